This is an optimization exercise on Yosys and OpenROAD, whose aim is small area, a short achievable clock period and few clock cycles, not a production implementation. At most, simulation tests tie the RTL to the original design; equivalence was not proved. Order is by start time. A run may have started before the one above it ended, and the first run may already hold edits. The series may have gaps, and a smaller design here may also do less where the tests do not look. For runs 8, 11 and 19, only the layout was checked, not whether the RTL still works. Power and IR drop assume default switching activity.

==> design/flow/design.v <==
module categorizer #(parameter bit EN_OUT_FF = 1'b0) (
  input                      CLK        ,
  input                      RSTn       ,
  input               [15:0] F          ,
  output logic        [ 5:0] TYPE       ,  
  output logic signed [ 6:0] EXPONENT   ,
  output logic        [10:0] SIGNIFICAND
);
  logic               NaNs       ;
  logic               NaNq       ;
  logic               Inf        ;
  logic               zero       ;
  logic               normal     ;
  logic               subnormal  ;
  logic signed [ 6:0] exponent   ;
  logic        [10:0] significand;
  logic exp_ones, exp_zeroes, sig_zeroes;
  assign exp_ones   =  &F[14:10];
  assign exp_zeroes = ~|F[14:10];
  assign sig_zeroes = ~|F[ 9: 0];
  assign NaNs = exp_ones & ~sig_zeroes & ~F[9];
  assign NaNq = exp_ones & F[9];
  assign Inf = exp_ones & sig_zeroes;
  assign zero = exp_zeroes & sig_zeroes;
  assign normal = ~exp_ones & ~exp_zeroes;
  assign subnormal = exp_zeroes & ~sig_zeroes;
  always_comb
    casez ({normal, F[9:0]})
      11'b1_??????????: begin
        significand = {1'b1, F[9:0]};
        exponent = F[14:10] - 15;
      end
      11'b0_1?????????: begin
        significand = F[9:0] << 1;
        exponent = -14 - 1;
      end
      11'b0_01????????: begin
        significand = F[9:0] << 2;
        exponent = -14 - 2;
      end
      11'b0_001???????: begin
        significand = F[9:0] << 3;
        exponent = -14 - 3;
      end
      11'b0_0001??????: begin
        significand = F[9:0] << 4;
        exponent = -14 - 4;
      end
      11'b0_00001?????: begin
        significand = F[9:0] << 5;
        exponent = -14 - 5;
      end
      11'b0_000001????: begin
        significand = F[9:0] << 6;
        exponent = -14 - 6;
      end
      11'b0_0000001???: begin
        significand = F[9:0] << 7;
        exponent = -14 - 7;
      end
      11'b0_00000001??: begin
        significand = F[9:0] << 8;
        exponent = -14 - 8;
      end
      11'b0_000000001?: begin
        significand = F[9:0] << 9;
        exponent = -14 - 9;
      end
      default: begin
        significand = F[9:0] << 10;
        exponent = -14 - 10;
      end
    endcase
  generate
    if (EN_OUT_FF)
      always_ff @( posedge CLK)
  begin
          TYPE[0] <= NaNs;
          TYPE[1] <= NaNq;
          TYPE[2] <= Inf;
          TYPE[3] <= zero;
          TYPE[4] <= subnormal;
          TYPE[5] <= normal;
          EXPONENT    <= exponent;
          SIGNIFICAND <= significand;
        end
    else
      always_comb begin
        TYPE[0] = NaNs;
        TYPE[1] = NaNq;
        TYPE[2] = Inf;
        TYPE[3] = zero;
        TYPE[4] = subnormal;
        TYPE[5] = normal;
        EXPONENT    = exponent;
        SIGNIFICAND = significand;
      end
  endgenerate
endmodule
module sig_mul #(parameter bit EN_OUT_FF = 1'b0) (
  input                     CLK ,
  input                     RSTn,
  input        [ 1:0][10:0] F   ,
  output logic [21:0]       P
);
  logic [21:0] prod;
  always_comb
    prod = F[0] * F[1];
  generate
    if (EN_OUT_FF)
      always_ff @(  posedge CLK)
          P <= prod;
    else
      always_comb
        P = prod;
  endgenerate
endmodule
module extreme_value_detector #(parameter bit EN_OUT_FF = 1'b0) (
  input                     CLK   ,
  input                     RSTn  ,
  input        [ 1:0][ 5:0] TYPES ,  
  input        [ 1:0][15:0] F     ,
  output logic [ 5:0]       P_TYPE,
  output logic [15:0]       P
);
  logic sign;
  logic [15:0] nans        ;
  logic [15:0] nanq        ;
  logic [15:0] inf         ;
  logic [15:0] zero_or_subs;
  logic        p_nans;
  logic        p_nanq;
  logic        p_inf ;
  logic        p_zero;
  logic [15:0] p     ;
  always_comb begin
    sign = F[0][15] ^ F[1][15];
    if (|{TYPES[1][0], TYPES[0][0]}) begin
      if (TYPES[0][0])
        nans = F[0];
      else
        nans = F[1];
      p_nans = 1'b1;
    end else begin
      nans = 'b0;
      p_nans = 1'b0;
    end
    if ((|{TYPES[1][1], TYPES[0][1]}) || (|{TYPES[1][2], TYPES[0][2]} && |{TYPES[1][3], TYPES[0][3]}))
      p_nanq = 1'b1;
    else
      p_nanq = 1'b0;
    if ((|{TYPES[1][2], TYPES[0][2]}) && (|{TYPES[1][3], TYPES[0][3]}))
      nanq = {sign, {5{1'b1}}, 1'b1, {9{1'b0}}};
    else if (|{TYPES[1][1], TYPES[0][1]}) begin
      if (TYPES[0][1])
        nanq = F[0];
      else
        nanq = F[1];
    end else
      nanq = 'b0;
    if ((|{TYPES[1][2], TYPES[0][2]}) && !(|{TYPES[1][3], TYPES[0][3]})) begin
      inf = {sign, {5{1'b1}}, {10{1'b0}}};
      p_inf = 1'b1;
    end else begin
      inf = 'b0;
      p_inf = 1'b0;
    end
    if (|{TYPES[1][3], TYPES[0][3]} || &{TYPES[1][4], TYPES[0][4]}) begin
      zero_or_subs = {sign, {15{1'b0}}};
      p_zero = 1'b1;
    end else begin
      zero_or_subs = 'b0;
      p_zero = 1'b0;
    end
  end
  logic [5:0] p_type;
  always_comb begin
    if (p_nans)
      p_type = 6'b000001;
    else if (p_nanq)
      p_type = 6'b000010;
    else if (p_inf)
      p_type = 6'b000100;
    else if (p_zero)
      p_type = 6'b001000;
    else
      p_type = 'b0;
    case (p_type)
      6'b000001: p = nans;
      6'b000010: p = nanq;
      6'b000100: p = inf;
      default  : p = zero_or_subs;
    endcase
  end
  generate
    if (EN_OUT_FF)
      always_ff @(  posedge CLK)
  begin
          P_TYPE <= p_type;
          P <= p;
        end
    else
      always_comb begin
        P_TYPE = p_type;
        P = p;
      end
  endgenerate
endmodule
module norm_calc #(parameter bit EN_OUT_FF = 1'b0) (
  input                           CLK                ,
  input                           RSTn               ,
  input        signed [ 1:0][6:0] EXPONENT           ,
  input               [21:0]      SIGNIFICAND_MUL    ,
  output logic                    SO                 ,  
  output logic signed [ 6:0]      EXPONENT_PRODUCT   ,
  output logic        [10:0]      SIGNIFICAND_PRODUCT,
  output logic        [ 2:0]      TYPE
);
  logic signed [ 6:0] exp_prod           ;
  logic signed [ 6:0] exponent_product   ;
  logic        [10:0] sig_prod           ;
  logic        [10:0] significand_product;
  logic prod_zero;
  logic prod_sub ;
  logic prod_inf ;
  always_comb begin
    exp_prod = EXPONENT[0] + EXPONENT[1] + SIGNIFICAND_MUL[21];
    if (SIGNIFICAND_MUL[21])
      sig_prod = SIGNIFICAND_MUL[21 -: 11];
    else
      sig_prod = SIGNIFICAND_MUL[20 -: 11];
    if (exp_prod < -24)
      prod_zero = 1'b1;
    else
      prod_zero = 1'b0;
    if ((exp_prod < -14) && (exp_prod > -25))
      prod_sub = 1'b1;
    else
      prod_sub = 1'b0;
    if (exp_prod > 15)
      prod_inf = 1'b1;
    else
      prod_inf = 1'b0;
  end
  always_comb begin
    case ({prod_zero, prod_sub, prod_inf})
      3'b001: begin
        exponent_product = 6'b111111;
        significand_product = 11'b00000000000;
      end
      3'b010: begin
        exponent_product = exp_prod;
        significand_product = sig_prod;
      end
      3'b100: begin
        exponent_product = 6'b000000;
        significand_product = 11'b00000000000;
      end
      default: begin
        exponent_product = exp_prod + 15;
        significand_product = sig_prod;
      end
    endcase
  end
  generate
    if (EN_OUT_FF)
      always_ff @(  posedge CLK)
  begin
          SO                  <= prod_sub;
          EXPONENT_PRODUCT    <= exponent_product;
          SIGNIFICAND_PRODUCT <= significand_product;
          TYPE                <= {prod_zero, prod_sub, prod_inf};
        end
    else
      always_comb begin
        SO                  = prod_sub;
        EXPONENT_PRODUCT    = exponent_product;
        SIGNIFICAND_PRODUCT = significand_product;
        TYPE                = {prod_zero, prod_sub, prod_inf};
      end
  endgenerate
endmodule
module subnorm_calc #(parameter bit EN_OUT_FF = 1'b0) (
  input                      CLK                ,
  input                      RSTn               ,
  input               [ 5:0] EXTR_TYPE          ,
  input               [15:0] EXTR_DATA          ,
  input                      SUB_V              ,
  input                      SIGN               ,
  input               [ 2:0] NORMAL_TYPE        ,
  input        signed [ 6:0] EXPONENT_PRODUCT   ,
  input               [10:0] SIGNIFICAND_PRODUCT,
  output logic        [ 5:0] P_TYPE             ,
  output logic        [15:0] P
);
  logic [ 5:0] p_type;
  logic [15:0] p     ;
  always_comb begin
    if (|EXTR_TYPE[3:0]) begin
        p_type = EXTR_TYPE;
        p = EXTR_DATA;
    end else if (SUB_V) begin
        p_type = 6'b010000;
        p[15   ] = SIGN;
        p[14:10] = 'b0;
          case (-EXPONENT_PRODUCT)
          7'd24  : p[9:0] = SIGNIFICAND_PRODUCT >> 10;
          7'd23   : p[9:0] = SIGNIFICAND_PRODUCT >>  9;
          7'd22   : p[9:0] = SIGNIFICAND_PRODUCT >>  8;
          7'd21   : p[9:0] = SIGNIFICAND_PRODUCT >>  7;
          7'd20   : p[9:0] = SIGNIFICAND_PRODUCT >>  6;
          7'd19   : p[9:0] = SIGNIFICAND_PRODUCT >>  5;
          7'd18   : p[9:0] = SIGNIFICAND_PRODUCT >>  4;
          7'd17   : p[9:0] = SIGNIFICAND_PRODUCT >>  3;
          7'd16   : p[9:0] = SIGNIFICAND_PRODUCT >>  2;
          7'd15   : p[9:0] = SIGNIFICAND_PRODUCT >>  1;
          default: p[9:0] = SIGNIFICAND_PRODUCT;
        endcase
    end else begin
      if (|NORMAL_TYPE)
        p_type = {2'b00, NORMAL_TYPE[2], NORMAL_TYPE[0], 2'b00};
      else
        p_type = 6'b100000;
      p[15   ] = SIGN;
      p[14:10] = EXPONENT_PRODUCT;
      p[ 9: 0] = SIGNIFICAND_PRODUCT;
    end
  end
  generate
    if (EN_OUT_FF)
      always_ff @(  posedge CLK)
  begin
          P_TYPE <= p_type;
          P <= p;
        end
    else
      always_comb begin
        P_TYPE = p_type;
        P = p;
      end
  endgenerate
endmodule
module multiplier #(parameter SYNC_STAGES = 0) (
  input                     CLK   ,
  input                     RSTn  ,
  input                     DVI   ,
  input        [ 1:0][15:0] DI    ,
  output logic              DVO   ,
  output       [ 5:0]       P_TYPE,  
  output       [15:0]       P
);
  localparam EN_SUBNORM_FF = SYNC_STAGES > 0 ? 1'b1 : 1'b0;
  localparam EN_NORM_FF    = SYNC_STAGES > 1 ? 1'b1 : 1'b0;
  localparam EN_MUL_FF     = SYNC_STAGES > 2 ? 1'b1 : 1'b0;
  localparam EN_CAT_FF     = SYNC_STAGES > 3 ? 1'b1 : 1'b0;
  logic [2:0] normal_type;
  logic [4:0] valid;
  always_comb
    valid[0] = DVI;
  always_ff @(negedge RSTn, posedge CLK)
    if (!RSTn)
      valid[4:1] <= 'b0;
    else
      valid[4:1] <= valid[3:0];
  logic [3:0] sign;
  always_comb
    sign[0] = DI[0][15] ^ DI[1][15];
  always_ff @( posedge CLK)
      sign[3:1] <= sign[2:0];
  logic [1:0][5:0] op_type;
  logic        [1:0][10:0] significand;
  logic signed [1:0][ 6:0] exponent   ;
  for (genvar i = 0; i < 2; i++)
    categorizer #(EN_CAT_FF) cat (
      .CLK        (CLK           ),
      .RSTn       (RSTn          ),
      .F          (DI[i]         ),
      .TYPE       (op_type[i]    ),
      .EXPONENT   (exponent[i]   ),
      .SIGNIFICAND(significand[i])
    );
  logic [1:0][15:0] input_data;
  generate
    if (EN_CAT_FF)
      always_ff @(negedge RSTn, posedge CLK)
        if (!RSTn)
          input_data <= 'b0;
        else
          input_data <= DI;
    else
      always_comb
        input_data = DI;
    endgenerate
  logic [ 5:0] extreme_data_type;
  logic [15:0] extreme_data     ;
  extreme_value_detector #(EN_MUL_FF) extreme_det (
    .CLK   (CLK              ),
    .RSTn  (RSTn             ),
    .TYPES (op_type          ),
    .F     (input_data       ),
    .P_TYPE(extreme_data_type),
    .P     (extreme_data     )
  );
  logic [21:0] significand_mul;
  sig_mul #(EN_MUL_FF) significand_multiplier (
    .CLK (CLK            ),
    .RSTn(RSTn           ),
    .F   (significand    ),
    .P   (significand_mul)
  );
  logic signed [1:0][6:0] exp;
  generate
    if (EN_MUL_FF)
      always_ff @(negedge RSTn, posedge CLK)
        if (!RSTn)
          exp <= 'b0;
        else
          exp <= exponent;
    else
      always_comb
        exp = exponent;
  endgenerate
  logic        [10:0] significand_product;
  logic signed [ 6:0] exponent_product   ;
  logic               subnormal_prod     ;
  norm_calc #(EN_NORM_FF) normal_calc (
    .CLK                (CLK                ),
    .RSTn               (RSTn               ),
    .EXPONENT           (exp                ),
    .SIGNIFICAND_MUL    (significand_mul    ),
    .SO                 (subnormal_prod     ),
    .EXPONENT_PRODUCT   (exponent_product   ),
    .SIGNIFICAND_PRODUCT(significand_product),
    .TYPE               (normal_type        )
  );
  logic [ 5:0] extr_data_type;
  logic [15:0] extr_data     ;
  generate
    if (EN_NORM_FF)
      always_ff @(negedge RSTn, posedge CLK)
        if (!RSTn) begin
          extr_data_type <= 'b0;
          extr_data <= 'b0;
        end else begin
          extr_data_type <= extreme_data_type;
          extr_data <= extreme_data;
        end
    else
      always_comb begin
        extr_data_type = extreme_data_type;
        extr_data = extreme_data;
      end
  endgenerate
  logic subnormal_sign;
  generate
    if (SYNC_STAGES > 3)
      always_comb
        subnormal_sign = sign[3];
    else if (SYNC_STAGES > 2)
      always_comb
        subnormal_sign = sign[2];
    else if (SYNC_STAGES > 1)
      always_comb
        subnormal_sign = sign[1];
    else
      always_comb
        subnormal_sign = sign[0];
  endgenerate
  subnorm_calc #(EN_SUBNORM_FF) subnormal_calc (
    .CLK                (CLK                ),
    .RSTn               (RSTn               ),
    .EXTR_TYPE          (extr_data_type     ),
    .EXTR_DATA          (extr_data          ),
    .SUB_V              (subnormal_prod     ),
    .SIGN               (subnormal_sign     ),
    .NORMAL_TYPE        (normal_type        ),
    .EXPONENT_PRODUCT   (exponent_product   ),
    .SIGNIFICAND_PRODUCT(significand_product),
    .P_TYPE             (P_TYPE             ),
    .P                  (P                  )
  );
  generate
    if (SYNC_STAGES > 3)
      always_comb
        DVO = valid[4];
    else if (SYNC_STAGES > 2)
      always_comb
        DVO = valid[3];
    else if (SYNC_STAGES > 1)
      always_comb
        DVO = valid[2];
    else if (SYNC_STAGES > 0)
      always_comb
        DVO = valid[1];
    else
      always_comb
        DVO = valid[0];
  endgenerate
endmodule
module post_add_norm #(parameter bit EN_OUT_FF = 1'b0) (
  input                      CLK                ,
  input                      RSTn               ,
  input                      DVI                ,
  input        signed [ 6:0] LARGEST_EXPONENT   ,
  input        signed [41:0] SUM_OF_SIGNIFICANDS,
  output logic signed [ 6:0] ACTUAL_EXPONENT    ,
  output logic        [10:0] ACTUAL_SIGNIFICAND ,
  output logic        [ 9:0] ACTUAL_OUTPUT_DATA
);
  logic [ 3:0] skip1      ;
  logic [ 5:0] stage1_exp ;
  logic [19:0] stage1_data;
  logic [ 7:0] skip2      ;
  logic [ 5:0] stage2_exp ;
  logic [10:0] stage2_data;
  logic signed [ 6:0] actual_exponent   ;
  logic        [10:0] actual_significand;
  logic        [ 9:0] output_data       ;
  always_comb begin
    for (int i = 0; i < 4; i++)
      if (SUM_OF_SIGNIFICANDS[40 - i*8 -: 8] == {8{SUM_OF_SIGNIFICANDS[41]}})
        skip1[3-i] = 1'b1;
      else
        skip1[3-i] = 1'b0;
    casez (skip1)
      4'b1111: begin
        stage1_data = {SUM_OF_SIGNIFICANDS[9:0], {10{1'b0}}};
        stage1_exp = 6'd32;
      end
      4'b111?: begin
        stage1_data = {SUM_OF_SIGNIFICANDS[17:0], {2{1'b0}}};
        stage1_exp = 6'd24;
      end
      4'b11??: begin
        stage1_data = SUM_OF_SIGNIFICANDS[25 -: 20];
        stage1_exp = 6'd16;
      end
      4'b1???: begin
        stage1_data = SUM_OF_SIGNIFICANDS[33 -: 20];
        stage1_exp = 6'd8;
      end
      default: begin
        stage1_data = SUM_OF_SIGNIFICANDS[41 -: 20];
        stage1_exp = 6'd0;
      end
    endcase
  end
  for (genvar i = 1; i < 9; i++)
    always_comb
      if (stage1_data[18 -: i] == {i{stage1_data[19]}})
        skip2[8-i] = 1'b1;
      else
        skip2[8-i] = 1'b0;
  always_comb begin
    casez (skip2)
      8'b11111111: begin
        stage2_data = stage1_data[10 -: 11];
        stage2_exp = 8;
      end
      8'b1111111?: begin
        stage2_data = stage1_data[11 -: 11];
        stage2_exp = 7;
      end
      8'b111111??: begin
        stage2_data = stage1_data[12 -: 11];
        stage2_exp = 6;
      end
      8'b11111???: begin
        stage2_data = stage1_data[13 -: 11];
        stage2_exp = 5;
      end
      8'b1111????: begin
        stage2_data = stage1_data[14 -: 11];
        stage2_exp = 4;
      end
      8'b111?????: begin
        stage2_data = stage1_data[15 -: 11];
        stage2_exp = 3;
      end
      8'b11??????: begin
        stage2_data = stage1_data[16 -: 11];
        stage2_exp = 2;
      end
      8'b1???????: begin
        stage2_data = stage1_data[17 -: 11];
        stage2_exp = 1;
      end
      default: begin
        stage2_data = stage1_data[18 -: 11];
        stage2_exp = 0;
      end
    endcase
    actual_exponent = LARGEST_EXPONENT - stage1_exp - stage2_exp;
    actual_significand = stage2_data;
    case (actual_exponent)
      -7'd24 : output_data = actual_significand[10:1] >> 9;
      -7'd23 : output_data = actual_significand[10:1] >> 8;
      -7'd22 : output_data = actual_significand[10:1] >> 7;
      -7'd21 : output_data = actual_significand[10:1] >> 6;
      -7'd20 : output_data = actual_significand[10:1] >> 5;
      -7'd19 : output_data = actual_significand[10:1] >> 4;
      -7'd18 : output_data = actual_significand[10:1] >> 3;
      -7'd17 : output_data = actual_significand[10:1] >> 2;
      -7'd16 : output_data = actual_significand[10:1] >> 1;
      -7'd15 : output_data = actual_significand[10:1];
      default: output_data = actual_significand[ 9:0];
    endcase
  end
  generate
    if (EN_OUT_FF)
      always_ff @( posedge CLK)
 begin
          if (DVI) begin
            ACTUAL_EXPONENT    <= actual_exponent;
            ACTUAL_SIGNIFICAND <= actual_significand;
            ACTUAL_OUTPUT_DATA <= output_data;
          end
        end
    else
      always_comb begin
        ACTUAL_EXPONENT    = actual_exponent;
        ACTUAL_SIGNIFICAND = actual_significand;
        ACTUAL_OUTPUT_DATA = output_data;
      end
  endgenerate
endmodule
module final_result #(parameter bit EN_OUT_FF = 1'b0) (
  input                      CLK                ,
  input                      RSTn               ,
  input                      DVI                ,
  input               [ 2:0] EXTREME_TYPE       ,
  input                      EXTREME_SIGN       ,
  input                      ACTUAL_SIGN        ,
  input        signed [41:0] SUM_OF_SIGNIFICANDS,
  input        signed [ 6:0] ACTUAL_EXPONENT    ,
  input               [10:0] ACTUAL_SIGNIFICAND ,
  input               [ 9:0] ACTUAL_OUTPUT_DATA ,
  output logic        [15:0] DO                 ,
  output logic        [ 5:0] DO_TYPE
);
  logic overflow, zero, subnormal;
  logic [15:0] output_data ;
  logic [ 5:0] output_type ;
  always_comb begin
    if (((signed'(ACTUAL_EXPONENT) == 7'sd15) && (&ACTUAL_SIGNIFICAND) && |SUM_OF_SIGNIFICANDS[28:0]) || (signed'(ACTUAL_EXPONENT) > 7'sd15))
      overflow = 1'b1;
    else
      overflow = 1'b0;
    if (((signed'(ACTUAL_EXPONENT) == -7'sd24) && (ACTUAL_OUTPUT_DATA[9:0] == 'b0) && (SUM_OF_SIGNIFICANDS == 'b0)) || (signed'(ACTUAL_EXPONENT) < -7'sd24))
      zero = 1'b1;
    else
      zero = 1'b0;
    if (ACTUAL_EXPONENT < -14)
      subnormal = 1'b1;
    else
      subnormal = 1'b0;
    if (|EXTREME_TYPE)
      output_data[15] = EXTREME_SIGN;
    else
      output_data[15] = ACTUAL_SIGN;
    if (EXTREME_TYPE[0]) begin
      output_data[14:10] = 5'b11111;
      output_data[ 9: 0] = 10'hFFF;
      output_type = 6'b000001;
    end else if (EXTREME_TYPE[1]) begin
      output_data[14:10] = 5'b11111;
      output_data[    9] = 1'b1;
      output_data[ 8: 0] = 10'hFFF;
      output_type = 6'b000010;;
    end else if (overflow || EXTREME_TYPE[2]) begin
      output_data[14:10] = 5'b11111;
      output_data[ 9: 0] = 10'h000;
      output_type = 6'b000100;
    end else if (zero) begin
      output_data[14:0] = 15'h0000;
      output_type = 6'b001000;
    end else if (subnormal) begin
      output_data[14:10] = 5'b00000;
      output_data[ 9: 0] = ACTUAL_OUTPUT_DATA;
      output_type = 6'b010000;
    end else begin
      output_data[14:10] = ACTUAL_EXPONENT + 15;
      output_data[ 9: 0] = ACTUAL_OUTPUT_DATA;
      output_type = 6'b100000;
    end
  end
  generate
    if (EN_OUT_FF)
      always_ff @( posedge CLK)
 begin
          if (DVI) begin
            DO      <= output_data;
            DO_TYPE <= output_type;
          end
        end
    else
      always_comb begin
        DO      = output_data;
        DO_TYPE = output_type;
      end
  endgenerate
endmodule
module acc #(
  parameter             SYNC_STAGES = 0   ,
  parameter bit         MODE        = 1'b0,
  parameter logic [5:0] RELEASE_CNT = 6'd2
) (
  input               CLK    ,
  input               RSTn   ,
  input               DVI    ,
  input               RELEASE,
  input        [ 5:0] DI_TYPE,
  input        [15:0] DI     ,
  output logic        DVO    ,
  output logic [ 5:0] DO_TYPE,
  output logic [15:0] DO
);
  parameter EN_FINAL_FF = SYNC_STAGES > 0 ? 1'b1 : 1'b0;
  parameter EN_POST_FF  = SYNC_STAGES > 1 ? 1'b1 : 1'b0;
  logic [10:0] presig          ;
  logic [11:0] new_significand_;
  logic signed [41:0] new_significand;
  logic signed [41:0] significand;
  logic signed [41:0] sig_sum;
  logic signed [41:0] sig_prod;
  logic signed [ 6:0] actual_exponent   ;
  logic        [10:0] actual_significand;
  logic        [ 9:0] output_data       ;
  logic [4:0] shift;
  logic [1:0] sign       ;
  logic       actual_sign;
  logic [4:0] dv_pp   ;
  logic       post_dv ;
  logic       final_dv;
  logic [2:0]      extreme_type   ;
  logic [2:0]      extreme_type_  ;
  logic [1:0][2:0] extreme_type_pp;
  logic            extreme_sign   ;
  logic            extreme_sign_  ;
  logic [1:0]      extreme_sign_pp;
  logic [15:0] input_data;
  logic output_valid;
  logic [5:0] rel_cnt ;
  logic       rel     ;
  logic       release_;
  always_ff @(negedge RSTn, posedge CLK)
    if (!RSTn)
      rel_cnt <= 6'd0;
    else begin
      if (DVI)
        if (rel_cnt < RELEASE_CNT-1)
          rel_cnt <= rel_cnt + 1;
        else
          rel_cnt <= 6'd0;
    end
  always_ff @(negedge RSTn, posedge CLK)
    if (!RSTn)
      rel <= 1'b0;
    else begin
      if (DVI)
        if (rel_cnt == RELEASE_CNT-1)
          rel <= 1'b1;
        else
          rel <= 1'b0;
    end
  generate
    if (MODE)
      always_comb
        release_ = rel;
    else
      always_comb
        release_ = RELEASE;
  endgenerate
  always_ff @(negedge RSTn, posedge CLK)
    if (!RSTn) begin
      extreme_type <= 3'b000;
      extreme_sign <= 1'b0;
    end else if (DVI && (release_  || (!(|extreme_type) && |DI_TYPE[2:0]))) begin
      extreme_type <= DI_TYPE;
      extreme_sign <= DI[15];
    end
  always_comb begin
    extreme_type_pp[0] = extreme_type;
    extreme_sign_pp[0] = extreme_sign;
  end
  always_ff @(posedge CLK) begin
    extreme_type_pp[1] <= extreme_type_pp[0];
    extreme_sign_pp[1] <= extreme_sign_pp[0];
  end
  always_comb
    dv_pp[0] = DVI;
  always_ff @(posedge CLK)
    dv_pp[4:1] <= dv_pp[3:0];
  always_comb begin
    if (DI_TYPE[3])
      input_data = 16'h0000;
    else
      input_data = DI;
    presig[10] = DI_TYPE[5];
    presig[9:0] =  input_data[9:0];
    if ( input_data[15])
      new_significand_ = (presig[10:0] ^ {11{1'b1}}) + 1;
    else
      new_significand_ = presig;
    new_significand_[11] =  input_data[15];
    shift = 30 - DI_TYPE[4] -  input_data[14:10];
    new_significand[41:0] = signed'({new_significand_[11], new_significand_, 29'd0}) >>> shift;
    sig_sum = sig_prod + new_significand;
  end
  always_ff @(negedge RSTn, posedge CLK)
    if (!RSTn) begin
      sig_prod <= 'b0;
    end else if (DVI) begin
      if (release_ )
        sig_prod <= new_significand;
      else
        sig_prod <= sig_sum;
    end
  always_comb
    if (sig_prod[41])
      significand = -sig_prod;
    else
      significand = sig_prod;
  post_add_norm #(EN_POST_FF) post_norm (
    .CLK                (CLK               ),
    .RSTn               (RSTn              ),
    .DVI                (post_dv           ),
    .LARGEST_EXPONENT   (16                ),
    .SUM_OF_SIGNIFICANDS(significand       ),
    .ACTUAL_EXPONENT    (actual_exponent   ),
    .ACTUAL_SIGNIFICAND (actual_significand),
    .ACTUAL_OUTPUT_DATA (output_data       )
  );
  always_ff @(posedge CLK)
    sign <= {sign[0], sig_prod[41] };
  generate
    if (SYNC_STAGES > 2)
      always_comb
        actual_sign = sign[1];
    else if (SYNC_STAGES > 1)
      always_comb
        actual_sign = sign[0];
    else
      always_comb
        actual_sign = sig_prod[41] ;
  endgenerate
  generate
    if (SYNC_STAGES > 1)
      always_comb begin
        extreme_type_ = extreme_type_pp[1];
        extreme_sign_ = extreme_sign_pp[1];
      end
    else
      always_comb begin
        extreme_type_ = extreme_type_pp[0];
        extreme_sign_ = extreme_sign_pp[0];
      end
  endgenerate
  logic sum_nz_q, sum_low_nz_q;
  always_ff @(posedge CLK)
    if (post_dv) begin
      sum_nz_q     <= |significand;
      sum_low_nz_q <= |significand[28:0];
    end
  logic signed [41:0] final_sum;
  always_comb
    final_sum = {12'd0, sum_nz_q, 28'd0, sum_low_nz_q};
  final_result #(EN_FINAL_FF) final_res (
    .CLK                (CLK               ),
    .RSTn               (RSTn              ),
    .DVI                (final_dv          ),
    .EXTREME_TYPE       (extreme_type_     ),
    .EXTREME_SIGN       (extreme_sign_     ),
    .ACTUAL_SIGN        (actual_sign       ),
    .SUM_OF_SIGNIFICANDS(final_sum         ),
    .ACTUAL_EXPONENT    (actual_exponent   ),
    .ACTUAL_SIGNIFICAND (actual_significand),
    .ACTUAL_OUTPUT_DATA (output_data       ),
    .DO                 (DO                ),
    .DO_TYPE            (DO_TYPE           )
  );
  generate
    if (SYNC_STAGES > 1)
      always_comb begin
        post_dv      = dv_pp[1];
        final_dv     = dv_pp[2];
        output_valid = dv_pp[3];
      end
    else if (SYNC_STAGES > 0)
      always_comb begin
        post_dv      = 1'b0;
        final_dv     = dv_pp[1];
        output_valid = dv_pp[2];
      end
    else
      always_comb begin
        post_dv      = 1'b0;
        final_dv     = 1'b0;
        output_valid = dv_pp[1];
      end
  endgenerate
  logic [5:0] valid_cnt;
  always_ff @(negedge RSTn, posedge CLK)
    if (!RSTn)
      valid_cnt <= 6'd0;
    else begin
      if (output_valid)
        if (valid_cnt < RELEASE_CNT-1)
          valid_cnt <= valid_cnt + 1;
        else
          valid_cnt <= 6'd0;
    end
  generate
    if (MODE)
      always_comb
        if (output_valid && (valid_cnt == RELEASE_CNT-1))
          DVO = 1'b1;
        else
          DVO = 1'b0;
    else
      always_comb
        DVO = output_valid;
  endgenerate
endmodule
module mac #(
  parameter             MULTIPIER_SYNC_STAGES   = 0   ,
  parameter             ACCUMULATOR_SYNC_STAGES = 0   ,
  parameter bit         ACC_CNT_RELEASE_MODE    = 1'b0,
  parameter logic [5:0] ACC_RELEASE_CNT         = 6'd2
) (
  input               CLK    ,
  input               RSTn   ,
  input               RELEASE,
  input               DVI    ,
  input  [ 1:0][15:0] DI     ,
  output              DVO    ,
  output [ 5:0]       DO_TYPE,
  output [15:0]       DO
);
  logic [MULTIPIER_SYNC_STAGES-1:0] release_pp ;
  logic [                      5:0] mul_do_type;
  logic [                     15:0] mul_do     ;
  logic                             acc_release;
  logic                             mul_dvo    ;
  multiplier #(MULTIPIER_SYNC_STAGES) mul (
    .CLK   (CLK        ),
    .RSTn  (RSTn       ),
    .DVI   (DVI        ),
    .DI    (DI         ),
    .DVO   (mul_dvo    ),
    .P_TYPE(mul_do_type),
    .P     (mul_do     )
  );
  always_ff @(posedge CLK)
    release_pp <= {release_pp[MULTIPIER_SYNC_STAGES-2:0], RELEASE};
  generate
    if (ACC_CNT_RELEASE_MODE)
      always_comb
        acc_release = 1'b0;
    else begin
      if (MULTIPIER_SYNC_STAGES == 0)
        always_comb
          acc_release = RELEASE;
      else
        always_comb
          acc_release = release_pp[MULTIPIER_SYNC_STAGES-1];
    end
  endgenerate
  acc #(ACCUMULATOR_SYNC_STAGES, ACC_CNT_RELEASE_MODE, ACC_RELEASE_CNT) accum (
    .CLK    (CLK        ),
    .RSTn   (RSTn       ),
    .DVI    (mul_dvo    ),
    .RELEASE(acc_release),
    .DI_TYPE(mul_do_type),
    .DI     (mul_do     ),
    .DVO    (DVO        ),
    .DO_TYPE(DO_TYPE    ),
    .DO     (DO         )
  );
endmodule
module sa #(parameter DIMENSION = 4) (
  input                                             CLK ,
  input                                             RSTn,
  input        [DIMENSION-1:0]                      DVI ,
  input        [          1:0][DIMENSION-1:0][15:0] DI  ,
  output logic [DIMENSION-1:0][DIMENSION-1:0]       DVO ,
  output logic [DIMENSION-1:0][DIMENSION-1:0][15:0] DO
);
  logic [DIMENSION-1:0][DIMENSION-1:0][15:0] row_pp   ;
  logic [DIMENSION-1:0][DIMENSION-1:0][15:0] column_pp;
  logic [DIMENSION-1:0][DIMENSION-1:0]       dv_pp    ;
  for (genvar i = 0; i < DIMENSION; i++) begin
    always_comb
      row_pp[i][0] = DI[0][i];
    always_ff @(posedge CLK)
      row_pp[i][DIMENSION-1:1] <= row_pp[i][DIMENSION-2:0];
    always_comb
      column_pp[i][0] = DI[1][i];
    always_ff @(posedge CLK)
      column_pp[i][DIMENSION-1:1] <= column_pp[i][DIMENSION-2:0];
    always_comb
      dv_pp[i][0] = DVI[i];
    always_ff @(posedge CLK)
      dv_pp[i][DIMENSION-1:1] <= dv_pp[i][DIMENSION-2:0];
  end
  logic [DIMENSION-1:0][DIMENSION-1:0]       dvo ;
  logic [DIMENSION-1:0][DIMENSION-1:0][15:0] dout;
  logic        dvo_1_1, dvo_1_2, dvo_2_1, dvo_2_2;
  logic [15:0] do_1_1, do_1_2, do_2_1, do_2_2;
  for (genvar i = 0; i < DIMENSION; i++)
    for (genvar j = 0; j < DIMENSION; j++) begin
      mac #(4,2,1'b1,DIMENSION) mul_n_acc (
        .CLK    (CLK                            ),
        .RSTn   (RSTn                           ),
        .RELEASE(1'b0                           ),
        .DVI    (dv_pp[i][j]                    ),
        .DI     ({column_pp[j][i], row_pp[i][j]}),
        .DVO    (DVO[i][j]                      ),
        .DO_TYPE(                               ),
        .DO     (DO[i][j]                       )
      );
    end
endmodule
==> design/flow/run.sh <==
#!/bin/bash
# synth_recipe.tcl (not shown) runs the flow's synth.tcl, then flattens the netlist and writes it again
# the make line also repeats each setting of config.mk as NAME=value (left out here)
make -C /OpenROAD-flow-scripts/flow DESIGN_CONFIG=/design/flow/config.mk WORK_HOME=/design/flow/orfs CLKGATE_MAP_FILE= SYNTH_SCRIPT=/design/flow/synth_recipe.tcl finish
==> design/flow/config.mk <==
export PLATFORM = sky130hd
export DESIGN_NAME = sa
export DESIGN_NICKNAME = sa
export VERILOG_FILES = /design/flow/design.v
export SDC_FILE = /design/flow/constraint.sdc
export NUM_CORES = 8
export LEC_CHECK = 0
export CAP_MARGIN = 20
export CORE_MARGIN = 2
export CORE_UTILIZATION = 40
export SLEW_MARGIN = 20
==> design/flow/constraint.sdc <==
create_clock -name core_clock -period 10.0 [get_ports {CLK}]
set_input_delay 2.0000 -clock core_clock [delete_from_list [all_inputs] [get_ports {CLK}]]
set_output_delay 2.0000 -clock core_clock [all_outputs]
set_load 0.01 [all_outputs]
==> results of run 1 <==
-- metal layers --
metal  track usage  vias to the layer above  part of all wire  routed length, microns
met1        0.3320                   155100              0.45                  518000
met3       0.03665                     1926             0.066                   76400
met4       0.07324                       60             0.032                   36700
met5             0                        -           0.00032                     371
li1              -                   151400                 -                       -
met2        0.3847                    11170              0.45                  523700
-- registers in the layout (all words and copies together) (netlist names), 112 cells and up, named ones only --
name / flops
genblk2.genblk1.mul_n_acc.mul.exp: 192
genblk2.genblk1.mul_n_acc.mul.extreme_det.P: 256
genblk2.genblk1.mul_n_acc.accum.sig_prod: 672
genblk2.genblk1.mul_n_acc.mul.genblk1.cat.SIGNIFICAND: 352
genblk2.genblk1.mul_n_acc.mul.genblk1.cat.EXPONENT: 192
genblk2.genblk1.mul_n_acc.mul.genblk1.cat.TYPE: 160
genblk2.genblk1.mul_n_acc.mul.subnormal_calc.P: 256
row_pp: 192
genblk2.genblk1.mul_n_acc.mul.extr_data: 256
genblk2.genblk1.mul_n_acc.accum.post_norm.ACTUAL_SIGNIFICAND: 176
genblk2.genblk1.mul_n_acc.accum.final_res.DO: 256
genblk2.genblk1.mul_n_acc.accum.post_norm.ACTUAL_EXPONENT: 112
column_pp: 192
genblk2.genblk1.mul_n_acc.mul.input_data: 512
genblk2.genblk1.mul_n_acc.mul.significand_multiplier.P: 192
genblk2.genblk1.mul_n_acc.accum.post_norm.ACTUAL_OUTPUT_DATA: 160
genblk2.genblk1.mul_n_acc.mul.normal_calc.EXPONENT_PRODUCT: 112
-- synth_stat cells (231+ instances only) --
cell type and number:
a221oi_1 261, a21o_1 649, clkbuf_1 2146, mux2_2 246, a31oi_1 478, or3_1 281
nor2_1 4027, mux2i_1 778, o21a_1 309, nand2_1 4377, xor2_1 850, fa_1 1312
edfxtp_1 736, a21oi_1 3233, a211oi_1 333, nand2b_1 348, and3_1 445, a22o_1 231
nor4_1 400, and2_1 1275, o22ai_1 370, nor3_1 1014, xnor2_1 914, nand3_1 847
inv_1 2737, o21ai_0 2503, nor2b_1 560, nand4_1 288, o31ai_1 375, ha_1 2094
a22oi_1 314, o211ai_1 323, dfxtp_1 2476, dfrtp_1 2032
-- metrics by stage --
step / cell area, sq um / util
global route: 404500 / 0.4403
CTS: 404300 / 0.4401
floorplan: 368600 / -
global placement: 382600 / 0.4165
detailed placement: 382600 / 0.4165
finish: 404600 / 0.4404
-- worst max-delay path: cells and delay by family, from the launching register on --
kind	cells	cell delay, ns
AO/OA/AOI/OAI	10	2.29
XOR/XNOR	2	0.60
adder cells (fa/ha/maj)	4	1.10
buffers and inverters	4	0.52
flip-flops	1	0.46
multiplexers	1	0.37
AND/OR/NAND/NOR	10	3.64
-- area by class of cell --
cell class	count	share of cell area
timing repair buffer	930	0.02013
clock buffer	836	0.04371
inverter	2802	0.02601
multi-input combinational	32650	0.5592
tap	12210	0.03777
antenna	65	0.0004020
sequential	5244	0.3029
clock inverter	320	0.009837
-- kinds of logic after synthesis --
logic type,count (synthesis)
flip-flops,5244
multiplexers,1030
AO/OA/AOI/OAI,11510
buffers and inverters,5259
XOR/XNOR,1766
AND/OR/NAND/NOR,14940
adder cells (fa/ha/maj),3406
-- timing repair --
| action | CTS | global route |
|---|---|---|
| gates resized for setup | 0 | 3 |
| setup buffers | 0 | 2 |
| endpoints found under the setup margin | 0 | 6 |
-- final timing paths --
path,endpoint,depth (start not counted)
worst min register to register,genblk2[2].genblk1[1].mul_n_acc.mul.extr_data[13],0
worst min-delay path,genblk2[2].genblk1[1].mul_n_acc.mul.extr_data[13],0
max in group asynchronous,genblk2[3].genblk1[2].mul_n_acc.mul.valid[4],4
worst max register to register,flop,31
worst max-delay path,flop,31
min in group asynchronous,genblk2[0].genblk1[0].mul_n_acc.mul.input_data[21],1
==> results.py, run 1 <==
metrics = {
    "global_routing": {
        "grt_first_pass_wirelength_mm": 1801,
        "grt_max_degree": 161,
        "antenna_found_initial": 156,
        "grt_use_total": 0.2392,
        "first_global_vias": 306800,
        "grt_overflow": 0,
    },
    "finish": {
        "multi_input_area_sq_um": 226300,
        "register_area_sq_um": 122600,
        "fin_cells": 55060,
        "area_growth_pct": 9.776,
        "finalNetCount": 45800,
        "final_cell_mix": "nand2_1 (4377), nor2_1 (4012), a21oi_1 (3228)",
        "layout_commonest_cell": "nand2_1",
        "post_route_cells_drive_above_1_share": 0.05911,
        "n_fill_cell": 89580,
    },
    "clock_network": {
        "cts_buffers": 629,
        "cts_buffer_depth": 5,
        "cts.sinks": 5244,
        "path_clk_slew_ns": 0.06,
        "htreeDepth": 6,
        "cts_tree": "built",
        "holdBufCountCts": 0,
        "root_buffer": "clkbuf_16",
        "clock_latency_ns": 1.11,
    },
    "placed_design": {
        "globalplace.congestion": 0.9453,
        "pre_cts_ws_ns": 0.8672,
        "io_buffers": 405,
        "dp_hpwl_mm": 878.7,
        "place_inst": 53830,
    },
    "logic_synthesis": {
        "netlist.area_leader.share": 0.1380,
        "synth_area_sq_um": 368600,
        "synth_top_family_by_area": "compound AO/OA/AOI/OAI gates",
        "syn_area_per_cell_sq_um": 8.541,
        "async_flop_share": 0.3875,
        "synthMuxAreaShare": 0.02896,
        "ys_seq_area_frac": 0.3324,
        "yosys_warnings": 14,
        "yosys.area_share.xor_xnor": 0.04201,
        "ys_ff_latch": 5244,
        "synth_ff_type": "dfxtp_1",
        "synth_compound_area_frac": 0.2040,
        "netlist_top_cells_area": "dfrtp_1 (14%), dfxtp_1 (13%), fa_1 (7.1%), ha_1 (7.1%), edfxtp_1 (6.0%)",
        "yosysUniqueCellTypes": 147,
        "synthAdderAreaFrac": 0.1423,
        "syn_nets": 46700,
        "synth_edf_count": 736,
        "synth_cells": 43160,
        "yosys.area_share.simple": 0.1958,
        "synth_top_area_cell": "dfrtp_1",
    },
    "sta": {
        "setup_ws_ns": 0.7247,
        "fin_hold_ws_ns": 0.2692,
        "setup_violations": 0,
        "period_minus_slack_ns": 9.275,
        "hold_violations": 0,
        "tightest_slew_ns": 1.256,
        "finClkSkew_ns": 0.1110,
        "relSlewSlack": 0.1587,
        "finalSetupTns_ns": 0,
        "fin_crit_sh": 0.9275,
        "clock.fmax_mhz": 107.8,
        "rsz0062_at_grt": "false",
        "finalMaxSlewViolations": 0,
    },
    "floorplan": {
        "die_area_sq_um": 929100,
        "fp.dieH_microns": 963.9,
        "start_util": 0.4012,
        "fp.dieW_microns": 963.9,
        "io_pins": 406,
        "core.rowCount": 352,
        "design.core.area_sq_um": 918700,
    },
    "worst_setup_path": {
        "crit_fanout": 11,
        "endpoint_kind": "flop",
        "critPathMaxStageDelay_ns": 0.65,
        "cp.arrival_ns": 10.01,
        "timing.critical_path.mode_cell": "ha_1",
        "cp-start-kind": "flop",
        "cp.required_ns": 10.74,
        "r2r_slack_ns": 0.72,
        "cp_slowest_cell": "or4b_2",
        "path_class": "flop to flop",
    },
    "drt": {
        "wl_per_cell_microns": 20.98,
        "vias": 319600,
        "drt_iter0_markers": 31250,
        "viasPerCell": 5.805,
        "drcViolationCount": 0,
        "routed_wl_mm": 1155,
        "dr.pass1.iters": 10,
        "drtAntennaViolNets": 0,
    },
    "run": {
        "maxCapViolations": 0,
    },
    "worst_hold_path": {
        "hp-class": "flop to flop",
    },
    "run_status": {
        "status": "complete, no violations",
    },
}
Testbench counts, summed over its fixed seeds: cycles 1,128.
Power of run 1 is not shown: the default activity estimate is doubtful for this run.
==> run 2, diff against run 1 <==
==> design/flow/design.v (replaced) <==
module categorizer (
  input        [15:0] F,
  output logic [18:0] D
);
  logic [4:0] ef;
  logic [9:0] f;
  logic       exp_ones, exp_zero, f_zero;
  logic [3:0] lz;
  logic [9:0] fs;
  always_comb begin
    ef = F[14:10];
    f  = F[9:0];
    exp_ones = &ef;
    exp_zero = ~|ef;
    f_zero   = ~|f;
    lz = 4'd9;
    for (int k = 0; k < 10; k++)
      if (f[k])
        lz = 4'(9 - k);
    fs = f << (lz + 4'd1);
    D[18] = F[15];
    D[17] = ~exp_ones & ~(exp_zero & f_zero);
    D[16] = exp_ones;
    if (exp_ones) begin
      D[15:10] = 6'd0;
      D[9:2]   = 8'd0;
      D[1]     = f[9];
      D[0]     = ~f_zero;
    end else if (exp_zero) begin
      D[15:10] = 6'(4'd9 - lz);
      D[9:0]   = fs;
    end else begin
      D[15:10] = 6'(ef) + 6'd9;
      D[9:0]   = f;
    end
  end
endmodule
module sig_mul (
  input  [9:0] A,
  input  [9:0] B,
  output [21:0] S,
  output [21:0] C
);
  wire t1;
  wire t2;
  wire t3;
  wire t4;
  wire t5;
  wire t6;
  wire t7;
  wire t8;
  wire t9;
  wire t10;
  wire t11;
  wire t12;
  wire t13;
  wire t14;
  wire t15;
  wire t16;
  wire t17;
  wire t18;
  wire t19;
  wire t20;
  wire t21;
  wire t22;
  wire t23;
  wire t24;
  wire t25;
  wire t26;
  wire t27;
  wire t28;
  wire t29;
  wire t30;
  wire t31;
  wire t32;
  wire t33;
  wire t34;
  wire t35;
  wire t36;
  wire t37;
  wire t38;
  wire t39;
  wire t40;
  wire t41;
  wire t42;
  wire t43;
  wire t44;
  wire t45;
  wire t46;
  wire t47;
  wire t48;
  wire t49;
  wire t50;
  wire t51;
  wire t52;
  wire t53;
  wire t54;
  wire t55;
  wire t56;
  wire t57;
  wire t58;
  wire t59;
  wire t60;
  wire t61;
  wire t62;
  wire t63;
  wire t64;
  wire t65;
  wire t66;
  wire t67;
  wire t68;
  wire t69;
  wire t70;
  wire t71;
  wire t72;
  wire t73;
  wire t74;
  wire t75;
  wire t76;
  wire t77;
  wire t78;
  wire t79;
  wire t80;
  wire t81;
  wire t82;
  wire t83;
  wire t84;
  wire t85;
  wire t86;
  wire t87;
  wire t88;
  wire t89;
  wire t90;
  wire t91;
  wire t92;
  wire t93;
  wire t94;
  wire t95;
  wire t96;
  wire t97;
  wire t98;
  wire t99;
  wire t100;
  wire t101;
  wire t102;
  wire t103;
  wire t104;
  wire t105;
  wire t106;
  wire t107;
  wire t108;
  wire t109;
  wire t110;
  wire t111;
  wire t112;
  wire t113;
  wire t114;
  wire t115;
  wire t116;
  wire t117;
  wire t118;
  wire t119;
  wire t120;
  wire t121;
  wire t122;
  wire t123;
  wire t124;
  wire t125;
  wire t126;
  wire t127;
  wire t128;
  wire t129;
  wire t130;
  wire t131;
  wire t132;
  wire t133;
  wire t134;
  wire t135;
  wire t136;
  wire t137;
  wire t138;
  wire t139;
  wire t140;
  wire t141;
  wire t142;
  wire t143;
  wire t144;
  wire t145;
  wire t146;
  wire t147;
  wire t148;
  wire t149;
  wire t150;
  wire t151;
  wire t152;
  wire t153;
  wire t154;
  wire t155;
  wire t156;
  wire t157;
  wire t158;
  wire t159;
  wire t160;
  wire t161;
  wire t162;
  wire t163;
  wire t164;
  wire t165;
  wire t166;
  wire t167;
  wire t168;
  wire t169;
  wire t170;
  wire t171;
  wire t172;
  wire t173;
  wire t174;
  wire t175;
  wire t176;
  wire t177;
  wire t178;
  wire t179;
  wire t180;
  assign t1 = (A[0] & B[9]) ^ (A[1] & B[8]);
  assign t2 = (A[0] & B[9]) & (A[1] & B[8]);
  assign t3 = (A[1] & B[9]) ^ (A[2] & B[8]) ^ (A[3] & B[7]);
  assign t4 = ((A[1] & B[9]) & (A[2] & B[8])) | ((A[1] & B[9]) & (A[3] & B[7])) | ((A[2] & B[8]) & (A[3] & B[7]));
  assign t5 = (A[4] & B[6]) ^ (A[5] & B[5]);
  assign t6 = (A[4] & B[6]) & (A[5] & B[5]);
  assign t7 = (A[2] & B[9]) ^ (A[3] & B[8]) ^ (A[4] & B[7]);
  assign t8 = ((A[2] & B[9]) & (A[3] & B[8])) | ((A[2] & B[9]) & (A[4] & B[7])) | ((A[3] & B[8]) & (A[4] & B[7]));
  assign t9 = (A[5] & B[6]) ^ (A[6] & B[5]);
  assign t10 = (A[5] & B[6]) & (A[6] & B[5]);
  assign t11 = (A[3] & B[9]) ^ (A[4] & B[8]) ^ (A[5] & B[7]);
  assign t12 = ((A[3] & B[9]) & (A[4] & B[8])) | ((A[3] & B[9]) & (A[5] & B[7])) | ((A[4] & B[8]) & (A[5] & B[7]));
  assign t13 = (A[0] & B[6]) ^ (A[1] & B[5]);
  assign t14 = (A[0] & B[6]) & (A[1] & B[5]);
  assign t15 = (A[0] & B[7]) ^ (A[1] & B[6]) ^ (A[2] & B[5]);
  assign t16 = ((A[0] & B[7]) & (A[1] & B[6])) | ((A[0] & B[7]) & (A[2] & B[5])) | ((A[1] & B[6]) & (A[2] & B[5]));
  assign t17 = (A[3] & B[4]) ^ (A[4] & B[3]);
  assign t18 = (A[3] & B[4]) & (A[4] & B[3]);
  assign t19 = (A[0] & B[8]) ^ (A[1] & B[7]) ^ (A[2] & B[6]);
  assign t20 = ((A[0] & B[8]) & (A[1] & B[7])) | ((A[0] & B[8]) & (A[2] & B[6])) | ((A[1] & B[7]) & (A[2] & B[6]));
  assign t21 = (A[3] & B[5]) ^ (A[4] & B[4]) ^ (A[5] & B[3]);
  assign t22 = ((A[3] & B[5]) & (A[4] & B[4])) | ((A[3] & B[5]) & (A[5] & B[3])) | ((A[4] & B[4]) & (A[5] & B[3]));
  assign t23 = (A[6] & B[2]) ^ (A[7] & B[1]);
  assign t24 = (A[6] & B[2]) & (A[7] & B[1]);
  assign t25 = t1 ^ (A[2] & B[7]) ^ (A[3] & B[6]);
  assign t26 = (t1 & (A[2] & B[7])) | (t1 & (A[3] & B[6])) | ((A[2] & B[7]) & (A[3] & B[6]));
  assign t27 = (A[4] & B[5]) ^ (A[5] & B[4]) ^ (A[6] & B[3]);
  assign t28 = ((A[4] & B[5]) & (A[5] & B[4])) | ((A[4] & B[5]) & (A[6] & B[3])) | ((A[5] & B[4]) & (A[6] & B[3]));
  assign t29 = (A[7] & B[2]) ^ (A[8] & B[1]) ^ (A[9] & B[0]);
  assign t30 = ((A[7] & B[2]) & (A[8] & B[1])) | ((A[7] & B[2]) & (A[9] & B[0])) | ((A[8] & B[1]) & (A[9] & B[0]));
  assign t31 = t3 ^ t5 ^ (A[6] & B[4]);
  assign t32 = (t3 & t5) | (t3 & (A[6] & B[4])) | (t5 & (A[6] & B[4]));
  assign t33 = (A[7] & B[3]) ^ (A[8] & B[2]) ^ (A[9] & B[1]);
  assign t34 = ((A[7] & B[3]) & (A[8] & B[2])) | ((A[7] & B[3]) & (A[9] & B[1])) | ((A[8] & B[2]) & (A[9] & B[1]));
  assign t35 = A[0] ^ B[0] ^ t2;
  assign t36 = (A[0] & B[0]) | (A[0] & t2) | (B[0] & t2);
  assign t37 = t7 ^ t9 ^ (A[7] & B[4]);
  assign t38 = (t7 & t9) | (t7 & (A[7] & B[4])) | (t9 & (A[7] & B[4]));
  assign t39 = (A[8] & B[3]) ^ (A[9] & B[2]) ^ A[1];
  assign t40 = ((A[8] & B[3]) & (A[9] & B[2])) | ((A[8] & B[3]) & A[1]) | ((A[9] & B[2]) & A[1]);
  assign t41 = B[1] ^ t4 ^ t6;
  assign t42 = (B[1] & t4) | (B[1] & t6) | (t4 & t6);
  assign t43 = t11 ^ (A[6] & B[6]) ^ (A[7] & B[5]);
  assign t44 = (t11 & (A[6] & B[6])) | (t11 & (A[7] & B[5])) | ((A[6] & B[6]) & (A[7] & B[5]));
  assign t45 = (A[8] & B[4]) ^ (A[9] & B[3]) ^ A[2];
  assign t46 = ((A[8] & B[4]) & (A[9] & B[3])) | ((A[8] & B[4]) & A[2]) | ((A[9] & B[3]) & A[2]);
  assign t47 = B[2] ^ t8 ^ t10;
  assign t48 = (B[2] & t8) | (B[2] & t10) | (t8 & t10);
  assign t49 = (A[4] & B[9]) ^ (A[5] & B[8]) ^ (A[6] & B[7]);
  assign t50 = ((A[4] & B[9]) & (A[5] & B[8])) | ((A[4] & B[9]) & (A[6] & B[7])) | ((A[5] & B[8]) & (A[6] & B[7]));
  assign t51 = (A[7] & B[6]) ^ (A[8] & B[5]) ^ (A[9] & B[4]);
  assign t52 = ((A[7] & B[6]) & (A[8] & B[5])) | ((A[7] & B[6]) & (A[9] & B[4])) | ((A[8] & B[5]) & (A[9] & B[4]));
  assign t53 = A[3] ^ B[3] ^ t12;
  assign t54 = (A[3] & B[3]) | (A[3] & t12) | (B[3] & t12);
  assign t55 = (A[5] & B[9]) ^ (A[6] & B[8]) ^ (A[7] & B[7]);
  assign t56 = ((A[5] & B[9]) & (A[6] & B[8])) | ((A[5] & B[9]) & (A[7] & B[7])) | ((A[6] & B[8]) & (A[7] & B[7]));
  assign t57 = (A[8] & B[6]) ^ (A[9] & B[5]) ^ A[4];
  assign t58 = ((A[8] & B[6]) & (A[9] & B[5])) | ((A[8] & B[6]) & A[4]) | ((A[9] & B[5]) & A[4]);
  assign t59 = (A[6] & B[9]) ^ (A[7] & B[8]) ^ (A[8] & B[7]);
  assign t60 = ((A[6] & B[9]) & (A[7] & B[8])) | ((A[6] & B[9]) & (A[8] & B[7])) | ((A[7] & B[8]) & (A[8] & B[7]));
  assign t61 = (A[0] & B[4]) ^ (A[1] & B[3]);
  assign t62 = (A[0] & B[4]) & (A[1] & B[3]);
  assign t63 = (A[0] & B[5]) ^ (A[1] & B[4]) ^ (A[2] & B[3]);
  assign t64 = ((A[0] & B[5]) & (A[1] & B[4])) | ((A[0] & B[5]) & (A[2] & B[3])) | ((A[1] & B[4]) & (A[2] & B[3]));
  assign t65 = (A[3] & B[2]) ^ (A[4] & B[1]);
  assign t66 = (A[3] & B[2]) & (A[4] & B[1]);
  assign t67 = t13 ^ (A[2] & B[4]) ^ (A[3] & B[3]);
  assign t68 = (t13 & (A[2] & B[4])) | (t13 & (A[3] & B[3])) | ((A[2] & B[4]) & (A[3] & B[3]));
  assign t69 = (A[4] & B[2]) ^ (A[5] & B[1]) ^ (A[6] & B[0]);
  assign t70 = ((A[4] & B[2]) & (A[5] & B[1])) | ((A[4] & B[2]) & (A[6] & B[0])) | ((A[5] & B[1]) & (A[6] & B[0]));
  assign t71 = t15 ^ t17 ^ (A[5] & B[2]);
  assign t72 = (t15 & t17) | (t15 & (A[5] & B[2])) | (t17 & (A[5] & B[2]));
  assign t73 = (A[6] & B[1]) ^ (A[7] & B[0]) ^ t14;
  assign t74 = ((A[6] & B[1]) & (A[7] & B[0])) | ((A[6] & B[1]) & t14) | ((A[7] & B[0]) & t14);
  assign t75 = t19 ^ t21 ^ t23;
  assign t76 = (t19 & t21) | (t19 & t23) | (t21 & t23);
  assign t77 = (A[8] & B[0]) ^ t16 ^ t18;
  assign t78 = ((A[8] & B[0]) & t16) | ((A[8] & B[0]) & t18) | (t16 & t18);
  assign t79 = t25 ^ t27 ^ t29;
  assign t80 = (t25 & t27) | (t25 & t29) | (t27 & t29);
  assign t81 = t20 ^ t22 ^ t24;
  assign t82 = (t20 & t22) | (t20 & t24) | (t22 & t24);
  assign t83 = t31 ^ t33 ^ t35;
  assign t84 = (t31 & t33) | (t31 & t35) | (t33 & t35);
  assign t85 = t26 ^ t28 ^ t30;
  assign t86 = (t26 & t28) | (t26 & t30) | (t28 & t30);
  assign t87 = t37 ^ t39 ^ t41;
  assign t88 = (t37 & t39) | (t37 & t41) | (t39 & t41);
  assign t89 = t32 ^ t34 ^ t36;
  assign t90 = (t32 & t34) | (t32 & t36) | (t34 & t36);
  assign t91 = t43 ^ t45 ^ t47;
  assign t92 = (t43 & t45) | (t43 & t47) | (t45 & t47);
  assign t93 = t38 ^ t40 ^ t42;
  assign t94 = (t38 & t40) | (t38 & t42) | (t40 & t42);
  assign t95 = t49 ^ t51 ^ t53;
  assign t96 = (t49 & t51) | (t49 & t53) | (t51 & t53);
  assign t97 = t44 ^ t46 ^ t48;
  assign t98 = (t44 & t46) | (t44 & t48) | (t46 & t48);
  assign t99 = t55 ^ t57 ^ B[4];
  assign t100 = (t55 & t57) | (t55 & B[4]) | (t57 & B[4]);
  assign t101 = t50 ^ t52 ^ t54;
  assign t102 = (t50 & t52) | (t50 & t54) | (t52 & t54);
  assign t103 = t59 ^ (A[9] & B[6]) ^ A[5];
  assign t104 = (t59 & (A[9] & B[6])) | (t59 & A[5]) | ((A[9] & B[6]) & A[5]);
  assign t105 = B[5] ^ t56 ^ t58;
  assign t106 = (B[5] & t56) | (B[5] & t58) | (t56 & t58);
  assign t107 = (A[7] & B[9]) ^ (A[8] & B[8]) ^ (A[9] & B[7]);
  assign t108 = ((A[7] & B[9]) & (A[8] & B[8])) | ((A[7] & B[9]) & (A[9] & B[7])) | ((A[8] & B[8]) & (A[9] & B[7]));
  assign t109 = A[6] ^ B[6] ^ t60;
  assign t110 = (A[6] & B[6]) | (A[6] & t60) | (B[6] & t60);
  assign t111 = (A[8] & B[9]) ^ (A[9] & B[8]) ^ A[7];
  assign t112 = ((A[8] & B[9]) & (A[9] & B[8])) | ((A[8] & B[9]) & A[7]) | ((A[9] & B[8]) & A[7]);
  assign t113 = (A[0] & B[3]) ^ (A[1] & B[2]);
  assign t114 = (A[0] & B[3]) & (A[1] & B[2]);
  assign t115 = t61 ^ (A[2] & B[2]) ^ (A[3] & B[1]);
  assign t116 = (t61 & (A[2] & B[2])) | (t61 & (A[3] & B[1])) | ((A[2] & B[2]) & (A[3] & B[1]));
  assign t117 = t63 ^ t65 ^ (A[5] & B[0]);
  assign t118 = (t63 & t65) | (t63 & (A[5] & B[0])) | (t65 & (A[5] & B[0]));
  assign t119 = t67 ^ t69 ^ t64;
  assign t120 = (t67 & t69) | (t67 & t64) | (t69 & t64);
  assign t121 = t71 ^ t73 ^ t68;
  assign t122 = (t71 & t73) | (t71 & t68) | (t73 & t68);
  assign t123 = t75 ^ t77 ^ t72;
  assign t124 = (t75 & t77) | (t75 & t72) | (t77 & t72);
  assign t125 = t79 ^ t81 ^ t76;
  assign t126 = (t79 & t81) | (t79 & t76) | (t81 & t76);
  assign t127 = t83 ^ t85 ^ t80;
  assign t128 = (t83 & t85) | (t83 & t80) | (t85 & t80);
  assign t129 = t87 ^ t89 ^ t84;
  assign t130 = (t87 & t89) | (t87 & t84) | (t89 & t84);
  assign t131 = t91 ^ t93 ^ t88;
  assign t132 = (t91 & t93) | (t91 & t88) | (t93 & t88);
  assign t133 = t95 ^ t97 ^ t92;
  assign t134 = (t95 & t97) | (t95 & t92) | (t97 & t92);
  assign t135 = t99 ^ t101 ^ t96;
  assign t136 = (t99 & t101) | (t99 & t96) | (t101 & t96);
  assign t137 = t103 ^ t105 ^ t100;
  assign t138 = (t103 & t105) | (t103 & t100) | (t105 & t100);
  assign t139 = t107 ^ t109 ^ t104;
  assign t140 = (t107 & t109) | (t107 & t104) | (t109 & t104);
  assign t141 = t111 ^ B[7] ^ t108;
  assign t142 = (t111 & B[7]) | (t111 & t108) | (B[7] & t108);
  assign t143 = (A[9] & B[9]) ^ A[8] ^ B[8];
  assign t144 = ((A[9] & B[9]) & A[8]) | ((A[9] & B[9]) & B[8]) | (A[8] & B[8]);
  assign t145 = (A[0] & B[2]) ^ (A[1] & B[1]);
  assign t146 = (A[0] & B[2]) & (A[1] & B[1]);
  assign t147 = t113 ^ (A[2] & B[1]) ^ (A[3] & B[0]);
  assign t148 = (t113 & (A[2] & B[1])) | (t113 & (A[3] & B[0])) | ((A[2] & B[1]) & (A[3] & B[0]));
  assign t149 = t115 ^ (A[4] & B[0]) ^ t114;
  assign t150 = (t115 & (A[4] & B[0])) | (t115 & t114) | ((A[4] & B[0]) & t114);
  assign t151 = t117 ^ t62 ^ t116;
  assign t152 = (t117 & t62) | (t117 & t116) | (t62 & t116);
  assign t153 = t119 ^ t66 ^ t118;
  assign t154 = (t119 & t66) | (t119 & t118) | (t66 & t118);
  assign t155 = t121 ^ t70 ^ t120;
  assign t156 = (t121 & t70) | (t121 & t120) | (t70 & t120);
  assign t157 = t123 ^ t74 ^ t122;
  assign t158 = (t123 & t74) | (t123 & t122) | (t74 & t122);
  assign t159 = t125 ^ t78 ^ t124;
  assign t160 = (t125 & t78) | (t125 & t124) | (t78 & t124);
  assign t161 = t127 ^ t82 ^ t126;
  assign t162 = (t127 & t82) | (t127 & t126) | (t82 & t126);
  assign t163 = t129 ^ t86 ^ t128;
  assign t164 = (t129 & t86) | (t129 & t128) | (t86 & t128);
  assign t165 = t131 ^ t90 ^ t130;
  assign t166 = (t131 & t90) | (t131 & t130) | (t90 & t130);
  assign t167 = t133 ^ t94 ^ t132;
  assign t168 = (t133 & t94) | (t133 & t132) | (t94 & t132);
  assign t169 = t135 ^ t98 ^ t134;
  assign t170 = (t135 & t98) | (t135 & t134) | (t98 & t134);
  assign t171 = t137 ^ t102 ^ t136;
  assign t172 = (t137 & t102) | (t137 & t136) | (t102 & t136);
  assign t173 = t139 ^ t106 ^ t138;
  assign t174 = (t139 & t106) | (t139 & t138) | (t106 & t138);
  assign t175 = t141 ^ t110 ^ t140;
  assign t176 = (t141 & t110) | (t141 & t140) | (t110 & t140);
  assign t177 = t143 ^ t112 ^ t142;
  assign t178 = (t143 & t112) | (t143 & t142) | (t112 & t142);
  assign t179 = A[9] ^ B[9] ^ t144;
  assign t180 = (A[9] & B[9]) | (A[9] & t144) | (B[9] & t144);
  wire [21:0] r0 = {1'b0, 1'b1, t179, t177, t175, t173, t171, t169, t167, t165, t163, t161, t159, t157, t155, t153, t151, t149, t147, t145, (A[0] & B[1]), (A[0] & B[0])};
  wire [21:0] r1 = {1'b0, t180, t178, t176, t174, t172, t170, t168, t166, t164, t162, t160, t158, t156, t154, t152, t150, t148, t146, (A[2] & B[0]), (A[1] & B[0]), 1'b0};
  assign S = r0;
  assign C = r1;
endmodule
module norm_calc (
  input        [21:0] MS  ,
  input        [21:0] MC  ,
  input        [ 6:0] ESUM,
  input               SGN ,
  input               NZ  ,
  input               SP  ,
  output logic [41:0] X   ,
  output logic        CI  ,
  output logic        SPO    
);
  logic [21:0] m;
  logic [11:0] mt;
  logic        add, neg;
  logic [ 5:0] r;
  logic [81:0] v;
  always_comb begin
    m   = MS + MC;
    add = NZ & (ESUM >= 7'd23) & ~ESUM[6];
    neg = add & SGN;
    mt  = add ? ({m[21:11], m[10] & ~m[21]} ^ {12{SGN}}) : 12'd0;
    r   = ~ESUM[5:0];
    v   = {{41{neg}}, mt, {29{neg}}};
    X   = 42'(v >> r);
    CI  = neg;
    SPO = SP | (NZ & (ESUM[6] | ((ESUM[5:0] == 6'd63) & m[21])));
  end
endmodule
module multiplier (
  input        [18:0] A     ,
  input        [18:0] B     ,
  output logic [21:0] MS    ,
  output logic [21:0] MC    ,
  output logic [ 6:0] ESUM  ,
  output logic        SGN   ,
  output logic        NZ    ,  
  output logic        SP    ,  
  output logic        NAN   ,
  output logic        SPSIGN
);
  logic a_zero, b_zero, a_inf, b_inf, a_nan, b_nan, a_snan, b_snan;
  sig_mul sm (
    .A(A[9:0]),
    .B(B[9:0]),
    .S(MS    ),
    .C(MC    )
  );
  always_comb begin
    ESUM = 7'(A[15:10]) + 7'(B[15:10]);
    SGN  = A[18] ^ B[18];
    NZ   = A[17] & B[17];
    a_zero = ~A[17] & ~A[16];
    b_zero = ~B[17] & ~B[16];
    a_nan  = A[16] & A[0];
    b_nan  = B[16] & B[0];
    a_inf  = A[16] & ~A[0];
    b_inf  = B[16] & ~B[0];
    a_snan = a_nan & ~A[1];
    b_snan = b_nan & ~B[1];
    NAN = a_nan | b_nan | (a_inf & b_zero) | (a_zero & b_inf);
    SP  = NAN | a_inf | b_inf;
    if (a_snan)
      SPSIGN = A[18];
    else if (b_snan)
      SPSIGN = B[18];
    else if (a_nan)
      SPSIGN = A[18];
    else if (b_nan)
      SPSIGN = B[18];
    else
      SPSIGN = A[18] ^ B[18];
  end
endmodule
module post_add_norm (
  input        [41:0] SUM ,
  output logic        SIGN,
  output logic [41:0] MAG
);
  always_comb begin
    SIGN = SUM[41];
    MAG  = SIGN ? -SUM : SUM;
  end
endmodule
module final_result (
  input        [41:0] MAG    ,
  input               SIGN   ,
  input               SP_ANY ,
  input               SP_NAN ,
  input               SP_SIGN,
  output logic [15:0] DO
);
  logic [ 4:0] lz;
  logic [ 4:0] sh;
  logic [39:0] norm;
  logic [ 4:0] expo;
  logic        ovf;
  always_comb begin
    lz = 5'd30;
    for (int k = 10; k < 40; k++)
      if (MAG[k])
        lz = 5'(39 - k);
    sh   = (lz == 5'd30) ? 5'd29 : lz;
    norm = MAG[39:0] << sh;
    expo = 5'd30 - lz;
    ovf = (|MAG[41:40]) || ((&MAG[39:29]) && (|MAG[28:0]));
    if (SP_ANY)
      DO = {SP_SIGN, SP_NAN ? 15'h7FFF : 15'h7C00};
    else if (ovf)
      DO = {SIGN, 15'h7C00};
    else
      DO = {SIGN, expo, norm[38:29]};
  end
endmodule
module acc (
  input               CLK    ,
  input               RSTn   ,
  input               DVI    ,
  input        [41:0] X      ,
  input               CI     ,
  input               SP     ,
  input               NAN    ,
  input               SPSIGN ,
  output logic [41:0] ACC    ,
  output logic        FIN    ,  
  output logic        SP_ANY ,
  output logic        SP_NAN ,
  output logic        SP_SIGN
);
  logic [1:0] cnt;
  logic       first;
  always_comb
    first = (cnt == 2'd0);
  always_ff @(posedge CLK)
    ACC <= ((DVI && first) ? 42'd0 : ACC) + X + 42'(CI);
  always_ff @(negedge RSTn, posedge CLK)
    if (!RSTn) begin
      cnt <= 2'd0;
      FIN <= 1'b0;
    end else begin
      if (DVI)
        cnt <= cnt + 2'd1;
      FIN <= DVI && (cnt == 2'd3);
    end
  always_ff @(posedge CLK)
    if (DVI && (first || (!SP_ANY && SP))) begin
      SP_ANY  <= SP;
      SP_NAN  <= NAN;
      SP_SIGN <= SPSIGN;
    end
endmodule
module mac (
  input               CLK ,
  input               RSTn,
  input               DVI ,
  input        [18:0] A   ,
  input        [18:0] B   ,
  output logic        FIN ,
  output logic [44:0] RES
);
  logic [21:0] p_ms, p_mc;
  logic [ 6:0] p_esum;
  logic        p_sgn, p_nz, p_sp, p_nan, p_spsign;
  multiplier mul (
    .A     (A       ),
    .B     (B       ),
    .MS    (p_ms    ),
    .MC    (p_mc    ),
    .ESUM  (p_esum  ),
    .SGN   (p_sgn   ),
    .NZ    (p_nz    ),
    .SP    (p_sp    ),
    .NAN   (p_nan   ),
    .SPSIGN(p_spsign)
  );
  logic        m_v;
  logic [21:0] m_ms, m_mc;
  logic [ 6:0] m_esum;
  logic        m_sgn, m_nz, m_sp, m_nan, m_spsign;
  always_ff @(negedge RSTn, posedge CLK)
    if (!RSTn)
      m_v <= 1'b0;
    else
      m_v <= DVI;
  always_ff @(posedge CLK) begin
    m_ms     <= p_ms;
    m_mc     <= p_mc;
    m_esum   <= p_esum;
    m_sgn    <= p_sgn;
    m_nz     <= p_nz & DVI;
    m_sp     <= p_sp;
    m_nan    <= p_nan;
    m_spsign <= p_spsign;
  end
  logic [41:0] q_x;
  logic        q_ci, q_sp;
  norm_calc align (
    .MS  (m_ms  ),
    .MC  (m_mc  ),
    .ESUM(m_esum),
    .SGN (m_sgn ),
    .NZ  (m_nz  ),
    .SP  (m_sp  ),
    .X   (q_x   ),
    .CI  (q_ci  ),
    .SPO (q_sp  )
  );
  logic        a_v;
  logic [41:0] a_x;
  logic        a_ci, a_sp, a_nan, a_spsign;
  always_ff @(negedge RSTn, posedge CLK)
    if (!RSTn)
      a_v <= 1'b0;
    else
      a_v <= m_v;
  always_ff @(posedge CLK) begin
    a_x      <= q_x;
    a_ci     <= q_ci;
    a_sp     <= q_sp;
    a_nan    <= m_nan;
    a_spsign <= m_spsign;
  end
  acc accum (
    .CLK    (CLK      ),
    .RSTn   (RSTn     ),
    .DVI    (a_v      ),
    .X      (a_x      ),
    .CI     (a_ci     ),
    .SP     (a_sp     ),
    .NAN    (a_nan    ),
    .SPSIGN (a_spsign ),
    .ACC    (RES[41:0]),
    .FIN    (FIN      ),
    .SP_ANY (RES[42]  ),
    .SP_NAN (RES[43]  ),
    .SP_SIGN(RES[44]  )
  );
endmodule
module sa #(parameter DIMENSION = 4) (
  input                                             CLK ,
  input                                             RSTn,
  input        [DIMENSION-1:0]                      DVI ,
  input        [          1:0][DIMENSION-1:0][15:0] DI  ,
  output logic [DIMENSION-1:0][DIMENSION-1:0]       DVO ,
  output logic [DIMENSION-1:0][DIMENSION-1:0][15:0] DO
);
  localparam N = DIMENSION;
  localparam W = 19;   
  logic [N-1:0][W-1:0] row_dec, col_dec;
  for (genvar i = 0; i < N; i++) begin : g_dec
    categorizer row_cat (.F(DI[0][i]), .D(row_dec[i]));
    categorizer col_cat (.F(DI[1][i]), .D(col_dec[i]));
  end
  logic [N-1:0][N-1:0][W-1:0] row_pp, col_pp;
  logic [N-1:0][N-1:0]        dv_pp;
  for (genvar i = 0; i < N; i++) begin : g_pp
    always_ff @(posedge CLK) begin
      row_pp[i][0] <= row_dec[i];
      col_pp[i][0] <= col_dec[i];
      for (int d = 1; d < N; d++) begin
        row_pp[i][d] <= row_pp[i][d-1];
        col_pp[i][d] <= col_pp[i][d-1];
      end
    end
    always_ff @(negedge RSTn, posedge CLK)
      if (!RSTn)
        dv_pp[i] <= '0;
      else
        dv_pp[i] <= {dv_pp[i][N-2:0], DVI[i]};
  end
  logic [N-1:0][N-1:0]       fin;
  logic [N-1:0][N-1:0][44:0] res;
  logic [N-1:0][44:0]        sel;
  logic [N-1:0][15:0]        result;
  logic [N-1:0][15:0]        do_q;
  logic [N-1:0][41:0]        mag_q;
  logic [N-1:0]              sign_q;
  logic [N-1:0][2:0]         sp_q;
  logic [N-1:0][N-1:0]       fin_q;
  logic [N-1:0]              n_sign;
  logic [N-1:0][41:0]        n_mag;
  for (genvar i = 0; i < N; i++) begin : g_row
    for (genvar j = 0; j < N; j++) begin : g_pe
      mac pe (
        .CLK (CLK         ),
        .RSTn(RSTn        ),
        .DVI (dv_pp[i][j] ),
        .A   (row_pp[i][j]),
        .B   (col_pp[j][i]),
        .FIN (fin[i][j]   ),
        .RES (res[i][j]   )
      );
    end
    always_comb begin
      sel[i] = '0;
      for (int j = 0; j < N; j++)
        sel[i] = sel[i] | (res[i][j] & {45{fin[i][j]}});
    end
    post_add_norm abs_val (
      .SUM (sel[i][41:0]),
      .SIGN(n_sign[i]   ),
      .MAG (n_mag[i]    )
    );
    always_ff @(posedge CLK) begin
      mag_q[i]  <= n_mag[i];
      sign_q[i] <= n_sign[i];
      sp_q[i]   <= sel[i][44:42];
    end
    always_ff @(negedge RSTn, posedge CLK)
      if (!RSTn)
        fin_q[i] <= '0;
      else
        fin_q[i] <= fin[i];
    final_result fr (
      .MAG    (mag_q[i]   ),
      .SIGN   (sign_q[i]  ),
      .SP_ANY (sp_q[i][0] ),
      .SP_NAN (sp_q[i][1] ),
      .SP_SIGN(sp_q[i][2] ),
      .DO     (result[i]  )
    );
    always_ff @(posedge CLK)
      do_q[i] <= result[i];
    always_ff @(negedge RSTn, posedge CLK)
      if (!RSTn)
        DVO[i] <= '0;
      else
        DVO[i] <= fin_q[i];
    for (genvar j = 0; j < N; j++) begin : g_do
      always_comb
        DO[i][j] = do_q[i];
    end
  end
endmodule
--- a/design/flow/config.mk
+++ b/design/flow/config.mk
@@ -9,3 +9,4 @@
 export CORE_MARGIN = 2
 export CORE_UTILIZATION = 40
+export SETUP_SLACK_MARGIN = 5
 export SLEW_MARGIN = 20
==> run 2 against run 1 <==
Still clean on timing, DRC and antenna. Die area fell by 42%. Synthesized cell count fell by 43%. Non-clock buffer count fell by 291. Hold slack improved by 0.053 ns. Clock skew fell by 0.027 ns. Global-route usage rose by 0.38 points. Critical path type unchanged. Highest routed layer unchanged.
==> results.py, run 2 <==
metrics = {
    "logic_synthesis": {
        "async_flop_share": 0.03218,
        "netlist_top_cells_area": "dfxtp_1 (29%), fa_1 (12%), ha_1 (7.7%), and2_1 (4.0%), xnor2_1 (3.7%)",
        "yosys_warnings": 8,
        "ys_seq_area_frac": 0.3060,
        "netlist.area_leader.share": 0.2872,
        "yosys-top-cells-count": "dfxtp_1 (3080), nor2_1 (2095), inv_1 (1998), nand2_1 (1904), a21oi_1 (1378)",
        "yosysUniqueCellTypes": 105,
        "synth.most_common_cell": "dfxtp_1",
        "synth_area_sq_um": 214700,
        "synth_cells": 24380,
        "syn_nets": 27160,
        "synth_top_area_cell": "dfxtp_1",
        "ys_ff_latch": 3232,
        "synth_edf_count": 48,
        "synth_ff_type": "dfxtp_1",
        "syn_area_per_cell_sq_um": 8.804,
    },
    "pwr": {
        "powerDensity_nw_per_um2": 338.8,
        "p_comb_frac": 0.552,
        "clkPwrFrac": 0.183,
        "power_w": 0.08063,
        "switchingPower_w": 0.03624,
        "vdd_drop_max_uv": 198.9,
        "swShare": 0.4495,
        "pwr-share-seq": 0.265,
        "p_int_w": 0.04438,
        "leakage_nw": 106.0,
    },
    "placed_design": {
        "globalplace.congestion": 0.9455,
        "io_buffers": 405,
        "place_inst": 31020,
        "dp_hpwl_mm": 528.3,
    },
    "sta": {
        "finClkSkew_ns": 0.08407,
        "fin_hold_ws_ns": 0.3217,
        "setup_violations": 0,
        "clock.fmax_mhz": 206.9,
        "fin_crit_sh": 0.4833,
        "finalMaxSlewViolations": 0,
        "finalSetupTns_ns": 0,
        "relSlewSlack": 0.2096,
        "rsz0062_at_grt": "false",
        "tightest_slew_ns": 1.156,
        "period_minus_slack_ns": 4.833,
        "hold_violations": 0,
    },
    "global_routing": {
        "grt_use_total": 0.2430,
        "grt_overflow": 0,
        "antenna_found_initial": 55,
        "grt_first_pass_wirelength_mm": 1039,
        "first_global_vias": 170800,
        "grt_max_degree": 52,
    },
    "floorplan": {
        "io_pins": 406,
        "design.core.area_sq_um": 535500,
        "start_util": 0.4009,
        "fp.dieH_microns": 736.6,
        "die_area_sq_um": 542600,
        "core.rowCount": 269,
        "fp.dieW_microns": 736.6,
    },
    "drt": {
        "dr.pass1.iters": 7,
        "viasPerCell": 5.600,
        "wl_per_cell_microns": 21.52,
        "drtAntennaViolNets": 0,
        "drt_iter0_markers": 17230,
        "vias": 177800,
        "drcViolationCount": 0,
        "routed_wl_mm": 682.9,
    },
    "clock_network": {
        "cts_buffers": 371,
        "path_clk_slew_ns": 0.06,
        "htreeDepth": 5,
        "root_buffer": "clkbuf_16",
        "clock_latency_ns": 1.03,
        "cts.sinks": 3232,
        "cts_buffer_depth": 4,
        "cts_tree": "built",
    },
    "finish": {
        "largest_registers": "g_row.g_pe.pe.a_x (672), g_row.g_pe.pe.accum.ACC (672), g_row.g_pe.pe.m_mc (320)",
        "fin_cells": 31740,
        "post_route_cells_drive_above_1_share": 0.05054,
        "area_growth_pct": 10.86,
        "final_cell_mix": "dfxtp_1 (3076), nor2_1 (2091), inv_1 (1998)",
        "layout_commonest_cell": "dfxtp_1",
        "finalNetCount": 27000,
    },
    "worst_setup_path": {
        "cp.arrival_ns": 5.77,
        "crit_fanout": 42,
        "path_class": "flop to flop",
        "cp-start-kind": "flop",
        "endpoint_kind": "flop",
        "cp.required_ns": 10.94,
    },
    "run": {
        "maxCapViolations": 0,
    },
    "run_status": {
        "status": "complete, no violations",
    },
    "worst_hold_path": {
        "hp-class": "flop to flop",
    },
}
## run 2: layer usage
| metal | track usage | up-vias | routed length [microns] |
|---|---|---|---|
| li1 | - | 83860 | - |
| met1 | 0.3456 | 86130 | 310700 |
| met2 | 0.3741 | 6554 | 295100 |
| met3 | 0.03955 | 1176 | 50520 |
| met4 | 0.08120 | 34 | 26420 |
| met5 | 0 | - | 212 |
## run 2: repair_timing
item / 4_1_cts / 5_1_grt
pin swaps: 0 / 5
hold buffers: 0 / 0
gates resized for setup: 5 / 60
gates cloned: 0 / 0
setup buffers: 0 / 11
setup endpoints to repair: 6 / 74
## run 2: cells by family after synthesis
kind of cell,count (synthesis),synth area share
buffers and inverters,3250,0.06031
multiplexers,604,0.02963
flip-flops,3232,0.3060
AO/OA/AOI/OAI,5771,0.1789
AND/OR/NAND/NOR,7575,0.1708
adder cells (fa/ha/maj),2644,0.2005
XOR/XNOR,1308,0.05375
## run 2: worst paths after layout
path                       slack [ns]                              from  cells after the start                                 to
max in group asynchronous        7.62                              RSTn                      2                          dv_pp[14]
setup reg to reg                 5.17  g_row[3].g_pe[2].pe.accum.cnt[0]                     20  g_row[3].g_pe[2].pe.accum.ACC[40]
hold reg to reg                  0.32         g_row[1].g_pe[1].pe.m_nan                      0          g_row[1].g_pe[1].pe.a_nan
min in group asynchronous        0.91                              RSTn                      1                             DVO[6]
hold / removal                   0.32         g_row[1].g_pe[1].pe.m_nan                      0          g_row[1].g_pe[1].pe.a_nan
setup / recovery                 5.17  g_row[3].g_pe[2].pe.accum.cnt[0]                     20  g_row[3].g_pe[2].pe.accum.ACC[40]
## run 2: worst max-delay path, stage by stage, from the launching register on
cell and delay [ns]:
dfrtp_1 0.38, inv_1 0.06, ha_1 0.21, nand2_1 0.07, buf_4 0.34, nand2_1 0.13
fa_1 0.41, inv_1 0.09, fa_1 0.22, a21o_1 0.12, a21oi_1 0.10, o21bai_1 0.21
a21oi_1 0.20, a2111oi_0 0.64, o21ai_0 0.23, a21boi_0 0.22, o21ai_0 0.13, a21boi_0 0.43
o31ai_2 0.15, o21ai_0 0.25, xor2_1 0.15
## run 2: power groups by stage
stage	clock, W	combinational (W)	sequential [W]
2_1_floorplan	0	0.0333	0.0194
3_3_place_gp	0	0.0430	0.0215
3_5_place_dp	0	0.0435	0.0216
4_1_cts	0.0150	0.0438	0.0214
5_1_grt	0.0155	0.0493	0.0217
6_report	0.0147	0.0445	0.0214
## run 2: layout make-up
| class | count | area [sq um] |
|---|---|---|
| antenna | 24 | 60.06 |
| clock buffer | 481 | 10280 |
| clock inverter | 200 | 2922 |
| fill | 52040 | 297500 |
| inverter | 2080 | 7807 |
| multi-input combinational | 17900 | 136400 |
| sequential | 3232 | 65710 |
| tap | 7181 | 8985 |
| timing repair buffer | 639 | 5839 |
## run 2: per-stage QoR
step           area, sq um  setup WS, ns    util
3_3_place_gp        224400         4.253  0.4190
3_5_place_dp        224400         4.399  0.4190
4_1_cts             237600         5.009  0.4437
6_report            238000         5.167  0.4445
5_1_grt             238000         4.983  0.4444
2_1_floorplan       214700         5.605       -
Testbench counts for the RTL of run 2, summed over its fixed seeds: cycles 1,120.
==> run 3, diff against run 2 <==
==> design/flow/design.v (replaced) <==
module categorizer (
  input        [15:0] F,
  output logic [18:0] D
);
  logic [4:0] ef;
  logic [9:0] f;
  logic       exp_ones, exp_zero, f_zero;
  logic [3:0] lz;
  logic [9:0] fs;
  always_comb begin
    ef = F[14:10];
    f  = F[9:0];
    exp_ones = &ef;
    exp_zero = ~|ef;
    f_zero   = ~|f;
    lz = 4'd9;
    for (int k = 0; k < 10; k++)
      if (f[k])
        lz = 4'(9 - k);
    fs = f << (lz + 4'd1);
    D[18] = F[15];
    D[17] = ~exp_ones & ~(exp_zero & f_zero);
    D[16] = exp_ones;
    if (exp_ones) begin
      D[15:10] = 6'd0;
      D[9:2]   = 8'd0;
      D[1]     = f[9];
      D[0]     = ~f_zero;
    end else if (exp_zero) begin
      D[15:10] = 6'(4'd9 - lz);
      D[9:0]   = fs;
    end else begin
      D[15:10] = 6'(ef) + 6'd9;
      D[9:0]   = f;
    end
  end
endmodule
module sig_mul (
  input  [9:0] A,
  input  [4:0] NEG,
  input  [5:0] ONE,
  input  [5:0] TWO,
  output [21:10] S,
  output [21:10] C,
  output CO   
);
  wire t1;
  wire t2;
  wire t3;
  wire t4;
  wire t5;
  wire t6;
  wire t7;
  wire t8;
  wire t9;
  wire t10;
  wire t11;
  wire t12;
  wire t13;
  wire t14;
  wire t15;
  wire t16;
  wire t17;
  wire t18;
  wire t19;
  wire t20;
  wire t21;
  wire t22;
  wire t23;
  wire t24;
  wire t25;
  wire t26;
  wire t27;
  wire t28;
  wire t29;
  wire t30;
  wire t31;
  wire t32;
  wire t33;
  wire t34;
  wire t35;
  wire t36;
  wire t37;
  wire t38;
  wire t39;
  wire t40;
  wire t41;
  wire t42;
  wire t43;
  wire t44;
  wire t45;
  wire t46;
  wire t47;
  wire t48;
  wire t49;
  wire t50;
  wire t51;
  wire t52;
  wire t53;
  wire t54;
  wire t55;
  wire t56;
  wire t57;
  wire t58;
  wire t59;
  wire t60;
  wire t61;
  wire t62;
  wire t63;
  wire t64;
  wire t65;
  wire t66;
  wire t67;
  wire t68;
  wire t69;
  wire t70;
  wire t71;
  wire t72;
  wire t73;
  wire t74;
  wire t75;
  wire t76;
  wire t77;
  wire t78;
  wire t79;
  wire t80;
  wire t81;
  wire t82;
  wire t83;
  wire t84;
  wire t85;
  wire t86;
  wire t87;
  wire t88;
  wire t89;
  wire t90;
  wire t91;
  wire t92;
  wire t93;
  wire t94;
  wire t95;
  wire t96;
  wire t97;
  wire t98;
  wire t99;
  wire t100;
  wire t101;
  wire t102;
  wire t103;
  wire t104;
  wire t105;
  wire t106;
  wire t107;
  wire t108;
  wire t109;
  wire t110;
  wire t111;
  wire t112;
  wire t113;
  wire t114;
  wire t115;
  wire t116;
  wire t117;
  wire t118;
  wire t119;
  wire t120;
  wire t121;
  wire t122;
  wire t123;
  wire t124;
  wire t125;
  wire t126;
  wire t127;
  wire t128;
  wire t129;
  wire t130;
  wire t131;
  wire t132;
  wire t133;
  wire t134;
  wire t135;
  wire t136;
  wire t137;
  wire t138;
  wire t139;
  wire t140;
  wire t141;
  wire t142;
  wire t143;
  wire t144;
  wire t145;
  wire t146;
  wire t147;
  wire t148;
  wire t149;
  wire t150;
  wire t151;
  wire t152;
  wire t153;
  wire t154;
  wire t155;
  wire t156;
  wire t157;
  wire t158;
  wire t159;
  wire t160;
  wire t161;
  wire t162;
  wire t163;
  wire t164;
  wire t165;
  wire t166;
  wire t167;
  wire t168;
  wire t169;
  wire t170;
  wire t171;
  wire t172;
  wire t173;
  wire t174;
  wire t175;
  wire t176;
  wire t177;
  wire t178;
  wire t179;
  wire t180;
  wire t181;
  wire t182;
  wire t183;
  wire t184;
  assign t1 = (((ONE[0] & A[0])) ^ NEG[0]);
  assign t2 = (((ONE[0] & A[1]) | (TWO[0] & A[0])) ^ NEG[0]);
  assign t3 = (((ONE[0] & A[2]) | (TWO[0] & A[1])) ^ NEG[0]);
  assign t4 = (((ONE[0] & A[3]) | (TWO[0] & A[2])) ^ NEG[0]);
  assign t5 = (((ONE[0] & A[4]) | (TWO[0] & A[3])) ^ NEG[0]);
  assign t6 = (((ONE[0] & A[5]) | (TWO[0] & A[4])) ^ NEG[0]);
  assign t7 = (((ONE[0] & A[6]) | (TWO[0] & A[5])) ^ NEG[0]);
  assign t8 = (((ONE[0] & A[7]) | (TWO[0] & A[6])) ^ NEG[0]);
  assign t9 = (((ONE[0] & A[8]) | (TWO[0] & A[7])) ^ NEG[0]);
  assign t10 = (((ONE[0] & A[9]) | (TWO[0] & A[8])) ^ NEG[0]);
  assign t11 = (((ONE[0]) | (TWO[0] & A[9])) ^ NEG[0]);
  assign t12 = (((TWO[0])) ^ NEG[0]);
  assign t13 = (((ONE[1] & A[0])) ^ NEG[1]);
  assign t14 = (((ONE[1] & A[1]) | (TWO[1] & A[0])) ^ NEG[1]);
  assign t15 = (((ONE[1] & A[2]) | (TWO[1] & A[1])) ^ NEG[1]);
  assign t16 = (((ONE[1] & A[3]) | (TWO[1] & A[2])) ^ NEG[1]);
  assign t17 = (((ONE[1] & A[4]) | (TWO[1] & A[3])) ^ NEG[1]);
  assign t18 = (((ONE[1] & A[5]) | (TWO[1] & A[4])) ^ NEG[1]);
  assign t19 = (((ONE[1] & A[6]) | (TWO[1] & A[5])) ^ NEG[1]);
  assign t20 = (((ONE[1] & A[7]) | (TWO[1] & A[6])) ^ NEG[1]);
  assign t21 = (((ONE[1] & A[8]) | (TWO[1] & A[7])) ^ NEG[1]);
  assign t22 = (((ONE[1] & A[9]) | (TWO[1] & A[8])) ^ NEG[1]);
  assign t23 = (((ONE[1]) | (TWO[1] & A[9])) ^ NEG[1]);
  assign t24 = (((TWO[1])) ^ NEG[1]);
  assign t25 = (((ONE[2] & A[0])) ^ NEG[2]);
  assign t26 = (((ONE[2] & A[1]) | (TWO[2] & A[0])) ^ NEG[2]);
  assign t27 = (((ONE[2] & A[2]) | (TWO[2] & A[1])) ^ NEG[2]);
  assign t28 = (((ONE[2] & A[3]) | (TWO[2] & A[2])) ^ NEG[2]);
  assign t29 = (((ONE[2] & A[4]) | (TWO[2] & A[3])) ^ NEG[2]);
  assign t30 = (((ONE[2] & A[5]) | (TWO[2] & A[4])) ^ NEG[2]);
  assign t31 = (((ONE[2] & A[6]) | (TWO[2] & A[5])) ^ NEG[2]);
  assign t32 = (((ONE[2] & A[7]) | (TWO[2] & A[6])) ^ NEG[2]);
  assign t33 = (((ONE[2] & A[8]) | (TWO[2] & A[7])) ^ NEG[2]);
  assign t34 = (((ONE[2] & A[9]) | (TWO[2] & A[8])) ^ NEG[2]);
  assign t35 = (((ONE[2]) | (TWO[2] & A[9])) ^ NEG[2]);
  assign t36 = (((TWO[2])) ^ NEG[2]);
  assign t37 = (((ONE[3] & A[0])) ^ NEG[3]);
  assign t38 = (((ONE[3] & A[1]) | (TWO[3] & A[0])) ^ NEG[3]);
  assign t39 = (((ONE[3] & A[2]) | (TWO[3] & A[1])) ^ NEG[3]);
  assign t40 = (((ONE[3] & A[3]) | (TWO[3] & A[2])) ^ NEG[3]);
  assign t41 = (((ONE[3] & A[4]) | (TWO[3] & A[3])) ^ NEG[3]);
  assign t42 = (((ONE[3] & A[5]) | (TWO[3] & A[4])) ^ NEG[3]);
  assign t43 = (((ONE[3] & A[6]) | (TWO[3] & A[5])) ^ NEG[3]);
  assign t44 = (((ONE[3] & A[7]) | (TWO[3] & A[6])) ^ NEG[3]);
  assign t45 = (((ONE[3] & A[8]) | (TWO[3] & A[7])) ^ NEG[3]);
  assign t46 = (((ONE[3] & A[9]) | (TWO[3] & A[8])) ^ NEG[3]);
  assign t47 = (((ONE[3]) | (TWO[3] & A[9])) ^ NEG[3]);
  assign t48 = (((TWO[3])) ^ NEG[3]);
  assign t49 = (((ONE[4] & A[0])) ^ NEG[4]);
  assign t50 = (((ONE[4] & A[1]) | (TWO[4] & A[0])) ^ NEG[4]);
  assign t51 = (((ONE[4] & A[2]) | (TWO[4] & A[1])) ^ NEG[4]);
  assign t52 = (((ONE[4] & A[3]) | (TWO[4] & A[2])) ^ NEG[4]);
  assign t53 = (((ONE[4] & A[4]) | (TWO[4] & A[3])) ^ NEG[4]);
  assign t54 = (((ONE[4] & A[5]) | (TWO[4] & A[4])) ^ NEG[4]);
  assign t55 = (((ONE[4] & A[6]) | (TWO[4] & A[5])) ^ NEG[4]);
  assign t56 = (((ONE[4] & A[7]) | (TWO[4] & A[6])) ^ NEG[4]);
  assign t57 = (((ONE[4] & A[8]) | (TWO[4] & A[7])) ^ NEG[4]);
  assign t58 = (((ONE[4] & A[9]) | (TWO[4] & A[8])) ^ NEG[4]);
  assign t59 = (((ONE[4]) | (TWO[4] & A[9])) ^ NEG[4]);
  assign t60 = (((TWO[4])) ^ NEG[4]);
  assign t61 = ((ONE[5] & A[0]));
  assign t62 = ((ONE[5] & A[1]) | (TWO[5] & A[0]));
  assign t63 = ((ONE[5] & A[2]) | (TWO[5] & A[1]));
  assign t64 = ((ONE[5] & A[3]) | (TWO[5] & A[2]));
  assign t65 = ((ONE[5] & A[4]) | (TWO[5] & A[3]));
  assign t66 = ((ONE[5] & A[5]) | (TWO[5] & A[4]));
  assign t67 = ((ONE[5] & A[6]) | (TWO[5] & A[5]));
  assign t68 = ((ONE[5] & A[7]) | (TWO[5] & A[6]));
  assign t69 = ((ONE[5] & A[8]) | (TWO[5] & A[7]));
  assign t70 = ((ONE[5] & A[9]) | (TWO[5] & A[8]));
  assign t71 = ((ONE[5]) | (TWO[5] & A[9]));
  assign t72 = ((TWO[5]));
  assign t73 = t7 ^ t17;
  assign t74 = t7 & t17;
  assign t75 = t8 ^ t18;
  assign t76 = t8 & t18;
  assign t77 = t9 ^ t19 ^ t29;
  assign t78 = (t9 & t19) | (t9 & t29) | (t19 & t29);
  assign t79 = t39 ^ t49;
  assign t80 = t39 & t49;
  assign t81 = t10 ^ t20 ^ t30;
  assign t82 = (t10 & t20) | (t10 & t30) | (t20 & t30);
  assign t83 = t40 ^ t50;
  assign t84 = t40 & t50;
  assign t85 = t11 ^ t21 ^ t31;
  assign t86 = (t11 & t21) | (t11 & t31) | (t21 & t31);
  assign t87 = t41 ^ t51 ^ t61;
  assign t88 = (t41 & t51) | (t41 & t61) | (t51 & t61);
  assign t89 = t12 ^ t22 ^ t32;
  assign t90 = (t12 & t22) | (t12 & t32) | (t22 & t32);
  assign t91 = t42 ^ t52 ^ t62;
  assign t92 = (t42 & t52) | (t42 & t62) | (t52 & t62);
  assign t93 = t23 ^ t33 ^ t43;
  assign t94 = (t23 & t33) | (t23 & t43) | (t33 & t43);
  assign t95 = t53 ^ t63 ^ NEG[0];
  assign t96 = (t53 & t63) | (t53 & NEG[0]) | (t63 & NEG[0]);
  assign t97 = t24 ^ t34 ^ t44;
  assign t98 = (t24 & t34) | (t24 & t44) | (t34 & t44);
  assign t99 = t54 ^ t64 ^ NEG[0];
  assign t100 = (t54 & t64) | (t54 & NEG[0]) | (t64 & NEG[0]);
  assign t101 = t35 ^ t45 ^ t55;
  assign t102 = (t35 & t45) | (t35 & t55) | (t45 & t55);
  assign t103 = t65 ^ ~NEG[0] ^ ~NEG[1];
  assign t104 = (t65 & ~NEG[0]) | (t65 & ~NEG[1]) | (~NEG[0] & ~NEG[1]);
  assign t105 = t36 ^ t46 ^ t56;
  assign t106 = (t36 & t46) | (t36 & t56) | (t46 & t56);
  assign t107 = t66 ^ 1'b1;
  assign t108 = t66 & 1'b1;
  assign t109 = t47 ^ t57 ^ t67;
  assign t110 = (t47 & t57) | (t47 & t67) | (t57 & t67);
  assign t111 = t48 ^ t58;
  assign t112 = t48 & t58;
  assign t113 = t5 ^ t15;
  assign t114 = t5 & t15;
  assign t115 = t6 ^ t16;
  assign t116 = t6 & t16;
  assign t117 = t73 ^ t27 ^ t37;
  assign t118 = (t73 & t27) | (t73 & t37) | (t27 & t37);
  assign t119 = t75 ^ t28 ^ t38;
  assign t120 = (t75 & t28) | (t75 & t38) | (t28 & t38);
  assign t121 = t77 ^ t79 ^ NEG[4];
  assign t122 = (t77 & t79) | (t77 & NEG[4]) | (t79 & NEG[4]);
  assign t123 = t81 ^ t83 ^ t78;
  assign t124 = (t81 & t83) | (t81 & t78) | (t83 & t78);
  assign t125 = t85 ^ t87 ^ t82;
  assign t126 = (t85 & t87) | (t85 & t82) | (t87 & t82);
  assign t127 = t89 ^ t91 ^ t86;
  assign t128 = (t89 & t91) | (t89 & t86) | (t91 & t86);
  assign t129 = t93 ^ t95 ^ t90;
  assign t130 = (t93 & t95) | (t93 & t90) | (t95 & t90);
  assign t131 = t97 ^ t99 ^ t94;
  assign t132 = (t97 & t99) | (t97 & t94) | (t99 & t94);
  assign t133 = t101 ^ t103 ^ t98;
  assign t134 = (t101 & t103) | (t101 & t98) | (t103 & t98);
  assign t135 = t105 ^ t107 ^ t102;
  assign t136 = (t105 & t107) | (t105 & t102) | (t107 & t102);
  assign t137 = t109 ^ ~NEG[2] ^ t106;
  assign t138 = (t109 & ~NEG[2]) | (t109 & t106) | (~NEG[2] & t106);
  assign t139 = t111 ^ t68 ^ 1'b1;
  assign t140 = (t111 & t68) | (t111 & 1'b1) | (t68 & 1'b1);
  assign t141 = t59 ^ t69 ^ ~NEG[3];
  assign t142 = (t59 & t69) | (t59 & ~NEG[3]) | (t69 & ~NEG[3]);
  assign t143 = t60 ^ t70;
  assign t144 = t60 & t70;
  assign t145 = t3 ^ t13;
  assign t146 = t3 & t13;
  assign t147 = t4 ^ t14;
  assign t148 = t4 & t14;
  assign t149 = t113 ^ t25 ^ NEG[2];
  assign t150 = (t113 & t25) | (t113 & NEG[2]) | (t25 & NEG[2]);
  assign t151 = t115 ^ t26 ^ t114;
  assign t152 = (t115 & t26) | (t115 & t114) | (t26 & t114);
  assign t153 = t117 ^ NEG[3] ^ t116;
  assign t154 = (t117 & NEG[3]) | (t117 & t116) | (NEG[3] & t116);
  assign t155 = t119 ^ t74 ^ t118;
  assign t156 = (t119 & t74) | (t119 & t118) | (t74 & t118);
  assign t157 = t121 ^ t76 ^ t120;
  assign t158 = (t121 & t76) | (t121 & t120) | (t76 & t120);
  assign t159 = t123 ^ t80 ^ t122;
  assign t160 = (t123 & t80) | (t123 & t122) | (t80 & t122);
  assign t161 = t125 ^ t84 ^ t124;
  assign t162 = (t125 & t84) | (t125 & t124) | (t84 & t124);
  assign t163 = t127 ^ t88 ^ t126;
  assign t164 = (t127 & t88) | (t127 & t126) | (t88 & t126);
  assign t165 = t129 ^ t92 ^ t128;
  assign t166 = (t129 & t92) | (t129 & t128) | (t92 & t128);
  assign t167 = t131 ^ t96 ^ t130;
  assign t168 = (t131 & t96) | (t131 & t130) | (t96 & t130);
  assign t169 = t133 ^ t100 ^ t132;
  assign t170 = (t133 & t100) | (t133 & t132) | (t100 & t132);
  assign t171 = t135 ^ t104 ^ t134;
  assign t172 = (t135 & t104) | (t135 & t134) | (t104 & t134);
  assign t173 = t137 ^ t108 ^ t136;
  assign t174 = (t137 & t108) | (t137 & t136) | (t108 & t136);
  assign t175 = t139 ^ t110 ^ t138;
  assign t176 = (t139 & t110) | (t139 & t138) | (t110 & t138);
  assign t177 = t141 ^ t112 ^ t140;
  assign t178 = (t141 & t112) | (t141 & t140) | (t112 & t140);
  assign t179 = t143 ^ 1'b1 ^ t142;
  assign t180 = (t143 & 1'b1) | (t143 & t142) | (1'b1 & t142);
  assign t181 = t71 ^ ~NEG[4] ^ t144;
  assign t182 = (t71 & ~NEG[4]) | (t71 & t144) | (~NEG[4] & t144);
  assign t183 = t72 ^ 1'b1;
  assign t184 = t72 & 1'b1;
  wire [21:0] r0 = {t183, t181, t179, t177, t175, t173, t171, t169, t167, t165, t163, t161, t159, t157, t155, t153, t151, t149, t147, t145, t2, t1};
  wire [21:0] r1 = {t182, t180, t178, t176, t174, t172, t170, t168, t166, t164, t162, t160, t158, t156, t154, t152, t150, t148, t146, NEG[1], 1'b0, NEG[0]};
  wire [10:0] low = {1'b0, r0[9:0]} + {1'b0, r1[9:0]};
  assign S = r0[21:10];
  assign C = r1[21:10];
  assign CO = low[10];
endmodule
module booth_enc (
  input        [9:0] B,
  output logic [4:0] NEG,
  output logic [5:0] ONE,
  output logic [5:0] TWO
);
  logic [11:0] b;   
  always_comb begin
    b = {1'b1, B, 1'b0};
    for (int k = 0; k < 5; k++) begin
      NEG[k] = b[2*k+2] & ~(b[2*k+1] & b[2*k]);
      ONE[k] = b[2*k+1] ^ b[2*k];
      TWO[k] = (b[2*k+2] & ~b[2*k+1] & ~b[2*k]) | (~b[2*k+2] & b[2*k+1] & b[2*k]);
    end
    ONE[5] = ~b[10];
    TWO[5] = b[10];
  end
endmodule
module subnorm_calc (
  input        [11:0] MS  ,
  input        [11:0] MC  ,
  input               CO  ,
  input        [ 6:0] ESUM,
  input               SGN ,
  input               NZ  ,
  input               SP  ,
  output logic [41:0] X   ,
  output logic        CI  ,
  output logic        SPO    
);
  logic [11:0] m;
  logic [11:0] mt;
  logic        add, neg;
  logic [ 5:0] r;
  logic [81:0] v;
  always_comb begin
    m   = MS + MC + 12'(CO);
    add = NZ & (ESUM >= 7'd23) & ~ESUM[6];
    neg = add & SGN;
    mt  = add ? ({m[11:1], m[0] & ~m[11]} ^ {12{SGN}}) : 12'd0;
    r   = ~ESUM[5:0];
    v   = {{41{neg}}, mt, {29{neg}}};
    X   = 42'(v >> r);
    CI  = neg;
    SPO = SP | (NZ & (ESUM[6] | ((ESUM[5:0] == 6'd63) & m[11])));
  end
endmodule
module multiplier (
  input        [18:0] A     ,
  input        [25:0] B     ,
  output logic [11:0] MS    ,
  output logic [11:0] MC    ,
  output logic        CO    ,
  output logic [ 6:0] ESUM  ,
  output logic        SGN   ,
  output logic        NZ    ,  
  output logic        SP    ,  
  output logic        NAN   ,
  output logic        SPSIGN
);
  logic a_zero, b_zero, a_inf, b_inf, a_nan, b_nan, a_snan, b_snan;
  sig_mul sm (
    .A  (A[9:0]  ),
    .NEG(B[16:12]),
    .ONE(B[11:6] ),
    .TWO(B[5:0]  ),
    .S  (MS      ),
    .C  (MC      ),
    .CO (CO      )
  );
  always_comb begin
    ESUM = 7'(A[15:10]) + 7'(B[22:17]);
    SGN  = A[18] ^ B[25];
    NZ   = A[17] & B[24];
    a_zero = ~A[17] & ~A[16];
    b_zero = ~B[24] & ~B[23];
    a_nan  = A[16] & A[0];
    b_nan  = B[23] & B[0];
    a_inf  = A[16] & ~A[0];
    b_inf  = B[23] & ~B[0];
    a_snan = a_nan & ~A[1];
    b_snan = b_nan & ~B[1];
    NAN = a_nan | b_nan | (a_inf & b_zero) | (a_zero & b_inf);
    SP  = NAN | a_inf | b_inf;
    if (a_snan)
      SPSIGN = A[18];
    else if (b_snan)
      SPSIGN = B[25];
    else if (a_nan)
      SPSIGN = A[18];
    else if (b_nan)
      SPSIGN = B[25];
    else
      SPSIGN = A[18] ^ B[25];
  end
endmodule
module post_add_norm (
  input        [41:0] SUM ,
  output logic        SIGN,
  output logic [41:0] MAG
);
  always_comb begin
    SIGN = SUM[41];
    MAG  = SIGN ? -SUM : SUM;
  end
endmodule
module final_result (
  input        [41:0] MAG    ,
  input               SIGN   ,
  input               SP_ANY ,
  input               SP_NAN ,
  input               SP_SIGN,
  output logic [15:0] DO
);
  logic [39:0] v;
  logic [ 4:0] lz;
  logic        sub;
  logic        ovf;
  always_comb begin
    v = MAG[39:0];
    lz[4] = ~|v[39:24]; if (lz[4]) v = v << 16;
    lz[3] = ~|v[39:32]; if (lz[3]) v = v << 8;
    lz[2] = ~|v[39:36]; if (lz[2]) v = v << 4;
    lz[1] = ~|v[39:38]; if (lz[1]) v = v << 2;
    lz[0] = ~v[39];     if (lz[0]) v = v << 1;
    sub = ~|MAG[39:10];   
    ovf = (|MAG[41:40]) || ((&MAG[39:29]) && (|MAG[28:0]));
    if (SP_ANY)
      DO = {SP_SIGN, SP_NAN ? 15'h7FFF : 15'h7C00};
    else if (ovf)
      DO = {SIGN, 15'h7C00};
    else if (sub)
      DO = {SIGN, 5'd0, MAG[9:0]};
    else
      DO = {SIGN, 5'd30 - lz, v[38:29]};
  end
endmodule
module acc (
  input               CLK    ,
  input               RSTn   ,
  input               DVI    ,
  input               DVN    ,  
  input        [41:0] X      ,
  input               CI     ,
  input               SP     ,
  input               NAN    ,
  input               SPSIGN ,
  output logic [41:0] ACC    ,
  output logic        FIN    ,  
  output logic        SP_ANY ,
  output logic        SP_NAN ,
  output logic        SP_SIGN
);
  logic [1:0] cnt;
  logic       first;   
  logic       first_n;
  logic       clr;     
  always_comb
    first_n = DVI ? (cnt == 2'd3) : first;
  always_ff @(negedge RSTn, posedge CLK)
    if (!RSTn)
      clr <= 1'b0;
    else
      clr <= DVN && first_n;
  always_ff @(posedge CLK)
    ACC <= (clr ? 42'd0 : ACC) + X + 42'(CI);
  always_ff @(negedge RSTn, posedge CLK)
    if (!RSTn) begin
      cnt   <= 2'd0;
      first <= 1'b1;
      FIN   <= 1'b0;
    end else begin
      if (DVI) begin
        cnt   <= cnt + 2'd1;
      end
      first <= first_n;
      FIN <= DVI && (cnt == 2'd3);
    end
  always_ff @(posedge CLK)
    if (DVI && (first || (!SP_ANY && SP))) begin
      SP_ANY  <= SP;
      SP_NAN  <= NAN;
      SP_SIGN <= SPSIGN;
    end
endmodule
module mac (
  input               CLK ,
  input               RSTn,
  input               DVI ,
  input        [18:0] A   ,
  input        [25:0] B   ,
  output logic        FIN ,
  output logic [44:0] RES
);
  logic [11:0] p_ms, p_mc;
  logic        p_co;
  logic [ 6:0] p_esum;
  logic        p_sgn, p_nz, p_sp, p_nan, p_spsign;
  multiplier mul (
    .A     (A       ),
    .B     (B       ),
    .MS    (p_ms    ),
    .MC    (p_mc    ),
    .CO    (p_co    ),
    .ESUM  (p_esum  ),
    .SGN   (p_sgn   ),
    .NZ    (p_nz    ),
    .SP    (p_sp    ),
    .NAN   (p_nan   ),
    .SPSIGN(p_spsign)
  );
  logic        m_v;
  logic [11:0] m_ms, m_mc;
  logic        m_co;
  logic [ 6:0] m_esum;
  logic        m_sgn, m_nz, m_sp, m_nan, m_spsign;
  always_ff @(negedge RSTn, posedge CLK)
    if (!RSTn)
      m_v <= 1'b0;
    else
      m_v <= DVI;
  always_ff @(posedge CLK) begin
    m_ms     <= p_ms;
    m_mc     <= p_mc;
    m_co     <= p_co;
    m_esum   <= p_esum;
    m_sgn    <= p_sgn;
    m_nz     <= p_nz & DVI;
    m_sp     <= p_sp;
    m_nan    <= p_nan;
    m_spsign <= p_spsign;
  end
  logic [41:0] q_x;
  logic        q_ci, q_sp;
  subnorm_calc align (
    .MS  (m_ms  ),
    .MC  (m_mc  ),
    .CO  (m_co  ),
    .ESUM(m_esum),
    .SGN (m_sgn ),
    .NZ  (m_nz  ),
    .SP  (m_sp  ),
    .X   (q_x   ),
    .CI  (q_ci  ),
    .SPO (q_sp  )
  );
  logic        a_v;
  logic [41:0] a_x;
  logic        a_ci, a_sp, a_nan, a_spsign;
  always_ff @(negedge RSTn, posedge CLK)
    if (!RSTn)
      a_v <= 1'b0;
    else
      a_v <= m_v;
  always_ff @(posedge CLK) begin
    a_x      <= q_x;
    a_ci     <= q_ci;
    a_sp     <= q_sp;
    a_nan    <= m_nan;
    a_spsign <= m_spsign;
  end
  acc accum (
    .CLK    (CLK      ),
    .RSTn   (RSTn     ),
    .DVI    (a_v      ),
    .DVN    (m_v      ),
    .X      (a_x      ),
    .CI     (a_ci     ),
    .SP     (a_sp     ),
    .NAN    (a_nan    ),
    .SPSIGN (a_spsign ),
    .ACC    (RES[41:0]),
    .FIN    (FIN      ),
    .SP_ANY (RES[42]  ),
    .SP_NAN (RES[43]  ),
    .SP_SIGN(RES[44]  )
  );
endmodule
module sa #(parameter DIMENSION = 4) (
  input                                             CLK ,
  input                                             RSTn,
  input        [DIMENSION-1:0]                      DVI ,
  input        [          1:0][DIMENSION-1:0][15:0] DI  ,
  output logic [DIMENSION-1:0][DIMENSION-1:0]       DVO ,
  output logic [DIMENSION-1:0][DIMENSION-1:0][15:0] DO
);
  localparam N = DIMENSION;
  localparam W  = 19;   
  localparam WC = 26;   
  logic [N-1:0][W-1:0]  row_dec, col_dec;
  logic [N-1:0][WC-1:0] col_enc;
  logic [1:0][N-1:0][15:0] di_q;
  logic [N-1:0]            dvi_q;
  always_ff @(posedge CLK)
    di_q <= DI;
  always_ff @(negedge RSTn, posedge CLK)
    if (!RSTn)
      dvi_q <= '0;
    else
      dvi_q <= DVI;
  for (genvar i = 0; i < N; i++) begin : g_dec
    logic [4:0] neg;
    logic [5:0] one, two;
    categorizer row_cat (.F(di_q[0][i]), .D(row_dec[i]));
    categorizer col_cat (.F(di_q[1][i]), .D(col_dec[i]));
    booth_enc   col_bth (.B(col_dec[i][9:0]), .NEG(neg), .ONE(one), .TWO(two));
    always_comb
      if (col_dec[i][16])
        col_enc[i] = {col_dec[i][18:10], 15'd0, col_dec[i][1:0]};
      else
        col_enc[i] = {col_dec[i][18:10], neg, one, two};
  end
  logic [N-1:0][N-1:0][W-1:0]  row_pp;
  logic [N-1:0][N-1:0][WC-1:0] col_pp;
  logic [N-1:0][N-1:0]        dv_pp;
  for (genvar i = 0; i < N; i++) begin : g_pp
    always_ff @(posedge CLK) begin
      row_pp[i][0] <= row_dec[i];
      col_pp[i][0] <= col_enc[i];
      for (int d = 1; d < N; d++) begin
        row_pp[i][d] <= row_pp[i][d-1];
        col_pp[i][d] <= col_pp[i][d-1];
      end
    end
    always_ff @(negedge RSTn, posedge CLK)
      if (!RSTn)
        dv_pp[i] <= '0;
      else
        dv_pp[i] <= {dv_pp[i][N-2:0], dvi_q[i]};
  end
  logic [N-1:0][N-1:0]       fin;
  logic [N-1:0][N-1:0][44:0] res;
  logic [N-1:0][44:0]        sel;
  logic [N-1:0][15:0]        result;
  logic [N-1:0][15:0]        do_q;
  logic [N-1:0][41:0]        mag_q;
  logic [N-1:0]              sign_q;
  logic [N-1:0][2:0]         sp_q;
  logic [N-1:0][N-1:0]       fin_q;
  logic [N-1:0]              n_sign;
  logic [N-1:0][41:0]        n_mag;
  for (genvar i = 0; i < N; i++) begin : g_row
    for (genvar j = 0; j < N; j++) begin : g_pe
      mac pe (
        .CLK (CLK         ),
        .RSTn(RSTn        ),
        .DVI (dv_pp[i][j] ),
        .A   (row_pp[i][j]),
        .B   (col_pp[j][i]),
        .FIN (fin[i][j]   ),
        .RES (res[i][j]   )
      );
    end
    always_comb begin
      sel[i] = '0;
      for (int j = 0; j < N; j++)
        sel[i] = sel[i] | (res[i][j] & {45{fin[i][j]}});
    end
    post_add_norm abs_val (
      .SUM (sel[i][41:0]),
      .SIGN(n_sign[i]   ),
      .MAG (n_mag[i]    )
    );
    always_ff @(posedge CLK) begin
      mag_q[i]  <= n_mag[i];
      sign_q[i] <= n_sign[i];
      sp_q[i]   <= sel[i][44:42];
    end
    always_ff @(negedge RSTn, posedge CLK)
      if (!RSTn)
        fin_q[i] <= '0;
      else
        fin_q[i] <= fin[i];
    final_result fr (
      .MAG    (mag_q[i]   ),
      .SIGN   (sign_q[i]  ),
      .SP_ANY (sp_q[i][0] ),
      .SP_NAN (sp_q[i][1] ),
      .SP_SIGN(sp_q[i][2] ),
      .DO     (result[i]  )
    );
    always_ff @(posedge CLK)
      do_q[i] <= result[i];
    always_ff @(negedge RSTn, posedge CLK)
      if (!RSTn)
        DVO[i] <= '0;
      else
        DVO[i] <= fin_q[i];
    for (genvar j = 0; j < N; j++) begin : g_do
      always_comb
        DO[i][j] = do_q[i];
    end
  end
endmodule
==> design/flow/flow/run.sh (new file) <==
#!/bin/bash
# Own layout flow: the standard synthesis unchanged, then the standard
# ORFS steps with timing repair aimed below the 10 ns clock period (the
# design is still laid out and signed off at the design's clock period and
# constraints).  Each step's output goes to a log file of its own.
set -euo pipefail

# extra make variables for the layout steps
EXTRA="MATCH_CELL_FOOTPRINT=0 SETUP_SLACK_MARGIN=6.7"

bash standard.sh synth > synth.log 2>&1
sed "s|\"\${@:-finish}\"|$EXTRA \"\${@:-finish}\"|" standard.sh > layout.sh
for step in floorplan place cts route finish; do
  bash layout.sh $step > $step.log 2>&1
done
==> design/flow/standard.sh (new file) <==
#!/bin/bash
# synth_recipe.tcl (not shown) runs the flow's synth.tcl, then flattens the netlist and writes it again
# the make line also repeats each setting of config.mk as NAME=value (left out here)
make -C /OpenROAD-flow-scripts/flow DESIGN_CONFIG=/design/flow/config.mk WORK_HOME=/design/flow/orfs CLKGATE_MAP_FILE= SYNTH_SCRIPT=/design/flow/synth_recipe.tcl "${@:-finish}"
--- a/design/flow/config.mk
+++ b/design/flow/config.mk
@@ -6,7 +6,7 @@
 export NUM_CORES = 8
 export LEC_CHECK = 0
+export ABC_AREA = 1
 export CAP_MARGIN = 20
 export CORE_MARGIN = 2
 export CORE_UTILIZATION = 40
-export SETUP_SLACK_MARGIN = 5
 export SLEW_MARGIN = 20
removed: design/flow/run.sh
==> run 3 against run 2 <==
Utilization increased by 1.7 points. Maximum frequency up 33%. Design area is essentially flat. Synthesized area shrank 3.5%. Synthesized cell count is 14% higher. Clock power hardly changed. Still clean. Critical path type is now flop to output port. Final cell count rose by 12%. Largest power group unchanged. Clock skew fell by 0.0035 ns.
==> results.py, run 3 <==
metrics = {
    "run_status": {
        "status": "complete, no violations",
    },
    "clock_network": {
        "root_buffer": "clkbuf_16",
        "path_clk_slew_ns": 0.06,
        "htreeDepth": 5,
        "cts_buffer_depth": 4,
        "cts_tree": "built",
        "clock_latency_ns": 1.03,
        "cts.sinks": 3284,
        "cts_buffers": 372,
    },
    "logic_synthesis": {
        "ys_seq_area_frac": 0.3232,
        "synth_top_area_cell": "dfxtp_1",
        "synth_edf_count": 48,
        "synth_top_family_by_area": "simple AND/OR/NAND/NOR gates",
        "yosys_warnings": 9,
        "yosys.area_share.simple": 0.2004,
        "netlist_top_cells_area": "dfxtp_1 (30%), nand2_1 (10%), ha_1 (7.8%), fa_1 (7.1%), inv_1 (6.9%)",
        "syn_area_per_cell_sq_um": 7.484,
        "synth_cells": 27680,
        "synth.most_common_cell": "nand2_1",
        "synthMuxAreaShare": 0.0005315,
        "netlist.area_leader.share": 0.2992,
        "async_flop_share": 0.04263,
        "synth_area_sq_um": 207200,
        "synth_compound_area_frac": 0.1385,
        "synth_ff_type": "dfxtp_1",
        "yosysUniqueCellTypes": 78,
        "ys_ff_latch": 3284,
        "synthAdderAreaFrac": 0.1492,
        "yosys.area_share.xor_xnor": 0.08849,
        "syn_nets": 29840,
        "yosys-top-cells-count": "nand2_1 (5606), inv_1 (3825), dfxtp_1 (3096), nor2_1 (2288), nand3_1 (1690)",
    },
    "drt": {
        "vias": 186200,
        "drcViolationCount": 0,
        "drt_iter0_markers": 16790,
        "routed_wl_mm": 725.9,
        "dr.pass1.iters": 7,
        "viasPerCell": 5.255,
        "wl_per_cell_microns": 20.49,
        "drtAntennaViolNets": 0,
    },
    "finish": {
        "multi_input_area_sq_um": 121700,
        "final_cell_mix": "nand2_1 (5587), inv_1 (3683), dfxtp_1 (2726)",
        "finalNetCount": 30330,
        "largest_registers": "g_row.g_pe.pe.a_x (672), g_row.g_pe.pe.accum.ACC (672), col_pp (416)",
        "post_route_cells_drive_above_1_share": 0.1049,
        "register_area_sq_um": 67930,
        "layout_commonest_cell": "nand2_1",
        "n_fill_cell": 51590,
        "area_growth_pct": 14.98,
    },
    "pwr": {
        "power_w": 0.08620,
        "vdd_drop_max_uv": 212.3,
        "leakage_nw": 117.9,
        "powerDensity_nw_per_um2": 361.9,
    },
    "floorplan": {
        "fp.dieW_microns": 723.6,
        "io_pins": 406,
        "core.rowCount": 264,
        "die_area_sq_um": 523700,
        "start_util": 0.4012,
        "design.core.area_sq_um": 516300,
        "fp.dieH_microns": 723.6,
    },
    "worst_setup_path": {
        "endpoint_kind": "output port",
        "critPathMaxStageDelay_ns": 0.47,
        "crit_family": "flip-flops",
        "crit_chain": "buf_6",
        "cp.arrival_ns": 1.62,
        "path_class": "flop to output port",
        "path_buf_inv": 1,
        "cp-start-kind": "flop",
        "cp_slowest_cell": "dfrtp_2",
        "cp.required_ns": 8.00,
        "crit_fanout": 1,
    },
    "placed_design": {
        "globalplace.congestion": 0.9817,
        "io_buffers": 405,
        "dp_hpwl_mm": 574.2,
    },
    "global_routing": {
        "grt_max_degree": 63,
        "antenna_found_initial": 45,
        "grt_overflow": 0,
        "first_global_vias": 176200,
        "grt_first_pass_wirelength_mm": 1071,
        "grt_use_total": 0.2644,
    },
    "sta": {
        "fin_crit_sh": 0.3624,
        "setup_violations": 0,
        "finClkSkew_ns": 0.08061,
        "period_minus_slack_ns": 3.624,
        "finalSetupTns_ns": 0,
        "tightest_slew_ns": 1.056,
        "rsz0062_at_grt": "true",
        "relSlewSlack": 0.2919,
        "finalMaxSlewViolations": 0,
        "clock.fmax_mhz": 275.9,
        "hold_violations": 0,
    },
    "run": {
        "maxCapViolations": 0,
    },
    "worst_hold_path": {
        "hp-class": "flop to flop",
    },
}
## run 3: changes by cell type after synthesis, sizes merged, moves of 432 or more
cell   change
xor2    +1223
inv     +1903
nand3   +1249
o22ai   +1028
nand2   +3738
xnor2    -432
and2    -1380
fa       -592
mux2i    -467
## run 3: final timing paths
path                                                    from                           end  slack, ns  cells after the start
worst max-delay path                                  DVO[4]                        DVO[4]       6.38                      1
worst min-delay path            g_row[0].g_pe[3].pe.m_spsign  g_row[0].g_pe[3].pe.a_spsign       0.32                      0
worst max register to register                   col_pp[234]      g_row[1].g_pe[2].pe.m_co       6.64                     10
worst min register to register  g_row[0].g_pe[3].pe.m_spsign  g_row[0].g_pe[3].pe.a_spsign       0.32                      0
max in group asynchronous                               RSTn                       DVO[10]       7.61                      2
min in group asynchronous                               RSTn                      fin_q[0]       0.85                      1
## run 3: per-stage QoR
stage	instance area (sq um)	hold WS, ns	std cells	setup WS, ns	util
after floorplan	207200	0.3096	27680	6.739	-
after global placement	215500	0.3113	34050	5.848	0.4174
after detailed placement	215500	0.3121	34050	5.816	0.4174
after CTS	231800	0.3184	34910	6.284	0.4490
after global routing	238100	0.3245	35410	6.332	0.4613
final	238200	0.3213	35420	6.376	0.4613
## run 3: cells by family (layout without fill, tap and decap cells)
group	after synthesis	after routing
AND/OR/NAND/NOR	10110	10110
XOR/XNOR	2093	2093
AO/OA/AOI/OAI	4946	4946
flip-flops	3284	3284
buffers and inverters	5206	6010
adder cells (fa/ha/maj)	2028	2028
other	0	26
multiplexers	11	11
## run 3: metal layers
layer | global-route usage | share of wire | vias up
met4 | 0.1134 | 0.050 | 6
met1 | 0.3589 | 0.44 | 87750
met5 | 0 | 0.000061 | -
li1 | - | - | 90510
met2 | 0.4200 | 0.44 | 6571
met3 | 0.03674 | 0.071 | 1320
## run 3: area by class of cell
| type | count | share of cell area |
|---|---|---|
| diodes | 26 | 0.0002732 |
| clock buffers | 483 | 0.04346 |
| clock inverters | 204 | 0.01040 |
| inverters | 4195 | 0.07102 |
| multi-input cells | 19190 | 0.5110 |
| flip-flops and latches | 3284 | 0.2852 |
| well taps | 6916 | 0.03633 |
| repair buffers | 1089 | 0.04138 |
| repair inverters | 39 | 0.0009088 |
## run 3: timing repair
item                                    in CTS  in global routing
pin swaps                                   12                 90
endpoints found under the setup margin    1236               1177
hold buffers                                 0                  0
gates cloned                                15                 31
buffers inserted                           154                457
gates resized for setup                   1845                763
## run 3: where the power goes
| group | internal (W) | switching [W] | leakage (nW) |
|---|---|---|---|
| clock network | 0.00830 | 0.00606 | 6.22 |
| logic | 0.0181 | 0.0318 | 83.5 |
| registers | 0.0182 | 0.00382 | 28.2 |
| total | 0.0445 | 0.0417 | 118 |
Testbench counts for the RTL of run 3, summed over its fixed seeds: cycles 1,128.
==> run 4, diff against run 3 <==
--- a/design/flow/design.v
+++ b/design/flow/design.v
@@ -521,7 +521,13 @@
   output logic [41:0] MAG
 );
+  logic [41:0] z;
   always_comb begin
     SIGN = SUM[41];
-    MAG  = SIGN ? -SUM : SUM;
+    z = {SUM[40:0], 1'b0};
+    for (int l = 1; l < 42; l = l * 2)
+      for (int i = 0; i < 42; i++)
+        if ((i / l) % 2 == 1)
+          z[i] = z[i] | z[(i / l) * l - 1];
+    MAG = SUM ^ ({42{SIGN}} & z);
   end
 endmodule
@@ -584,6 +590,21 @@
     else
       clr <= DVN && first_n;
+  logic [41:0] a, g, p, gg, pp;
+  always_comb begin
+    a  = clr ? 42'd0 : ACC;
+    g  = a & X;
+    p  = a ^ X;
+    gg = g;
+    pp = p;
+    gg[0] = g[0] | (p[0] & CI);
+    for (int l = 1; l < 42; l = l * 2)
+      for (int i = 0; i < 42; i++)
+        if ((i / l) % 2 == 1) begin
+          gg[i] = gg[i] | (pp[i] & gg[(i / l) * l - 1]);
+          pp[i] = pp[i] & pp[(i / l) * l - 1];
+        end
+  end
   always_ff @(posedge CLK)
-    ACC <= (clr ? 42'd0 : ACC) + X + 42'(CI);
+    ACC <= p ^ {gg[40:0], CI};
   always_ff @(negedge RSTn, posedge CLK)
     if (!RSTn) begin
@@ -754,5 +775,5 @@
   logic [N-1:0][44:0]        sel;
   logic [N-1:0][15:0]        result;
-  logic [N-1:0][15:0]        do_q;
+  logic [N-1:0][N-1:0][15:0] do_q;
   logic [N-1:0][41:0]        mag_q;
   logic [N-1:0]              sign_q;
@@ -801,14 +822,13 @@
       .DO     (result[i]  )
     );
+    for (genvar j = 0; j < N; j++) begin : g_doq
+      always_ff @(posedge CLK)
+        do_q[i][j] <= result[i] & {16{fin_q[i][j]}};
+    end
     always_ff @(posedge CLK)
-      do_q[i] <= result[i];
-    always_ff @(negedge RSTn, posedge CLK)
-      if (!RSTn)
-        DVO[i] <= '0;
-      else
-        DVO[i] <= fin_q[i];
+      DVO[i] <= fin_q[i];
     for (genvar j = 0; j < N; j++) begin : g_do
       always_comb
-        DO[i][j] = do_q[i];
+        DO[i][j] = do_q[i][j];
     end
   end
--- a/design/flow/flow/run.sh
+++ b/design/flow/flow/run.sh
@@ -3,9 +3,11 @@
 # ORFS steps with timing repair aimed below the 10 ns clock period (the
 # design is still laid out and signed off at the design's clock period and
-# constraints).  Each step's output goes to a log file of its own.
+# constraints), gate resizing across cell footprints, and a clock tree
+# without dummy loads.  Each step's output goes to a log file of its own.
 set -euo pipefail
 
 # extra make variables for the layout steps
-EXTRA="MATCH_CELL_FOOTPRINT=0 SETUP_SLACK_MARGIN=6.7"
+EXTRA="MATCH_CELL_FOOTPRINT=0 SETUP_SLACK_MARGIN=6.5"
+export CTS_ARGS="-sink_clustering_enable -repair_clock_nets -sink_clustering_size 40 -sink_clustering_max_diameter 55 -dont_use_dummy_load"
 
 bash standard.sh synth > synth.log 2>&1
--- a/design/flow/config.mk
+++ b/design/flow/config.mk
@@ -9,4 +9,4 @@
 export CAP_MARGIN = 20
 export CORE_MARGIN = 2
-export CORE_UTILIZATION = 40
+export CORE_UTILIZATION = 50
 export SLEW_MARGIN = 20
==> run 4 against run 3 <==
Still clean. Wire length down 11%. Critical path depth rose by 9. Final cell count is 13% lower. Combinational power fell by 12%. First-iteration DRC count is 16% lower. Global-route usage is 4.2 points higher. Flip-flop and latch count up 192. Non-clock buffer count fell by 228. Utilization increased by 9.6 points. Count of clock-buffer cells in the layout down 117. Via count fell by 10%. Largest cell class unchanged.
==> results.py, run 4 <==
metrics = {
    "logic_synthesis": {
        "async_flop_share": 0.03567,
        "yosysUniqueCellTypes": 73,
        "ys_ff_latch": 3476,
        "ys_seq_area_frac": 0.3538,
        "syn_nets": 27480,
        "synth_cells": 25260,
        "netlist.area_leader.share": 0.3309,
        "synth_ff_type": "dfxtp_1",
        "netlist_top_cells_area": "dfxtp_1 (33%), nand2_1 (9.3%), fa_1 (8.2%), ha_1 (8.0%), xor2_1 (7.2%)",
        "synth_area_sq_um": 199900,
        "synth_top_area_cell": "dfxtp_1",
        "synth_edf_count": 48,
        "yosys-top-cells-count": "nand2_1 (4975), dfxtp_1 (3304), inv_1 (3257), nor2_1 (2004), nand3_1 (1646)",
        "yosys_warnings": 9,
        "synth.most_common_cell": "nand2_1",
        "syn_area_per_cell_sq_um": 7.914,
    },
    "drt": {
        "drcViolationCount": 0,
        "wl_met1_mm": 284.9,
        "highest_layer": "met5",
        "dr.pass1.iters": 8,
        "drt_iter0_markers": 14110,
        "met2WireLength_mm": 283.7,
        "drtAntennaViolNets": 0,
        "viasPerCell": 5.408,
        "wl_per_cell_microns": 20.82,
        "vias": 167200,
        "routed_wl_mm": 643.5,
        "dr_wl_met3_mm": 42.80,
    },
    "global_routing": {
        "first_global_vias": 158300,
        "grt_overflow": 0,
        "grt_use_total": 0.3066,
        "grt_first_pass_wirelength_mm": 962.1,
        "antenna_found_initial": 38,
        "grt_max_degree": 57,
    },
    "run_status": {
        "status": "complete, no violations",
    },
    "finish": {
        "post_route_cells_drive_above_1_share": 0.08134,
        "n_fill_cell": 37680,
        "layout_commonest_cell": "nand2_1",
        "area_growth_pct": 11.17,
        "largest_registers": "g_row.g_pe.pe.a_x (672), g_row.g_pe.pe.accum.ACC (672), col_pp (416)",
        "fin_cells": 30910,
        "final_cell_mix": "nand2_1 (4936), inv_1 (3188), dfxtp_1 (3099)",
        "finalNetCount": 27850,
    },
    "sta": {
        "setup_violations": 0,
        "clock.fmax_mhz": 286.3,
        "finalMaxSlewViolations": 0,
        "tightest_slew_ns": 1.190,
        "rsz0062_at_grt": "true",
        "finalSetupTns_ns": 0,
        "finClkSkew_ns": 0.09384,
        "period_minus_slack_ns": 3.493,
        "fin_crit_sh": 0.3493,
        "hold_violations": 0,
        "relSlewSlack": 0.2010,
    },
    "pwr": {
        "p_int_w": 0.04147,
        "clkPwrFrac": 0.148,
        "switchingPower_w": 0.03685,
        "powerDensity_nw_per_um2": 352.5,
        "swShare": 0.4705,
        "pwr-share-seq": 0.292,
        "p_comb_frac": 0.561,
        "vdd_drop_max_uv": 217.0,
        "leakage_nw": 112.8,
    },
    "worst_setup_path": {
        "endpoint_kind": "flop",
        "worst_r2r_endpoint": "g_row[2].g_pe[0].pe.a_x[27]",
        "cp_slowest_cell": "dfxtp_1",
        "crit_chain": "xnor2_1, xnor2_1, nand2_1, o21ai_0, o21ai_0, nand2_1, nand2_1, o21ai_0, nand2_1, nand2_1",
        "r2r_slack_ns": 6.51,
        "path_class": "flop to flop",
        "cp.required_ns": 10.92,
        "cp.arrival_ns": 4.41,
        "timing.rr.start": "g_row[2].g_pe[0].pe.m_sgn",
        "crit_fanout": 12,
        "crit_family": "XOR/XNOR gates",
        "cp-start-kind": "flop",
        "timing.critical_path.mode_cell": "nand2_1",
        "critPathMaxStageDelay_ns": 0.97,
        "path_buf_inv": 0,
        "ff2ff_path_depth": 10,
    },
    "clock_network": {
        "cts_buffers": 366,
        "holdBufCountCts": 0,
        "path_clk_slew_ns": 0.09,
        "cts_tree": "built",
        "cts.sinks": 3476,
        "clock_latency_ns": 0.99,
        "htreeDepth": 5,
        "cts_buffer_depth": 4,
        "root_buffer": "clkbuf_16",
    },
    "floorplan": {
        "core.rowCount": 232,
        "die_area_sq_um": 404800,
        "start_util": 0.5015,
        "fp.dieW_microns": 636.3,
        "fp.dieH_microns": 636.3,
        "design.core.area_sq_um": 398600,
        "io_pins": 406,
    },
    "worst_hold_path": {
        "hp-class": "flop to flop",
        "hold_end": "g_row[3].g_pe[0].pe.a_nan",
        "holdCritStartpoint": "g_row[3].g_pe[0].pe.m_nan",
        "hold_depth": 0,
    },
    "placed_design": {
        "io_buffers": 405,
        "dp_hpwl_mm": 510.2,
        "place_inst": 30100,
        "globalplace.congestion": 0.9680,
    },
    "run": {
        "maxCapViolations": 0,
    },
}
-- run 4: cell types whose count changed in the layout (fill, tap and decap cells not counted), sizes merged, moves of 126 or more --
cell and change:
nand2 -574, inv -533, a21oi -507, buf -474
nor2 -297, dfxtp +208, o21ai -190, clkinvlp -163
a31oi -126
-- run 4: repair_timing --
item | 4_1_cts | 5_1_grt
setup endpoints to repair | 1215 | 1109
pin swaps | 37 | 130
buffers inserted | 77 | 296
cloned | 19 | 24
hold endpoints to repair | 0 | 0
gates resized for setup | 825 | 569
-- run 4: metal layers --
layer / up-vias / track usage
met1: 78730 / 0.4178
met5: - / 0
li1: 81840 / -
met4: 14 / 0.1322
met3: 1079 / 0.04660
met2: 5498 / 0.4827
-- run 4: cell families after synthesis --
logic type      share of synthesized area
xor+xnor                          0.08873
buf+inv                           0.08659
simple gates                       0.1939
compound gates                     0.1153
flops                              0.3538
fa+ha+maj                          0.1614
mux                             0.0004006
-- run 4: through the flow --
step	setup slack (ns)	hold WS (ns)	utilization	power, W	instance area, sq um
final	6.507	0.3024	0.5575	0.07832	222200
after global routing	6.394	0.3159	0.5575	0.08504	222200
after CTS	6.472	0.2970	0.5468	0.07688	217900
after detailed placement	5.630	0.3121	0.5201	0.06462	207300
after global placement	5.713	0.3113	0.5201	0.06405	207300
after floorplan	6.630	0.3096	-	0.05166	199900
-- run 4: power groups by stage --
stage / clock [W] / combinational (W) / sequential, W
after detailed placement: 0 / 0.0417 / 0.0229
after floorplan: 0 / 0.0309 / 0.0208
after CTS: 0.0118 / 0.0423 / 0.0227
final: 0.0116 / 0.0439 / 0.0228
after global routing: 0.0123 / 0.0495 / 0.0232
after global placement: 0 / 0.0411 / 0.0229
-- run 4: cell type report --
| type | count | area, sq um | share of cell area |
|---|---|---|---|
| multi-input combinational | 17290 | 113500 | 0.5106 |
| timing repair buffer | 861 | 7574 | 0.03408 |
| tap | 5265 | 6588 | 0.02965 |
| antenna | 27 | 67.56 | 0.0003041 |
| sequential | 3476 | 71030 | 0.3196 |
| clock buffer | 366 | 9159 | 0.04122 |
| timing repair inverter | 26 | 130.1 | 0.0005856 |
| inverter | 3600 | 14210 | 0.06393 |
-- run 4: worst max path at each step --
stage | slack, ns | cells after the start | start | end
6_report | 6.51 | 10 | g_row[2].g_pe[0].pe.m_sgn | g_row[2].g_pe[0].pe.a_x[27]
2_1_floorplan | 6.63 | 17 | g_row[0].g_pe[0].pe.accum.clr | g_row[0].g_pe[0].pe.accum.ACC[32]
3_3_place_gp | 5.71 | 18 | g_row[0].g_pe[3].pe.accum.clr | g_row[0].g_pe[3].pe.accum.ACC[33]
3_5_place_dp | 5.63 | 17 | g_row[1].g_pe[2].pe.accum.clr | g_row[1].g_pe[2].pe.accum.ACC[32]
5_1_grt | 6.39 | 19 | g_row[1].g_pe[0].pe.m_mc[0] | g_row[1].g_pe[0].pe.a_x[36]
4_1_cts | 6.47 | 17 | g_row[1].g_pe[2].pe.accum.clr | g_row[1].g_pe[2].pe.accum.ACC[32]
Testbench counts for the RTL of run 4, summed over its fixed seeds: cycles 1,128.
==> run 5, diff against run 4 <==
--- a/design/flow/design.v
+++ b/design/flow/design.v
@@ -731,37 +731,30 @@
   localparam WC = 26;   
   logic [N-1:0][W-1:0]  row_dec, col_dec;
-  logic [N-1:0][WC-1:0] col_enc;
-  logic [1:0][N-1:0][15:0] di_q;
-  logic [N-1:0]            dvi_q;
-  always_ff @(posedge CLK)
-    di_q <= DI;
-  always_ff @(negedge RSTn, posedge CLK)
-    if (!RSTn)
-      dvi_q <= '0;
-    else
-      dvi_q <= DVI;
   for (genvar i = 0; i < N; i++) begin : g_dec
+    categorizer row_cat (.F(DI[0][i]), .D(row_dec[i]));
+    categorizer col_cat (.F(DI[1][i]), .D(col_dec[i]));
+  end
+  logic [N-1:0][N:0][W-1:0]    row_pp;
+  logic [N-1:0][W-1:0]         col_q;     
+  logic [N-1:0][WC-1:0]        col_enc;
+  logic [N-1:0][N-1:1][WC-1:0] col_pp;    
+  logic [N-1:0][N:0]           dv_pp;
+  for (genvar i = 0; i < N; i++) begin : g_pp
     logic [4:0] neg;
     logic [5:0] one, two;
-    categorizer row_cat (.F(di_q[0][i]), .D(row_dec[i]));
-    categorizer col_cat (.F(di_q[1][i]), .D(col_dec[i]));
-    booth_enc   col_bth (.B(col_dec[i][9:0]), .NEG(neg), .ONE(one), .TWO(two));
+    booth_enc col_bth (.B(col_q[i][9:0]), .NEG(neg), .ONE(one), .TWO(two));
     always_comb
-      if (col_dec[i][16])
-        col_enc[i] = {col_dec[i][18:10], 15'd0, col_dec[i][1:0]};
+      if (col_q[i][16])
+        col_enc[i] = {col_q[i][18:10], 15'd0, col_q[i][1:0]};
       else
-        col_enc[i] = {col_dec[i][18:10], neg, one, two};
-  end
-  logic [N-1:0][N-1:0][W-1:0]  row_pp;
-  logic [N-1:0][N-1:0][WC-1:0] col_pp;
-  logic [N-1:0][N-1:0]        dv_pp;
-  for (genvar i = 0; i < N; i++) begin : g_pp
+        col_enc[i] = {col_q[i][18:10], neg, one, two};
     always_ff @(posedge CLK) begin
       row_pp[i][0] <= row_dec[i];
-      col_pp[i][0] <= col_enc[i];
-      for (int d = 1; d < N; d++) begin
+      for (int d = 1; d <= N; d++)
         row_pp[i][d] <= row_pp[i][d-1];
+      col_q[i]     <= col_dec[i];
+      col_pp[i][1] <= col_enc[i];
+      for (int d = 2; d < N; d++)
         col_pp[i][d] <= col_pp[i][d-1];
-      end
     end
     always_ff @(negedge RSTn, posedge CLK)
@@ -769,5 +762,5 @@
         dv_pp[i] <= '0;
       else
-        dv_pp[i] <= {dv_pp[i][N-2:0], dvi_q[i]};
+        dv_pp[i] <= {dv_pp[i][N-1:0], DVI[i]};
   end
   logic [N-1:0][N-1:0]       fin;
@@ -775,5 +768,5 @@
   logic [N-1:0][44:0]        sel;
   logic [N-1:0][15:0]        result;
-  logic [N-1:0][N-1:0][15:0] do_q;
+  logic [N-1:0][15:0]        do_q;
   logic [N-1:0][41:0]        mag_q;
   logic [N-1:0]              sign_q;
@@ -784,10 +777,12 @@
   for (genvar i = 0; i < N; i++) begin : g_row
     for (genvar j = 0; j < N; j++) begin : g_pe
+      localparam int DR = (i == 0) ? j + 1 : j;
+      localparam int DC = (i == 0) ? 1 : i;
       mac pe (
-        .CLK (CLK         ),
-        .RSTn(RSTn        ),
-        .DVI (dv_pp[i][j] ),
-        .A   (row_pp[i][j]),
-        .B   (col_pp[j][i]),
+        .CLK (CLK          ),
+        .RSTn(RSTn         ),
+        .DVI (dv_pp[i][DR] ),
+        .A   (row_pp[i][DR]),
+        .B   (col_pp[j][DC]),
         .FIN (fin[i][j]   ),
         .RES (res[i][j]   )
@@ -822,13 +817,11 @@
       .DO     (result[i]  )
     );
-    for (genvar j = 0; j < N; j++) begin : g_doq
-      always_ff @(posedge CLK)
-        do_q[i][j] <= result[i] & {16{fin_q[i][j]}};
-    end
+    always_ff @(posedge CLK)
+      do_q[i] <= result[i];
     always_ff @(posedge CLK)
       DVO[i] <= fin_q[i];
     for (genvar j = 0; j < N; j++) begin : g_do
       always_comb
-        DO[i][j] = do_q[i][j];
+        DO[i][j] = do_q[i];
     end
   end
--- a/design/flow/flow/run.sh
+++ b/design/flow/flow/run.sh
@@ -3,10 +3,11 @@
 # ORFS steps with timing repair aimed below the 10 ns clock period (the
 # design is still laid out and signed off at the design's clock period and
-# constraints), gate resizing across cell footprints, and a clock tree
-# without dummy loads.  Each step's output goes to a log file of its own.
+# constraints), gate resizing across cell footprints, a clock tree without
+# dummy loads, and the DO pins that share a register placed side by side.
+# Each step's output goes to a log file of its own.
 set -euo pipefail
 
 # extra make variables for the layout steps
-EXTRA="MATCH_CELL_FOOTPRINT=0 SETUP_SLACK_MARGIN=6.5"
+EXTRA="MATCH_CELL_FOOTPRINT=0 SETUP_SLACK_MARGIN=6.45 PRE_IO_PLACEMENT_TCL=$(pwd)/flow/io.tcl"
 export CTS_ARGS="-sink_clustering_enable -repair_clock_nets -sink_clustering_size 40 -sink_clustering_max_diameter 55 -dont_use_dummy_load"
 
==> design/flow/flow/io.tcl (new file) <==
# Pin placement: the four DO ports of a row that show the same register bit
# (DO[i][0..3][b]) are placed next to each other.
for {set i 0} {$i < 4} {incr i} {
  for {set b 0} {$b < 16} {incr b} {
    set pins {}
    for {set j 0} {$j < 4} {incr j} {
      lappend pins "DO\[[expr {$i * 64 + $j * 16 + $b}]\]"
    }
    set_io_pin_constraint -group -order -pin_names $pins
  }
}
==> run 5 against run 4 <==
Flip-flop and latch count shrank 336. Hold slack lost 0.018 ns. Still clean on timing, DRC and antenna. Combinational power is essentially flat. Global-route usage grew 1.8 points. Critical path depth grew 3.
==> results.py, run 5 <==
metrics = {
    "floorplan": {
        "fp.dieW_microns": 627.2,
        "start_util": 0.5028,
        "fp.dieH_microns": 627.2,
        "io_pins": 406,
        "core.rowCount": 228,
        "design.core.area_sq_um": 386300,
        "die_area_sq_um": 393400,
    },
    "clock_network": {
        "htreeDepth": 5,
        "holdBufCountCts": 0,
        "cts_buffer_depth": 4,
        "cts_buffers": 345,
        "root_buffer": "clkbuf_16",
        "path_clk_slew_ns": 0.07,
        "cts_tree": "built",
        "clock_latency_ns": 0.99,
        "cts.sinks": 3140,
    },
    "drt": {
        "drcViolationCount": 0,
        "drt_iter0_markers": 15610,
        "routed_wl_mm": 657.6,
        "vias": 168200,
        "drtAntennaViolNets": 0,
        "wl_per_cell_microns": 21.27,
        "viasPerCell": 5.438,
        "dr.pass1.iters": 8,
    },
    "finish": {
        "fin_cells": 30920,
        "design_area_sq_um": 216200,
        "largest_registers": "g_row.g_pe.pe.a_x (672), g_row.g_pe.pe.accum.ACC (672), col_pp (312)",
        "final_cell_mix": "nand2_1 (5582), inv_1 (3177), dfxtp_1 (2765)",
        "area_growth_pct": 11.31,
        "layout_commonest_cell": "nand2_1",
        "finalNetCount": 27930,
        "post_route_cells_drive_above_1_share": 0.08439,
    },
    "placed_design": {
        "io_buffers": 405,
        "dp_hpwl_mm": 516.0,
        "place_area_sq_um": 201000,
        "place_inst": 30020,
        "globalplace.congestion": 0.9884,
    },
    "logic_synthesis": {
        "synth_ff_type": "dfxtp_1",
        "yosys.area_share.xor_xnor": 0.08330,
        "synth_cells": 25360,
        "syn_area_per_cell_sq_um": 7.658,
        "synth_top_family_by_area": "simple AND/OR/NAND/NOR gates",
        "synth_edf_count": 48,
        "syn_nets": 27580,
        "synthMuxAreaShare": 0.0007280,
        "synthAdderAreaFrac": 0.1661,
        "yosys-top-cells-count": "nand2_1 (5628), inv_1 (3271), dfxtp_1 (2971), nor2_1 (1807), nand3_1 (1743)",
        "yosys.area_share.simple": 0.2051,
        "yosys_warnings": 9,
        "netlist.area_leader.share": 0.3063,
        "synth.most_common_cell": "nand2_1",
        "synth_area_sq_um": 194200,
        "yosysUniqueCellTypes": 72,
        "ys_seq_area_frac": 0.3294,
        "synth_compound_area_frac": 0.1195,
        "netlist_top_cells_area": "dfxtp_1 (31%), nand2_1 (11%), fa_1 (8.4%), ha_1 (8.2%), xor2_1 (7.0%)",
        "async_flop_share": 0.03854,
        "ys_ff_latch": 3140,
        "synth_top_area_cell": "dfxtp_1",
    },
    "global_routing": {
        "grt_overflow": 0,
        "antenna_found_initial": 64,
        "first_global_vias": 157400,
        "grt_first_pass_wirelength_mm": 973.1,
        "grt_use_total": 0.3241,
        "grt_max_degree": 55,
    },
    "pwr": {
        "vdd_drop_max_uv": 235.4,
        "powerDensity_nw_per_um2": 351.1,
        "leakage_nw": 110.0,
    },
    "sta": {
        "hold_violations": 0,
        "fin_crit_sh": 0.3534,
        "finalMaxSlewViolations": 0,
        "finalSetupTns_ns": 0,
        "setup_violations": 0,
        "relSlewSlack": 0.1700,
        "period_minus_slack_ns": 3.534,
        "finClkSkew_ns": 0.09533,
        "rsz0062_at_grt": "true",
        "tightest_slew_ns": 1.244,
        "clock.fmax_mhz": 283.0,
    },
    "run_status": {
        "status": "complete, no violations",
    },
    "worst_hold_path": {
        "hp-class": "flop to flop",
    },
    "run": {
        "maxCapViolations": 0,
    },
    "worst_setup_path": {
        "crit_chain": "clkinvlp_4, o22ai_1, xor2_1, ha_1, fa_1, inv_1, fa_1, inv_1, ha_1, nand2_1, a21oi_1, a211oi_1, o21ai_0",
        "cp.required_ns": 10.81,
        "path_buf_inv": 3,
        "crit_family": "adder cells",
        "path_class": "flop to flop",
        "cp-start-kind": "flop",
        "cp.arrival_ns": 4.34,
        "critPathMaxStageDelay_ns": 0.58,
        "endpoint_kind": "flop",
        "cp_slowest_cell": "dfxtp_1",
        "crit_fanout": 5,
    },
}
-- run 5: cell count changes in the layout (fill, tap and decap cells not counted), sizes merged, moves of 27 or more --
cell,change
clkinv,-30
xnor2,-101
nand4,-33
nand2,+599
xor2,-77
o21ai,+29
buf,+146
nor2,-198
a21oi,+53
or2,-27
nand3,+84
dfxtp,-333
-- run 5: final cells by class --
cell class / count / area [sq um]
Antenna cell: 44 / 110.1
Clock buffer: 345 / 8633
Fill cell: 37150 / 170100
Inverter: 3588 / 14220
Multi-Input combinational cell: 17580 / 113400
Sequential cell: 3140 / 64330
Tap cell: 5175 / 6475
Timing Repair Buffer: 1025 / 8876
Timing Repair inverter: 28 / 142.6
-- run 5: worst reg2reg max path, stage by stage (launching register included) --
cell	delay, ns
dfxtp_1	0.58
clkinvlp_4	0.25
o22ai_1	0.27
xor2_1	0.21
ha_1	0.27
fa_1	0.48
inv_1	0.05
fa_1	0.48
inv_1	0.05
ha_1	0.30
nand2_1	0.06
a21oi_1	0.04
a211oi_1	0.23
o21ai_0	0.11
-- run 5: path summary, 6_finish.rpt --
path | slack (ns) | end | cells past startpoint | startpoint
hold / removal | 0.28 | col_pp[95] | 0 | col_q[29]
setup / recovery | 6.47 | g_row[0].g_pe[2].pe.m_co | 13 | g_row[0].g_pe[2].pe.A[6]
hold reg to reg | 0.28 | col_pp[95] | 0 | col_q[29]
setup reg to reg | 6.47 | g_row[0].g_pe[2].pe.m_co | 13 | g_row[0].g_pe[2].pe.A[6]
max in group asynchronous | 7.55 | g_row[2].g_pe[3].pe.accum.clr | 2 | RSTn
min in group asynchronous | 1.04 | fin_q[13] | 1 | RSTn
-- run 5: kinds of logic (layout without fill, tap and decap cells) --
group | count (synthesis) | count (layout)
AOI/OAI and AO/OA | 3982 | 3982
xor gates and xnor gates | 1847 | 1847
adders and majority gates | 2088 | 2088
buffers and inverters | 4643 | 4986
DFF | 3140 | 3140
muxes | 14 | 14
other | 0 | 44
and+or+nand+nor | 9646 | 9646
-- run 5: where the power goes --
group | switching (W) | internal (W) | leakage, nW
Sequential | 0.00339 | 0.0175 | 26.8
Clock | 0.00481 | 0.00600 | 4.25
Combinational | 0.0282 | 0.0160 | 79.0
-- run 5: per-layer routing --
| layer | vias to the layer above | share of wire | routed length (microns) | GRT usage |
|---|---|---|---|---|
| met3 | 1206 | 0.074 | 48790 | 0.04458 |
| met1 | 78990 | 0.43 | 285000 | 0.4411 |
| met4 | 10 | 0.057 | 37230 | 0.1543 |
| met2 | 5935 | 0.44 | 286600 | 0.5073 |
| li1 | 82030 | - | - | - |
| met5 | - | 0.00010 | 69 | 0 |
-- run 5: repair_timing --
item / 4_1_cts / 5_1_grt
resized for setup: 872 / 450
pin swaps: 77 / 134
setup endpoints to repair: 1301 / 861
cloned: 26 / 21
setup buffers: 196 / 272
-- run 5: through the flow --
| stage | total power [W] | hold WS, ns | setup slack [ns] | utilization |
|---|---|---|---|---|
| after floorplan | 0.04987 | 0.3096 | 6.295 | - |
| after global placement | 0.06239 | 0.3109 | 4.613 | 0.5204 |
| after detailed placement | 0.06295 | 0.3121 | 4.767 | 0.5205 |
| after CTS | 0.07481 | 0.2866 | 6.390 | 0.5507 |
| after global routing | 0.08242 | 0.2805 | 6.401 | 0.5595 |
| final | 0.07589 | 0.2848 | 6.466 | 0.5596 |
Testbench counts for the RTL of run 5, summed over its fixed seeds: cycles 1,120.
==> run 6, diff against run 5 <==
--- a/design/flow/design.v
+++ b/design/flow/design.v
@@ -768,5 +768,5 @@
   logic [N-1:0][44:0]        sel;
   logic [N-1:0][15:0]        result;
-  logic [N-1:0][15:0]        do_q;
+  logic [N-1:0][N-1:0][15:0] do_q;
   logic [N-1:0][41:0]        mag_q;
   logic [N-1:0]              sign_q;
@@ -817,11 +817,13 @@
       .DO     (result[i]  )
     );
-    always_ff @(posedge CLK)
-      do_q[i] <= result[i];
+    for (genvar j = 0; j < N; j++) begin : g_doq
+      always_ff @(posedge CLK)
+        do_q[i][j] <= result[i] & {16{fin_q[i][j]}};
+    end
     always_ff @(posedge CLK)
       DVO[i] <= fin_q[i];
     for (genvar j = 0; j < N; j++) begin : g_do
       always_comb
-        DO[i][j] = do_q[i];
+        DO[i][j] = do_q[i][j];
     end
   end
==> design/flow/flow/run.sh (replaced) <==
#!/bin/bash
# Own layout flow: the standard synthesis unchanged, then the standard
# ORFS steps with timing repair aimed below the 10 ns clock period (the
# design is still laid out and signed off at the design's clock period and
# constraints), gate resizing across cell footprints, and a clock tree
# without dummy loads.  Each step's output goes to a log file of its own.
set -euo pipefail

# extra make variables for the layout steps
EXTRA="MATCH_CELL_FOOTPRINT=0 SETUP_SLACK_MARGIN=6.45"
export CTS_ARGS="-sink_clustering_enable -repair_clock_nets -sink_clustering_size 40 -sink_clustering_max_diameter 55 -dont_use_dummy_load"

bash standard.sh synth > synth.log 2>&1
sed "s|\"\${@:-finish}\"|$EXTRA \"\${@:-finish}\"|" standard.sh > layout.sh
for step in floorplan place cts route finish; do
  bash layout.sh $step > $step.log 2>&1
done
--- a/design/flow/config.mk
+++ b/design/flow/config.mk
@@ -9,4 +9,4 @@
 export CAP_MARGIN = 20
 export CORE_MARGIN = 2
-export CORE_UTILIZATION = 50
+export CORE_UTILIZATION = 60
 export SLEW_MARGIN = 20
removed: design/flow/flow/io.tcl
==> run 6 against run 5 <==
Synthesized area is 1.3% higher. Register-to-register slack better by 0.04 ns. Still clean on timing, DRC and antenna. Clock skew is 0.0010 ns higher. Flip-flop and latch count is 192 higher. Setup slack better by 0.040 ns. Critical endpoint is now g_row[3].g_pe[2].pe.m_co.
==> results.py, run 6 <==
metrics = {
    "drt": {
        "wl_per_cell_microns": 20.87,
        "dr.pass1.iters": 6,
        "drcViolationCount": 0,
        "vias": 168400,
        "viasPerCell": 5.657,
        "routed_wl_mm": 621.2,
        "drtAntennaViolNets": 0,
        "drt_iter0_markers": 17720,
    },
    "floorplan": {
        "design.core.area_sq_um": 326900,
        "die_area_sq_um": 332500,
        "start_util": 0.6019,
        "fp.dieW_microns": 576.6,
        "fp.dieH_microns": 576.6,
        "core.rowCount": 210,
        "io_pins": 406,
    },
    "clock_network": {
        "cts.sinks": 3332,
        "htreeDepth": 5,
        "cts_buffer_depth": 4,
        "path_clk_slew_ns": 0.09,
        "root_buffer": "clkbuf_16",
        "cts_tree": "built",
        "holdBufCountCts": 0,
        "clock_latency_ns": 0.95,
        "cts_buffers": 303,
    },
    "sta": {
        "relSlewSlack": 0.1736,
        "fin_crit_sh": 0.3494,
        "tightest_slew_ns": 1.238,
        "finalMaxSlewViolations": 0,
        "clock.fmax_mhz": 286.2,
        "period_minus_slack_ns": 3.494,
        "hold_violations": 0,
        "rsz0062_at_grt": "true",
        "finalSetupTns_ns": 0,
        "setup_violations": 0,
        "fin_hold_ws_ns": 0.2616,
        "finClkSkew_ns": 0.09637,
    },
    "worst_setup_path": {
        "ff2ff_path_depth": 13,
        "cp.arrival_ns": 4.27,
        "crit_chain": "inv_1, o22ai_1, xor2_1, ha_1, inv_1, fa_1, inv_1, fa_1, ha_1, nand2_1, a21oi_1, a211oi_1, o21ai_0",
        "timing.critical_path.mode_cell": "inv_1",
        "cp.required_ns": 10.78,
        "cp_slowest_cell": "dfxtp_1",
        "critPathMaxStageDelay_ns": 0.50,
        "crit_family": "adder cells",
        "cp-start-kind": "flop",
        "endpoint_kind": "flop",
        "path_depth": 13,
        "path_class": "flop to flop",
        "path_buf_inv": 3,
        "crit_fanout": 12,
        "r2r_slack_ns": 6.51,
    },
    "placed_design": {
        "place_inst": 28950,
        "globalplace.congestion": 0.9926,
        "io_buffers": 405,
        "dp_hpwl_mm": 482.4,
        "place_area_sq_um": 203400,
    },
    "logic_synthesis": {
        "ys_seq_area_frac": 0.3447,
        "async_flop_share": 0.03631,
        "synth_cells": 25060,
        "netlist_top_cells_area": "dfxtp_1 (32%), nand2_1 (9.5%), fa_1 (8.3%), ha_1 (8.1%), xor2_1 (7.2%)",
        "synth_edf_count": 48,
        "syn_area_per_cell_sq_um": 7.849,
        "yosys_warnings": 9,
        "yosysUniqueCellTypes": 79,
        "synth_area_sq_um": 196700,
        "yosys-top-cells-count": "nand2_1 (4962), inv_1 (3224), dfxtp_1 (3163), nor2_1 (2017), nand3_1 (1655)",
        "ys_ff_latch": 3332,
        "synth_ff_type": "dfxtp_1",
        "synth.most_common_cell": "nand2_1",
        "synth_top_area_cell": "dfxtp_1",
        "netlist.area_leader.share": 0.3219,
        "syn_nets": 27290,
    },
    "finish": {
        "design_area_sq_um": 218400,
        "final_cell_mix": "nand2_1 (4911), inv_1 (3160), dfxtp_1 (3036)",
        "area_growth_pct": 11.04,
        "finalNetCount": 27590,
        "largest_registers": "g_row.g_pe.pe.a_x (672), g_row.g_pe.pe.accum.ACC (672), col_pp (312)",
        "fin_cells": 29770,
        "post_route_cells_drive_above_1_share": 0.07588,
        "layout_commonest_cell": "nand2_1",
    },
    "run": {
        "maxCapViolations": 0,
    },
    "run_status": {
        "status": "complete, no violations",
    },
    "global_routing": {
        "antenna_found_initial": 53,
        "first_global_vias": 157700,
        "grt_max_degree": 48,
        "grt_use_total": 0.3615,
        "grt_overflow": 0,
        "grt_first_pass_wirelength_mm": 931.4,
    },
    "worst_hold_path": {
        "hold_depth": 0,
        "hp-class": "flop to flop",
    },
}
==> run 6: kinds of logic (layout without fill, tap and decap cells) <==
| kind of cell | Yosys count | in the layout | share of synthesized area |
|---|---|---|---|
| compound gates | 3930 | 3931 | 0.1173 |
| mux | 12 | 12 | 0.0006106 |
| fa+ha+maj | 2088 | 2088 | 0.1639 |
| other cells | 0 | 50 | 0 |
| simple gates | 9245 | 9247 | 0.1966 |
| xor+xnor | 1998 | 1999 | 0.08903 |
| flops | 3332 | 3332 | 0.3447 |
| buf+inv | 4458 | 4760 | 0.08783 |
==> run 6: layer usage <==
layer / vias up / share of wire / global-route usage
li1: 81200 / - / -
met1: 78880 / 0.43 / 0.5044
met2: 7008 / 0.42 / 0.5386
met3: 1289 / 0.099 / 0.08041
met4: 20 / 0.049 / 0.1539
met5: - / 0.00021 / 0
==> run 6: final cells by class <==
cell class / instances / area (sq um)
Tap cell: 4346 / 5438
Sequential cell: 3332 / 68030
Inverter: 3504 / 13820
Clock buffer: 303 / 7582
Multi-Input combinational cell: 17280 / 114100
Timing Repair Buffer: 918 / 9196
Antenna cell: 50 / 125.1
Fill cell: 28230 / 108400
Timing Repair inverter: 35 / 175.2
==> run 6: final timing paths <==
check	from	end
hold reg to reg	g_row[0].g_pe[1].pe.A[3]	g_row[0].g_pe[2].pe.A[3]
hold / removal	g_row[0].g_pe[1].pe.A[3]	g_row[0].g_pe[2].pe.A[3]
setup / recovery	g_row[3].g_pe[2].pe.A[7]	g_row[3].g_pe[2].pe.m_co
setup reg to reg	g_row[3].g_pe[2].pe.A[7]	g_row[3].g_pe[2].pe.m_co
min in group asynchronous	RSTn	fin_q[12]
max in group asynchronous	RSTn	g_row[1].g_pe[2].pe.accum.clr
==> run 6: what timing repair did <==
item                                     CTS  global route
buffers inserted                         125           282
gates cloned                              27            23
pin swaps                                 44           117
gates resized for setup                  650           513
hold endpoints to repair                   0             0
endpoints found under the setup margin  1532          1142
==> run 6: per-stage QoR <==
stage | util | worst slack (ns)
finish | 0.6683 | 6.506
global route | 0.6682 | 6.352
global placement | 0.6223 | 4.742
floorplan | - | 6.269
detailed placement | 0.6224 | 4.738
CTS | 0.6556 | 6.451
Testbench counts for the RTL of run 6, summed over its fixed seeds: cycles 1,120.
Power of run 6 is not shown: the default activity estimate is doubtful for this run.
==> run 7, diff against run 6 <==
--- a/design/flow/flow/run.sh
+++ b/design/flow/flow/run.sh
@@ -8,5 +8,5 @@
 
 # extra make variables for the layout steps
-EXTRA="MATCH_CELL_FOOTPRINT=0 SETUP_SLACK_MARGIN=6.45"
+EXTRA="MATCH_CELL_FOOTPRINT=0 SETUP_SLACK_MARGIN=6.5"
 export CTS_ARGS="-sink_clustering_enable -repair_clock_nets -sink_clustering_size 40 -sink_clustering_max_diameter 55 -dont_use_dummy_load"
 
--- a/design/flow/config.mk
+++ b/design/flow/config.mk
@@ -9,4 +9,4 @@
 export CAP_MARGIN = 20
 export CORE_MARGIN = 2
-export CORE_UTILIZATION = 60
+export CORE_UTILIZATION = 50
 export SLEW_MARGIN = 20
==> run 7 against run 6 <==
First-iteration DRC count is 17% lower. Via count is 1.4% lower. Global-route usage down 4.7 points. Wire length is 4.2% higher. Utilization down 10 points. Design area rose by 1.2%. Critical path type unchanged. Highest routed layer unchanged.
==> results.py, run 7 <==
metrics = {
    "logic_synthesis": {
        "yosys-top-cells-count": "nand2_1 (4962), inv_1 (3224), dfxtp_1 (3163), nor2_1 (2017), nand3_1 (1655)",
        "synth_top_area_cell": "dfxtp_1",
        "synthMuxAreaShare": 0.0006106,
        "synth.most_common_cell": "nand2_1",
        "ys_seq_area_frac": 0.3447,
        "synth_top_family_by_area": "simple AND/OR/NAND/NOR gates",
        "async_flop_share": 0.03631,
        "netlist.area_leader.share": 0.3219,
        "synth_cells": 25060,
        "yosysUniqueCellTypes": 79,
        "syn_area_per_cell_sq_um": 7.849,
        "yosys.area_share.xor_xnor": 0.08903,
        "netlist_top_cells_area": "dfxtp_1 (32%), nand2_1 (9.5%), fa_1 (8.3%), ha_1 (8.1%), xor2_1 (7.2%)",
        "synth_area_sq_um": 196700,
        "synth_edf_count": 48,
        "syn_nets": 27290,
        "yosys.area_share.simple": 0.1966,
        "ys_ff_latch": 3332,
        "yosys_warnings": 9,
        "synth_compound_area_frac": 0.1173,
        "synthAdderAreaFrac": 0.1639,
        "synth_ff_type": "dfxtp_1",
    },
    "sta": {
        "rsz0062_at_grt": "true",
        "finalMaxSlewViolations": 0,
        "finalSetupTns_ns": 0,
        "hold_violations": 0,
        "tightest_slew_ns": 1.225,
        "finClkSkew_ns": 0.1009,
        "setup_violations": 0,
        "period_minus_slack_ns": 3.486,
        "fin_crit_sh": 0.3486,
        "setup_ws_ns": 6.514,
        "clock.fmax_mhz": 286.9,
        "relSlewSlack": 0.1824,
    },
    "drt": {
        "drcViolationCount": 0,
        "wl_per_cell_microns": 21.03,
        "routed_wl_mm": 647.2,
        "drtAntennaViolNets": 0,
        "viasPerCell": 5.398,
        "vias": 166100,
        "dr.pass1.iters": 8,
        "drt_iter0_markers": 14770,
    },
    "clock_network": {
        "clock_latency_ns": 0.99,
        "path_clk_slew_ns": 0.09,
        "holdBufCountCts": 0,
        "htreeDepth": 5,
        "cts_tree": "built",
        "cts.sinks": 3332,
        "cts_buffers": 349,
        "root_buffer": "clkbuf_16",
        "cts_buffer_depth": 4,
    },
    "worst_setup_path": {
        "cp.arrival_ns": 4.28,
        "r2r_slack_ns": 6.51,
        "cp.required_ns": 10.79,
        "endpoint_kind": "flop",
        "crit_start": "col_pp[83]",
        "cp-start-kind": "flop",
        "timing.rr.start": "col_pp[83]",
        "ff2ff_path_depth": 7,
        "worst_r2r_endpoint": "g_row[1].g_pe[1].pe.m_ms[1]",
        "crit_fanout": 19,
        "path_class": "flop to flop",
    },
    "finish": {
        "layout_commonest_cell": "nand2_1",
        "largest_registers": "g_row.g_pe.pe.a_x (672), g_row.g_pe.pe.accum.ACC (672), col_pp (312)",
        "area_growth_pct": 12.40,
        "final_cell_mix": "nand2_1 (4884), inv_1 (3123), dfxtp_1 (2974)",
        "finalNetCount": 27740,
        "design_area_sq_um": 221100,
        "final_util": 0.5641,
        "post_route_cells_drive_above_1_share": 0.09655,
        "n_fill_cell": 37230,
    },
    "global_routing": {
        "grt_use_total": 0.3146,
        "grt_max_degree": 47,
        "first_global_vias": 157500,
        "grt_overflow": 0,
        "antenna_found_initial": 63,
        "grt_first_pass_wirelength_mm": 967.0,
    },
    "floorplan": {
        "fp.dieH_microns": 631.3,
        "io_pins": 406,
        "core.rowCount": 230,
        "design.core.area_sq_um": 392000,
        "die_area_sq_um": 398500,
        "fp.dieW_microns": 631.3,
        "start_util": 0.5019,
    },
    "worst_hold_path": {
        "holdCritStartpoint": "g_row[3].g_pe[1].pe.m_spsign",
        "hold_depth": 0,
        "hold_end": "g_row[3].g_pe[1].pe.a_spsign",
        "hp-class": "flop to flop",
    },
    "placed_design": {
        "pre_cts_ws_ns": 4.656,
        "place_area_sq_um": 204700,
        "io_buffers": 405,
        "globalplace.congestion": 0.9657,
        "dp_hpwl_mm": 503.3,
    },
    "run": {
        "maxCapViolations": 0,
    },
    "run_status": {
        "status": "complete, no violations",
    },
}
[run 7: worst max-delay path by stage]
stage,slack [ns],cells past startpoint,to
4_1_cts,6.38,18,g_row[1].g_pe[0].pe.accum.ACC[33]
3_3_place_gp,4.59,13,col_q[66]
5_1_grt,6.44,24,g_row[2].g_pe[3].pe.accum.ACC[7]
2_1_floorplan,6.27,14,row_pp[8]
6_report,6.51,7,g_row[1].g_pe[1].pe.m_ms[1]
3_5_place_dp,4.66,13,col_q[66]
[run 7: layout make-up]
| class | instances | area (sq um) | share of cell area |
|---|---|---|---|
| flip-flops and latches | 3332 | 68120 | 0.3081 |
| well taps | 5220 | 6531 | 0.02954 |
| repair inverters | 40 | 207.7 | 0.0009393 |
| repair buffers | 1021 | 8897 | 0.04024 |
| clock buffers | 349 | 8733 | 0.03950 |
| multi-input cells | 17270 | 114500 | 0.5179 |
| inverters | 3504 | 14040 | 0.06348 |
| diodes | 31 | 77.57 | 0.0003508 |
[run 7: logic make-up (layout without fill, tap and decap cells)]
group / Yosys count / count (layout)
AOI/OAI and AO/OA: 3930 / 3930
xor gates and xnor gates: 1998 / 1998
buffers and inverters: 4458 / 4914
adders and majority gates: 2088 / 2088
muxes: 12 / 12
other: 0 / 31
DFF: 3332 / 3332
and+or+nand+nor: 9245 / 9246
[run 7: worst max-delay path, cell delays in order (launching register included)]
cell and delay [ns]:
dfxtp_1 0.63, clkinv_1 0.65, o22ai_1 0.37, inv_1 0.12
fa_1 0.57, inv_1 0.06, fa_1 0.53, fa_1 0.41
[run 7: per-stage QoR]
stage,cells,hold slack (ns)
after floorplan,25060,0.3096
after global placement,29820,0.3112
after detailed placement,29820,0.3121
after CTS,30430,0.3041
after global routing,30750,0.3118
final,30770,0.3046
[run 7: per-layer routing]
layer,vias up,wire length (microns),track usage
met1,78110,296900,0.4495
met5,-,72,0
li1,81490,-,-
met3,913,48660,0.05410
met4,12,23460,0.1016
met2,5581,278100,0.4813
[run 7: repair_timing]
action                     4_1_cts  5_1_grt
setup endpoints to repair     1619     1202
pin swaps                       57      147
buffers inserted               216      287
gates resized for setup       1104      664
cloned                          37       24
Power of run 7 is not shown: the default activity estimate is doubtful for this run.
==> run 8, diff against run 7 <==
--- a/design/flow/design.v
+++ b/design/flow/design.v
@@ -450,5 +450,6 @@
   output logic        SPO    
 );
-  logic [11:0] m;
+  logic [11:0] ms, mc, c;
+  logic        co;
   logic [11:0] mt;
   logic        add, neg;
@@ -456,13 +457,16 @@
   logic [81:0] v;
   always_comb begin
-    m   = MS + MC + 12'(CO);
     add = NZ & (ESUM >= 7'd23) & ~ESUM[6];
     neg = add & SGN;
-    mt  = add ? ({m[11:1], m[0] & ~m[11]} ^ {12{SGN}}) : 12'd0;
+    ms  = (MS & {12{add}}) ^ {12{neg}};
+    mc  = (MC & {12{add}}) ^ {12{neg}};
+    co  = (CO & add) ^ neg;
+    c   = ms + mc + 12'(co);
+    mt  = {c[11:1], ((c[0] ^ neg) & ~(c[11] ^ neg)) ^ neg};
     r   = ~ESUM[5:0];
     v   = {{41{neg}}, mt, {29{neg}}};
     X   = 42'(v >> r);
     CI  = neg;
-    SPO = SP | (NZ & (ESUM[6] | ((ESUM[5:0] == 6'd63) & m[11])));
+    SPO = SP | (NZ & (ESUM[6] | ((ESUM[5:0] == 6'd63) & (c[11] ^ neg))));
   end
 endmodule
@@ -768,5 +772,5 @@
   logic [N-1:0][44:0]        sel;
   logic [N-1:0][15:0]        result;
-  logic [N-1:0][N-1:0][15:0] do_q;
+  logic [N-1:0][15:0]        do_q;
   logic [N-1:0][41:0]        mag_q;
   logic [N-1:0]              sign_q;
@@ -817,13 +821,11 @@
       .DO     (result[i]  )
     );
-    for (genvar j = 0; j < N; j++) begin : g_doq
-      always_ff @(posedge CLK)
-        do_q[i][j] <= result[i] & {16{fin_q[i][j]}};
-    end
+    always_ff @(posedge CLK)
+      do_q[i] <= result[i];
     always_ff @(posedge CLK)
       DVO[i] <= fin_q[i];
     for (genvar j = 0; j < N; j++) begin : g_do
       always_comb
-        DO[i][j] = do_q[i][j];
+        DO[i][j] = do_q[i];
     end
   end
--- a/design/flow/flow/run.sh
+++ b/design/flow/flow/run.sh
@@ -3,10 +3,11 @@
 # ORFS steps with timing repair aimed below the 10 ns clock period (the
 # design is still laid out and signed off at the design's clock period and
-# constraints), gate resizing across cell footprints, and a clock tree
-# without dummy loads.  Each step's output goes to a log file of its own.
+# constraints), gate resizing across cell footprints, a clock tree without
+# dummy loads, and the DO pins that share a register placed side by side.
+# Each step's output goes to a log file of its own.
 set -euo pipefail
 
 # extra make variables for the layout steps
-EXTRA="MATCH_CELL_FOOTPRINT=0 SETUP_SLACK_MARGIN=6.5"
+EXTRA="MATCH_CELL_FOOTPRINT=0 SETUP_SLACK_MARGIN=6.5 PRE_IO_PLACEMENT_TCL=$(pwd)/flow/io.tcl"
 export CTS_ARGS="-sink_clustering_enable -repair_clock_nets -sink_clustering_size 40 -sink_clustering_max_diameter 55 -dont_use_dummy_load"
 
==> design/flow/flow/io.tcl (new file) <==
# Pin placement: the four DO ports of a row that show the same register bit
# (DO[i][0..3][b]) are placed next to each other.
for {set i 0} {$i < 4} {incr i} {
  for {set b 0} {$b < 16} {incr b} {
    set pins {}
    for {set j 0} {$j < 4} {incr j} {
      lappend pins "DO\[[expr {$i * 64 + $j * 16 + $b}]\]"
    }
    set_io_pin_constraint -group -order -pin_names $pins
  }
}
==> run 8 against run 7 <==
Maximum frequency shrank 1.4%. Flip-flop and latch count shrank 192. Synthesized cell count grew 1.1%. Register-to-register slack lost 0.05 ns. Final cell count grew 1.9%. Global-route usage grew 1.7 points. Via count grew 4.5%.
==> results.py, run 8 <==
metrics = {
    "worst_setup_path": {
        "ff2ff_path_depth": 25,
        "worst_r2r_endpoint": "g_row[1].g_pe[2].pe.a_x[5]",
        "cp.arrival_ns": 4.37,
        "path_class": "flop to flop",
        "cp_slowest_cell": "dfxtp_4",
        "timing.rr.start": "g_row[1].g_pe[2].pe.m_esum[5]",
        "cp-start-kind": "flop",
        "endpoint_kind": "flop",
        "r2r_slack_ns": 6.46,
        "critPathMaxStageDelay_ns": 0.35,
        "cp.required_ns": 10.83,
        "crit_fanout": 6,
    },
    "pwr": {
        "pwr-share-seq": 0.278,
        "switchingPower_w": 0.03579,
        "swShare": 0.4677,
        "vdd_drop_max_uv": 217.0,
        "p_comb_frac": 0.580,
        "powerDensity_nw_per_um2": 331.4,
        "p_int_w": 0.04073,
        "leakage_nw": 112.5,
        "clkPwrFrac": 0.141,
    },
    "clock_network": {
        "cts_tree": "built",
        "cts_buffers": 344,
        "clock_latency_ns": 1.00,
        "cts.sinks": 3140,
        "root_buffer": "clkbuf_16",
        "htreeDepth": 5,
        "path_clk_slew_ns": 0.07,
        "cts_buffer_depth": 4,
    },
    "global_routing": {
        "first_global_vias": 162700,
        "antenna_found_initial": 81,
        "grt_first_pass_wirelength_mm": 1010,
        "grt_max_degree": 56,
        "grt_use_total": 0.3315,
        "grt_overflow": 0,
    },
    "drt": {
        "vias": 173600,
        "wl_per_cell_microns": 21.97,
        "routed_wl_mm": 689.2,
        "drtAntennaViolNets": 0,
        "viasPerCell": 5.534,
        "drt_iter0_markers": 15710,
        "drcViolationCount": 0,
        "dr.pass1.iters": 9,
    },
    "sta": {
        "finalSetupTns_ns": 0,
        "finClkSkew_ns": 0.08306,
        "hold_violations": 0,
        "rsz0062_at_grt": "true",
        "clock.fmax_mhz": 282.8,
        "fin_crit_sh": 0.3536,
        "setup_violations": 0,
        "tightest_slew_ns": 1.248,
        "period_minus_slack_ns": 3.536,
        "finalMaxSlewViolations": 0,
        "relSlewSlack": 0.1665,
    },
    "floorplan": {
        "core.rowCount": 229,
        "fp.dieH_microns": 630.0,
        "die_area_sq_um": 396900,
        "fp.dieW_microns": 630.0,
        "io_pins": 406,
        "start_util": 0.5029,
        "design.core.area_sq_um": 389700,
    },
    "logic_synthesis": {
        "syn_nets": 27550,
        "ys_ff_latch": 3140,
        "syn_area_per_cell_sq_um": 7.736,
        "netlist.area_leader.share": 0.3035,
        "synth_cells": 25330,
        "yosysUniqueCellTypes": 70,
        "ys_seq_area_frac": 0.3264,
        "yosys-top-cells-count": "nand2_1 (4558), inv_1 (3458), dfxtp_1 (2971), nor2_1 (2085), nand3_1 (1658)",
        "async_flop_share": 0.03854,
        "synth_edf_count": 48,
        "yosys_warnings": 9,
        "synth_top_area_cell": "dfxtp_1",
        "synth_area_sq_um": 196000,
        "synth.most_common_cell": "nand2_1",
        "synth_ff_type": "dfxtp_1",
        "netlist_top_cells_area": "dfxtp_1 (30%), nand2_1 (8.7%), fa_1 (8.3%), ha_1 (8.1%), xor2_1 (6.9%)",
    },
    "worst_hold_path": {
        "hp-class": "flop to flop",
        "hold_depth": 0,
        "holdCritStartpoint": "col_q[71]",
        "hold_end": "col_pp[255]",
    },
    "finish": {
        "final_util": 0.5926,
        "area_growth_pct": 17.84,
        "layout_commonest_cell": "nand2_1",
        "finalNetCount": 28310,
        "post_route_cells_drive_above_1_share": 0.1652,
        "multi_input_area_sq_um": 123100,
        "largest_registers": "g_row.g_pe.pe.a_x (672), g_row.g_pe.pe.accum.ACC (672), col_pp (312)",
        "final_cell_mix": "nand2_1 (4135), inv_1 (3265), dfxtp_1 (2697)",
        "register_area_sq_um": 64700,
        "n_fill_cell": 35940,
    },
    "placed_design": {
        "globalplace.congestion": 1.007,
        "dp_hpwl_mm": 524.0,
        "io_buffers": 405,
    },
    "run": {
        "maxCapViolations": 0,
    },
    "run_status": {
        "status": "complete, no violations",
    },
}
run 8: cell types whose count changed in the layout (fill, tap and decap cells not counted), sizes merged, moves of 87 or more:
cell    change
xnor2     +320
nand2     -449
buf       +476
o211ai     +90
dfxtp     -192
xor2       -87
a21oi     +194
o21ai     +106
inv       +225
run 8: routing by layer:
metal / up-vias / part of all wire / wire length, microns / GRT usage
li1: 83000 / - / - / -
met1: 82280 / 0.43 / 294700 / 0.4504
met2: 6838 / 0.43 / 294800 / 0.5005
met3: 1453 / 0.085 / 58580 / 0.06425
met4: 30 / 0.059 / 40760 / 0.1698
met5: - / 0.00061 / 420 / 0
run 8: worst max-delay path, delay by kind of cell (launching register included):
kind                     cells  cell delay [ns]
flip-flops                   1             0.35
adder cells (fa/ha/maj)      1             0.17
AO/OA/AOI/OAI                7             1.05
XOR/XNOR                     2             0.34
buffers and inverters        7             0.82
AND/OR/NAND/NOR              8             0.65
run 8: timing repair:
action	CTS	global route
endpoints found under the setup margin	1600	1160
hold buffers	0	0
pin swaps	161	835
resized for setup	1927	2278
endpoints found under the hold margin	0	0
setup buffers	446	482
cloned	55	17
run 8: kinds of logic (layout without fill, tap and decap cells):
family,Yosys count,after routing,synth area share
AO/OA/AOI/OAI,4267,4267,0.1264
XOR/XNOR,2231,2231,0.09971
adder cells (fa/ha/maj),2088,2088,0.1646
buffers and inverters,4835,5567,0.09753
flip-flops,3140,3140,0.3264
multiplexers,18,18,0.0009322
other,0,84,0
AND/OR/NAND/NOR,8751,8778,0.1845
run 8: how the worst max path moves through the flow:
stage                                       start                     endpoint  slack, ns  cells after the start
floorplan                                   DI[1]                    row_pp[8]       6.27                     14
global placement    g_row[0].g_pe[0].pe.m_esum[2]  g_row[0].g_pe[0].pe.a_x[11]       4.63                     20
detailed placement  g_row[2].g_pe[1].pe.m_esum[3]  g_row[2].g_pe[1].pe.a_x[26]       4.55                     23
CTS                                      do_q[23]                       DO[71]       6.46                      1
global route        g_row[2].g_pe[1].pe.m_esum[5]  g_row[2].g_pe[1].pe.a_x[34]       6.25                     25
finish              g_row[1].g_pe[2].pe.m_esum[5]   g_row[1].g_pe[2].pe.a_x[5]       6.46                     25
run 8: layout make-up:
| class | count | area share |
|---|---|---|
| antenna | 84 | 0.0009103 |
| clock buffer | 344 | 0.03728 |
| inverter | 3719 | 0.06450 |
| multi-input combinational | 17380 | 0.5330 |
| sequential | 3140 | 0.2802 |
| tap | 5197 | 0.02816 |
| timing repair buffer | 1487 | 0.05554 |
| timing repair inverter | 17 | 0.0003847 |
run 8: through the flow:
stage,std cells,hold slack [ns],power [W],setup WS (ns),area [sq um]
final,31370,0.2492,0.07652,6.464,230900
after global routing,31320,0.2564,0.08262,6.248,230800
after CTS,30790,0.2500,0.07262,6.463,218500
after detailed placement,29940,0.3121,0.05964,4.555,203000
after global placement,29940,0.3113,0.05909,4.635,203000
after floorplan,25330,0.3096,0.04804,6.269,196700
run 8: power groups by stage:
stage	logic (W)	registers, W	clock network (W)
final	0.0444	0.0213	0.0108
after CTS	0.0403	0.0213	0.0110
after global routing	0.0496	0.0216	0.0115
after detailed placement	0.0381	0.0216	0
after floorplan	0.0288	0.0192	0
after global placement	0.0375	0.0216	0
==> run 9, diff against run 8 <==
--- a/design/flow/design.v
+++ b/design/flow/design.v
@@ -450,6 +450,5 @@
   output logic        SPO    
 );
-  logic [11:0] ms, mc, c;
-  logic        co;
+  logic [11:0] m;
   logic [11:0] mt;
   logic        add, neg;
@@ -457,16 +456,13 @@
   logic [81:0] v;
   always_comb begin
+    m   = MS + MC + 12'(CO);
     add = NZ & (ESUM >= 7'd23) & ~ESUM[6];
     neg = add & SGN;
-    ms  = (MS & {12{add}}) ^ {12{neg}};
-    mc  = (MC & {12{add}}) ^ {12{neg}};
-    co  = (CO & add) ^ neg;
-    c   = ms + mc + 12'(co);
-    mt  = {c[11:1], ((c[0] ^ neg) & ~(c[11] ^ neg)) ^ neg};
+    mt  = add ? ({m[11:1], m[0] & ~m[11]} ^ {12{SGN}}) : 12'd0;
     r   = ~ESUM[5:0];
     v   = {{41{neg}}, mt, {29{neg}}};
     X   = 42'(v >> r);
     CI  = neg;
-    SPO = SP | (NZ & (ESUM[6] | ((ESUM[5:0] == 6'd63) & (c[11] ^ neg))));
+    SPO = SP | (NZ & (ESUM[6] | ((ESUM[5:0] == 6'd63) & m[11])));
   end
 endmodule
==> design/flow/flow/run.sh (replaced) <==
#!/bin/bash
# Own layout flow: the standard synthesis unchanged, then the standard
# ORFS steps with timing repair aimed below the 10 ns clock period (the
# design is still laid out and signed off at the design's clock period and
# constraints), gate resizing across cell footprints, a clock tree without
# dummy loads, buf_2 port buffers, and the DO pins that share a register
# placed side by side.
# Each step's output goes to a log file of its own.
set -euo pipefail

# extra make variables for the layout steps
EXTRA="MATCH_CELL_FOOTPRINT=0 SETUP_SLACK_MARGIN=6.55 PRE_IO_PLACEMENT_TCL=$(pwd)/flow/io.tcl"
export BUFFER_PORTS_ARGS="-buffer_cell sky130_fd_sc_hd__buf_2"
export CTS_ARGS="-sink_clustering_enable -repair_clock_nets -sink_clustering_size 40 -sink_clustering_max_diameter 50 -dont_use_dummy_load"

bash standard.sh synth > synth.log 2>&1
sed "s|\"\${@:-finish}\"|$EXTRA \"\${@:-finish}\"|" standard.sh > layout.sh
for step in floorplan place cts route finish; do
  bash layout.sh $step > $step.log 2>&1
done
==> run 9 against run 8 <==
Maximum frequency increased by 1.6%. Clock power is 9% higher. Clock skew is 0.0055 ns higher. Via count decreased by 2.3%. Power rose by 2.0%. Non-clock buffer count down 258. Register-to-register slack improved by 0.13 ns. Sequential share of layout area grew 1.3 points. Combinational power increased by 2%. Hold slack improved by 0.018 ns. Final cell count is 0.42% lower. Critical endpoint is now DO[14].
==> results.py, run 9 <==
metrics = {
    "run_status": {
        "status": "complete, no violations",
    },
    "finish": {
        "largest_registers": "g_row.g_pe.pe.a_x (672), g_row.g_pe.pe.accum.ACC (672), col_pp (312)",
        "finalNetCount": 28180,
        "post_route_cells_drive_above_1_share": 0.1101,
        "final_util": 0.5703,
        "layout_commonest_cell": "nand2_1",
        "area_growth_pct": 13.43,
        "final_cell_mix": "nand2_1 (5564), inv_1 (3134), dfxtp_1 (2713)",
        "n_fill_cell": 36460,
    },
    "global_routing": {
        "use_met1": 0.4405,
        "antenna_found_initial": 67,
        "grt_first_pass_wirelength_mm": 977.2,
        "use_met2": 0.5044,
        "first_global_vias": 159000,
        "grt_overflow": 0,
        "grt_max_degree": 49,
        "grt_use_met3": 0.04587,
        "grt_use_total": 0.3248,
        "grt_busiest_layer": "met2",
    },
    "sta": {
        "relSlewSlack": 0.1783,
        "fin_hold_ws_ns": 0.2669,
        "clock.fmax_mhz": 287.4,
        "finalMaxSlewViolations": 0,
        "finClkSkew_ns": 0.08855,
        "period_minus_slack_ns": 3.480,
        "rsz0062_at_grt": "true",
        "finalSetupTns_ns": 0,
        "fin_crit_sh": 0.3480,
        "hold_violations": 0,
        "tightest_slew_ns": 1.231,
        "setup_violations": 0,
    },
    "logic_synthesis": {
        "ys_seq_area_frac": 0.3294,
        "synth_ff_type": "dfxtp_1",
        "synth_top_area_cell": "dfxtp_1",
        "syn_area_per_cell_sq_um": 7.658,
        "yosys-top-cells-count": "nand2_1 (5628), inv_1 (3271), dfxtp_1 (2971), nor2_1 (1807), nand3_1 (1743)",
        "syn_nets": 27580,
        "yosysUniqueCellTypes": 72,
        "async_flop_share": 0.03854,
        "synth.most_common_cell": "nand2_1",
        "netlist.area_leader.share": 0.3063,
        "netlist_top_cells_area": "dfxtp_1 (31%), nand2_1 (11%), fa_1 (8.4%), ha_1 (8.2%), xor2_1 (7.0%)",
        "yosys_warnings": 9,
        "synth_cells": 25360,
        "ys_ff_latch": 3140,
        "synth_area_sq_um": 194200,
        "synth_edf_count": 48,
    },
    "drt": {
        "routed_wl_mm": 661.6,
        "drt_iter0_markers": 15190,
        "drcViolationCount": 0,
        "viasPerCell": 5.428,
        "vias": 169600,
        "dr.pass1.iters": 9,
        "wl_per_cell_microns": 21.18,
        "drtAntennaViolNets": 0,
    },
    "clock_network": {
        "cts_tree": "built",
        "cts_buffers": 393,
        "path_clk_slew_ns": 0.07,
        "holdBufCountCts": 0,
        "htreeDepth": 5,
        "root_buffer": "clkbuf_16",
        "cts.sinks": 3140,
        "clock_latency_ns": 1.00,
        "cts_buffer_depth": 4,
    },
    "worst_setup_path": {
        "path_class": "flop to output port",
        "cp.arrival_ns": 1.48,
        "critPathMaxStageDelay_ns": 0.36,
        "crit_fanout": 4,
        "cp_slowest_cell": "dfxtp_4",
        "crit_family": "flip-flops",
        "cp.required_ns": 8.00,
        "timing.rr.start": "g_row[2].g_pe[2].pe.A[7]",
        "crit_chain": "buf_6",
        "path_buf_inv": 1,
        "endpoint_kind": "output port",
        "cp-start-kind": "flop",
        "crit_start": "do_q[14]",
    },
    "pwr": {
        "leakage_nw": 111.0,
        "powerDensity_nw_per_um2": 354.2,
        "vdd_drop_max_uv": 233.8,
    },
    "floorplan": {
        "fp.dieW_microns": 627.2,
        "die_area_sq_um": 393400,
        "start_util": 0.5028,
        "design.core.area_sq_um": 386300,
        "core.rowCount": 228,
        "io_pins": 406,
        "fp.dieH_microns": 627.2,
    },
    "placed_design": {
        "dp_hpwl_mm": 513.8,
        "globalplace.congestion": 0.9808,
        "io_buffers": 405,
    },
    "run": {
        "maxCapViolations": 0,
    },
    "worst_hold_path": {
        "hp-class": "flop to flop",
        "holdCritStartpoint": "g_row[2].g_pe[3].pe.m_nan",
    },
}
[run 9: cell types whose count changed in the layout (fill, tap and decap cells not counted), moves of 143 or more]
cell     previous run  this run
buf_4             937       735
buf_6             136       279
nand2_1          4135      5564
nand2_2           371        84
nand3_1          1290      1723
nand3_2           351        25
o21ai_0           707       908
xnor2_1           651       275
[run 9: logic make-up (layout without fill, tap and decap cells)]
group,count (synthesis),count (layout),synth area share
flops,3140,3140,0.3294
fa+ha+maj,2088,2088,0.1661
xor+xnor,1847,1847,0.08330
mux,14,14,0.0007280
buf+inv,4643,5242,0.09589
simple gates,9646,9646,0.2051
compound gates,3982,3982,0.1195
other cells,0,104,0
[run 9: area by class of cell]
cell class | instances | area [sq um] | area share
Multi-Input combinational cell | 17580 | 113800 | 0.5167
Sequential cell | 3140 | 64620 | 0.2933
Inverter | 3588 | 14420 | 0.06545
Timing Repair Buffer | 1229 | 10700 | 0.04858
Clock buffer | 393 | 9834 | 0.04464
Tap cell | 5175 | 6475 | 0.02939
Antenna cell | 104 | 260.3 | 0.001181
Timing Repair inverter | 32 | 163.9 | 0.0007441
[run 9: routing by layer]
metal | vias to the layer above | share of wire
met2 | 6108 | 0.44
li1 | 82620 | -
met1 | 79600 | 0.43
met4 | 10 | 0.058
met3 | 1238 | 0.073
met5 | - | 0.00012
[run 9: through the flow]
step / setup WS, ns / instances / cell area [sq um] / power (W)
floorplan: 6.295 / 25360 / 195000 / 0.04988
global placement: 5.658 / 30020 / 199200 / 0.06201
detailed placement: 5.627 / 30020 / 199300 / 0.06249
CTS: 6.437 / 30690 / 214800 / 0.07631
global route: 6.462 / 31200 / 220200 / 0.08461
finish: 6.520 / 31240 / 220300 / 0.07803
[run 9: where the power goes]
group	switching [W]	internal (W)
Clock	0.00498	0.00679
Sequential	0.00350	0.0175
Combinational	0.0286	0.0166
[run 9: what timing repair did]
item,4_1_cts,5_1_grt
endpoints found under the setup margin,1313,1095
pin swaps,101,141
gates resized for setup,859,543
cloned,33,26
buffers inserted,249,416
[run 9: worst paths after layout]
path | slack [ns] | to | depth (start not counted)
setup / recovery | 6.52 | DO[14] | 1
max in group asynchronous | 7.53 | g_row[1].g_pe[2].pe.accum.clr | 2
hold / removal | 0.27 | g_row[2].g_pe[3].pe.a_nan | 0
hold reg to reg | 0.27 | g_row[2].g_pe[3].pe.a_nan | 0
setup reg to reg | 6.59 | g_row[2].g_pe[2].pe.m_co | 10
min in group asynchronous | 1.09 | g_row[3].g_pe[1].pe.a_v | 1
[run 9: worst register-to-register path: cells and delay by family (launching register included)]
kind / cells / cell delay [ns]
AND/OR/NAND/NOR: 1 / 0.07
XOR/XNOR: 1 / 0.24
flip-flops: 1 / 0.56
adder cells (fa/ha/maj): 4 / 1.71
buffers and inverters: 2 / 0.38
AO/OA/AOI/OAI: 2 / 0.40
Testbench counts for the RTL of run 9, summed over its fixed seeds: cycles 1,120.
==> run 10, diff against run 9 <==
--- a/design/flow/flow/run.sh
+++ b/design/flow/flow/run.sh
@@ -4,6 +4,5 @@
 # design is still laid out and signed off at the design's clock period and
 # constraints), gate resizing across cell footprints, a clock tree without
-# dummy loads, buf_2 port buffers, and the DO pins that share a register
-# placed side by side.
+# dummy loads, and the DO pins that share a register placed side by side.
 # Each step's output goes to a log file of its own.
 set -euo pipefail
@@ -11,5 +10,4 @@
 # extra make variables for the layout steps
 EXTRA="MATCH_CELL_FOOTPRINT=0 SETUP_SLACK_MARGIN=6.55 PRE_IO_PLACEMENT_TCL=$(pwd)/flow/io.tcl"
-export BUFFER_PORTS_ARGS="-buffer_cell sky130_fd_sc_hd__buf_2"
 export CTS_ARGS="-sink_clustering_enable -repair_clock_nets -sink_clustering_size 40 -sink_clustering_max_diameter 50 -dont_use_dummy_load"
 
==> run 10 against run 9 <==
Flip-flop and latch count unchanged. First-iteration DRC count down 2.6%. Largest cell class unchanged. Critical path type unchanged. Maximum frequency down 0.13%. Sequential power about the same. Non-clock buffer count down 11. Critical endpoint is now DO[113].
==> results.py, run 10 <==
metrics = {
    "placed_design": {
        "dp_hpwl_mm": 510.3,
        "globalplace.congestion": 0.9826,
        "place_area_sq_um": 201200,
        "io_buffers": 405,
    },
    "global_routing": {
        "grt_use_total": 0.3234,
        "first_global_vias": 159400,
        "antenna_found_initial": 48,
        "grt_overflow": 0,
        "grt_max_degree": 49,
        "grt_first_pass_wirelength_mm": 974.6,
    },
    "logic_synthesis": {
        "async_flop_share": 0.03854,
        "yosys-top-cells-count": "nand2_1 (5628), inv_1 (3271), dfxtp_1 (2971), nor2_1 (1807), nand3_1 (1743)",
        "synth_area_sq_um": 194200,
        "syn_nets": 27580,
        "synth_edf_count": 48,
        "netlist_top_cells_area": "dfxtp_1 (31%), nand2_1 (11%), fa_1 (8.4%), ha_1 (8.2%), xor2_1 (7.0%)",
        "yosys.area_share.xor_xnor": 0.08330,
        "netlist.area_leader.share": 0.3063,
        "synthAdderAreaFrac": 0.1661,
        "synth_top_area_cell": "dfxtp_1",
        "syn_area_per_cell_sq_um": 7.658,
        "yosys.area_share.simple": 0.2051,
        "synth_compound_area_frac": 0.1195,
        "synth.most_common_cell": "nand2_1",
        "synth_cells": 25360,
        "ys_seq_area_frac": 0.3294,
        "synthMuxAreaShare": 0.0007280,
        "ys_ff_latch": 3140,
        "yosys_warnings": 9,
        "synth_top_family_by_area": "simple AND/OR/NAND/NOR gates",
        "yosysUniqueCellTypes": 72,
        "synth_ff_type": "dfxtp_1",
    },
    "worst_setup_path": {
        "crit_start": "do_q[17]",
        "ff2ff_path_depth": 10,
        "crit_chain": "buf_6",
        "path_buf_inv": 1,
        "critPathMaxStageDelay_ns": 0.39,
        "crit_family": "flip-flops",
        "timing.rr.start": "g_row[0].g_pe[2].pe.A[8]",
        "cp-start-kind": "flop",
        "cp.required_ns": 8.00,
        "cp_slowest_cell": "dfxtp_4",
        "crit_fanout": 4,
        "worst_r2r_endpoint": "g_row[0].g_pe[2].pe.m_co",
        "endpoint_kind": "output port",
        "cp.arrival_ns": 1.48,
        "r2r_slack_ns": 6.58,
        "path_class": "flop to output port",
    },
    "drt": {
        "met2WireLength_mm": 286.1,
        "drcViolationCount": 0,
        "routed_wl_mm": 655.7,
        "wl_per_cell_microns": 21.01,
        "highest_layer": "met5",
        "wl_met1_mm": 283.3,
        "dr.pass1.iters": 8,
        "dr_wl_met3_mm": 47.55,
        "vias": 169000,
        "viasPerCell": 5.417,
        "drt_iter0_markers": 14800,
        "drtAntennaViolNets": 0,
    },
    "floorplan": {
        "fp.dieH_microns": 627.2,
        "core.rowCount": 228,
        "fp.dieW_microns": 627.2,
        "design.core.area_sq_um": 386300,
        "die_area_sq_um": 393400,
        "start_util": 0.5028,
        "io_pins": 406,
    },
    "sta": {
        "period_minus_slack_ns": 3.484,
        "finClkSkew_ns": 0.08889,
        "finalSetupTns_ns": 0,
        "tightest_slew_ns": 1.212,
        "clock.fmax_mhz": 287.0,
        "finalMaxSlewViolations": 0,
        "relSlewSlack": 0.1912,
        "rsz0062_at_grt": "true",
        "fin_crit_sh": 0.3484,
        "hold_violations": 0,
        "setup_violations": 0,
    },
    "clock_network": {
        "root_buffer": "clkbuf_16",
        "clock_latency_ns": 1.00,
        "cts.sinks": 3140,
        "holdBufCountCts": 0,
        "cts_buffers": 384,
        "htreeDepth": 5,
        "cts_tree": "built",
        "cts_buffer_depth": 4,
        "path_clk_slew_ns": 0.07,
    },
    "finish": {
        "post_route_cells_drive_above_1_share": 0.1062,
        "finalNetCount": 28160,
        "area_growth_pct": 13.68,
        "design_area_sq_um": 220800,
        "largest_registers": "g_row.g_pe.pe.a_x (672), g_row.g_pe.pe.accum.ACC (672), col_pp (312)",
        "layout_commonest_cell": "nand2_1",
        "final_cell_mix": "nand2_1 (5548), inv_1 (3130), dfxtp_1 (2704)",
        "n_fill_cell": 36480,
    },
    "worst_hold_path": {
        "holdCritStartpoint": "col_q[18]",
        "hold_end": "col_pp[25]",
        "hold_depth": 0,
        "hp-class": "flop to flop",
    },
    "pwr": {
        "powerDensity_nw_per_um2": 351.5,
        "leakage_nw": 111.2,
        "vdd_drop_max_uv": 217.4,
    },
    "run": {
        "maxCapViolations": 0,
    },
    "run_status": {
        "status": "complete, no violations",
    },
}
run 10: where the power goes:
part	internal [W]	leakage [nW]	switching (W)
clock network	0.00665	4.73	0.00494
registers	0.0175	26.8	0.00339
logic	0.0166	79.6	0.0284
run 10: layout make-up:
type | instances | area [sq um] | area share
antenna | 96 | 240.2 | 0.001088
multi-input combinational | 17580 | 114000 | 0.5165
inverter | 3588 | 14420 | 0.06533
sequential | 3140 | 64600 | 0.2926
timing repair buffer | 1218 | 11260 | 0.05098
tap | 5175 | 6475 | 0.02933
timing repair inverter | 28 | 140.1 | 0.0006348
clock buffer | 384 | 9609 | 0.04353
run 10: stage by stage:
step	std cells	hold slack [ns]	util	setup slack [ns]	total power, W
6_report	31210	0.2744	0.5715	6.516	0.07759
5_1_grt	31180	0.2885	0.5714	6.428	0.08420
2_1_floorplan	25360	0.3096	-	6.295	0.04988
3_3_place_gp	30010	0.3111	0.5208	4.438	0.06223
4_1_cts	30720	0.2670	0.5585	6.444	0.07607
3_5_place_dp	30010	0.3121	0.5208	4.594	0.06280
run 10: worst max path at each step:
stage / end / slack, ns / cells after the start
finish: DO[113] / 6.52 / 1
global route: g_row[2].g_pe[2].pe.a_x[15] / 6.43 / 13
CTS: DO[113] / 6.44 / 1
detailed placement: g_row[2].g_pe[0].pe.A[8] / 4.59 / 14
global placement: g_row[2].g_pe[0].pe.A[8] / 4.44 / 14
floorplan: row_pp[8] / 6.30 / 15
run 10: timing repair:
| action | in CTS | in global routing |
|---|---|---|
| cloned | 39 | 20 |
| setup buffers | 293 | 370 |
| pin swaps | 129 | 190 |
| setup endpoints to repair | 1436 | 1143 |
| gates resized for setup | 1723 | 565 |
run 10: cells by family (layout without fill, tap and decap cells):
family	after synthesis	after routing
other	0	96
buffers and inverters	4643	5218
muxes	14	14
xor gates and xnor gates	1847	1847
and+or+nand+nor	9646	9647
adders and majority gates	2088	2088
DFF	3140	3140
AOI/OAI and AO/OA	3982	3982
run 10: metal layers:
layer  vias up  GRT usage
met4        24     0.1733
li1      82570          -
met2      5935     0.5004
met3      1316    0.05196
met1     79200     0.4330
met5         -          0
==> run 11, diff against run 10 <==
--- a/design/flow/design.v
+++ b/design/flow/design.v
@@ -439,30 +439,29 @@
 endmodule
 module subnorm_calc (
-  input        [11:0] MS  ,
-  input        [11:0] MC  ,
-  input               CO  ,
-  input        [ 6:0] ESUM,
-  input               SGN ,
-  input               NZ  ,
-  input               SP  ,
-  output logic [41:0] X   ,
-  output logic        CI  ,
-  output logic        SPO    
+  input        [11:0] MS   ,
+  input        [11:0] MC   ,
+  input               CO   ,
+  input        [ 5:0] R    ,
+  input               ADD  ,
+  input               OVF  ,
+  input               OVF63,
+  input               SGN  ,
+  input               SP   ,
+  output logic [41:0] X    ,
+  output logic        CI   ,
+  output logic        SPO     
 );
   logic [11:0] m;
   logic [11:0] mt;
-  logic        add, neg;
-  logic [ 5:0] r;
+  logic        neg;
   logic [81:0] v;
   always_comb begin
     m   = MS + MC + 12'(CO);
-    add = NZ & (ESUM >= 7'd23) & ~ESUM[6];
-    neg = add & SGN;
-    mt  = add ? ({m[11:1], m[0] & ~m[11]} ^ {12{SGN}}) : 12'd0;
-    r   = ~ESUM[5:0];
+    neg = ADD & SGN;
+    mt  = ADD ? ({m[11:1], m[0] & ~m[11]} ^ {12{SGN}}) : 12'd0;
     v   = {{41{neg}}, mt, {29{neg}}};
-    X   = 42'(v >> r);
+    X   = 42'(v >> R);
     CI  = neg;
-    SPO = SP | (NZ & (ESUM[6] | ((ESUM[5:0] == 6'd63) & m[11])));
+    SPO = SP | OVF | (OVF63 & m[11]);
   end
 endmodule
@@ -473,7 +472,9 @@
   output logic [11:0] MC    ,
   output logic        CO    ,
-  output logic [ 6:0] ESUM  ,
+  output logic [ 5:0] R     ,
+  output logic        ADD   ,
+  output logic        OVF   ,
+  output logic        OVF63 ,
   output logic        SGN   ,
-  output logic        NZ    ,  
   output logic        SP    ,  
   output logic        NAN   ,
@@ -481,4 +482,6 @@
 );
   logic a_zero, b_zero, a_inf, b_inf, a_nan, b_nan, a_snan, b_snan;
+  logic [6:0] esum;
+  logic       nz;
   sig_mul sm (
     .A  (A[9:0]  ),
@@ -491,7 +494,11 @@
   );
   always_comb begin
-    ESUM = 7'(A[15:10]) + 7'(B[22:17]);
-    SGN  = A[18] ^ B[25];
-    NZ   = A[17] & B[24];
+    esum  = 7'(A[15:10]) + 7'(B[22:17]);
+    nz    = A[17] & B[24];   
+    R     = ~esum[5:0];
+    ADD   = nz & (esum >= 7'd23) & ~esum[6];
+    OVF   = nz & esum[6];
+    OVF63 = nz & (esum[5:0] == 6'd63);
+    SGN   = A[18] ^ B[25];
     a_zero = ~A[17] & ~A[16];
     b_zero = ~B[24] & ~B[23];
@@ -637,6 +644,7 @@
   logic [11:0] p_ms, p_mc;
   logic        p_co;
-  logic [ 6:0] p_esum;
-  logic        p_sgn, p_nz, p_sp, p_nan, p_spsign;
+  logic [ 5:0] p_r;
+  logic        p_add, p_ovf, p_ovf63;
+  logic        p_sgn, p_sp, p_nan, p_spsign;
   multiplier mul (
     .A     (A       ),
@@ -645,7 +653,9 @@
     .MC    (p_mc    ),
     .CO    (p_co    ),
-    .ESUM  (p_esum  ),
+    .R     (p_r     ),
+    .ADD   (p_add   ),
+    .OVF   (p_ovf   ),
+    .OVF63 (p_ovf63 ),
     .SGN   (p_sgn   ),
-    .NZ    (p_nz    ),
     .SP    (p_sp    ),
     .NAN   (p_nan   ),
@@ -655,6 +665,7 @@
   logic [11:0] m_ms, m_mc;
   logic        m_co;
-  logic [ 6:0] m_esum;
-  logic        m_sgn, m_nz, m_sp, m_nan, m_spsign;
+  logic [ 5:0] m_r;
+  logic        m_add, m_ovf, m_ovf63;
+  logic        m_sgn, m_sp, m_nan, m_spsign;
   always_ff @(negedge RSTn, posedge CLK)
     if (!RSTn)
@@ -666,7 +677,9 @@
     m_mc     <= p_mc;
     m_co     <= p_co;
-    m_esum   <= p_esum;
+    m_r      <= p_r;
+    m_add    <= p_add & DVI;
+    m_ovf    <= p_ovf;
+    m_ovf63  <= p_ovf63;
     m_sgn    <= p_sgn;
-    m_nz     <= p_nz & DVI;
     m_sp     <= p_sp;
     m_nan    <= p_nan;
@@ -679,7 +692,9 @@
     .MC  (m_mc  ),
     .CO  (m_co  ),
-    .ESUM(m_esum),
+    .R    (m_r    ),
+    .ADD  (m_add  ),
+    .OVF  (m_ovf  ),
+    .OVF63(m_ovf63),
     .SGN (m_sgn ),
-    .NZ  (m_nz  ),
     .SP  (m_sp  ),
     .X   (q_x   ),
--- a/design/flow/flow/run.sh
+++ b/design/flow/flow/run.sh
@@ -4,5 +4,6 @@
 # design is still laid out and signed off at the design's clock period and
 # constraints), gate resizing across cell footprints, a clock tree without
-# dummy loads, and the DO pins that share a register placed side by side.
+# dummy loads, buf_2 port buffers, and the DO pins that share a register
+# placed side by side.
 # Each step's output goes to a log file of its own.
 set -euo pipefail
@@ -10,4 +11,5 @@
 # extra make variables for the layout steps
 EXTRA="MATCH_CELL_FOOTPRINT=0 SETUP_SLACK_MARGIN=6.55 PRE_IO_PLACEMENT_TCL=$(pwd)/flow/io.tcl"
+export BUFFER_PORTS_ARGS="-buffer_cell sky130_fd_sc_hd__buf_2"
 export CTS_ARGS="-sink_clustering_enable -repair_clock_nets -sink_clustering_size 40 -sink_clustering_max_diameter 50 -dont_use_dummy_load"
 
==> run 11 against run 10 <==
Synthesized cell count is 3.5% higher. Largest cell class unchanged. Highest routed layer unchanged. Flip-flop and latch count increased by 16. Power increased by 3.0%. Count of clock-buffer cells in the layout shrank 2. Combinational power rose by 4.9%.
==> results.py, run 11 <==
metrics = {
    "drt": {
        "dr.pass1.iters": 7,
        "routed_wl_mm": 674.3,
        "drcViolationCount": 0,
        "vias": 175200,
        "drt_iter0_markers": 16430,
        "wl_per_cell_microns": 21.13,
        "viasPerCell": 5.490,
        "drtAntennaViolNets": 0,
    },
    "sta": {
        "clock.fmax_mhz": 289.3,
        "fin_crit_sh": 0.3457,
        "finalSetupTns_ns": 0,
        "relSlewSlack": 0.1946,
        "hold_violations": 0,
        "setup_violations": 0,
        "finClkSkew_ns": 0.1066,
        "rsz0062_at_grt": "true",
        "tightest_slew_ns": 1.208,
        "period_minus_slack_ns": 3.457,
        "fin_hold_ws_ns": 0.2958,
        "finalMaxSlewViolations": 0,
    },
    "logic_synthesis": {
        "synth_cells": 26240,
        "synth.most_common_cell": "nand2_1",
        "yosys_warnings": 9,
        "synth_ff_type": "dfxtp_1",
        "synth_area_sq_um": 199000,
        "syn_area_per_cell_sq_um": 7.585,
        "synth_top_area_cell": "dfxtp_1",
        "yosys-top-cells-count": "nand2_1 (5637), inv_1 (3460), dfxtp_1 (2987), nor2_1 (1991), nand3_1 (1949)",
        "netlist_top_cells_area": "dfxtp_1 (30%), nand2_1 (11%), fa_1 (8.2%), ha_1 (8.0%), xor2_1 (6.7%)",
        "netlist.area_leader.share": 0.3005,
        "yosysUniqueCellTypes": 77,
        "syn_nets": 28460,
        "ys_ff_latch": 3156,
        "synth_edf_count": 48,
        "ys_seq_area_frac": 0.3231,
        "async_flop_share": 0.03834,
    },
    "floorplan": {
        "fp.dieW_microns": 634.9,
        "start_util": 0.5025,
        "core.rowCount": 231,
        "io_pins": 406,
        "design.core.area_sq_um": 396000,
        "die_area_sq_um": 403000,
        "fp.dieH_microns": 634.9,
    },
    "placed_design": {
        "io_buffers": 405,
        "dp_hpwl_mm": 525.6,
        "globalplace.congestion": 1.018,
    },
    "worst_setup_path": {
        "crit_family": "flip-flops",
        "endpoint_kind": "output port",
        "cp.arrival_ns": 1.46,
        "timing.rr.start": "col_pp[26]",
        "crit_chain": "buf_2",
        "crit_fanout": 4,
        "worst_r2r_endpoint": "g_row[2].g_pe[0].pe.m_co",
        "critPathMaxStageDelay_ns": 0.35,
        "r2r_slack_ns": 6.59,
        "ff2ff_path_depth": 12,
        "cp_slowest_cell": "dfxtp_4",
        "path_buf_inv": 1,
        "path_class": "flop to output port",
        "cp.required_ns": 8.00,
        "cp-start-kind": "flop",
    },
    "global_routing": {
        "grt_busiest_layer": "met2",
        "use_met2": 0.4908,
        "grt_first_pass_wirelength_mm": 1009,
        "first_global_vias": 165200,
        "grt_use_total": 0.3226,
        "grt_overflow": 0,
        "antenna_found_initial": 59,
        "use_met1": 0.4548,
        "grt_use_met3": 0.05383,
        "grt_max_degree": 51,
    },
    "finish": {
        "area_growth_pct": 12.13,
        "final_cell_mix": "nand2_1 (5544), inv_1 (3366), dfxtp_1 (2786)",
        "largest_registers": "g_row.g_pe.pe.a_x (672), g_row.g_pe.pe.accum.ACC (672), col_pp (312)",
        "finalNetCount": 28830,
        "layout_commonest_cell": "nand2_1",
        "post_route_cells_drive_above_1_share": 0.09972,
        "n_fill_cell": 37760,
    },
    "pwr": {
        "powerDensity_nw_per_um2": 358.0,
        "leakage_nw": 111.7,
        "vdd_drop_max_uv": 213.4,
    },
    "worst_hold_path": {
        "hold_depth": 0,
        "hp-class": "flop to flop",
        "holdCritStartpoint": "col_q[10]",
        "hold_end": "col_pp[17]",
    },
    "clock_network": {
        "holdBufCountCts": 0,
        "cts_tree": "built",
        "htreeDepth": 5,
        "cts.sinks": 3156,
        "cts_buffer_depth": 4,
        "clock_latency_ns": 0.99,
        "cts_buffers": 382,
        "path_clk_slew_ns": 0.06,
        "root_buffer": "clkbuf_16",
    },
    "run_status": {
        "status": "complete, no violations",
    },
    "run": {
        "maxCapViolations": 0,
    },
}
[run 11: changes by cell type after synthesis, moves of 48 or more]
cell,change
clkbuf_1,+113
clkinv_1,-48
inv_1,+189
nand3_1,+206
nor2_1,+184
nor3_1,+52
o211ai_1,+63
xnor2_1,+59
[run 11: kinds of logic (layout without fill, tap and decap cells)]
kind of cell / after synthesis / after routing / share of synthesized area
AND/OR/NAND/NOR: 10090 / 10090 / 0.2110
buffers and inverters: 4852 / 5221 / 0.09765
AO/OA/AOI/OAI: 4177 / 4177 / 0.1236
flip-flops: 3156 / 3156 / 0.3231
adder cells (fa/ha/maj): 2088 / 2088 / 0.1621
XOR/XNOR: 1867 / 1867 / 0.08225
multiplexers: 7 / 7 / 0.0003584
other: 0 / 58 / 0
[run 11: worst max path at each step]
stage	startpoint	cells after the start	to	slack, ns
floorplan	DI[113]	16	col_q[65]	6.28
global placement	DI[81]	13	col_q[28]	5.13
detailed placement	DI[81]	13	col_q[28]	5.12
CTS	do_q[47]	1	DO[191]	6.46
global route	do_q[47]	1	DO[159]	6.47
finish	do_q[47]	1	DO[191]	6.54
[run 11: power breakdown]
group / internal (W) / switching [W]
registers: 0.0177 / 0.00338
logic: 0.0171 / 0.0302
clock network: 0.00661 / 0.00493
total: 0.0414 / 0.0385
[run 11: area by class of cell]
cell class              count  area [sq um]  share of cell area
flip-flops and latches   3156         64790              0.2904
well taps                5242          6559             0.02939
repair buffers           1105          9651             0.04325
multi-input cells       18230        117700              0.5274
diodes                     58         145.1           0.0006505
repair inverters           17         87.58           0.0003925
inverters                3717         14670             0.06574
clock buffers             382          9559             0.04284
[run 11: per-layer routing]
layer  wire length (microns)  up-vias  share of wire
met3                   53620     1171          0.080
met2                  287700     6560           0.43
met1                  302900    82280           0.45
met4                   29800       22          0.044
li1                        -    85130              -
met5                     218        -        0.00032
[run 11: timing repair]
action,CTS,global route
gates cloned,29,13
pin swaps,109,166
setup buffers,269,237
resized for setup,792,557
setup endpoints to repair,823,952
[run 11: through the flow]
stage | cell area (sq um) | power [W] | worst slack (ns) | cells | util
global placement | 204100 | 0.06427 | 5.132 | 30920 | 0.5155
global route | 223100 | 0.08657 | 6.474 | 31880 | 0.5634
floorplan | 199900 | 0.05136 | 6.277 | 26240 | -
finish | 223100 | 0.07989 | 6.543 | 31910 | 0.5635
detailed placement | 204200 | 0.06481 | 5.119 | 30920 | 0.5156
CTS | 219500 | 0.07839 | 6.459 | 31600 | 0.5543
==> run 12, diff against run 11 <==
==> design/flow/design.v: back to that of run 5 <==
--- a/design/flow/flow/run.sh
+++ b/design/flow/flow/run.sh
@@ -10,5 +10,5 @@
 
 # extra make variables for the layout steps
-EXTRA="MATCH_CELL_FOOTPRINT=0 SETUP_SLACK_MARGIN=6.55 PRE_IO_PLACEMENT_TCL=$(pwd)/flow/io.tcl"
+EXTRA="MATCH_CELL_FOOTPRINT=0 SETUP_SLACK_MARGIN=6.62 PRE_IO_PLACEMENT_TCL=$(pwd)/flow/io.tcl"
 export BUFFER_PORTS_ARGS="-buffer_cell sky130_fd_sc_hd__buf_2"
 export CTS_ARGS="-sink_clustering_enable -repair_clock_nets -sink_clustering_size 40 -sink_clustering_max_diameter 50 -dont_use_dummy_load"
==> run 12 against run 11 <==
Global-route usage grew 0.12 points. Synthesized cell count shrank 3.3%. Design area shrank 0.79%. Final cell count shrank 2.0%. Setup slack lost 0.034 ns. Wire length shrank 2.2%. Largest power group unchanged. Highest routed layer unchanged.
==> results.py, run 12 <==
metrics = {
    "drt": {
        "viasPerCell": 5.424,
        "drcViolationCount": 0,
        "routed_wl_mm": 659.7,
        "drt_iter0_markers": 15040,
        "drtAntennaViolNets": 0,
        "dr.pass1.iters": 7,
        "vias": 169700,
        "wl_per_cell_microns": 21.09,
    },
    "clock_network": {
        "cts_buffer_depth": 4,
        "htreeDepth": 5,
        "path_clk_slew_ns": 0.08,
        "root_buffer": "clkbuf_16",
        "cts_tree": "built",
        "holdBufCountCts": 0,
        "cts.sinks": 3140,
        "cts_buffers": 384,
        "clock_latency_ns": 1.03,
    },
    "floorplan": {
        "core.rowCount": 228,
        "design.core.area_sq_um": 386300,
        "fp.dieW_microns": 627.2,
        "io_pins": 406,
        "start_util": 0.5028,
        "fp.dieH_microns": 627.2,
        "die_area_sq_um": 393400,
    },
    "pwr": {
        "clkPwrFrac": 0.148,
        "swShare": 0.4747,
        "vdd_drop_max_uv": 210.7,
        "switchingPower_w": 0.03710,
        "leakage_nw": 111.2,
        "p_comb_frac": 0.583,
        "pwr-share-seq": 0.269,
        "powerDensity_nw_per_um2": 353.0,
        "p_int_w": 0.04105,
    },
    "placed_design": {
        "globalplace.congestion": 0.9750,
        "place_inst": 30010,
        "place_area_sq_um": 199300,
        "dp_hpwl_mm": 509.5,
        "io_buffers": 405,
    },
    "worst_setup_path": {
        "cp.arrival_ns": 1.49,
        "path_class": "flop to output port",
        "critPathMaxStageDelay_ns": 0.39,
        "endpoint_kind": "output port",
        "crit_chain": "buf_6",
        "cp_slowest_cell": "dfxtp_4",
        "path_buf_inv": 1,
        "cp.required_ns": 8.00,
        "crit_fanout": 4,
        "cp-start-kind": "flop",
        "r2r_slack_ns": 6.62,
        "crit_family": "flip-flops",
    },
    "sta": {
        "finalSetupTns_ns": 0,
        "tightest_slew_ns": 1.194,
        "rsz0062_at_grt": "true",
        "relSlewSlack": 0.2031,
        "fin_hold_ws_ns": 0.2798,
        "setup_violations": 0,
        "fin_crit_sh": 0.3490,
        "clock.fmax_mhz": 286.5,
        "hold_violations": 0,
        "finalMaxSlewViolations": 0,
        "period_minus_slack_ns": 3.490,
        "finClkSkew_ns": 0.1148,
    },
    "logic_synthesis": {
        "netlist.area_leader.share": 0.3063,
        "synth_cells": 25360,
        "syn_nets": 27580,
        "synth_ff_type": "dfxtp_1",
        "synth_top_area_cell": "dfxtp_1",
        "ys_seq_area_frac": 0.3294,
        "synth_area_sq_um": 194200,
        "synth_edf_count": 48,
        "syn_area_per_cell_sq_um": 7.658,
        "yosys_warnings": 9,
        "async_flop_share": 0.03854,
        "yosys-top-cells-count": "nand2_1 (5628), inv_1 (3271), dfxtp_1 (2971), nor2_1 (1807), nand3_1 (1743)",
        "synth.most_common_cell": "nand2_1",
        "ys_ff_latch": 3140,
        "yosysUniqueCellTypes": 72,
        "netlist_top_cells_area": "dfxtp_1 (31%), nand2_1 (11%), fa_1 (8.4%), ha_1 (8.2%), xor2_1 (7.0%)",
    },
    "finish": {
        "n_fill_cell": 36340,
        "register_area_sq_um": 64730,
        "fin_cells": 31280,
        "multi_input_area_sq_um": 114200,
        "final_util": 0.5731,
        "design_area_sq_um": 221400,
        "finalNetCount": 28220,
        "largest_registers": "g_row.g_pe.pe.a_x (672), g_row.g_pe.pe.accum.ACC (672), col_pp (312)",
        "post_route_cells_drive_above_1_share": 0.1181,
        "layout_commonest_cell": "nand2_1",
        "area_growth_pct": 13.99,
        "final_cell_mix": "nand2_1 (5527), inv_1 (3104), dfxtp_1 (2668)",
    },
    "run": {
        "maxCapViolations": 0,
    },
    "global_routing": {
        "grt_overflow": 0,
        "grt_max_degree": 58,
        "antenna_found_initial": 57,
        "grt_first_pass_wirelength_mm": 973.9,
        "first_global_vias": 158600,
        "grt_use_total": 0.3238,
    },
    "run_status": {
        "status": "complete, no violations",
    },
    "worst_hold_path": {
        "hp-class": "flop to flop",
    },
}
[run 12: changes by cell type in the layout (fill, tap and decap cells not counted), moves of 52 or more]
cell        previous run  this run
inv_1               3366      3104
xnor2_1              337       275
o211ai_1             133        70
buf_4                630       760
clkinvlp_4           130       227
dfxtp_1             2786      2668
nor2_1              1956      1769
nor3_1               135        83
dfxtp_4               91       145
nand3_1             1912      1713
[run 12: timing repair]
item                        CTS  global route
gates resized for setup     945           703
cloned                       46            29
setup buffers               301           405
pin swaps                   124           207
setup endpoints to repair  1434          1188
[run 12: worst paths after layout]
kind	startpoint	endpoint	cells past startpoint
worst max-delay path	do_q[16]	DO[96]	1
worst min-delay path	g_row[2].g_pe[1].pe.m_spsign	g_row[2].g_pe[1].pe.a_spsign	0
worst max register to register	g_row[2].g_pe[2].pe.A[8]	g_row[2].g_pe[2].pe.m_co	10
worst min register to register	g_row[2].g_pe[1].pe.m_spsign	g_row[2].g_pe[1].pe.a_spsign	0
max in group asynchronous	RSTn	g_row[1].g_pe[1].pe.accum.clr	3
min in group asynchronous	RSTn	g_row[3].g_pe[0].pe.accum.clr	1
[run 12: cells by family after synthesis]
group | share of synthesized area
AOI/OAI and AO/OA | 0.1195
and+or+nand+nor | 0.2051
adders and majority gates | 0.1661
muxes | 0.0007280
buffers and inverters | 0.09589
xor gates and xnor gates | 0.08330
DFF | 0.3294
[run 12: layout make-up]
cell class                      count  share of cell area
Timing Repair Buffer             1269             0.05057
Clock buffer                      384             0.04341
Antenna cell                      108            0.001221
Sequential cell                  3140              0.2924
Tap cell                         5175             0.02925
Timing Repair inverter             41            0.001000
Inverter                         3588             0.06608
Multi-Input combinational cell  17580              0.5160
[run 12: per-layer routing]
layer | share of wire | global-route usage
met2 | 0.44 | 0.5001
met5 | 0.00018 | 0
met1 | 0.43 | 0.4364
met3 | 0.074 | 0.05477
met4 | 0.055 | 0.1629
[run 12: power groups by stage]
stage / combinational (W) / clock [W] / sequential, W
after global placement: 0.0410 / 0 / 0.0209
final: 0.0455 / 0.0116 / 0.0210
after floorplan: 0.0308 / 0 / 0.0190
after global routing: 0.0510 / 0.0123 / 0.0214
after detailed placement: 0.0415 / 0 / 0.0209
after CTS: 0.0435 / 0.0118 / 0.0209
[run 12: metrics by stage]
stage	power (W)	worst slack (ns)
floorplan	0.04989	6.308
global placement	0.06188	4.917
detailed placement	0.06240	5.012
CTS	0.07613	6.450
global route	0.08469	6.445
finish	0.07814	6.510
Testbench counts for the RTL of run 12, summed over its fixed seeds: cycles 1,120.
==> run 13, diff against run 12 <==
--- a/design/flow/flow/run.sh
+++ b/design/flow/flow/run.sh
@@ -10,7 +10,7 @@
 
 # extra make variables for the layout steps
-EXTRA="MATCH_CELL_FOOTPRINT=0 SETUP_SLACK_MARGIN=6.62 PRE_IO_PLACEMENT_TCL=$(pwd)/flow/io.tcl"
+EXTRA="MATCH_CELL_FOOTPRINT=0 SETUP_SLACK_MARGIN=6.55 PRE_IO_PLACEMENT_TCL=$(pwd)/flow/io.tcl"
 export BUFFER_PORTS_ARGS="-buffer_cell sky130_fd_sc_hd__buf_2"
-export CTS_ARGS="-sink_clustering_enable -repair_clock_nets -sink_clustering_size 40 -sink_clustering_max_diameter 50 -dont_use_dummy_load"
+export CTS_ARGS="-sink_clustering_enable -repair_clock_nets -sink_clustering_size 40 -sink_clustering_max_diameter 60 -dont_use_dummy_load"
 
 bash standard.sh synth > synth.log 2>&1
--- a/design/flow/config.mk
+++ b/design/flow/config.mk
@@ -9,4 +9,4 @@
 export CAP_MARGIN = 20
 export CORE_MARGIN = 2
-export CORE_UTILIZATION = 50
+export CORE_UTILIZATION = 55
 export SLEW_MARGIN = 20
==> run 13 against run 12 <==
Still clean. Die area down 9.0%. Utilization rose by 4.0 points. Power shrank 3.8%. Design area decreased by 2.5%. Highest routed layer unchanged.
==> results.py, run 13 <==
metrics = {
    "run_status": {
        "status": "complete, no violations",
    },
    "floorplan": {
        "core.rowCount": 218,
        "start_util": 0.5515,
        "io_pins": 406,
        "die_area_sq_um": 357900,
        "design.core.area_sq_um": 352100,
        "fp.dieH_microns": 598.2,
        "fp.dieW_microns": 598.2,
    },
    "logic_synthesis": {
        "synth_top_area_cell": "dfxtp_1",
        "synth_area_sq_um": 194200,
        "async_flop_share": 0.03854,
        "ys_seq_area_frac": 0.3294,
        "syn_nets": 27580,
        "synth_cells": 25360,
        "synth_ff_type": "dfxtp_1",
        "synth_edf_count": 48,
        "netlist_top_cells_area": "dfxtp_1 (31%), nand2_1 (11%), fa_1 (8.4%), ha_1 (8.2%), xor2_1 (7.0%)",
        "yosysUniqueCellTypes": 72,
        "yosys_warnings": 9,
        "ys_ff_latch": 3140,
        "yosys-top-cells-count": "nand2_1 (5628), inv_1 (3271), dfxtp_1 (2971), nor2_1 (1807), nand3_1 (1743)",
        "syn_area_per_cell_sq_um": 7.658,
        "synth.most_common_cell": "nand2_1",
        "netlist.area_leader.share": 0.3063,
    },
    "drt": {
        "viasPerCell": 5.524,
        "vias": 168500,
        "wl_per_cell_microns": 21.11,
        "drtAntennaViolNets": 0,
        "drt_iter0_markers": 13840,
        "dr.pass1.iters": 6,
        "routed_wl_mm": 643.9,
        "drcViolationCount": 0,
    },
    "worst_setup_path": {
        "crit_family": "flip-flops",
        "crit_fanout": 4,
        "cp.required_ns": 8.00,
        "crit_chain": "buf_6",
        "cp_slowest_cell": "dfxtp_4",
        "path_buf_inv": 1,
        "critPathMaxStageDelay_ns": 0.41,
        "cp.arrival_ns": 1.49,
        "path_class": "flop to output port",
        "cp-start-kind": "flop",
        "endpoint_kind": "output port",
    },
    "finish": {
        "final_util": 0.6127,
        "finalNetCount": 27970,
        "multi_input_area_sq_um": 113700,
        "final_cell_mix": "nand2_1 (5570), inv_1 (3153), dfxtp_1 (2708)",
        "largest_registers": "g_row.g_pe.pe.a_x (672), g_row.g_pe.pe.accum.ACC (672), col_pp (312)",
        "design_area_sq_um": 215800,
        "layout_commonest_cell": "nand2_1",
        "post_route_cells_drive_above_1_share": 0.1015,
        "register_area_sq_um": 64590,
        "fin_cells": 30500,
        "n_fill_cell": 32420,
        "area_growth_pct": 11.10,
    },
    "pwr": {
        "swShare": 0.4806,
        "switchingPower_w": 0.03612,
        "powerDensity_nw_per_um2": 348.3,
        "p_comb_frac": 0.592,
        "pwr-share-seq": 0.280,
        "p_int_w": 0.03903,
        "vdd_drop_max_uv": 232.6,
        "leakage_nw": 109.2,
        "clkPwrFrac": 0.128,
    },
    "placed_design": {
        "globalplace.congestion": 1.053,
        "dp_hpwl_mm": 504.6,
        "place_inst": 29570,
        "io_buffers": 405,
        "pre_cts_ws_ns": 4.910,
        "place_area_sq_um": 198600,
    },
    "sta": {
        "finalMaxSlewViolations": 0,
        "tightest_slew_ns": 1.168,
        "finalSetupTns_ns": 0,
        "finClkSkew_ns": 0.1005,
        "relSlewSlack": 0.2202,
        "setup_ws_ns": 6.509,
        "period_minus_slack_ns": 3.491,
        "rsz0062_at_grt": "true",
        "clock.fmax_mhz": 286.4,
        "fin_crit_sh": 0.3491,
        "setup_violations": 0,
        "hold_violations": 0,
    },
    "global_routing": {
        "antenna_found_initial": 50,
        "grt_use_total": 0.3501,
        "grt_first_pass_wirelength_mm": 959.3,
        "grt_overflow": 0,
        "grt_max_degree": 50,
        "first_global_vias": 159100,
    },
    "clock_network": {
        "clock_latency_ns": 1.00,
        "root_buffer": "clkbuf_16",
        "htreeDepth": 5,
        "cts_tree": "built",
        "path_clk_slew_ns": 0.12,
        "cts.sinks": 3140,
        "cts_buffer_depth": 4,
        "holdBufCountCts": 0,
        "cts_buffers": 287,
    },
    "run": {
        "maxCapViolations": 0,
    },
    "worst_hold_path": {
        "hp-class": "flop to flop",
    },
}
==> run 13: worst reg2reg max path, delay by kind of cell (launching register included) <==
family | cells | cell delay [ns]
AOI/OAI and AO/OA | 4 | 0.65
xor gates and xnor gates | 1 | 0.15
adders and majority gates | 3 | 1.40
buffers and inverters | 4 | 0.72
DFF | 1 | 0.35
and+or+nand+nor | 1 | 0.07
==> run 13: path summary, 6_finish.rpt <==
check / startpoint / endpoint / slack [ns] / cells after the start
worst max-delay path: do_q[50] / DO[210] / 6.51 / 1
worst min-delay path: g_row[1].g_pe[0].pe.m_spsign / g_row[1].g_pe[0].pe.a_spsign / 0.29 / 0
worst max register to register: g_row[2].g_pe[0].pe.A[0] / g_row[2].g_pe[0].pe.m_co / 6.54 / 13
worst min register to register: g_row[1].g_pe[0].pe.m_spsign / g_row[1].g_pe[0].pe.a_spsign / 0.29 / 0
max in group asynchronous: RSTn / g_row[2].g_pe[1].pe.accum.clr / 6.94 / 3
min in group asynchronous: RSTn / g_row[1].g_pe[0].pe.accum.cnt[0] / 1.02 / 1
==> run 13: final cells by class <==
cell class | instances | area share
Clock buffer | 287 | 0.03329
Timing Repair Buffer | 1125 | 0.04533
Tap cell | 4730 | 0.02743
Sequential cell | 3140 | 0.2994
Multi-Input combinational cell | 17580 | 0.5271
Timing Repair inverter | 28 | 0.0006495
Antenna cell | 27 | 0.0003132
Inverter | 3588 | 0.06654
==> run 13: repair_timing <==
item / CTS / global route
setup endpoints to repair: 1296 / 1102
setup buffers: 272 / 295
gates resized for setup: 839 / 486
gates cloned: 35 / 21
pin swaps: 100 / 144
==> run 13: cells by family (layout without fill, tap and decap cells) <==
family,after synthesis,in the layout,synth area share
adder cells (fa/ha/maj),2088,2088,0.1661
AO/OA/AOI/OAI,3982,3982,0.1195
XOR/XNOR,1847,1847,0.08330
multiplexers,14,14,0.0007280
flip-flops,3140,3140,0.3294
buffers and inverters,4643,5028,0.09589
other,0,27,0
AND/OR/NAND/NOR,9646,9646,0.2051
==> run 13: metrics by stage <==
step	total power [W]	hold slack (ns)
final	0.07515	0.2862
after global routing	0.08159	0.2996
after CTS	0.07356	0.2857
after detailed placement	0.06188	0.3121
after global placement	0.06122	0.3101
after floorplan	0.04988	0.3096
==> run 13: per-layer routing <==
| metal | vias to the layer above | share of wire | track usage |
|---|---|---|---|
| li1 | 82120 | - | - |
| met1 | 79050 | 0.41 | 0.4397 |
| met2 | 5879 | 0.45 | 0.5651 |
| met3 | 1428 | 0.068 | 0.05365 |
| met4 | 16 | 0.074 | 0.2188 |
| met5 | - | 0.00017 | 0 |
==> run 13: power by group through the flow <==
stage	clock network (W)	registers [W]	logic (W)
floorplan	0	0.0190	0.0308
global placement	0	0.0209	0.0403
detailed placement	0	0.0209	0.0410
CTS	0.00981	0.0209	0.0429
global route	0.0103	0.0214	0.0499
finish	0.00965	0.0210	0.0445
==> run 14, diff against run 13 <==
--- a/design/flow/flow/run.sh
+++ b/design/flow/flow/run.sh
@@ -12,5 +12,5 @@
 EXTRA="MATCH_CELL_FOOTPRINT=0 SETUP_SLACK_MARGIN=6.55 PRE_IO_PLACEMENT_TCL=$(pwd)/flow/io.tcl"
 export BUFFER_PORTS_ARGS="-buffer_cell sky130_fd_sc_hd__buf_2"
-export CTS_ARGS="-sink_clustering_enable -repair_clock_nets -sink_clustering_size 40 -sink_clustering_max_diameter 60 -dont_use_dummy_load"
+export CTS_ARGS="-sink_clustering_enable -repair_clock_nets -sink_clustering_size 40 -sink_clustering_max_diameter 55 -dont_use_dummy_load"
 
 bash standard.sh synth > synth.log 2>&1
--- a/design/flow/config.mk
+++ b/design/flow/config.mk
@@ -9,4 +9,5 @@
 export CAP_MARGIN = 20
 export CORE_MARGIN = 2
-export CORE_UTILIZATION = 55
+export CORE_UTILIZATION = 50
+export PLACE_DENSITY = 0.75
 export SLEW_MARGIN = 20
==> run 14 against run 13 <==
Setup slack better by 0.0028 ns. Flip-flop and latch count stayed put. Combinational power hardly changed. Synthesized area stayed put. Die area is 9.9% higher. Maximum frequency hardly changed. Clock skew is 0.017 ns higher. Largest cell class unchanged. Largest power group unchanged.
==> results.py, run 14 <==
metrics = {
    "finish": {
        "finalNetCount": 27990,
        "largest_registers": "g_row.g_pe.pe.a_x (672), g_row.g_pe.pe.accum.ACC (672), col_pp (312)",
        "final_util": 0.5608,
        "final_cell_mix": "nand2_1 (5557), inv_1 (3144), dfxtp_1 (2736)",
        "post_route_cells_drive_above_1_share": 0.1024,
        "area_growth_pct": 11.54,
        "layout_commonest_cell": "nand2_1",
        "design_area_sq_um": 216600,
        "n_fill_cell": 35170,
    },
    "worst_setup_path": {
        "worst_r2r_endpoint": "g_row[0].g_pe[1].pe.accum.ACC[7]",
        "crit_fanout": 19,
        "timing.rr.start": "g_row[0].g_pe[1].pe.accum.clr",
        "r2r_slack_ns": 6.53,
        "path_class": "input port to flop",
        "endpoint": "g_row[2].g_pe[0].pe.A[11]",
        "cp.required_ns": 10.82,
        "cp.arrival_ns": 4.31,
        "ff2ff_path_depth": 25,
        "crit_start": "DI[42]",
        "endpoint_kind": "flop",
        "cp-start-kind": "input port",
    },
    "floorplan": {
        "fp.dieW_microns": 627.2,
        "io_pins": 406,
        "die_area_sq_um": 393400,
        "core.rowCount": 228,
        "fp.dieH_microns": 627.2,
        "design.core.area_sq_um": 386300,
        "start_util": 0.5028,
    },
    "pwr": {
        "pwr-share-seq": 0.278,
        "vdd_drop_max_uv": 234.9,
        "clkPwrFrac": 0.135,
        "swShare": 0.4784,
        "leakage_nw": 109.3,
        "switchingPower_w": 0.03603,
        "p_int_w": 0.03927,
        "p_comb_frac": 0.587,
        "powerDensity_nw_per_um2": 347.6,
    },
    "placed_design": {
        "place_area_sq_um": 198900,
        "dp_hpwl_mm": 479.9,
        "globalplace.congestion": 1.003,
        "io_buffers": 405,
    },
    "sta": {
        "tightest_slew_ns": 1.462,
        "period_minus_slack_ns": 3.489,
        "finalMaxSlewViolations": 0,
        "setup_violations": 0,
        "clock.fmax_mhz": 286.6,
        "fin_crit_sh": 0.3489,
        "relSlewSlack": 0.02422,
        "hold_violations": 0,
        "rsz0062_at_grt": "true",
        "finClkSkew_ns": 0.1172,
        "finalSetupTns_ns": 0,
    },
    "drt": {
        "vias": 172000,
        "routed_wl_mm": 628.6,
        "drt_iter0_markers": 17120,
        "drcViolationCount": 0,
        "dr.pass1.iters": 8,
        "wl_per_cell_microns": 20.23,
        "drtAntennaViolNets": 0,
        "viasPerCell": 5.536,
    },
    "clock_network": {
        "cts.sinks": 3140,
        "cts_buffer_depth": 4,
        "path_clk_slew_ns": 0.08,
        "htreeDepth": 5,
        "cts_tree": "built",
        "clock_latency_ns": 0.99,
        "root_buffer": "clkbuf_16",
        "holdBufCountCts": 0,
        "cts_buffers": 314,
    },
    "run": {
        "maxCapViolations": 0,
    },
    "logic_synthesis": {
        "async_flop_share": 0.03854,
        "yosys-top-cells-count": "nand2_1 (5628), inv_1 (3271), dfxtp_1 (2971), nor2_1 (1807), nand3_1 (1743)",
        "syn_nets": 27580,
        "ys_ff_latch": 3140,
        "synth_area_sq_um": 194200,
        "netlist_top_cells_area": "dfxtp_1 (31%), nand2_1 (11%), fa_1 (8.4%), ha_1 (8.2%), xor2_1 (7.0%)",
        "synth_ff_type": "dfxtp_1",
        "yosys_warnings": 9,
        "yosysUniqueCellTypes": 72,
        "syn_area_per_cell_sq_um": 7.658,
        "synth_cells": 25360,
        "netlist.area_leader.share": 0.3063,
        "synth_edf_count": 48,
        "synth.most_common_cell": "nand2_1",
        "ys_seq_area_frac": 0.3294,
        "synth_top_area_cell": "dfxtp_1",
    },
    "global_routing": {
        "grt_use_total": 0.3051,
        "grt_busiest_layer": "met2",
        "use_met2": 0.4680,
        "grt_first_pass_wirelength_mm": 934.1,
        "grt_max_degree": 51,
        "antenna_found_initial": 80,
        "use_met1": 0.4033,
        "first_global_vias": 159900,
        "grt_overflow": 0,
        "grt_use_met3": 0.06514,
    },
    "run_status": {
        "status": "complete, no violations",
    },
    "worst_hold_path": {
        "hp-class": "flop to flop",
    },
}
## run 14: cell counts after synthesis
Identical to the previous run, type by type.
## run 14: through the flow
stage               total power (W)  cells  setup WS, ns  hold WS (ns)
global placement            0.06014  29970         5.106        0.3102
global route                0.08144  31040         6.431        0.2955
finish                      0.07530  31070         6.511        0.2912
detailed placement          0.06127  29970         5.224        0.3121
CTS                         0.07314  30560         6.439        0.2916
floorplan                   0.04988  25360         6.295        0.3096
## run 14: worst max-delay path: stages
cell	delay (ns)
buf_2	0.13
clkinvlp_4	0.42
ha_2	0.91
o21ai_0	0.28
buf_4	0.24
a21oi_1	0.32
## run 14: metal layers
layer / vias to the layer above / part of all wire
met3: 1541 / 0.096
met1: 80390 / 0.41
li1: 82310 / -
met5: - / 0.00087
met4: 48 / 0.060
met2: 7718 / 0.43
## run 14: worst min-delay path by stage
stage	start	to	slack [ns]	depth (start not counted)
2_1_floorplan	col_q[34]	col_pp[100]	0.31	0
3_3_place_gp	row_pp[16]	g_row[0].g_pe[0].pe.A[16]	0.31	0
3_5_place_dp	col_q[17]	col_pp[24]	0.31	0
4_1_cts	g_row[1].g_pe[1].pe.m_nan	g_row[1].g_pe[1].pe.a_nan	0.29	0
5_1_grt	col_q[33]	col_pp[99]	0.30	0
6_report	row_pp[16]	g_row[0].g_pe[0].pe.A[16]	0.29	0
## run 14: cell type report
class / instances / area, sq um / area share
flip-flops and latches: 3140 / 64490 / 0.2977
repair inverters: 37 / 193.9 / 0.0008953
well taps: 5175 / 6475 / 0.02989
inverters: 3588 / 14410 / 0.06651
multi-input cells: 17580 / 113700 / 0.5251
diodes: 131 / 327.8 / 0.001513
repair buffers: 1109 / 9115 / 0.04208
clock buffers: 314 / 7858 / 0.03627
## run 14: timing repair
item,in CTS,in global routing
gates resized for setup,690,537
endpoints found under the setup margin,1208,1002
gates cloned,33,34
pin swaps,101,160
buffers inserted,242,350
## run 14: logic make-up after synthesis
| group | share of synthesized area |
|---|---|
| mux | 0.0007280 |
| simple gates | 0.2051 |
| flops | 0.3294 |
| fa+ha+maj | 0.1661 |
| xor+xnor | 0.08330 |
| buf+inv | 0.09589 |
| compound gates | 0.1195 |
## run 14: power groups by stage
stage	sequential, W	combinational [W]	clock (W)
6_report	0.0210	0.0442	0.0102
3_3_place_gp	0.0208	0.0394	0
4_1_cts	0.0208	0.0421	0.0103
3_5_place_dp	0.0208	0.0404	0
2_1_floorplan	0.0190	0.0308	0
5_1_grt	0.0213	0.0494	0.0107
==> run 15, diff against run 14 <==
--- a/design/flow/config.mk
+++ b/design/flow/config.mk
@@ -10,4 +10,4 @@
 export CORE_MARGIN = 2
 export CORE_UTILIZATION = 50
-export PLACE_DENSITY = 0.75
+export PLACE_DENSITY = 0.82
 export SLEW_MARGIN = 20
==> run 15 against run 14 <==
Die area is the same. Critical path type is now flop to flop. Largest cell class unchanged. Design area is essentially flat. Largest power group unchanged. Critical endpoint is now g_row[3].g_pe[1].pe.m_co. First-iteration DRC count grew 13%.
==> results.py, run 15 <==
metrics = {
    "run_status": {
        "status": "complete, no violations",
    },
    "pwr": {
        "leakage_nw": 109.3,
        "power_w": 0.07526,
        "vdd_drop_max_uv": 252.4,
        "powerDensity_nw_per_um2": 347.6,
    },
    "sta": {
        "clock.fmax_mhz": 278.7,
        "hold_violations": 0,
        "setup_violations": 0,
        "fin_crit_sh": 0.3588,
        "finalMaxSlewViolations": 0,
        "tightest_slew_ns": 1.116,
        "rsz0062_at_grt": "true",
        "relSlewSlack": 0.2517,
        "finClkSkew_ns": 0.1009,
        "period_minus_slack_ns": 3.588,
        "finalSetupTns_ns": 0,
    },
    "drt": {
        "routed_wl_mm": 630.5,
        "vias": 174200,
        "drtAntennaViolNets": 0,
        "drt_iter0_markers": 19370,
        "viasPerCell": 5.599,
        "dr.pass1.iters": 12,
        "drcViolationCount": 0,
        "wl_per_cell_microns": 20.26,
    },
    "logic_synthesis": {
        "syn_area_per_cell_sq_um": 7.658,
        "synth_top_area_cell": "dfxtp_1",
        "async_flop_share": 0.03854,
        "yosys-top-cells-count": "nand2_1 (5628), inv_1 (3271), dfxtp_1 (2971), nor2_1 (1807), nand3_1 (1743)",
        "synth_area_sq_um": 194200,
        "ys_ff_latch": 3140,
        "yosysUniqueCellTypes": 72,
        "synth.most_common_cell": "nand2_1",
        "yosys_warnings": 9,
        "netlist.area_leader.share": 0.3063,
        "syn_nets": 27580,
        "synth_ff_type": "dfxtp_1",
        "synth_cells": 25360,
        "ys_seq_area_frac": 0.3294,
        "netlist_top_cells_area": "dfxtp_1 (31%), nand2_1 (11%), fa_1 (8.4%), ha_1 (8.2%), xor2_1 (7.0%)",
        "synth_edf_count": 48,
    },
    "finish": {
        "post_route_cells_drive_above_1_share": 0.1042,
        "fin_cells": 31120,
        "layout_commonest_cell": "nand2_1",
        "area_growth_pct": 11.49,
        "final_util": 0.5606,
        "largest_registers": "g_row.g_pe.pe.a_x (672), g_row.g_pe.pe.accum.ACC (672), col_pp (312)",
        "final_cell_mix": "nand2_1 (5573), inv_1 (3146), dfxtp_1 (2707)",
        "design_area_sq_um": 216500,
        "finalNetCount": 28040,
    },
    "worst_setup_path": {
        "timing.rr.start": "col_pp[138]",
        "path_class": "flop to flop",
        "cp_slowest_cell": "fa_1",
        "crit_start": "col_pp[138]",
        "cp.required_ns": 10.73,
        "crit_family": "adder cells",
        "crit_chain": "clkinvlp_4, o22ai_1, xor2_1, fa_1, fa_1, inv_1, fa_1, ha_1, a21oi_1, nand2_1",
        "cp.arrival_ns": 4.31,
        "path_buf_inv": 2,
        "cp-start-kind": "flop",
        "endpoint_kind": "flop",
        "timing.critical_path.mode_cell": "fa_1",
        "crit_fanout": 6,
        "r2r_slack_ns": 6.41,
        "critPathMaxStageDelay_ns": 0.49,
    },
    "placed_design": {
        "place_inst": 29960,
        "dp_hpwl_mm": 476.0,
        "globalplace.congestion": 1.015,
        "io_buffers": 405,
        "place_area_sq_um": 198800,
    },
    "clock_network": {
        "cts_tree": "built",
        "path_clk_slew_ns": 0.07,
        "cts.sinks": 3140,
        "cts_buffers": 304,
        "root_buffer": "clkbuf_16",
        "clock_latency_ns": 0.99,
        "cts_buffer_depth": 4,
        "htreeDepth": 5,
        "holdBufCountCts": 0,
    },
    "global_routing": {
        "antenna_found_initial": 96,
        "grt_overflow": 0,
        "grt_max_degree": 90,
        "first_global_vias": 162800,
        "grt_use_total": 0.3046,
        "grt_first_pass_wirelength_mm": 936.4,
    },
    "floorplan": {
        "fp.dieH_microns": 627.2,
        "fp.dieW_microns": 627.2,
        "design.core.area_sq_um": 386300,
        "core.rowCount": 228,
        "io_pins": 406,
        "start_util": 0.5028,
        "die_area_sq_um": 393400,
    },
    "worst_hold_path": {
        "holdCritStartpoint": "row_pp[16]",
        "hp-class": "flop to flop",
    },
    "run": {
        "maxCapViolations": 0,
    },
}
==> run 15: cells by family after synthesis <==
group           share of synthesized area
fa+ha+maj                          0.1661
simple gates                       0.2051
mux                             0.0007280
flops                              0.3294
buf+inv                           0.09589
xor+xnor                          0.08330
compound gates                     0.1195
==> run 15: worst paths after layout <==
check,end,cells past startpoint
worst max register to register,g_row[3].g_pe[1].pe.m_co,10
max in group asynchronous,g_row[1].g_pe[0].pe.accum.FIN,2
worst min-delay path,g_row[0].g_pe[0].pe.A[16],0
worst min register to register,g_row[0].g_pe[0].pe.A[16],0
worst max-delay path,g_row[3].g_pe[1].pe.m_co,10
min in group asynchronous,fin_q[12],1
==> run 15: metal layers <==
layer | GRT usage | up-vias | part of all wire
li1 | - | 82360 | -
met1 | 0.3953 | 81220 | 0.40
met2 | 0.4583 | 8703 | 0.42
met3 | 0.06607 | 1918 | 0.10
met4 | 0.1964 | 52 | 0.077
met5 | 0 | - | 0.00056
==> run 15: where the power goes <==
group	internal, W	switching, W	leakage [nW]
clock	0.00532	0.00465	3.75
sequential	0.0175	0.00354	26.8
combinational	0.0163	0.0280	78.8
==> run 15: repair_timing <==
item                                    in CTS  in global routing
gates cloned                                33                 25
endpoints found under the setup margin    1195               1037
resized for setup                          631                568
setup buffers                              280                385
pin swaps                                   96                144
==> run 15: layout make-up <==
type,count,area [sq um]
antenna,132,330.3
clock buffer,304,7607
fill,34160,169700
inverter,3588,14430
multi-input combinational,17580,113600
sequential,3140,64540
tap,5175,6475
timing repair buffer,1175,9435
timing repair inverter,30,152.6
==> run 15: metrics by stage <==
stage / setup WS (ns) / hold slack (ns)
floorplan: 6.295 / 0.3096
global placement: 5.011 / 0.3101
detailed placement: 5.048 / 0.3121
CTS: 6.508 / 0.2614
global route: 6.403 / 0.2607
finish: 6.412 / 0.2531
==> run 16, diff against run 15 <==
--- a/design/flow/flow/run.sh
+++ b/design/flow/flow/run.sh
@@ -12,5 +12,5 @@
 EXTRA="MATCH_CELL_FOOTPRINT=0 SETUP_SLACK_MARGIN=6.55 PRE_IO_PLACEMENT_TCL=$(pwd)/flow/io.tcl"
 export BUFFER_PORTS_ARGS="-buffer_cell sky130_fd_sc_hd__buf_2"
-export CTS_ARGS="-sink_clustering_enable -repair_clock_nets -sink_clustering_size 40 -sink_clustering_max_diameter 55 -dont_use_dummy_load"
+export CTS_ARGS="-sink_clustering_enable -repair_clock_nets -sink_clustering_size 40 -sink_clustering_max_diameter 60 -dont_use_dummy_load"
 
 bash standard.sh synth > synth.log 2>&1
--- a/design/flow/config.mk
+++ b/design/flow/config.mk
@@ -10,4 +10,4 @@
 export CORE_MARGIN = 2
 export CORE_UTILIZATION = 50
-export PLACE_DENSITY = 0.82
+export PLACE_DENSITY = 0.68
 export SLEW_MARGIN = 20
==> run 16 against run 15 <==
Non-clock buffer count down 68. Setup slack better by 0.15 ns. Register-to-register slack improved by 0.17 ns. Critical path type is now flop to output port. Largest power group unchanged. Highest routed layer unchanged.
==> results.py, run 16 <==
metrics = {
    "pwr": {
        "power_w": 0.07462,
        "leakage_nw": 108.7,
        "powerDensity_nw_per_um2": 346.8,
        "vdd_drop_max_uv": 215.4,
    },
    "logic_synthesis": {
        "netlist_top_cells_area": "dfxtp_1 (31%), nand2_1 (11%), fa_1 (8.4%), ha_1 (8.2%), xor2_1 (7.0%)",
        "synth_top_area_cell": "dfxtp_1",
        "synth_cells": 25360,
        "yosysUniqueCellTypes": 72,
        "synth.most_common_cell": "nand2_1",
        "synth_area_sq_um": 194200,
        "syn_nets": 27580,
        "netlist.area_leader.share": 0.3063,
        "async_flop_share": 0.03854,
        "yosys_warnings": 9,
        "synth_ff_type": "dfxtp_1",
        "yosys-top-cells-count": "nand2_1 (5628), inv_1 (3271), dfxtp_1 (2971), nor2_1 (1807), nand3_1 (1743)",
        "ys_seq_area_frac": 0.3294,
        "syn_area_per_cell_sq_um": 7.658,
        "ys_ff_latch": 3140,
        "synth_edf_count": 48,
    },
    "sta": {
        "finalSetupTns_ns": 0,
        "relSlewSlack": 0.1152,
        "setup_violations": 0,
        "fin_crit_sh": 0.3440,
        "rsz0062_at_grt": "true",
        "clock.fmax_mhz": 290.7,
        "finClkSkew_ns": 0.07788,
        "tightest_slew_ns": 1.325,
        "hold_violations": 0,
        "period_minus_slack_ns": 3.440,
        "finalMaxSlewViolations": 0,
    },
    "finish": {
        "largest_registers": "g_row.g_pe.pe.a_x (672), g_row.g_pe.pe.accum.ACC (672), col_pp (312)",
        "final_util": 0.5570,
        "area_growth_pct": 10.79,
        "layout_commonest_cell": "nand2_1",
        "post_route_cells_drive_above_1_share": 0.09956,
        "final_cell_mix": "nand2_1 (5571), inv_1 (3151), dfxtp_1 (2728)",
        "design_area_sq_um": 215200,
        "multi_input_area_sq_um": 113700,
        "finalNetCount": 27950,
        "register_area_sq_um": 64460,
        "n_fill_cell": 36160,
    },
    "clock_network": {
        "cts_buffers": 279,
        "cts_buffer_depth": 4,
        "htreeDepth": 5,
        "path_clk_slew_ns": 0.08,
        "cts.sinks": 3140,
        "root_buffer": "clkbuf_16",
        "clock_latency_ns": 0.96,
        "cts_tree": "built",
    },
    "floorplan": {
        "design.core.area_sq_um": 386300,
        "start_util": 0.5028,
        "fp.dieW_microns": 627.2,
        "fp.dieH_microns": 627.2,
        "die_area_sq_um": 393400,
        "io_pins": 406,
        "core.rowCount": 228,
    },
    "worst_setup_path": {
        "crit_family": "flip-flops",
        "timing.rr.start": "g_row[0].g_pe[2].pe.A[8]",
        "path_buf_inv": 1,
        "cp.required_ns": 8.00,
        "cp_slowest_cell": "dfxtp_4",
        "ff2ff_path_depth": 10,
        "critPathMaxStageDelay_ns": 0.39,
        "path_class": "flop to output port",
        "endpoint_kind": "output port",
        "r2r_slack_ns": 6.58,
        "cp-start-kind": "flop",
        "crit_chain": "buf_6",
        "worst_r2r_endpoint": "g_row[0].g_pe[2].pe.m_co",
        "crit_start": "do_q[31]",
        "crit_fanout": 4,
        "cp.arrival_ns": 1.44,
    },
    "run": {
        "maxCapViolations": 0,
    },
    "placed_design": {
        "dp_hpwl_mm": 486.2,
        "place_area_sq_um": 199000,
        "io_buffers": 405,
        "globalplace.congestion": 0.9938,
    },
    "drt": {
        "dr.pass1.iters": 9,
        "drtAntennaViolNets": 0,
        "vias": 169400,
        "drt_iter0_markers": 17230,
        "viasPerCell": 5.462,
        "wl_per_cell_microns": 20.24,
        "drcViolationCount": 0,
        "routed_wl_mm": 627.9,
    },
    "global_routing": {
        "first_global_vias": 157300,
        "grt_overflow": 0,
        "antenna_found_initial": 81,
        "grt_first_pass_wirelength_mm": 939.2,
        "grt_use_total": 0.3079,
        "grt_max_degree": 64,
    },
    "run_status": {
        "status": "complete, no violations",
    },
    "worst_hold_path": {
        "hold_end": "g_row[1].g_pe[2].pe.a_spsign",
        "hold_depth": 0,
        "hp-class": "flop to flop",
        "holdCritStartpoint": "g_row[1].g_pe[2].pe.m_spsign",
    },
}
[run 16: cell counts after synthesis]
Identical to the previous run, type by type.
[run 16: worst max path at each step]
| stage | to | slack [ns] | cells past startpoint |
|---|---|---|---|
| floorplan | row_pp[8] | 6.30 | 15 |
| global placement | g_row[2].g_pe[0].pe.A[8] | 5.01 | 14 |
| detailed placement | g_row[2].g_pe[0].pe.A[8] | 5.15 | 14 |
| CTS | g_row[1].g_pe[2].pe.accum.ACC[32] | 6.48 | 18 |
| global route | g_row[2].g_pe[0].pe.m_co | 6.38 | 12 |
| finish | DO[95] | 6.56 | 1 |
[run 16: cells by family (layout without fill, tap and decap cells)]
group / count (synthesis) / in the layout / synth area share
xor+xnor: 1847 / 1847 / 0.08330
mux: 14 / 14 / 0.0007280
simple gates: 9646 / 9646 / 0.2051
other cells: 0 / 120 / 0
fa+ha+maj: 2088 / 2088 / 0.1661
flops: 3140 / 3140 / 0.3294
buf+inv: 4643 / 5005 / 0.09589
compound gates: 3982 / 3982 / 0.1195
[run 16: cell type report]
class | instances | share of cell area
multi-input combinational | 17580 | 0.5283
sequential | 3140 | 0.2996
inverter | 3588 | 0.06668
timing repair buffer | 1107 | 0.04075
clock buffer | 279 | 0.03245
tap | 5175 | 0.03009
antenna | 120 | 0.001396
timing repair inverter | 31 | 0.0007327
[run 16: where the power goes]
group	total (W)	internal, W	switching, W
Sequential	0.0209	0.0175	0.00339
Combinational	0.0443	0.0162	0.0281
Clock	0.00946	0.00490	0.00456
Total	0.0746	0.0386	0.0360
[run 16: what timing repair did]
| item | CTS | global route |
|---|---|---|
| hold buffers | 0 | 0 |
| gates resized for setup | 630 | 479 |
| endpoints found under the setup margin | 1192 | 1014 |
| buffers inserted | 236 | 341 |
| cloned | 31 | 30 |
| pin swaps | 96 | 137 |
[run 16: worst register-to-register path, cell delays in order, from the launching register on]
cell and delay [ns]:
dfxtp_1 0.57, clkinvlp_4 0.25, o22ai_1 0.24, xor2_1 0.24, fa_1 0.47, fa_1 0.49, inv_1 0.05, fa_1 0.44
ha_1 0.32, a21oi_1 0.13, o21ai_1 0.08
[run 16: through the flow]
stage,setup WS [ns],cells,hold slack [ns]
2_1_floorplan,6.295,25360,0.3096
3_3_place_gp,5.010,29980,0.3100
3_5_place_dp,5.153,29980,0.3121
4_1_cts,6.481,30530,0.3048
5_1_grt,6.384,30990,0.3004
6_report,6.560,31020,0.3064
[run 16: routing by layer]
layer | vias up | track usage | routed length [microns]
met2 | 6726 | 0.4703 | 268100
met1 | 79280 | 0.4274 | 274500
met4 | 34 | 0.1325 | 31680
li1 | 82150 | - | -
met5 | - | 0 | 233
met3 | 1237 | 0.05338 | 53360
==> run 17, diff against run 16 <==
--- a/design/flow/flow/run.sh
+++ b/design/flow/flow/run.sh
@@ -12,5 +12,5 @@
 EXTRA="MATCH_CELL_FOOTPRINT=0 SETUP_SLACK_MARGIN=6.55 PRE_IO_PLACEMENT_TCL=$(pwd)/flow/io.tcl"
 export BUFFER_PORTS_ARGS="-buffer_cell sky130_fd_sc_hd__buf_2"
-export CTS_ARGS="-sink_clustering_enable -repair_clock_nets -sink_clustering_size 40 -sink_clustering_max_diameter 60 -dont_use_dummy_load"
+export CTS_ARGS="-sink_clustering_enable -repair_clock_nets -sink_clustering_size 40 -sink_clustering_max_diameter 55 -dont_use_dummy_load"
 
 bash standard.sh synth > synth.log 2>&1
==> run 17 against run 16 <==
Sequential power about the same. Critical path depth stayed put. Register-to-register slack worse by 0.02 ns. Wire length up 0.33%. Non-clock buffer count grew 20.
==> results.py, run 17 <==
metrics = {
    "floorplan": {
        "fp.dieH_microns": 627.2,
        "die_area_sq_um": 393400,
        "design.core.area_sq_um": 386300,
        "start_util": 0.5028,
        "core.rowCount": 228,
        "fp.dieW_microns": 627.2,
        "io_pins": 406,
    },
    "pwr": {
        "powerDensity_nw_per_um2": 348.3,
        "leakage_nw": 109.3,
        "power_w": 0.07547,
        "vdd_drop_max_uv": 233.3,
    },
    "clock_network": {
        "cts.sinks": 3140,
        "clock_latency_ns": 0.97,
        "cts_tree": "built",
        "htreeDepth": 5,
        "cts_buffers": 316,
        "root_buffer": "clkbuf_16",
        "holdBufCountCts": 0,
        "cts_buffer_depth": 4,
        "path_clk_slew_ns": 0.09,
    },
    "sta": {
        "fin_crit_sh": 0.3457,
        "rsz0062_at_grt": "true",
        "finalMaxSlewViolations": 0,
        "finClkSkew_ns": 0.09105,
        "tightest_slew_ns": 1.323,
        "relSlewSlack": 0.1167,
        "clock.fmax_mhz": 289.3,
        "finalSetupTns_ns": 0,
        "hold_violations": 0,
        "setup_violations": 0,
        "period_minus_slack_ns": 3.457,
    },
    "logic_synthesis": {
        "syn_nets": 27580,
        "synth_cells": 25360,
        "synth_ff_type": "dfxtp_1",
        "async_flop_share": 0.03854,
        "ys_seq_area_frac": 0.3294,
        "synth_edf_count": 48,
        "yosys_warnings": 9,
        "syn_area_per_cell_sq_um": 7.658,
        "synth_area_sq_um": 194200,
        "synth_top_area_cell": "dfxtp_1",
        "yosys-top-cells-count": "nand2_1 (5628), inv_1 (3271), dfxtp_1 (2971), nor2_1 (1807), nand3_1 (1743)",
        "ys_ff_latch": 3140,
        "yosysUniqueCellTypes": 72,
        "synth.most_common_cell": "nand2_1",
        "netlist_top_cells_area": "dfxtp_1 (31%), nand2_1 (11%), fa_1 (8.4%), ha_1 (8.2%), xor2_1 (7.0%)",
        "netlist.area_leader.share": 0.3063,
    },
    "finish": {
        "final_cell_mix": "nand2_1 (5577), inv_1 (3145), dfxtp_1 (2720)",
        "design_area_sq_um": 216700,
        "area_growth_pct": 11.57,
        "final_util": 0.5610,
        "post_route_cells_drive_above_1_share": 0.1018,
        "layout_commonest_cell": "nand2_1",
        "n_fill_cell": 35990,
        "largest_registers": "g_row.g_pe.pe.a_x (672), g_row.g_pe.pe.accum.ACC (672), col_pp (312)",
        "finalNetCount": 28000,
    },
    "worst_setup_path": {
        "cp.required_ns": 8.00,
        "path_class": "flop to output port",
        "cp_slowest_cell": "dfxtp_4",
        "path_buf_inv": 1,
        "crit_chain": "buf_6",
        "crit_family": "flip-flops",
        "crit_fanout": 4,
        "cp-start-kind": "flop",
        "endpoint_kind": "output port",
        "critPathMaxStageDelay_ns": 0.39,
        "cp.arrival_ns": 1.46,
    },
    "run_status": {
        "status": "complete, no violations",
    },
    "global_routing": {
        "grt_max_degree": 64,
        "grt_overflow": 0,
        "antenna_found_initial": 83,
        "first_global_vias": 157800,
        "grt_first_pass_wirelength_mm": 942.2,
        "grt_use_total": 0.3089,
    },
    "drt": {
        "drt_iter0_markers": 17340,
        "drcViolationCount": 0,
        "dr.pass1.iters": 6,
        "wl_per_cell_microns": 20.27,
        "drtAntennaViolNets": 0,
        "routed_wl_mm": 629.9,
        "viasPerCell": 5.478,
        "vias": 170300,
    },
    "placed_design": {
        "dp_hpwl_mm": 486.2,
        "io_buffers": 405,
        "globalplace.congestion": 0.9938,
        "place_area_sq_um": 199000,
    },
    "run": {
        "maxCapViolations": 0,
    },
    "worst_hold_path": {
        "hp-class": "flop to flop",
    },
}
-- run 17: cells by family after synthesis --
| kind of cell | count (synthesis) | share of synthesized area |
|---|---|---|
| AO/OA/AOI/OAI | 3982 | 0.1195 |
| XOR/XNOR | 1847 | 0.08330 |
| adder cells (fa/ha/maj) | 2088 | 0.1661 |
| buffers and inverters | 4643 | 0.09589 |
| flip-flops | 3140 | 0.3294 |
| multiplexers | 14 | 0.0007280 |
| AND/OR/NAND/NOR | 9646 | 0.2051 |
-- run 17: report_power, final --
part	internal, W	leakage (nW)	switching (W)	total, W
combinational	0.0163	78.6	0.0281	0.0444
sequential	0.0175	26.8	0.00341	0.0209
clock	0.00552	3.89	0.00468	0.0102
total	0.0393	109	0.0362	0.0755
-- run 17: timing repair --
action	in CTS	in global routing
resized for setup	709	486
buffers inserted	247	350
pin swaps	98	126
gates cloned	33	29
hold endpoints to repair	0	0
setup endpoints to repair	1181	1065
-- run 17: final timing paths --
kind / slack [ns] / end / startpoint / depth (start not counted)
max in group asynchronous: 7.19 / g_row[1].g_pe[2].pe.accum.clr / RSTn / 2
worst min-delay path: 0.30 / g_row[1].g_pe[3].pe.a_nan / g_row[1].g_pe[3].pe.m_nan / 0
worst max register to register: 6.56 / g_row[2].g_pe[1].pe.m_co / col_pp[105] / 10
worst min register to register: 0.30 / g_row[1].g_pe[3].pe.a_nan / g_row[1].g_pe[3].pe.m_nan / 0
worst max-delay path: 6.54 / DO[79] / do_q[31] / 1
min in group asynchronous: 1.09 / dv_pp[15] / RSTn / 1
-- run 17: layout make-up --
type | count | area, sq um | area share
Multi-Input combinational cell | 17580 | 113600 | 0.5243
Antenna cell | 128 | 320.3 | 0.001478
Clock buffer | 316 | 7908 | 0.03649
Timing Repair Buffer | 1127 | 9294 | 0.04289
Inverter | 3588 | 14370 | 0.06633
Sequential cell | 3140 | 64540 | 0.2979
Timing Repair inverter | 32 | 165.2 | 0.0007622
Tap cell | 5175 | 6475 | 0.02988
-- run 17: routing by layer --
layer,track usage,up-vias,share of wire
met2,0.4715,6894,0.43
li1,-,82290,-
met5,0,-,0.00028
met3,0.05177,1211,0.085
met1,0.4296,79850,0.44
met4,0.1342,26,0.049
-- run 17: per-stage QoR --
step           instances  setup WS, ns  hold WS (ns)
2_1_floorplan      25360         6.295        0.3096
3_3_place_gp       29980         5.010        0.3100
3_5_place_dp       29980         5.153        0.3121
4_1_cts            30580         6.470        0.3008
5_1_grt            31050         6.433        0.3035
6_report           31080         6.543        0.3008
==> run 18, diff against run 17 <==
--- a/design/flow/flow/run.sh
+++ b/design/flow/flow/run.sh
@@ -12,5 +12,5 @@
 EXTRA="MATCH_CELL_FOOTPRINT=0 SETUP_SLACK_MARGIN=6.55 PRE_IO_PLACEMENT_TCL=$(pwd)/flow/io.tcl"
 export BUFFER_PORTS_ARGS="-buffer_cell sky130_fd_sc_hd__buf_2"
-export CTS_ARGS="-sink_clustering_enable -repair_clock_nets -sink_clustering_size 40 -sink_clustering_max_diameter 55 -dont_use_dummy_load"
+export CTS_ARGS="-sink_clustering_enable -repair_clock_nets -sink_clustering_size 40 -sink_clustering_max_diameter 60 -dont_use_dummy_load"
 
 bash standard.sh synth > synth.log 2>&1
--- a/design/flow/config.mk
+++ b/design/flow/config.mk
@@ -10,4 +10,4 @@
 export CORE_MARGIN = 2
 export CORE_UTILIZATION = 50
-export PLACE_DENSITY = 0.68
+export PLACE_DENSITY = 0.65
 export SLEW_MARGIN = 20
==> run 18 against run 17 <==
Still clean on timing, DRC and antenna. Via count decreased by 0.60%. Critical path depth unchanged. Count of clock-buffer cells in the layout decreased by 14. Hold slack improved by 0.0067 ns. Utilization about the same. Synthesized area unchanged. Design area about the same. Sequential power about the same. Non-clock buffer count increased by 17. Critical path type unchanged. Highest routed layer unchanged.
==> results.py, run 18 <==
metrics = {
    "finish": {
        "post_route_cells_drive_above_1_share": 0.1047,
        "n_fill_cell": 36440,
        "fin_cells": 31080,
        "layout_commonest_cell": "nand2_1",
        "finalNetCount": 28010,
        "final_cell_mix": "nand2_1 (5565), inv_1 (3142), dfxtp_1 (2694)",
        "area_growth_pct": 11.62,
        "largest_registers": "g_row.g_pe.pe.a_x (672), g_row.g_pe.pe.accum.ACC (672), col_pp (312)",
    },
    "pwr": {
        "leakage_nw": 109.3,
        "vdd_drop_max_uv": 272.9,
        "powerDensity_nw_per_um2": 347.9,
    },
    "global_routing": {
        "grt_overflow": 0,
        "grt_use_total": 0.3160,
        "grt_max_degree": 89,
        "grt_first_pass_wirelength_mm": 955.9,
        "first_global_vias": 158100,
        "antenna_found_initial": 52,
    },
    "sta": {
        "tightest_slew_ns": 1.258,
        "finClkSkew_ns": 0.1063,
        "setup_violations": 0,
        "clock.fmax_mhz": 288.3,
        "fin_crit_sh": 0.3468,
        "rsz0062_at_grt": "true",
        "relSlewSlack": 0.1616,
        "finalMaxSlewViolations": 0,
        "finalSetupTns_ns": 0,
        "hold_violations": 0,
        "period_minus_slack_ns": 3.468,
    },
    "logic_synthesis": {
        "ys_seq_area_frac": 0.3294,
        "async_flop_share": 0.03854,
        "ys_ff_latch": 3140,
        "yosys.area_share.simple": 0.2051,
        "synthMuxAreaShare": 0.0007280,
        "synthAdderAreaFrac": 0.1661,
        "synth_top_family_by_area": "simple AND/OR/NAND/NOR gates",
        "synth_top_area_cell": "dfxtp_1",
        "synth_edf_count": 48,
        "synth_ff_type": "dfxtp_1",
        "synth_area_sq_um": 194200,
        "yosys-top-cells-count": "nand2_1 (5628), inv_1 (3271), dfxtp_1 (2971), nor2_1 (1807), nand3_1 (1743)",
        "netlist.area_leader.share": 0.3063,
        "yosys.area_share.xor_xnor": 0.08330,
        "synth_compound_area_frac": 0.1195,
        "synth.most_common_cell": "nand2_1",
        "yosysUniqueCellTypes": 72,
        "netlist_top_cells_area": "dfxtp_1 (31%), nand2_1 (11%), fa_1 (8.4%), ha_1 (8.2%), xor2_1 (7.0%)",
        "synth_cells": 25360,
        "yosys_warnings": 9,
        "syn_area_per_cell_sq_um": 7.658,
        "syn_nets": 27580,
    },
    "floorplan": {
        "design.core.area_sq_um": 386300,
        "start_util": 0.5028,
        "fp.dieH_microns": 627.2,
        "fp.dieW_microns": 627.2,
        "die_area_sq_um": 393400,
        "io_pins": 406,
        "core.rowCount": 228,
    },
    "worst_setup_path": {
        "cp.required_ns": 8.00,
        "endpoint_kind": "output port",
        "crit_chain": "buf_6",
        "path_class": "flop to output port",
        "crit_family": "flip-flops",
        "critPathMaxStageDelay_ns": 0.39,
        "crit_fanout": 4,
        "cp.arrival_ns": 1.47,
        "cp-start-kind": "flop",
        "cp_slowest_cell": "dfxtp_4",
        "path_buf_inv": 1,
    },
    "placed_design": {
        "dp_hpwl_mm": 498.8,
        "globalplace.congestion": 1.006,
        "io_buffers": 405,
        "place_inst": 30000,
    },
    "clock_network": {
        "cts_tree": "built",
        "cts_buffers": 302,
        "path_clk_slew_ns": 0.10,
        "cts.sinks": 3140,
        "htreeDepth": 5,
        "root_buffer": "clkbuf_16",
        "holdBufCountCts": 0,
        "cts_buffer_depth": 4,
        "clock_latency_ns": 1.01,
    },
    "drt": {
        "routed_wl_mm": 641.8,
        "met2WireLength_mm": 280.9,
        "vias": 169200,
        "drcViolationCount": 0,
        "dr.pass1.iters": 8,
        "wl_per_cell_microns": 20.65,
        "wl_met1_mm": 276.1,
        "dr_wl_met3_mm": 49.17,
        "viasPerCell": 5.446,
        "drtAntennaViolNets": 0,
        "highest_layer": "met5",
        "drt_iter0_markers": 15410,
    },
    "worst_hold_path": {
        "hp-class": "flop to flop",
    },
    "run": {
        "maxCapViolations": 0,
    },
    "run_status": {
        "status": "complete, no violations",
    },
}
[run 18: cell counts after synthesis]
No cell type changed its count.
[run 18: worst paths after layout]
kind / from / end / slack [ns] / cells after the start
worst max-delay path: do_q[46] / DO[174] / 6.53 / 1
worst max register to register: col_pp[221] / g_row[3].g_pe[2].pe.m_co / 6.57 / 9
worst min-delay path: col_q[70] / col_pp[254] / 0.31 / 0
max in group asynchronous: RSTn / g_row[0].g_pe[0].pe.accum.clr / 7.68 / 2
min in group asynchronous: RSTn / fin_q[15] / 1.01 / 1
worst min register to register: col_q[70] / col_pp[254] / 0.31 / 0
[run 18: kinds of logic (layout without fill, tap and decap cells)]
family	Yosys count	after routing
flops	3140	3140
other cells	0	119
fa+ha+maj	2088	2088
compound gates	3982	3982
buf+inv	4643	5065
simple gates	9646	9646
mux	14	14
xor+xnor	1847	1847
[run 18: stage by stage]
step | cell area, sq um | util | hold WS [ns] | setup slack (ns) | power, W
floorplan | 195000 | - | 0.3096 | 6.295 | 0.04988
global route | 216700 | 0.5610 | 0.3061 | 6.485 | 0.08190
global placement | 199200 | 0.5156 | 0.3102 | 4.935 | 0.06133
detailed placement | 199200 | 0.5156 | 0.3121 | 5.084 | 0.06210
CTS | 212600 | 0.5503 | 0.3082 | 6.480 | 0.07400
finish | 216800 | 0.5612 | 0.3075 | 6.532 | 0.07542
[run 18: layout make-up]
cell class | instances | area [sq um] | share of cell area
inverters | 3588 | 14400 | 0.06645
well taps | 5175 | 6475 | 0.02987
repair inverters | 31 | 155.1 | 0.0007157
repair buffers | 1144 | 9542 | 0.04402
clock buffers | 302 | 7557 | 0.03486
diodes | 119 | 297.8 | 0.001374
flip-flops and latches | 3140 | 64650 | 0.2983
multi-input cells | 17580 | 113700 | 0.5245
[run 18: metal layers]
layer,vias up,global-route usage
li1,82230,-
met5,-,0
met1,79590,0.4239
met2,6148,0.4922
met4,20,0.1579
met3,1253,0.05206
[run 18: power breakdown]
group / switching [W] / internal, W
sequential: 0.00344 / 0.0175
combinational: 0.0282 / 0.0164
clock: 0.00464 / 0.00528
total: 0.0363 / 0.0392
[run 18: repair_timing]
item / 4_1_cts / 5_1_grt
resized for setup: 813 / 516
setup endpoints to repair: 1333 / 1033
cloned: 38 / 21
setup buffers: 301 / 292
pin swaps: 117 / 160
==> run 19, diff against run 18 <==
--- a/design/flow/design.v
+++ b/design/flow/design.v
@@ -301,118 +301,118 @@
   assign t71 = ((ONE[5]) | (TWO[5] & A[9]));
   assign t72 = ((TWO[5]));
-  assign t73 = t7 ^ t17;
-  assign t74 = t7 & t17;
-  assign t75 = t8 ^ t18;
-  assign t76 = t8 & t18;
-  assign t77 = t9 ^ t19 ^ t29;
-  assign t78 = (t9 & t19) | (t9 & t29) | (t19 & t29);
-  assign t79 = t39 ^ t49;
-  assign t80 = t39 & t49;
-  assign t81 = t10 ^ t20 ^ t30;
-  assign t82 = (t10 & t20) | (t10 & t30) | (t20 & t30);
-  assign t83 = t40 ^ t50;
-  assign t84 = t40 & t50;
-  assign t85 = t11 ^ t21 ^ t31;
-  assign t86 = (t11 & t21) | (t11 & t31) | (t21 & t31);
-  assign t87 = t41 ^ t51 ^ t61;
-  assign t88 = (t41 & t51) | (t41 & t61) | (t51 & t61);
-  assign t89 = t12 ^ t22 ^ t32;
-  assign t90 = (t12 & t22) | (t12 & t32) | (t22 & t32);
-  assign t91 = t42 ^ t52 ^ t62;
-  assign t92 = (t42 & t52) | (t42 & t62) | (t52 & t62);
-  assign t93 = t23 ^ t33 ^ t43;
-  assign t94 = (t23 & t33) | (t23 & t43) | (t33 & t43);
-  assign t95 = t53 ^ t63 ^ NEG[0];
-  assign t96 = (t53 & t63) | (t53 & NEG[0]) | (t63 & NEG[0]);
-  assign t97 = t24 ^ t34 ^ t44;
-  assign t98 = (t24 & t34) | (t24 & t44) | (t34 & t44);
-  assign t99 = t54 ^ t64 ^ NEG[0];
-  assign t100 = (t54 & t64) | (t54 & NEG[0]) | (t64 & NEG[0]);
-  assign t101 = t35 ^ t45 ^ t55;
-  assign t102 = (t35 & t45) | (t35 & t55) | (t45 & t55);
-  assign t103 = t65 ^ ~NEG[0] ^ ~NEG[1];
-  assign t104 = (t65 & ~NEG[0]) | (t65 & ~NEG[1]) | (~NEG[0] & ~NEG[1]);
-  assign t105 = t36 ^ t46 ^ t56;
-  assign t106 = (t36 & t46) | (t36 & t56) | (t46 & t56);
-  assign t107 = t66 ^ 1'b1;
-  assign t108 = t66 & 1'b1;
-  assign t109 = t47 ^ t57 ^ t67;
-  assign t110 = (t47 & t57) | (t47 & t67) | (t57 & t67);
-  assign t111 = t48 ^ t58;
-  assign t112 = t48 & t58;
-  assign t113 = t5 ^ t15;
-  assign t114 = t5 & t15;
-  assign t115 = t6 ^ t16;
-  assign t116 = t6 & t16;
-  assign t117 = t73 ^ t27 ^ t37;
-  assign t118 = (t73 & t27) | (t73 & t37) | (t27 & t37);
-  assign t119 = t75 ^ t28 ^ t38;
-  assign t120 = (t75 & t28) | (t75 & t38) | (t28 & t38);
-  assign t121 = t77 ^ t79 ^ NEG[4];
-  assign t122 = (t77 & t79) | (t77 & NEG[4]) | (t79 & NEG[4]);
-  assign t123 = t81 ^ t83 ^ t78;
-  assign t124 = (t81 & t83) | (t81 & t78) | (t83 & t78);
-  assign t125 = t85 ^ t87 ^ t82;
-  assign t126 = (t85 & t87) | (t85 & t82) | (t87 & t82);
-  assign t127 = t89 ^ t91 ^ t86;
-  assign t128 = (t89 & t91) | (t89 & t86) | (t91 & t86);
-  assign t129 = t93 ^ t95 ^ t90;
-  assign t130 = (t93 & t95) | (t93 & t90) | (t95 & t90);
-  assign t131 = t97 ^ t99 ^ t94;
-  assign t132 = (t97 & t99) | (t97 & t94) | (t99 & t94);
-  assign t133 = t101 ^ t103 ^ t98;
-  assign t134 = (t101 & t103) | (t101 & t98) | (t103 & t98);
-  assign t135 = t105 ^ t107 ^ t102;
-  assign t136 = (t105 & t107) | (t105 & t102) | (t107 & t102);
-  assign t137 = t109 ^ ~NEG[2] ^ t106;
-  assign t138 = (t109 & ~NEG[2]) | (t109 & t106) | (~NEG[2] & t106);
-  assign t139 = t111 ^ t68 ^ 1'b1;
-  assign t140 = (t111 & t68) | (t111 & 1'b1) | (t68 & 1'b1);
-  assign t141 = t59 ^ t69 ^ ~NEG[3];
-  assign t142 = (t59 & t69) | (t59 & ~NEG[3]) | (t69 & ~NEG[3]);
-  assign t143 = t60 ^ t70;
-  assign t144 = t60 & t70;
-  assign t145 = t3 ^ t13;
-  assign t146 = t3 & t13;
-  assign t147 = t4 ^ t14;
-  assign t148 = t4 & t14;
-  assign t149 = t113 ^ t25 ^ NEG[2];
-  assign t150 = (t113 & t25) | (t113 & NEG[2]) | (t25 & NEG[2]);
-  assign t151 = t115 ^ t26 ^ t114;
-  assign t152 = (t115 & t26) | (t115 & t114) | (t26 & t114);
-  assign t153 = t117 ^ NEG[3] ^ t116;
-  assign t154 = (t117 & NEG[3]) | (t117 & t116) | (NEG[3] & t116);
-  assign t155 = t119 ^ t74 ^ t118;
-  assign t156 = (t119 & t74) | (t119 & t118) | (t74 & t118);
-  assign t157 = t121 ^ t76 ^ t120;
-  assign t158 = (t121 & t76) | (t121 & t120) | (t76 & t120);
-  assign t159 = t123 ^ t80 ^ t122;
-  assign t160 = (t123 & t80) | (t123 & t122) | (t80 & t122);
-  assign t161 = t125 ^ t84 ^ t124;
-  assign t162 = (t125 & t84) | (t125 & t124) | (t84 & t124);
-  assign t163 = t127 ^ t88 ^ t126;
-  assign t164 = (t127 & t88) | (t127 & t126) | (t88 & t126);
-  assign t165 = t129 ^ t92 ^ t128;
-  assign t166 = (t129 & t92) | (t129 & t128) | (t92 & t128);
-  assign t167 = t131 ^ t96 ^ t130;
-  assign t168 = (t131 & t96) | (t131 & t130) | (t96 & t130);
-  assign t169 = t133 ^ t100 ^ t132;
-  assign t170 = (t133 & t100) | (t133 & t132) | (t100 & t132);
-  assign t171 = t135 ^ t104 ^ t134;
-  assign t172 = (t135 & t104) | (t135 & t134) | (t104 & t134);
-  assign t173 = t137 ^ t108 ^ t136;
-  assign t174 = (t137 & t108) | (t137 & t136) | (t108 & t136);
-  assign t175 = t139 ^ t110 ^ t138;
-  assign t176 = (t139 & t110) | (t139 & t138) | (t110 & t138);
-  assign t177 = t141 ^ t112 ^ t140;
-  assign t178 = (t141 & t112) | (t141 & t140) | (t112 & t140);
-  assign t179 = t143 ^ 1'b1 ^ t142;
-  assign t180 = (t143 & 1'b1) | (t143 & t142) | (1'b1 & t142);
-  assign t181 = t71 ^ ~NEG[4] ^ t144;
-  assign t182 = (t71 & ~NEG[4]) | (t71 & t144) | (~NEG[4] & t144);
+  assign t73 = t3 ^ t13;
+  assign t74 = t3 & t13;
+  assign t75 = t4 ^ t14;
+  assign t76 = t4 & t14;
+  assign t77 = t5 ^ t15 ^ t25;
+  assign t78 = (t5 & t15) | (t5 & t25) | (t15 & t25);
+  assign t79 = t6 ^ t16 ^ t26;
+  assign t80 = (t6 & t16) | (t6 & t26) | (t16 & t26);
+  assign t81 = t7 ^ t17 ^ t27;
+  assign t82 = (t7 & t17) | (t7 & t27) | (t17 & t27);
+  assign t83 = t37 ^ NEG[3];
+  assign t84 = t37 & NEG[3];
+  assign t85 = t8 ^ t18 ^ t28;
+  assign t86 = (t8 & t18) | (t8 & t28) | (t18 & t28);
+  assign t87 = t9 ^ t19 ^ t29;
+  assign t88 = (t9 & t19) | (t9 & t29) | (t19 & t29);
+  assign t89 = t39 ^ t49 ^ NEG[4];
+  assign t90 = (t39 & t49) | (t39 & NEG[4]) | (t49 & NEG[4]);
+  assign t91 = t10 ^ t20 ^ t30;
+  assign t92 = (t10 & t20) | (t10 & t30) | (t20 & t30);
+  assign t93 = t40 ^ t50;
+  assign t94 = t40 & t50;
+  assign t95 = t11 ^ t21 ^ t31;
+  assign t96 = (t11 & t21) | (t11 & t31) | (t21 & t31);
+  assign t97 = t41 ^ t51 ^ t61;
+  assign t98 = (t41 & t51) | (t41 & t61) | (t51 & t61);
+  assign t99 = t12 ^ t22 ^ t32;
+  assign t100 = (t12 & t22) | (t12 & t32) | (t22 & t32);
+  assign t101 = t42 ^ t52 ^ t62;
+  assign t102 = (t42 & t52) | (t42 & t62) | (t52 & t62);
+  assign t103 = t23 ^ t33 ^ t43;
+  assign t104 = (t23 & t33) | (t23 & t43) | (t33 & t43);
+  assign t105 = t53 ^ t63 ^ NEG[0];
+  assign t106 = (t53 & t63) | (t53 & NEG[0]) | (t63 & NEG[0]);
+  assign t107 = t24 ^ t34 ^ t44;
+  assign t108 = (t24 & t34) | (t24 & t44) | (t34 & t44);
+  assign t109 = t54 ^ t64 ^ NEG[0];
+  assign t110 = (t54 & t64) | (t54 & NEG[0]) | (t64 & NEG[0]);
+  assign t111 = t35 ^ t45 ^ t55;
+  assign t112 = (t35 & t45) | (t35 & t55) | (t45 & t55);
+  assign t113 = t65 ^ ~NEG[0] ^ ~NEG[1];
+  assign t114 = (t65 & ~NEG[0]) | (t65 & ~NEG[1]) | (~NEG[0] & ~NEG[1]);
+  assign t115 = t36 ^ t46 ^ t56;
+  assign t116 = (t36 & t46) | (t36 & t56) | (t46 & t56);
+  assign t117 = t66 ^ 1'b1;
+  assign t118 = t66 & 1'b1;
+  assign t119 = t47 ^ t57 ^ t67;
+  assign t120 = (t47 & t57) | (t47 & t67) | (t57 & t67);
+  assign t121 = t48 ^ t58;
+  assign t122 = t48 & t58;
+  assign t123 = t77 ^ NEG[2];
+  assign t124 = t77 & NEG[2];
+  assign t125 = t79 ^ t78;
+  assign t126 = t79 & t78;
+  assign t127 = t81 ^ t83 ^ t80;
+  assign t128 = (t81 & t83) | (t81 & t80) | (t83 & t80);
+  assign t129 = t85 ^ t38 ^ t82;
+  assign t130 = (t85 & t38) | (t85 & t82) | (t38 & t82);
+  assign t131 = t87 ^ t89 ^ t86;
+  assign t132 = (t87 & t89) | (t87 & t86) | (t89 & t86);
+  assign t133 = t91 ^ t93 ^ t88;
+  assign t134 = (t91 & t93) | (t91 & t88) | (t93 & t88);
+  assign t135 = t95 ^ t97 ^ t92;
+  assign t136 = (t95 & t97) | (t95 & t92) | (t97 & t92);
+  assign t137 = t99 ^ t101 ^ t96;
+  assign t138 = (t99 & t101) | (t99 & t96) | (t101 & t96);
+  assign t139 = t103 ^ t105 ^ t100;
+  assign t140 = (t103 & t105) | (t103 & t100) | (t105 & t100);
+  assign t141 = t107 ^ t109 ^ t104;
+  assign t142 = (t107 & t109) | (t107 & t104) | (t109 & t104);
+  assign t143 = t111 ^ t113 ^ t108;
+  assign t144 = (t111 & t113) | (t111 & t108) | (t113 & t108);
+  assign t145 = t115 ^ t117 ^ t112;
+  assign t146 = (t115 & t117) | (t115 & t112) | (t117 & t112);
+  assign t147 = t119 ^ ~NEG[2] ^ t116;
+  assign t148 = (t119 & ~NEG[2]) | (t119 & t116) | (~NEG[2] & t116);
+  assign t149 = t121 ^ t68 ^ 1'b1;
+  assign t150 = (t121 & t68) | (t121 & 1'b1) | (t68 & 1'b1);
+  assign t151 = t59 ^ t69 ^ ~NEG[3];
+  assign t152 = (t59 & t69) | (t59 & ~NEG[3]) | (t69 & ~NEG[3]);
+  assign t153 = t60 ^ t70;
+  assign t154 = t60 & t70;
+  assign t155 = t129 ^ t84;
+  assign t156 = t129 & t84;
+  assign t157 = t131 ^ t130;
+  assign t158 = t131 & t130;
+  assign t159 = t133 ^ t90 ^ t132;
+  assign t160 = (t133 & t90) | (t133 & t132) | (t90 & t132);
+  assign t161 = t135 ^ t94 ^ t134;
+  assign t162 = (t135 & t94) | (t135 & t134) | (t94 & t134);
+  assign t163 = t137 ^ t98 ^ t136;
+  assign t164 = (t137 & t98) | (t137 & t136) | (t98 & t136);
+  assign t165 = t139 ^ t102 ^ t138;
+  assign t166 = (t139 & t102) | (t139 & t138) | (t102 & t138);
+  assign t167 = t141 ^ t106 ^ t140;
+  assign t168 = (t141 & t106) | (t141 & t140) | (t106 & t140);
+  assign t169 = t143 ^ t110 ^ t142;
+  assign t170 = (t143 & t110) | (t143 & t142) | (t110 & t142);
+  assign t171 = t145 ^ t114 ^ t144;
+  assign t172 = (t145 & t114) | (t145 & t144) | (t114 & t144);
+  assign t173 = t147 ^ t118 ^ t146;
+  assign t174 = (t147 & t118) | (t147 & t146) | (t118 & t146);
+  assign t175 = t149 ^ t120 ^ t148;
+  assign t176 = (t149 & t120) | (t149 & t148) | (t120 & t148);
+  assign t177 = t151 ^ t122 ^ t150;
+  assign t178 = (t151 & t122) | (t151 & t150) | (t122 & t150);
+  assign t179 = t153 ^ 1'b1 ^ t152;
+  assign t180 = (t153 & 1'b1) | (t153 & t152) | (1'b1 & t152);
+  assign t181 = t71 ^ ~NEG[4] ^ t154;
+  assign t182 = (t71 & ~NEG[4]) | (t71 & t154) | (~NEG[4] & t154);
   assign t183 = t72 ^ 1'b1;
   assign t184 = t72 & 1'b1;
-  wire [21:0] r0 = {t183, t181, t179, t177, t175, t173, t171, t169, t167, t165, t163, t161, t159, t157, t155, t153, t151, t149, t147, t145, t2, t1};
-  wire [21:0] r1 = {t182, t180, t178, t176, t174, t172, t170, t168, t166, t164, t162, t160, t158, t156, t154, t152, t150, t148, t146, NEG[1], 1'b0, NEG[0]};
+  wire [21:0] r0 = {t183, t181, t179, t177, t175, t173, t171, t169, t167, t165, t163, t161, t159, t157, t155, t127, t125, t123, t75, t73, t2, t1};
+  wire [21:0] r1 = {t182, t180, t178, t176, t174, t172, t170, t168, t166, t164, t162, t160, t158, t156, t128, t126, t124, t76, t74, NEG[1], 1'b0, NEG[0]};
   wire [10:0] low = {1'b0, r0[9:0]} + {1'b0, r1[9:0]};
   assign S = r0[21:10];
--- a/design/flow/config.mk
+++ b/design/flow/config.mk
@@ -10,4 +10,4 @@
 export CORE_MARGIN = 2
 export CORE_UTILIZATION = 50
-export PLACE_DENSITY = 0.65
+export PLACE_DENSITY = 0.68
 export SLEW_MARGIN = 20
==> run 19 against run 18 <==
First-iteration DRC count grew 2.0%. Non-clock buffer count shrank 33. Still clean. Clock skew rose by 0.0075 ns. Hold slack worse by 0.032 ns. Combinational power about the same.
==> results.py, run 19 <==
metrics = {
    "run_status": {
        "status": "complete, no violations",
    },
    "clock_network": {
        "clock_latency_ns": 0.97,
        "cts_tree": "built",
        "cts_buffers": 295,
        "holdBufCountCts": 0,
        "htreeDepth": 5,
        "cts.sinks": 3140,
        "root_buffer": "clkbuf_16",
        "path_clk_slew_ns": 0.09,
        "cts_buffer_depth": 4,
    },
    "sta": {
        "clock.fmax_mhz": 289.4,
        "period_minus_slack_ns": 3.455,
        "tightest_slew_ns": 1.221,
        "setup_violations": 0,
        "fin_crit_sh": 0.3455,
        "finalMaxSlewViolations": 0,
        "relSlewSlack": 0.1772,
        "setup_ws_ns": 6.545,
        "finalSetupTns_ns": 0,
        "finClkSkew_ns": 0.1137,
        "rsz0062_at_grt": "true",
        "hold_violations": 0,
    },
    "finish": {
        "n_fill_cell": 35830,
        "layout_commonest_cell": "nand2_1",
        "area_growth_pct": 11.16,
        "post_route_cells_drive_above_1_share": 0.1021,
        "largest_registers": "g_row.g_pe.pe.a_x (672), g_row.g_pe.pe.accum.ACC (672), col_pp (312)",
        "register_area_sq_um": 64500,
        "final_cell_mix": "nand2_1 (5544), inv_1 (3040), dfxtp_1 (2721)",
        "multi_input_area_sq_um": 113600,
        "finalNetCount": 27820,
    },
    "logic_synthesis": {
        "synth_top_area_cell": "dfxtp_1",
        "synth.most_common_cell": "nand2_1",
        "yosysUniqueCellTypes": 76,
        "yosys-top-cells-count": "nand2_1 (5603), inv_1 (3154), dfxtp_1 (2971), nor2_1 (1822), nand3_1 (1743)",
        "synth_ff_type": "dfxtp_1",
        "synth_edf_count": 48,
        "syn_area_per_cell_sq_um": 7.679,
        "netlist_top_cells_area": "dfxtp_1 (31%), nand2_1 (11%), fa_1 (8.4%), ha_1 (8.1%), xor2_1 (7.0%)",
        "netlist.area_leader.share": 0.3071,
        "async_flop_share": 0.03854,
        "ys_ff_latch": 3140,
        "yosys_warnings": 9,
        "syn_nets": 27430,
        "ys_seq_area_frac": 0.3303,
        "synth_cells": 25220,
        "synth_area_sq_um": 193700,
    },
    "worst_setup_path": {
        "path_class": "flop to flop",
        "crit_chain": "inv_1, o22ai_1, xor2_1, ha_1, inv_1, fa_1, fa_1, inv_1, ha_1, a21oi_1, nand2_1",
        "worst_r2r_endpoint": "g_row[2].g_pe[2].pe.m_co",
        "timing.critical_path.mode_cell": "inv_1",
        "cp_slowest_cell": "dfxtp_1",
        "cp.required_ns": 10.78,
        "cp.arrival_ns": 4.23,
        "r2r_slack_ns": 6.54,
        "endpoint": "g_row[2].g_pe[2].pe.m_co",
        "crit_fanout": 9,
        "timing.rr.start": "g_row[2].g_pe[2].pe.A[0]",
        "endpoint_kind": "flop",
        "crit_start": "g_row[2].g_pe[2].pe.A[0]",
        "cp-start-kind": "flop",
        "ff2ff_path_depth": 11,
        "critPathMaxStageDelay_ns": 0.66,
    },
    "floorplan": {
        "io_pins": 406,
        "core.rowCount": 228,
        "fp.dieW_microns": 626.3,
        "fp.dieH_microns": 626.3,
        "start_util": 0.5021,
        "die_area_sq_um": 392300,
        "design.core.area_sq_um": 385700,
    },
    "drt": {
        "drt_iter0_markers": 15720,
        "drcViolationCount": 0,
        "vias": 168900,
        "drtAntennaViolNets": 0,
        "wl_per_cell_microns": 20.54,
        "routed_wl_mm": 633.1,
        "viasPerCell": 5.480,
        "dr.pass1.iters": 7,
    },
    "placed_design": {
        "io_buffers": 405,
        "dp_hpwl_mm": 490.6,
        "pre_cts_ws_ns": 5.009,
        "globalplace.congestion": 1.011,
    },
    "global_routing": {
        "antenna_found_initial": 57,
        "grt_max_degree": 51,
        "first_global_vias": 158400,
        "grt_overflow": 0,
        "grt_use_total": 0.3121,
        "grt_first_pass_wirelength_mm": 945.7,
    },
    "pwr": {
        "swShare": 0.4810,
        "p_int_w": 0.03889,
        "pwr-share-seq": 0.279,
        "leakage_nw": 108.3,
        "powerDensity_nw_per_um2": 348.0,
        "vdd_drop_max_uv": 241.2,
        "clkPwrFrac": 0.130,
        "p_comb_frac": 0.591,
        "switchingPower_w": 0.03604,
    },
    "run": {
        "maxCapViolations": 0,
    },
    "worst_hold_path": {
        "hp-class": "flop to flop",
    },
}
-- run 19: changes by cell type after synthesis, sizes merged, moves of 15 or more --
cell    previous run  this run
a21oi           1118      1096
a31oi             87        71
clkbuf           583       568
clkinv           236       251
inv             3352      3236
nand2           5667      5646
nor2            1859      1879
xnor2            287       307
xor2            1560      1542
-- run 19: critical path: cells and delay by family (launching register included) --
family / cells / cell delay (ns)
adders and majority gates: 4 / 1.52
DFF: 1 / 0.66
buffers and inverters: 3 / 0.42
AOI/OAI and AO/OA: 2 / 0.35
xor gates and xnor gates: 1 / 0.20
and+or+nand+nor: 1 / 0.13
-- run 19: area by class of cell --
type,instances,share of cell area
multi-input cells,17540,0.5277
clock buffers,295,0.03429
diodes,50,0.0005812
well taps,5175,0.03008
flip-flops and latches,3140,0.2996
inverters,3487,0.06513
repair buffers,1111,0.04189
repair inverters,29,0.0007323
-- run 19: kinds of logic (layout without fill, tap and decap cells) --
logic type / Yosys count / in the layout / share of synthesized area
simple gates: 9656 / 9656 / 0.2064
compound gates: 3943 / 3943 / 0.1188
other cells: 0 / 50 / 0
mux: 19 / 19 / 0.0009950
fa+ha+maj: 2076 / 2076 / 0.1658
xor+xnor: 1849 / 1849 / 0.08363
flops: 3140 / 3140 / 0.3303
buf+inv: 4535 / 4922 / 0.09407
-- run 19: power groups by stage --
stage / clock, W / sequential [W] / combinational [W]
finish: 0.00974 / 0.0209 / 0.0443
global route: 0.0104 / 0.0213 / 0.0495
CTS: 0.00991 / 0.0208 / 0.0424
floorplan: 0 / 0.0190 / 0.0307
global placement: 0 / 0.0208 / 0.0399
detailed placement: 0 / 0.0209 / 0.0408
-- run 19: worst min-delay path by stage --
stage	start	slack (ns)	cells past startpoint	endpoint
3_5_place_dp	col_q[34]	0.31	0	col_pp[100]
2_1_floorplan	col_q[34]	0.31	0	col_pp[100]
5_1_grt	g_row[2].g_pe[3].pe.m_nan	0.27	0	g_row[2].g_pe[3].pe.a_nan
4_1_cts	g_row[2].g_pe[3].pe.m_nan	0.27	0	g_row[2].g_pe[3].pe.a_nan
3_3_place_gp	g_row[3].g_pe[2].pe.m_nan	0.31	0	g_row[3].g_pe[2].pe.a_nan
6_report	g_row[2].g_pe[3].pe.m_nan	0.28	0	g_row[2].g_pe[3].pe.a_nan
-- run 19: layer usage --
metal  track usage  part of all wire  up-vias
met1        0.3982              0.41    78800
met4        0.1967             0.073       36
met5             0           0.00038        -
met2        0.4890              0.44     6733
met3       0.05565             0.078     1591
li1              -                 -    81780
-- run 19: through the flow --
step / utilization / total power [W] / area [sq um] / hold WS [ns] / cells
4_1_cts: 0.5467 / 0.07311 / 210800 / 0.2732 / 30450
3_5_place_dp: 0.5149 / 0.06164 / 198600 / 0.3121 / 29860
3_3_place_gp: 0.5148 / 0.06074 / 198600 / 0.3103 / 29850
6_report: 0.5581 / 0.07492 / 215300 / 0.2757 / 30830
5_1_grt: 0.5579 / 0.08118 / 215200 / 0.2713 / 30790
2_1_floorplan: - / 0.04974 / 194500 / 0.3096 / 25220
-- run 19: what timing repair did --
item | in CTS | in global routing
setup endpoints to repair | 1187 | 1063
endpoints found under the hold margin | 0 | 0
gates cloned | 32 | 25
setup buffers | 265 | 308
pin swaps | 108 | 145
gates resized for setup | 643 | 568
==> run 20, diff against run 19 <==
==> design/flow/design.v: back to that of run 5 <==
--- a/design/flow/config.mk
+++ b/design/flow/config.mk
@@ -10,4 +10,5 @@
 export CORE_MARGIN = 2
 export CORE_UTILIZATION = 50
+export GPL_ROUTABILITY_DRIVEN = 0
 export PLACE_DENSITY = 0.68
 export SLEW_MARGIN = 20
==> run 20 against run 19 <==
Synthesized cell count rose by 0.56%. Setup slack better by 0.0051 ns. Flip-flop and latch count did not move. Synthesized area is 0.28% higher. Hold slack worse by 0.013 ns. Wire length decreased by 4.5%. Critical path type unchanged. Critical endpoint is now g_row[3].g_pe[1].pe.accum.ACC[7]. Largest cell class unchanged.
==> results.py, run 20 <==
metrics = {
    "run_status": {
        "status": "complete, no violations",
    },
    "worst_setup_path": {
        "cp.arrival_ns": 4.32,
        "endpoint_kind": "flop",
        "cp-start-kind": "flop",
        "path_class": "flop to flop",
        "cp.required_ns": 10.87,
        "crit_fanout": 7,
    },
    "sta": {
        "setup_violations": 0,
        "relSlewSlack": 0.1634,
        "hold_violations": 0,
        "finalSetupTns_ns": 0,
        "tightest_slew_ns": 1.253,
        "fin_hold_ws_ns": 0.2630,
        "clock.fmax_mhz": 289.9,
        "finalMaxSlewViolations": 0,
        "finClkSkew_ns": 0.1488,
        "rsz0062_at_grt": "true",
        "period_minus_slack_ns": 3.450,
        "fin_crit_sh": 0.3450,
    },
    "logic_synthesis": {
        "netlist_top_cells_area": "dfxtp_1 (31%), nand2_1 (11%), fa_1 (8.4%), ha_1 (8.2%), xor2_1 (7.0%)",
        "synth_top_area_cell": "dfxtp_1",
        "syn_nets": 27580,
        "async_flop_share": 0.03854,
        "yosysUniqueCellTypes": 72,
        "synth_cells": 25360,
        "synth.most_common_cell": "nand2_1",
        "yosys-top-cells-count": "nand2_1 (5628), inv_1 (3271), dfxtp_1 (2971), nor2_1 (1807), nand3_1 (1743)",
        "synth_edf_count": 48,
        "synth_ff_type": "dfxtp_1",
        "ys_ff_latch": 3140,
        "syn_area_per_cell_sq_um": 7.658,
        "synth_area_sq_um": 194200,
        "yosys_warnings": 9,
        "netlist.area_leader.share": 0.3063,
        "ys_seq_area_frac": 0.3294,
    },
    "clock_network": {
        "path_clk_slew_ns": 0.11,
        "cts.sinks": 3140,
        "clock_latency_ns": 0.97,
        "cts_buffer_depth": 4,
        "holdBufCountCts": 0,
        "htreeDepth": 5,
        "cts_buffers": 280,
        "root_buffer": "clkbuf_16",
        "cts_tree": "built",
    },
    "floorplan": {
        "io_pins": 406,
        "core.rowCount": 228,
        "design.core.area_sq_um": 386300,
        "fp.dieH_microns": 627.2,
        "start_util": 0.5028,
        "die_area_sq_um": 393400,
        "fp.dieW_microns": 627.2,
    },
    "drt": {
        "drt_iter0_markers": 18040,
        "viasPerCell": 5.488,
        "dr.pass1.iters": 8,
        "drtAntennaViolNets": 0,
        "drcViolationCount": 0,
        "routed_wl_mm": 604.6,
        "wl_per_cell_microns": 19.51,
        "vias": 170100,
    },
    "finish": {
        "n_fill_cell": 35480,
        "final_cell_mix": "nand2_1 (5573), inv_1 (3164), dfxtp_1 (2755)",
        "area_growth_pct": 10.41,
        "finalNetCount": 27900,
        "post_route_cells_drive_above_1_share": 0.09606,
        "layout_commonest_cell": "nand2_1",
        "largest_registers": "g_row.g_pe.pe.a_x (672), g_row.g_pe.pe.accum.ACC (672), col_pp (312)",
    },
    "pwr": {
        "leakage_nw": 108.5,
        "powerDensity_nw_per_um2": 345.3,
        "power_w": 0.07404,
        "vdd_drop_max_uv": 211.7,
    },
    "global_routing": {
        "grt_max_degree": 44,
        "antenna_found_initial": 71,
        "grt_use_total": 0.2949,
        "grt_overflow": 0,
        "first_global_vias": 156500,
        "grt_first_pass_wirelength_mm": 906.3,
    },
    "worst_hold_path": {
        "hp-class": "flop to flop",
    },
    "placed_design": {
        "dp_hpwl_mm": 464.8,
        "io_buffers": 405,
    },
    "run": {
        "maxCapViolations": 0,
    },
}
==> run 20: cell count changes after synthesis, sizes merged, moves of 6 or more <==
cell | previous run | this run
inv | 3236 | 3352
a21oi | 1096 | 1118
nand2 | 5646 | 5667
nor2 | 1879 | 1859
xnor2 | 307 | 287
xor2 | 1542 | 1560
a31oi | 71 | 87
clkbuf | 568 | 583
clkinv | 251 | 236
ha | 1260 | 1272
buf | 480 | 472
nand3 | 1758 | 1752
==> run 20: worst paths after layout <==
path | startpoint | to | slack (ns) | cells after the start
setup / recovery | g_row[3].g_pe[1].pe.accum.clr | g_row[3].g_pe[1].pe.accum.ACC[7] | 6.55 | 24
hold reg to reg | g_row[3].g_pe[2].pe.m_spsign | g_row[3].g_pe[2].pe.a_spsign | 0.26 | 0
setup reg to reg | g_row[3].g_pe[1].pe.accum.clr | g_row[3].g_pe[1].pe.accum.ACC[7] | 6.55 | 24
max in group asynchronous | RSTn | fin_q[3] | 7.52 | 2
hold / removal | g_row[3].g_pe[2].pe.m_spsign | g_row[3].g_pe[2].pe.a_spsign | 0.26 | 0
min in group asynchronous | RSTn | fin_q[14] | 1.06 | 1
==> run 20: cell type report <==
cell class	count	area, sq um	area share
flip-flops and latches	3140	64420	0.3004
repair buffers	1060	8173	0.03811
diodes	143	357.8	0.001669
repair inverters	27	143.9	0.0006710
multi-input cells	17580	113600	0.5297
well taps	5175	6475	0.03020
inverters	3588	14260	0.06653
clock buffers	280	7007	0.03268
==> run 20: metal layers <==
metal,wire length (microns),vias up,GRT usage
met1,253800,78870,0.3970
li1,-,82070,-
met2,254500,7691,0.4434
met4,37650,32,0.1616
met5,203,-,0.004075
met3,58420,1415,0.05799
==> run 20: kinds of logic after synthesis <==
logic type      synth area share
simple gates              0.2051
buf+inv                  0.09589
compound gates            0.1195
flops                     0.3294
fa+ha+maj                 0.1661
xor+xnor                 0.08330
mux                    0.0007280
==> run 20: stage by stage <==
step                      cell area (sq um)  cells  worst slack (ns)  utilization
after floorplan                      195000  25360             6.295            -
after global placement               198800  29960             5.238       0.5147
after detailed placement             198800  29960             5.240       0.5147
after CTS                            210400  30560             6.481       0.5448
after global routing                 214400  30970             6.449       0.5550
final                                214400  30990             6.550       0.5551
==> run 20: what timing repair did <==
action,CTS,global route
buffers inserted,281,271
gates resized for setup,561,454
endpoints found under the setup margin,1092,925
cloned,36,19
pin swaps,103,149
==> run 20: power breakdown <==
| part | internal [W] | switching, W |
|---|---|---|
| clock network | 0.00491 | 0.00453 |
| registers | 0.0175 | 0.00334 |
| logic | 0.0161 | 0.0277 |
==> run 20: worst max-delay path, stage by stage (launching register included) <==
cell     delay (ns)
dfrtp_2        0.40
buf_12         0.13
inv_2          0.04
nand2_2        0.06
fa_2           0.19
inv_2          0.04
fa_2           0.40
nand2_1        0.10
nand2_1        0.10
o21ai_2        0.10
o21ai_2        0.08
buf_4          0.14
buf_4          0.12
buf_4          0.13
buf_4          0.13
buf_4          0.12
buf_4          0.13
buf_4          0.13
buf_4          0.13
buf_4          0.12
buf_4          0.12
buf_4          0.13
buf_6          0.11
a21oi_2        0.14
xnor2_1        0.12
Testbench counts for the RTL of run 20, summed over its fixed seeds: cycles 1,120.
==> run 21, diff against run 20 <==
--- a/design/flow/flow/run.sh
+++ b/design/flow/flow/run.sh
@@ -4,6 +4,6 @@
 # design is still laid out and signed off at the design's clock period and
 # constraints), gate resizing across cell footprints, a clock tree without
-# dummy loads, buf_2 port buffers, and the DO pins that share a register
-# placed side by side.
+# dummy loads, buf_2 port buffers, the DO pins that share a register placed
+# side by side and the clock pin in the middle of an edge.
 # Each step's output goes to a log file of its own.
 set -euo pipefail
--- a/design/flow/flow/io.tcl
+++ b/design/flow/flow/io.tcl
@@ -10,2 +10,8 @@
   }
 }
+
+# The clock pin goes to the middle of the left edge, close to the root of
+# the clock tree at the centre of the die.
+set die [[ord::get_db_block] getDieArea]
+set mid [expr {[$die yMax] / 2000.0}]
+set_io_pin_constraint -pin_names {CLK} -region left:[expr {$mid - 10}]-[expr {$mid + 10}]
--- a/design/flow/config.mk
+++ b/design/flow/config.mk
@@ -10,5 +10,4 @@
 export CORE_MARGIN = 2
 export CORE_UTILIZATION = 50
-export GPL_ROUTABILITY_DRIVEN = 0
 export PLACE_DENSITY = 0.68
 export SLEW_MARGIN = 20
==> run 21 against run 20 <==
Design area grew 0.32%. First-iteration DRC count decreased by 6.4%. Power is 0.82% higher. Sequential power is essentially flat. Hold slack gained 0.018 ns. Combinational power up 2%. Utilization increased by 0.18 points. Count of clock-buffer cells in the layout down 5. Final cell count up 0.25%. Clock skew decreased by 0.047 ns. Setup slack got worse by 0.0041 ns. Highest routed layer unchanged.
==> results.py, run 21 <==
metrics = {
    "logic_synthesis": {
        "synth_cells": 25360,
        "synth_edf_count": 48,
        "ys_ff_latch": 3140,
        "synth_top_area_cell": "dfxtp_1",
        "synth.most_common_cell": "nand2_1",
        "async_flop_share": 0.03854,
        "synth_ff_type": "dfxtp_1",
        "yosys_warnings": 9,
        "yosysUniqueCellTypes": 72,
        "ys_seq_area_frac": 0.3294,
        "netlist.area_leader.share": 0.3063,
        "syn_area_per_cell_sq_um": 7.658,
        "netlist_top_cells_area": "dfxtp_1 (31%), nand2_1 (11%), fa_1 (8.4%), ha_1 (8.2%), xor2_1 (7.0%)",
        "yosys-top-cells-count": "nand2_1 (5628), inv_1 (3271), dfxtp_1 (2971), nor2_1 (1807), nand3_1 (1743)",
        "syn_nets": 27580,
        "synth_area_sq_um": 194200,
    },
    "floorplan": {
        "core.rowCount": 228,
        "io_pins": 406,
        "fp.dieW_microns": 627.2,
        "start_util": 0.5028,
        "die_area_sq_um": 393400,
        "design.core.area_sq_um": 386300,
        "fp.dieH_microns": 627.2,
    },
    "sta": {
        "setup_violations": 0,
        "relSlewSlack": 0.1282,
        "finClkSkew_ns": 0.1014,
        "tightest_slew_ns": 1.306,
        "period_minus_slack_ns": 3.454,
        "fin_crit_sh": 0.3454,
        "finalMaxSlewViolations": 0,
        "hold_violations": 0,
        "finalSetupTns_ns": 0,
        "rsz0062_at_grt": "true",
        "clock.fmax_mhz": 289.5,
    },
    "clock_network": {
        "cts_buffer_depth": 4,
        "cts.sinks": 3140,
        "cts_buffers": 275,
        "clock_latency_ns": 0.96,
        "cts_tree": "built",
        "holdBufCountCts": 0,
        "root_buffer": "clkbuf_16",
        "htreeDepth": 5,
        "path_clk_slew_ns": 0.10,
    },
    "global_routing": {
        "grt_use_total": 0.3064,
        "grt_max_degree": 48,
        "antenna_found_initial": 91,
        "grt_overflow": 0,
        "first_global_vias": 156500,
        "grt_first_pass_wirelength_mm": 933.9,
    },
    "worst_setup_path": {
        "worst_r2r_endpoint": "g_row[0].g_pe[2].pe.m_co",
        "cp.required_ns": 10.74,
        "path_class": "flop to flop",
        "cp-start-kind": "flop",
        "cp_slowest_cell": "dfxtp_1",
        "ff2ff_path_depth": 10,
        "timing.critical_path.mode_cell": "fa_1",
        "timing.rr.start": "g_row[0].g_pe[2].pe.A[9]",
        "cp.arrival_ns": 4.19,
        "crit_chain": "inv_1, o22ai_1, xor2_1, fa_1, fa_1, inv_1, fa_1, ha_1, a21oi_1, o21ai_0",
        "endpoint_kind": "flop",
        "critPathMaxStageDelay_ns": 0.59,
        "crit_fanout": 8,
        "crit_family": "adder cells",
        "path_buf_inv": 2,
        "r2r_slack_ns": 6.55,
    },
    "finish": {
        "design_area_sq_um": 215100,
        "final_cell_mix": "nand2_1 (5569), inv_1 (3135), dfxtp_1 (2713)",
        "layout_commonest_cell": "nand2_1",
        "area_growth_pct": 10.77,
        "multi_input_area_sq_um": 113700,
        "register_area_sq_um": 64460,
        "n_fill_cell": 36190,
        "largest_registers": "g_row.g_pe.pe.a_x (672), g_row.g_pe.pe.accum.ACC (672), col_pp (312)",
        "post_route_cells_drive_above_1_share": 0.1025,
        "finalNetCount": 28000,
    },
    "drt": {
        "drt_iter0_markers": 16890,
        "wl_per_cell_microns": 20.20,
        "vias": 169700,
        "routed_wl_mm": 627.5,
        "drtAntennaViolNets": 0,
        "drcViolationCount": 0,
        "dr.pass1.iters": 6,
        "viasPerCell": 5.462,
    },
    "worst_hold_path": {
        "hold_end": "col_pp[98]",
        "hold_depth": 0,
        "holdCritStartpoint": "col_q[32]",
        "hp-class": "flop to flop",
    },
    "pwr": {
        "vdd_drop_max_uv": 254.2,
        "leakage_nw": 108.7,
        "powerDensity_nw_per_um2": 347.0,
    },
    "run_status": {
        "status": "complete, no violations",
    },
    "run": {
        "maxCapViolations": 0,
    },
    "placed_design": {
        "dp_hpwl_mm": 486.7,
        "place_area_sq_um": 199000,
        "globalplace.congestion": 0.9967,
        "io_buffers": 405,
    },
}
-- run 21: cell counts after synthesis --
No cell type changed its count.
-- run 21: cells by family after synthesis --
| group | share of synthesized area |
|---|---|
| buffers and inverters | 0.09589 |
| AND/OR/NAND/NOR | 0.2051 |
| multiplexers | 0.0007280 |
| XOR/XNOR | 0.08330 |
| adder cells (fa/ha/maj) | 0.1661 |
| flip-flops | 0.3294 |
| AO/OA/AOI/OAI | 0.1195 |
-- run 21: area by class of cell --
cell class,count,share of cell area
clock buffer,275,0.03199
multi-input combinational,17580,0.5288
tap,5175,0.03010
inverter,3588,0.06696
antenna,121,0.001408
sequential,3140,0.2997
timing repair buffer,1160,0.04035
timing repair inverter,33,0.0007910
-- run 21: metal layers --
metal,GRT usage,wire [microns]
met3,0.05309,54430
met2,0.4657,268400
met1,0.4264,273100
met5,0,261
met4,0.1333,31290
-- run 21: where the power goes --
part	internal [W]	total, W	switching [W]	leakage (nW)
sequential	0.0175	0.0208	0.00336	26.8
combinational	0.0162	0.0445	0.0283	78.5
clock	0.00483	0.00936	0.00452	3.39
-- run 21: stage by stage --
stage	cells	setup slack, ns	hold WS (ns)	power [W]	utilization
6_report	31070	6.546	0.2805	0.07465	0.5569
5_1_grt	31040	6.460	0.2830	0.08097	0.5567
4_1_cts	30540	6.455	0.2909	0.07264	0.5438
3_5_place_dp	29980	5.065	0.3121	0.06188	0.5151
3_3_place_gp	29980	4.979	0.3098	0.06101	0.5151
2_1_floorplan	25360	6.295	0.3096	0.04988	-
-- run 21: repair_timing --
action	in CTS	in global routing
resized for setup	543	532
pin swaps	103	155
cloned	35	28
endpoints found under the setup margin	1268	957
endpoints found under the hold margin	0	0
setup buffers	251	380
-- run 21: worst max-delay path by stage --
stage                                        from                           endpoint  slack, ns  cells after the start
CTS                 g_row[0].g_pe[2].pe.accum.clr  g_row[0].g_pe[2].pe.accum.ACC[32]       6.45                     18
detailed placement                         DI[33]           g_row[2].g_pe[0].pe.A[8]       5.06                     14
finish                   g_row[0].g_pe[2].pe.A[9]           g_row[0].g_pe[2].pe.m_co       6.55                     10
floorplan                                   DI[1]                          row_pp[8]       6.30                     15
global placement                           DI[33]           g_row[2].g_pe[0].pe.A[8]       4.98                     14
global route        g_row[3].g_pe[3].pe.accum.clr  g_row[3].g_pe[3].pe.accum.ACC[36]       6.46                     22
==> run 22, diff against run 21 <==
--- a/design/flow/flow/run.sh
+++ b/design/flow/flow/run.sh
@@ -4,6 +4,6 @@
 # design is still laid out and signed off at the design's clock period and
 # constraints), gate resizing across cell footprints, a clock tree without
-# dummy loads, buf_2 port buffers, the DO pins that share a register placed
-# side by side and the clock pin in the middle of an edge.
+# dummy loads, buf_2 port buffers, and the DO pins that share a register
+# placed side by side.
 # Each step's output goes to a log file of its own.
 set -euo pipefail
==> design/flow/flow/io.tcl (replaced) <==
# Pin placement: the four DO ports of a row that show the same register bit
# (DO[i][0..3][b]) are placed next to each other.
for {set i 0} {$i < 4} {incr i} {
  for {set b 0} {$b < 16} {incr b} {
    set pins {}
    for {set j 0} {$j < 4} {incr j} {
      lappend pins "DO\[[expr {$i * 64 + $j * 16 + $b}]\]"
    }
    set_io_pin_constraint -group -order -pin_names $pins
  }
}
--- a/design/flow/config.mk
+++ b/design/flow/config.mk
@@ -9,5 +9,5 @@
 export CAP_MARGIN = 20
 export CORE_MARGIN = 2
-export CORE_UTILIZATION = 50
+export CORE_UTILIZATION = 55
 export PLACE_DENSITY = 0.68
 export SLEW_MARGIN = 20
==> run 22 against run 21 <==
Non-clock buffer count is 5 lower. Critical path type is now flop to output port. First-iteration DRC count shrank 3.2%. Still clean on timing, DRC and antenna. Sequential power hardly changed. Via count rose by 0.19%. Flip-flop and latch count is the same. Critical endpoint is now DVO[2]. Wire length is 0.80% higher. Utilization rose by 5.4 points. Synthesized cell count did not move. Clock power up 2%. Global-route usage increased by 3.5 points. Hold slack improved by 0.0077 ns.
==> results.py, run 22 <==
metrics = {
    "global_routing": {
        "first_global_vias": 158300,
        "grt_first_pass_wirelength_mm": 943.5,
        "grt_use_total": 0.3413,
        "grt_overflow": 0,
        "antenna_found_initial": 52,
        "grt_max_degree": 54,
    },
    "clock_network": {
        "cts.sinks": 3140,
        "cts_buffers": 284,
        "holdBufCountCts": 0,
        "path_clk_slew_ns": 0.11,
        "cts_tree": "built",
        "root_buffer": "clkbuf_16",
        "cts_buffer_depth": 4,
        "clock_latency_ns": 0.97,
        "htreeDepth": 5,
    },
    "worst_setup_path": {
        "path_buf_inv": 1,
        "crit_chain": "buf_6",
        "crit_family": "flip-flops",
        "cp.required_ns": 8.00,
        "cp.arrival_ns": 1.46,
        "path_class": "flop to output port",
        "endpoint_kind": "output port",
        "crit_fanout": 1,
        "cp_slowest_cell": "dfxtp_4",
        "ff2ff_path_depth": 10,
        "cp-start-kind": "flop",
        "critPathMaxStageDelay_ns": 0.41,
        "path_depth": 1,
    },
    "logic_synthesis": {
        "async_flop_share": 0.03854,
        "synth_top_area_cell": "dfxtp_1",
        "syn_area_per_cell_sq_um": 7.658,
        "ys_seq_area_frac": 0.3294,
        "netlist_top_cells_area": "dfxtp_1 (31%), nand2_1 (11%), fa_1 (8.4%), ha_1 (8.2%), xor2_1 (7.0%)",
        "yosys-top-cells-count": "nand2_1 (5628), inv_1 (3271), dfxtp_1 (2971), nor2_1 (1807), nand3_1 (1743)",
        "synth_edf_count": 48,
        "ys_ff_latch": 3140,
        "synth_cells": 25360,
        "yosysUniqueCellTypes": 72,
        "netlist.area_leader.share": 0.3063,
        "yosys_warnings": 9,
        "synth_ff_type": "dfxtp_1",
        "syn_nets": 27580,
        "synth_area_sq_um": 194200,
        "synth.most_common_cell": "nand2_1",
    },
    "pwr": {
        "leakage_nw": 108.9,
        "powerDensity_nw_per_um2": 349.6,
        "pwr-share-seq": 0.278,
        "swShare": 0.4846,
        "power_w": 0.07516,
        "switchingPower_w": 0.03642,
        "clkPwrFrac": 0.127,
        "vdd_drop_max_uv": 211.7,
        "p_int_w": 0.03874,
        "p_comb_frac": 0.595,
    },
    "finish": {
        "largest_registers": "g_row.g_pe.pe.a_x (672), g_row.g_pe.pe.accum.ACC (672), col_pp (312)",
        "area_growth_pct": 10.72,
        "post_route_cells_drive_above_1_share": 0.1023,
        "finalNetCount": 28000,
        "register_area_sq_um": 64480,
        "n_fill_cell": 31890,
        "design_area_sq_um": 215000,
        "layout_commonest_cell": "nand2_1",
        "final_cell_mix": "nand2_1 (5567), inv_1 (3139), dfxtp_1 (2724)",
        "multi_input_area_sq_um": 113700,
    },
    "drt": {
        "routed_wl_mm": 632.5,
        "dr.pass1.iters": 9,
        "vias": 170000,
        "drt_iter0_markers": 16360,
        "wl_per_cell_microns": 20.68,
        "viasPerCell": 5.559,
        "drcViolationCount": 0,
        "drtAntennaViolNets": 0,
    },
    "sta": {
        "tightest_slew_ns": 1.231,
        "setup_ws_ns": 6.537,
        "finalMaxSlewViolations": 0,
        "fin_crit_sh": 0.3463,
        "fin_hold_ws_ns": 0.2882,
        "period_minus_slack_ns": 3.463,
        "rsz0062_at_grt": "true",
        "finalSetupTns_ns": 0,
        "relSlewSlack": 0.1796,
        "setup_violations": 0,
        "hold_violations": 0,
        "clock.fmax_mhz": 288.8,
        "finClkSkew_ns": 0.1313,
    },
    "floorplan": {
        "fp.dieH_microns": 598.2,
        "start_util": 0.5515,
        "die_area_sq_um": 357900,
        "design.core.area_sq_um": 352100,
        "fp.dieW_microns": 598.2,
        "core.rowCount": 218,
        "io_pins": 406,
    },
    "placed_design": {
        "io_buffers": 405,
        "pre_cts_ws_ns": 5.090,
        "place_area_sq_um": 198500,
        "dp_hpwl_mm": 490.7,
        "globalplace.congestion": 0.9956,
    },
    "run_status": {
        "status": "complete, no violations",
    },
    "worst_hold_path": {
        "hold_depth": 0,
        "hp-class": "flop to flop",
    },
    "run": {
        "maxCapViolations": 0,
    },
}
[run 22: cell counts after synthesis]
No cell type changed its count.
[run 22: path summary, 6_finish.rpt]
path	startpoint	endpoint	slack, ns
min in group asynchronous	RSTn	fin_q[15]	1.06
max reg2reg	g_row[0].g_pe[3].pe.A[9]	g_row[0].g_pe[3].pe.m_co	6.59
max	DVO[2]	DVO[2]	6.54
min	g_row[2].g_pe[2].pe.m_spsign	g_row[2].g_pe[2].pe.a_spsign	0.29
max in group asynchronous	RSTn	g_row[1].g_pe[0].pe.accum.clr	6.86
min reg2reg	g_row[2].g_pe[2].pe.m_spsign	g_row[2].g_pe[2].pe.a_spsign	0.29
[run 22: power by group through the flow]
stage               registers, W  clock network, W  logic (W)
floorplan                 0.0190                 0     0.0308
global placement          0.0208                 0     0.0405
detailed placement        0.0209                 0     0.0413
CTS                       0.0208           0.00969     0.0428
global route              0.0213            0.0101     0.0501
finish                    0.0209           0.00955     0.0447
[run 22: kinds of logic after synthesis]
kind of cell / count (synthesis) / synth area share
simple gates: 9646 / 0.2051
mux: 14 / 0.0007280
flops: 3140 / 0.3294
buf+inv: 4643 / 0.09589
fa+ha+maj: 2088 / 0.1661
compound gates: 3982 / 0.1195
xor+xnor: 1847 / 0.08330
[run 22: per-layer routing]
metal	share of wire	GRT usage
met1	0.43	0.4555
met5	0.00017	0
met3	0.074	0.05084
met2	0.44	0.5296
met4	0.064	0.1928
[run 22: timing repair]
item,CTS,global route
setup endpoints to repair,1251,1002
pin swaps,100,139
cloned,34,25
resized for setup,619,520
setup buffers,264,350
[run 22: metrics by stage]
step	cells	utilization
floorplan	25360	-
global placement	29550	0.5638
detailed placement	29550	0.5638
CTS	30130	0.5972
global route	30550	0.6103
finish	30590	0.6106
[run 22: final cells by class]
cell class                      instances  area share
Tap cell                             4730     0.02752
Inverter                             3588     0.06689
Timing Repair inverter                 30   0.0007332
Sequential cell                      3140      0.2999
Clock buffer                          284     0.03305
Multi-Input combinational cell      17580      0.5289
Antenna cell                           81   0.0009427
Timing Repair Buffer                 1155     0.04206
==> run 23, diff against run 22 <==
--- a/design/flow/config.mk
+++ b/design/flow/config.mk
@@ -9,5 +9,5 @@
 export CAP_MARGIN = 20
 export CORE_MARGIN = 2
-export CORE_UTILIZATION = 55
+export CORE_UTILIZATION = 45
 export PLACE_DENSITY = 0.68
 export SLEW_MARGIN = 20
==> run 23 against run 22 <==
Highest routed layer unchanged. Count of clock-buffer cells in the layout grew 15. Largest power group unchanged. Clock power grew 3.4%. Sequential share of layout area shrank 0.21 points.
==> results.py, run 23 <==
metrics = {
    "run_status": {
        "status": "complete, no violations",
    },
    "drt": {
        "wl_per_cell_microns": 20.12,
        "dr.pass1.iters": 8,
        "drt_iter0_markers": 16890,
        "routed_wl_mm": 634.4,
        "viasPerCell": 5.398,
        "drtAntennaViolNets": 0,
        "drcViolationCount": 0,
        "vias": 170200,
    },
    "logic_synthesis": {
        "syn_nets": 27580,
        "yosys_warnings": 9,
        "synth_top_family_by_area": "simple AND/OR/NAND/NOR gates",
        "ys_seq_area_frac": 0.3294,
        "yosysUniqueCellTypes": 72,
        "synth_area_sq_um": 194200,
        "synthAdderAreaFrac": 0.1661,
        "yosys.area_share.simple": 0.2051,
        "yosys.area_share.xor_xnor": 0.08330,
        "synth_top_area_cell": "dfxtp_1",
        "synthMuxAreaShare": 0.0007280,
        "synth.most_common_cell": "nand2_1",
        "synth_compound_area_frac": 0.1195,
        "netlist_top_cells_area": "dfxtp_1 (31%), nand2_1 (11%), fa_1 (8.4%), ha_1 (8.2%), xor2_1 (7.0%)",
        "syn_area_per_cell_sq_um": 7.658,
        "synth_edf_count": 48,
        "async_flop_share": 0.03854,
        "synth_cells": 25360,
        "netlist.area_leader.share": 0.3063,
        "yosys-top-cells-count": "nand2_1 (5628), inv_1 (3271), dfxtp_1 (2971), nor2_1 (1807), nand3_1 (1743)",
        "ys_ff_latch": 3140,
        "synth_ff_type": "dfxtp_1",
    },
    "placed_design": {
        "dp_hpwl_mm": 490.1,
        "globalplace.congestion": 0.9737,
        "io_buffers": 405,
        "place_inst": 30540,
    },
    "clock_network": {
        "clock_latency_ns": 1.00,
        "cts_buffer_depth": 4,
        "path_clk_slew_ns": 0.07,
        "root_buffer": "clkbuf_16",
        "htreeDepth": 5,
        "cts_tree": "built",
        "holdBufCountCts": 0,
        "cts_buffers": 299,
        "cts.sinks": 3140,
    },
    "finish": {
        "layout_commonest_cell": "nand2_1",
        "post_route_cells_drive_above_1_share": 0.1007,
        "finalNetCount": 27990,
        "largest_registers": "g_row.g_pe.pe.a_x (672), g_row.g_pe.pe.accum.ACC (672), col_pp (312)",
        "fin_cells": 31540,
        "final_cell_mix": "nand2_1 (5580), inv_1 (3148), dfxtp_1 (2736)",
        "area_growth_pct": 11.48,
    },
    "worst_setup_path": {
        "path_buf_inv": 1,
        "cp-start-kind": "flop",
        "cp.required_ns": 8.00,
        "r2r_slack_ns": 6.59,
        "endpoint_kind": "output port",
        "crit_fanout": 4,
        "cp.arrival_ns": 1.43,
        "crit_chain": "buf_6",
        "timing.rr.start": "g_row[3].g_pe[1].pe.A[0]",
        "ff2ff_path_depth": 11,
        "worst_r2r_endpoint": "g_row[3].g_pe[1].pe.m_co",
        "critPathMaxStageDelay_ns": 0.38,
        "path_class": "flop to output port",
        "cp_slowest_cell": "dfxtp_4",
        "crit_family": "flip-flops",
    },
    "floorplan": {
        "fp.dieW_microns": 660.9,
        "start_util": 0.4513,
        "core.rowCount": 241,
        "die_area_sq_um": 436800,
        "design.core.area_sq_um": 430300,
        "io_pins": 406,
        "fp.dieH_microns": 660.9,
    },
    "pwr": {
        "powerDensity_nw_per_um2": 344.8,
        "vdd_drop_max_uv": 215.5,
        "leakage_nw": 109.1,
    },
    "global_routing": {
        "grt_max_degree": 57,
        "grt_overflow": 0,
        "first_global_vias": 159000,
        "grt_use_total": 0.2795,
        "grt_first_pass_wirelength_mm": 948.1,
        "antenna_found_initial": 81,
    },
    "worst_hold_path": {
        "hold_depth": 0,
        "hp-class": "flop to flop",
        "hold_end": "col_pp[256]",
        "holdCritStartpoint": "col_q[72]",
    },
    "sta": {
        "finalSetupTns_ns": 0,
        "tightest_slew_ns": 1.274,
        "period_minus_slack_ns": 3.429,
        "fin_hold_ws_ns": 0.2662,
        "fin_crit_sh": 0.3429,
        "finalMaxSlewViolations": 0,
        "setup_violations": 0,
        "hold_violations": 0,
        "relSlewSlack": 0.1497,
        "clock.fmax_mhz": 291.6,
        "rsz0062_at_grt": "true",
        "finClkSkew_ns": 0.1161,
    },
    "run": {
        "maxCapViolations": 0,
    },
}
## run 23: cell counts after synthesis
No cell type changed its count.
## run 23: layout make-up
| cell class | count | area (sq um) |
|---|---|---|
| repair buffers | 1134 | 9175 |
| multi-input cells | 17580 | 113500 |
| inverters | 3588 | 14400 |
| clock buffers | 299 | 7482 |
| repair inverters | 28 | 146.4 |
| well taps | 5710 | 7144 |
| fillers | 41320 | 213800 |
| diodes | 63 | 157.7 |
| flip-flops and latches | 3140 | 64460 |
## run 23: per-layer routing
layer  wire (microns)  up-vias  global-route usage
met2           269600     6961              0.4232
met3            53690     1228             0.04848
li1                 -    82200                   -
met5              104        -                   0
met4            32210       16              0.1267
met1           278800    79830              0.3879
## run 23: repair_timing
item                                     CTS  global route
pin swaps                                102           155
resized for setup                        646           494
setup buffers                            255           330
cloned                                    33            23
endpoints found under the setup margin  1259          1036
## run 23: how the worst max path moves through the flow
stage / from / end / slack, ns / cells past startpoint
4_1_cts: do_q[39] / DO[183] / 6.50 / 1
6_report: do_q[26] / DO[74] / 6.57 / 1
5_1_grt: do_q[47] / DO[175] / 6.51 / 1
3_3_place_gp: DI[33] / g_row[2].g_pe[0].pe.A[8] / 5.05 / 14
2_1_floorplan: DI[1] / row_pp[8] / 6.30 / 15
3_5_place_dp: DI[33] / g_row[2].g_pe[0].pe.A[8] / 5.16 / 14
## run 23: logic make-up after synthesis
family / Yosys count
xor+xnor: 1847
flops: 3140
mux: 14
simple gates: 9646
buf+inv: 4643
fa+ha+maj: 2088
compound gates: 3982
## run 23: stage by stage
stage               utilization  setup WS (ns)  total power, W  instance area [sq um]
finish                   0.5032          6.571         0.07464                 216500
global route             0.5030          6.508         0.08111                 216400
CTS                      0.4928          6.496         0.07304                 212100
detailed placement       0.4644          5.160         0.06153                 199800
global placement         0.4644          5.053         0.06058                 199800
floorplan                     -          6.295         0.04988                 195000
## run 23: report_power, final
group          total, W  switching (W)  internal [W]  leakage [nW]
logic            0.0438         0.0276        0.0162          78.7
clock network   0.00987        0.00463       0.00524          3.68
registers        0.0209        0.00344        0.0175          26.8
==> run 24, diff against run 23 <==
--- a/design/flow/config.mk
+++ b/design/flow/config.mk
@@ -6,8 +6,8 @@
 export NUM_CORES = 8
 export LEC_CHECK = 0
-export ABC_AREA = 1
+export ABC_AREA = 0
 export CAP_MARGIN = 20
 export CORE_MARGIN = 2
-export CORE_UTILIZATION = 45
+export CORE_UTILIZATION = 50
 export PLACE_DENSITY = 0.68
 export SLEW_MARGIN = 20
==> run 24 against run 23 <==
Still clean on timing, DRC and antenna. Die area down 7.4%. Synthesized area up 2.8%. Final cell count down 11%. Sequential share of layout area down 2.4 points. First-iteration DRC count up 9.1%. Maximum frequency down 9.1%. Global-route usage up 3.3 points. Clock skew up 0.0064 ns. Hold slack worse by 0.015 ns. Setup slack worse by 0.34 ns. Count of clock-buffer cells in the layout down 11. Highest routed layer unchanged.
==> results.py, run 24 <==
metrics = {
    "worst_setup_path": {
        "cp.arrival_ns": 4.49,
        "timing.rr.start": "g_row[2].g_pe[0].pe.accum.FIN",
        "cp_slowest_cell": "or4_4",
        "path_class": "flop to flop",
        "endpoint_kind": "flop",
        "crit_start": "g_row[2].g_pe[0].pe.accum.FIN",
        "r2r_slack_ns": 6.23,
        "crit_fanout": 10,
        "ff2ff_path_depth": 11,
        "path_buf_inv": 1,
        "timing.critical_path.mode_cell": "or4_4",
        "worst_r2r_endpoint": "mag_q[118]",
        "critPathMaxStageDelay_ns": 0.59,
        "cp-start-kind": "flop",
        "cp.required_ns": 10.71,
        "crit_chain": "buf_12, a22oi_2, nand2_1, or3_1, or4_4, nor4_4, nand3_4, or4_4, or3_4, a21oi_2, a31oi_1",
        "crit_family": "simple AND/OR/NAND/NOR gates",
    },
    "sta": {
        "finClkSkew_ns": 0.1226,
        "fin_crit_sh": 0.3774,
        "finalSetupTns_ns": 0,
        "clock.fmax_mhz": 265.0,
        "relSlewSlack": 0.2083,
        "finalMaxSlewViolations": 0,
        "hold_violations": 0,
        "setup_violations": 0,
        "period_minus_slack_ns": 3.774,
        "rsz0062_at_grt": "true",
        "tightest_slew_ns": 1.186,
    },
    "clock_network": {
        "cts_tree": "built",
        "htreeDepth": 5,
        "cts_buffers": 288,
        "root_buffer": "clkbuf_16",
        "clock_latency_ns": 0.98,
        "path_clk_slew_ns": 0.11,
        "cts_buffer_depth": 4,
        "cts.sinks": 3140,
        "holdBufCountCts": 0,
    },
    "finish": {
        "post_route_cells_drive_above_1_share": 0.2073,
        "final_util": 0.5922,
        "area_growth_pct": 18.22,
        "layout_commonest_cell": "dfxtp_1",
        "largest_registers": "g_row.g_pe.pe.a_x (672), g_row.g_pe.pe.accum.ACC (672), col_pp (312)",
        "final_cell_mix": "dfxtp_1 (2643), xnor2_1 (1328), inv_1 (1308)",
        "fin_cells": 27930,
        "finalNetCount": 24850,
    },
    "floorplan": {
        "fp.dieW_microns": 635.9,
        "design.core.area_sq_um": 398600,
        "core.rowCount": 232,
        "start_util": 0.5010,
        "die_area_sq_um": 404400,
        "fp.dieH_microns": 635.9,
        "io_pins": 406,
    },
    "placed_design": {
        "globalplace.congestion": 0.9826,
        "io_buffers": 405,
        "place_inst": 26600,
        "dp_hpwl_mm": 477.9,
    },
    "drt": {
        "routed_wl_mm": 671.6,
        "viasPerCell": 6.157,
        "drtAntennaViolNets": 0,
        "drt_iter0_markers": 18420,
        "wl_per_cell_microns": 24.05,
        "drcViolationCount": 0,
        "vias": 172000,
        "dr.pass1.iters": 9,
    },
    "global_routing": {
        "antenna_found_initial": 53,
        "grt_first_pass_wirelength_mm": 993.6,
        "first_global_vias": 161100,
        "grt_max_degree": 54,
        "grt_overflow": 0,
        "grt_use_total": 0.3124,
    },
    "logic_synthesis": {
        "syn_area_per_cell_sq_um": 8.988,
        "synth_cells": 22210,
        "async_flop_share": 0.03854,
        "syn_nets": 24440,
        "yosysUniqueCellTypes": 106,
        "ys_ff_latch": 3140,
        "netlist_top_cells_area": "dfxtp_1 (30%), fa_1 (8.2%), ha_1 (8.0%), xnor2_1 (6.1%), a22oi_1 (4.2%)",
        "synth.most_common_cell": "dfxtp_1",
        "yosys_warnings": 9,
        "yosys-top-cells-count": "dfxtp_1 (2971), xnor2_1 (1399), inv_1 (1373), nor2_1 (1360), nand2_1 (1339)",
        "netlist.area_leader.share": 0.2979,
        "ys_seq_area_frac": 0.3204,
        "synth_edf_count": 48,
        "synth_area_sq_um": 199700,
        "synth_ff_type": "dfxtp_1",
        "synth_top_area_cell": "dfxtp_1",
    },
    "run_status": {
        "status": "complete, no violations",
    },
    "worst_hold_path": {
        "hp-class": "flop to flop",
        "holdCritStartpoint": "row_pp[11]",
        "hold_depth": 0,
        "hold_end": "g_row[0].g_pe[0].pe.A[11]",
    },
    "run": {
        "maxCapViolations": 0,
    },
}
[run 24: cell count changes in the layout (fill, tap and decap cells not counted), moves of 224 or more]
cell,previous run,this run
o21ai_0,916,623
o22ai_1,1084,73
nand3_1,1729,340
nor3_1,84,374
nor2_1,1775,1261
xnor2_1,280,1328
o21a_1,25,252
a21o_1,68,411
nand2_1,5580,1274
a22oi_1,0,1042
buf_4,642,866
inv_1,3148,1308
nor2b_1,0,810
xor2_1,1535,664
[run 24: layer usage]
metal | wire [microns] | share of wire | vias up | global-route usage
met1 | 283700 | 0.42 | 83580 | 0.4340
met4 | 38240 | 0.057 | 20 | 0.1453
met5 | 133 | 0.00020 | - | 0
li1 | - | - | 78750 | -
met2 | 290700 | 0.43 | 8101 | 0.4749
met3 | 58920 | 0.088 | 1513 | 0.05035
[run 24: cell families after synthesis]
family	Yosys count	share of synthesized area
AO/OA/AOI/OAI	5911	0.2023
XOR/XNOR	2098	0.09279
adder cells (fa/ha/maj)	2088	0.1615
buffers and inverters	2905	0.05842
flip-flops	3140	0.3204
multiplexers	460	0.02502
AND/OR/NAND/NOR	5611	0.1396
[run 24: metrics by stage]
stage,hold WS [ns],cell area (sq um),setup slack (ns)
3_3_place_gp,0.3115,205000,5.256
2_1_floorplan,0.3096,201300,5.980
3_5_place_dp,0.3121,205000,5.263
6_report,0.2517,236000,6.226
4_1_cts,0.2568,224400,6.245
5_1_grt,0.2642,236000,6.093
[run 24: final cells by class]
cell class	instances	area [sq um]
diodes	40	100.1
clock buffers	288	7207
fillers	33820	162500
inverters	1414	5479
multi-input cells	16170	137900
flip-flops and latches	3140	64700
well taps	5265	6588
repair buffers	1609	14040
repair inverters	3	15.01
[run 24: worst max-delay path by stage]
stage,to,slack (ns),cells after the start
after CTS,g_row[1].g_pe[2].pe.accum.ACC[41],6.25,16
after floorplan,col_q[63],5.98,10
after global routing,mag_q[82],6.09,13
after global placement,g_row[2].g_pe[0].pe.a_x[30],5.26,12
final,mag_q[118],6.23,11
after detailed placement,g_row[2].g_pe[0].pe.a_x[30],5.26,12
[run 24: repair_timing]
| item | 4_1_cts | 5_1_grt |
|---|---|---|
| resized for setup | 1783 | 1801 |
| pin swaps | 606 | 968 |
| setup endpoints to repair | 1371 | 1010 |
| hold endpoints to repair | 0 | 0 |
| gates cloned | 49 | 10 |
| buffers inserted | 509 | 439 |
Power of run 24 is not shown: the default activity estimate is doubtful for this run.

[static timing again, ports no longer ideal]
How much do the figures lean on ideal ports? The routed layouts below were timed once more, with nothing changed but the port constraints.
Step 1 (the two cells are an assumption about what drives the block):
set clk [get_ports {CLK}]
set_driving_cell -lib_cell sky130_fd_sc_hd__clkbuf_16 $clk
set_driving_cell -lib_cell sky130_fd_sc_hd__buf_2 [delete_from_list [all_inputs] $clk]
Step 2 adds t to the input delays and takes it off the output delays; t is the mean of the earliest and latest rising clock arrival at the registers after step 1. Input paths then give back, and output paths get back, about the clock's delay inside the block.
Slacks: no drivers / after step 1 / after step 2; pairs: no drivers / after step 1.
| run | shift t [ns] | setup WS [ns] | hold WS [ns] | worst setup path after step 2 | worst data-port slew with drivers (ns) |
|---|---|---|---|---|---|
| run 1 | 1.204 | 0.725 / 0.725 / 0.725 | 0.269 / 0.269 / 0.269 | register to register | 0.26 |
| run 2 | 1.126 | 5.167 / 5.167 / 4.444 | 0.322 / 0.322 / 0.322 | input to register | 0.22 |
| run 3 | 1.125 | 6.376 / 6.243 / 6.569 | 0.321 / 0.321 / 0.321 | input, reset recovery | 0.12 |
| run 4 | 1.056 | 6.507 / 6.450 / 5.945 | 0.302 / 0.302 / 0.302 | input, reset recovery | 0.06 |
| run 5 | 1.066 | 6.466 / 6.380 / 5.548 | 0.285 / 0.285 / 0.285 | input to register | 0.07 |
| run 6 | 1.035 | 6.506 / 6.361 / 5.326 | 0.262 / 0.262 / 0.262 | input to register | 0.52 |
| run 7 | 1.059 | 6.514 / 6.447 / 5.553 | 0.305 / 0.305 / 0.305 | input to register | 0.21 |
| run 8 | 1.058 | 6.464 / 6.420 / 5.448 | 0.249 / 0.249 / 0.249 | input to register | 0.33 |
| run 9 | 1.067 | 6.520 / 6.405 / 5.485 | 0.267 / 0.267 / 0.267 | input to register | 0.57 |
| run 10 | 1.057 | 6.516 / 6.395 / 5.338 | 0.274 / 0.274 / 0.274 | input to register | 0.56 |
| run 11 | 1.073 | 6.543 / 6.417 / 5.620 | 0.296 / 0.296 / 0.296 | input to register | 0.56 |
| run 12 | 1.100 | 6.510 / 6.383 / 5.520 | 0.280 / 0.280 / 0.280 | input to register | 0.45 |
| run 13 | 1.059 | 6.509 / 6.384 / 5.729 | 0.286 / 0.286 / 0.286 | input to register | 0.41 |
| run 14 | 1.044 | 6.511 / 6.419 / 5.518 | 0.291 / 0.291 / 0.291 | input to register | 0.44 |
| run 15 | 1.046 | 6.412 / 6.412 / 5.430 | 0.253 / 0.253 / 0.253 | input to register | 0.53 |
| run 16 | 1.028 | 6.560 / 6.443 / 5.457 | 0.306 / 0.306 / 0.306 | input to register | 0.63 |
| run 17 | 1.035 | 6.543 / 6.426 / 5.500 | 0.301 / 0.301 / 0.301 | input to register | 0.59 |
| run 18 | 1.052 | 6.532 / 6.436 / 5.646 | 0.307 / 0.307 / 0.307 | input to register | 0.50 |
| run 19 | 1.035 | 6.545 / 6.456 / 5.777 | 0.276 / 0.276 / 0.276 | input to register | 0.34 |
| run 20 | 1.013 | 6.550 / 6.477 / 5.534 | 0.263 / 0.263 / 0.263 | input to register | 0.62 |
| run 21 | 0.997 | 6.546 / 6.509 / 5.516 | 0.280 / 0.280 / 0.280 | input to register | 0.62 |
| run 22 | 1.018 | 6.537 / 6.424 / 5.587 | 0.288 / 0.288 / 0.288 | input to register | 0.52 |
| run 23 | 1.045 | 6.571 / 6.452 / 5.539 | 0.266 / 0.266 / 0.266 | input to register | 0.30 |
| run 24 | 1.031 | 6.226 / 6.226 / 5.679 | 0.252 / 0.252 / 0.252 | input to register | 0.39 |
After both steps every run listed still meets setup and hold. For run 6, which loses most, drivers alone change the setup slack by -0.145 ns; drivers and shift together by -1.180 ns. The worst setup slack also covers recovery checks on asynchronous resets.
